This design comes from an exercise in tuning for small area on the open sky130 flow, not from production work.
At most, simulation tests tie the RTL to the original design; equivalence was not proved.
Runs are listed by start time; runs that overlapped did not see each other's results, and the first one shown may already differ from the original design.
Not every run is shown, and edits may drop behaviour that the tests do not exercise.
The RTL of runs 1, 6 to 8, 12 and 25 was laid out without a check of its function.
No activity file was given, so power comes from the tool's default toggle rates.

### design/flow/run.sh
#!/bin/bash
# synth_recipe.tcl (not shown) runs the flow's synth.tcl, then flattens the netlist and writes it again
# the make line also repeats each setting of config.mk as NAME=value (left out here)
make -C /OpenROAD-flow-scripts/flow DESIGN_CONFIG=/design/flow/config.mk WORK_HOME=/design/flow/orfs CLKGATE_MAP_FILE= SYNTH_SCRIPT=/design/flow/synth_recipe.tcl finish
### design/flow/config.mk
export PLATFORM = sky130hd
export DESIGN_NAME = calc_mvd_cost
export DESIGN_NICKNAME = calc_mvd_cost
export VERILOG_FILES = /design/flow/design.v
export SDC_FILE = /design/flow/constraint.sdc
export NUM_CORES = 4
export LEC_CHECK = 0
export CAP_MARGIN = 20
export CORE_MARGIN = 2
export CORE_UTILIZATION = 40
export SLEW_MARGIN = 20
### design/flow/constraint.sdc
create_clock -name core_clock -period 9.0 [get_ports {ap_clk}]
set_input_delay 1.8000 -clock core_clock [delete_from_list [all_inputs] [get_ports {ap_clk}]]
set_output_delay 1.8000 -clock core_clock [all_outputs]
set_load 0.01 [all_outputs]
### design/flow/design.v
module calc_mvd_cost (
    input                       ap_clk,
    input                       ap_rst,
    input                       ap_start,
    input                       ap_ce,
    output logic                ap_done,
    output logic                ap_ready,
    output logic                ap_idle,
    input        [31:0]         x,
    input        [31:0]         y,
    input        [31:0]         mv_shift,
    input        [15:0]         mv_cand_0,
    input        [15:0]         mv_cand_1,
    input        [15:0]         mv_cand_2,
    input        [15:0]         mv_cand_3,
    output logic [63:0]         bitcost,
    output logic                bitcost_ap_vld,
    input        [63:0]         lambda_sqrt_integer_int64,
    input        [63:0]         lambda_sqrt_decimal_int64,
    output logic [63:0]         mvd_cost_int64,
    output logic                mvd_cost_int64_ap_vld
);
    localparam LAMBDA_DECIMAL_SHIFT_BITS = 14;
    localparam CTX_FRAC_BITS = 15;
    logic [31:0] x_shifted, y_shifted;
    logic [63:0] lambda_sqrt_integer_reg, lambda_sqrt_decimal_reg;
    logic [63:0] lambda_sqrt_integer_s2, lambda_sqrt_decimal_s2;
    logic [63:0] lambda_sqrt_integer_s3, lambda_sqrt_decimal_s3;
    logic [15:0] mv_cand_reg[4];
    logic [3:0] pipeline_valid;
    logic same_cand;
    logic [63:0] cand1_cost, cand2_cost;
    logic [63:0] selected_cost;
    logic [63:0] bitcost_s3;
    logic [63:0] cost_mult_lambda_int;
    logic [63:0] cost_mult_lambda_dec;
    logic ap_idle_r;
    logic ap_done_r;
    always_ff @(posedge ap_clk or posedge ap_rst) begin
        if (ap_rst) begin
            ap_idle_r <= 1'b1;
            ap_done_r <= 1'b0;
            x_shifted <= 32'b0;
            y_shifted <= 32'b0;
            lambda_sqrt_integer_reg <= 64'b0;
            lambda_sqrt_decimal_reg <= 64'b0;
            mv_cand_reg[0] <= 16'b0;
            mv_cand_reg[1] <= 16'b0;
            mv_cand_reg[2] <= 16'b0;
            mv_cand_reg[3] <= 16'b0;
            pipeline_valid[0] <= 1'b0;
            same_cand <= 1'b0;
            cand1_cost <= 64'b0;
            cand2_cost <= 64'b0;
            lambda_sqrt_integer_s2 <= 64'b0;
            lambda_sqrt_decimal_s2 <= 64'b0;
            pipeline_valid[1] <= 1'b0;
            selected_cost <= 0;
            lambda_sqrt_integer_s3 <= 64'b0;
            lambda_sqrt_decimal_s3 <= 64'b0;
            pipeline_valid[2] <= 1'b0;
            bitcost_s3 <= 64'b0;
            cost_mult_lambda_int <= 64'b0;
            cost_mult_lambda_dec <= 64'b0;
            pipeline_valid[3] <= 1'b0;
            bitcost <= 64'b0;
            bitcost_ap_vld <= 1'b0;
            mvd_cost_int64 <= 64'b0;
            mvd_cost_int64_ap_vld <= 1'b0;
        end
        else if (ap_ce) begin
            ap_idle_r <= ap_idle;
            ap_done_r <= ap_done;
            if (ap_start) begin
                x_shifted <= x << mv_shift;
                y_shifted <= y << mv_shift;
                lambda_sqrt_integer_reg <= lambda_sqrt_integer_int64;
                lambda_sqrt_decimal_reg <= lambda_sqrt_decimal_int64;
                mv_cand_reg[0] <= mv_cand_0;
                mv_cand_reg[1] <= mv_cand_1;
                mv_cand_reg[2] <= mv_cand_2;
                mv_cand_reg[3] <= mv_cand_3;
                pipeline_valid[0] <= 1'b1;
            end
            else begin
                pipeline_valid[0] <= 1'b0;
            end
            pipeline_valid[1] <= pipeline_valid[0];
            lambda_sqrt_integer_s2 <= lambda_sqrt_integer_reg;
            lambda_sqrt_decimal_s2 <= lambda_sqrt_decimal_reg;
                same_cand <= (mv_cand_reg[0] == mv_cand_reg[2]) && (mv_cand_reg[1] == mv_cand_reg[3]);
                cand1_cost <= get_mvd_coding_cost(
                    $signed(x_shifted) - $signed(mv_cand_reg[0]),
                    $signed(y_shifted) - $signed(mv_cand_reg[1])
                );
                cand2_cost <= get_mvd_coding_cost(
                    $signed(x_shifted) - $signed(mv_cand_reg[2]),
                    $signed(y_shifted) - $signed(mv_cand_reg[3])
                );
            pipeline_valid[2] <= pipeline_valid[1];
            lambda_sqrt_integer_s3 <= lambda_sqrt_integer_s2;
            lambda_sqrt_decimal_s3 <= lambda_sqrt_decimal_s2;
                if (same_cand) begin
                    selected_cost <= cand1_cost;
                end
                else begin
                    selected_cost <= (cand2_cost < cand1_cost) ? cand2_cost : cand1_cost;
                end
            pipeline_valid[3] <= pipeline_valid[2];
                bitcost_s3 <= selected_cost;
                cost_mult_lambda_int <= selected_cost * lambda_sqrt_integer_s3;
                cost_mult_lambda_dec <= selected_cost * lambda_sqrt_decimal_s3;
            bitcost_ap_vld <= pipeline_valid[3];
            mvd_cost_int64_ap_vld <= pipeline_valid[3];
                bitcost <= bitcost_s3;
                mvd_cost_int64 <= cost_mult_lambda_int + (cost_mult_lambda_dec >> LAMBDA_DECIMAL_SHIFT_BITS);
        end
    end
    assign ap_ready = 1'b1;
    assign ap_done  = mvd_cost_int64_ap_vld;
    always_comb begin
        ap_idle = ap_idle_r;
        if (ap_start && ap_ce) begin
            ap_idle = 0;
        end
        else if (ap_done_r && ap_ce) begin
            ap_idle = 1;
        end
    end
    function automatic logic [63:0] get_mvd_coding_cost(input logic signed [31:0] mvd_hor, input logic signed [31:0] mvd_ver);
        logic [63:0] bitcost_temp;
        logic [63:0] x_abs, y_abs;
        logic [63:0] Q;
        logic [63:0] a, b;
        bitcost_temp = 64'd4 << CTX_FRAC_BITS;
        x_abs = (mvd_hor < 0) ? -mvd_hor : mvd_hor;
        y_abs = (mvd_ver < 0) ? -mvd_ver : mvd_ver;
        Q = 64'd1 << CTX_FRAC_BITS;
        bitcost_temp += (x_abs == 1) ? Q : 64'b0;
        bitcost_temp += (y_abs == 1) ? Q : 64'b0;
        a = get_ep_ex_golomb_bitcost_withpow(x_abs);
        b = get_ep_ex_golomb_bitcost_withpow(y_abs);
        get_mvd_coding_cost = ((a + b + bitcost_temp) >> CTX_FRAC_BITS) << 34;
    endfunction
    function automatic logic [63:0] get_ep_ex_golomb_bitcost_withpow(input logic [63:0] symbol);
        if (symbol >= 32768)
            get_ep_ex_golomb_bitcost_withpow = 64'd983040;
        else if (symbol >= 16384)
            get_ep_ex_golomb_bitcost_withpow = 64'd917504;
        else if (symbol >= 8192)
            get_ep_ex_golomb_bitcost_withpow = 64'd851968;
        else if (symbol >= 4096)
            get_ep_ex_golomb_bitcost_withpow = 64'd786432;
        else if (symbol >= 2048)
            get_ep_ex_golomb_bitcost_withpow = 64'd720896;
        else if (symbol >= 1024)
            get_ep_ex_golomb_bitcost_withpow = 64'd655360;
        else if (symbol >= 512)
            get_ep_ex_golomb_bitcost_withpow = 64'd589824;
        else if (symbol >= 256)
            get_ep_ex_golomb_bitcost_withpow = 64'd524288;
        else if (symbol >= 128)
            get_ep_ex_golomb_bitcost_withpow = 64'd458752;
        else if (symbol >= 64)
            get_ep_ex_golomb_bitcost_withpow = 64'd393216;
        else if (symbol >= 32)
            get_ep_ex_golomb_bitcost_withpow = 64'd327680;
        else if (symbol >= 16)
            get_ep_ex_golomb_bitcost_withpow = 64'd262144;
        else if (symbol >= 8)
            get_ep_ex_golomb_bitcost_withpow = 64'd196608;
        else if (symbol >= 4)
            get_ep_ex_golomb_bitcost_withpow = 64'd131072;
        else if (symbol >= 2)
            get_ep_ex_golomb_bitcost_withpow = 64'd65536;
        else
            get_ep_ex_golomb_bitcost_withpow = 64'd0;
    endfunction
endmodule
==> results.py, run 1 <==
metrics = {
    "status": {
        "status": "timing/DRC/antenna clean",
    },
    "clock_tree": {
        "postCtsSetupBuffers": 0,
        "cts_resized": 0,
        "clockBufferDepth": 3,
        "cts_tree": "done",
        "clk_pin_slew_ps": 60,
        "clkLatencyLatePin_ps": 660,
        "clock-sinks": 455,
        "cts_buffers": 54,
        "clockRootBuffer": "clkbuf_16",
        "h-tree-depth": 2,
        "postCtsHoldBufs": 0,
    },
    "sta": {
        "whs_ps": 492,
        "slew_violations": 0,
        "setup_violations": 0,
        "relSlewSlack_pct": 31.8,
        "setup_ws_ps": 1010,
        "fin_tns_setup_ps": 0,
        "max_clock_freq_mhz": 125,
        "worst_pin_slew_ps": 1020,
        "fin_crit_sh_pct": 88.8,
        "rsz0062_at_grt": "false",
        "finClkSkew_ps": 16.2,
        "timing.final.crit_period_ps": 7990,
        "hold_viol_final": 0,
    },
    "die": {
        "die_x_um": 360,
        "die-area_um2": 129000,
        "row_count": 130,
        "initial_core_util_pct": 40.3,
        "ios": 425,
        "fp.dieH_um": 360,
        "core_um2": 126000,
    },
    "pwr": {
        "internal-power_mw": 9.29,
        "vdd_drop_max_v": 0.000300,
        "sw_frac_of_total_pct": 45.5,
        "clkPwrFrac_pct": 13.5,
        "leakagePower_nw": 26.3,
        "p_per_area_nw_per_um2": 301,
        "sequentialPowerShare_pct": 18.0,
        "p_sw_mw": 7.74,
        "p_total_mw": 17.0,
        "power_frac_comb_pct": 68.5,
    },
    "synth": {
        "synth_top_area_cell": "dfrtp_1",
        "synth.area.top_cells": "dfrtp_1, ha_1, fa_1",
        "async_flop_share_pct": 100,
        "syn-cell-area_um2": 50600,
        "ys_seq_area_share_pct": 22.5,
        "synth_edf_count": 0,
        "synth_flop_cell": "dfrtp_1",
        "yosysWarnings": 2,
        "avgSynthCellArea_um2": 9.12,
        "ys_types": 103,
        "synth_top_area_share_pct": 22.5,
        "synthCells": 5545,
        "synth_seq_cells": 455,
    },
    "setup_path": {
        "crit_path_frequent_cell": "ha_1",
        "crit_cells": 30,
        "end_kind": "flip-flop",
        "cp_slowest_cell": "fa_1",
        "critical_path.max_stage_delay_ps": 530,
        "worstPathRequired_ps": 9540,
        "arrival_ps": 8530,
        "path_class": "reg2reg",
        "critPathBufInv": 5,
        "path_delay_family": "adder cells",
        "start_kind": "flip-flop",
        "reg2reg_depth": 30,
        "cp_max_fo": 29,
        "r2r_slack_ps": 1010,
    },
    "hold_path": {
        "hold_path.class": "reg2reg",
        "min_path_cells": 1,
    },
    "detailed_routing": {
        "drt_iter0_markers": 2312,
        "drtAntennaViolNets": 0,
        "top_layer_used": "met5",
        "dr.pass1.iters": 6,
        "wl_per_cell_um": 18.3,
        "wl_met1_um": 61600,
        "num_vias": 40584,
        "wirelength_um": 136000,
        "drc_errors": 0,
        "drt-vias-per-instance": 5.48,
        "wl_met3_um": 6060,
        "wl_met2_um": 64300,
    },
    "placement": {
        "dp_hpwl_um": 108000,
        "place_ws_ps": 1000,
        "numPortBuffers": 278,
        "place_congestion": 0.887,
    },
    "cells_and_area": {
        "syn_to_final_growth_pct": 11.8,
        "final_common_cell": "ha_1",
        "fin_nets": 6852,
        "drive_above_1_share_pct": 10.8,
        "largest_reg_flops": 64,
        "mostFrequentLayoutCells": "ha_1, inv_1, nand2_1, dfrtp_1, mux2_2",
        "post-route-util_pct": 45.0,
    },
    "global_routing": {
        "grt_pass1_wl_um": 221000,
        "grtUsageTotal_pct": 21.0,
        "antenna_found_initial": 6,
        "grt_pass1_vias": 40279,
        "grt_overflow": 0,
        "grt_max_degree": 147,
    },
    "flow_run": {
        "cap_violations": 0,
    },
}
-- synthesized netlist by cell type (19+ instances only) --
master    number
nand3_1       86
nand2b_1      43
or3_1         39
o22ai_1       23
nor4_1        38
clkbuf_1     194
o21bai_1      22
o211ai_1      24
o31ai_1       38
nand4_1       39
nor3_1       105
or2_2         34
fa_1         235
a31oi_1       36
nor2_1       242
nand2_1      458
and3_1        40
mux4_2        42
buf_4         80
o21a_1        36
ha_1         619
a22o_1        37
mux2_2       355
dfrtp_1      454
a21o_1        74
o21ai_0      208
mux2i_1       89
inv_1        599
o31a_1        19
nor2b_1      100
xnor2_1      189
xor2_1        70
a21oi_1      274
a211oi_1      97
and2_1       196
-- worst register-to-register path, delay by kind of cell, from the launching register on --
family,cells,cell delay [ps]
flops,1,460
buf+inv,5,900
mux,1,260
compound gates,8,1570
xor+xnor,1,120
fa+ha+maj,11,4170
simple gates,4,380
-- stage by stage --
step | area [um^2] | cells
2_1_floorplan | 50900 | 5621
3_3_place_gp | 54700 | 7300
3_5_place_dp | 54700 | 7300
4_1_cts | 56500 | 7397
5_1_grt | 56500 | 7397
6_report | 56600 | 7400
-- metal layers --
metal / global-route usage, % / vias up
met5: 0 / -
met4: 6.13 / 2
met3: 2.19 / 162
met2: 35.4 / 935
met1: 28.4 / 19846
li1: - / 19639
-- power by group through the flow --
| stage | combinational [mW] | clock [mW] | sequential [mW] |
|---|---|---|---|
| 2_1_floorplan | 9.08 | 0 | 2.90 |
| 3_3_place_gp | 11.6 | 0 | 3.11 |
| 3_5_place_dp | 11.7 | 0 | 3.11 |
| 4_1_cts | 11.9 | 2.38 | 3.08 |
| 5_1_grt | 13.7 | 2.45 | 3.14 |
| 6_report | 11.7 | 2.31 | 3.06 |
-- final cells by class --
class,count,area (um^2)
multi-input cells,4274,35800
clock buffers,67,1480
flip-flops and latches,455,11400
repair buffers,322,3140
fillers,12279,69000
well taps,1650,2060
inverters,599,2250
clock inverters,30,373
diodes,3,7.51
-- final timing paths --
kind	from	endpoint
worst max-delay path	selected_cost[38]	cost_mult_lambda_int[63]
worst min-delay path	x_shifted[0]	x_shifted[0]
worst max register to register	selected_cost[38]	cost_mult_lambda_int[63]
worst min register to register	x_shifted[0]	x_shifted[0]
max in group asynchronous	ap_rst	bitcost_s3[36]
min in group asynchronous	ap_rst	lambda_sqrt_integer_reg[18]
-- cell families (layout without fill, tap and decap cells) --
logic type      count (synthesis)  in the layout  share of synthesized area (%)
simple gates                 1516           1516                           15.2
other cells                     2             81                         0.0149
compound gates               1081           1081                           14.4
mux                           486            486                           11.5
xor+xnor                      259            259                           4.49
buf+inv                       892           1018                           7.22
fa+ha+maj                     854            854                           24.6
flops                         455            455                           22.5
==> run 2: changes to the inputs <==
==> design/flow/design.v (replaced) <==
module calc_mvd_cost (
    input                       ap_clk,
    input                       ap_rst,
    input                       ap_start,
    input                       ap_ce,
    output logic                ap_done,
    output logic                ap_ready,
    output logic                ap_idle,
    input        [31:0]         x,
    input        [31:0]         y,
    input        [31:0]         mv_shift,
    input        [15:0]         mv_cand_0,
    input        [15:0]         mv_cand_1,
    input        [15:0]         mv_cand_2,
    input        [15:0]         mv_cand_3,
    output logic [63:0]         bitcost,
    output logic                bitcost_ap_vld,
    input        [63:0]         lambda_sqrt_integer_int64,
    input        [63:0]         lambda_sqrt_decimal_int64,
    output logic [63:0]         mvd_cost_int64,
    output logic                mvd_cost_int64_ap_vld
);
    logic        shift_big;
    logic [31:0] xs, ys;
    assign shift_big = |mv_shift[31:5];
    assign xs = shift_big ? 32'd0 : (x << mv_shift[4:0]);
    assign ys = shift_big ? 32'd0 : (y << mv_shift[4:0]);
    function automatic logic [3:0] hi_flags(input logic [15:0] hi);
        logic hzf, hof;
        hzf = ~|hi[15:1];
        hof = &hi[15:1];
        hi_flags = {hof & ~hi[0], hof & hi[0], hzf & hi[0], hzf & ~hi[0]};
    endfunction
    function automatic logic [4:0] comp_class(input logic [15:0] lo, input logic [3:0] hf,
                                              input logic [15:0] c);
        logic [16:0] t;
        logic [15:0] d, a;
        logic        sml, one;
        logic [3:0]  l;
        t = {1'b0, lo} + {1'b0, ~c} + 17'd1;
        d = t[15:0];
        case ({d[15], t[16], c[15]})
            3'b000: sml = hf[1];    
            3'b001: sml = hf[0];    
            3'b010: sml = hf[0];    
            3'b011: sml = hf[2];    
            3'b100: sml = hf[0];    
            3'b101: sml = hf[2];
            3'b110: sml = hf[2];
            default: sml = hf[3];   
        endcase
        a = d[15] ? (~d + 16'd1) : d;
        l = 4'd0;
        for (int i = 1; i < 16; i++)
            if (a[i]) l = i[3:0];
        one = sml & (a == 16'd1);
        comp_class = sml ? {one, l} : {1'b0, 4'd15};
    endfunction
    logic [3:0] xhf, yhf;
    logic [4:0] ca_h, ca_v, cb_h, cb_v;
    logic [5:0] ma, mb, m0;
    assign xhf = hi_flags(xs[31:16]);
    assign yhf = hi_flags(ys[31:16]);
    assign ca_h = comp_class(xs[15:0], xhf, mv_cand_0);
    assign ca_v = comp_class(ys[15:0], yhf, mv_cand_1);
    assign cb_h = comp_class(xs[15:0], xhf, mv_cand_2);
    assign cb_v = comp_class(ys[15:0], yhf, mv_cand_3);
    assign ma = {{1'b0, ca_h[3:0]} + {1'b0, ca_v[3:0]} + {4'd0, ca_h[4] & ca_v[4]}, ca_h[4] ^ ca_v[4]};
    assign mb = {{1'b0, cb_h[3:0]} + {1'b0, cb_v[3:0]} + {4'd0, cb_h[4] & cb_v[4]}, cb_h[4] ^ cb_v[4]};
    assign m0 = (mb < ma) ? mb : ma;
    logic [4:0]  vld;
    logic        ap_idle_r, ap_done_r;
    logic [5:0]  m1, m2, m3, m4, m5;
    logic [29:0] li1, ld1;
    logic [43:0] r2, r3, r4, r5;
    logic [6:0]  n1;
    logic [29:0] p1, q1, h1;
    assign n1 = {1'b0, m1} + 7'd4;
    assign p1 = n1 * ld1;
    assign q1 = n1 * li1;
    assign h1 = q1 + {14'd0, p1[29:14]};
    always_ff @(posedge ap_clk or posedge ap_rst) begin
        if (ap_rst) begin
            vld <= 5'd0;
            ap_idle_r <= 1'b1;
            ap_done_r <= 1'b0;
        end else if (ap_ce) begin
            vld <= {vld[3:0], ap_start};
            ap_idle_r <= ap_idle;
            ap_done_r <= ap_done;
        end
    end
    always_ff @(posedge ap_clk) begin
        if (ap_ce) begin
            m1 <= m0;
            li1 <= lambda_sqrt_integer_int64[29:0];
            ld1 <= lambda_sqrt_decimal_int64[29:0];
            m2 <= m1;
            r2 <= {h1, p1[13:0]};
            m3 <= m2;
            r3 <= r2;
            m4 <= m3;
            r4 <= r3;
            m5 <= m4;
            r5 <= r4;
        end
    end
    logic [6:0] n5;
    assign n5 = {1'b0, m5} + 7'd4;
    assign ap_done = vld[4];
    assign bitcost_ap_vld = vld[4];
    assign mvd_cost_int64_ap_vld = vld[4];
    assign ap_ready = 1'b1;
    assign bitcost = {23'd0, n5, 34'd0};
    assign mvd_cost_int64 = {r5, 20'd0};
    always_comb begin
        ap_idle = ap_idle_r;
        if (ap_start && ap_ce)
            ap_idle = 1'b0;
        else if (ap_done_r && ap_ce)
            ap_idle = 1'b1;
    end
endmodule
==> run 2 against run 1 <==
  * The layout now fails its checks (negative setup slack)
  * Final area fell by 29%
  * Critical path depth rose by 17
  * Global-route usage fell by 1.7 points
  * Critical endpoint is now r2[42]
  * Highest routed layer unchanged
==> results.py, run 2 <==
metrics = {
    "status": {
        "status": "finished with violations",
        "violations": "negative setup slack",
    },
    "synth": {
        "ys_seq_area_share_pct": 26.2,
        "synthAdderAreaFrac_pct": 23.3,
        "synth_top_family_by_area": "adder cells",
        "synth.area.top_cells": "edfxtp_1, fa_1, ha_1",
        "avgSynthCellArea_um2": 9.64,
        "ys_types": 128,
        "synth_flop_cell": "edfxtp_1",
        "async_flop_share_pct": 2.56,
        "synth_top_area_share_pct": 25.7,
        "synth-xor-area-share_pct": 5.16,
        "synth.cells.most_frequent": "inv_1, nand2_1, fa_1, edfxtp_1, and2_1",
        "synth_top_area_cell": "edfxtp_1",
        "synth_edf_count": 266,
        "syn-cell-area_um2": 31100,
        "yosysMostFrequentCell": "inv_1",
        "yosys.area_share.simple_pct": 18.1,
        "synth_compound_area_share_pct": 11.9,
        "yosysWarnings": 1,
        "synthCells": 3231,
        "synthMuxAreaShare_pct": 6.35,
        "synth_seq_cells": 273,
    },
    "sta": {
        "setup_ws_ps": -420,
        "setup_violations": 10,
        "timing.final.crit_period_ps": 9420,
        "max_clock_freq_mhz": 106,
        "slew_violations": 0,
        "fin_crit_sh_pct": 105,
        "hold_viol_final": 0,
        "finClkSkew_ps": 19.0,
        "rsz0062_at_grt": "true",
        "worst_pin_slew_ps": 992,
        "relSlewSlack_pct": 33.8,
    },
    "cells_and_area": {
        "antennaDiodeCount": 0,
        "drive_above_1_share_pct": 22.5,
        "fillers": 7048,
        "design_area_um2": 40300,
        "mostFrequentLayoutCells": "buf_4, inv_1, nand2_1, clkdlybuf4s50_1, edfxtp_1",
        "final_common_cell": "buf_4",
        "fin_nets": 4662,
        "multi_input_area_um2": 21400,
        "syn_to_final_growth_pct": 29.5,
        "seq_area_um2": 8160,
    },
    "global_routing": {
        "grt_max_degree": 194,
        "grt_overflow": 0,
        "grt_pass1_vias": 24685,
        "grt_pass1_wl_um": 127000,
        "antenna_found_initial": 9,
        "grtUsageTotal_pct": 19.3,
    },
    "setup_path": {
        "cp_slowest_cell": "fa_1",
        "start_kind": "flip-flop",
        "path_class": "reg2reg",
        "end_kind": "flip-flop",
        "crit_path_frequent_cell": "fa_1",
        "cp_max_fo": 4,
        "worstPathRequired_ps": 9310,
        "critical_path.max_stage_delay_ps": 530,
        "arrival_ps": 9730,
    },
    "clock_tree": {
        "clock-sinks": 273,
        "cts_buffers": 29,
        "h-tree-depth": 1,
        "clockBufferDepth": 3,
        "clk_pin_slew_ps": 60,
        "clockRootBuffer": "clkbuf_16",
        "clkLatencyLatePin_ps": 570,
        "cts_tree": "done",
    },
    "die": {
        "fp.dieH_um": 283,
        "die_x_um": 283,
        "initial_core_util_pct": 40.3,
        "ios": 425,
        "row_count": 102,
        "core_um2": 77200,
        "die-area_um2": 80100,
    },
    "placement": {
        "numPortBuffers": 278,
        "place_area_um2": 38300,
        "place_ws_ps": -968,
        "dp_hpwl_um": 63900,
        "place_congestion": 0.901,
    },
    "detailed_routing": {
        "drt-vias-per-instance": 4.96,
        "drtAntennaViolNets": 0,
        "drt_iter0_markers": 1343,
        "wl_per_cell_um": 15.7,
        "wirelength_um": 78900,
        "drc_errors": 0,
        "dr.pass1.iters": 5,
        "num_vias": 24871,
    },
    "hold_path": {
        "hold_path.class": "reg2reg",
    },
    "flow_run": {
        "cap_violations": 0,
    },
}
==> run 2: layer usage <==
metal / routed length (um) / track usage [%] / vias up
li1: - / - / 12340
met1: 34600 / 25.3 / 11870
met2: 38500 / 33.6 / 534
met3: 3740 / 2.85 / 109
met4: 2010 / 4.72 / 18
met5: 109 / 0 / -
==> run 2: final timing paths <==
kind                         from   endpoint  slack (ps)  cells past startpoint
setup / recovery            m1[2]     r2[42]        -420                     47
hold / removal             r3[23]     r4[23]         410                      0
setup reg to reg            m1[2]     r2[42]        -420                     47
hold reg to reg            r3[23]     r4[23]         410                      0
max in group asynchronous  ap_rst  ap_idle_r        7260                      2
min in group asynchronous  ap_rst     vld[4]        1470                      2
==> run 2: critical path, delay by kind of cell (launching register included) <==
family	cells	cell delay, ps
fa+ha+maj	10	4110
buf+inv	9	630
simple gates	7	790
flops	1	440
xor+xnor	1	100
compound gates	20	3080
==> run 2: cell families after synthesis <==
family	count (synthesis)
DFF	273
and+or+nand+nor	1085
other	2
buffers and inverters	621
AOI/OAI and AO/OA	534
muxes	124
adders and majority gates	420
xor gates and xnor gates	172
==> run 2: area by class of cell <==
| class | count | share of cell area [%] |
|---|---|---|
| clock inverters | 20 | 0.397 |
| multi-input cells | 2413 | 53.2 |
| inverters | 433 | 4.03 |
| well taps | 1040 | 3.23 |
| flip-flops and latches | 273 | 20.3 |
| clock buffers | 34 | 1.87 |
| repair buffers | 806 | 17.0 |
==> run 2: stage by stage <==
stage          std cells  utilization [%]  hold WS (ps)  setup TNS (ps)
2_1_floorplan       3307                -           400            -833
3_3_place_gp        4926             49.6           400          -10070
3_5_place_dp        4926             49.6           405          -12420
4_1_cts             5002             51.3           416           -3490
5_1_grt             5019             52.2           415           -9060
6_report            5019             52.2           412           -2870
==> run 2: repair_timing <==
item,4_1_cts,5_1_grt
resized for setup,55,119
endpoints found under the setup margin,18,23
pin swaps,45,76
cloned,0,0
hold buffers,0,0
buffers inserted,23,23
Power of run 2 is not shown: default switching activity piles up to over one toggle a cycle in this logic, so the estimate is an artifact.
==> run 3: changes to the inputs <==
--- a/design/flow/config.mk
+++ b/design/flow/config.mk
@@ -7,5 +7,5 @@
 export LEC_CHECK = 0
 export CAP_MARGIN = 20
 export CORE_MARGIN = 2
-export CORE_UTILIZATION = 40
+export CORE_UTILIZATION = 65
 export SLEW_MARGIN = 20
==> run 3 against run 2 <==
  * The flow now stops in 5_1_grt
  * Synthesized area unchanged
  * Synthesized cell count unchanged
==> results.py, run 3 <==
metrics = {
    "synth": {
        "yosysWarnings": 1,
        "yosys.area_share.simple_pct": 18.1,
        "synth_compound_area_share_pct": 11.9,
        "synth.area.top_cells": "edfxtp_1, fa_1, ha_1",
        "synth_edf_count": 266,
        "avgSynthCellArea_um2": 9.64,
        "synthCells": 3231,
        "synthMuxAreaShare_pct": 6.35,
        "synth_top_area_share_pct": 25.7,
        "synthAdderAreaFrac_pct": 23.3,
        "ys_seq_area_share_pct": 26.2,
        "synth_top_family_by_area": "adder cells",
        "yosysMostFrequentCell": "inv_1",
        "synth_flop_cell": "edfxtp_1",
        "ys_types": 128,
        "syn-cell-area_um2": 31100,
        "synth-xor-area-share_pct": 5.16,
        "synth.cells.most_frequent": "inv_1, nand2_1, fa_1, edfxtp_1, and2_1",
        "async_flop_share_pct": 2.56,
        "synth_top_area_cell": "edfxtp_1",
        "synth_seq_cells": 273,
    },
    "placement": {
        "place_congestion": 0.947,
        "numPortBuffers": 278,
        "dp_hpwl_um": 69900,
        "placed_cells": 4394,
    },
    "die": {
        "fp.dieH_um": 223,
        "die_x_um": 223,
        "initial_core_util_pct": 65.5,
        "row_count": 80,
        "ios": 425,
    },
    "clock_tree": {
        "clockRootBuffer": "clkbuf_16",
        "clockBufferDepth": 3,
        "h-tree-depth": 1,
        "cts_buffers": 26,
        "clock-sinks": 273,
    },
    "status": {
        "haltStage": "5_1_grt",
        "status": "aborted with a tool error",
        "stop_error": "[ERROR GRT-0232] Routing congestion too high. Check the congestion heatmap in the GUI.",
    },
    "global_routing": {
        "grt_overflow": 137,
        "antenna_found_initial": 22,
        "grtUsageTotal_pct": 76.5,
        "grt_max_degree": 106,
    },
    "sta": {
        "worstEndpointType": "register input",
        "grt-worst-endpoint": "r2[43]$_DFFE_PP_/D",
    },
}
## run 3: cell counts after synthesis
Identical to the previous run, type by type.
## run 3: worst min-delay path by stage
stage | from | slack (ps) | to | cells past startpoint
CTS | m2[0] | 420 | m3[0] | 0
detailed placement | m3[1] | 400 | m4[1] | 0
global placement | r2[16] | 400 | r3[16] | 0
floorplan | m2[0] | 400 | m3[0] | 0
## run 3: what timing repair did
item / 4_1_cts
hold buffers: 0
endpoints found under the hold margin: 0
endpoints found under the setup margin: 25
gates resized for setup: 97
cloned: 1
setup buffers: 52
pin swaps: 65
## run 3: metal layers
metal  GRT overflow  track usage, %
met1              7            77.3
met2             55            90.1
met3             13            66.5
met4             61            66.9
met5              1            51.9
## run 3: metrics by stage
step                      instance area [um^2]  setup slack (ps)
after floorplan                          31700              -215
after global placement                   36900              -549
after detailed placement                 36900             -1120
after CTS                                38700              -972
## run 3: cell families after synthesis
group | Yosys count
adder cells (fa/ha/maj) | 420
XOR/XNOR | 172
flip-flops | 273
multiplexers | 124
AND/OR/NAND/NOR | 1085
AO/OA/AOI/OAI | 534
other | 2
buffers and inverters | 621
==> run 4: changes to the inputs <==
==> design/flow/flow/run.sh (new file) <==
#!/bin/bash
set -euo pipefail
bash standard.sh "BUFFER_PORTS_ARGS=-buffer_cell sky130_fd_sc_hd__buf_1" finish > standard_flow.log 2>&1
==> design/flow/standard.sh (new file) <==
#!/bin/bash
# synth_recipe.tcl (not shown) runs the flow's synth.tcl, then flattens the netlist and writes it again
# the make line also repeats each setting of config.mk as NAME=value (left out here)
make -C /OpenROAD-flow-scripts/flow DESIGN_CONFIG=/design/flow/config.mk WORK_HOME=/design/flow/orfs CLKGATE_MAP_FILE= SYNTH_SCRIPT=/design/flow/synth_recipe.tcl "${@:-finish}"
--- a/design/flow/config.mk
+++ b/design/flow/config.mk
@@ -7,5 +7,5 @@
 export LEC_CHECK = 0
 export CAP_MARGIN = 20
 export CORE_MARGIN = 2
-export CORE_UTILIZATION = 65
+export CORE_UTILIZATION = 40
 export SLEW_MARGIN = 20
removed: design/flow/run.sh
==> run 4 against run 3 <==
  * Synthesized area did not move
  * Synthesized cell count unchanged
  * Now fails the layout checks on negative setup slack
==> results.py, run 4 <==
metrics = {
    "sta": {
        "finClkSkew_ps": 11.1,
        "hold_viol_final": 0,
        "relSlewSlack_pct": 33.1,
        "setup_ws_ps": -727,
        "timing.final.crit_period_ps": 9730,
        "max_clock_freq_mhz": 103,
        "slew_violations": 0,
        "setup_violations": 13,
        "rsz0062_at_grt": "true",
        "fin_tns_setup_ps": -6170,
        "worst_pin_slew_ps": 1000,
        "fin_crit_sh_pct": 108,
        "whs_ps": 412,
    },
    "flow_run": {
        "cap_violations": 0,
    },
    "detailed_routing": {
        "dr.pass1.iters": 5,
        "drt-vias-per-instance": 4.99,
        "wl_per_cell_um": 15.9,
        "num_vias": 24558,
        "wirelength_um": 78400,
        "drt_iter0_markers": 1395,
        "drc_errors": 0,
        "drtAntennaViolNets": 0,
    },
    "synth": {
        "synthCells": 3231,
        "synth.cells.most_frequent": "inv_1, nand2_1, fa_1, edfxtp_1, and2_1",
        "ys_types": 128,
        "synth_seq_cells": 273,
        "ys_seq_area_share_pct": 26.2,
        "yosysMostFrequentCell": "inv_1",
        "synth_edf_count": 266,
        "avgSynthCellArea_um2": 9.64,
        "syn-cell-area_um2": 31100,
        "synth_flop_cell": "edfxtp_1",
        "async_flop_share_pct": 2.56,
        "yosysWarnings": 1,
        "synth_top_area_cell": "edfxtp_1",
        "synth.area.top_cells": "edfxtp_1, fa_1, ha_1",
        "synth_top_area_share_pct": 25.7,
    },
    "cells_and_area": {
        "syn_to_final_growth_pct": 21.4,
        "final_common_cell": "buf_4",
        "drive_above_1_share_pct": 19.9,
        "fin_nets": 4567,
        "post-route-util_pct": 48.9,
        "design_area_um2": 37800,
        "fillers": 7262,
        "mostFrequentLayoutCells": "buf_4, inv_1, nand2_1, buf_1",
    },
    "global_routing": {
        "grt_pass1_wl_um": 125000,
        "grt_overflow": 0,
        "grtUsageTotal_pct": 19.1,
        "grt_pass1_vias": 23986,
        "grt_max_degree": 81,
        "antenna_found_initial": 11,
    },
    "status": {
        "status": "finished with violations",
        "violations": "negative setup slack",
    },
    "die": {
        "core_um2": 77200,
        "fp.dieH_um": 283,
        "die-area_um2": 80100,
        "row_count": 102,
        "initial_core_util_pct": 40.3,
        "die_x_um": 283,
        "ios": 425,
    },
    "clock_tree": {
        "clk_pin_slew_ps": 60,
        "cts_tree": "done",
        "h-tree-depth": 1,
        "clkLatencyLatePin_ps": 570,
        "clockRootBuffer": "clkbuf_16",
        "cts_buffers": 29,
        "clockBufferDepth": 3,
        "postCtsHoldBufs": 0,
        "clock-sinks": 273,
    },
    "setup_path": {
        "crit_path_frequent_cell": "buf_4",
        "arrival_ps": 10050,
        "cp_max_fo": 3,
        "start_kind": "flip-flop",
        "cp_slowest_cell": "fa_1",
        "worstPathRequired_ps": 9320,
        "end_kind": "flip-flop",
        "critical_path.max_stage_delay_ps": 540,
        "critPathBufInv": 49,
        "path_class": "reg2reg",
        "path_delay_family": "buffers and inverters",
    },
    "placement": {
        "dp_hpwl_um": 62200,
        "place_area_um2": 35500,
        "numPortBuffers": 278,
        "place_congestion": 0.925,
    },
    "hold_path": {
        "hold_path.class": "reg2reg",
    },
}
==> run 4: path summary, 6_finish.rpt <==
| kind | startpoint | end | slack [ps] | depth (start not counted) |
|---|---|---|---|---|
| worst min register to register | r2[27] | r3[27] | 410 | 0 |
| worst max register to register | m1[2] | r2[8] | -730 | 60 |
| max in group asynchronous | ap_rst | ap_idle_r | 7610 | 2 |
| worst min-delay path | r2[27] | r3[27] | 410 | 0 |
| min in group asynchronous | ap_rst | vld[0] | 1130 | 2 |
| worst max-delay path | m1[2] | r2[8] | -730 | 60 |
==> run 4: cell families (layout without fill, tap and decap cells) <==
kind of cell,count (synthesis),in the layout,share of synthesized area [%]
buffers and inverters,621,1196,8.99
other,2,80,0.0241
DFF,273,273,26.2
and+or+nand+nor,1085,1085,18.1
xor gates and xnor gates,172,172,5.16
AOI/OAI and AO/OA,534,534,11.9
adders and majority gates,420,420,23.3
muxes,124,124,6.35
==> run 4: cell type report <==
cell class,instances,area (um^2),share of cell area (%)
flip-flops and latches,273,8160,21.6
well taps,1040,1300,3.44
clock buffers,35,748,1.98
diodes,2,5.00,0.0132
multi-input cells,2413,21300,56.5
clock inverters,17,250,0.662
inverters,433,1630,4.31
repair buffers,711,4350,11.5
==> run 4: layer usage <==
layer	global-route usage, %	routed length, um	part of all wire (%)	vias up
met5	0	75	0.096	-
met4	5.92	2390	3.0	12
met2	32.7	37700	48	559
met3	2.56	3750	4.8	134
li1	-	-	-	12128
met1	25.1	34500	44	11725
==> run 4: timing repair <==
item	in CTS	in global routing
setup buffers	64	15
resized for setup	31	105
endpoints found under the setup margin	16	24
hold endpoints to repair	0	0
pin swaps	38	80
==> run 4: stage by stage <==
step           instances  setup WS, ps
3_5_place_dp        4795          -932
6_report            4924          -727
3_3_place_gp        4795          -819
2_1_floorplan       3307          -215
4_1_cts             4911          -447
5_1_grt             4922         -1000
Power of run 4 is left out for the same reason.
==> run 5: changes to the inputs <==
--- a/design/flow/design.v
+++ b/design/flow/design.v
@@ -71,14 +71,14 @@
     logic [4:0]  vld;
     logic        ap_idle_r, ap_done_r;
     logic [5:0]  m1, m2, m3, m4, m5;
-    logic [29:0] li1, ld1;
-    logic [43:0] r2, r3, r4, r5;
-    logic [6:0]  n1;
-    logic [29:0] p1, q1, h1;
+    logic [29:0] li1, ld1, li2, p2;
+    logic [43:0] r3, r4, r5;
+    logic [6:0]  n1, n2;
+    logic [29:0] p1, h2;
     assign n1 = {1'b0, m1} + 7'd4;
     assign p1 = n1 * ld1;
-    assign q1 = n1 * li1;
-    assign h1 = q1 + {14'd0, p1[29:14]};
+    assign n2 = {1'b0, m2} + 7'd4;
+    assign h2 = n2 * li2 + {14'd0, p2[29:14]};
     always_ff @(posedge ap_clk or posedge ap_rst) begin
         if (ap_rst) begin
             vld <= 5'd0;
@@ -96,9 +96,10 @@
             li1 <= lambda_sqrt_integer_int64[29:0];
             ld1 <= lambda_sqrt_decimal_int64[29:0];
             m2 <= m1;
-            r2 <= {h1, p1[13:0]};
+            li2 <= li1;
+            p2 <= p1;
             m3 <= m2;
-            r3 <= r2;
+            r3 <= {h2, p2[13:0]};
             m4 <= m3;
             r4 <= r3;
             m5 <= m4;
==> run 5 against run 4 <==
  * Now clean on timing, DRC and antenna
  * Via count up 2.8%
  * Final area fell by 1.5%
  * Hold slack got worse by 6.9 ps
  * First-iteration DRC count grew 3.2%
  * Non-clock buffer count down 114
  * Setup slack improved by 1200 ps
  * Sequential share of layout area increased by 1.6 points
  * Critical endpoint is now m1[5]
  * Synthesized cell count rose by 0.53%
  * Register-to-register slack better by 2600 ps
==> results.py, run 5 <==
metrics = {
    "status": {
        "status": "timing/DRC/antenna clean",
    },
    "setup_path": {
        "arrival_ps": 8860,
        "path_class": "in2reg",
        "cp_max_fo": 4,
        "end_kind": "flip-flop",
        "worstPathRequired_ps": 9310,
        "critical_path.max_stage_delay_ps": 530,
        "r2r_slack_ps": 1900,
        "cp_slowest_cell": "a2111oi_4",
        "crit_path_frequent_cell": "ha_1",
        "start_kind": "primary input",
    },
    "global_routing": {
        "grt_pass1_wl_um": 129000,
        "grtUsageTotal_pct": 19.1,
        "grt_use_met1_pct": 26.1,
        "use_met3_pct": 1.87,
        "grt_max_degree": 88,
        "grt_overflow": 0,
        "grt-busiest-layer": "met2",
        "globalRouteMet2Util_pct": 32.8,
        "grt_pass1_vias": 24651,
        "antenna_found_initial": 8,
    },
    "placement": {
        "place_congestion": 0.937,
        "numPortBuffers": 278,
        "dp_hpwl_um": 65100,
    },
    "flow_run": {
        "cap_violations": 0,
    },
    "synth": {
        "yosysWarnings": 1,
        "ys_seq_area_share_pct": 26.8,
        "synth_top_area_cell": "edfxtp_1",
        "syn-cell-area_um2": 32200,
        "async_flop_share_pct": 2.42,
        "synth.cells.most_frequent": "nand2_1, inv_1, edfxtp_1, fa_1, nor2_1",
        "synth_flop_cell": "edfxtp_1",
        "yosysMostFrequentCell": "nand2_1",
        "ys_types": 131,
        "synth_edf_count": 282,
        "synth.area.top_cells": "edfxtp_1, fa_1, ha_1",
        "synthCells": 3248,
        "synth_top_area_share_pct": 26.3,
        "synth_seq_cells": 289,
        "avgSynthCellArea_um2": 9.92,
    },
    "sta": {
        "slew_violations": 0,
        "hold_viol_final": 0,
        "worst_pin_slew_ps": 1040,
        "finClkSkew_ps": 20.9,
        "setup_violations": 0,
        "max_clock_freq_mhz": 117,
        "fin_crit_sh_pct": 95.0,
        "rsz0062_at_grt": "false",
        "relSlewSlack_pct": 30.9,
        "timing.final.crit_period_ps": 8550,
    },
    "die": {
        "initial_core_util_pct": 40.2,
        "core_um2": 80200,
        "ios": 425,
        "fp.dieH_um": 288,
        "die_x_um": 288,
        "row_count": 104,
        "die-area_um2": 82900,
    },
    "detailed_routing": {
        "drc_errors": 0,
        "num_vias": 25237,
        "wl_per_cell_um": 16.5,
        "drtAntennaViolNets": 0,
        "drt_iter0_markers": 1439,
        "dr.pass1.iters": 5,
        "drt-vias-per-instance": 5.21,
        "wirelength_um": 79800,
    },
    "clock_tree": {
        "clkLatencyLatePin_ps": 580,
        "cts_tree": "done",
        "h-tree-depth": 1,
        "clk_pin_slew_ps": 60,
        "clockRootBuffer": "clkbuf_16",
        "cts_buffers": 31,
        "clockBufferDepth": 3,
        "clock-sinks": 289,
    },
    "cells_and_area": {
        "post-route-util_pct": 46.4,
        "seq_area_um2": 8640,
        "fin_nets": 4466,
        "multi_input_area_um2": 21600,
        "syn_to_final_growth_pct": 15.5,
        "drive_above_1_share_pct": 15.7,
        "mostFrequentLayoutCells": "nand2_1, inv_1, buf_4, edfxtp_1, buf_1",
        "final_common_cell": "nand2_1",
        "fillers": 7777,
    },
    "hold_path": {
        "hold_path.class": "reg2reg",
    },
}
-- run 5: changes by cell type after synthesis, sizes merged, moves of 11 or more --
cell    before  now
nor3        58   71
inv        432  326
a21o        25   42
xnor2      136  122
xor2        36   54
mux2i       50   66
or2         11   26
mux2        25   36
and2       190  145
edfxtp     266  282
-- run 5: kinds of logic (layout without fill, tap and decap cells) --
group,Yosys count,after routing,synth area share [%]
adders and majority gates,431,431,22.8
DFF,289,289,26.8
and+or+nand+nor,1073,1073,17.3
buffers and inverters,521,977,7.49
AOI/OAI and AO/OA,596,596,13.1
muxes,160,160,7.42
xor gates and xnor gates,176,176,4.98
other,2,82,0.0233
-- run 5: path summary, 6_finish.rpt --
check	startpoint	to	cells after the start
setup / recovery	mv_shift[22]	m1[5]	33
hold / removal	li1[20]	li2[20]	0
setup reg to reg	m2[2]	r3[42]	23
hold reg to reg	li1[20]	li2[20]	0
max in group asynchronous	ap_rst	ap_idle_r	2
min in group asynchronous	ap_rst	vld[0]	2
-- run 5: stage by stage --
stage	hold slack [ps]	area (um^2)	instances	setup WS (ps)	TNS, ps
global route	403	37200	4843	9.48	0
detailed placement	405	36200	4784	-248	-989
CTS	396	37100	4838	351	0
floorplan	400	32500	3324	25.4	0
finish	406	37200	4844	449	0
global placement	402	36200	4784	-252	-1030
-- run 5: area by class of cell --
| type | count | share of cell area [%] |
|---|---|---|
| Antenna cell | 4 | 0.0269 |
| Multi-Input combinational cell | 2514 | 57.9 |
| Timing Repair Buffer | 597 | 9.39 |
| Clock buffer | 34 | 2.11 |
| Clock inverter | 20 | 0.474 |
| Tap cell | 1060 | 3.56 |
| Sequential cell | 289 | 23.2 |
| Inverter | 326 | 3.29 |
-- run 5: per-layer routing --
| metal | wire, um | up-vias |
|---|---|---|
| li1 | - | 12303 |
| met1 | 35800 | 12204 |
| met2 | 38500 | 619 |
| met3 | 3630 | 103 |
| met4 | 1770 | 8 |
| met5 | 53 | - |
-- run 5: worst max-delay path, delay by kind of cell --
family | cells | cell delay [ps]
compound gates | 8 | 1750
xor+xnor | 1 | 220
fa+ha+maj | 6 | 1540
buf+inv | 5 | 660
mux | 1 | 350
simple gates | 12 | 2500
-- run 5: timing repair --
action | in CTS | in global routing
setup buffers | 0 | 1
gates resized for setup | 0 | 11
hold buffers | 0 | 0
setup endpoints to repair | 0 | 6
Power of run 5 is not shown: the default activity estimate is doubtful for this run.
==> run 6: changes to the inputs <==
==> design/flow/design.v (replaced) <==
module calc_mvd_cost (
    input                       ap_clk,
    input                       ap_rst,
    input                       ap_start,
    input                       ap_ce,
    output logic                ap_done,
    output logic                ap_ready,
    output logic                ap_idle,
    input        [31:0]         x,
    input        [31:0]         y,
    input        [31:0]         mv_shift,
    input        [15:0]         mv_cand_0,
    input        [15:0]         mv_cand_1,
    input        [15:0]         mv_cand_2,
    input        [15:0]         mv_cand_3,
    output logic [63:0]         bitcost,
    output logic                bitcost_ap_vld,
    input        [63:0]         lambda_sqrt_integer_int64,
    input        [63:0]         lambda_sqrt_decimal_int64,
    output logic [63:0]         mvd_cost_int64,
    output logic                mvd_cost_int64_ap_vld
);
    logic        shift_big;
    assign shift_big = |mv_shift[31:5];
    function automatic logic [17:0] shift_axis(input logic [31:0] v, input logic [4:0] s,
                                               input logic big);
        logic [31:0] u;
        logic [15:0] lo;
        logic        f0, f1;
        u  = v << s[3:0];
        lo = (s[4] | big) ? 16'd0 : u[15:0];
        f0 = big | (s[4] ? (u[15:0] == 16'h0000) : (u[31:16] == 16'h0000));
        f1 = ~big & (s[4] ? (u[15:0] == 16'hFFFF) : (u[31:16] == 16'hFFFF));
        shift_axis = {f1, f0, lo};
    endfunction
    function automatic logic [4:0] comp_class(input logic [17:0] xa, input logic [15:0] c);
        logic [16:0] t;
        logic [15:0] d;
        logic [14:0] u;
        logic [15:1] th;
        logic        sgn, sml, one;
        logic [3:0]  l;
        t = {1'b0, xa[15:0]} + {1'b0, ~c} + 17'd1;
        d = t[15:0];
        sgn = d[15];
        sml = (d[15] ^ t[16] ^ c[15]) ? xa[16] : xa[17];
        u = d[14:0] ^ {15{sgn}};
        for (int i = 1; i < 15; i++)
            th[i] = (|(u >> i)) | (sgn & (&(u | ~((15'd1 << i) - 15'd1))));
        th[15] = sgn & (&u);
        l[3] = th[8];
        l[2] = (th[4] & ~th[8]) | th[12];
        l[1] = (th[2] & ~th[4]) | (th[6] & ~th[8]) | (th[10] & ~th[12]) | th[14];
        l[0] = (th[1] & ~th[2]) | (th[3] & ~th[4]) | (th[5] & ~th[6]) | (th[7] & ~th[8]) |
               (th[9] & ~th[10]) | (th[11] & ~th[12]) | (th[13] & ~th[14]) | th[15];
        one = (u[14:1] == 14'd0) & (u[0] ^ sgn);
        comp_class = {one & sml, l | {4{~sml}}};
    endfunction
    logic [17:0] xa, ya;
    logic [4:0]  ca_h, ca_v, cb_h, cb_v;
    logic [5:0]  ma, mb, m0;
    assign xa = shift_axis(x, mv_shift[4:0], shift_big);
    assign ya = shift_axis(y, mv_shift[4:0], shift_big);
    assign ca_h = comp_class(xa, mv_cand_0);
    assign ca_v = comp_class(ya, mv_cand_1);
    assign cb_h = comp_class(xa, mv_cand_2);
    assign cb_v = comp_class(ya, mv_cand_3);
    assign ma = {{1'b0, ca_h[3:0]} + {1'b0, ca_v[3:0]} + {4'd0, ca_h[4] & ca_v[4]}, ca_h[4] ^ ca_v[4]};
    assign mb = {{1'b0, cb_h[3:0]} + {1'b0, cb_v[3:0]} + {4'd0, cb_h[4] & cb_v[4]}, cb_h[4] ^ cb_v[4]};
    assign m0 = (mb < ma) ? mb : ma;
    logic [4:0]  vld;
    logic        ap_idle_r, ap_done_r;
    logic [5:0]  m1, m2, m3, m4, m5;
    logic [29:0] li1, ld1, li2, p2;
    logic [43:0] r3, r4, r5;
    logic [29:0] p1, h2;
    logic pt_w1, pt_w2, pt_w3, pt_w4, pt_w5, pt_w6, pt_w7, pt_w8, pt_w9, pt_w10, pt_w11, pt_w12, pt_w13, pt_w14, pt_w15, pt_w16, pt_w17, pt_w18, pt_w19, pt_w20, pt_w21, pt_w22, pt_w23, pt_w24, pt_w25, pt_w26, pt_w27, pt_w28, pt_w29, pt_w30, pt_w31, pt_w32, pt_w33, pt_w34, pt_w35, pt_w36, pt_w37, pt_w38, pt_w39, pt_w40, pt_w41, pt_w42, pt_w43, pt_w44, pt_w45, pt_w46, pt_w47, pt_w48, pt_w49, pt_w50, pt_w51, pt_w52, pt_w53, pt_w54, pt_w55, pt_w56, pt_w57, pt_w58, pt_w59, pt_w60, pt_w61, pt_w62, pt_w63, pt_w64, pt_w65, pt_w66, pt_w67, pt_w68, pt_w69, pt_w70, pt_w71, pt_w72, pt_w73, pt_w74, pt_w75, pt_w76, pt_w77, pt_w78, pt_w79, pt_w80, pt_w81, pt_w82, pt_w83, pt_w84, pt_w85, pt_w86, pt_w87, pt_w88, pt_w89, pt_w90, pt_w91, pt_w92, pt_w93, pt_w94, pt_w95, pt_w96, pt_w97, pt_w98, pt_w99, pt_w100, pt_w101, pt_w102, pt_w103, pt_w104, pt_w105, pt_w106, pt_w107, pt_w108, pt_w109, pt_w110, pt_w111, pt_w112, pt_w113, pt_w114, pt_w115, pt_w116, pt_w117, pt_w118, pt_w119, pt_w120, pt_w121, pt_w122, pt_w123, pt_w124, pt_w125, pt_w126, pt_w127, pt_w128, pt_w129, pt_w130, pt_w131, pt_w132, pt_w133, pt_w134, pt_w135, pt_w136, pt_w137, pt_w138, pt_w139, pt_w140, pt_w141, pt_w142, pt_w143, pt_w144, pt_w145, pt_w146, pt_w147, pt_w148, pt_w149, pt_w150, pt_w151, pt_w152, pt_w153, pt_w154, pt_w155, pt_w156, pt_w157, pt_w158, pt_w159, pt_w160, pt_w161, pt_w162, pt_w163, pt_w164, pt_w165, pt_w166, pt_w167, pt_w168, pt_w169, pt_w170, pt_w171, pt_w172, pt_w173, pt_w174, pt_w175, pt_w176, pt_w177, pt_w178, pt_w179, pt_w180, pt_w181, pt_w182, pt_w183, pt_w184, pt_w185, pt_w186, pt_w187, pt_w188, pt_w189, pt_w190, pt_w191, pt_w192, pt_w193, pt_w194, pt_w195, pt_w196, pt_w197, pt_w198, pt_w199, pt_w200, pt_w201, pt_w202, pt_w203, pt_w204, pt_w205, pt_w206, pt_w207, pt_w208, pt_w209, pt_w210, pt_w211, pt_w212, pt_w213, pt_w214, pt_w215, pt_w216, pt_w217, pt_w218, pt_w219, pt_w220, pt_w221, pt_w222, pt_w223, pt_w224, pt_w225, pt_w226, pt_w227, pt_w228, pt_w229, pt_w230, pt_w231, pt_w232, pt_w233, pt_w234, pt_w235, pt_w236, pt_w237, pt_w238, pt_w239, pt_w240, pt_w241, pt_w242, pt_w243, pt_w244, pt_w245, pt_w246, pt_w247, pt_w248, pt_w249, pt_w250, pt_w251, pt_w252, pt_w253, pt_w254, pt_w255, pt_w256, pt_w257, pt_w258, pt_w259, pt_w260, pt_w261, pt_w262, pt_w263, pt_w264, pt_w265, pt_w266, pt_w267, pt_w268;
    assign pt_w1 = (m1[0] & ld1[5]) ^ (m1[1] & ld1[4]);
    assign pt_w2 = (m1[0] & ld1[5]) & (m1[1] & ld1[4]);
    assign pt_w3 = (m1[0] & ld1[6]) ^ (m1[1] & ld1[5]) ^ (m1[2] & ld1[4]);
    assign pt_w4 = ((m1[0] & ld1[6]) & (m1[1] & ld1[5])) | ((m1[2] & ld1[4]) & ((m1[0] & ld1[6]) ^ (m1[1] & ld1[5])));
    assign pt_w5 = (m1[0] & ld1[7]) ^ (m1[1] & ld1[6]) ^ (m1[2] & ld1[5]);
    assign pt_w6 = ((m1[0] & ld1[7]) & (m1[1] & ld1[6])) | ((m1[2] & ld1[5]) & ((m1[0] & ld1[7]) ^ (m1[1] & ld1[6])));
    assign pt_w7 = (m1[0] & ld1[8]) ^ (m1[1] & ld1[7]) ^ (m1[2] & ld1[6]);
    assign pt_w8 = ((m1[0] & ld1[8]) & (m1[1] & ld1[7])) | ((m1[2] & ld1[6]) & ((m1[0] & ld1[8]) ^ (m1[1] & ld1[7])));
    assign pt_w9 = (m1[0] & ld1[9]) ^ (m1[1] & ld1[8]) ^ (m1[2] & ld1[7]);
    assign pt_w10 = ((m1[0] & ld1[9]) & (m1[1] & ld1[8])) | ((m1[2] & ld1[7]) & ((m1[0] & ld1[9]) ^ (m1[1] & ld1[8])));
    assign pt_w11 = (m1[0] & ld1[10]) ^ (m1[1] & ld1[9]) ^ (m1[2] & ld1[8]);
    assign pt_w12 = ((m1[0] & ld1[10]) & (m1[1] & ld1[9])) | ((m1[2] & ld1[8]) & ((m1[0] & ld1[10]) ^ (m1[1] & ld1[9])));
    assign pt_w13 = (m1[0] & ld1[11]) ^ (m1[1] & ld1[10]) ^ (m1[2] & ld1[9]);
    assign pt_w14 = ((m1[0] & ld1[11]) & (m1[1] & ld1[10])) | ((m1[2] & ld1[9]) & ((m1[0] & ld1[11]) ^ (m1[1] & ld1[10])));
    assign pt_w15 = (m1[0] & ld1[12]) ^ (m1[1] & ld1[11]) ^ (m1[2] & ld1[10]);
    assign pt_w16 = ((m1[0] & ld1[12]) & (m1[1] & ld1[11])) | ((m1[2] & ld1[10]) & ((m1[0] & ld1[12]) ^ (m1[1] & ld1[11])));
    assign pt_w17 = (m1[0] & ld1[13]) ^ (m1[1] & ld1[12]) ^ (m1[2] & ld1[11]);
    assign pt_w18 = ((m1[0] & ld1[13]) & (m1[1] & ld1[12])) | ((m1[2] & ld1[11]) & ((m1[0] & ld1[13]) ^ (m1[1] & ld1[12])));
    assign pt_w19 = (m1[0] & ld1[14]) ^ (m1[1] & ld1[13]) ^ (m1[2] & ld1[12]);
    assign pt_w20 = ((m1[0] & ld1[14]) & (m1[1] & ld1[13])) | ((m1[2] & ld1[12]) & ((m1[0] & ld1[14]) ^ (m1[1] & ld1[13])));
    assign pt_w21 = (m1[0] & ld1[15]) ^ (m1[1] & ld1[14]) ^ (m1[2] & ld1[13]);
    assign pt_w22 = ((m1[0] & ld1[15]) & (m1[1] & ld1[14])) | ((m1[2] & ld1[13]) & ((m1[0] & ld1[15]) ^ (m1[1] & ld1[14])));
    assign pt_w23 = (m1[0] & ld1[16]) ^ (m1[1] & ld1[15]) ^ (m1[2] & ld1[14]);
    assign pt_w24 = ((m1[0] & ld1[16]) & (m1[1] & ld1[15])) | ((m1[2] & ld1[14]) & ((m1[0] & ld1[16]) ^ (m1[1] & ld1[15])));
    assign pt_w25 = (m1[0] & ld1[17]) ^ (m1[1] & ld1[16]) ^ (m1[2] & ld1[15]);
    assign pt_w26 = ((m1[0] & ld1[17]) & (m1[1] & ld1[16])) | ((m1[2] & ld1[15]) & ((m1[0] & ld1[17]) ^ (m1[1] & ld1[16])));
    assign pt_w27 = (m1[0] & ld1[18]) ^ (m1[1] & ld1[17]) ^ (m1[2] & ld1[16]);
    assign pt_w28 = ((m1[0] & ld1[18]) & (m1[1] & ld1[17])) | ((m1[2] & ld1[16]) & ((m1[0] & ld1[18]) ^ (m1[1] & ld1[17])));
    assign pt_w29 = (m1[0] & ld1[19]) ^ (m1[1] & ld1[18]) ^ (m1[2] & ld1[17]);
    assign pt_w30 = ((m1[0] & ld1[19]) & (m1[1] & ld1[18])) | ((m1[2] & ld1[17]) & ((m1[0] & ld1[19]) ^ (m1[1] & ld1[18])));
    assign pt_w31 = (m1[0] & ld1[20]) ^ (m1[1] & ld1[19]) ^ (m1[2] & ld1[18]);
    assign pt_w32 = ((m1[0] & ld1[20]) & (m1[1] & ld1[19])) | ((m1[2] & ld1[18]) & ((m1[0] & ld1[20]) ^ (m1[1] & ld1[19])));
    assign pt_w33 = (m1[0] & ld1[21]) ^ (m1[1] & ld1[20]) ^ (m1[2] & ld1[19]);
    assign pt_w34 = ((m1[0] & ld1[21]) & (m1[1] & ld1[20])) | ((m1[2] & ld1[19]) & ((m1[0] & ld1[21]) ^ (m1[1] & ld1[20])));
    assign pt_w35 = (m1[0] & ld1[22]) ^ (m1[1] & ld1[21]) ^ (m1[2] & ld1[20]);
    assign pt_w36 = ((m1[0] & ld1[22]) & (m1[1] & ld1[21])) | ((m1[2] & ld1[20]) & ((m1[0] & ld1[22]) ^ (m1[1] & ld1[21])));
    assign pt_w37 = (m1[0] & ld1[23]) ^ (m1[1] & ld1[22]) ^ (m1[2] & ld1[21]);
    assign pt_w38 = ((m1[0] & ld1[23]) & (m1[1] & ld1[22])) | ((m1[2] & ld1[21]) & ((m1[0] & ld1[23]) ^ (m1[1] & ld1[22])));
    assign pt_w39 = (m1[0] & ld1[24]) ^ (m1[1] & ld1[23]) ^ (m1[2] & ld1[22]);
    assign pt_w40 = ((m1[0] & ld1[24]) & (m1[1] & ld1[23])) | ((m1[2] & ld1[22]) & ((m1[0] & ld1[24]) ^ (m1[1] & ld1[23])));
    assign pt_w41 = (m1[0] & ld1[25]) ^ (m1[1] & ld1[24]) ^ (m1[2] & ld1[23]);
    assign pt_w42 = ((m1[0] & ld1[25]) & (m1[1] & ld1[24])) | ((m1[2] & ld1[23]) & ((m1[0] & ld1[25]) ^ (m1[1] & ld1[24])));
    assign pt_w43 = (m1[0] & ld1[26]) ^ (m1[1] & ld1[25]) ^ (m1[2] & ld1[24]);
    assign pt_w44 = ((m1[0] & ld1[26]) & (m1[1] & ld1[25])) | ((m1[2] & ld1[24]) & ((m1[0] & ld1[26]) ^ (m1[1] & ld1[25])));
    assign pt_w45 = (m1[0] & ld1[27]) ^ (m1[1] & ld1[26]) ^ (m1[2] & ld1[25]);
    assign pt_w46 = ((m1[0] & ld1[27]) & (m1[1] & ld1[26])) | ((m1[2] & ld1[25]) & ((m1[0] & ld1[27]) ^ (m1[1] & ld1[26])));
    assign pt_w47 = (m1[0] & ld1[28]) ^ (m1[1] & ld1[27]) ^ (m1[2] & ld1[26]);
    assign pt_w48 = ((m1[0] & ld1[28]) & (m1[1] & ld1[27])) | ((m1[2] & ld1[26]) & ((m1[0] & ld1[28]) ^ (m1[1] & ld1[27])));
    assign pt_w49 = (m1[0] & ld1[29]) ^ (m1[1] & ld1[28]) ^ (m1[2] & ld1[27]);
    assign pt_w50 = ((m1[0] & ld1[29]) & (m1[1] & ld1[28])) | ((m1[2] & ld1[27]) & ((m1[0] & ld1[29]) ^ (m1[1] & ld1[28])));
    assign pt_w51 = (m1[0] & ld1[3]) ^ (m1[1] & ld1[2]);
    assign pt_w52 = (m1[0] & ld1[3]) & (m1[1] & ld1[2]);
    assign pt_w53 = (m1[0] & ld1[4]) ^ (m1[1] & ld1[3]) ^ (m1[2] & ld1[2]);
    assign pt_w54 = ((m1[0] & ld1[4]) & (m1[1] & ld1[3])) | ((m1[2] & ld1[2]) & ((m1[0] & ld1[4]) ^ (m1[1] & ld1[3])));
    assign pt_w55 = (m1[3] & ld1[1]) ^ (m1[4] & ld1[0]);
    assign pt_w56 = (m1[3] & ld1[1]) & (m1[4] & ld1[0]);
    assign pt_w57 = pt_w1 ^ (m1[2] & ld1[3]) ^ (m1[3] & ld1[2]);
    assign pt_w58 = (pt_w1 & (m1[2] & ld1[3])) | ((m1[3] & ld1[2]) & (pt_w1 ^ (m1[2] & ld1[3])));
    assign pt_w59 = (m1[4] & ld1[1]) ^ (m1[5] & ld1[0]) ^ ld1[3];
    assign pt_w60 = ((m1[4] & ld1[1]) & (m1[5] & ld1[0])) | (ld1[3] & ((m1[4] & ld1[1]) ^ (m1[5] & ld1[0])));
    assign pt_w61 = pt_w3 ^ (m1[3] & ld1[3]) ^ (m1[4] & ld1[2]);
    assign pt_w62 = (pt_w3 & (m1[3] & ld1[3])) | ((m1[4] & ld1[2]) & (pt_w3 ^ (m1[3] & ld1[3])));
    assign pt_w63 = (m1[5] & ld1[1]) ^ ld1[4] ^ pt_w2;
    assign pt_w64 = ((m1[5] & ld1[1]) & ld1[4]) | (pt_w2 & ((m1[5] & ld1[1]) ^ ld1[4]));
    assign pt_w65 = pt_w5 ^ (m1[3] & ld1[4]) ^ (m1[4] & ld1[3]);
    assign pt_w66 = (pt_w5 & (m1[3] & ld1[4])) | ((m1[4] & ld1[3]) & (pt_w5 ^ (m1[3] & ld1[4])));
    assign pt_w67 = (m1[5] & ld1[2]) ^ ld1[5] ^ pt_w4;
    assign pt_w68 = ((m1[5] & ld1[2]) & ld1[5]) | (pt_w4 & ((m1[5] & ld1[2]) ^ ld1[5]));
    assign pt_w69 = pt_w7 ^ (m1[3] & ld1[5]) ^ (m1[4] & ld1[4]);
    assign pt_w70 = (pt_w7 & (m1[3] & ld1[5])) | ((m1[4] & ld1[4]) & (pt_w7 ^ (m1[3] & ld1[5])));
    assign pt_w71 = (m1[5] & ld1[3]) ^ ld1[6] ^ pt_w6;
    assign pt_w72 = ((m1[5] & ld1[3]) & ld1[6]) | (pt_w6 & ((m1[5] & ld1[3]) ^ ld1[6]));
    assign pt_w73 = pt_w9 ^ (m1[3] & ld1[6]) ^ (m1[4] & ld1[5]);
    assign pt_w74 = (pt_w9 & (m1[3] & ld1[6])) | ((m1[4] & ld1[5]) & (pt_w9 ^ (m1[3] & ld1[6])));
    assign pt_w75 = (m1[5] & ld1[4]) ^ ld1[7] ^ pt_w8;
    assign pt_w76 = ((m1[5] & ld1[4]) & ld1[7]) | (pt_w8 & ((m1[5] & ld1[4]) ^ ld1[7]));
    assign pt_w77 = pt_w11 ^ (m1[3] & ld1[7]) ^ (m1[4] & ld1[6]);
    assign pt_w78 = (pt_w11 & (m1[3] & ld1[7])) | ((m1[4] & ld1[6]) & (pt_w11 ^ (m1[3] & ld1[7])));
    assign pt_w79 = (m1[5] & ld1[5]) ^ ld1[8] ^ pt_w10;
    assign pt_w80 = ((m1[5] & ld1[5]) & ld1[8]) | (pt_w10 & ((m1[5] & ld1[5]) ^ ld1[8]));
    assign pt_w81 = pt_w13 ^ (m1[3] & ld1[8]) ^ (m1[4] & ld1[7]);
    assign pt_w82 = (pt_w13 & (m1[3] & ld1[8])) | ((m1[4] & ld1[7]) & (pt_w13 ^ (m1[3] & ld1[8])));
    assign pt_w83 = (m1[5] & ld1[6]) ^ ld1[9] ^ pt_w12;
    assign pt_w84 = ((m1[5] & ld1[6]) & ld1[9]) | (pt_w12 & ((m1[5] & ld1[6]) ^ ld1[9]));
    assign pt_w85 = pt_w15 ^ (m1[3] & ld1[9]) ^ (m1[4] & ld1[8]);
    assign pt_w86 = (pt_w15 & (m1[3] & ld1[9])) | ((m1[4] & ld1[8]) & (pt_w15 ^ (m1[3] & ld1[9])));
    assign pt_w87 = (m1[5] & ld1[7]) ^ ld1[10] ^ pt_w14;
    assign pt_w88 = ((m1[5] & ld1[7]) & ld1[10]) | (pt_w14 & ((m1[5] & ld1[7]) ^ ld1[10]));
    assign pt_w89 = pt_w17 ^ (m1[3] & ld1[10]) ^ (m1[4] & ld1[9]);
    assign pt_w90 = (pt_w17 & (m1[3] & ld1[10])) | ((m1[4] & ld1[9]) & (pt_w17 ^ (m1[3] & ld1[10])));
    assign pt_w91 = (m1[5] & ld1[8]) ^ ld1[11] ^ pt_w16;
    assign pt_w92 = ((m1[5] & ld1[8]) & ld1[11]) | (pt_w16 & ((m1[5] & ld1[8]) ^ ld1[11]));
    assign pt_w93 = pt_w19 ^ (m1[3] & ld1[11]) ^ (m1[4] & ld1[10]);
    assign pt_w94 = (pt_w19 & (m1[3] & ld1[11])) | ((m1[4] & ld1[10]) & (pt_w19 ^ (m1[3] & ld1[11])));
    assign pt_w95 = (m1[5] & ld1[9]) ^ ld1[12] ^ pt_w18;
    assign pt_w96 = ((m1[5] & ld1[9]) & ld1[12]) | (pt_w18 & ((m1[5] & ld1[9]) ^ ld1[12]));
    assign pt_w97 = pt_w21 ^ (m1[3] & ld1[12]) ^ (m1[4] & ld1[11]);
    assign pt_w98 = (pt_w21 & (m1[3] & ld1[12])) | ((m1[4] & ld1[11]) & (pt_w21 ^ (m1[3] & ld1[12])));
    assign pt_w99 = (m1[5] & ld1[10]) ^ ld1[13] ^ pt_w20;
    assign pt_w100 = ((m1[5] & ld1[10]) & ld1[13]) | (pt_w20 & ((m1[5] & ld1[10]) ^ ld1[13]));
    assign pt_w101 = pt_w23 ^ (m1[3] & ld1[13]) ^ (m1[4] & ld1[12]);
    assign pt_w102 = (pt_w23 & (m1[3] & ld1[13])) | ((m1[4] & ld1[12]) & (pt_w23 ^ (m1[3] & ld1[13])));
    assign pt_w103 = (m1[5] & ld1[11]) ^ ld1[14] ^ pt_w22;
    assign pt_w104 = ((m1[5] & ld1[11]) & ld1[14]) | (pt_w22 & ((m1[5] & ld1[11]) ^ ld1[14]));
    assign pt_w105 = pt_w25 ^ (m1[3] & ld1[14]) ^ (m1[4] & ld1[13]);
    assign pt_w106 = (pt_w25 & (m1[3] & ld1[14])) | ((m1[4] & ld1[13]) & (pt_w25 ^ (m1[3] & ld1[14])));
    assign pt_w107 = (m1[5] & ld1[12]) ^ ld1[15] ^ pt_w24;
    assign pt_w108 = ((m1[5] & ld1[12]) & ld1[15]) | (pt_w24 & ((m1[5] & ld1[12]) ^ ld1[15]));
    assign pt_w109 = pt_w27 ^ (m1[3] & ld1[15]) ^ (m1[4] & ld1[14]);
    assign pt_w110 = (pt_w27 & (m1[3] & ld1[15])) | ((m1[4] & ld1[14]) & (pt_w27 ^ (m1[3] & ld1[15])));
    assign pt_w111 = (m1[5] & ld1[13]) ^ ld1[16] ^ pt_w26;
    assign pt_w112 = ((m1[5] & ld1[13]) & ld1[16]) | (pt_w26 & ((m1[5] & ld1[13]) ^ ld1[16]));
    assign pt_w113 = pt_w29 ^ (m1[3] & ld1[16]) ^ (m1[4] & ld1[15]);
    assign pt_w114 = (pt_w29 & (m1[3] & ld1[16])) | ((m1[4] & ld1[15]) & (pt_w29 ^ (m1[3] & ld1[16])));
    assign pt_w115 = (m1[5] & ld1[14]) ^ ld1[17] ^ pt_w28;
    assign pt_w116 = ((m1[5] & ld1[14]) & ld1[17]) | (pt_w28 & ((m1[5] & ld1[14]) ^ ld1[17]));
    assign pt_w117 = pt_w31 ^ (m1[3] & ld1[17]) ^ (m1[4] & ld1[16]);
    assign pt_w118 = (pt_w31 & (m1[3] & ld1[17])) | ((m1[4] & ld1[16]) & (pt_w31 ^ (m1[3] & ld1[17])));
    assign pt_w119 = (m1[5] & ld1[15]) ^ ld1[18] ^ pt_w30;
    assign pt_w120 = ((m1[5] & ld1[15]) & ld1[18]) | (pt_w30 & ((m1[5] & ld1[15]) ^ ld1[18]));
    assign pt_w121 = pt_w33 ^ (m1[3] & ld1[18]) ^ (m1[4] & ld1[17]);
    assign pt_w122 = (pt_w33 & (m1[3] & ld1[18])) | ((m1[4] & ld1[17]) & (pt_w33 ^ (m1[3] & ld1[18])));
    assign pt_w123 = (m1[5] & ld1[16]) ^ ld1[19] ^ pt_w32;
    assign pt_w124 = ((m1[5] & ld1[16]) & ld1[19]) | (pt_w32 & ((m1[5] & ld1[16]) ^ ld1[19]));
    assign pt_w125 = pt_w35 ^ (m1[3] & ld1[19]) ^ (m1[4] & ld1[18]);
    assign pt_w126 = (pt_w35 & (m1[3] & ld1[19])) | ((m1[4] & ld1[18]) & (pt_w35 ^ (m1[3] & ld1[19])));
    assign pt_w127 = (m1[5] & ld1[17]) ^ ld1[20] ^ pt_w34;
    assign pt_w128 = ((m1[5] & ld1[17]) & ld1[20]) | (pt_w34 & ((m1[5] & ld1[17]) ^ ld1[20]));
    assign pt_w129 = pt_w37 ^ (m1[3] & ld1[20]) ^ (m1[4] & ld1[19]);
    assign pt_w130 = (pt_w37 & (m1[3] & ld1[20])) | ((m1[4] & ld1[19]) & (pt_w37 ^ (m1[3] & ld1[20])));
    assign pt_w131 = (m1[5] & ld1[18]) ^ ld1[21] ^ pt_w36;
    assign pt_w132 = ((m1[5] & ld1[18]) & ld1[21]) | (pt_w36 & ((m1[5] & ld1[18]) ^ ld1[21]));
    assign pt_w133 = pt_w39 ^ (m1[3] & ld1[21]) ^ (m1[4] & ld1[20]);
    assign pt_w134 = (pt_w39 & (m1[3] & ld1[21])) | ((m1[4] & ld1[20]) & (pt_w39 ^ (m1[3] & ld1[21])));
    assign pt_w135 = (m1[5] & ld1[19]) ^ ld1[22] ^ pt_w38;
    assign pt_w136 = ((m1[5] & ld1[19]) & ld1[22]) | (pt_w38 & ((m1[5] & ld1[19]) ^ ld1[22]));
    assign pt_w137 = pt_w41 ^ (m1[3] & ld1[22]) ^ (m1[4] & ld1[21]);
    assign pt_w138 = (pt_w41 & (m1[3] & ld1[22])) | ((m1[4] & ld1[21]) & (pt_w41 ^ (m1[3] & ld1[22])));
    assign pt_w139 = (m1[5] & ld1[20]) ^ ld1[23] ^ pt_w40;
    assign pt_w140 = ((m1[5] & ld1[20]) & ld1[23]) | (pt_w40 & ((m1[5] & ld1[20]) ^ ld1[23]));
    assign pt_w141 = pt_w43 ^ (m1[3] & ld1[23]) ^ (m1[4] & ld1[22]);
    assign pt_w142 = (pt_w43 & (m1[3] & ld1[23])) | ((m1[4] & ld1[22]) & (pt_w43 ^ (m1[3] & ld1[23])));
    assign pt_w143 = (m1[5] & ld1[21]) ^ ld1[24] ^ pt_w42;
    assign pt_w144 = ((m1[5] & ld1[21]) & ld1[24]) | (pt_w42 & ((m1[5] & ld1[21]) ^ ld1[24]));
    assign pt_w145 = pt_w45 ^ (m1[3] & ld1[24]) ^ (m1[4] & ld1[23]);
    assign pt_w146 = (pt_w45 & (m1[3] & ld1[24])) | ((m1[4] & ld1[23]) & (pt_w45 ^ (m1[3] & ld1[24])));
    assign pt_w147 = (m1[5] & ld1[22]) ^ ld1[25] ^ pt_w44;
    assign pt_w148 = ((m1[5] & ld1[22]) & ld1[25]) | (pt_w44 & ((m1[5] & ld1[22]) ^ ld1[25]));
    assign pt_w149 = pt_w47 ^ (m1[3] & ld1[25]) ^ (m1[4] & ld1[24]);
    assign pt_w150 = (pt_w47 & (m1[3] & ld1[25])) | ((m1[4] & ld1[24]) & (pt_w47 ^ (m1[3] & ld1[25])));
    assign pt_w151 = (m1[5] & ld1[23]) ^ ld1[26] ^ pt_w46;
    assign pt_w152 = ((m1[5] & ld1[23]) & ld1[26]) | (pt_w46 & ((m1[5] & ld1[23]) ^ ld1[26]));
    assign pt_w153 = pt_w49 ^ (m1[3] & ld1[26]) ^ (m1[4] & ld1[25]);
    assign pt_w154 = (pt_w49 & (m1[3] & ld1[26])) | ((m1[4] & ld1[25]) & (pt_w49 ^ (m1[3] & ld1[26])));
    assign pt_w155 = (m1[5] & ld1[24]) ^ ld1[27] ^ pt_w48;
    assign pt_w156 = ((m1[5] & ld1[24]) & ld1[27]) | (pt_w48 & ((m1[5] & ld1[24]) ^ ld1[27]));
    assign pt_w157 = (m1[0] & ld1[2]) ^ (m1[1] & ld1[1]);
    assign pt_w158 = (m1[0] & ld1[2]) & (m1[1] & ld1[1]);
    assign pt_w159 = pt_w51 ^ (m1[2] & ld1[1]) ^ (m1[3] & ld1[0]);
    assign pt_w160 = (pt_w51 & (m1[2] & ld1[1])) | ((m1[3] & ld1[0]) & (pt_w51 ^ (m1[2] & ld1[1])));
    assign pt_w161 = pt_w53 ^ pt_w55 ^ ld1[2];
    assign pt_w162 = (pt_w53 & pt_w55) | (ld1[2] & (pt_w53 ^ pt_w55));
    assign pt_w163 = pt_w57 ^ pt_w59 ^ pt_w54;
    assign pt_w164 = (pt_w57 & pt_w59) | (pt_w54 & (pt_w57 ^ pt_w59));
    assign pt_w165 = pt_w61 ^ pt_w63 ^ pt_w58;
    assign pt_w166 = (pt_w61 & pt_w63) | (pt_w58 & (pt_w61 ^ pt_w63));
    assign pt_w167 = pt_w65 ^ pt_w67 ^ pt_w62;
    assign pt_w168 = (pt_w65 & pt_w67) | (pt_w62 & (pt_w65 ^ pt_w67));
    assign pt_w169 = pt_w69 ^ pt_w71 ^ pt_w66;
    assign pt_w170 = (pt_w69 & pt_w71) | (pt_w66 & (pt_w69 ^ pt_w71));
    assign pt_w171 = pt_w73 ^ pt_w75 ^ pt_w70;
    assign pt_w172 = (pt_w73 & pt_w75) | (pt_w70 & (pt_w73 ^ pt_w75));
    assign pt_w173 = pt_w77 ^ pt_w79 ^ pt_w74;
    assign pt_w174 = (pt_w77 & pt_w79) | (pt_w74 & (pt_w77 ^ pt_w79));
    assign pt_w175 = pt_w81 ^ pt_w83 ^ pt_w78;
    assign pt_w176 = (pt_w81 & pt_w83) | (pt_w78 & (pt_w81 ^ pt_w83));
    assign pt_w177 = pt_w85 ^ pt_w87 ^ pt_w82;
    assign pt_w178 = (pt_w85 & pt_w87) | (pt_w82 & (pt_w85 ^ pt_w87));
    assign pt_w179 = pt_w89 ^ pt_w91 ^ pt_w86;
    assign pt_w180 = (pt_w89 & pt_w91) | (pt_w86 & (pt_w89 ^ pt_w91));
    assign pt_w181 = pt_w93 ^ pt_w95 ^ pt_w90;
    assign pt_w182 = (pt_w93 & pt_w95) | (pt_w90 & (pt_w93 ^ pt_w95));
    assign pt_w183 = pt_w97 ^ pt_w99 ^ pt_w94;
    assign pt_w184 = (pt_w97 & pt_w99) | (pt_w94 & (pt_w97 ^ pt_w99));
    assign pt_w185 = pt_w101 ^ pt_w103 ^ pt_w98;
    assign pt_w186 = (pt_w101 & pt_w103) | (pt_w98 & (pt_w101 ^ pt_w103));
    assign pt_w187 = pt_w105 ^ pt_w107 ^ pt_w102;
    assign pt_w188 = (pt_w105 & pt_w107) | (pt_w102 & (pt_w105 ^ pt_w107));
    assign pt_w189 = pt_w109 ^ pt_w111 ^ pt_w106;
    assign pt_w190 = (pt_w109 & pt_w111) | (pt_w106 & (pt_w109 ^ pt_w111));
    assign pt_w191 = pt_w113 ^ pt_w115 ^ pt_w110;
    assign pt_w192 = (pt_w113 & pt_w115) | (pt_w110 & (pt_w113 ^ pt_w115));
    assign pt_w193 = pt_w117 ^ pt_w119 ^ pt_w114;
    assign pt_w194 = (pt_w117 & pt_w119) | (pt_w114 & (pt_w117 ^ pt_w119));
    assign pt_w195 = pt_w121 ^ pt_w123 ^ pt_w118;
    assign pt_w196 = (pt_w121 & pt_w123) | (pt_w118 & (pt_w121 ^ pt_w123));
    assign pt_w197 = pt_w125 ^ pt_w127 ^ pt_w122;
    assign pt_w198 = (pt_w125 & pt_w127) | (pt_w122 & (pt_w125 ^ pt_w127));
    assign pt_w199 = pt_w129 ^ pt_w131 ^ pt_w126;
    assign pt_w200 = (pt_w129 & pt_w131) | (pt_w126 & (pt_w129 ^ pt_w131));
    assign pt_w201 = pt_w133 ^ pt_w135 ^ pt_w130;
    assign pt_w202 = (pt_w133 & pt_w135) | (pt_w130 & (pt_w133 ^ pt_w135));
    assign pt_w203 = pt_w137 ^ pt_w139 ^ pt_w134;
    assign pt_w204 = (pt_w137 & pt_w139) | (pt_w134 & (pt_w137 ^ pt_w139));
    assign pt_w205 = pt_w141 ^ pt_w143 ^ pt_w138;
    assign pt_w206 = (pt_w141 & pt_w143) | (pt_w138 & (pt_w141 ^ pt_w143));
    assign pt_w207 = pt_w145 ^ pt_w147 ^ pt_w142;
    assign pt_w208 = (pt_w145 & pt_w147) | (pt_w142 & (pt_w145 ^ pt_w147));
    assign pt_w209 = pt_w149 ^ pt_w151 ^ pt_w146;
    assign pt_w210 = (pt_w149 & pt_w151) | (pt_w146 & (pt_w149 ^ pt_w151));
    assign pt_w211 = pt_w153 ^ pt_w155 ^ pt_w150;
    assign pt_w212 = (pt_w153 & pt_w155) | (pt_w150 & (pt_w153 ^ pt_w155));
    assign pt_w213 = pt_w157 ^ (m1[2] & ld1[0]);
    assign pt_w214 = pt_w157 & (m1[2] & ld1[0]);
    assign pt_w215 = pt_w159 ^ ld1[1] ^ pt_w158;
    assign pt_w216 = (pt_w159 & ld1[1]) | (pt_w158 & (pt_w159 ^ ld1[1]));
    assign pt_w217 = pt_w161 ^ pt_w52 ^ pt_w160;
    assign pt_w218 = (pt_w161 & pt_w52) | (pt_w160 & (pt_w161 ^ pt_w52));
    assign pt_w219 = pt_w163 ^ pt_w56 ^ pt_w162;
    assign pt_w220 = (pt_w163 & pt_w56) | (pt_w162 & (pt_w163 ^ pt_w56));
    assign pt_w221 = pt_w165 ^ pt_w60 ^ pt_w164;
    assign pt_w222 = (pt_w165 & pt_w60) | (pt_w164 & (pt_w165 ^ pt_w60));
    assign pt_w223 = pt_w167 ^ pt_w64 ^ pt_w166;
    assign pt_w224 = (pt_w167 & pt_w64) | (pt_w166 & (pt_w167 ^ pt_w64));
    assign pt_w225 = pt_w169 ^ pt_w68 ^ pt_w168;
    assign pt_w226 = (pt_w169 & pt_w68) | (pt_w168 & (pt_w169 ^ pt_w68));
    assign pt_w227 = pt_w171 ^ pt_w72 ^ pt_w170;
    assign pt_w228 = (pt_w171 & pt_w72) | (pt_w170 & (pt_w171 ^ pt_w72));
    assign pt_w229 = pt_w173 ^ pt_w76 ^ pt_w172;
    assign pt_w230 = (pt_w173 & pt_w76) | (pt_w172 & (pt_w173 ^ pt_w76));
    assign pt_w231 = pt_w175 ^ pt_w80 ^ pt_w174;
    assign pt_w232 = (pt_w175 & pt_w80) | (pt_w174 & (pt_w175 ^ pt_w80));
    assign pt_w233 = pt_w177 ^ pt_w84 ^ pt_w176;
    assign pt_w234 = (pt_w177 & pt_w84) | (pt_w176 & (pt_w177 ^ pt_w84));
    assign pt_w235 = pt_w179 ^ pt_w88 ^ pt_w178;
    assign pt_w236 = (pt_w179 & pt_w88) | (pt_w178 & (pt_w179 ^ pt_w88));
    assign pt_w237 = pt_w181 ^ pt_w92 ^ pt_w180;
    assign pt_w238 = (pt_w181 & pt_w92) | (pt_w180 & (pt_w181 ^ pt_w92));
    assign pt_w239 = pt_w183 ^ pt_w96 ^ pt_w182;
    assign pt_w240 = (pt_w183 & pt_w96) | (pt_w182 & (pt_w183 ^ pt_w96));
    assign pt_w241 = pt_w185 ^ pt_w100 ^ pt_w184;
    assign pt_w242 = (pt_w185 & pt_w100) | (pt_w184 & (pt_w185 ^ pt_w100));
    assign pt_w243 = pt_w187 ^ pt_w104 ^ pt_w186;
    assign pt_w244 = (pt_w187 & pt_w104) | (pt_w186 & (pt_w187 ^ pt_w104));
    assign pt_w245 = pt_w189 ^ pt_w108 ^ pt_w188;
    assign pt_w246 = (pt_w189 & pt_w108) | (pt_w188 & (pt_w189 ^ pt_w108));
    assign pt_w247 = pt_w191 ^ pt_w112 ^ pt_w190;
    assign pt_w248 = (pt_w191 & pt_w112) | (pt_w190 & (pt_w191 ^ pt_w112));
    assign pt_w249 = pt_w193 ^ pt_w116 ^ pt_w192;
    assign pt_w250 = (pt_w193 & pt_w116) | (pt_w192 & (pt_w193 ^ pt_w116));
    assign pt_w251 = pt_w195 ^ pt_w120 ^ pt_w194;
    assign pt_w252 = (pt_w195 & pt_w120) | (pt_w194 & (pt_w195 ^ pt_w120));
    assign pt_w253 = pt_w197 ^ pt_w124 ^ pt_w196;
    assign pt_w254 = (pt_w197 & pt_w124) | (pt_w196 & (pt_w197 ^ pt_w124));
    assign pt_w255 = pt_w199 ^ pt_w128 ^ pt_w198;
    assign pt_w256 = (pt_w199 & pt_w128) | (pt_w198 & (pt_w199 ^ pt_w128));
    assign pt_w257 = pt_w201 ^ pt_w132 ^ pt_w200;
    assign pt_w258 = (pt_w201 & pt_w132) | (pt_w200 & (pt_w201 ^ pt_w132));
    assign pt_w259 = pt_w203 ^ pt_w136 ^ pt_w202;
    assign pt_w260 = (pt_w203 & pt_w136) | (pt_w202 & (pt_w203 ^ pt_w136));
    assign pt_w261 = pt_w205 ^ pt_w140 ^ pt_w204;
    assign pt_w262 = (pt_w205 & pt_w140) | (pt_w204 & (pt_w205 ^ pt_w140));
    assign pt_w263 = pt_w207 ^ pt_w144 ^ pt_w206;
    assign pt_w264 = (pt_w207 & pt_w144) | (pt_w206 & (pt_w207 ^ pt_w144));
    assign pt_w265 = pt_w209 ^ pt_w148 ^ pt_w208;
    assign pt_w266 = (pt_w209 & pt_w148) | (pt_w208 & (pt_w209 ^ pt_w148));
    assign pt_w267 = pt_w211 ^ pt_w152 ^ pt_w210;
    assign pt_w268 = (pt_w211 & pt_w152) | (pt_w210 & (pt_w211 ^ pt_w152));
    logic [29:0] pt_a, pt_b;
    assign pt_a = {pt_w267, pt_w265, pt_w263, pt_w261, pt_w259, pt_w257, pt_w255, pt_w253, pt_w251, pt_w249, pt_w247, pt_w245, pt_w243, pt_w241, pt_w239, pt_w237, pt_w235, pt_w233, pt_w231, pt_w229, pt_w227, pt_w225, pt_w223, pt_w221, pt_w219, pt_w217, pt_w215, pt_w213, (m1[0] & ld1[1]), (m1[0] & ld1[0])};
    assign pt_b = {pt_w266, pt_w264, pt_w262, pt_w260, pt_w258, pt_w256, pt_w254, pt_w252, pt_w250, pt_w248, pt_w246, pt_w244, pt_w242, pt_w240, pt_w238, pt_w236, pt_w234, pt_w232, pt_w230, pt_w228, pt_w226, pt_w224, pt_w222, pt_w220, pt_w218, pt_w216, pt_w214, ld1[0], (m1[1] & ld1[0]), 1'b0};
    assign p1 = pt_a + pt_b;
    logic qt_w1, qt_w2, qt_w3, qt_w4, qt_w5, qt_w6, qt_w7, qt_w8, qt_w9, qt_w10, qt_w11, qt_w12, qt_w13, qt_w14, qt_w15, qt_w16, qt_w17, qt_w18, qt_w19, qt_w20, qt_w21, qt_w22, qt_w23, qt_w24, qt_w25, qt_w26, qt_w27, qt_w28, qt_w29, qt_w30, qt_w31, qt_w32, qt_w33, qt_w34, qt_w35, qt_w36, qt_w37, qt_w38, qt_w39, qt_w40, qt_w41, qt_w42, qt_w43, qt_w44, qt_w45, qt_w46, qt_w47, qt_w48, qt_w49, qt_w50, qt_w51, qt_w52, qt_w53, qt_w54, qt_w55, qt_w56, qt_w57, qt_w58, qt_w59, qt_w60, qt_w61, qt_w62, qt_w63, qt_w64, qt_w65, qt_w66, qt_w67, qt_w68, qt_w69, qt_w70, qt_w71, qt_w72, qt_w73, qt_w74, qt_w75, qt_w76, qt_w77, qt_w78, qt_w79, qt_w80, qt_w81, qt_w82, qt_w83, qt_w84, qt_w85, qt_w86, qt_w87, qt_w88, qt_w89, qt_w90, qt_w91, qt_w92, qt_w93, qt_w94, qt_w95, qt_w96, qt_w97, qt_w98, qt_w99, qt_w100, qt_w101, qt_w102, qt_w103, qt_w104, qt_w105, qt_w106, qt_w107, qt_w108, qt_w109, qt_w110, qt_w111, qt_w112, qt_w113, qt_w114, qt_w115, qt_w116, qt_w117, qt_w118, qt_w119, qt_w120, qt_w121, qt_w122, qt_w123, qt_w124, qt_w125, qt_w126, qt_w127, qt_w128, qt_w129, qt_w130, qt_w131, qt_w132, qt_w133, qt_w134, qt_w135, qt_w136, qt_w137, qt_w138, qt_w139, qt_w140, qt_w141, qt_w142, qt_w143, qt_w144, qt_w145, qt_w146, qt_w147, qt_w148, qt_w149, qt_w150, qt_w151, qt_w152, qt_w153, qt_w154, qt_w155, qt_w156, qt_w157, qt_w158, qt_w159, qt_w160, qt_w161, qt_w162, qt_w163, qt_w164, qt_w165, qt_w166, qt_w167, qt_w168, qt_w169, qt_w170, qt_w171, qt_w172, qt_w173, qt_w174, qt_w175, qt_w176, qt_w177, qt_w178, qt_w179, qt_w180, qt_w181, qt_w182, qt_w183, qt_w184, qt_w185, qt_w186, qt_w187, qt_w188, qt_w189, qt_w190, qt_w191, qt_w192, qt_w193, qt_w194, qt_w195, qt_w196, qt_w197, qt_w198, qt_w199, qt_w200, qt_w201, qt_w202, qt_w203, qt_w204, qt_w205, qt_w206, qt_w207, qt_w208, qt_w209, qt_w210, qt_w211, qt_w212, qt_w213, qt_w214, qt_w215, qt_w216, qt_w217, qt_w218, qt_w219, qt_w220, qt_w221, qt_w222, qt_w223, qt_w224, qt_w225, qt_w226, qt_w227, qt_w228, qt_w229, qt_w230, qt_w231, qt_w232, qt_w233, qt_w234, qt_w235, qt_w236, qt_w237, qt_w238, qt_w239, qt_w240, qt_w241, qt_w242, qt_w243, qt_w244, qt_w245, qt_w246, qt_w247, qt_w248, qt_w249, qt_w250, qt_w251, qt_w252, qt_w253, qt_w254, qt_w255, qt_w256, qt_w257, qt_w258, qt_w259, qt_w260, qt_w261, qt_w262, qt_w263, qt_w264, qt_w265, qt_w266, qt_w267, qt_w268, qt_w269, qt_w270, qt_w271, qt_w272, qt_w273, qt_w274, qt_w275, qt_w276, qt_w277, qt_w278, qt_w279, qt_w280, qt_w281, qt_w282, qt_w283, qt_w284, qt_w285, qt_w286, qt_w287, qt_w288, qt_w289, qt_w290, qt_w291, qt_w292, qt_w293, qt_w294, qt_w295, qt_w296, qt_w297, qt_w298, qt_w299, qt_w300, qt_w301, qt_w302, qt_w303, qt_w304, qt_w305, qt_w306, qt_w307, qt_w308, qt_w309, qt_w310, qt_w311, qt_w312, qt_w313, qt_w314, qt_w315, qt_w316, qt_w317, qt_w318, qt_w319, qt_w320, qt_w321, qt_w322, qt_w323, qt_w324, qt_w325, qt_w326;
    assign qt_w1 = (m2[0] & li2[4]) ^ (m2[1] & li2[3]);
    assign qt_w2 = (m2[0] & li2[4]) & (m2[1] & li2[3]);
    assign qt_w3 = (m2[0] & li2[5]) ^ (m2[1] & li2[4]) ^ (m2[2] & li2[3]);
    assign qt_w4 = ((m2[0] & li2[5]) & (m2[1] & li2[4])) | ((m2[2] & li2[3]) & ((m2[0] & li2[5]) ^ (m2[1] & li2[4])));
    assign qt_w5 = (m2[3] & li2[2]) ^ (m2[4] & li2[1]);
    assign qt_w6 = (m2[3] & li2[2]) & (m2[4] & li2[1]);
    assign qt_w7 = (m2[0] & li2[6]) ^ (m2[1] & li2[5]) ^ (m2[2] & li2[4]);
    assign qt_w8 = ((m2[0] & li2[6]) & (m2[1] & li2[5])) | ((m2[2] & li2[4]) & ((m2[0] & li2[6]) ^ (m2[1] & li2[5])));
    assign qt_w9 = (m2[3] & li2[3]) ^ (m2[4] & li2[2]) ^ (m2[5] & li2[1]);
    assign qt_w10 = ((m2[3] & li2[3]) & (m2[4] & li2[2])) | ((m2[5] & li2[1]) & ((m2[3] & li2[3]) ^ (m2[4] & li2[2])));
    assign qt_w11 = (m2[0] & li2[7]) ^ (m2[1] & li2[6]) ^ (m2[2] & li2[5]);
    assign qt_w12 = ((m2[0] & li2[7]) & (m2[1] & li2[6])) | ((m2[2] & li2[5]) & ((m2[0] & li2[7]) ^ (m2[1] & li2[6])));
    assign qt_w13 = (m2[3] & li2[4]) ^ (m2[4] & li2[3]) ^ (m2[5] & li2[2]);
    assign qt_w14 = ((m2[3] & li2[4]) & (m2[4] & li2[3])) | ((m2[5] & li2[2]) & ((m2[3] & li2[4]) ^ (m2[4] & li2[3])));
    assign qt_w15 = (m2[0] & li2[8]) ^ (m2[1] & li2[7]) ^ (m2[2] & li2[6]);
    assign qt_w16 = ((m2[0] & li2[8]) & (m2[1] & li2[7])) | ((m2[2] & li2[6]) & ((m2[0] & li2[8]) ^ (m2[1] & li2[7])));
    assign qt_w17 = (m2[3] & li2[5]) ^ (m2[4] & li2[4]) ^ (m2[5] & li2[3]);
    assign qt_w18 = ((m2[3] & li2[5]) & (m2[4] & li2[4])) | ((m2[5] & li2[3]) & ((m2[3] & li2[5]) ^ (m2[4] & li2[4])));
    assign qt_w19 = (m2[0] & li2[9]) ^ (m2[1] & li2[8]) ^ (m2[2] & li2[7]);
    assign qt_w20 = ((m2[0] & li2[9]) & (m2[1] & li2[8])) | ((m2[2] & li2[7]) & ((m2[0] & li2[9]) ^ (m2[1] & li2[8])));
    assign qt_w21 = (m2[3] & li2[6]) ^ (m2[4] & li2[5]) ^ (m2[5] & li2[4]);
    assign qt_w22 = ((m2[3] & li2[6]) & (m2[4] & li2[5])) | ((m2[5] & li2[4]) & ((m2[3] & li2[6]) ^ (m2[4] & li2[5])));
    assign qt_w23 = (m2[0] & li2[10]) ^ (m2[1] & li2[9]) ^ (m2[2] & li2[8]);
    assign qt_w24 = ((m2[0] & li2[10]) & (m2[1] & li2[9])) | ((m2[2] & li2[8]) & ((m2[0] & li2[10]) ^ (m2[1] & li2[9])));
    assign qt_w25 = (m2[3] & li2[7]) ^ (m2[4] & li2[6]) ^ (m2[5] & li2[5]);
    assign qt_w26 = ((m2[3] & li2[7]) & (m2[4] & li2[6])) | ((m2[5] & li2[5]) & ((m2[3] & li2[7]) ^ (m2[4] & li2[6])));
    assign qt_w27 = (m2[0] & li2[11]) ^ (m2[1] & li2[10]) ^ (m2[2] & li2[9]);
    assign qt_w28 = ((m2[0] & li2[11]) & (m2[1] & li2[10])) | ((m2[2] & li2[9]) & ((m2[0] & li2[11]) ^ (m2[1] & li2[10])));
    assign qt_w29 = (m2[3] & li2[8]) ^ (m2[4] & li2[7]) ^ (m2[5] & li2[6]);
    assign qt_w30 = ((m2[3] & li2[8]) & (m2[4] & li2[7])) | ((m2[5] & li2[6]) & ((m2[3] & li2[8]) ^ (m2[4] & li2[7])));
    assign qt_w31 = (m2[0] & li2[12]) ^ (m2[1] & li2[11]) ^ (m2[2] & li2[10]);
    assign qt_w32 = ((m2[0] & li2[12]) & (m2[1] & li2[11])) | ((m2[2] & li2[10]) & ((m2[0] & li2[12]) ^ (m2[1] & li2[11])));
    assign qt_w33 = (m2[3] & li2[9]) ^ (m2[4] & li2[8]) ^ (m2[5] & li2[7]);
    assign qt_w34 = ((m2[3] & li2[9]) & (m2[4] & li2[8])) | ((m2[5] & li2[7]) & ((m2[3] & li2[9]) ^ (m2[4] & li2[8])));
    assign qt_w35 = (m2[0] & li2[13]) ^ (m2[1] & li2[12]) ^ (m2[2] & li2[11]);
    assign qt_w36 = ((m2[0] & li2[13]) & (m2[1] & li2[12])) | ((m2[2] & li2[11]) & ((m2[0] & li2[13]) ^ (m2[1] & li2[12])));
    assign qt_w37 = (m2[3] & li2[10]) ^ (m2[4] & li2[9]) ^ (m2[5] & li2[8]);
    assign qt_w38 = ((m2[3] & li2[10]) & (m2[4] & li2[9])) | ((m2[5] & li2[8]) & ((m2[3] & li2[10]) ^ (m2[4] & li2[9])));
    assign qt_w39 = (m2[0] & li2[14]) ^ (m2[1] & li2[13]) ^ (m2[2] & li2[12]);
    assign qt_w40 = ((m2[0] & li2[14]) & (m2[1] & li2[13])) | ((m2[2] & li2[12]) & ((m2[0] & li2[14]) ^ (m2[1] & li2[13])));
    assign qt_w41 = (m2[3] & li2[11]) ^ (m2[4] & li2[10]) ^ (m2[5] & li2[9]);
    assign qt_w42 = ((m2[3] & li2[11]) & (m2[4] & li2[10])) | ((m2[5] & li2[9]) & ((m2[3] & li2[11]) ^ (m2[4] & li2[10])));
    assign qt_w43 = (m2[0] & li2[15]) ^ (m2[1] & li2[14]) ^ (m2[2] & li2[13]);
    assign qt_w44 = ((m2[0] & li2[15]) & (m2[1] & li2[14])) | ((m2[2] & li2[13]) & ((m2[0] & li2[15]) ^ (m2[1] & li2[14])));
    assign qt_w45 = (m2[3] & li2[12]) ^ (m2[4] & li2[11]) ^ (m2[5] & li2[10]);
    assign qt_w46 = ((m2[3] & li2[12]) & (m2[4] & li2[11])) | ((m2[5] & li2[10]) & ((m2[3] & li2[12]) ^ (m2[4] & li2[11])));
    assign qt_w47 = (m2[0] & li2[16]) ^ (m2[1] & li2[15]) ^ (m2[2] & li2[14]);
    assign qt_w48 = ((m2[0] & li2[16]) & (m2[1] & li2[15])) | ((m2[2] & li2[14]) & ((m2[0] & li2[16]) ^ (m2[1] & li2[15])));
    assign qt_w49 = (m2[3] & li2[13]) ^ (m2[4] & li2[12]);
    assign qt_w50 = (m2[3] & li2[13]) & (m2[4] & li2[12]);
    assign qt_w51 = (m2[0] & li2[17]) ^ (m2[1] & li2[16]) ^ (m2[2] & li2[15]);
    assign qt_w52 = ((m2[0] & li2[17]) & (m2[1] & li2[16])) | ((m2[2] & li2[15]) & ((m2[0] & li2[17]) ^ (m2[1] & li2[16])));
    assign qt_w53 = (m2[3] & li2[14]) ^ (m2[4] & li2[13]);
    assign qt_w54 = (m2[3] & li2[14]) & (m2[4] & li2[13]);
    assign qt_w55 = (m2[0] & li2[18]) ^ (m2[1] & li2[17]) ^ (m2[2] & li2[16]);
    assign qt_w56 = ((m2[0] & li2[18]) & (m2[1] & li2[17])) | ((m2[2] & li2[16]) & ((m2[0] & li2[18]) ^ (m2[1] & li2[17])));
    assign qt_w57 = (m2[3] & li2[15]) ^ (m2[4] & li2[14]);
    assign qt_w58 = (m2[3] & li2[15]) & (m2[4] & li2[14]);
    assign qt_w59 = (m2[0] & li2[19]) ^ (m2[1] & li2[18]) ^ (m2[2] & li2[17]);
    assign qt_w60 = ((m2[0] & li2[19]) & (m2[1] & li2[18])) | ((m2[2] & li2[17]) & ((m2[0] & li2[19]) ^ (m2[1] & li2[18])));
    assign qt_w61 = (m2[3] & li2[16]) ^ (m2[4] & li2[15]);
    assign qt_w62 = (m2[3] & li2[16]) & (m2[4] & li2[15]);
    assign qt_w63 = (m2[0] & li2[20]) ^ (m2[1] & li2[19]) ^ (m2[2] & li2[18]);
    assign qt_w64 = ((m2[0] & li2[20]) & (m2[1] & li2[19])) | ((m2[2] & li2[18]) & ((m2[0] & li2[20]) ^ (m2[1] & li2[19])));
    assign qt_w65 = (m2[3] & li2[17]) ^ (m2[4] & li2[16]);
    assign qt_w66 = (m2[3] & li2[17]) & (m2[4] & li2[16]);
    assign qt_w67 = (m2[0] & li2[21]) ^ (m2[1] & li2[20]) ^ (m2[2] & li2[19]);
    assign qt_w68 = ((m2[0] & li2[21]) & (m2[1] & li2[20])) | ((m2[2] & li2[19]) & ((m2[0] & li2[21]) ^ (m2[1] & li2[20])));
    assign qt_w69 = (m2[3] & li2[18]) ^ (m2[4] & li2[17]);
    assign qt_w70 = (m2[3] & li2[18]) & (m2[4] & li2[17]);
    assign qt_w71 = (m2[0] & li2[22]) ^ (m2[1] & li2[21]) ^ (m2[2] & li2[20]);
    assign qt_w72 = ((m2[0] & li2[22]) & (m2[1] & li2[21])) | ((m2[2] & li2[20]) & ((m2[0] & li2[22]) ^ (m2[1] & li2[21])));
    assign qt_w73 = (m2[3] & li2[19]) ^ (m2[4] & li2[18]);
    assign qt_w74 = (m2[3] & li2[19]) & (m2[4] & li2[18]);
    assign qt_w75 = (m2[0] & li2[23]) ^ (m2[1] & li2[22]) ^ (m2[2] & li2[21]);
    assign qt_w76 = ((m2[0] & li2[23]) & (m2[1] & li2[22])) | ((m2[2] & li2[21]) & ((m2[0] & li2[23]) ^ (m2[1] & li2[22])));
    assign qt_w77 = (m2[3] & li2[20]) ^ (m2[4] & li2[19]);
    assign qt_w78 = (m2[3] & li2[20]) & (m2[4] & li2[19]);
    assign qt_w79 = (m2[0] & li2[24]) ^ (m2[1] & li2[23]) ^ (m2[2] & li2[22]);
    assign qt_w80 = ((m2[0] & li2[24]) & (m2[1] & li2[23])) | ((m2[2] & li2[22]) & ((m2[0] & li2[24]) ^ (m2[1] & li2[23])));
    assign qt_w81 = (m2[3] & li2[21]) ^ (m2[4] & li2[20]);
    assign qt_w82 = (m2[3] & li2[21]) & (m2[4] & li2[20]);
    assign qt_w83 = (m2[0] & li2[25]) ^ (m2[1] & li2[24]) ^ (m2[2] & li2[23]);
    assign qt_w84 = ((m2[0] & li2[25]) & (m2[1] & li2[24])) | ((m2[2] & li2[23]) & ((m2[0] & li2[25]) ^ (m2[1] & li2[24])));
    assign qt_w85 = (m2[3] & li2[22]) ^ (m2[4] & li2[21]);
    assign qt_w86 = (m2[3] & li2[22]) & (m2[4] & li2[21]);
    assign qt_w87 = (m2[0] & li2[26]) ^ (m2[1] & li2[25]) ^ (m2[2] & li2[24]);
    assign qt_w88 = ((m2[0] & li2[26]) & (m2[1] & li2[25])) | ((m2[2] & li2[24]) & ((m2[0] & li2[26]) ^ (m2[1] & li2[25])));
    assign qt_w89 = (m2[3] & li2[23]) ^ (m2[4] & li2[22]);
    assign qt_w90 = (m2[3] & li2[23]) & (m2[4] & li2[22]);
    assign qt_w91 = (m2[0] & li2[27]) ^ (m2[1] & li2[26]) ^ (m2[2] & li2[25]);
    assign qt_w92 = ((m2[0] & li2[27]) & (m2[1] & li2[26])) | ((m2[2] & li2[25]) & ((m2[0] & li2[27]) ^ (m2[1] & li2[26])));
    assign qt_w93 = (m2[3] & li2[24]) ^ (m2[4] & li2[23]);
    assign qt_w94 = (m2[3] & li2[24]) & (m2[4] & li2[23]);
    assign qt_w95 = (m2[0] & li2[28]) ^ (m2[1] & li2[27]) ^ (m2[2] & li2[26]);
    assign qt_w96 = ((m2[0] & li2[28]) & (m2[1] & li2[27])) | ((m2[2] & li2[26]) & ((m2[0] & li2[28]) ^ (m2[1] & li2[27])));
    assign qt_w97 = (m2[3] & li2[25]) ^ (m2[4] & li2[24]);
    assign qt_w98 = (m2[3] & li2[25]) & (m2[4] & li2[24]);
    assign qt_w99 = (m2[0] & li2[29]) ^ (m2[1] & li2[28]) ^ (m2[2] & li2[27]);
    assign qt_w100 = ((m2[0] & li2[29]) & (m2[1] & li2[28])) | ((m2[2] & li2[27]) & ((m2[0] & li2[29]) ^ (m2[1] & li2[28])));
    assign qt_w101 = (m2[3] & li2[26]) ^ (m2[4] & li2[25]);
    assign qt_w102 = (m2[3] & li2[26]) & (m2[4] & li2[25]);
    assign qt_w103 = (m2[0] & li2[2]) ^ (m2[1] & li2[1]);
    assign qt_w104 = (m2[0] & li2[2]) & (m2[1] & li2[1]);
    assign qt_w105 = (m2[0] & li2[3]) ^ (m2[1] & li2[2]) ^ (m2[2] & li2[1]);
    assign qt_w106 = ((m2[0] & li2[3]) & (m2[1] & li2[2])) | ((m2[2] & li2[1]) & ((m2[0] & li2[3]) ^ (m2[1] & li2[2])));
    assign qt_w107 = (m2[3] & li2[0]) ^ li2[1];
    assign qt_w108 = (m2[3] & li2[0]) & li2[1];
    assign qt_w109 = qt_w1 ^ (m2[2] & li2[2]) ^ (m2[3] & li2[1]);
    assign qt_w110 = (qt_w1 & (m2[2] & li2[2])) | ((m2[3] & li2[1]) & (qt_w1 ^ (m2[2] & li2[2])));
    assign qt_w111 = (m2[4] & li2[0]) ^ li2[2] ^ p2[18];
    assign qt_w112 = ((m2[4] & li2[0]) & li2[2]) | (p2[18] & ((m2[4] & li2[0]) ^ li2[2]));
    assign qt_w113 = qt_w3 ^ qt_w5 ^ (m2[5] & li2[0]);
    assign qt_w114 = (qt_w3 & qt_w5) | ((m2[5] & li2[0]) & (qt_w3 ^ qt_w5));
    assign qt_w115 = li2[3] ^ p2[19] ^ qt_w2;
    assign qt_w116 = (li2[3] & p2[19]) | (qt_w2 & (li2[3] ^ p2[19]));
    assign qt_w117 = qt_w7 ^ qt_w9 ^ li2[4];
    assign qt_w118 = (qt_w7 & qt_w9) | (li2[4] & (qt_w7 ^ qt_w9));
    assign qt_w119 = p2[20] ^ qt_w4 ^ qt_w6;
    assign qt_w120 = (p2[20] & qt_w4) | (qt_w6 & (p2[20] ^ qt_w4));
    assign qt_w121 = qt_w11 ^ qt_w13 ^ li2[5];
    assign qt_w122 = (qt_w11 & qt_w13) | (li2[5] & (qt_w11 ^ qt_w13));
    assign qt_w123 = p2[21] ^ qt_w8 ^ qt_w10;
    assign qt_w124 = (p2[21] & qt_w8) | (qt_w10 & (p2[21] ^ qt_w8));
    assign qt_w125 = qt_w15 ^ qt_w17 ^ li2[6];
    assign qt_w126 = (qt_w15 & qt_w17) | (li2[6] & (qt_w15 ^ qt_w17));
    assign qt_w127 = p2[22] ^ qt_w12 ^ qt_w14;
    assign qt_w128 = (p2[22] & qt_w12) | (qt_w14 & (p2[22] ^ qt_w12));
    assign qt_w129 = qt_w19 ^ qt_w21 ^ li2[7];
    assign qt_w130 = (qt_w19 & qt_w21) | (li2[7] & (qt_w19 ^ qt_w21));
    assign qt_w131 = p2[23] ^ qt_w16 ^ qt_w18;
    assign qt_w132 = (p2[23] & qt_w16) | (qt_w18 & (p2[23] ^ qt_w16));
    assign qt_w133 = qt_w23 ^ qt_w25 ^ li2[8];
    assign qt_w134 = (qt_w23 & qt_w25) | (li2[8] & (qt_w23 ^ qt_w25));
    assign qt_w135 = p2[24] ^ qt_w20 ^ qt_w22;
    assign qt_w136 = (p2[24] & qt_w20) | (qt_w22 & (p2[24] ^ qt_w20));
    assign qt_w137 = qt_w27 ^ qt_w29 ^ li2[9];
    assign qt_w138 = (qt_w27 & qt_w29) | (li2[9] & (qt_w27 ^ qt_w29));
    assign qt_w139 = p2[25] ^ qt_w24 ^ qt_w26;
    assign qt_w140 = (p2[25] & qt_w24) | (qt_w26 & (p2[25] ^ qt_w24));
    assign qt_w141 = qt_w31 ^ qt_w33 ^ li2[10];
    assign qt_w142 = (qt_w31 & qt_w33) | (li2[10] & (qt_w31 ^ qt_w33));
    assign qt_w143 = p2[26] ^ qt_w28 ^ qt_w30;
    assign qt_w144 = (p2[26] & qt_w28) | (qt_w30 & (p2[26] ^ qt_w28));
    assign qt_w145 = qt_w35 ^ qt_w37 ^ li2[11];
    assign qt_w146 = (qt_w35 & qt_w37) | (li2[11] & (qt_w35 ^ qt_w37));
    assign qt_w147 = p2[27] ^ qt_w32 ^ qt_w34;
    assign qt_w148 = (p2[27] & qt_w32) | (qt_w34 & (p2[27] ^ qt_w32));
    assign qt_w149 = qt_w39 ^ qt_w41 ^ li2[12];
    assign qt_w150 = (qt_w39 & qt_w41) | (li2[12] & (qt_w39 ^ qt_w41));
    assign qt_w151 = p2[28] ^ qt_w36 ^ qt_w38;
    assign qt_w152 = (p2[28] & qt_w36) | (qt_w38 & (p2[28] ^ qt_w36));
    assign qt_w153 = qt_w43 ^ qt_w45 ^ li2[13];
    assign qt_w154 = (qt_w43 & qt_w45) | (li2[13] & (qt_w43 ^ qt_w45));
    assign qt_w155 = p2[29] ^ qt_w40 ^ qt_w42;
    assign qt_w156 = (p2[29] & qt_w40) | (qt_w42 & (p2[29] ^ qt_w40));
    assign qt_w157 = qt_w47 ^ qt_w49 ^ (m2[5] & li2[11]);
    assign qt_w158 = (qt_w47 & qt_w49) | ((m2[5] & li2[11]) & (qt_w47 ^ qt_w49));
    assign qt_w159 = li2[14] ^ qt_w44 ^ qt_w46;
    assign qt_w160 = (li2[14] & qt_w44) | (qt_w46 & (li2[14] ^ qt_w44));
    assign qt_w161 = qt_w51 ^ qt_w53 ^ (m2[5] & li2[12]);
    assign qt_w162 = (qt_w51 & qt_w53) | ((m2[5] & li2[12]) & (qt_w51 ^ qt_w53));
    assign qt_w163 = li2[15] ^ qt_w48 ^ qt_w50;
    assign qt_w164 = (li2[15] & qt_w48) | (qt_w50 & (li2[15] ^ qt_w48));
    assign qt_w165 = qt_w55 ^ qt_w57 ^ (m2[5] & li2[13]);
    assign qt_w166 = (qt_w55 & qt_w57) | ((m2[5] & li2[13]) & (qt_w55 ^ qt_w57));
    assign qt_w167 = li2[16] ^ qt_w52 ^ qt_w54;
    assign qt_w168 = (li2[16] & qt_w52) | (qt_w54 & (li2[16] ^ qt_w52));
    assign qt_w169 = qt_w59 ^ qt_w61 ^ (m2[5] & li2[14]);
    assign qt_w170 = (qt_w59 & qt_w61) | ((m2[5] & li2[14]) & (qt_w59 ^ qt_w61));
    assign qt_w171 = li2[17] ^ qt_w56 ^ qt_w58;
    assign qt_w172 = (li2[17] & qt_w56) | (qt_w58 & (li2[17] ^ qt_w56));
    assign qt_w173 = qt_w63 ^ qt_w65 ^ (m2[5] & li2[15]);
    assign qt_w174 = (qt_w63 & qt_w65) | ((m2[5] & li2[15]) & (qt_w63 ^ qt_w65));
    assign qt_w175 = li2[18] ^ qt_w60 ^ qt_w62;
    assign qt_w176 = (li2[18] & qt_w60) | (qt_w62 & (li2[18] ^ qt_w60));
    assign qt_w177 = qt_w67 ^ qt_w69 ^ (m2[5] & li2[16]);
    assign qt_w178 = (qt_w67 & qt_w69) | ((m2[5] & li2[16]) & (qt_w67 ^ qt_w69));
    assign qt_w179 = li2[19] ^ qt_w64 ^ qt_w66;
    assign qt_w180 = (li2[19] & qt_w64) | (qt_w66 & (li2[19] ^ qt_w64));
    assign qt_w181 = qt_w71 ^ qt_w73 ^ (m2[5] & li2[17]);
    assign qt_w182 = (qt_w71 & qt_w73) | ((m2[5] & li2[17]) & (qt_w71 ^ qt_w73));
    assign qt_w183 = li2[20] ^ qt_w68 ^ qt_w70;
    assign qt_w184 = (li2[20] & qt_w68) | (qt_w70 & (li2[20] ^ qt_w68));
    assign qt_w185 = qt_w75 ^ qt_w77 ^ (m2[5] & li2[18]);
    assign qt_w186 = (qt_w75 & qt_w77) | ((m2[5] & li2[18]) & (qt_w75 ^ qt_w77));
    assign qt_w187 = li2[21] ^ qt_w72 ^ qt_w74;
    assign qt_w188 = (li2[21] & qt_w72) | (qt_w74 & (li2[21] ^ qt_w72));
    assign qt_w189 = qt_w79 ^ qt_w81 ^ (m2[5] & li2[19]);
    assign qt_w190 = (qt_w79 & qt_w81) | ((m2[5] & li2[19]) & (qt_w79 ^ qt_w81));
    assign qt_w191 = li2[22] ^ qt_w76 ^ qt_w78;
    assign qt_w192 = (li2[22] & qt_w76) | (qt_w78 & (li2[22] ^ qt_w76));
    assign qt_w193 = qt_w83 ^ qt_w85 ^ (m2[5] & li2[20]);
    assign qt_w194 = (qt_w83 & qt_w85) | ((m2[5] & li2[20]) & (qt_w83 ^ qt_w85));
    assign qt_w195 = li2[23] ^ qt_w80 ^ qt_w82;
    assign qt_w196 = (li2[23] & qt_w80) | (qt_w82 & (li2[23] ^ qt_w80));
    assign qt_w197 = qt_w87 ^ qt_w89 ^ (m2[5] & li2[21]);
    assign qt_w198 = (qt_w87 & qt_w89) | ((m2[5] & li2[21]) & (qt_w87 ^ qt_w89));
    assign qt_w199 = li2[24] ^ qt_w84 ^ qt_w86;
    assign qt_w200 = (li2[24] & qt_w84) | (qt_w86 & (li2[24] ^ qt_w84));
    assign qt_w201 = qt_w91 ^ qt_w93 ^ (m2[5] & li2[22]);
    assign qt_w202 = (qt_w91 & qt_w93) | ((m2[5] & li2[22]) & (qt_w91 ^ qt_w93));
    assign qt_w203 = li2[25] ^ qt_w88 ^ qt_w90;
    assign qt_w204 = (li2[25] & qt_w88) | (qt_w90 & (li2[25] ^ qt_w88));
    assign qt_w205 = qt_w95 ^ qt_w97 ^ (m2[5] & li2[23]);
    assign qt_w206 = (qt_w95 & qt_w97) | ((m2[5] & li2[23]) & (qt_w95 ^ qt_w97));
    assign qt_w207 = li2[26] ^ qt_w92 ^ qt_w94;
    assign qt_w208 = (li2[26] & qt_w92) | (qt_w94 & (li2[26] ^ qt_w92));
    assign qt_w209 = qt_w99 ^ qt_w101 ^ (m2[5] & li2[24]);
    assign qt_w210 = (qt_w99 & qt_w101) | ((m2[5] & li2[24]) & (qt_w99 ^ qt_w101));
    assign qt_w211 = li2[27] ^ qt_w96 ^ qt_w98;
    assign qt_w212 = (li2[27] & qt_w96) | (qt_w98 & (li2[27] ^ qt_w96));
    assign qt_w213 = qt_w103 ^ (m2[2] & li2[0]);
    assign qt_w214 = qt_w103 & (m2[2] & li2[0]);
    assign qt_w215 = qt_w105 ^ qt_w107 ^ p2[17];
    assign qt_w216 = (qt_w105 & qt_w107) | (p2[17] & (qt_w105 ^ qt_w107));
    assign qt_w217 = qt_w109 ^ qt_w111 ^ qt_w106;
    assign qt_w218 = (qt_w109 & qt_w111) | (qt_w106 & (qt_w109 ^ qt_w111));
    assign qt_w219 = qt_w113 ^ qt_w115 ^ qt_w110;
    assign qt_w220 = (qt_w113 & qt_w115) | (qt_w110 & (qt_w113 ^ qt_w115));
    assign qt_w221 = qt_w117 ^ qt_w119 ^ qt_w114;
    assign qt_w222 = (qt_w117 & qt_w119) | (qt_w114 & (qt_w117 ^ qt_w119));
    assign qt_w223 = qt_w121 ^ qt_w123 ^ qt_w118;
    assign qt_w224 = (qt_w121 & qt_w123) | (qt_w118 & (qt_w121 ^ qt_w123));
    assign qt_w225 = qt_w125 ^ qt_w127 ^ qt_w122;
    assign qt_w226 = (qt_w125 & qt_w127) | (qt_w122 & (qt_w125 ^ qt_w127));
    assign qt_w227 = qt_w129 ^ qt_w131 ^ qt_w126;
    assign qt_w228 = (qt_w129 & qt_w131) | (qt_w126 & (qt_w129 ^ qt_w131));
    assign qt_w229 = qt_w133 ^ qt_w135 ^ qt_w130;
    assign qt_w230 = (qt_w133 & qt_w135) | (qt_w130 & (qt_w133 ^ qt_w135));
    assign qt_w231 = qt_w137 ^ qt_w139 ^ qt_w134;
    assign qt_w232 = (qt_w137 & qt_w139) | (qt_w134 & (qt_w137 ^ qt_w139));
    assign qt_w233 = qt_w141 ^ qt_w143 ^ qt_w138;
    assign qt_w234 = (qt_w141 & qt_w143) | (qt_w138 & (qt_w141 ^ qt_w143));
    assign qt_w235 = qt_w145 ^ qt_w147 ^ qt_w142;
    assign qt_w236 = (qt_w145 & qt_w147) | (qt_w142 & (qt_w145 ^ qt_w147));
    assign qt_w237 = qt_w149 ^ qt_w151 ^ qt_w146;
    assign qt_w238 = (qt_w149 & qt_w151) | (qt_w146 & (qt_w149 ^ qt_w151));
    assign qt_w239 = qt_w153 ^ qt_w155 ^ qt_w150;
    assign qt_w240 = (qt_w153 & qt_w155) | (qt_w150 & (qt_w153 ^ qt_w155));
    assign qt_w241 = qt_w157 ^ qt_w159 ^ qt_w154;
    assign qt_w242 = (qt_w157 & qt_w159) | (qt_w154 & (qt_w157 ^ qt_w159));
    assign qt_w243 = qt_w161 ^ qt_w163 ^ qt_w158;
    assign qt_w244 = (qt_w161 & qt_w163) | (qt_w158 & (qt_w161 ^ qt_w163));
    assign qt_w245 = qt_w165 ^ qt_w167 ^ qt_w162;
    assign qt_w246 = (qt_w165 & qt_w167) | (qt_w162 & (qt_w165 ^ qt_w167));
    assign qt_w247 = qt_w169 ^ qt_w171 ^ qt_w166;
    assign qt_w248 = (qt_w169 & qt_w171) | (qt_w166 & (qt_w169 ^ qt_w171));
    assign qt_w249 = qt_w173 ^ qt_w175 ^ qt_w170;
    assign qt_w250 = (qt_w173 & qt_w175) | (qt_w170 & (qt_w173 ^ qt_w175));
    assign qt_w251 = qt_w177 ^ qt_w179 ^ qt_w174;
    assign qt_w252 = (qt_w177 & qt_w179) | (qt_w174 & (qt_w177 ^ qt_w179));
    assign qt_w253 = qt_w181 ^ qt_w183 ^ qt_w178;
    assign qt_w254 = (qt_w181 & qt_w183) | (qt_w178 & (qt_w181 ^ qt_w183));
    assign qt_w255 = qt_w185 ^ qt_w187 ^ qt_w182;
    assign qt_w256 = (qt_w185 & qt_w187) | (qt_w182 & (qt_w185 ^ qt_w187));
    assign qt_w257 = qt_w189 ^ qt_w191 ^ qt_w186;
    assign qt_w258 = (qt_w189 & qt_w191) | (qt_w186 & (qt_w189 ^ qt_w191));
    assign qt_w259 = qt_w193 ^ qt_w195 ^ qt_w190;
    assign qt_w260 = (qt_w193 & qt_w195) | (qt_w190 & (qt_w193 ^ qt_w195));
    assign qt_w261 = qt_w197 ^ qt_w199 ^ qt_w194;
    assign qt_w262 = (qt_w197 & qt_w199) | (qt_w194 & (qt_w197 ^ qt_w199));
    assign qt_w263 = qt_w201 ^ qt_w203 ^ qt_w198;
    assign qt_w264 = (qt_w201 & qt_w203) | (qt_w198 & (qt_w201 ^ qt_w203));
    assign qt_w265 = qt_w205 ^ qt_w207 ^ qt_w202;
    assign qt_w266 = (qt_w205 & qt_w207) | (qt_w202 & (qt_w205 ^ qt_w207));
    assign qt_w267 = qt_w209 ^ qt_w211 ^ qt_w206;
    assign qt_w268 = (qt_w209 & qt_w211) | (qt_w206 & (qt_w209 ^ qt_w211));
    assign qt_w269 = (m2[0] & li2[1]) ^ (m2[1] & li2[0]);
    assign qt_w270 = (m2[0] & li2[1]) & (m2[1] & li2[0]);
    assign qt_w271 = qt_w213 ^ li2[0] ^ p2[16];
    assign qt_w272 = (qt_w213 & li2[0]) | (p2[16] & (qt_w213 ^ li2[0]));
    assign qt_w273 = qt_w215 ^ qt_w104 ^ qt_w214;
    assign qt_w274 = (qt_w215 & qt_w104) | (qt_w214 & (qt_w215 ^ qt_w104));
    assign qt_w275 = qt_w217 ^ qt_w108 ^ qt_w216;
    assign qt_w276 = (qt_w217 & qt_w108) | (qt_w216 & (qt_w217 ^ qt_w108));
    assign qt_w277 = qt_w219 ^ qt_w112 ^ qt_w218;
    assign qt_w278 = (qt_w219 & qt_w112) | (qt_w218 & (qt_w219 ^ qt_w112));
    assign qt_w279 = qt_w221 ^ qt_w116 ^ qt_w220;
    assign qt_w280 = (qt_w221 & qt_w116) | (qt_w220 & (qt_w221 ^ qt_w116));
    assign qt_w281 = qt_w223 ^ qt_w120 ^ qt_w222;
    assign qt_w282 = (qt_w223 & qt_w120) | (qt_w222 & (qt_w223 ^ qt_w120));
    assign qt_w283 = qt_w225 ^ qt_w124 ^ qt_w224;
    assign qt_w284 = (qt_w225 & qt_w124) | (qt_w224 & (qt_w225 ^ qt_w124));
    assign qt_w285 = qt_w227 ^ qt_w128 ^ qt_w226;
    assign qt_w286 = (qt_w227 & qt_w128) | (qt_w226 & (qt_w227 ^ qt_w128));
    assign qt_w287 = qt_w229 ^ qt_w132 ^ qt_w228;
    assign qt_w288 = (qt_w229 & qt_w132) | (qt_w228 & (qt_w229 ^ qt_w132));
    assign qt_w289 = qt_w231 ^ qt_w136 ^ qt_w230;
    assign qt_w290 = (qt_w231 & qt_w136) | (qt_w230 & (qt_w231 ^ qt_w136));
    assign qt_w291 = qt_w233 ^ qt_w140 ^ qt_w232;
    assign qt_w292 = (qt_w233 & qt_w140) | (qt_w232 & (qt_w233 ^ qt_w140));
    assign qt_w293 = qt_w235 ^ qt_w144 ^ qt_w234;
    assign qt_w294 = (qt_w235 & qt_w144) | (qt_w234 & (qt_w235 ^ qt_w144));
    assign qt_w295 = qt_w237 ^ qt_w148 ^ qt_w236;
    assign qt_w296 = (qt_w237 & qt_w148) | (qt_w236 & (qt_w237 ^ qt_w148));
    assign qt_w297 = qt_w239 ^ qt_w152 ^ qt_w238;
    assign qt_w298 = (qt_w239 & qt_w152) | (qt_w238 & (qt_w239 ^ qt_w152));
    assign qt_w299 = qt_w241 ^ qt_w156 ^ qt_w240;
    assign qt_w300 = (qt_w241 & qt_w156) | (qt_w240 & (qt_w241 ^ qt_w156));
    assign qt_w301 = qt_w243 ^ qt_w160 ^ qt_w242;
    assign qt_w302 = (qt_w243 & qt_w160) | (qt_w242 & (qt_w243 ^ qt_w160));
    assign qt_w303 = qt_w245 ^ qt_w164 ^ qt_w244;
    assign qt_w304 = (qt_w245 & qt_w164) | (qt_w244 & (qt_w245 ^ qt_w164));
    assign qt_w305 = qt_w247 ^ qt_w168 ^ qt_w246;
    assign qt_w306 = (qt_w247 & qt_w168) | (qt_w246 & (qt_w247 ^ qt_w168));
    assign qt_w307 = qt_w249 ^ qt_w172 ^ qt_w248;
    assign qt_w308 = (qt_w249 & qt_w172) | (qt_w248 & (qt_w249 ^ qt_w172));
    assign qt_w309 = qt_w251 ^ qt_w176 ^ qt_w250;
    assign qt_w310 = (qt_w251 & qt_w176) | (qt_w250 & (qt_w251 ^ qt_w176));
    assign qt_w311 = qt_w253 ^ qt_w180 ^ qt_w252;
    assign qt_w312 = (qt_w253 & qt_w180) | (qt_w252 & (qt_w253 ^ qt_w180));
    assign qt_w313 = qt_w255 ^ qt_w184 ^ qt_w254;
    assign qt_w314 = (qt_w255 & qt_w184) | (qt_w254 & (qt_w255 ^ qt_w184));
    assign qt_w315 = qt_w257 ^ qt_w188 ^ qt_w256;
    assign qt_w316 = (qt_w257 & qt_w188) | (qt_w256 & (qt_w257 ^ qt_w188));
    assign qt_w317 = qt_w259 ^ qt_w192 ^ qt_w258;
    assign qt_w318 = (qt_w259 & qt_w192) | (qt_w258 & (qt_w259 ^ qt_w192));
    assign qt_w319 = qt_w261 ^ qt_w196 ^ qt_w260;
    assign qt_w320 = (qt_w261 & qt_w196) | (qt_w260 & (qt_w261 ^ qt_w196));
    assign qt_w321 = qt_w263 ^ qt_w200 ^ qt_w262;
    assign qt_w322 = (qt_w263 & qt_w200) | (qt_w262 & (qt_w263 ^ qt_w200));
    assign qt_w323 = qt_w265 ^ qt_w204 ^ qt_w264;
    assign qt_w324 = (qt_w265 & qt_w204) | (qt_w264 & (qt_w265 ^ qt_w204));
    assign qt_w325 = qt_w267 ^ qt_w208 ^ qt_w266;
    assign qt_w326 = (qt_w267 & qt_w208) | (qt_w266 & (qt_w267 ^ qt_w208));
    logic [29:0] qt_a, qt_b;
    assign qt_a = {qt_w325, qt_w323, qt_w321, qt_w319, qt_w317, qt_w315, qt_w313, qt_w311, qt_w309, qt_w307, qt_w305, qt_w303, qt_w301, qt_w299, qt_w297, qt_w295, qt_w293, qt_w291, qt_w289, qt_w287, qt_w285, qt_w283, qt_w281, qt_w279, qt_w277, qt_w275, qt_w273, qt_w271, qt_w269, (m2[0] & li2[0])};
    assign qt_b = {qt_w324, qt_w322, qt_w320, qt_w318, qt_w316, qt_w314, qt_w312, qt_w310, qt_w308, qt_w306, qt_w304, qt_w302, qt_w300, qt_w298, qt_w296, qt_w294, qt_w292, qt_w290, qt_w288, qt_w286, qt_w284, qt_w282, qt_w280, qt_w278, qt_w276, qt_w274, qt_w272, qt_w270, p2[15], p2[14]};
    assign h2 = qt_a + qt_b;
    always_ff @(posedge ap_clk or posedge ap_rst) begin
        if (ap_rst) begin
            vld <= 5'd0;
            ap_idle_r <= 1'b1;
            ap_done_r <= 1'b0;
        end else if (ap_ce) begin
            vld <= {vld[3:0], ap_start};
            ap_idle_r <= ap_idle;
            ap_done_r <= ap_done;
        end
    end
    always_ff @(posedge ap_clk) begin
        if (ap_ce) begin
            m1 <= m0;
            li1 <= lambda_sqrt_integer_int64[29:0];
            ld1 <= lambda_sqrt_decimal_int64[29:0];
            m2 <= m1;
            li2 <= li1;
            p2 <= p1;
            m3 <= m2;
            r3 <= {h2, p2[13:0]};
            m4 <= m3;
            r4 <= r3;
            m5 <= m4;
            r5 <= r4;
        end
    end
    logic [6:0] n5;
    assign n5 = {1'b0, m5} + 7'd4;
    assign ap_done = vld[4];
    assign bitcost_ap_vld = vld[4];
    assign mvd_cost_int64_ap_vld = vld[4];
    assign ap_ready = 1'b1;
    assign bitcost = {23'd0, n5, 34'd0};
    assign mvd_cost_int64 = {r5, 20'd0};
    always_comb begin
        ap_idle = ap_idle_r;
        if (ap_start && ap_ce)
            ap_idle = 1'b0;
        else if (ap_done_r && ap_ce)
            ap_idle = 1'b1;
    end
endmodule
==> run 6 against run 5 <==
  * Synthesized cell count is 1.8% lower
  * Setup slack worse by 18 ps
  * First-iteration DRC count shrank 0.14%
  * Global-route usage shrank 0.58 points
  * Register-to-register slack gained 320 ps
  * Wire length down 8.5%
  * Synthesized area shrank 4.9%
  * Critical path type unchanged
==> results.py, run 6 <==
metrics = {
    "status": {
        "status": "timing/DRC/antenna clean",
    },
    "cells_and_area": {
        "syn_to_final_growth_pct": 15.6,
        "post-route-util_pct": 46.7,
        "fin_nets": 4386,
        "drive_above_1_share_pct": 12.2,
        "mostFrequentLayoutCells": "inv_1, nand2_1, edfxtp_1, buf_1, fa_1",
        "final_common_cell": "inv_1",
    },
    "sta": {
        "rsz0062_at_grt": "false",
        "slew_violations": 0,
        "fin_tns_setup_ps": 0,
        "worst_pin_slew_ps": 1060,
        "fin_crit_sh_pct": 95.2,
        "hold_viol_final": 0,
        "finClkSkew_ps": 21.7,
        "timing.final.crit_period_ps": 8570,
        "relSlewSlack_pct": 29.0,
        "setup_ws_ps": 432,
        "max_clock_freq_mhz": 117,
        "setup_violations": 0,
    },
    "hold_path": {
        "hold_path.class": "reg2reg",
        "holdCritStartpoint": "r3[25]",
        "min_path_cells": 0,
        "min_to": "r4[25]",
    },
    "detailed_routing": {
        "drt_iter0_markers": 1437,
        "wl_per_cell_um": 15.5,
        "wirelength_um": 73000,
        "dr.pass1.iters": 6,
        "drt-vias-per-instance": 5.03,
        "num_vias": 23738,
        "drtAntennaViolNets": 0,
        "drc_errors": 0,
    },
    "global_routing": {
        "grt_pass1_vias": 23283,
        "grt_pass1_wl_um": 119000,
        "antenna_found_initial": 3,
        "grt_overflow": 0,
        "grtUsageTotal_pct": 18.5,
        "grt_max_degree": 82,
    },
    "pwr": {
        "vdd_drop_max_v": 0.000331,
        "p_per_area_nw_per_um2": 349,
        "leakagePower_nw": 15.6,
        "p_total_mw": 12.4,
    },
    "setup_path": {
        "cp_max_fo": 3,
        "worstSetupStartpoint": "mv_shift[12]",
        "reg2reg_from": "m1[0]",
        "path_class": "in2reg",
        "arrival_ps": 8910,
        "critical_path.max_stage_delay_ps": 560,
        "r2r_slack_ps": 2220,
        "end_kind": "flip-flop",
        "worstPathRequired_ps": 9340,
        "cp_slowest_cell": "or4b_1",
        "rr_endpoint": "p2[28]",
        "reg2reg_depth": 21,
        "start_kind": "primary input",
    },
    "synth": {
        "synth_top_area_share_pct": 27.6,
        "ys_seq_area_share_pct": 28.2,
        "yosysMostFrequentCell": "inv_1",
        "synth_edf_count": 282,
        "yosysWarnings": 1,
        "ys_types": 105,
        "synth.cells.most_frequent": "inv_1, nand2_1, edfxtp_1, fa_1, and2_1",
        "synth_flop_cell": "edfxtp_1",
        "avgSynthCellArea_um2": 9.61,
        "synth_seq_cells": 289,
        "syn-cell-area_um2": 30600,
        "async_flop_share_pct": 2.42,
        "synth.area.top_cells": "edfxtp_1, fa_1, ha_1",
        "synthCells": 3190,
        "synth_top_area_cell": "edfxtp_1",
    },
    "placement": {
        "place_congestion": 0.936,
        "numPortBuffers": 278,
        "place_ws_ps": -361,
        "dp_hpwl_um": 58900,
    },
    "clock_tree": {
        "h-tree-depth": 1,
        "cts_tree": "done",
        "clkLatencyLatePin_ps": 590,
        "clk_pin_slew_ps": 60,
        "cts_buffers": 31,
        "clockBufferDepth": 3,
        "clockRootBuffer": "clkbuf_16",
        "clock-sinks": 289,
    },
    "die": {
        "initial_core_util_pct": 40.4,
        "fp.dieH_um": 281,
        "die_x_um": 281,
        "ios": 425,
        "die-area_um2": 78800,
        "row_count": 101,
        "core_um2": 75900,
    },
    "flow_run": {
        "cap_violations": 0,
    },
}
[run 6: cell count changes after synthesis, sizes merged, moves of 13 or more]
cell / previous run / this run
a211oi: 36 / 19
and2: 145 / 186
buf: 126 / 112
inv: 326 / 435
maj3: 16 / 3
mux2: 36 / 23
mux2i: 66 / 87
mux4: 58 / 21
nand2: 362 / 336
nand2b: 52 / 35
nor2b: 57 / 34
o31ai: 25 / 5
[run 6: worst max path at each step]
stage / endpoint / slack (ps) / cells past startpoint
after floorplan: m1[0] / 5 / 37
final: m1[0] / 430 / 33
after CTS: m1[0] / 260 / 33
after global routing: m1[0] / 20 / 34
after detailed placement: m1[5] / -360 / 33
after global placement: m1[5] / -320 / 33
[run 6: layout make-up]
| class | count | area, um^2 |
|---|---|---|
| clock inverters | 20 | 201 |
| diodes | 2 | 5.00 |
| fillers | 7307 | 40500 |
| inverters | 435 | 1630 |
| clock buffers | 36 | 795 |
| well taps | 1030 | 1290 |
| repair buffers | 539 | 3040 |
| multi-input cells | 2367 | 19800 |
| flip-flops and latches | 289 | 8640 |
[run 6: stage by stage]
step	hold slack [ps]	area, um^2	instances
finish	398	35400	4718
global placement	401	34300	4659
global route	402	35400	4718
CTS	394	35300	4715
floorplan	400	31000	3266
detailed placement	405	34300	4659
[run 6: worst max-delay path: cells and delay by family]
family / cells / cell delay (ps)
AND/OR/NAND/NOR: 8 / 2120
AO/OA/AOI/OAI: 12 / 2100
adder cells (fa/ha/maj): 5 / 1340
buffers and inverters: 5 / 650
multiplexers: 2 / 620
XOR/XNOR: 1 / 250
[run 6: cells by family after synthesis]
| family | synth area share, % |
|---|---|
| AOI/OAI and AO/OA | 11.1 |
| xor gates and xnor gates | 4.65 |
| adders and majority gates | 24.4 |
| buffers and inverters | 8.59 |
| DFF | 28.2 |
| muxes | 5.24 |
| other | 0.0245 |
| and+or+nand+nor | 17.8 |
[run 6: power by group]
group | internal, mW | switching, mW | leakage, nW
Combinational | 3.84 | 4.82 | 12.3
Clock | 0.719 | 0.528 | 0.485
Sequential | 2.34 | 0.131 | 2.84
[run 6: routing by layer]
metal  track usage, %  vias to the layer above  wire length (um)
met4             4.72                        0              1720
met3             1.60                       92              2720
met1             25.4                    11452             33900
li1                 -                    11682                 -
met5                0                        -                 0
met2             31.7                      512             34700
[run 6: repair_timing]
item,in CTS,in global routing
setup endpoints to repair,0,6
hold buffers,0,0
buffers inserted,0,1
resized for setup,0,24
==> run 7: changes to the inputs <==
--- a/design/flow/config.mk
+++ b/design/flow/config.mk
@@ -8,4 +8,5 @@
 export CAP_MARGIN = 20
 export CORE_MARGIN = 2
 export CORE_UTILIZATION = 40
+export GPL_TIMING_DRIVEN = 0
 export SLEW_MARGIN = 20
==> run 7 against run 6 <==
  * Critical path type unchanged
  * Still clean on timing, DRC and antenna
  * Sequential cell count unchanged
  * Sequential power about the same
  * Synthesized area unchanged
  * Final cell count decreased by 0.38%
  * Critical endpoint unchanged
  * Largest cell class unchanged
  * Die area unchanged
  * Sequential share of layout area decreased by 0.37 points
==> results.py, run 7 <==
metrics = {
    "status": {
        "status": "timing/DRC/antenna clean",
    },
    "setup_path": {
        "worstPathRequired_ps": 9290,
        "critPathBufInv": 8,
        "arrival_ps": 9060,
        "end_kind": "flip-flop",
        "worstSetupStartpoint": "mv_shift[0]",
        "path_class": "in2reg",
        "cp_max_fo": 10,
        "crit_cells": 36,
        "path_delay_family": "compound AO/OA/AOI/OAI gates",
        "start_kind": "primary input",
        "cp_slowest_cell": "or4_4",
        "reg2reg_depth": 22,
        "reg2reg_from": "m1[2]",
        "critical_path.max_stage_delay_ps": 600,
    },
    "sta": {
        "timing.final.crit_period_ps": 8780,
        "worst_pin_slew_ps": 890,
        "max_clock_freq_mhz": 114,
        "finClkSkew_ps": 31.2,
        "fin_tns_setup_ps": 0,
        "relSlewSlack_pct": 39.9,
        "slew_violations": 0,
        "setup_violations": 0,
        "fin_crit_sh_pct": 97.5,
        "hold_viol_final": 0,
    },
    "cells_and_area": {
        "design_area_um2": 36000,
        "mostFrequentLayoutCells": "inv_1, nand2_1, edfxtp_1, buf_1, fa_1",
        "syn_to_final_growth_pct": 17.4,
        "final_common_cell": "inv_1",
        "fillers": 7330,
        "fin_nets": 4362,
        "drive_above_1_share_pct": 12.3,
    },
    "global_routing": {
        "grt_pass1_vias": 22910,
        "grt_overflow": 0,
        "grt_pass1_wl_um": 121000,
        "grt_max_degree": 36,
        "antenna_found_initial": 9,
        "grtUsageTotal_pct": 19.3,
    },
    "synth": {
        "synth.area.top_cells": "edfxtp_1, fa_1, ha_1",
        "async_flop_share_pct": 2.42,
        "synth_seq_cells": 289,
        "avgSynthCellArea_um2": 9.61,
        "synth.cells.most_frequent": "inv_1, nand2_1, edfxtp_1, fa_1, and2_1",
        "yosysMostFrequentCell": "inv_1",
        "ys_types": 105,
        "ys_seq_area_share_pct": 28.2,
        "synth_top_area_share_pct": 27.6,
        "synth_flop_cell": "edfxtp_1",
        "synth_top_area_cell": "edfxtp_1",
        "syn-cell-area_um2": 30600,
        "synthCells": 3190,
        "yosysWarnings": 1,
        "synth_edf_count": 282,
    },
    "placement": {
        "numPortBuffers": 277,
        "place_congestion": 0.955,
        "dp_hpwl_um": 62200,
        "place_area_um2": 33500,
    },
    "clock_tree": {
        "clk_pin_slew_ps": 60,
        "clkLatencyLatePin_ps": 550,
        "clockRootBuffer": "clkbuf_16",
        "clock-sinks": 289,
        "cts_buffers": 35,
        "clockBufferDepth": 3,
        "h-tree-depth": 2,
        "cts_tree": "done",
    },
    "die": {
        "row_count": 101,
        "ios": 425,
        "fp.dieH_um": 281,
        "core_um2": 75900,
        "die-area_um2": 78800,
        "initial_core_util_pct": 40.4,
        "die_x_um": 281,
    },
    "pwr": {
        "leakagePower_nw": 15.6,
        "p_per_area_nw_per_um2": 350,
        "vdd_drop_max_v": 0.000367,
    },
    "detailed_routing": {
        "num_vias": 23748,
        "dr.pass1.iters": 6,
        "wirelength_um": 77300,
        "wl_met2_um": 36900,
        "drt-vias-per-instance": 5.05,
        "wl_per_cell_um": 16.5,
        "drt_iter0_markers": 1415,
        "drc_errors": 0,
        "wl_met3_um": 3120,
        "top_layer_used": "met5",
        "wl_met1_um": 34600,
        "drtAntennaViolNets": 0,
    },
    "flow_run": {
        "cap_violations": 0,
    },
    "hold_path": {
        "min_path_cells": 0,
        "holdCritStartpoint": "li1[12]",
        "hold_path.class": "reg2reg",
    },
}
-- run 7: cell count changes in the layout (fill, tap and decap cells not counted), sizes merged --
cell	delta
clkbuf	+57
bufinv	+1
clkinvlp	-1
clkinv	+4
buf	-82
diode	+3
-- run 7: through the flow --
stage	worst slack [ps]	power, mW	hold slack [ps]	utilization (%)	instances
2_1_floorplan	4.79	9.21	400	-	3266
3_3_place_gp	-6270	11.0	401	43.9	4573
3_5_place_dp	-1700	11.1	405	44.1	4582
4_1_cts	6.31	12.7	395	46.4	4656
5_1_grt	-47.2	14.0	403	47.4	4700
6_report	224	12.6	395	47.4	4700
-- run 7: power breakdown --
part           internal, mW  leakage [nW]  total [mW]  switching (mW)
logic                  3.86          12.1        8.69            4.84
clock network         0.854         0.575        1.41           0.556
registers              2.34          2.84        2.48           0.140
-- run 7: worst register-to-register path, delay by kind of cell, from the launching register on --
kind / cells / cell delay, ps
DFF: 1 / 340
and+or+nand+nor: 3 / 760
AOI/OAI and AO/OA: 8 / 2230
adders and majority gates: 5 / 2190
xor gates and xnor gates: 1 / 60
buffers and inverters: 5 / 1160
-- run 7: area by class of cell --
class	count	area [um^2]	area share, %
Timing Repair Buffer	341	1650	4.58
Clock inverter	24	255	0.710
Tap cell	1030	1290	3.58
Multi-Input combinational cell	2367	20400	56.7
Buffer	170	1180	3.27
Clock buffer	39	912	2.54
Sequential cell	289	8640	24.0
Inverter	435	1640	4.55
Antenna cell	5	12.5	0.0348
-- run 7: path summary, 6_finish.rpt --
kind	end	slack, ps
min in group asynchronous	ap_done_r	1140
max reg2reg	p2[28]	2000
min reg2reg	li2[12]	390
max in group asynchronous	ap_idle_r	7590
max	m1[0]	220
min	li2[12]	390
-- run 7: what timing repair did --
item,4_1_cts,5_1_grt
pin swaps,11,51
resized for setup,109,104
gates cloned,0,0
endpoints found under the setup margin,6,6
hold buffers,0,0
setup buffers,15,40
-- run 7: kinds of logic after synthesis --
family / Yosys count / share of synthesized area [%]
AOI/OAI and AO/OA: 508 / 11.1
xor gates and xnor gates: 160 / 4.65
adders and majority gates: 434 / 24.4
buffers and inverters: 610 / 8.59
DFF: 289 / 28.2
muxes: 131 / 5.24
other: 2 / 0.0245
and+or+nand+nor: 1056 / 17.8
-- run 7: routing by layer --
layer,GRT usage [%],vias up
met5,0,-
met4,7.06,8
met3,2.34,138
met2,32.6,606
met1,25.5,11351
li1,-,11645
==> run 8: changes to the inputs <==
==> design/flow/flow/run.sh (replaced) <==
#!/bin/bash
set -euo pipefail
bash standard.sh "BUFFER_PORTS_ARGS=-buffer_cell sky130_fd_sc_hd__buf_1" GPL_KEEP_OVERFLOW=0 finish > standard_flow.log 2>&1
--- a/design/flow/config.mk
+++ b/design/flow/config.mk
@@ -8,5 +8,4 @@
 export CAP_MARGIN = 20
 export CORE_MARGIN = 2
 export CORE_UTILIZATION = 40
-export GPL_TIMING_DRIVEN = 0
 export SLEW_MARGIN = 20
==> run 8 against run 7 <==
  * First-iteration DRC count increased by 0.49%
  * Still clean on timing, DRC and antenna
  * Final cell count decreased by 4.1%
  * Sequential share of layout area increased by 0.83 points
  * Sequential cell count unchanged
  * Die area unchanged
  * Final area decreased by 3.3%
  * Combinational power decreased by 2.3%
  * Total power decreased by 1.5%
  * Setup slack improved by 47 ps
  * Non-clock buffer count decreased by 185
==> results.py, run 8 <==
metrics = {
    "cells_and_area": {
        "seq_area_um2": 8640,
        "multi_input_area_um2": 20300,
        "fillers": 7309,
        "drive_above_1_share_pct": 8.20,
        "final_common_cell": "inv_1",
        "mostFrequentLayoutCells": "inv_1, nand2_1, edfxtp_1, buf_1, fa_1",
        "fin_nets": 4175,
        "syn_to_final_growth_pct": 13.4,
    },
    "detailed_routing": {
        "drt_iter0_markers": 1422,
        "drc_errors": 0,
        "wl_per_cell_um": 16.1,
        "drt-vias-per-instance": 5.11,
        "dr.pass1.iters": 6,
        "wirelength_um": 72500,
        "drtAntennaViolNets": 0,
        "num_vias": 23043,
    },
    "setup_path": {
        "start_kind": "primary input",
        "end_kind": "flip-flop",
        "reg2reg_from": "m1[1]",
        "arrival_ps": 9060,
        "reg2reg_depth": 22,
        "cp_slowest_cell": "or4_4",
        "worstPathRequired_ps": 9330,
        "worstSetupStartpoint": "mv_shift[2]",
        "path_class": "in2reg",
        "critical_path.max_stage_delay_ps": 590,
        "cp_max_fo": 21,
    },
    "synth": {
        "synthCells": 3190,
        "synth_flop_cell": "edfxtp_1",
        "yosysWarnings": 1,
        "avgSynthCellArea_um2": 9.61,
        "syn-cell-area_um2": 30600,
        "synth_seq_cells": 289,
        "ys_seq_area_share_pct": 28.2,
        "async_flop_share_pct": 2.42,
        "yosysMostFrequentCell": "inv_1",
        "synth_edf_count": 282,
        "ys_types": 105,
        "synth_top_area_share_pct": 27.6,
        "synth.cells.most_frequent": "inv_1, nand2_1, edfxtp_1, fa_1, and2_1",
        "synth.area.top_cells": "edfxtp_1, fa_1, ha_1",
        "synth_top_area_cell": "edfxtp_1",
    },
    "sta": {
        "hold_viol_final": 0,
        "finClkSkew_ps": 30.7,
        "fin_crit_sh_pct": 97.0,
        "max_clock_freq_mhz": 115,
        "setup_violations": 0,
        "slew_violations": 0,
        "relSlewSlack_pct": 21.6,
        "fin_tns_setup_ps": 0,
        "whs_ps": 404,
        "timing.final.crit_period_ps": 8730,
        "worst_pin_slew_ps": 1160,
    },
    "pwr": {
        "leakagePower_nw": 14.8,
        "p_per_area_nw_per_um2": 357,
        "vdd_drop_max_v": 0.000353,
        "p_total_mw": 12.4,
    },
    "die": {
        "fp.dieH_um": 281,
        "die_x_um": 281,
        "row_count": 101,
        "ios": 425,
        "core_um2": 75900,
        "die-area_um2": 78800,
        "initial_core_util_pct": 40.4,
    },
    "global_routing": {
        "grt_pass1_vias": 22583,
        "antenna_found_initial": 5,
        "grtUsageTotal_pct": 18.2,
        "grt_max_degree": 41,
        "grt_pass1_wl_um": 117000,
        "grt_overflow": 0,
    },
    "clock_tree": {
        "clockRootBuffer": "clkbuf_16",
        "cts_tree": "done",
        "h-tree-depth": 1,
        "cts_buffers": 31,
        "clock-sinks": 289,
        "postCtsHoldBufs": 0,
        "clockBufferDepth": 3,
        "clk_pin_slew_ps": 60,
        "clkLatencyLatePin_ps": 610,
    },
    "hold_path": {
        "hold_path.class": "reg2reg",
        "min_path_cells": 0,
        "holdCritStartpoint": "r3[26]",
    },
    "placement": {
        "dp_hpwl_um": 57100,
        "numPortBuffers": 278,
        "place_congestion": 0.899,
    },
    "flow_run": {
        "cap_violations": 0,
    },
    "status": {
        "status": "timing/DRC/antenna clean",
    },
}
[run 8: cell counts after synthesis]
Identical to the previous run, type by type.
[run 8: kinds of logic (layout without fill, tap and decap cells)]
logic type	count (synthesis)	in the layout	synth area share, %
and+or+nand+nor	1056	1057	17.8
buffers and inverters	610	818	8.59
AOI/OAI and AO/OA	508	508	11.1
adders and majority gates	434	434	24.4
DFF	289	289	28.2
xor gates and xnor gates	160	160	4.65
muxes	131	131	5.24
other	2	80	0.0245
[run 8: final timing paths]
check,endpoint,slack [ps]
max in group asynchronous,ap_idle_r,7610
worst min-delay path,r4[26],400
worst max-delay path,m1[5],270
worst max register to register,p2[28],2240
worst min register to register,r4[26],400
min in group asynchronous,vld[3],1120
[run 8: routing by layer]
| metal | GRT usage, % | wire length, um | part of all wire, % |
|---|---|---|---|
| met4 | 5.35 | 2040 | 2.8 |
| met3 | 2.16 | 3360 | 4.6 |
| met1 | 24.7 | 32900 | 45 |
| met5 | 0 | 46 | 0.063 |
| met2 | 30.4 | 34100 | 47 |
[run 8: layout make-up]
cell class,instances,share of cell area (%)
Clock inverter,19,0.849
Antenna cell,2,0.0144
Multi-Input combinational cell,2368,58.3
Inverter,435,4.74
Timing Repair inverter,1,0.0144
Tap cell,1030,3.71
Clock buffer,37,2.30
Timing Repair Buffer,326,5.20
Sequential cell,289,24.9
[run 8: critical path, delay by kind of cell]
kind,cells,cell delay [ps]
AND/OR/NAND/NOR,6,1500
buffers and inverters,6,880
AO/OA/AOI/OAI,13,2640
XOR/XNOR,1,290
multiplexers,1,350
adder cells (fa/ha/maj),5,1550
[run 8: metrics by stage]
stage	worst slack [ps]	utilization [%]	cells	area [um^2]
2_1_floorplan	4.79	-	3266	31000
3_3_place_gp	-6880	42.5	4399	32300
3_5_place_dp	-1680	43.1	4419	32700
4_1_cts	25.9	44.9	4484	34100
5_1_grt	-31.0	45.8	4506	34800
6_report	271	45.8	4507	34800
[run 8: where the power goes]
group | internal (mW) | switching, mW
Clock | 0.834 | 0.527
Sequential | 2.34 | 0.204
Combinational | 3.81 | 4.68
[run 8: timing repair]
item / 4_1_cts / 5_1_grt
setup endpoints to repair: 6 / 6
cloned: 2 / 3
gates resized for setup: 41 / 77
hold endpoints to repair: 0 / 0
pin swaps: 8 / 17
buffers inserted: 7 / 16
==> run 9: changes to the inputs <==
--- a/design/flow/design.v
+++ b/design/flow/design.v
@@ -58,7 +58,7 @@
     endfunction
     logic [17:0] xa, ya;
     logic [4:0]  ca_h, ca_v, cb_h, cb_v;
-    logic [5:0]  ma, mb, m0;
+    logic [5:0]  ma, mb;
     assign xa = shift_axis(x, mv_shift[4:0], shift_big);
     assign ya = shift_axis(y, mv_shift[4:0], shift_big);
     assign ca_h = comp_class(xa, mv_cand_0);
@@ -67,10 +67,10 @@
     assign cb_v = comp_class(ya, mv_cand_3);
     assign ma = {{1'b0, ca_h[3:0]} + {1'b0, ca_v[3:0]} + {4'd0, ca_h[4] & ca_v[4]}, ca_h[4] ^ ca_v[4]};
     assign mb = {{1'b0, cb_h[3:0]} + {1'b0, cb_v[3:0]} + {4'd0, cb_h[4] & cb_v[4]}, cb_h[4] ^ cb_v[4]};
-    assign m0 = (mb < ma) ? mb : ma;
     logic [4:0]  vld;
     logic        ap_idle_r, ap_done_r;
-    logic [5:0]  m1, m2, m3, m4, m5;
+    logic [5:0]  ma1, mb1, m1, m2, m3, m4, m5;
+    assign m1 = (mb1 < ma1) ? mb1 : ma1;
     logic [29:0] li1, ld1, li2, p2;
     logic [43:0] r3, r4, r5;
     logic [29:0] p1, h2;
@@ -691,7 +691,8 @@
     end
     always_ff @(posedge ap_clk) begin
         if (ap_ce) begin
-            m1 <= m0;
+            ma1 <= ma;
+            mb1 <= mb;
             li1 <= lambda_sqrt_integer_int64[29:0];
             ld1 <= lambda_sqrt_decimal_int64[29:0];
             m2 <= m1;
==> design/flow/flow/run.sh (replaced) <==
#!/bin/bash
set -euo pipefail
bash standard.sh "BUFFER_PORTS_ARGS=-buffer_cell sky130_fd_sc_hd__buf_1" finish > standard_flow.log 2>&1
==> run 9 against run 8 <==
  * Non-clock buffer count fell by 5
  * Critical path type is now reg2reg
  * Global-route usage fell by 0.86 points
  * Critical endpoint is now p2[28]
  * Combinational power fell by 6.8%
  * Critical path depth fell by 2
  * Final area fell by 1.4%
  * Largest power group unchanged
  * Sequential power fell by 3%
==> results.py, run 9 <==
metrics = {
    "setup_path": {
        "critical_path.max_stage_delay_ps": 740,
        "arrival_ps": 8600,
        "worstPathRequired_ps": 9330,
        "crit_path_frequent_cell": "inv_1",
        "end_kind": "flip-flop",
        "cp_slowest_cell": "inv_1",
        "path_class": "reg2reg",
        "start_kind": "flip-flop",
        "cp_max_fo": 24,
    },
    "clock_tree": {
        "h-tree-depth": 1,
        "postCtsSetupBuffers": 0,
        "clk_pin_slew_ps": 70,
        "cts_resized": 0,
        "clockBufferDepth": 3,
        "cts_buffers": 31,
        "cts_tree": "done",
        "clockRootBuffer": "clkbuf_16",
        "clkLatencyLatePin_ps": 580,
        "clock-sinks": 295,
        "postCtsHoldBufs": 0,
    },
    "status": {
        "status": "timing/DRC/antenna clean",
    },
    "synth": {
        "synth_top_area_share_pct": 27.6,
        "synth.cells.most_frequent": "inv_1, nand2_1, edfxtp_1, fa_1, ha_1",
        "ys_types": 118,
        "async_flop_share_pct": 2.37,
        "synth_seq_cells": 295,
        "synth_edf_count": 288,
        "yosys.area_share.simple_pct": 16.8,
        "synth_top_area_cell": "edfxtp_1",
        "synthAdderAreaFrac_pct": 23.9,
        "syn-cell-area_um2": 31300,
        "synthMuxAreaShare_pct": 6.55,
        "synth.area.top_cells": "edfxtp_1, fa_1, ha_1",
        "avgSynthCellArea_um2": 9.86,
        "yosysWarnings": 1,
        "synth_compound_area_share_pct": 11.0,
        "synth-xor-area-share_pct": 4.78,
        "synth_flop_cell": "edfxtp_1",
        "yosysMostFrequentCell": "inv_1",
        "synth_top_family_by_area": "adder cells",
        "synthCells": 3179,
        "ys_seq_area_share_pct": 28.2,
    },
    "pwr": {
        "leakagePower_nw": 14.5,
        "sequentialPowerShare_pct": 21.3,
        "power_frac_comb_pct": 68.0,
        "clkPwrFrac_pct": 10.7,
        "internal-power_mw": 6.62,
        "vdd_drop_max_v": 0.000239,
        "sw_frac_of_total_pct": 43.1,
        "p_per_area_nw_per_um2": 339,
        "p_sw_mw": 5.01,
        "p_total_mw": 11.6,
    },
    "sta": {
        "setup_violations": 0,
        "finClkSkew_ps": 14.4,
        "hold_viol_final": 0,
        "timing.final.crit_period_ps": 8260,
        "fin_crit_sh_pct": 91.8,
        "slew_violations": 0,
        "max_clock_freq_mhz": 121,
        "fin_tns_setup_ps": 0,
        "rsz0062_at_grt": "false",
        "relSlewSlack_pct": 33.7,
        "worst_pin_slew_ps": 995,
    },
    "global_routing": {
        "grt_max_degree": 158,
        "grt_overflow": 0,
        "grt_pass1_wl_um": 115000,
        "antenna_found_initial": 7,
        "grt_pass1_vias": 22569,
        "grtUsageTotal_pct": 17.3,
    },
    "cells_and_area": {
        "post-route-util_pct": 44.2,
        "stdcell_count": 4499,
        "fin_nets": 4154,
        "drive_above_1_share_pct": 7.06,
        "mostFrequentLayoutCells": "inv_1, nand2_1, edfxtp_1, buf_1, fa_1",
        "syn_to_final_growth_pct": 9.37,
        "design_area_um2": 34300,
        "final_common_cell": "inv_1",
    },
    "die": {
        "row_count": 102,
        "ios": 425,
        "die_x_um": 284,
        "core_um2": 77500,
        "fp.dieH_um": 284,
        "initial_core_util_pct": 40.4,
        "die-area_um2": 80600,
    },
    "detailed_routing": {
        "dr.pass1.iters": 7,
        "num_vias": 22892,
        "drt-vias-per-instance": 5.09,
        "drt_iter0_markers": 1293,
        "wl_per_cell_um": 15.7,
        "drc_errors": 0,
        "drtAntennaViolNets": 0,
        "wirelength_um": 70800,
    },
    "flow_run": {
        "cap_violations": 0,
    },
    "placement": {
        "dp_hpwl_um": 56200,
        "numPortBuffers": 278,
        "place_congestion": 0.878,
        "place_area_um2": 33200,
        "placed_cells": 4438,
    },
    "hold_path": {
        "hold_path.class": "reg2reg",
    },
}
==> run 9: through the flow <==
stage / hold slack (ps) / worst slack [ps]
after global placement: 401 / 672
after detailed placement: 405 / 636
after floorplan: 400 / 626
final: 411 / 735
after CTS: 414 / 605
after global routing: 412 / 41.3
==> run 9: worst paths after layout <==
check	startpoint	to	slack, ps	cells past startpoint
max	ma1[1]	p2[28]	740	30
min	r4[26]	r5[26]	410	0
max reg2reg	ma1[1]	p2[28]	740	30
min reg2reg	r4[26]	r5[26]	410	0
max in group asynchronous	ap_rst	ap_idle_r	7610	2
min in group asynchronous	ap_rst	vld[4]	1120	2
==> run 9: power groups by stage <==
stage	logic, mW	clock network, mW	registers, mW
5_1_grt	9.09	1.34	2.51
3_3_place_gp	7.85	0	2.50
3_5_place_dp	7.93	0	2.51
4_1_cts	8.00	1.30	2.48
6_report	7.91	1.25	2.47
2_1_floorplan	6.36	0	2.47
==> run 9: final cells by class <==
cell class | count | area [um^2]
Antenna cell | 3 | 7.51
Clock buffer | 35 | 791
Clock inverter | 23 | 218
Fill cell | 7545 | 43200
Inverter | 453 | 1700
Multi-Input combinational cell | 2329 | 20000
Sequential cell | 295 | 8820
Tap cell | 1040 | 1300
Timing Repair Buffer | 321 | 1390
==> run 9: kinds of logic after synthesis <==
| group | Yosys count |
|---|---|
| and+or+nand+nor | 1025 |
| buffers and inverters | 631 |
| AOI/OAI and AO/OA | 492 |
| adders and majority gates | 436 |
| DFF | 295 |
| xor gates and xnor gates | 164 |
| muxes | 134 |
| other | 2 |
==> run 9: metal layers <==
metal  routed length (um)  track usage, %
met5                   12               0
met4                 1680            4.34
met3                 3120            1.98
met2                33600            29.4
met1                32400            23.6
==> run 9: critical path: cells and delay by family, from the launching register on <==
family	cells	cell delay, ps
XOR/XNOR	1	80
buffers and inverters	7	1340
AO/OA/AOI/OAI	13	3550
flip-flops	1	380
AND/OR/NAND/NOR	3	300
multiplexers	1	290
adder cells (fa/ha/maj)	5	2090
==> run 10: changes to the inputs <==
==> design/flow/flow/run.sh (replaced) <==
#!/bin/bash
set -euo pipefail
work=$(pwd)
mkdir -p custom
# ORFS's synth.tcl, with the ABC script swapped after the preamble sets it
sed 's|^source \$::env(SCRIPTS_DIR)/synth_preamble.tcl$|&\nset abc_args [lreplace $abc_args 1 1 '"$work"'/flow/abc_area_timing.script]|' \
    "$FLOW_HOME/scripts/synth.tcl" > custom/synth.tcl
grep -q abc_area_timing custom/synth.tcl
sed 's|^source \$::env(SCRIPTS_DIR)/synth.tcl$|source '"$work"'/custom/synth.tcl|' synth_recipe.tcl > custom/synth_recipe.tcl
grep -q custom/synth.tcl custom/synth_recipe.tcl
bash standard.sh SYNTH_SCRIPT="$work/custom/synth_recipe.tcl" SYNTH_ARGS=-noabc \
    "BUFFER_PORTS_ARGS=-buffer_cell sky130_fd_sc_hd__buf_1" GPL_KEEP_OVERFLOW=0 finish > standard_flow.log 2>&1
==> design/flow/flow/abc_area_timing.script (new file) <==
&get -n
&st
&dch
&nf -R 1000
&put
buffer -c
topo
stime -c
upsize -c
dnsize -c
==> run 10 against run 9 <==
  * Setup slack got worse by 290 ps
  * Still clean on timing, DRC and antenna
  * Global-route usage about the same
  * Clock skew grew 1.4 ps
  * Critical endpoint is now mb1[3]
==> results.py, run 10 <==
metrics = {
    "sta": {
        "slew_violations": 0,
        "max_clock_freq_mhz": 117,
        "setup_ws_ps": 447,
        "rsz0062_at_grt": "false",
        "timing.final.crit_period_ps": 8550,
        "relSlewSlack_pct": 28.3,
        "finClkSkew_ps": 15.8,
        "hold_viol_final": 0,
        "fin_tns_setup_ps": 0,
        "worst_pin_slew_ps": 1070,
        "setup_violations": 0,
        "whs_ps": 415,
        "fin_crit_sh_pct": 95.0,
    },
    "placement": {
        "place_ws_ps": -874,
        "dp_hpwl_um": 50500,
        "place_congestion": 0.912,
        "placed_cells": 3790,
        "place_area_um2": 30000,
        "numPortBuffers": 278,
    },
    "synth": {
        "synth_flop_cell": "edfxtp_1",
        "synth_seq_cells": 295,
        "avgSynthCellArea_um2": 10.5,
        "synth_edf_count": 288,
        "syn-cell-area_um2": 27900,
        "synthCells": 2647,
        "ys_seq_area_share_pct": 31.7,
        "synth.cells.most_frequent": "edfxtp_1, fa_1, nand2_1, a21oi_1, nor2b_1",
        "synth_top_area_share_pct": 31.0,
        "async_flop_share_pct": 2.37,
        "synth.area.top_cells": "edfxtp_1, fa_1, ha_1",
        "yosysWarnings": 1,
        "yosysMostFrequentCell": "edfxtp_1",
        "ys_types": 74,
        "synth_top_area_cell": "edfxtp_1",
    },
    "pwr": {
        "leakagePower_nw": 12.6,
        "p_total_mw": 11.2,
        "p_per_area_nw_per_um2": 358,
        "vdd_drop_max_v": 0.000241,
    },
    "die": {
        "core_um2": 68800,
        "die-area_um2": 71800,
        "die_x_um": 268,
        "ios": 425,
        "fp.dieH_um": 268,
        "initial_core_util_pct": 40.5,
        "row_count": 96,
    },
    "cells_and_area": {
        "design_area_um2": 31300,
        "seq_area_um2": 8820,
        "stdcell_count": 3878,
        "final_common_cell": "edfxtp_1",
        "mostFrequentLayoutCells": "edfxtp_1, buf_1, fa_1, nand2_1, a21oi_1",
        "post-route-util_pct": 45.5,
        "fin_nets": 3659,
        "drive_above_1_share_pct": 6.28,
        "fillers": 6512,
        "multi_input_area_um2": 18200,
        "syn_to_final_growth_pct": 12.4,
    },
    "setup_path": {
        "r2r_slack_ps": 770,
        "end_kind": "flip-flop",
        "cp_slowest_cell": "fa_1",
        "path_class": "in2reg",
        "arrival_ps": 8860,
        "reg2reg_depth": 27,
        "worstPathRequired_ps": 9300,
        "critical_path.max_stage_delay_ps": 520,
        "cp_max_fo": 36,
        "start_kind": "primary input",
    },
    "detailed_routing": {
        "wl_per_cell_um": 16.2,
        "num_vias": 19645,
        "drc_errors": 0,
        "wirelength_um": 62700,
        "dr.pass1.iters": 5,
        "drt-vias-per-instance": 5.07,
        "drt_iter0_markers": 1108,
        "drtAntennaViolNets": 0,
    },
    "clock_tree": {
        "cts_tree": "done",
        "clockRootBuffer": "clkbuf_16",
        "cts_buffers": 29,
        "clk_pin_slew_ps": 70,
        "h-tree-depth": 1,
        "clkLatencyLatePin_ps": 560,
        "clock-sinks": 295,
        "clockBufferDepth": 3,
        "postCtsHoldBufs": 0,
    },
    "global_routing": {
        "grtUsageTotal_pct": 17.3,
        "grt_use_met1_pct": 22.3,
        "grt_max_degree": 55,
        "grt_overflow": 0,
        "antenna_found_initial": 4,
        "grt-busiest-layer": "met2",
        "use_met3_pct": 1.68,
        "grt_pass1_wl_um": 102000,
        "globalRouteMet2Util_pct": 31.3,
        "grt_pass1_vias": 20442,
    },
    "hold_path": {
        "hold_path.class": "reg2reg",
        "min_path_cells": 0,
    },
    "status": {
        "status": "timing/DRC/antenna clean",
    },
    "flow_run": {
        "cap_violations": 0,
    },
}
[run 10: worst paths after layout]
path,endpoint,from
worst max-delay path,mb1[3],mv_shift[0]
worst min-delay path,r5[28],r4[28]
worst max register to register,p2[29],ma1[1]
worst min register to register,r5[28],r4[28]
max in group asynchronous,ap_idle_r,ap_rst
min in group asynchronous,vld[0],ap_rst
[run 10: kinds of logic (layout without fill, tap and decap cells)]
group / count (synthesis) / in the layout / share of synthesized area, %
AND/OR/NAND/NOR: 907 / 907 / 17.0
adder cells (fa/ha/maj): 444 / 444 / 27.3
AO/OA/AOI/OAI: 433 / 433 / 8.95
flip-flops: 295 / 295 / 31.7
buffers and inverters: 267 / 486 / 4.80
XOR/XNOR: 204 / 206 / 6.57
multiplexers: 95 / 95 / 3.71
other: 2 / 81 / 0.0269
[run 10: power breakdown]
part / switching [mW] / leakage, nW / internal [mW]
clock network: 0.526 / 0.459 / 0.709
logic: 4.16 / 9.20 / 3.28
registers: 0.155 / 2.90 / 2.39
[run 10: layer usage]
layer | wire length (um) | up-vias
met2 | 31500 | 408
met3 | 2530 | 75
met5 | 22 | -
met1 | 27400 | 9618
li1 | - | 9540
met4 | 1270 | 4
[run 10: layout make-up]
| type | instances | area share [%] |
|---|---|---|
| clock buffer | 31 | 2.34 |
| multi-input combinational | 2163 | 58.0 |
| clock inverter | 21 | 0.739 |
| inverter | 100 | 1.22 |
| tap | 931 | 3.72 |
| sequential | 295 | 28.2 |
| antenna | 3 | 0.0240 |
| timing repair buffer | 334 | 5.84 |
[run 10: worst max-delay path: cells and delay by family]
family,cells,cell delay [ps]
muxes,1,200
xor gates and xnor gates,3,810
AOI/OAI and AO/OA,8,1590
buffers and inverters,4,930
adders and majority gates,3,1290
and+or+nand+nor,13,2210
[run 10: timing repair]
item	in CTS	in global routing
pin swaps	1	4
gates cloned	2	0
gates resized for setup	3	9
setup endpoints to repair	8	11
setup buffers	0	30
==> run 11: changes to the inputs <==
--- a/design/flow/flow/run.sh
+++ b/design/flow/flow/run.sh
@@ -9,4 +9,4 @@
 sed 's|^source \$::env(SCRIPTS_DIR)/synth.tcl$|source '"$work"'/custom/synth.tcl|' synth_recipe.tcl > custom/synth_recipe.tcl
 grep -q custom/synth.tcl custom/synth_recipe.tcl
 bash standard.sh SYNTH_SCRIPT="$work/custom/synth_recipe.tcl" SYNTH_ARGS=-noabc \
-    "BUFFER_PORTS_ARGS=-buffer_cell sky130_fd_sc_hd__buf_1" GPL_KEEP_OVERFLOW=0 finish > standard_flow.log 2>&1
+    "BUFFER_PORTS_ARGS=-buffer_cell sky130_fd_sc_hd__buf_1" finish > standard_flow.log 2>&1
==> run 11 against run 10 <==
  * Still clean
  * Register-to-register slack gained 420 ps
  * Clock skew grew 1.5 ps
  * Wire length grew 2.4%
  * Critical path depth shrank 1
==> results.py, run 11 <==
metrics = {
    "global_routing": {
        "grt_max_degree": 169,
        "grt_pass1_vias": 20687,
        "antenna_found_initial": 8,
        "grtUsageTotal_pct": 17.7,
        "grt_pass1_wl_um": 103000,
        "grt_overflow": 0,
    },
    "die": {
        "die-area_um2": 71800,
        "core_um2": 68800,
        "initial_core_util_pct": 40.5,
        "row_count": 96,
        "fp.dieH_um": 268,
        "die_x_um": 268,
        "ios": 425,
    },
    "sta": {
        "setup_violations": 0,
        "slew_violations": 0,
        "max_clock_freq_mhz": 122,
        "finClkSkew_ps": 17.4,
        "timing.final.crit_period_ps": 8190,
        "worst_pin_slew_ps": 920,
        "rsz0062_at_grt": "false",
        "fin_tns_setup_ps": 0,
        "fin_crit_sh_pct": 91.0,
        "hold_viol_final": 0,
        "setup_ws_ps": 811,
        "relSlewSlack_pct": 38.7,
    },
    "setup_path": {
        "cp_max_fo": 12,
        "path_class": "in2reg",
        "worstPathRequired_ps": 9310,
        "critical_path.max_stage_delay_ps": 470,
        "start_kind": "primary input",
        "reg2reg_from": "ma1[1]",
        "cp_slowest_cell": "fa_1",
        "end_kind": "flip-flop",
        "worstSetupStartpoint": "mv_shift[15]",
        "arrival_ps": 8500,
    },
    "synth": {
        "synthCells": 2647,
        "synth_edf_count": 288,
        "yosysWarnings": 1,
        "synth_top_area_share_pct": 31.0,
        "yosysMostFrequentCell": "edfxtp_1",
        "synth.cells.most_frequent": "edfxtp_1, fa_1, nand2_1, a21oi_1, nor2b_1",
        "avgSynthCellArea_um2": 10.5,
        "async_flop_share_pct": 2.37,
        "ys_types": 74,
        "synth.area.top_cells": "edfxtp_1, fa_1, ha_1",
        "synth_flop_cell": "edfxtp_1",
        "ys_seq_area_share_pct": 31.7,
        "syn-cell-area_um2": 27900,
        "synth_seq_cells": 295,
        "synth_top_area_cell": "edfxtp_1",
    },
    "cells_and_area": {
        "post-route-util_pct": 44.8,
        "syn_to_final_growth_pct": 10.7,
        "fin_nets": 3649,
        "final_common_cell": "edfxtp_1",
        "drive_above_1_share_pct": 5.86,
        "mostFrequentLayoutCells": "edfxtp_1, buf_1, fa_1, nand2_1, a21oi_1",
    },
    "clock_tree": {
        "clk_pin_slew_ps": 60,
        "postCtsHoldBufs": 0,
        "postCtsSetupBuffers": 0,
        "clockRootBuffer": "clkbuf_16",
        "clkLatencyLatePin_ps": 570,
        "clockBufferDepth": 3,
        "cts_tree": "done",
        "clock-sinks": 295,
        "cts_resized": 0,
        "cts_buffers": 30,
        "h-tree-depth": 1,
    },
    "detailed_routing": {
        "drc_errors": 0,
        "dr.pass1.iters": 5,
        "wirelength_um": 64200,
        "wl_per_cell_um": 16.6,
        "drt_iter0_markers": 1103,
        "num_vias": 19748,
        "drtAntennaViolNets": 0,
        "drt-vias-per-instance": 5.10,
    },
    "hold_path": {
        "hold_path.class": "reg2reg",
        "holdCritStartpoint": "r4[34]",
    },
    "pwr": {
        "internal-power_mw": 6.38,
        "clkPwrFrac_pct": 11.2,
        "p_sw_mw": 4.84,
        "vdd_drop_max_v": 0.000235,
        "leakagePower_nw": 12.4,
        "sequentialPowerShare_pct": 22.5,
        "sw_frac_of_total_pct": 43.1,
        "power_frac_comb_pct": 66.3,
        "p_per_area_nw_per_um2": 364,
    },
    "placement": {
        "place_ws_ps": 232,
        "numPortBuffers": 278,
        "dp_hpwl_um": 51600,
        "place_congestion": 0.910,
    },
    "flow_run": {
        "cap_violations": 0,
    },
    "status": {
        "status": "timing/DRC/antenna clean",
    },
}
## run 11: logic make-up (layout without fill, tap and decap cells)
family,after synthesis,in the layout,share of synthesized area [%]
AOI/OAI and AO/OA,433,433,8.95
xor gates and xnor gates,204,204,6.57
adders and majority gates,444,444,27.3
buffers and inverters,267,481,4.80
DFF,295,295,31.7
muxes,95,95,3.71
other,2,80,0.0269
and+or+nand+nor,907,907,17.0
## run 11: stage by stage
stage | instances | power (mW) | area (um^2) | hold WS (ps)
after floorplan | 2723 | 8.36 | 28200 | 400
after global placement | 3811 | 9.78 | 29800 | 400
after detailed placement | 3811 | 9.98 | 29800 | 405
after CTS | 3867 | 11.3 | 30800 | 417
after global routing | 3869 | 12.4 | 30800 | 424
final | 3870 | 11.2 | 30800 | 415
## run 11: cell type report
class | count | area, um^2
clock inverters | 23 | 215
multi-input cells | 2161 | 18000
well taps | 931 | 1160
clock buffers | 33 | 783
flip-flops and latches | 295 | 8820
fillers | 6511 | 38000
inverters | 100 | 378
diodes | 2 | 5.00
repair buffers | 325 | 1440
## run 11: power by group through the flow
| stage | clock, mW | sequential (mW) | combinational [mW] |
|---|---|---|---|
| 6_report | 1.25 | 2.53 | 7.43 |
| 5_1_grt | 1.35 | 2.56 | 8.45 |
| 4_1_cts | 1.30 | 2.54 | 7.47 |
| 3_5_place_dp | 0 | 2.56 | 7.42 |
| 3_3_place_gp | 0 | 2.55 | 7.23 |
| 2_1_floorplan | 0 | 2.52 | 5.84 |
## run 11: worst paths after layout
check,slack [ps],cells after the start,endpoint
min reg2reg,410,0,r5[34]
min in group asynchronous,1130,2,vld[0]
max,810,31,mb1[3]
max reg2reg,1190,30,p2[29]
min,410,0,r5[34]
max in group asynchronous,7600,2,ap_idle_r
## run 11: metal layers
layer / up-vias / GRT usage, % / share of wire, %
met1: 9667 / 22.2 / 43
li1: 9530 / - / -
met2: 468 / 32.6 / 51
met5: - / 0 / 0.081
met4: 10 / 3.68 / 1.6
met3: 73 / 2.13 / 4.7
## run 11: critical path, delay by kind of cell
kind / cells / cell delay, ps
buffers and inverters: 2 / 150
adders and majority gates: 4 / 1570
and+or+nand+nor: 15 / 3120
AOI/OAI and AO/OA: 8 / 1380
xor gates and xnor gates: 2 / 440
==> run 12: changes to the inputs <==
--- a/design/flow/design.v
+++ b/design/flow/design.v
@@ -35,12 +35,26 @@
     endfunction
     function automatic logic [4:0] comp_class(input logic [17:0] xa, input logic [15:0] c);
         logic [16:0] t;
+        logic [7:0]  rh, ih;
+        logic        cl, ch;
         logic [15:0] d;
         logic [14:0] u;
         logic [15:1] th;
         logic        sgn, sml, one;
         logic [3:0]  l;
-        t = {1'b0, xa[15:0]} + {1'b0, ~c} + 17'd1;
+        cl = 1'b1;
+        for (int i = 0; i < 8; i++) begin
+            t[i] = xa[i] ^ ~c[i] ^ cl;
+            cl = (xa[i] & ~c[i]) | (cl & (xa[i] ^ ~c[i]));
+        end
+        ch = 1'b0;
+        for (int i = 8; i < 16; i++) begin
+            rh[i - 8] = xa[i] ^ ~c[i] ^ ch;
+            ch = (xa[i] & ~c[i]) | (ch & (xa[i] ^ ~c[i]));
+        end
+        ih = rh + 8'd1;
+        t[15:8] = cl ? ih : rh;
+        t[16] = ch | (cl & (&rh));
         d = t[15:0];
         sgn = d[15];
         sml = (d[15] ^ t[16] ^ c[15]) ? xa[16] : xa[17];
@@ -58,18 +72,18 @@
     endfunction
     logic [17:0] xa, ya;
     logic [4:0]  ca_h, ca_v, cb_h, cb_v;
-    logic [5:0]  ma, mb;
     assign xa = shift_axis(x, mv_shift[4:0], shift_big);
     assign ya = shift_axis(y, mv_shift[4:0], shift_big);
     assign ca_h = comp_class(xa, mv_cand_0);
     assign ca_v = comp_class(ya, mv_cand_1);
     assign cb_h = comp_class(xa, mv_cand_2);
     assign cb_v = comp_class(ya, mv_cand_3);
-    assign ma = {{1'b0, ca_h[3:0]} + {1'b0, ca_v[3:0]} + {4'd0, ca_h[4] & ca_v[4]}, ca_h[4] ^ ca_v[4]};
-    assign mb = {{1'b0, cb_h[3:0]} + {1'b0, cb_v[3:0]} + {4'd0, cb_h[4] & cb_v[4]}, cb_h[4] ^ cb_v[4]};
     logic [4:0]  vld;
     logic        ap_idle_r, ap_done_r;
+    logic [4:0]  ca_h1, ca_v1, cb_h1, cb_v1;
     logic [5:0]  ma1, mb1, m1, m2, m3, m4, m5;
+    assign ma1 = {{1'b0, ca_h1[3:0]} + {1'b0, ca_v1[3:0]} + {4'd0, ca_h1[4] & ca_v1[4]}, ca_h1[4] ^ ca_v1[4]};
+    assign mb1 = {{1'b0, cb_h1[3:0]} + {1'b0, cb_v1[3:0]} + {4'd0, cb_h1[4] & cb_v1[4]}, cb_h1[4] ^ cb_v1[4]};
     assign m1 = (mb1 < ma1) ? mb1 : ma1;
     logic [29:0] li1, ld1, li2, p2;
     logic [43:0] r3, r4, r5;
@@ -346,7 +360,174 @@
     logic [29:0] pt_a, pt_b;
     assign pt_a = {pt_w267, pt_w265, pt_w263, pt_w261, pt_w259, pt_w257, pt_w255, pt_w253, pt_w251, pt_w249, pt_w247, pt_w245, pt_w243, pt_w241, pt_w239, pt_w237, pt_w235, pt_w233, pt_w231, pt_w229, pt_w227, pt_w225, pt_w223, pt_w221, pt_w219, pt_w217, pt_w215, pt_w213, (m1[0] & ld1[1]), (m1[0] & ld1[0])};
     assign pt_b = {pt_w266, pt_w264, pt_w262, pt_w260, pt_w258, pt_w256, pt_w254, pt_w252, pt_w250, pt_w248, pt_w246, pt_w244, pt_w242, pt_w240, pt_w238, pt_w236, pt_w234, pt_w232, pt_w230, pt_w228, pt_w226, pt_w224, pt_w222, pt_w220, pt_w218, pt_w216, pt_w214, ld1[0], (m1[1] & ld1[0]), 1'b0};
-    assign p1 = pt_a + pt_b;
+    logic [29:0] pa_g, pa_p, pa_s;
+    assign pa_g = pt_a & pt_b;
+    assign pa_p = pt_a ^ pt_b;
+    wire pa_G1 = pa_g[1] | (pa_p[1] & pa_g[0]);
+    wire pa_P1 = pa_p[1] & pa_p[0];
+    wire pa_G2 = pa_g[3] | (pa_p[3] & pa_g[2]);
+    wire pa_P2 = pa_p[3] & pa_p[2];
+    wire pa_G3 = pa_g[5] | (pa_p[5] & pa_g[4]);
+    wire pa_P3 = pa_p[5] & pa_p[4];
+    wire pa_G4 = pa_g[7] | (pa_p[7] & pa_g[6]);
+    wire pa_P4 = pa_p[7] & pa_p[6];
+    wire pa_G5 = pa_g[9] | (pa_p[9] & pa_g[8]);
+    wire pa_P5 = pa_p[9] & pa_p[8];
+    wire pa_G6 = pa_g[11] | (pa_p[11] & pa_g[10]);
+    wire pa_P6 = pa_p[11] & pa_p[10];
+    wire pa_G7 = pa_g[13] | (pa_p[13] & pa_g[12]);
+    wire pa_P7 = pa_p[13] & pa_p[12];
+    wire pa_G8 = pa_g[15] | (pa_p[15] & pa_g[14]);
+    wire pa_P8 = pa_p[15] & pa_p[14];
+    wire pa_G9 = pa_g[17] | (pa_p[17] & pa_g[16]);
+    wire pa_P9 = pa_p[17] & pa_p[16];
+    wire pa_G10 = pa_g[19] | (pa_p[19] & pa_g[18]);
+    wire pa_P10 = pa_p[19] & pa_p[18];
+    wire pa_G11 = pa_g[21] | (pa_p[21] & pa_g[20]);
+    wire pa_P11 = pa_p[21] & pa_p[20];
+    wire pa_G12 = pa_g[23] | (pa_p[23] & pa_g[22]);
+    wire pa_P12 = pa_p[23] & pa_p[22];
+    wire pa_G13 = pa_g[25] | (pa_p[25] & pa_g[24]);
+    wire pa_P13 = pa_p[25] & pa_p[24];
+    wire pa_G14 = pa_g[27] | (pa_p[27] & pa_g[26]);
+    wire pa_P14 = pa_p[27] & pa_p[26];
+    wire pa_G15 = pa_g[2] | (pa_p[2] & pa_G1);
+    wire pa_P15 = pa_p[2] & pa_P1;
+    wire pa_G16 = pa_G2 | (pa_P2 & pa_G1);
+    wire pa_P16 = pa_P2 & pa_P1;
+    wire pa_G17 = pa_g[6] | (pa_p[6] & pa_G3);
+    wire pa_P17 = pa_p[6] & pa_P3;
+    wire pa_G18 = pa_G4 | (pa_P4 & pa_G3);
+    wire pa_P18 = pa_P4 & pa_P3;
+    wire pa_G19 = pa_g[10] | (pa_p[10] & pa_G5);
+    wire pa_P19 = pa_p[10] & pa_P5;
+    wire pa_G20 = pa_G6 | (pa_P6 & pa_G5);
+    wire pa_P20 = pa_P6 & pa_P5;
+    wire pa_G21 = pa_g[14] | (pa_p[14] & pa_G7);
+    wire pa_P21 = pa_p[14] & pa_P7;
+    wire pa_G22 = pa_G8 | (pa_P8 & pa_G7);
+    wire pa_P22 = pa_P8 & pa_P7;
+    wire pa_G23 = pa_g[18] | (pa_p[18] & pa_G9);
+    wire pa_P23 = pa_p[18] & pa_P9;
+    wire pa_G24 = pa_G10 | (pa_P10 & pa_G9);
+    wire pa_P24 = pa_P10 & pa_P9;
+    wire pa_G25 = pa_g[22] | (pa_p[22] & pa_G11);
+    wire pa_P25 = pa_p[22] & pa_P11;
+    wire pa_G26 = pa_G12 | (pa_P12 & pa_G11);
+    wire pa_P26 = pa_P12 & pa_P11;
+    wire pa_G27 = pa_g[26] | (pa_p[26] & pa_G13);
+    wire pa_P27 = pa_p[26] & pa_P13;
+    wire pa_G28 = pa_G14 | (pa_P14 & pa_G13);
+    wire pa_P28 = pa_P14 & pa_P13;
+    wire pa_G29 = pa_g[4] | (pa_p[4] & pa_G16);
+    wire pa_P29 = pa_p[4] & pa_P16;
+    wire pa_G30 = pa_G3 | (pa_P3 & pa_G16);
+    wire pa_P30 = pa_P3 & pa_P16;
+    wire pa_G31 = pa_G17 | (pa_P17 & pa_G16);
+    wire pa_P31 = pa_P17 & pa_P16;
+    wire pa_G32 = pa_G18 | (pa_P18 & pa_G16);
+    wire pa_P32 = pa_P18 & pa_P16;
+    wire pa_G33 = pa_g[12] | (pa_p[12] & pa_G20);
+    wire pa_P33 = pa_p[12] & pa_P20;
+    wire pa_G34 = pa_G7 | (pa_P7 & pa_G20);
+    wire pa_P34 = pa_P7 & pa_P20;
+    wire pa_G35 = pa_G21 | (pa_P21 & pa_G20);
+    wire pa_P35 = pa_P21 & pa_P20;
+    wire pa_G36 = pa_G22 | (pa_P22 & pa_G20);
+    wire pa_P36 = pa_P22 & pa_P20;
+    wire pa_G37 = pa_g[20] | (pa_p[20] & pa_G24);
+    wire pa_P37 = pa_p[20] & pa_P24;
+    wire pa_G38 = pa_G11 | (pa_P11 & pa_G24);
+    wire pa_P38 = pa_P11 & pa_P24;
+    wire pa_G39 = pa_G25 | (pa_P25 & pa_G24);
+    wire pa_P39 = pa_P25 & pa_P24;
+    wire pa_G40 = pa_G26 | (pa_P26 & pa_G24);
+    wire pa_P40 = pa_P26 & pa_P24;
+    wire pa_G41 = pa_g[28] | (pa_p[28] & pa_G28);
+    wire pa_P41 = pa_p[28] & pa_P28;
+    wire pa_G42 = pa_g[8] | (pa_p[8] & pa_G32);
+    wire pa_P42 = pa_p[8] & pa_P32;
+    wire pa_G43 = pa_G5 | (pa_P5 & pa_G32);
+    wire pa_P43 = pa_P5 & pa_P32;
+    wire pa_G44 = pa_G19 | (pa_P19 & pa_G32);
+    wire pa_P44 = pa_P19 & pa_P32;
+    wire pa_G45 = pa_G20 | (pa_P20 & pa_G32);
+    wire pa_P45 = pa_P20 & pa_P32;
+    wire pa_G46 = pa_G33 | (pa_P33 & pa_G32);
+    wire pa_P46 = pa_P33 & pa_P32;
+    wire pa_G47 = pa_G34 | (pa_P34 & pa_G32);
+    wire pa_P47 = pa_P34 & pa_P32;
+    wire pa_G48 = pa_G35 | (pa_P35 & pa_G32);
+    wire pa_P48 = pa_P35 & pa_P32;
+    wire pa_G49 = pa_G36 | (pa_P36 & pa_G32);
+    wire pa_P49 = pa_P36 & pa_P32;
+    wire pa_G50 = pa_g[24] | (pa_p[24] & pa_G40);
+    wire pa_P50 = pa_p[24] & pa_P40;
+    wire pa_G51 = pa_G13 | (pa_P13 & pa_G40);
+    wire pa_P51 = pa_P13 & pa_P40;
+    wire pa_G52 = pa_G27 | (pa_P27 & pa_G40);
+    wire pa_P52 = pa_P27 & pa_P40;
+    wire pa_G53 = pa_G28 | (pa_P28 & pa_G40);
+    wire pa_P53 = pa_P28 & pa_P40;
+    wire pa_G54 = pa_G41 | (pa_P41 & pa_G40);
+    wire pa_P54 = pa_P41 & pa_P40;
+    wire pa_G55 = pa_g[16] | (pa_p[16] & pa_G49);
+    wire pa_P55 = pa_p[16] & pa_P49;
+    wire pa_G56 = pa_G9 | (pa_P9 & pa_G49);
+    wire pa_P56 = pa_P9 & pa_P49;
+    wire pa_G57 = pa_G23 | (pa_P23 & pa_G49);
+    wire pa_P57 = pa_P23 & pa_P49;
+    wire pa_G58 = pa_G24 | (pa_P24 & pa_G49);
+    wire pa_P58 = pa_P24 & pa_P49;
+    wire pa_G59 = pa_G37 | (pa_P37 & pa_G49);
+    wire pa_P59 = pa_P37 & pa_P49;
+    wire pa_G60 = pa_G38 | (pa_P38 & pa_G49);
+    wire pa_P60 = pa_P38 & pa_P49;
+    wire pa_G61 = pa_G39 | (pa_P39 & pa_G49);
+    wire pa_P61 = pa_P39 & pa_P49;
+    wire pa_G62 = pa_G40 | (pa_P40 & pa_G49);
+    wire pa_P62 = pa_P40 & pa_P49;
+    wire pa_G63 = pa_G50 | (pa_P50 & pa_G49);
+    wire pa_P63 = pa_P50 & pa_P49;
+    wire pa_G64 = pa_G51 | (pa_P51 & pa_G49);
+    wire pa_P64 = pa_P51 & pa_P49;
+    wire pa_G65 = pa_G52 | (pa_P52 & pa_G49);
+    wire pa_P65 = pa_P52 & pa_P49;
+    wire pa_G66 = pa_G53 | (pa_P53 & pa_G49);
+    wire pa_P66 = pa_P53 & pa_P49;
+    wire pa_G67 = pa_G54 | (pa_P54 & pa_G49);
+    wire pa_P67 = pa_P54 & pa_P49;
+    assign pa_s[0] = pa_p[0];
+    assign pa_s[1] = pa_p[1] ^ pa_g[0];
+    assign pa_s[2] = pa_p[2] ^ pa_G1;
+    assign pa_s[3] = pa_p[3] ^ pa_G15;
+    assign pa_s[4] = pa_p[4] ^ pa_G16;
+    assign pa_s[5] = pa_p[5] ^ pa_G29;
+    assign pa_s[6] = pa_p[6] ^ pa_G30;
+    assign pa_s[7] = pa_p[7] ^ pa_G31;
+    assign pa_s[8] = pa_p[8] ^ pa_G32;
+    assign pa_s[9] = pa_p[9] ^ pa_G42;
+    assign pa_s[10] = pa_p[10] ^ pa_G43;
+    assign pa_s[11] = pa_p[11] ^ pa_G44;
+    assign pa_s[12] = pa_p[12] ^ pa_G45;
+    assign pa_s[13] = pa_p[13] ^ pa_G46;
+    assign pa_s[14] = pa_p[14] ^ pa_G47;
+    assign pa_s[15] = pa_p[15] ^ pa_G48;
+    assign pa_s[16] = pa_p[16] ^ pa_G49;
+    assign pa_s[17] = pa_p[17] ^ pa_G55;
+    assign pa_s[18] = pa_p[18] ^ pa_G56;
+    assign pa_s[19] = pa_p[19] ^ pa_G57;
+    assign pa_s[20] = pa_p[20] ^ pa_G58;
+    assign pa_s[21] = pa_p[21] ^ pa_G59;
+    assign pa_s[22] = pa_p[22] ^ pa_G60;
+    assign pa_s[23] = pa_p[23] ^ pa_G61;
+    assign pa_s[24] = pa_p[24] ^ pa_G62;
+    assign pa_s[25] = pa_p[25] ^ pa_G63;
+    assign pa_s[26] = pa_p[26] ^ pa_G64;
+    assign pa_s[27] = pa_p[27] ^ pa_G65;
+    assign pa_s[28] = pa_p[28] ^ pa_G66;
+    assign pa_s[29] = pa_p[29] ^ pa_G67;
+    assign p1 = pa_s;
     logic qt_w1, qt_w2, qt_w3, qt_w4, qt_w5, qt_w6, qt_w7, qt_w8, qt_w9, qt_w10, qt_w11, qt_w12, qt_w13, qt_w14, qt_w15, qt_w16, qt_w17, qt_w18, qt_w19, qt_w20, qt_w21, qt_w22, qt_w23, qt_w24, qt_w25, qt_w26, qt_w27, qt_w28, qt_w29, qt_w30, qt_w31, qt_w32, qt_w33, qt_w34, qt_w35, qt_w36, qt_w37, qt_w38, qt_w39, qt_w40, qt_w41, qt_w42, qt_w43, qt_w44, qt_w45, qt_w46, qt_w47, qt_w48, qt_w49, qt_w50, qt_w51, qt_w52, qt_w53, qt_w54, qt_w55, qt_w56, qt_w57, qt_w58, qt_w59, qt_w60, qt_w61, qt_w62, qt_w63, qt_w64, qt_w65, qt_w66, qt_w67, qt_w68, qt_w69, qt_w70, qt_w71, qt_w72, qt_w73, qt_w74, qt_w75, qt_w76, qt_w77, qt_w78, qt_w79, qt_w80, qt_w81, qt_w82, qt_w83, qt_w84, qt_w85, qt_w86, qt_w87, qt_w88, qt_w89, qt_w90, qt_w91, qt_w92, qt_w93, qt_w94, qt_w95, qt_w96, qt_w97, qt_w98, qt_w99, qt_w100, qt_w101, qt_w102, qt_w103, qt_w104, qt_w105, qt_w106, qt_w107, qt_w108, qt_w109, qt_w110, qt_w111, qt_w112, qt_w113, qt_w114, qt_w115, qt_w116, qt_w117, qt_w118, qt_w119, qt_w120, qt_w121, qt_w122, qt_w123, qt_w124, qt_w125, qt_w126, qt_w127, qt_w128, qt_w129, qt_w130, qt_w131, qt_w132, qt_w133, qt_w134, qt_w135, qt_w136, qt_w137, qt_w138, qt_w139, qt_w140, qt_w141, qt_w142, qt_w143, qt_w144, qt_w145, qt_w146, qt_w147, qt_w148, qt_w149, qt_w150, qt_w151, qt_w152, qt_w153, qt_w154, qt_w155, qt_w156, qt_w157, qt_w158, qt_w159, qt_w160, qt_w161, qt_w162, qt_w163, qt_w164, qt_w165, qt_w166, qt_w167, qt_w168, qt_w169, qt_w170, qt_w171, qt_w172, qt_w173, qt_w174, qt_w175, qt_w176, qt_w177, qt_w178, qt_w179, qt_w180, qt_w181, qt_w182, qt_w183, qt_w184, qt_w185, qt_w186, qt_w187, qt_w188, qt_w189, qt_w190, qt_w191, qt_w192, qt_w193, qt_w194, qt_w195, qt_w196, qt_w197, qt_w198, qt_w199, qt_w200, qt_w201, qt_w202, qt_w203, qt_w204, qt_w205, qt_w206, qt_w207, qt_w208, qt_w209, qt_w210, qt_w211, qt_w212, qt_w213, qt_w214, qt_w215, qt_w216, qt_w217, qt_w218, qt_w219, qt_w220, qt_w221, qt_w222, qt_w223, qt_w224, qt_w225, qt_w226, qt_w227, qt_w228, qt_w229, qt_w230, qt_w231, qt_w232, qt_w233, qt_w234, qt_w235, qt_w236, qt_w237, qt_w238, qt_w239, qt_w240, qt_w241, qt_w242, qt_w243, qt_w244, qt_w245, qt_w246, qt_w247, qt_w248, qt_w249, qt_w250, qt_w251, qt_w252, qt_w253, qt_w254, qt_w255, qt_w256, qt_w257, qt_w258, qt_w259, qt_w260, qt_w261, qt_w262, qt_w263, qt_w264, qt_w265, qt_w266, qt_w267, qt_w268, qt_w269, qt_w270, qt_w271, qt_w272, qt_w273, qt_w274, qt_w275, qt_w276, qt_w277, qt_w278, qt_w279, qt_w280, qt_w281, qt_w282, qt_w283, qt_w284, qt_w285, qt_w286, qt_w287, qt_w288, qt_w289, qt_w290, qt_w291, qt_w292, qt_w293, qt_w294, qt_w295, qt_w296, qt_w297, qt_w298, qt_w299, qt_w300, qt_w301, qt_w302, qt_w303, qt_w304, qt_w305, qt_w306, qt_w307, qt_w308, qt_w309, qt_w310, qt_w311, qt_w312, qt_w313, qt_w314, qt_w315, qt_w316, qt_w317, qt_w318, qt_w319, qt_w320, qt_w321, qt_w322, qt_w323, qt_w324, qt_w325, qt_w326;
     assign qt_w1 = (m2[0] & li2[4]) ^ (m2[1] & li2[3]);
     assign qt_w2 = (m2[0] & li2[4]) & (m2[1] & li2[3]);
@@ -677,7 +858,42 @@
     logic [29:0] qt_a, qt_b;
     assign qt_a = {qt_w325, qt_w323, qt_w321, qt_w319, qt_w317, qt_w315, qt_w313, qt_w311, qt_w309, qt_w307, qt_w305, qt_w303, qt_w301, qt_w299, qt_w297, qt_w295, qt_w293, qt_w291, qt_w289, qt_w287, qt_w285, qt_w283, qt_w281, qt_w279, qt_w277, qt_w275, qt_w273, qt_w271, qt_w269, (m2[0] & li2[0])};
     assign qt_b = {qt_w324, qt_w322, qt_w320, qt_w318, qt_w316, qt_w314, qt_w312, qt_w310, qt_w308, qt_w306, qt_w304, qt_w302, qt_w300, qt_w298, qt_w296, qt_w294, qt_w292, qt_w290, qt_w288, qt_w286, qt_w284, qt_w282, qt_w280, qt_w278, qt_w276, qt_w274, qt_w272, qt_w270, p2[15], p2[14]};
-    assign h2 = qt_a + qt_b;
+    logic [29:0] qa_s;
+    logic [9:0] qa_r0;
+    logic qa_c0;
+    always_comb begin
+        qa_c0 = 1'b0;
+        for (int i = 0; i < 10; i++) begin
+            qa_r0[i] = qt_a[0 + i] ^ qt_b[0 + i] ^ qa_c0;
+            qa_c0 = (qt_a[0 + i] & qt_b[0 + i]) | (qa_c0 & (qt_a[0 + i] ^ qt_b[0 + i]));
+        end
+    end
+    assign qa_s[9:0] = qa_r0;
+    wire qa_k0 = qa_c0;
+    logic [9:0] qa_r1;
+    logic qa_c1;
+    always_comb begin
+        qa_c1 = 1'b0;
+        for (int i = 0; i < 10; i++) begin
+            qa_r1[i] = qt_a[10 + i] ^ qt_b[10 + i] ^ qa_c1;
+            qa_c1 = (qt_a[10 + i] & qt_b[10 + i]) | (qa_c1 & (qt_a[10 + i] ^ qt_b[10 + i]));
+        end
+    end
+    wire [9:0] qa_i1 = qa_r1 + 10'd1;
+    assign qa_s[19:10] = qa_k0 ? qa_i1 : qa_r1;
+    wire qa_k1 = qa_c1 | (qa_k0 & (&qa_r1));
+    logic [9:0] qa_r2;
+    logic qa_c2;
+    always_comb begin
+        qa_c2 = 1'b0;
+        for (int i = 0; i < 10; i++) begin
+            qa_r2[i] = qt_a[20 + i] ^ qt_b[20 + i] ^ qa_c2;
+            qa_c2 = (qt_a[20 + i] & qt_b[20 + i]) | (qa_c2 & (qt_a[20 + i] ^ qt_b[20 + i]));
+        end
+    end
+    wire [9:0] qa_i2 = qa_r2 + 10'd1;
+    assign qa_s[29:20] = qa_k1 ? qa_i2 : qa_r2;
+    assign h2 = qa_s;
     always_ff @(posedge ap_clk or posedge ap_rst) begin
         if (ap_rst) begin
             vld <= 5'd0;
@@ -691,8 +907,10 @@
     end
     always_ff @(posedge ap_clk) begin
         if (ap_ce) begin
-            ma1 <= ma;
-            mb1 <= mb;
+            ca_h1 <= ca_h;
+            ca_v1 <= ca_v;
+            cb_h1 <= cb_h;
+            cb_v1 <= cb_v;
             li1 <= lambda_sqrt_integer_int64[29:0];
             ld1 <= lambda_sqrt_decimal_int64[29:0];
             m2 <= m1;
==> run 12 against run 11 <==
  * Synthesized area fell by 2.9%
  * Still clean on timing, DRC and antenna
  * Non-clock buffer count rose by 109
  * Setup slack worse by 470 ps
  * Final cell count fell by 6.7%
  * Die area shrank 2.8%
  * Wire length shrank 6.5%
  * Critical endpoint is now cb_v1[0]
  * Sequential cell count is 8 higher
==> results.py, run 12 <==
metrics = {
    "synth": {
        "synth_top_area_share_pct": 32.8,
        "yosys.area_share.simple_pct": 17.2,
        "synth-xor-area-share_pct": 5.13,
        "synth_top_area_cell": "edfxtp_1",
        "async_flop_share_pct": 2.31,
        "synth.area.top_cells": "edfxtp_1, fa_1, and2_1",
        "synth_edf_count": 296,
        "yosysMostFrequentCell": "fa_1",
        "synthMuxAreaShare_pct": 4.00,
        "syn-cell-area_um2": 27100,
        "yosysWarnings": 1,
        "synth.cells.most_frequent": "fa_1, edfxtp_1, and2_1, nand2_1, nor2_1",
        "avgSynthCellArea_um2": 11.6,
        "synth_top_family_by_area": "adder cells",
        "synth_flop_cell": "edfxtp_1",
        "synth_seq_cells": 303,
        "synth_compound_area_share_pct": 5.43,
        "ys_seq_area_share_pct": 33.5,
        "synthCells": 2335,
        "ys_types": 71,
        "synthAdderAreaFrac_pct": 30.5,
    },
    "die": {
        "fp.dieH_um": 264,
        "row_count": 95,
        "die_x_um": 264,
        "ios": 425,
        "initial_core_util_pct": 40.4,
        "core_um2": 67000,
        "die-area_um2": 69800,
    },
    "clock_tree": {
        "clkLatencyLatePin_ps": 580,
        "h-tree-depth": 1,
        "cts_buffers": 31,
        "clock-sinks": 303,
        "postCtsHoldBufs": 0,
        "clockRootBuffer": "clkbuf_16",
        "cts_tree": "done",
        "clockBufferDepth": 3,
        "clk_pin_slew_ps": 70,
    },
    "global_routing": {
        "grt_max_degree": 79,
        "grt_pass1_vias": 19193,
        "grtUsageTotal_pct": 17.2,
        "grt_pass1_wl_um": 97600,
        "antenna_found_initial": 6,
        "grt_overflow": 0,
    },
    "setup_path": {
        "cp_max_fo": 14,
        "start_kind": "primary input",
        "end_kind": "flip-flop",
        "worstPathRequired_ps": 9300,
        "path_class": "in2reg",
        "arrival_ps": 8960,
    },
    "cells_and_area": {
        "design_area_um2": 31100,
        "stdcell_count": 3611,
        "fillers": 6222,
        "syn_to_final_growth_pct": 15.1,
        "drive_above_1_share_pct": 11.9,
        "fin_nets": 3453,
        "final_common_cell": "fa_1",
        "mostFrequentLayoutCells": "fa_1, edfxtp_1, buf_1, and2_1, nand2_1",
    },
    "detailed_routing": {
        "num_vias": 18063,
        "drc_errors": 0,
        "drt_iter0_markers": 925,
        "drtAntennaViolNets": 0,
        "drt-vias-per-instance": 5.00,
        "wl_per_cell_um": 16.6,
        "dr.pass1.iters": 7,
        "wirelength_um": 60100,
    },
    "placement": {
        "place_congestion": 0.889,
        "place_ws_ps": -243,
        "numPortBuffers": 278,
        "place_area_um2": 30000,
        "dp_hpwl_um": 48700,
        "placed_cells": 3545,
    },
    "sta": {
        "relSlewSlack_pct": 35.1,
        "finClkSkew_ps": 23.3,
        "fin_crit_sh_pct": 96.2,
        "worst_pin_slew_ps": 974,
        "slew_violations": 0,
        "hold_viol_final": 0,
        "max_clock_freq_mhz": 115,
        "setup_violations": 0,
        "rsz0062_at_grt": "false",
        "timing.final.crit_period_ps": 8660,
        "setup_ws_ps": 340,
        "whs_ps": 407,
    },
    "status": {
        "status": "timing/DRC/antenna clean",
    },
    "hold_path": {
        "hold_path.class": "reg2reg",
    },
    "flow_run": {
        "cap_violations": 0,
    },
}
## run 12: cell count changes in the layout (fill, tap and decap cells not counted), moves of 43 or more
cell     before  now
and2_1      168  220
ha_1        172   94
fa_1        272  334
a21oi_1     183   99
xnor2_1     136   93
nor2b_1     178  124
buf_4        45  150
inv_1        99   50
## run 12: cell families (layout without fill, tap and decap cells)
| logic type | count (synthesis) | after routing |
|---|---|---|
| fa+ha+maj | 448 | 448 |
| other cells | 2 | 80 |
| compound gates | 255 | 255 |
| flops | 303 | 303 |
| xor+xnor | 155 | 155 |
| buf+inv | 217 | 542 |
| simple gates | 854 | 854 |
| mux | 101 | 101 |
## run 12: through the flow
| step | utilization, % | TNS (ps) |
|---|---|---|
| after floorplan | - | -201 |
| after global placement | 44.7 | -572 |
| after detailed placement | 44.7 | -1130 |
| after CTS | 46.2 | 0 |
| after global routing | 46.4 | 0 |
| final | 46.5 | 0 |
## run 12: critical path, stage by stage
cell and delay (ps):
buf_1 70, nor4_1 270, and4_1 220, nand4_1 90, buf_4 180, nor2_4 160
buf_12 120, nand2_1 90, ha_1 230, fa_1 380, fa_2 350, fa_2 350
fa_2 340, fa_2 340, fa_2 350, fa_2 400, or3_4 360, nor4_4 350
xnor2_4 230, buf_4 290, xnor2_1 170, and3_1 210, nand4_1 120, nor3_1 280
and3_1 240, a21boi_0 370, o221ai_1 190, or3_1 390
## run 12: area by class of cell
cell class | count | area, um^2 | share of cell area, %
clock buffer | 35 | 791 | 2.54
multi-input combinational | 1891 | 17500 | 56.1
clock inverter | 21 | 234 | 0.751
inverter | 52 | 195 | 0.627
sequential | 303 | 9060 | 29.1
tap | 873 | 1090 | 3.51
timing repair buffer | 434 | 2300 | 7.38
antenna | 2 | 5.00 | 0.0161
## run 12: repair_timing
item	4_1_cts	5_1_grt
setup buffers	0	8
resized for setup	0	12
endpoints found under the setup margin	0	11
## run 12: worst paths after layout
check	endpoint	cells past startpoint	slack (ps)	start
worst min register to register	r4[11]	0	410	r3[11]
worst max-delay path	cb_v1[0]	28	340	mv_shift[17]
worst max register to register	p2[27]	29	660	ca_v1[4]
max in group asynchronous	ap_idle_r	2	7610	ap_rst
min in group asynchronous	vld[1]	2	1120	ap_rst
worst min-delay path	r4[11]	0	410	r3[11]
## run 12: per-layer routing
metal / global-route usage [%] / vias to the layer above / wire length (um) / part of all wire [%]
li1: - / 8617 / - / -
met1: 21.4 / 8982 / 24700 / 41
met2: 31.5 / 387 / 31300 / 52
met3: 2.57 / 69 / 2990 / 5.0
met4: 3.99 / 8 / 1020 / 1.7
met5: 0 / - / 46 / 0.077
Power of run 12 is not shown: the default activity estimate is doubtful for this run.
==> run 13: changes to the inputs <==
--- a/design/flow/design.v
+++ b/design/flow/design.v
@@ -38,8 +38,7 @@
         logic [7:0]  rh, ih;
         logic        cl, ch;
         logic [15:0] d;
-        logic [14:0] u;
-        logic [15:1] th;
+        logic [15:0] a;
         logic        sgn, sml, one;
         logic [3:0]  l;
         cl = 1'b1;
@@ -58,16 +57,11 @@
         d = t[15:0];
         sgn = d[15];
         sml = (d[15] ^ t[16] ^ c[15]) ? xa[16] : xa[17];
-        u = d[14:0] ^ {15{sgn}};
-        for (int i = 1; i < 15; i++)
-            th[i] = (|(u >> i)) | (sgn & (&(u | ~((15'd1 << i) - 15'd1))));
-        th[15] = sgn & (&u);
-        l[3] = th[8];
-        l[2] = (th[4] & ~th[8]) | th[12];
-        l[1] = (th[2] & ~th[4]) | (th[6] & ~th[8]) | (th[10] & ~th[12]) | th[14];
-        l[0] = (th[1] & ~th[2]) | (th[3] & ~th[4]) | (th[5] & ~th[6]) | (th[7] & ~th[8]) |
-               (th[9] & ~th[10]) | (th[11] & ~th[12]) | (th[13] & ~th[14]) | th[15];
-        one = (u[14:1] == 14'd0) & (u[0] ^ sgn);
+        a = sgn ? (~d + 16'd1) : d;
+        l = 4'd0;
+        for (int i = 1; i < 16; i++)
+            if (a[i]) l = i[3:0];
+        one = (a == 16'd1);
         comp_class = {one & sml, l | {4{~sml}}};
     endfunction
     logic [17:0] xa, ya;
--- a/design/flow/config.mk
+++ b/design/flow/config.mk
@@ -8,4 +8,5 @@
 export CAP_MARGIN = 20
 export CORE_MARGIN = 2
 export CORE_UTILIZATION = 40
+export CTS_BUF_LIST = sky130_fd_sc_hd__clkbuf_4
 export SLEW_MARGIN = 20
==> run 13 against run 12 <==
  * Critical path depth increased by 3
  * Sequential cell count did not move
  * Setup slack gained 350 ps
  * First-iteration DRC count fell by 22%
  * Critical path type is now reg2reg
==> results.py, run 13 <==
metrics = {
    "sta": {
        "setup_ws_ps": 688,
        "whs_ps": 380,
        "worst_pin_slew_ps": 952,
        "timing.final.crit_period_ps": 8310,
        "slew_violations": 0,
        "finClkSkew_ps": 67.2,
        "setup_violations": 0,
        "rsz0062_at_grt": "false",
        "max_clock_freq_mhz": 120,
        "hold_viol_final": 0,
        "fin_crit_sh_pct": 92.4,
        "relSlewSlack_pct": 36.5,
    },
    "die": {
        "initial_core_util_pct": 40.3,
        "die-area_um2": 69700,
        "ios": 425,
        "row_count": 95,
        "fp.dieH_um": 264,
        "die_x_um": 264,
        "core_um2": 67000,
    },
    "synth": {
        "synth_compound_area_share_pct": 5.78,
        "synthAdderAreaFrac_pct": 30.5,
        "synth-xor-area-share_pct": 4.98,
        "yosys.area_share.simple_pct": 16.6,
        "avgSynthCellArea_um2": 11.6,
        "synth_edf_count": 296,
        "ys_seq_area_share_pct": 33.5,
        "synthCells": 2332,
        "synthMuxAreaShare_pct": 4.05,
        "synth_top_family_by_area": "adder cells",
        "synth.cells.most_frequent": "fa_1, edfxtp_1, and2_1, nand2_1, nor2_1",
        "synth_seq_cells": 303,
        "synth_top_area_cell": "edfxtp_1",
        "ys_types": 73,
        "async_flop_share_pct": 2.31,
        "yosysWarnings": 1,
        "syn-cell-area_um2": 27000,
        "synth_top_area_share_pct": 32.9,
        "synth.area.top_cells": "edfxtp_1, fa_1, and2_1",
        "yosysMostFrequentCell": "fa_1",
        "synth_flop_cell": "edfxtp_1",
    },
    "cells_and_area": {
        "design_area_um2": 30000,
        "fin_nets": 3401,
        "mostFrequentLayoutCells": "fa_1, edfxtp_1, buf_1, and2_1, nand2_1",
        "post-route-util_pct": 44.7,
        "syn_to_final_growth_pct": 10.8,
        "drive_above_1_share_pct": 9.48,
        "final_common_cell": "fa_1",
    },
    "hold_path": {
        "min_to": "m4[5]",
        "min_path_cells": 0,
        "holdCritStartpoint": "m3[5]",
        "hold_path.class": "reg2reg",
    },
    "setup_path": {
        "path_class": "reg2reg",
        "reg2reg_depth": 31,
        "worstPathRequired_ps": 9500,
        "rr_endpoint": "p2[27]",
        "r2r_slack_ps": 690,
        "end_kind": "flip-flop",
        "start_kind": "flip-flop",
        "cp_slowest_cell": "fa_1",
        "cp_max_fo": 22,
        "critical_path.max_stage_delay_ps": 560,
        "reg2reg_from": "ca_h1[4]",
        "arrival_ps": 8810,
    },
    "flow_run": {
        "cap_violations": 0,
    },
    "global_routing": {
        "grt_pass1_vias": 19438,
        "grt_overflow": 0,
        "antenna_found_initial": 9,
        "grt_pass1_wl_um": 96900,
        "grtUsageTotal_pct": 17.3,
        "grt_max_degree": 80,
    },
    "detailed_routing": {
        "drt_iter0_markers": 720,
        "wl_per_cell_um": 16.6,
        "drtAntennaViolNets": 0,
        "num_vias": 17854,
        "dr.pass1.iters": 5,
        "drt-vias-per-instance": 4.96,
        "drc_errors": 0,
        "wirelength_um": 59600,
    },
    "placement": {
        "place_ws_ps": -76.1,
        "numPortBuffers": 278,
        "dp_hpwl_um": 47800,
        "place_congestion": 0.892,
        "place_area_um2": 28900,
    },
    "clock_tree": {
        "postCtsHoldBufs": 0,
        "clockRootBuffer": "clkbuf_4",
        "clkLatencyLatePin_ps": 800,
        "clock-sinks": 303,
        "cts_buffers": 79,
        "h-tree-depth": 3,
        "cts_resized": 0,
        "clockBufferDepth": 3,
        "clk_pin_slew_ps": 60,
        "postCtsSetupBuffers": 0,
        "cts_tree": "done",
    },
    "status": {
        "status": "timing/DRC/antenna clean",
    },
}
[run 13: changes by cell type in the layout (fill, tap and decap cells not counted), sizes merged, moves of 6 or more]
cell | previous run | this run
buf | 431 | 332
clkbuf | 38 | 114
clkinv | 10 | 28
inv | 57 | 45
nand2 | 172 | 180
nor2 | 140 | 156
nor4 | 31 | 25
nor4b | 12 | 6
o21ai | 89 | 106
or3 | 17 | 9
[run 13: metal layers]
| metal | vias up | share of wire, % | GRT usage [%] |
|---|---|---|---|
| met3 | 96 | 5.0 | 3.65 |
| met1 | 8804 | 40 | 20.5 |
| li1 | 8524 | - | - |
| met2 | 416 | 52 | 31.1 |
| met4 | 14 | 2.5 | 5.79 |
| met5 | - | 0.16 | 0 |
[run 13: how the worst max path moves through the flow]
stage,cells after the start,end,from
2_1_floorplan,29,ca_v1[0],mv_shift[9]
5_1_grt,31,ca_h1[0],mv_shift[7]
6_report,31,p2[27],ca_h1[4]
4_1_cts,31,p2[28],ca_h1[4]
3_3_place_gp,31,ca_h1[0],mv_shift[13]
3_5_place_dp,31,ca_h1[0],mv_shift[7]
[run 13: cell type report]
class,instances,area (um^2)
antenna,4,10.0
multi-input combinational,1896,17100
clock inverter,31,210
timing repair buffer,336,1490
fill,6351,37100
sequential,303,9060
tap,873,1090
inverter,45,169
clock buffer,110,826
[run 13: kinds of logic (layout without fill, tap and decap cells)]
logic type               after synthesis  after routing
AND/OR/NAND/NOR                      841            841
adder cells (fa/ha/maj)              448            448
flip-flops                           303            303
AO/OA/AOI/OAI                        275            275
buffers and inverters                209            522
XOR/XNOR                             153            153
multiplexers                         101            101
other                                  2             82
[run 13: worst max-delay path: cells and delay by family (launching register included)]
kind	cells	cell delay, ps
xor+xnor	1	110
flops	1	410
mux	1	490
fa+ha+maj	8	3090
simple gates	8	850
compound gates	11	2660
buf+inv	2	430
[run 13: metrics by stage]
step / setup TNS (ps) / std cells
final: 0 / 3598
after global routing: 0 / 3597
after CTS: 0 / 3594
after detailed placement: -76.1 / 3453
after global placement: 0 / 3453
after floorplan: 0 / 2408
Power of run 13 is not shown: the default activity estimate is doubtful for this run.
==> run 14: changes to the inputs <==
--- a/design/flow/config.mk
+++ b/design/flow/config.mk
@@ -8,5 +8,4 @@
 export CAP_MARGIN = 20
 export CORE_MARGIN = 2
 export CORE_UTILIZATION = 40
-export CTS_BUF_LIST = sky130_fd_sc_hd__clkbuf_4
 export SLEW_MARGIN = 20
==> run 14 against run 13 <==
  * Setup slack worse by 6.5 ps
  * Register-to-register slack about the same
  * Critical path depth up 1
  * Non-clock buffer count up 1
  * Sequential cell count unchanged
  * Final area up 0.10%
  * Wire length down 0.74%
  * Hold slack better by 25 ps
  * Synthesized cell count unchanged
  * Final cell count down 2.5%
  * Still clean
  * Sequential share of layout area about the same
==> results.py, run 14 <==
metrics = {
    "status": {
        "status": "timing/DRC/antenna clean",
    },
    "detailed_routing": {
        "wirelength_um": 59200,
        "wl_per_cell_um": 16.9,
        "dr.pass1.iters": 4,
        "drtAntennaViolNets": 0,
        "drc_errors": 0,
        "drt-vias-per-instance": 5.01,
        "num_vias": 17572,
        "drt_iter0_markers": 840,
    },
    "sta": {
        "max_clock_freq_mhz": 120,
        "worst_pin_slew_ps": 973,
        "fin_crit_sh_pct": 92.4,
        "hold_viol_final": 0,
        "timing.final.crit_period_ps": 8320,
        "fin_tns_setup_ps": 0,
        "finClkSkew_ps": 19.1,
        "relSlewSlack_pct": 35.1,
        "slew_violations": 0,
        "rsz0062_at_grt": "false",
        "setup_violations": 0,
    },
    "cells_and_area": {
        "syn_to_final_growth_pct": 10.9,
        "fin_nets": 3357,
        "mostFrequentLayoutCells": "fa_1, edfxtp_1, buf_1, and2_1, nand2_1",
        "final_common_cell": "fa_1",
        "antennaDiodeCount": 0,
        "drive_above_1_share_pct": 6.94,
    },
    "synth": {
        "ys_types": 73,
        "avgSynthCellArea_um2": 11.6,
        "synth_top_area_cell": "edfxtp_1",
        "yosysWarnings": 1,
        "synth_seq_cells": 303,
        "syn-cell-area_um2": 27000,
        "async_flop_share_pct": 2.31,
        "synth.area.top_cells": "edfxtp_1, fa_1, and2_1",
        "synth_top_area_share_pct": 32.9,
        "ys_seq_area_share_pct": 33.5,
        "synth_flop_cell": "edfxtp_1",
        "synthCells": 2332,
        "yosysMostFrequentCell": "fa_1",
        "synth_edf_count": 296,
        "synth.cells.most_frequent": "fa_1, edfxtp_1, and2_1, nand2_1, nor2_1",
    },
    "die": {
        "row_count": 95,
        "die_x_um": 264,
        "die-area_um2": 69700,
        "core_um2": 67000,
        "initial_core_util_pct": 40.3,
        "ios": 425,
        "fp.dieH_um": 264,
    },
    "hold_path": {
        "hold_path.class": "reg2reg",
        "holdCritStartpoint": "r4[4]",
    },
    "setup_path": {
        "reg2reg_from": "ca_h1[4]",
        "end_kind": "flip-flop",
        "worstSetupStartpoint": "ca_h1[4]",
        "arrival_ps": 8580,
        "cp_max_fo": 22,
        "critical_path.max_stage_delay_ps": 560,
        "start_kind": "flip-flop",
        "path_class": "reg2reg",
        "worstPathRequired_ps": 9260,
        "cp_slowest_cell": "fa_1",
    },
    "global_routing": {
        "globalRouteMet2Util_pct": 30.8,
        "grtUsageTotal_pct": 17.0,
        "antenna_found_initial": 7,
        "grt_pass1_vias": 18954,
        "grt_overflow": 0,
        "grt_pass1_wl_um": 96000,
        "grt_use_met1_pct": 20.6,
        "grt_max_degree": 80,
        "use_met3_pct": 3.14,
        "grt-busiest-layer": "met2",
    },
    "placement": {
        "numPortBuffers": 278,
        "place_congestion": 0.892,
        "dp_hpwl_um": 47800,
    },
    "clock_tree": {
        "clockRootBuffer": "clkbuf_16",
        "cts_tree": "done",
        "postCtsHoldBufs": 0,
        "h-tree-depth": 2,
        "cts_buffers": 34,
        "clkLatencyLatePin_ps": 530,
        "clk_pin_slew_ps": 60,
        "clock-sinks": 303,
        "clockBufferDepth": 3,
    },
    "flow_run": {
        "cap_violations": 0,
    },
}
-- run 14: cell count changes in the layout (fill, tap and decap cells not counted), moves of 2 or more --
| cell | previous run | this run |
|---|---|---|
| clkbuf_1 | 0 | 3 |
| clkbuf_16 | 0 | 35 |
| clkbuf_4 | 112 | 2 |
| clkinv_1 | 20 | 8 |
| clkinv_2 | 8 | 3 |
| clkinvlp_4 | 0 | 2 |
| diode_2 | 4 | 0 |
-- run 14: path summary, 6_finish.rpt --
kind / end / slack (ps) / cells past startpoint
max in group asynchronous: ap_idle_r / 7570 / 2
worst max-delay path: p2[22] / 680 / 32
worst min register to register: r5[4] / 410 / 0
min in group asynchronous: vld[0] / 1170 / 2
worst min-delay path: r5[4] / 410 / 0
worst max register to register: p2[22] / 680 / 32
-- run 14: critical path: cells and delay by family, from the launching register on --
kind                       cells  cell delay, ps
xor gates and xnor gates       1             150
muxes                          1             480
adders and majority gates      8            3100
and+or+nand+nor               10            1080
AOI/OAI and AO/OA             10            2390
DFF                            1             400
buffers and inverters          2             430
-- run 14: cell families after synthesis --
| logic type | count (synthesis) | share of synthesized area [%] |
|---|---|---|
| simple gates | 841 | 16.6 |
| fa+ha+maj | 448 | 30.5 |
| flops | 303 | 33.5 |
| compound gates | 275 | 5.78 |
| buf+inv | 209 | 4.51 |
| xor+xnor | 153 | 4.98 |
| mux | 101 | 4.05 |
| other cells | 2 | 0.0278 |
-- run 14: metrics by stage --
stage | cell area [um^2] | setup slack (ps) | std cells | hold slack, ps | utilization, %
2_1_floorplan | 27300 | 266 | 2408 | 400 | -
3_3_place_gp | 28900 | 59.8 | 3453 | 400 | 43.1
3_5_place_dp | 28900 | -76.1 | 3453 | 405 | 43.1
4_1_cts | 30000 | 450 | 3508 | 404 | 44.7
5_1_grt | 30000 | 79.3 | 3509 | 400 | 44.8
6_report | 30000 | 682 | 3509 | 405 | 44.8
-- run 14: routing by layer --
| layer | wire, um | part of all wire (%) |
|---|---|---|
| met1 | 24100 | 41 |
| met2 | 30700 | 52 |
| met3 | 2890 | 4.9 |
| met4 | 1460 | 2.5 |
| met5 | 97 | 0.16 |
-- run 14: layout make-up --
cell class,count,area [um^2]
clock buffers,38,887
multi-input cells,1896,17100
well taps,873,1090
inverters,45,169
repair buffers,337,1500
fillers,6295,37000
flip-flops and latches,303,9060
clock inverters,17,176
-- run 14: what timing repair did --
item	CTS	global route
setup endpoints to repair	0	3
hold endpoints to repair	0	0
resized for setup	0	2
setup buffers	0	1
Power of run 14 is not shown: the default activity estimate is doubtful for this run.
==> run 15: changes to the inputs <==
--- a/design/flow/config.mk
+++ b/design/flow/config.mk
@@ -8,4 +8,6 @@
 export CAP_MARGIN = 20
 export CORE_MARGIN = 2
 export CORE_UTILIZATION = 40
+export CTS_CLUSTER_DIAMETER = 150
+export CTS_CLUSTER_SIZE = 30
 export SLEW_MARGIN = 20
==> run 15 against run 14 <==
  * Global-route usage fell by 0.22 points
  * Clock skew rose by 12 ps
  * Synthesized cell count did not move
  * Critical path depth did not move
  * Clock-buffer cell count fell by 20
  * Wire length fell by 0.83%
  * Die area did not move
  * Synthesized area did not move
==> results.py, run 15 <==
metrics = {
    "synth": {
        "synth.area.top_cells": "edfxtp_1, fa_1, and2_1",
        "ys_seq_area_share_pct": 33.5,
        "synthAdderAreaFrac_pct": 30.5,
        "synth_compound_area_share_pct": 5.78,
        "synth_seq_cells": 303,
        "ys_types": 73,
        "synthCells": 2332,
        "yosysMostFrequentCell": "fa_1",
        "synth_edf_count": 296,
        "synthMuxAreaShare_pct": 4.05,
        "yosysWarnings": 1,
        "avgSynthCellArea_um2": 11.6,
        "synth_top_area_share_pct": 32.9,
        "async_flop_share_pct": 2.31,
        "synth_flop_cell": "edfxtp_1",
        "synth.cells.most_frequent": "fa_1, edfxtp_1, and2_1, nand2_1, nor2_1",
        "syn-cell-area_um2": 27000,
        "synth_top_family_by_area": "adder cells",
        "yosys.area_share.simple_pct": 16.6,
        "synth-xor-area-share_pct": 4.98,
        "synth_top_area_cell": "edfxtp_1",
    },
    "placement": {
        "placed_cells": 3453,
        "numPortBuffers": 278,
        "place_congestion": 0.892,
        "place_ws_ps": -76.1,
        "dp_hpwl_um": 47800,
    },
    "detailed_routing": {
        "drc_errors": 0,
        "drtAntennaViolNets": 0,
        "wl_per_cell_um": 16.9,
        "wirelength_um": 58700,
        "drt-vias-per-instance": 5.03,
        "num_vias": 17488,
        "dr.pass1.iters": 5,
        "drt_iter0_markers": 939,
    },
    "cells_and_area": {
        "final_common_cell": "fa_1",
        "drive_above_1_share_pct": 5.88,
        "stdcell_count": 3474,
        "syn_to_final_growth_pct": 8.54,
        "mostFrequentLayoutCells": "fa_1, edfxtp_1, buf_1, and2_1, nand2_1",
        "post-route-util_pct": 43.8,
        "fin_nets": 3337,
        "antennaDiodeCount": 0,
    },
    "setup_path": {
        "cp_max_fo": 5,
        "end_kind": "flip-flop",
        "reg2reg_depth": 31,
        "start_kind": "primary input",
        "r2r_slack_ps": 660,
        "path_class": "in2reg",
        "arrival_ps": 8680,
        "worstPathRequired_ps": 9270,
        "cp_slowest_cell": "fa_1",
        "reg2reg_from": "ca_h1[4]",
        "crit_path_frequent_cell": "fa_1",
        "rr_endpoint": "p2[27]",
        "critical_path.max_stage_delay_ps": 440,
    },
    "die": {
        "die_x_um": 264,
        "core_um2": 67000,
        "die-area_um2": 69700,
        "row_count": 95,
        "initial_core_util_pct": 40.3,
        "ios": 425,
        "fp.dieH_um": 264,
    },
    "status": {
        "status": "timing/DRC/antenna clean",
    },
    "sta": {
        "setup_ws_ps": 599,
        "slew_violations": 0,
        "relSlewSlack_pct": 37.0,
        "fin_tns_setup_ps": 0,
        "timing.final.crit_period_ps": 8400,
        "rsz0062_at_grt": "false",
        "fin_crit_sh_pct": 93.3,
        "hold_viol_final": 0,
        "setup_violations": 0,
        "max_clock_freq_mhz": 119,
        "finClkSkew_ps": 30.6,
        "worst_pin_slew_ps": 946,
    },
    "clock_tree": {
        "postCtsHoldBufs": 0,
        "clock-sinks": 303,
        "clockBufferDepth": 3,
        "h-tree-depth": 1,
        "cts_buffers": 14,
        "clkLatencyLatePin_ps": 540,
        "clockRootBuffer": "clkbuf_16",
        "clk_pin_slew_ps": 110,
        "cts_tree": "done",
    },
    "global_routing": {
        "antenna_found_initial": 7,
        "grtUsageTotal_pct": 16.8,
        "grt_max_degree": 80,
        "grt_overflow": 0,
        "grt_pass1_vias": 18773,
        "grt_pass1_wl_um": 95200,
    },
    "hold_path": {
        "min_path_cells": 0,
        "hold_path.class": "reg2reg",
        "holdCritStartpoint": "r3[37]",
        "min_to": "r4[37]",
    },
    "flow_run": {
        "cap_violations": 0,
    },
}
-- run 15: worst max path at each step --
stage / from / cells after the start / slack [ps] / end
final: mv_shift[7] / 32 / 600 / ca_h1[0]
after global routing: mv_shift[7] / 32 / 20 / ca_h1[0]
after CTS: ca_h1[4] / 31 / 450 / p2[28]
after detailed placement: mv_shift[7] / 31 / -80 / ca_h1[0]
after global placement: mv_shift[13] / 31 / 60 / ca_h1[0]
after floorplan: mv_shift[9] / 29 / 270 / ca_v1[0]
-- run 15: per-stage QoR --
step / hold WS, ps / cell area, um^2
global placement: 400 / 28900
global route: 429 / 29400
CTS: 418 / 29300
floorplan: 400 / 27300
finish: 425 / 29400
detailed placement: 405 / 28900
-- run 15: logic make-up (layout without fill, tap and decap cells) --
group | count (synthesis) | count (layout)
AOI/OAI and AO/OA | 275 | 275
adders and majority gates | 448 | 448
and+or+nand+nor | 841 | 841
other | 2 | 78
xor gates and xnor gates | 153 | 153
muxes | 101 | 101
buffers and inverters | 209 | 402
DFF | 303 | 303
-- run 15: worst max-delay path: cells and delay by family --
family	cells	cell delay, ps
xor gates and xnor gates	2	390
AOI/OAI and AO/OA	5	540
buffers and inverters	3	420
adders and majority gates	8	3020
and+or+nand+nor	14	2490
-- run 15: final cells by class --
type	count	area, um^2
Timing Repair Buffer	337	1500
Tap cell	873	1090
Multi-Input combinational cell	1896	17100
Clock buffer	18	387
Sequential cell	303	9060
Clock inverter	2	32.5
Fill cell	6361	37700
Inverter	45	169
-- run 15: layer usage --
layer  vias up  GRT usage, %  routed length, um
met5         -             0                 97
met4        14          3.96               1160
met3        72          2.47               2670
met2       392          30.9              30700
met1      8699          20.7              24100
li1       8311             -                  -
-- run 15: timing repair --
action	in CTS	in global routing
endpoints found under the setup margin	0	6
resized for setup	0	1
setup buffers	0	1
Power of run 15 is not shown: the default activity estimate is doubtful for this run.
==> run 16: changes to the inputs <==
--- a/design/flow/config.mk
+++ b/design/flow/config.mk
@@ -8,6 +8,6 @@
 export CAP_MARGIN = 20
 export CORE_MARGIN = 2
 export CORE_UTILIZATION = 40
-export CTS_CLUSTER_DIAMETER = 150
-export CTS_CLUSTER_SIZE = 30
+export CTS_CLUSTER_DIAMETER = 100
+export CTS_CLUSTER_SIZE = 24
 export SLEW_MARGIN = 20
==> run 16 against run 15 <==
  * Die area stayed put
  * Critical path type unchanged
  * Global-route usage is 0.084 points higher
  * Critical path depth stayed put
  * Highest routed layer unchanged
  * Largest cell class unchanged
  * Maximum frequency is 0.16% lower
  * Still clean
  * Critical endpoint unchanged
==> results.py, run 16 <==
metrics = {
    "sta": {
        "relSlewSlack_pct": 36.7,
        "rsz0062_at_grt": "false",
        "max_clock_freq_mhz": 119,
        "slew_violations": 0,
        "hold_viol_final": 0,
        "finClkSkew_ps": 23.6,
        "fin_crit_sh_pct": 93.5,
        "setup_violations": 0,
        "timing.final.crit_period_ps": 8410,
        "worst_pin_slew_ps": 949,
    },
    "clock_tree": {
        "h-tree-depth": 1,
        "clockRootBuffer": "clkbuf_16",
        "clockBufferDepth": 3,
        "cts_tree": "done",
        "postCtsHoldBufs": 0,
        "clkLatencyLatePin_ps": 540,
        "cts_buffers": 18,
        "clock-sinks": 303,
        "clk_pin_slew_ps": 90,
    },
    "synth": {
        "ys_types": 73,
        "synth_seq_cells": 303,
        "synth.area.top_cells": "edfxtp_1, fa_1, and2_1",
        "synthCells": 2332,
        "synth.cells.most_frequent": "fa_1, edfxtp_1, and2_1, nand2_1, nor2_1",
        "async_flop_share_pct": 2.31,
        "synth_compound_area_share_pct": 5.78,
        "synthAdderAreaFrac_pct": 30.5,
        "yosys.area_share.simple_pct": 16.6,
        "yosysMostFrequentCell": "fa_1",
        "synth-xor-area-share_pct": 4.98,
        "synth_flop_cell": "edfxtp_1",
        "avgSynthCellArea_um2": 11.6,
        "synthMuxAreaShare_pct": 4.05,
        "synth_top_area_cell": "edfxtp_1",
        "ys_seq_area_share_pct": 33.5,
        "yosysWarnings": 1,
        "synth_top_family_by_area": "adder cells",
        "synth_edf_count": 296,
        "synth_top_area_share_pct": 32.9,
        "syn-cell-area_um2": 27000,
    },
    "flow_run": {
        "cap_violations": 0,
    },
    "cells_and_area": {
        "antennaDiodeCount": 0,
        "seq_area_um2": 9060,
        "syn_to_final_growth_pct": 9.07,
        "fin_nets": 3341,
        "drive_above_1_share_pct": 6.17,
        "mostFrequentLayoutCells": "fa_1, edfxtp_1, buf_1, and2_1, nand2_1",
        "stdcell_count": 3482,
        "final_common_cell": "fa_1",
        "multi_input_area_um2": 17100,
        "fillers": 6338,
        "design_area_um2": 29500,
    },
    "setup_path": {
        "path_class": "in2reg",
        "r2r_slack_ps": 710,
        "cp_max_fo": 5,
        "critical_path.max_stage_delay_ps": 440,
        "critPathBufInv": 3,
        "reg2reg_depth": 31,
        "path_delay_family": "adder cells",
        "crit_path_frequent_cell": "fa_1",
        "arrival_ps": 8680,
        "end_kind": "flip-flop",
        "worstPathRequired_ps": 9260,
        "cp_slowest_cell": "fa_1",
        "crit_cells": 32,
        "start_kind": "primary input",
    },
    "detailed_routing": {
        "wirelength_um": 59100,
        "wl_per_cell_um": 17.0,
        "drt-vias-per-instance": 5.04,
        "drc_errors": 0,
        "num_vias": 17538,
        "dr.pass1.iters": 5,
        "drtAntennaViolNets": 0,
        "drt_iter0_markers": 849,
    },
    "global_routing": {
        "grt_overflow": 0,
        "use_met3_pct": 2.42,
        "grtUsageTotal_pct": 16.9,
        "grt_use_met1_pct": 20.7,
        "antenna_found_initial": 7,
        "grt_pass1_vias": 18763,
        "grt_max_degree": 80,
        "grt-busiest-layer": "met2",
        "globalRouteMet2Util_pct": 30.9,
        "grt_pass1_wl_um": 95400,
    },
    "placement": {
        "place_congestion": 0.892,
        "placed_cells": 3453,
        "dp_hpwl_um": 47800,
        "numPortBuffers": 278,
        "place_area_um2": 28900,
    },
    "die": {
        "ios": 425,
        "die_x_um": 264,
        "core_um2": 67000,
        "initial_core_util_pct": 40.3,
        "die-area_um2": 69700,
        "fp.dieH_um": 264,
        "row_count": 95,
    },
    "hold_path": {
        "hold_path.class": "reg2reg",
        "min_path_cells": 0,
    },
    "status": {
        "status": "timing/DRC/antenna clean",
    },
}
-- run 16: cell families after synthesis --
kind of cell               Yosys count
xor gates and xnor gates           153
AOI/OAI and AO/OA                  275
buffers and inverters              209
adders and majority gates          448
DFF                                303
muxes                              101
and+or+nand+nor                    841
other                                2
-- run 16: layout make-up --
cell class	count	area share [%]
multi-input combinational	1896	58.0
inverter	45	0.573
tap	873	3.70
clock buffer	22	1.65
sequential	303	30.7
timing repair buffer	337	5.08
clock inverter	6	0.259
-- run 16: through the flow --
| step | setup WS (ps) | hold slack [ps] | setup TNS [ps] | util, % |
|---|---|---|---|---|
| floorplan | 266 | 400 | 0 | - |
| global placement | 59.8 | 400 | 0 | 43.1 |
| detailed placement | -76.1 | 405 | -76.1 | 43.1 |
| CTS | 468 | 425 | 0 | 44.0 |
| global route | 9.60 | 422 | 0 | 44.0 |
| finish | 585 | 421 | 0 | 44.0 |
-- run 16: timing repair --
| item | in CTS | in global routing |
|---|---|---|
| buffers inserted | 0 | 1 |
| endpoints found under the setup margin | 0 | 6 |
| gates resized for setup | 0 | 1 |
-- run 16: worst paths after layout --
check / start / end
max: mv_shift[7] / ca_h1[0]
min: r4[2] / r5[2]
max reg2reg: ca_h1[4] / p2[27]
min reg2reg: r4[2] / r5[2]
max in group asynchronous: ap_rst / ap_idle_r
min in group asynchronous: ap_rst / vld[0]
-- run 16: worst register-to-register path, delay by kind of cell (launching register included) --
kind / cells / cell delay [ps]
fa+ha+maj: 8 / 3090
buf+inv: 2 / 430
mux: 1 / 480
simple gates: 8 / 850
flops: 1 / 410
compound gates: 11 / 2660
xor+xnor: 1 / 110
-- run 16: routing by layer --
layer	vias up	part of all wire [%]	wire (um)
met2	382	52	30600
met4	14	2.4	1430
met5	-	0.16	97
met1	8734	41	24200
li1	8325	-	-
met3	83	4.5	2680
Power of run 16 is not shown: the default activity estimate is doubtful for this run.
==> run 17: changes to the inputs <==
--- a/design/flow/flow/run.sh
+++ b/design/flow/flow/run.sh
@@ -8,5 +8,5 @@
 grep -q abc_area_timing custom/synth.tcl
 sed 's|^source \$::env(SCRIPTS_DIR)/synth.tcl$|source '"$work"'/custom/synth.tcl|' synth_recipe.tcl > custom/synth_recipe.tcl
 grep -q custom/synth.tcl custom/synth_recipe.tcl
-bash standard.sh SYNTH_SCRIPT="$work/custom/synth_recipe.tcl" SYNTH_ARGS=-noabc \
+bash standard.sh SYNTH_SCRIPT="$work/custom/synth_recipe.tcl" SYNTH_ARGS=-noabc SYNTH_INSBUF=0 \
     "BUFFER_PORTS_ARGS=-buffer_cell sky130_fd_sc_hd__buf_1" finish > standard_flow.log 2>&1
--- a/design/flow/config.mk
+++ b/design/flow/config.mk
@@ -8,6 +8,5 @@
 export CAP_MARGIN = 20
 export CORE_MARGIN = 2
 export CORE_UTILIZATION = 40
-export CTS_CLUSTER_DIAMETER = 100
-export CTS_CLUSTER_SIZE = 24
+export GPL_TIMING_DRIVEN = 0
 export SLEW_MARGIN = 20
==> run 17 against run 16 <==
  * Synthesized area shrank 2.3%
  * Maximum frequency is 1.8% lower
  * Non-clock buffer count grew 43
  * Final area grew 2.9%
  * Still clean
  * Global-route usage grew 1.7 points
  * Wire length increased by 5.8%
  * Sequential cell count unchanged
  * Core utilization increased by 2.2 points
  * Clock skew down 0.79 ps
  * Via count grew 2.8%
==> results.py, run 17 <==
metrics = {
    "status": {
        "status": "timing/DRC/antenna clean",
    },
    "clock_tree": {
        "h-tree-depth": 2,
        "clockRootBuffer": "clkbuf_16",
        "clk_pin_slew_ps": 60,
        "cts_tree": "done",
        "cts_buffers": 34,
        "clockBufferDepth": 3,
        "clock-sinks": 303,
        "clkLatencyLatePin_ps": 540,
    },
    "detailed_routing": {
        "num_vias": 18034,
        "wl_met1_um": 25900,
        "wl_met3_um": 2800,
        "drt_iter0_markers": 864,
        "drt-vias-per-instance": 5.08,
        "wl_met2_um": 32600,
        "drtAntennaViolNets": 0,
        "dr.pass1.iters": 7,
        "wl_per_cell_um": 17.6,
        "top_layer_used": "met5",
        "wirelength_um": 62500,
        "drc_errors": 0,
    },
    "global_routing": {
        "grt_pass1_vias": 19238,
        "antenna_found_initial": 7,
        "grt_pass1_wl_um": 100000,
        "grt_overflow": 0,
        "grtUsageTotal_pct": 18.6,
        "grt_max_degree": 38,
    },
    "synth": {
        "avgSynthCellArea_um2": 11.7,
        "ys_seq_area_share_pct": 34.3,
        "synthCells": 2250,
        "synth_flop_cell": "edfxtp_1",
        "synth.area.top_cells": "edfxtp_1, fa_1, and2_1",
        "synth.cells.most_frequent": "fa_1, edfxtp_1, and2_1, nand2_1, nor2_1",
        "ys_types": 73,
        "async_flop_share_pct": 2.31,
        "yosysWarnings": 1,
        "syn-cell-area_um2": 26400,
        "synth_top_area_cell": "edfxtp_1",
        "synth_edf_count": 296,
        "synth_seq_cells": 303,
        "synth_top_area_share_pct": 33.6,
        "yosysMostFrequentCell": "fa_1",
    },
    "setup_path": {
        "arrival_ps": 8850,
        "reg2reg_depth": 22,
        "crit_chain": "clkbuf_1 > clkbuf_1 > and2_1 > fa_1 > fa_1 > fa_1 > fa_1 > ha_1 > fa_1 > fa_1 > fa_1 > fa_1 > fa_1 > fa_1 > fa_1 > fa_1 > fa_1 > a31o_2 > nand4_1 > nor2_1 > nand3_1 > xnor2_1",
        "start_kind": "flip-flop",
        "end_kind": "flip-flop",
        "crit_path_frequent_cell": "fa_1",
        "reg2reg_from": "m2[1]",
        "cp_max_fo": 10,
        "path_class": "reg2reg",
        "worstPathRequired_ps": 9280,
        "rr_endpoint": "r3[43]",
        "r2r_slack_ps": 430,
        "cp_slowest_cell": "fa_1",
        "critical_path.max_stage_delay_ps": 540,
    },
    "placement": {
        "dp_hpwl_um": 51500,
        "place_area_um2": 29000,
        "place_congestion": 0.934,
        "placed_cells": 3475,
        "numPortBuffers": 275,
    },
    "hold_path": {
        "hold_path.class": "reg2reg",
        "min_to": "r3[7]",
        "min_path_cells": 0,
        "holdCritStartpoint": "p2[7]",
    },
    "die": {
        "ios": 425,
        "fp.dieH_um": 261,
        "die_x_um": 261,
        "core_um2": 65600,
        "die-area_um2": 68200,
        "row_count": 94,
        "initial_core_util_pct": 40.3,
    },
    "flow_run": {
        "cap_violations": 0,
    },
    "sta": {
        "rsz0062_at_grt": "false",
        "relSlewSlack_pct": 46.4,
        "finClkSkew_ps": 22.8,
        "hold_viol_final": 0,
        "slew_violations": 0,
        "max_clock_freq_mhz": 117,
        "fin_crit_sh_pct": 95.2,
        "worst_pin_slew_ps": 799,
        "setup_violations": 0,
        "timing.final.crit_period_ps": 8570,
    },
    "cells_and_area": {
        "stdcell_count": 3549,
        "design_area_um2": 30300,
        "final_common_cell": "fa_1",
        "syn_to_final_growth_pct": 14.8,
        "drive_above_1_share_pct": 7.38,
        "mostFrequentLayoutCells": "fa_1, edfxtp_1, buf_1, and2_1, nand2_1",
        "fin_nets": 3400,
        "post-route-util_pct": 46.2,
    },
}
[run 17: per-layer routing]
layer / vias to the layer above / global-route usage [%]
met5: - / 0
met4: 8 / 4.29
met3: 85 / 2.57
met2: 444 / 34.4
met1: 9054 / 22.9
li1: 8443 / -
[run 17: cells by family after synthesis]
| logic type | count (synthesis) | synth area share, % |
|---|---|---|
| simple gates | 841 | 17.0 |
| fa+ha+maj | 448 | 31.2 |
| flops | 303 | 34.3 |
| compound gates | 275 | 5.92 |
| xor+xnor | 153 | 5.10 |
| buf+inv | 127 | 2.29 |
| mux | 101 | 4.15 |
| other cells | 2 | 0.0284 |
[run 17: cell type report]
class | instances | area [um^2]
Inverter | 45 | 169
Timing Repair Buffer | 299 | 1350
Sequential cell | 303 | 9060
Buffer | 81 | 445
Fill cell | 6132 | 35300
Clock inverter | 23 | 190
Multi-Input combinational cell | 1896 | 17200
Clock buffer | 37 | 883
Tap cell | 864 | 1080
Antenna cell | 1 | 2.50
[run 17: how the worst max path moves through the flow]
stage / from / endpoint / slack (ps) / depth (start not counted)
3_5_place_dp: mv_shift[7] / cb_v1[0] / -1440 / 30
2_1_floorplan: mv_shift[9] / ca_v1[0] / 270 / 29
3_3_place_gp: ap_ce / ap_idle / -6720 / 5
6_report: m2[1] / r3[43] / 430 / 22
4_1_cts: mv_shift[7] / ca_v1[0] / -40 / 31
5_1_grt: mv_shift[7] / ca_v1[0] / 20 / 32
[run 17: critical path: cells and delay by family, from the launching register on]
family	cells	cell delay, ps
fa+ha+maj	14	5750
buf+inv	2	930
simple gates	4	750
flops	1	440
compound gates	1	280
xor+xnor	1	140
[run 17: per-stage QoR]
stage	setup slack, ps	hold WS (ps)	TNS (ps)
3_3_place_gp	-6720	401	-1460810
3_5_place_dp	-1440	405	-23300
6_report	433	408	0
4_1_cts	-43.3	410	-43.3
5_1_grt	20.3	420	0
2_1_floorplan	266	400	0
[run 17: repair_timing]
| item | in CTS | in global routing |
|---|---|---|
| hold buffers | 0 | 0 |
| pin swaps | 0 | 5 |
| setup endpoints to repair | 25 | 35 |
| gates resized for setup | 6 | 32 |
| setup buffers | 2 | 12 |
Power of run 17 is not shown: the default activity estimate is doubtful for this run.
==> run 18: changes to the inputs <==
--- a/design/flow/flow/run.sh
+++ b/design/flow/flow/run.sh
@@ -8,5 +8,5 @@
 grep -q abc_area_timing custom/synth.tcl
 sed 's|^source \$::env(SCRIPTS_DIR)/synth.tcl$|source '"$work"'/custom/synth.tcl|' synth_recipe.tcl > custom/synth_recipe.tcl
 grep -q custom/synth.tcl custom/synth_recipe.tcl
-bash standard.sh SYNTH_SCRIPT="$work/custom/synth_recipe.tcl" SYNTH_ARGS=-noabc SYNTH_INSBUF=0 \
+bash standard.sh SYNTH_SCRIPT="$work/custom/synth_recipe.tcl" SYNTH_ARGS=-noabc \
     "BUFFER_PORTS_ARGS=-buffer_cell sky130_fd_sc_hd__buf_1" finish > standard_flow.log 2>&1
==> design/flow/config.mk (replaced) <==
export PLATFORM = sky130hd
export DESIGN_NAME = calc_mvd_cost
export DESIGN_NICKNAME = calc_mvd_cost
export VERILOG_FILES = /design/flow/design.v
export SDC_FILE = /design/flow/constraint.sdc
export NUM_CORES = 4
export LEC_CHECK = 0
export CAP_MARGIN = 5
export CORE_MARGIN = 2
export CORE_UTILIZATION = 40
export CTS_CLUSTER_DIAMETER = 100
export CTS_CLUSTER_SIZE = 24
export SLEW_MARGIN = 5
==> run 18 against run 17 <==
  * Via count down 2.8%
  * Non-clock buffer count decreased by 43
  * Register-to-register slack better by 280 ps
  * Maximum frequency rose by 1.8%
  * Final area shrank 2.8%
  * Critical endpoint is now ca_h1[0]
  * Highest routed layer unchanged
  * Die area is 2.3% higher
  * Synthesized cell count increased by 3.6%
==> results.py, run 18 <==
metrics = {
    "sta": {
        "timing.final.crit_period_ps": 8410,
        "rsz0062_at_grt": "false",
        "finClkSkew_ps": 23.6,
        "max_clock_freq_mhz": 119,
        "worst_pin_slew_ps": 949,
        "relSlewSlack_pct": 36.7,
        "hold_viol_final": 0,
        "setup_violations": 0,
        "fin_crit_sh_pct": 93.5,
        "setup_ws_ps": 585,
        "slew_violations": 0,
    },
    "cells_and_area": {
        "antennaDiodeCount": 0,
        "final_common_cell": "fa_1",
        "syn_to_final_growth_pct": 9.07,
        "fin_nets": 3341,
        "drive_above_1_share_pct": 6.17,
        "design_area_um2": 29500,
        "mostFrequentLayoutCells": "fa_1, edfxtp_1, buf_1, and2_1, nand2_1",
        "post-route-util_pct": 44.0,
        "fillers": 6338,
    },
    "setup_path": {
        "path_class": "in2reg",
        "crit_path_frequent_cell": "fa_1",
        "arrival_ps": 8680,
        "worstSetupStartpoint": "mv_shift[7]",
        "reg2reg_from": "ca_h1[4]",
        "critPathBufInv": 3,
        "worstPathRequired_ps": 9260,
        "path_delay_family": "adder cells",
        "critical_path.max_stage_delay_ps": 440,
        "start_kind": "primary input",
        "cp_slowest_cell": "fa_1",
        "end_kind": "flip-flop",
        "cp_max_fo": 5,
    },
    "clock_tree": {
        "cts_buffers": 18,
        "clkLatencyLatePin_ps": 540,
        "clockBufferDepth": 3,
        "h-tree-depth": 1,
        "cts_tree": "done",
        "clock-sinks": 303,
        "clk_pin_slew_ps": 90,
        "clockRootBuffer": "clkbuf_16",
    },
    "synth": {
        "ys_types": 73,
        "synth_top_area_share_pct": 32.9,
        "synth.area.top_cells": "edfxtp_1, fa_1, and2_1",
        "yosysMostFrequentCell": "fa_1",
        "synth_edf_count": 296,
        "avgSynthCellArea_um2": 11.6,
        "synth.cells.most_frequent": "fa_1, edfxtp_1, and2_1, nand2_1, nor2_1",
        "async_flop_share_pct": 2.31,
        "yosysWarnings": 1,
        "synthCells": 2332,
        "syn-cell-area_um2": 27000,
        "synth_top_area_cell": "edfxtp_1",
        "synth_seq_cells": 303,
        "synth_flop_cell": "edfxtp_1",
        "ys_seq_area_share_pct": 33.5,
    },
    "global_routing": {
        "grt_pass1_vias": 18763,
        "antenna_found_initial": 7,
        "grtUsageTotal_pct": 16.9,
        "grt_pass1_wl_um": 95400,
        "grt_overflow": 0,
        "grt_max_degree": 80,
    },
    "hold_path": {
        "hold_path.class": "reg2reg",
        "holdCritStartpoint": "r4[2]",
    },
    "die": {
        "core_um2": 67000,
        "fp.dieH_um": 264,
        "initial_core_util_pct": 40.3,
        "row_count": 95,
        "die-area_um2": 69700,
        "ios": 425,
        "die_x_um": 264,
    },
    "placement": {
        "place_congestion": 0.892,
        "numPortBuffers": 278,
        "place_area_um2": 28900,
        "dp_hpwl_um": 47800,
        "place_ws_ps": -76.1,
    },
    "detailed_routing": {
        "drt_iter0_markers": 849,
        "dr.pass1.iters": 5,
        "drt-vias-per-instance": 5.04,
        "wirelength_um": 59100,
        "num_vias": 17538,
        "wl_per_cell_um": 17.0,
        "drtAntennaViolNets": 0,
        "drc_errors": 0,
    },
    "status": {
        "status": "timing/DRC/antenna clean",
    },
    "flow_run": {
        "cap_violations": 0,
    },
}
[run 18: cell types whose count changed in the layout (fill, tap and decap cells not counted), sizes merged, moves of 2 or more]
| cell | delta |
|---|---|
| clkbuf | -48 |
| bufinv | -2 |
| clkinv | -13 |
| buf | -10 |
[run 18: cells by family after synthesis]
family / count (synthesis) / synth area share, %
other cells: 2 / 0.0278
buf+inv: 209 / 4.51
compound gates: 275 / 5.78
xor+xnor: 153 / 4.98
flops: 303 / 33.5
mux: 101 / 4.05
fa+ha+maj: 448 / 30.5
simple gates: 841 / 16.6
[run 18: per-layer routing]
metal	GRT usage, %	up-vias	wire (um)
met1	20.7	8734	24200
li1	-	8325	-
met3	2.42	83	2680
met5	0	-	97
met4	4.65	14	1430
met2	30.9	382	30600
[run 18: worst paths after layout]
| path | endpoint | slack (ps) | depth (start not counted) |
|---|---|---|---|
| worst max-delay path | ca_h1[0] | 590 | 32 |
| worst min-delay path | r5[2] | 420 | 0 |
| worst max register to register | p2[27] | 710 | 31 |
| worst min register to register | r5[2] | 420 | 0 |
| max in group asynchronous | ap_idle_r | 7590 | 2 |
| min in group asynchronous | vld[0] | 1150 | 2 |
[run 18: layout make-up]
type | instances | area [um^2] | share of cell area (%)
clock buffer | 22 | 487 | 1.65
tap | 873 | 1090 | 3.70
timing repair buffer | 337 | 1500 | 5.08
clock inverter | 6 | 76.3 | 0.259
multi-input combinational | 1896 | 17100 | 58.0
inverter | 45 | 169 | 0.573
sequential | 303 | 9060 | 30.7
[run 18: stage by stage]
step | hold slack (ps) | setup TNS, ps | instances
floorplan | 400 | 0 | 2408
global placement | 400 | 0 | 3453
detailed placement | 405 | -76.1 | 3453
CTS | 425 | 0 | 3481
global route | 422 | 0 | 3482
finish | 421 | 0 | 3482
[run 18: what timing repair did]
item / in CTS / in global routing
hold buffers: 0 / 0
gates resized for setup: 0 / 1
setup endpoints to repair: 0 / 6
buffers inserted: 0 / 1
hold endpoints to repair: 0 / 0
Power of run 18 is not shown: the default activity estimate is doubtful for this run.
==> run 19: changes to the inputs <==
==> design/flow/config.mk (replaced) <==
export PLATFORM = sky130hd
export DESIGN_NAME = calc_mvd_cost
export DESIGN_NICKNAME = calc_mvd_cost
export VERILOG_FILES = /design/flow/design.v
export SDC_FILE = /design/flow/constraint.sdc
export NUM_CORES = 4
export LEC_CHECK = 0
export CAP_MARGIN = 20
export CORE_MARGIN = 2
export CORE_UTILIZATION = 50
export CTS_CLUSTER_DIAMETER = 100
export CTS_CLUSTER_SIZE = 24
export PLACE_DENSITY = 0.7
export SLEW_MARGIN = 20
==> run 19 against run 18 <==
  * Via count increased by 0.19%
  * Setup slack got worse by 110 ps
  * Die area is 20% lower
  * Sequential cell count is the same
  * Sequential share of layout area is 0.35 points higher
  * First-iteration DRC count down 6.5%
  * Still clean
==> results.py, run 19 <==
metrics = {
    "detailed_routing": {
        "wirelength_um": 56700,
        "drc_errors": 0,
        "drt_iter0_markers": 794,
        "wl_per_cell_um": 17.2,
        "num_vias": 17572,
        "dr.pass1.iters": 6,
        "drtAntennaViolNets": 0,
        "drt-vias-per-instance": 5.32,
    },
    "placement": {
        "place_congestion": 0.946,
        "placed_cells": 3276,
        "place_area_um2": 28700,
        "numPortBuffers": 278,
        "dp_hpwl_um": 45800,
    },
    "die": {
        "core_um2": 53600,
        "fp.dieH_um": 237,
        "die-area_um2": 56000,
        "ios": 425,
        "row_count": 85,
        "die_x_um": 237,
        "initial_core_util_pct": 50.5,
    },
    "setup_path": {
        "arrival_ps": 8790,
        "worstPathRequired_ps": 9260,
        "path_class": "in2reg",
        "r2r_slack_ps": 570,
        "crit_path_frequent_cell": "fa_1",
        "cp_max_fo": 11,
        "cp_slowest_cell": "fa_1",
        "reg2reg_depth": 29,
        "critPathBufInv": 3,
        "start_kind": "primary input",
        "critical_path.max_stage_delay_ps": 440,
        "path_delay_family": "adder cells",
        "end_kind": "flip-flop",
        "crit_cells": 32,
    },
    "synth": {
        "synth_top_area_cell": "edfxtp_1",
        "synth_edf_count": 296,
        "synth.cells.most_frequent": "fa_1, edfxtp_1, and2_1, nand2_1, nor2_1",
        "ys_seq_area_share_pct": 33.5,
        "ys_types": 73,
        "avgSynthCellArea_um2": 11.6,
        "syn-cell-area_um2": 27000,
        "yosysWarnings": 1,
        "synth_flop_cell": "edfxtp_1",
        "synth.area.top_cells": "edfxtp_1, fa_1, and2_1",
        "yosysMostFrequentCell": "fa_1",
        "async_flop_share_pct": 2.31,
        "synth_seq_cells": 303,
        "synthCells": 2332,
        "synth_top_area_share_pct": 32.9,
    },
    "sta": {
        "timing.final.crit_period_ps": 8530,
        "hold_viol_final": 0,
        "fin_crit_sh_pct": 94.7,
        "relSlewSlack_pct": 38.2,
        "finClkSkew_ps": 15.3,
        "worst_pin_slew_ps": 927,
        "setup_violations": 0,
        "slew_violations": 0,
        "max_clock_freq_mhz": 117,
        "rsz0062_at_grt": "false",
    },
    "hold_path": {
        "min_path_cells": 0,
        "hold_path.class": "reg2reg",
    },
    "cells_and_area": {
        "design_area_um2": 29200,
        "syn_to_final_growth_pct": 7.86,
        "stdcell_count": 3305,
        "final_common_cell": "fa_1",
        "fillers": 4654,
        "fin_nets": 3339,
        "drive_above_1_share_pct": 5.99,
        "mostFrequentLayoutCells": "fa_1, edfxtp_1, buf_1, and2_1, nand2_1",
    },
    "clock_tree": {
        "clockBufferDepth": 3,
        "clockRootBuffer": "clkbuf_16",
        "clock-sinks": 303,
        "cts_tree": "done",
        "cts_resized": 0,
        "clk_pin_slew_ps": 90,
        "cts_buffers": 17,
        "h-tree-depth": 1,
        "postCtsSetupBuffers": 0,
        "clkLatencyLatePin_ps": 510,
        "postCtsHoldBufs": 0,
    },
    "global_routing": {
        "grt_max_degree": 74,
        "antenna_found_initial": 6,
        "grt_pass1_wl_um": 93000,
        "grt_overflow": 0,
        "grtUsageTotal_pct": 20.5,
        "grt_pass1_vias": 18733,
    },
    "status": {
        "status": "timing/DRC/antenna clean",
    },
    "flow_run": {
        "cap_violations": 0,
    },
}
[run 19: cell types whose count changed in the layout (fill, tap and decap cells not counted), moves of 2 or more]
cell and delta:
diode_2 +5, inv_6 -3, mux2i_2 +3, mux2i_4 -3, clkbuf_16 -2
[run 19: metal layers]
layer,vias up,share of wire (%),track usage [%]
met5,-,0.041,0
met4,4,2.0,5.27
met3,76,4.4,1.98
met2,408,52,37.5
met1,8778,42,26.2
li1,8306,-,-
[run 19: cells by family (layout without fill, tap and decap cells)]
family	count (synthesis)	after routing	synth area share, %
and+or+nand+nor	841	841	16.6
AOI/OAI and AO/OA	275	275	5.78
muxes	101	101	4.05
buffers and inverters	209	405	4.51
xor gates and xnor gates	153	153	4.98
DFF	303	303	33.5
other	2	83	0.0278
adders and majority gates	448	448	30.5
[run 19: area by class of cell]
class	instances	area (um^2)	share of cell area, %
diodes	5	12.5	0.0429
clock buffers	20	437	1.50
clock inverters	4	38.8	0.133
inverters	45	169	0.579
multi-input cells	1896	17100	58.6
flip-flops and latches	303	9060	31.1
well taps	696	871	2.98
repair buffers	336	1490	5.11
[run 19: through the flow]
step / hold slack [ps] / setup slack, ps / setup TNS, ps / util [%]
final: 415 / 473 / 0 / 54.4
after global routing: 416 / 30.0 / 0 / 54.4
after CTS: 416 / 426 / 0 / 54.4
after detailed placement: 405 / -108 / -197 / 53.5
after global placement: 401 / -7.40 / -7.40 / 53.5
after floorplan: 400 / 266 / 0 / -
[run 19: worst paths after layout]
path,start,to
min in group asynchronous,ap_rst,vld[2]
hold / removal,m4[2],m5[2]
setup reg to reg,ca_v1[4],p2[21]
hold reg to reg,m4[2],m5[2]
max in group asynchronous,ap_rst,ap_idle_r
setup / recovery,mv_shift[7],ca_h1[0]
Power of run 19 is not shown: the default activity estimate is doubtful for this run.
==> run 20: changes to the inputs <==
==> design/flow/flow/abc_area_timing.script (replaced) <==
&get -n
&st
&dch
&nf -R 1000
&st
&dch
&nf -R 1000
&put
buffer -c
topo
stime -c
upsize -c
dnsize -c
==> run 20 against run 19 <==
  * Still clean on timing, DRC and antenna
  * Sequential cell count unchanged
  * First-iteration DRC count down 14%
  * Die area shrank 0.13%
  * Global-route usage down 0.30 points
  * Core utilization increased by 0.19 points
  * Wire length decreased by 1.7%
  * Synthesized cell count is 0.81% higher
  * Non-clock buffer count fell by 2
  * Hold slack lost 22 ps
  * Setup slack better by 58 ps
==> results.py, run 20 <==
metrics = {
    "sta": {
        "max_clock_freq_mhz": 118,
        "setup_ws_ps": 531,
        "fin_crit_sh_pct": 94.1,
        "slew_violations": 0,
        "timing.final.crit_period_ps": 8470,
        "whs_ps": 393,
        "setup_violations": 0,
        "rsz0062_at_grt": "false",
        "worst_pin_slew_ps": 997,
        "finClkSkew_ps": 31.4,
        "hold_viol_final": 0,
        "relSlewSlack_pct": 33.5,
    },
    "synth": {
        "synth.area.top_cells": "edfxtp_1, fa_1, and2_1",
        "ys_seq_area_share_pct": 33.6,
        "ys_types": 72,
        "yosysMostFrequentCell": "fa_1",
        "synth_flop_cell": "edfxtp_1",
        "synthCells": 2351,
        "synth_compound_area_share_pct": 5.81,
        "avgSynthCellArea_um2": 11.5,
        "synthMuxAreaShare_pct": 3.78,
        "synth.cells.most_frequent": "fa_1, edfxtp_1, and2_1, nand2_1, nor2_1",
        "async_flop_share_pct": 2.31,
        "syn-cell-area_um2": 27000,
        "synth-xor-area-share_pct": 4.90,
        "synth_edf_count": 296,
        "synthAdderAreaFrac_pct": 30.5,
        "synth_top_family_by_area": "adder cells",
        "yosys.area_share.simple_pct": 17.0,
        "synth_top_area_share_pct": 32.9,
        "yosysWarnings": 1,
        "synth_top_area_cell": "edfxtp_1",
        "synth_seq_cells": 303,
    },
    "hold_path": {
        "hold_path.class": "reg2reg",
        "holdCritStartpoint": "r4[1]",
        "min_path_cells": 0,
        "min_to": "r5[1]",
    },
    "setup_path": {
        "reg2reg_depth": 32,
        "critical_path.max_stage_delay_ps": 460,
        "cp_max_fo": 6,
        "cp_slowest_cell": "or4_1",
        "worstPathRequired_ps": 9280,
        "start_kind": "primary input",
        "arrival_ps": 8750,
        "end_kind": "flip-flop",
        "path_delay_family": "adder cells",
        "crit_path_frequent_cell": "fa_1",
        "crit_cells": 32,
        "critPathBufInv": 5,
        "r2r_slack_ps": 790,
        "reg2reg_from": "ca_v1[4]",
        "rr_endpoint": "p2[22]",
        "path_class": "in2reg",
    },
    "flow_run": {
        "cap_violations": 0,
    },
    "detailed_routing": {
        "drt-vias-per-instance": 5.29,
        "drt_iter0_markers": 679,
        "wl_per_cell_um": 16.8,
        "dr.pass1.iters": 5,
        "wirelength_um": 55800,
        "drtAntennaViolNets": 0,
        "drc_errors": 0,
        "num_vias": 17584,
    },
    "die": {
        "fp.dieH_um": 236,
        "row_count": 85,
        "ios": 425,
        "die_x_um": 236,
        "initial_core_util_pct": 50.4,
        "die-area_um2": 55900,
        "core_um2": 53600,
    },
    "placement": {
        "place_ws_ps": -249,
        "dp_hpwl_um": 45000,
        "place_congestion": 0.914,
        "placed_cells": 3296,
        "numPortBuffers": 278,
    },
    "clock_tree": {
        "clk_pin_slew_ps": 100,
        "clockRootBuffer": "clkbuf_16",
        "clkLatencyLatePin_ps": 540,
        "cts_buffers": 18,
        "clock-sinks": 303,
        "cts_tree": "done",
        "postCtsHoldBufs": 0,
        "h-tree-depth": 1,
        "clockBufferDepth": 3,
    },
    "global_routing": {
        "grt_pass1_wl_um": 92100,
        "grt_overflow": 0,
        "antenna_found_initial": 5,
        "grt_max_degree": 82,
        "grtUsageTotal_pct": 20.2,
        "grt_pass1_vias": 18878,
    },
    "cells_and_area": {
        "drive_above_1_share_pct": 6.39,
        "mostFrequentLayoutCells": "fa_1, edfxtp_1, buf_1, and2_1, nand2_1",
        "syn_to_final_growth_pct": 8.37,
        "fin_nets": 3361,
        "multi_input_area_um2": 17100,
        "stdcell_count": 3326,
        "fillers": 4686,
        "seq_area_um2": 9060,
        "final_common_cell": "fa_1",
    },
    "status": {
        "status": "timing/DRC/antenna clean",
    },
}
run 20: cell count changes in the layout (fill, tap and decap cells not counted), sizes merged, moves of 6 or more:
cell    before  now
a21oi      105  125
mux2i       51   44
nor3        26   32
nor2       156  163
a21o         7   14
xor2        54   42
nand2b      17   23
and3        11   17
inv         46   60
nand3       33   26
nand2      180  171
nor2b      120  128
run 20: layout make-up:
class	count	share of cell area [%]
Antenna cell	2	0.0171
Clock buffer	23	1.71
Clock inverter	4	0.227
Inverter	58	0.744
Multi-Input combinational cell	1906	58.3
Sequential cell	303	31.0
Tap cell	696	2.97
Timing Repair Buffer	334	5.03
run 20: kinds of logic after synthesis:
family                     after synthesis
and+or+nand+nor                        861
adders and majority gates              448
DFF                                    303
AOI/OAI and AO/OA                      280
buffers and inverters                  218
xor gates and xnor gates               146
muxes                                   93
other                                    2
run 20: worst reg2reg max path, delay by kind of cell (launching register included):
kind,cells,cell delay (ps)
compound gates,10,1900
fa+ha+maj,9,3790
buf+inv,4,600
flops,1,390
mux,1,440
simple gates,8,890
run 20: per-layer routing:
| metal | global-route usage (%) | part of all wire (%) | vias to the layer above |
|---|---|---|---|
| met5 | 0 | 0.059 | - |
| met4 | 4.95 | 2.0 | 6 |
| met3 | 2.94 | 4.4 | 69 |
| met2 | 37.5 | 53 | 340 |
| met1 | 24.7 | 41 | 8822 |
| li1 | - | - | 8347 |
run 20: metrics by stage:
step	util (%)	setup TNS, ps	instance area [um^2]
global route	54.6	0	29300
global placement	53.5	-109	28700
finish	54.6	0	29300
CTS	54.6	0	29300
floorplan	-	0	27300
detailed placement	53.5	-887	28700
run 20: worst max-delay path by stage:
stage	startpoint	end	slack, ps
2_1_floorplan	mv_shift[3]	ca_h1[0]	230
3_3_place_gp	mv_shift[13]	ca_v1[0]	-50
3_5_place_dp	mv_shift[17]	ca_v1[0]	-250
4_1_cts	mv_shift[17]	ca_v1[0]	300
5_1_grt	mv_shift[10]	cb_v1[0]	70
6_report	mv_shift[17]	ca_v1[0]	530
run 20: what timing repair did:
| action | CTS | global route |
|---|---|---|
| setup endpoints to repair | 0 | 5 |
| setup buffers | 0 | 1 |
| resized for setup | 0 | 2 |
Power of run 20 is not shown: the default activity estimate is doubtful for this run.
==> run 21: too many edits to list; what changed since run 20 <==
design/flow/design.v: 936 -> 748 lines; modules unchanged: 0
  calc_mvd_cost: edited, 936 -> 748 lines, shown in part
==> module calc_mvd_cost as of run 21, first 44 of 748 lines <==
module calc_mvd_cost (
    input                       ap_clk,
    input                       ap_rst,
    input                       ap_start,
    input                       ap_ce,
    output logic                ap_done,
    output logic                ap_ready,
    output logic                ap_idle,
    input        [31:0]         x,
    input        [31:0]         y,
    input        [31:0]         mv_shift,
    input        [15:0]         mv_cand_0,
    input        [15:0]         mv_cand_1,
    input        [15:0]         mv_cand_2,
    input        [15:0]         mv_cand_3,
    output logic [63:0]         bitcost,
    output logic                bitcost_ap_vld,
    input        [63:0]         lambda_sqrt_integer_int64,
    input        [63:0]         lambda_sqrt_decimal_int64,
    output logic [63:0]         mvd_cost_int64,
    output logic                mvd_cost_int64_ap_vld
);
    logic        shift_big;
    assign shift_big = |mv_shift[31:5];
    function automatic logic [17:0] shift_axis(input logic [31:0] v, input logic [4:0] s,
                                               input logic big);
        logic [31:0] u;
        logic [15:0] lo;
        logic        f0, f1;
        u  = v << s[3:0];
        lo = (s[4] | big) ? 16'd0 : u[15:0];
        f0 = big | (s[4] ? (u[15:0] == 16'h0000) : (u[31:16] == 16'h0000));
        f1 = ~big & (s[4] ? (u[15:0] == 16'hFFFF) : (u[31:16] == 16'hFFFF));
        shift_axis = {f1, f0, lo};
    endfunction
    function automatic logic [4:0] comp_class(input logic [17:0] xa, input logic [15:0] c);
        logic [16:0] t;
        logic [7:0]  rh, ih;
        logic        cl, ch;
        logic [15:0] d;
        logic [15:0] a;
        logic        sgn, sml, one;
        logic [3:0]  l;
        cl = 1'b1;
==> design/flow/flow/abc_area_timing.script (replaced) <==
&get -n
&st
&dch
&nf -R 1000
&put
buffer -c
topo
stime -c
upsize -c
dnsize -c
==> run 21 against run 20 <==
  * Synthesized cell count down 1.2%
  * Non-clock buffer count down 1
  * Critical endpoint is now p2[29]
  * Clock-buffer cell count down 2
  * Wire length up 2.4%
  * Clock skew about the same
  * Highest routed layer unchanged
  * Maximum frequency up 0.25%
==> results.py, run 21 <==
metrics = {
    "clock_tree": {
        "cts_buffers": 17,
        "cts_tree": "done",
        "clkLatencyLatePin_ps": 530,
        "clk_pin_slew_ps": 90,
        "clockBufferDepth": 3,
        "h-tree-depth": 1,
        "postCtsHoldBufs": 0,
        "clockRootBuffer": "clkbuf_16",
        "clock-sinks": 303,
    },
    "setup_path": {
        "worstPathRequired_ps": 9250,
        "path_class": "reg2reg",
        "critPathBufInv": 3,
        "path_delay_family": "compound AO/OA/AOI/OAI gates",
        "end_kind": "flip-flop",
        "cp_max_fo": 13,
        "cp_slowest_cell": "fa_1",
        "crit_path_frequent_cell": "fa_1",
        "start_kind": "flip-flop",
        "arrival_ps": 8700,
        "critical_path.max_stage_delay_ps": 530,
    },
    "synth": {
        "async_flop_share_pct": 2.31,
        "yosys.area_share.simple_pct": 10.7,
        "ys_seq_area_share_pct": 34.8,
        "synth_seq_cells": 303,
        "yosysWarnings": 1,
        "synth_top_area_share_pct": 34.1,
        "synth_top_area_cell": "edfxtp_1",
        "synth_top_family_by_area": "adder cells",
        "synth-xor-area-share_pct": 10.6,
        "syn-cell-area_um2": 26100,
        "ys_types": 73,
        "synth.cells.most_frequent": "edfxtp_1, fa_1, xnor2_1, nand2_1, nor2_1",
        "synthMuxAreaShare_pct": 4.10,
        "synth.area.top_cells": "edfxtp_1, fa_1, xnor2_1",
        "yosysMostFrequentCell": "edfxtp_1",
        "synthAdderAreaFrac_pct": 24.2,
        "synth_edf_count": 296,
        "synth_compound_area_share_pct": 10.8,
        "synth_flop_cell": "edfxtp_1",
        "synthCells": 2322,
        "avgSynthCellArea_um2": 11.2,
    },
    "detailed_routing": {
        "wl_per_cell_um": 17.5,
        "dr.pass1.iters": 5,
        "drtAntennaViolNets": 0,
        "drc_errors": 0,
        "num_vias": 18040,
        "drt_iter0_markers": 1155,
        "drt-vias-per-instance": 5.54,
        "wirelength_um": 57100,
    },
    "sta": {
        "setup_violations": 0,
        "whs_ps": 421,
        "relSlewSlack_pct": 34.7,
        "finClkSkew_ps": 31.6,
        "rsz0062_at_grt": "true",
        "max_clock_freq_mhz": 118,
        "timing.final.crit_period_ps": 8450,
        "slew_violations": 0,
        "fin_crit_sh_pct": 93.9,
        "worst_pin_slew_ps": 980,
        "hold_viol_final": 0,
    },
    "global_routing": {
        "grt_pass1_wl_um": 90900,
        "grtUsageTotal_pct": 20.8,
        "grt_max_degree": 88,
        "grt_pass1_vias": 18049,
        "antenna_found_initial": 8,
        "grt_overflow": 0,
    },
    "die": {
        "core_um2": 51400,
        "die-area_um2": 54000,
        "die_x_um": 232,
        "initial_core_util_pct": 50.7,
        "row_count": 83,
        "ios": 425,
        "fp.dieH_um": 232,
    },
    "cells_and_area": {
        "syn_to_final_growth_pct": 8.15,
        "final_common_cell": "edfxtp_1",
        "mostFrequentLayoutCells": "edfxtp_1, buf_1, fa_1, xnor2_1, nand2_1",
        "multi_input_area_um2": 16100,
        "drive_above_1_share_pct": 6.34,
        "fillers": 4411,
        "fin_nets": 3210,
        "seq_area_um2": 9060,
    },
    "status": {
        "status": "timing/DRC/antenna clean",
    },
    "placement": {
        "numPortBuffers": 278,
        "place_congestion": 0.893,
        "dp_hpwl_um": 44700,
    },
    "flow_run": {
        "cap_violations": 0,
    },
    "hold_path": {
        "hold_path.class": "reg2reg",
    },
}
## run 21: path summary, 6_finish.rpt
kind,startpoint,end,slack [ps],cells after the start
min in group asynchronous,ap_rst,vld[4],1170,2
setup reg to reg,cb_v1[4],p2[29],550,32
max in group asynchronous,ap_rst,ap_idle_r,7570,2
setup / recovery,cb_v1[4],p2[29],550,32
hold reg to reg,m3[5],m4[5],420,0
hold / removal,m3[5],m4[5],420,0
## run 21: repair_timing
action,in CTS,in global routing
gates resized for setup,0,4
endpoints found under the setup margin,0,14
setup buffers,0,4
## run 21: stage by stage
step / instance area [um^2] / cells / TNS [ps] / util, % / setup WS, ps
2_1_floorplan: 26300 / 2398 / 0 / - / 283
3_3_place_gp: 27600 / 3223 / 0 / 53.7 / 126
3_5_place_dp: 27600 / 3223 / -15.7 / 53.7 / -15.7
4_1_cts: 28100 / 3249 / 0 / 54.7 / 135
5_1_grt: 28200 / 3253 / -27.9 / 54.8 / -27.9
6_report: 28200 / 3255 / 0 / 54.8 / 552
## run 21: layer usage
metal	track usage, %	up-vias	wire length, um
met1	25.9	8802	22800
met4	7.19	12	1690
met3	2.47	116	3080
met2	37.4	570	29500
li1	-	8540	-
met5	0	-	76
## run 21: cell families after synthesis
family | count (synthesis)
adder cells (fa/ha/maj) | 352
other | 2
flip-flops | 303
AO/OA/AOI/OAI | 437
XOR/XNOR | 315
AND/OR/NAND/NOR | 582
multiplexers | 100
buffers and inverters | 231
## run 21: area by class of cell
class | count | share of cell area, %
diodes | 2 | 0.0178
clock buffers | 21 | 1.60
clock inverters | 5 | 0.244
inverters | 47 | 0.626
multi-input cells | 1864 | 57.1
flip-flops and latches | 303 | 32.2
well taps | 680 | 3.02
repair buffers | 333 | 5.24
## run 21: worst register-to-register path, delay by kind of cell (launching register included)
kind | cells | cell delay [ps]
flops | 1 | 400
buf+inv | 3 | 530
fa+ha+maj | 8 | 3150
simple gates | 4 | 480
xor+xnor | 2 | 390
compound gates | 15 | 3230
Power of run 21 is left out: the tool's default activity adds up to more than one toggle a clock period on the data nets, which glitch-free logic cannot reach.
==> run 22: changes to the inputs <==
==> design/flow/design.v (replaced) <==
module calc_mvd_cost (
    input                       ap_clk,
    input                       ap_rst,
    input                       ap_start,
    input                       ap_ce,
    output logic                ap_done,
    output logic                ap_ready,
    output logic                ap_idle,
    input        [31:0]         x,
    input        [31:0]         y,
    input        [31:0]         mv_shift,
    input        [15:0]         mv_cand_0,
    input        [15:0]         mv_cand_1,
    input        [15:0]         mv_cand_2,
    input        [15:0]         mv_cand_3,
    output logic [63:0]         bitcost,
    output logic                bitcost_ap_vld,
    input        [63:0]         lambda_sqrt_integer_int64,
    input        [63:0]         lambda_sqrt_decimal_int64,
    output logic [63:0]         mvd_cost_int64,
    output logic                mvd_cost_int64_ap_vld
);
    logic        shift_big;
    assign shift_big = |mv_shift[31:5];
    function automatic logic [17:0] shift_axis(input logic [31:0] v, input logic [4:0] s,
                                               input logic big);
        logic [31:0] u;
        logic [15:0] lo;
        logic        f0, f1;
        u  = v << s[3:0];
        lo = (s[4] | big) ? 16'd0 : u[15:0];
        f0 = big | (s[4] ? (u[15:0] == 16'h0000) : (u[31:16] == 16'h0000));
        f1 = ~big & (s[4] ? (u[15:0] == 16'hFFFF) : (u[31:16] == 16'hFFFF));
        shift_axis = {f1, f0, lo};
    endfunction
    function automatic logic [4:0] comp_class(input logic [17:0] xa, input logic [15:0] c);
        logic [16:0] t;
        logic [7:0]  rh, ih;
        logic        cl, ch;
        logic [15:0] d;
        logic [15:0] a;
        logic        sgn, sml, one;
        logic [3:0]  l;
        cl = 1'b1;
        for (int i = 0; i < 8; i++) begin
            t[i] = xa[i] ^ ~c[i] ^ cl;
            cl = (xa[i] & ~c[i]) | (cl & (xa[i] ^ ~c[i]));
        end
        ch = 1'b0;
        for (int i = 8; i < 16; i++) begin
            rh[i - 8] = xa[i] ^ ~c[i] ^ ch;
            ch = (xa[i] & ~c[i]) | (ch & (xa[i] ^ ~c[i]));
        end
        ih = rh + 8'd1;
        t[15:8] = cl ? ih : rh;
        t[16] = ch | (cl & (&rh));
        d = t[15:0];
        sgn = d[15];
        sml = (d[15] ^ t[16] ^ c[15]) ? xa[16] : xa[17];
        a = sgn ? (~d + 16'd1) : d;
        l = 4'd0;
        for (int i = 1; i < 16; i++)
            if (a[i]) l = i[3:0];
        one = (a == 16'd1);
        comp_class = {one & sml, l | {4{~sml}}};
    endfunction
    logic [17:0] xa, ya;
    logic [4:0]  ca_h, ca_v, cb_h, cb_v;
    assign xa = shift_axis(x, mv_shift[4:0], shift_big);
    assign ya = shift_axis(y, mv_shift[4:0], shift_big);
    assign ca_h = comp_class(xa, mv_cand_0);
    assign ca_v = comp_class(ya, mv_cand_1);
    assign cb_h = comp_class(xa, mv_cand_2);
    assign cb_v = comp_class(ya, mv_cand_3);
    logic [4:0]  vld;
    logic        ap_idle_r, ap_done_r;
    logic [4:0]  ca_h1, ca_v1, cb_h1, cb_v1;
    logic [5:0]  ma1, mb1, m1, m2, m3, m4, m5;
    assign ma1 = {{1'b0, ca_h1[3:0]} + {1'b0, ca_v1[3:0]} + {4'd0, ca_h1[4] & ca_v1[4]}, ca_h1[4] ^ ca_v1[4]};
    assign mb1 = {{1'b0, cb_h1[3:0]} + {1'b0, cb_v1[3:0]} + {4'd0, cb_h1[4] & cb_v1[4]}, cb_h1[4] ^ cb_v1[4]};
    assign m1 = (mb1 < ma1) ? mb1 : ma1;
    logic [29:0] li1, ld1, li2, p2;
    logic [43:0] r3, r4, r5;
    logic [29:0] p1, h2;
    wire [6:0] pt_n = {1'b0, m1} + 7'd4;
    wire pt_one0 = pt_n[0] ^ 1'b0;
    wire pt_two0 = (pt_n[1] & ~pt_n[0] & ~1'b0) | (~pt_n[1] & pt_n[0] & 1'b0);
    wire pt_neg0 = pt_n[1];
    wire pt_one1 = pt_n[2] ^ pt_n[1];
    wire pt_two1 = (pt_n[3] & ~pt_n[2] & ~pt_n[1]) | (~pt_n[3] & pt_n[2] & pt_n[1]);
    wire pt_neg1 = pt_n[3];
    wire pt_one2 = pt_n[4] ^ pt_n[3];
    wire pt_two2 = (pt_n[5] & ~pt_n[4] & ~pt_n[3]) | (~pt_n[5] & pt_n[4] & pt_n[3]);
    wire pt_neg2 = pt_n[5];
    wire pt_top = pt_n[6] | pt_n[5];
    logic pt_w1, pt_w2, pt_w3, pt_w4, pt_w5, pt_w6, pt_w7, pt_w8, pt_w9, pt_w10, pt_w11, pt_w12, pt_w13, pt_w14, pt_w15, pt_w16, pt_w17, pt_w18, pt_w19, pt_w20, pt_w21, pt_w22, pt_w23, pt_w24, pt_w25, pt_w26, pt_w27, pt_w28, pt_w29, pt_w30, pt_w31, pt_w32, pt_w33, pt_w34, pt_w35, pt_w36, pt_w37, pt_w38, pt_w39, pt_w40, pt_w41, pt_w42, pt_w43, pt_w44, pt_w45, pt_w46, pt_w47, pt_w48, pt_w49, pt_w50, pt_w51, pt_w52, pt_w53, pt_w54, pt_w55, pt_w56, pt_w57, pt_w58, pt_w59, pt_w60, pt_w61, pt_w62, pt_w63, pt_w64, pt_w65, pt_w66, pt_w67, pt_w68, pt_w69, pt_w70, pt_w71, pt_w72, pt_w73, pt_w74, pt_w75, pt_w76, pt_w77, pt_w78, pt_w79, pt_w80, pt_w81, pt_w82, pt_w83, pt_w84, pt_w85, pt_w86, pt_w87, pt_w88, pt_w89, pt_w90, pt_w91, pt_w92, pt_w93, pt_w94, pt_w95, pt_w96, pt_w97, pt_w98, pt_w99, pt_w100, pt_w101, pt_w102, pt_w103, pt_w104, pt_w105, pt_w106, pt_w107, pt_w108;
    assign pt_w1 = (((pt_one0 & ld1[4]) | (pt_two0 & ld1[3])) ^ pt_neg0) ^ (((pt_one1 & ld1[2]) | (pt_two1 & ld1[1])) ^ pt_neg1);
    assign pt_w2 = (((pt_one0 & ld1[4]) | (pt_two0 & ld1[3])) ^ pt_neg0) & (((pt_one1 & ld1[2]) | (pt_two1 & ld1[1])) ^ pt_neg1);
    assign pt_w3 = (((pt_one0 & ld1[5]) | (pt_two0 & ld1[4])) ^ pt_neg0) ^ (((pt_one1 & ld1[3]) | (pt_two1 & ld1[2])) ^ pt_neg1);
    assign pt_w4 = (((pt_one0 & ld1[5]) | (pt_two0 & ld1[4])) ^ pt_neg0) & (((pt_one1 & ld1[3]) | (pt_two1 & ld1[2])) ^ pt_neg1);
    assign pt_w5 = (((pt_one0 & ld1[6]) | (pt_two0 & ld1[5])) ^ pt_neg0) ^ (((pt_one1 & ld1[4]) | (pt_two1 & ld1[3])) ^ pt_neg1) ^ (((pt_one2 & ld1[2]) | (pt_two2 & ld1[1])) ^ pt_neg2);
    assign pt_w6 = ((((pt_one0 & ld1[6]) | (pt_two0 & ld1[5])) ^ pt_neg0) & (((pt_one1 & ld1[4]) | (pt_two1 & ld1[3])) ^ pt_neg1)) | ((((pt_one2 & ld1[2]) | (pt_two2 & ld1[1])) ^ pt_neg2) & ((((pt_one0 & ld1[6]) | (pt_two0 & ld1[5])) ^ pt_neg0) ^ (((pt_one1 & ld1[4]) | (pt_two1 & ld1[3])) ^ pt_neg1)));
    assign pt_w7 = (((pt_one0 & ld1[7]) | (pt_two0 & ld1[6])) ^ pt_neg0) ^ (((pt_one1 & ld1[5]) | (pt_two1 & ld1[4])) ^ pt_neg1) ^ (((pt_one2 & ld1[3]) | (pt_two2 & ld1[2])) ^ pt_neg2);
    assign pt_w8 = ((((pt_one0 & ld1[7]) | (pt_two0 & ld1[6])) ^ pt_neg0) & (((pt_one1 & ld1[5]) | (pt_two1 & ld1[4])) ^ pt_neg1)) | ((((pt_one2 & ld1[3]) | (pt_two2 & ld1[2])) ^ pt_neg2) & ((((pt_one0 & ld1[7]) | (pt_two0 & ld1[6])) ^ pt_neg0) ^ (((pt_one1 & ld1[5]) | (pt_two1 & ld1[4])) ^ pt_neg1)));
    assign pt_w9 = (((pt_one0 & ld1[8]) | (pt_two0 & ld1[7])) ^ pt_neg0) ^ (((pt_one1 & ld1[6]) | (pt_two1 & ld1[5])) ^ pt_neg1) ^ (((pt_one2 & ld1[4]) | (pt_two2 & ld1[3])) ^ pt_neg2);
    assign pt_w10 = ((((pt_one0 & ld1[8]) | (pt_two0 & ld1[7])) ^ pt_neg0) & (((pt_one1 & ld1[6]) | (pt_two1 & ld1[5])) ^ pt_neg1)) | ((((pt_one2 & ld1[4]) | (pt_two2 & ld1[3])) ^ pt_neg2) & ((((pt_one0 & ld1[8]) | (pt_two0 & ld1[7])) ^ pt_neg0) ^ (((pt_one1 & ld1[6]) | (pt_two1 & ld1[5])) ^ pt_neg1)));
    assign pt_w11 = (((pt_one0 & ld1[9]) | (pt_two0 & ld1[8])) ^ pt_neg0) ^ (((pt_one1 & ld1[7]) | (pt_two1 & ld1[6])) ^ pt_neg1) ^ (((pt_one2 & ld1[5]) | (pt_two2 & ld1[4])) ^ pt_neg2);
    assign pt_w12 = ((((pt_one0 & ld1[9]) | (pt_two0 & ld1[8])) ^ pt_neg0) & (((pt_one1 & ld1[7]) | (pt_two1 & ld1[6])) ^ pt_neg1)) | ((((pt_one2 & ld1[5]) | (pt_two2 & ld1[4])) ^ pt_neg2) & ((((pt_one0 & ld1[9]) | (pt_two0 & ld1[8])) ^ pt_neg0) ^ (((pt_one1 & ld1[7]) | (pt_two1 & ld1[6])) ^ pt_neg1)));
    assign pt_w13 = (((pt_one0 & ld1[10]) | (pt_two0 & ld1[9])) ^ pt_neg0) ^ (((pt_one1 & ld1[8]) | (pt_two1 & ld1[7])) ^ pt_neg1) ^ (((pt_one2 & ld1[6]) | (pt_two2 & ld1[5])) ^ pt_neg2);
    assign pt_w14 = ((((pt_one0 & ld1[10]) | (pt_two0 & ld1[9])) ^ pt_neg0) & (((pt_one1 & ld1[8]) | (pt_two1 & ld1[7])) ^ pt_neg1)) | ((((pt_one2 & ld1[6]) | (pt_two2 & ld1[5])) ^ pt_neg2) & ((((pt_one0 & ld1[10]) | (pt_two0 & ld1[9])) ^ pt_neg0) ^ (((pt_one1 & ld1[8]) | (pt_two1 & ld1[7])) ^ pt_neg1)));
    assign pt_w15 = (((pt_one0 & ld1[11]) | (pt_two0 & ld1[10])) ^ pt_neg0) ^ (((pt_one1 & ld1[9]) | (pt_two1 & ld1[8])) ^ pt_neg1) ^ (((pt_one2 & ld1[7]) | (pt_two2 & ld1[6])) ^ pt_neg2);
    assign pt_w16 = ((((pt_one0 & ld1[11]) | (pt_two0 & ld1[10])) ^ pt_neg0) & (((pt_one1 & ld1[9]) | (pt_two1 & ld1[8])) ^ pt_neg1)) | ((((pt_one2 & ld1[7]) | (pt_two2 & ld1[6])) ^ pt_neg2) & ((((pt_one0 & ld1[11]) | (pt_two0 & ld1[10])) ^ pt_neg0) ^ (((pt_one1 & ld1[9]) | (pt_two1 & ld1[8])) ^ pt_neg1)));
    assign pt_w17 = (((pt_one0 & ld1[12]) | (pt_two0 & ld1[11])) ^ pt_neg0) ^ (((pt_one1 & ld1[10]) | (pt_two1 & ld1[9])) ^ pt_neg1) ^ (((pt_one2 & ld1[8]) | (pt_two2 & ld1[7])) ^ pt_neg2);
    assign pt_w18 = ((((pt_one0 & ld1[12]) | (pt_two0 & ld1[11])) ^ pt_neg0) & (((pt_one1 & ld1[10]) | (pt_two1 & ld1[9])) ^ pt_neg1)) | ((((pt_one2 & ld1[8]) | (pt_two2 & ld1[7])) ^ pt_neg2) & ((((pt_one0 & ld1[12]) | (pt_two0 & ld1[11])) ^ pt_neg0) ^ (((pt_one1 & ld1[10]) | (pt_two1 & ld1[9])) ^ pt_neg1)));
    assign pt_w19 = (((pt_one0 & ld1[13]) | (pt_two0 & ld1[12])) ^ pt_neg0) ^ (((pt_one1 & ld1[11]) | (pt_two1 & ld1[10])) ^ pt_neg1) ^ (((pt_one2 & ld1[9]) | (pt_two2 & ld1[8])) ^ pt_neg2);
    assign pt_w20 = ((((pt_one0 & ld1[13]) | (pt_two0 & ld1[12])) ^ pt_neg0) & (((pt_one1 & ld1[11]) | (pt_two1 & ld1[10])) ^ pt_neg1)) | ((((pt_one2 & ld1[9]) | (pt_two2 & ld1[8])) ^ pt_neg2) & ((((pt_one0 & ld1[13]) | (pt_two0 & ld1[12])) ^ pt_neg0) ^ (((pt_one1 & ld1[11]) | (pt_two1 & ld1[10])) ^ pt_neg1)));
    assign pt_w21 = (((pt_one0 & ld1[14]) | (pt_two0 & ld1[13])) ^ pt_neg0) ^ (((pt_one1 & ld1[12]) | (pt_two1 & ld1[11])) ^ pt_neg1) ^ (((pt_one2 & ld1[10]) | (pt_two2 & ld1[9])) ^ pt_neg2);
    assign pt_w22 = ((((pt_one0 & ld1[14]) | (pt_two0 & ld1[13])) ^ pt_neg0) & (((pt_one1 & ld1[12]) | (pt_two1 & ld1[11])) ^ pt_neg1)) | ((((pt_one2 & ld1[10]) | (pt_two2 & ld1[9])) ^ pt_neg2) & ((((pt_one0 & ld1[14]) | (pt_two0 & ld1[13])) ^ pt_neg0) ^ (((pt_one1 & ld1[12]) | (pt_two1 & ld1[11])) ^ pt_neg1)));
    assign pt_w23 = (((pt_one0 & ld1[15]) | (pt_two0 & ld1[14])) ^ pt_neg0) ^ (((pt_one1 & ld1[13]) | (pt_two1 & ld1[12])) ^ pt_neg1) ^ (((pt_one2 & ld1[11]) | (pt_two2 & ld1[10])) ^ pt_neg2);
    assign pt_w24 = ((((pt_one0 & ld1[15]) | (pt_two0 & ld1[14])) ^ pt_neg0) & (((pt_one1 & ld1[13]) | (pt_two1 & ld1[12])) ^ pt_neg1)) | ((((pt_one2 & ld1[11]) | (pt_two2 & ld1[10])) ^ pt_neg2) & ((((pt_one0 & ld1[15]) | (pt_two0 & ld1[14])) ^ pt_neg0) ^ (((pt_one1 & ld1[13]) | (pt_two1 & ld1[12])) ^ pt_neg1)));
    assign pt_w25 = (((pt_one0 & ld1[16]) | (pt_two0 & ld1[15])) ^ pt_neg0) ^ (((pt_one1 & ld1[14]) | (pt_two1 & ld1[13])) ^ pt_neg1) ^ (((pt_one2 & ld1[12]) | (pt_two2 & ld1[11])) ^ pt_neg2);
    assign pt_w26 = ((((pt_one0 & ld1[16]) | (pt_two0 & ld1[15])) ^ pt_neg0) & (((pt_one1 & ld1[14]) | (pt_two1 & ld1[13])) ^ pt_neg1)) | ((((pt_one2 & ld1[12]) | (pt_two2 & ld1[11])) ^ pt_neg2) & ((((pt_one0 & ld1[16]) | (pt_two0 & ld1[15])) ^ pt_neg0) ^ (((pt_one1 & ld1[14]) | (pt_two1 & ld1[13])) ^ pt_neg1)));
    assign pt_w27 = (((pt_one0 & ld1[17]) | (pt_two0 & ld1[16])) ^ pt_neg0) ^ (((pt_one1 & ld1[15]) | (pt_two1 & ld1[14])) ^ pt_neg1) ^ (((pt_one2 & ld1[13]) | (pt_two2 & ld1[12])) ^ pt_neg2);
    assign pt_w28 = ((((pt_one0 & ld1[17]) | (pt_two0 & ld1[16])) ^ pt_neg0) & (((pt_one1 & ld1[15]) | (pt_two1 & ld1[14])) ^ pt_neg1)) | ((((pt_one2 & ld1[13]) | (pt_two2 & ld1[12])) ^ pt_neg2) & ((((pt_one0 & ld1[17]) | (pt_two0 & ld1[16])) ^ pt_neg0) ^ (((pt_one1 & ld1[15]) | (pt_two1 & ld1[14])) ^ pt_neg1)));
    assign pt_w29 = (((pt_one0 & ld1[18]) | (pt_two0 & ld1[17])) ^ pt_neg0) ^ (((pt_one1 & ld1[16]) | (pt_two1 & ld1[15])) ^ pt_neg1) ^ (((pt_one2 & ld1[14]) | (pt_two2 & ld1[13])) ^ pt_neg2);
    assign pt_w30 = ((((pt_one0 & ld1[18]) | (pt_two0 & ld1[17])) ^ pt_neg0) & (((pt_one1 & ld1[16]) | (pt_two1 & ld1[15])) ^ pt_neg1)) | ((((pt_one2 & ld1[14]) | (pt_two2 & ld1[13])) ^ pt_neg2) & ((((pt_one0 & ld1[18]) | (pt_two0 & ld1[17])) ^ pt_neg0) ^ (((pt_one1 & ld1[16]) | (pt_two1 & ld1[15])) ^ pt_neg1)));
    assign pt_w31 = (((pt_one0 & ld1[19]) | (pt_two0 & ld1[18])) ^ pt_neg0) ^ (((pt_one1 & ld1[17]) | (pt_two1 & ld1[16])) ^ pt_neg1) ^ (((pt_one2 & ld1[15]) | (pt_two2 & ld1[14])) ^ pt_neg2);
    assign pt_w32 = ((((pt_one0 & ld1[19]) | (pt_two0 & ld1[18])) ^ pt_neg0) & (((pt_one1 & ld1[17]) | (pt_two1 & ld1[16])) ^ pt_neg1)) | ((((pt_one2 & ld1[15]) | (pt_two2 & ld1[14])) ^ pt_neg2) & ((((pt_one0 & ld1[19]) | (pt_two0 & ld1[18])) ^ pt_neg0) ^ (((pt_one1 & ld1[17]) | (pt_two1 & ld1[16])) ^ pt_neg1)));
    assign pt_w33 = (((pt_one0 & ld1[20]) | (pt_two0 & ld1[19])) ^ pt_neg0) ^ (((pt_one1 & ld1[18]) | (pt_two1 & ld1[17])) ^ pt_neg1) ^ (((pt_one2 & ld1[16]) | (pt_two2 & ld1[15])) ^ pt_neg2);
    assign pt_w34 = ((((pt_one0 & ld1[20]) | (pt_two0 & ld1[19])) ^ pt_neg0) & (((pt_one1 & ld1[18]) | (pt_two1 & ld1[17])) ^ pt_neg1)) | ((((pt_one2 & ld1[16]) | (pt_two2 & ld1[15])) ^ pt_neg2) & ((((pt_one0 & ld1[20]) | (pt_two0 & ld1[19])) ^ pt_neg0) ^ (((pt_one1 & ld1[18]) | (pt_two1 & ld1[17])) ^ pt_neg1)));
    assign pt_w35 = (((pt_one0 & ld1[21]) | (pt_two0 & ld1[20])) ^ pt_neg0) ^ (((pt_one1 & ld1[19]) | (pt_two1 & ld1[18])) ^ pt_neg1) ^ (((pt_one2 & ld1[17]) | (pt_two2 & ld1[16])) ^ pt_neg2);
    assign pt_w36 = ((((pt_one0 & ld1[21]) | (pt_two0 & ld1[20])) ^ pt_neg0) & (((pt_one1 & ld1[19]) | (pt_two1 & ld1[18])) ^ pt_neg1)) | ((((pt_one2 & ld1[17]) | (pt_two2 & ld1[16])) ^ pt_neg2) & ((((pt_one0 & ld1[21]) | (pt_two0 & ld1[20])) ^ pt_neg0) ^ (((pt_one1 & ld1[19]) | (pt_two1 & ld1[18])) ^ pt_neg1)));
    assign pt_w37 = (((pt_one0 & ld1[22]) | (pt_two0 & ld1[21])) ^ pt_neg0) ^ (((pt_one1 & ld1[20]) | (pt_two1 & ld1[19])) ^ pt_neg1) ^ (((pt_one2 & ld1[18]) | (pt_two2 & ld1[17])) ^ pt_neg2);
    assign pt_w38 = ((((pt_one0 & ld1[22]) | (pt_two0 & ld1[21])) ^ pt_neg0) & (((pt_one1 & ld1[20]) | (pt_two1 & ld1[19])) ^ pt_neg1)) | ((((pt_one2 & ld1[18]) | (pt_two2 & ld1[17])) ^ pt_neg2) & ((((pt_one0 & ld1[22]) | (pt_two0 & ld1[21])) ^ pt_neg0) ^ (((pt_one1 & ld1[20]) | (pt_two1 & ld1[19])) ^ pt_neg1)));
    assign pt_w39 = (((pt_one0 & ld1[23]) | (pt_two0 & ld1[22])) ^ pt_neg0) ^ (((pt_one1 & ld1[21]) | (pt_two1 & ld1[20])) ^ pt_neg1) ^ (((pt_one2 & ld1[19]) | (pt_two2 & ld1[18])) ^ pt_neg2);
    assign pt_w40 = ((((pt_one0 & ld1[23]) | (pt_two0 & ld1[22])) ^ pt_neg0) & (((pt_one1 & ld1[21]) | (pt_two1 & ld1[20])) ^ pt_neg1)) | ((((pt_one2 & ld1[19]) | (pt_two2 & ld1[18])) ^ pt_neg2) & ((((pt_one0 & ld1[23]) | (pt_two0 & ld1[22])) ^ pt_neg0) ^ (((pt_one1 & ld1[21]) | (pt_two1 & ld1[20])) ^ pt_neg1)));
    assign pt_w41 = (((pt_one0 & ld1[24]) | (pt_two0 & ld1[23])) ^ pt_neg0) ^ (((pt_one1 & ld1[22]) | (pt_two1 & ld1[21])) ^ pt_neg1) ^ (((pt_one2 & ld1[20]) | (pt_two2 & ld1[19])) ^ pt_neg2);
    assign pt_w42 = ((((pt_one0 & ld1[24]) | (pt_two0 & ld1[23])) ^ pt_neg0) & (((pt_one1 & ld1[22]) | (pt_two1 & ld1[21])) ^ pt_neg1)) | ((((pt_one2 & ld1[20]) | (pt_two2 & ld1[19])) ^ pt_neg2) & ((((pt_one0 & ld1[24]) | (pt_two0 & ld1[23])) ^ pt_neg0) ^ (((pt_one1 & ld1[22]) | (pt_two1 & ld1[21])) ^ pt_neg1)));
    assign pt_w43 = (((pt_one0 & ld1[25]) | (pt_two0 & ld1[24])) ^ pt_neg0) ^ (((pt_one1 & ld1[23]) | (pt_two1 & ld1[22])) ^ pt_neg1) ^ (((pt_one2 & ld1[21]) | (pt_two2 & ld1[20])) ^ pt_neg2);
    assign pt_w44 = ((((pt_one0 & ld1[25]) | (pt_two0 & ld1[24])) ^ pt_neg0) & (((pt_one1 & ld1[23]) | (pt_two1 & ld1[22])) ^ pt_neg1)) | ((((pt_one2 & ld1[21]) | (pt_two2 & ld1[20])) ^ pt_neg2) & ((((pt_one0 & ld1[25]) | (pt_two0 & ld1[24])) ^ pt_neg0) ^ (((pt_one1 & ld1[23]) | (pt_two1 & ld1[22])) ^ pt_neg1)));
    assign pt_w45 = (((pt_one0 & ld1[26]) | (pt_two0 & ld1[25])) ^ pt_neg0) ^ (((pt_one1 & ld1[24]) | (pt_two1 & ld1[23])) ^ pt_neg1) ^ (((pt_one2 & ld1[22]) | (pt_two2 & ld1[21])) ^ pt_neg2);
    assign pt_w46 = ((((pt_one0 & ld1[26]) | (pt_two0 & ld1[25])) ^ pt_neg0) & (((pt_one1 & ld1[24]) | (pt_two1 & ld1[23])) ^ pt_neg1)) | ((((pt_one2 & ld1[22]) | (pt_two2 & ld1[21])) ^ pt_neg2) & ((((pt_one0 & ld1[26]) | (pt_two0 & ld1[25])) ^ pt_neg0) ^ (((pt_one1 & ld1[24]) | (pt_two1 & ld1[23])) ^ pt_neg1)));
    assign pt_w47 = (((pt_one0 & ld1[27]) | (pt_two0 & ld1[26])) ^ pt_neg0) ^ (((pt_one1 & ld1[25]) | (pt_two1 & ld1[24])) ^ pt_neg1) ^ (((pt_one2 & ld1[23]) | (pt_two2 & ld1[22])) ^ pt_neg2);
    assign pt_w48 = ((((pt_one0 & ld1[27]) | (pt_two0 & ld1[26])) ^ pt_neg0) & (((pt_one1 & ld1[25]) | (pt_two1 & ld1[24])) ^ pt_neg1)) | ((((pt_one2 & ld1[23]) | (pt_two2 & ld1[22])) ^ pt_neg2) & ((((pt_one0 & ld1[27]) | (pt_two0 & ld1[26])) ^ pt_neg0) ^ (((pt_one1 & ld1[25]) | (pt_two1 & ld1[24])) ^ pt_neg1)));
    assign pt_w49 = (((pt_one0 & ld1[28]) | (pt_two0 & ld1[27])) ^ pt_neg0) ^ (((pt_one1 & ld1[26]) | (pt_two1 & ld1[25])) ^ pt_neg1) ^ (((pt_one2 & ld1[24]) | (pt_two2 & ld1[23])) ^ pt_neg2);
    assign pt_w50 = ((((pt_one0 & ld1[28]) | (pt_two0 & ld1[27])) ^ pt_neg0) & (((pt_one1 & ld1[26]) | (pt_two1 & ld1[25])) ^ pt_neg1)) | ((((pt_one2 & ld1[24]) | (pt_two2 & ld1[23])) ^ pt_neg2) & ((((pt_one0 & ld1[28]) | (pt_two0 & ld1[27])) ^ pt_neg0) ^ (((pt_one1 & ld1[26]) | (pt_two1 & ld1[25])) ^ pt_neg1)));
    assign pt_w51 = (((pt_one0 & ld1[29]) | (pt_two0 & ld1[28])) ^ pt_neg0) ^ (((pt_one1 & ld1[27]) | (pt_two1 & ld1[26])) ^ pt_neg1) ^ (((pt_one2 & ld1[25]) | (pt_two2 & ld1[24])) ^ pt_neg2);
    assign pt_w52 = ((((pt_one0 & ld1[29]) | (pt_two0 & ld1[28])) ^ pt_neg0) & (((pt_one1 & ld1[27]) | (pt_two1 & ld1[26])) ^ pt_neg1)) | ((((pt_one2 & ld1[25]) | (pt_two2 & ld1[24])) ^ pt_neg2) & ((((pt_one0 & ld1[29]) | (pt_two0 & ld1[28])) ^ pt_neg0) ^ (((pt_one1 & ld1[27]) | (pt_two1 & ld1[26])) ^ pt_neg1)));
    assign pt_w53 = (((pt_one0 & ld1[2]) | (pt_two0 & ld1[1])) ^ pt_neg0) ^ ((pt_one1 & ld1[0]) ^ pt_neg1);
    assign pt_w54 = (((pt_one0 & ld1[2]) | (pt_two0 & ld1[1])) ^ pt_neg0) & ((pt_one1 & ld1[0]) ^ pt_neg1);
    assign pt_w55 = (((pt_one0 & ld1[3]) | (pt_two0 & ld1[2])) ^ pt_neg0) ^ (((pt_one1 & ld1[1]) | (pt_two1 & ld1[0])) ^ pt_neg1);
    assign pt_w56 = (((pt_one0 & ld1[3]) | (pt_two0 & ld1[2])) ^ pt_neg0) & (((pt_one1 & ld1[1]) | (pt_two1 & ld1[0])) ^ pt_neg1);
    assign pt_w57 = pt_w1 ^ ((pt_one2 & ld1[0]) ^ pt_neg2) ^ pt_neg2;
    assign pt_w58 = (pt_w1 & ((pt_one2 & ld1[0]) ^ pt_neg2)) | (pt_neg2 & (pt_w1 ^ ((pt_one2 & ld1[0]) ^ pt_neg2)));
    assign pt_w59 = pt_w3 ^ (((pt_one2 & ld1[1]) | (pt_two2 & ld1[0])) ^ pt_neg2) ^ pt_w2;
    assign pt_w60 = (pt_w3 & (((pt_one2 & ld1[1]) | (pt_two2 & ld1[0])) ^ pt_neg2)) | (pt_w2 & (pt_w3 ^ (((pt_one2 & ld1[1]) | (pt_two2 & ld1[0])) ^ pt_neg2)));
    assign pt_w61 = pt_w5 ^ (pt_top & ld1[0]) ^ pt_w4;
    assign pt_w62 = (pt_w5 & (pt_top & ld1[0])) | (pt_w4 & (pt_w5 ^ (pt_top & ld1[0])));
    assign pt_w63 = pt_w7 ^ (pt_top & ld1[1]) ^ pt_w6;
    assign pt_w64 = (pt_w7 & (pt_top & ld1[1])) | (pt_w6 & (pt_w7 ^ (pt_top & ld1[1])));
    assign pt_w65 = pt_w9 ^ (pt_top & ld1[2]) ^ pt_w8;
    assign pt_w66 = (pt_w9 & (pt_top & ld1[2])) | (pt_w8 & (pt_w9 ^ (pt_top & ld1[2])));
    assign pt_w67 = pt_w11 ^ (pt_top & ld1[3]) ^ pt_w10;
    assign pt_w68 = (pt_w11 & (pt_top & ld1[3])) | (pt_w10 & (pt_w11 ^ (pt_top & ld1[3])));
    assign pt_w69 = pt_w13 ^ (pt_top & ld1[4]) ^ pt_w12;
    assign pt_w70 = (pt_w13 & (pt_top & ld1[4])) | (pt_w12 & (pt_w13 ^ (pt_top & ld1[4])));
    assign pt_w71 = pt_w15 ^ (pt_top & ld1[5]) ^ pt_w14;
    assign pt_w72 = (pt_w15 & (pt_top & ld1[5])) | (pt_w14 & (pt_w15 ^ (pt_top & ld1[5])));
    assign pt_w73 = pt_w17 ^ (pt_top & ld1[6]) ^ pt_w16;
    assign pt_w74 = (pt_w17 & (pt_top & ld1[6])) | (pt_w16 & (pt_w17 ^ (pt_top & ld1[6])));
    assign pt_w75 = pt_w19 ^ (pt_top & ld1[7]) ^ pt_w18;
    assign pt_w76 = (pt_w19 & (pt_top & ld1[7])) | (pt_w18 & (pt_w19 ^ (pt_top & ld1[7])));
    assign pt_w77 = pt_w21 ^ (pt_top & ld1[8]) ^ pt_w20;
    assign pt_w78 = (pt_w21 & (pt_top & ld1[8])) | (pt_w20 & (pt_w21 ^ (pt_top & ld1[8])));
    assign pt_w79 = pt_w23 ^ (pt_top & ld1[9]) ^ pt_w22;
    assign pt_w80 = (pt_w23 & (pt_top & ld1[9])) | (pt_w22 & (pt_w23 ^ (pt_top & ld1[9])));
    assign pt_w81 = pt_w25 ^ (pt_top & ld1[10]) ^ pt_w24;
    assign pt_w82 = (pt_w25 & (pt_top & ld1[10])) | (pt_w24 & (pt_w25 ^ (pt_top & ld1[10])));
    assign pt_w83 = pt_w27 ^ (pt_top & ld1[11]) ^ pt_w26;
    assign pt_w84 = (pt_w27 & (pt_top & ld1[11])) | (pt_w26 & (pt_w27 ^ (pt_top & ld1[11])));
    assign pt_w85 = pt_w29 ^ (pt_top & ld1[12]) ^ pt_w28;
    assign pt_w86 = (pt_w29 & (pt_top & ld1[12])) | (pt_w28 & (pt_w29 ^ (pt_top & ld1[12])));
    assign pt_w87 = pt_w31 ^ (pt_top & ld1[13]) ^ pt_w30;
    assign pt_w88 = (pt_w31 & (pt_top & ld1[13])) | (pt_w30 & (pt_w31 ^ (pt_top & ld1[13])));
    assign pt_w89 = pt_w33 ^ (pt_top & ld1[14]) ^ pt_w32;
    assign pt_w90 = (pt_w33 & (pt_top & ld1[14])) | (pt_w32 & (pt_w33 ^ (pt_top & ld1[14])));
    assign pt_w91 = pt_w35 ^ (pt_top & ld1[15]) ^ pt_w34;
    assign pt_w92 = (pt_w35 & (pt_top & ld1[15])) | (pt_w34 & (pt_w35 ^ (pt_top & ld1[15])));
    assign pt_w93 = pt_w37 ^ (pt_top & ld1[16]) ^ pt_w36;
    assign pt_w94 = (pt_w37 & (pt_top & ld1[16])) | (pt_w36 & (pt_w37 ^ (pt_top & ld1[16])));
    assign pt_w95 = pt_w39 ^ (pt_top & ld1[17]) ^ pt_w38;
    assign pt_w96 = (pt_w39 & (pt_top & ld1[17])) | (pt_w38 & (pt_w39 ^ (pt_top & ld1[17])));
    assign pt_w97 = pt_w41 ^ (pt_top & ld1[18]) ^ pt_w40;
    assign pt_w98 = (pt_w41 & (pt_top & ld1[18])) | (pt_w40 & (pt_w41 ^ (pt_top & ld1[18])));
    assign pt_w99 = pt_w43 ^ (pt_top & ld1[19]) ^ pt_w42;
    assign pt_w100 = (pt_w43 & (pt_top & ld1[19])) | (pt_w42 & (pt_w43 ^ (pt_top & ld1[19])));
    assign pt_w101 = pt_w45 ^ (pt_top & ld1[20]) ^ pt_w44;
    assign pt_w102 = (pt_w45 & (pt_top & ld1[20])) | (pt_w44 & (pt_w45 ^ (pt_top & ld1[20])));
    assign pt_w103 = pt_w47 ^ (pt_top & ld1[21]) ^ pt_w46;
    assign pt_w104 = (pt_w47 & (pt_top & ld1[21])) | (pt_w46 & (pt_w47 ^ (pt_top & ld1[21])));
    assign pt_w105 = pt_w49 ^ (pt_top & ld1[22]) ^ pt_w48;
    assign pt_w106 = (pt_w49 & (pt_top & ld1[22])) | (pt_w48 & (pt_w49 ^ (pt_top & ld1[22])));
    assign pt_w107 = pt_w51 ^ (pt_top & ld1[23]) ^ pt_w50;
    assign pt_w108 = (pt_w51 & (pt_top & ld1[23])) | (pt_w50 & (pt_w51 ^ (pt_top & ld1[23])));
    logic [29:0] pt_a, pt_b;
    assign pt_a = {pt_w107, pt_w105, pt_w103, pt_w101, pt_w99, pt_w97, pt_w95, pt_w93, pt_w91, pt_w89, pt_w87, pt_w85, pt_w83, pt_w81, pt_w79, pt_w77, pt_w75, pt_w73, pt_w71, pt_w69, pt_w67, pt_w65, pt_w63, pt_w61, pt_w59, pt_w57, pt_w55, pt_w53, (((pt_one0 & ld1[1]) | (pt_two0 & ld1[0])) ^ pt_neg0), ((pt_one0 & ld1[0]) ^ pt_neg0)};
    assign pt_b = {pt_w106, pt_w104, pt_w102, pt_w100, pt_w98, pt_w96, pt_w94, pt_w92, pt_w90, pt_w88, pt_w86, pt_w84, pt_w82, pt_w80, pt_w78, pt_w76, pt_w74, pt_w72, pt_w70, pt_w68, pt_w66, pt_w64, pt_w62, pt_w60, pt_w58, pt_w56, pt_w54, pt_neg1, 1'b0, pt_neg0};
    logic [29:0] pa_g, pa_p, pa_s;
    assign pa_g = pt_a & pt_b;
    assign pa_p = pt_a ^ pt_b;
    wire pa_G1 = pa_g[1] | (pa_p[1] & pa_g[0]);
    wire pa_P1 = pa_p[1] & pa_p[0];
    wire pa_G2 = pa_g[3] | (pa_p[3] & pa_g[2]);
    wire pa_P2 = pa_p[3] & pa_p[2];
    wire pa_G3 = pa_g[5] | (pa_p[5] & pa_g[4]);
    wire pa_P3 = pa_p[5] & pa_p[4];
    wire pa_G4 = pa_g[7] | (pa_p[7] & pa_g[6]);
    wire pa_P4 = pa_p[7] & pa_p[6];
    wire pa_G5 = pa_g[9] | (pa_p[9] & pa_g[8]);
    wire pa_P5 = pa_p[9] & pa_p[8];
    wire pa_G6 = pa_g[11] | (pa_p[11] & pa_g[10]);
    wire pa_P6 = pa_p[11] & pa_p[10];
    wire pa_G7 = pa_g[13] | (pa_p[13] & pa_g[12]);
    wire pa_P7 = pa_p[13] & pa_p[12];
    wire pa_G8 = pa_g[15] | (pa_p[15] & pa_g[14]);
    wire pa_P8 = pa_p[15] & pa_p[14];
    wire pa_G9 = pa_g[17] | (pa_p[17] & pa_g[16]);
    wire pa_P9 = pa_p[17] & pa_p[16];
    wire pa_G10 = pa_g[19] | (pa_p[19] & pa_g[18]);
    wire pa_P10 = pa_p[19] & pa_p[18];
    wire pa_G11 = pa_g[21] | (pa_p[21] & pa_g[20]);
    wire pa_P11 = pa_p[21] & pa_p[20];
    wire pa_G12 = pa_g[23] | (pa_p[23] & pa_g[22]);
    wire pa_P12 = pa_p[23] & pa_p[22];
    wire pa_G13 = pa_g[25] | (pa_p[25] & pa_g[24]);
    wire pa_P13 = pa_p[25] & pa_p[24];
    wire pa_G14 = pa_g[27] | (pa_p[27] & pa_g[26]);
    wire pa_P14 = pa_p[27] & pa_p[26];
    wire pa_G15 = pa_g[2] | (pa_p[2] & pa_G1);
    wire pa_P15 = pa_p[2] & pa_P1;
    wire pa_G16 = pa_G2 | (pa_P2 & pa_G1);
    wire pa_P16 = pa_P2 & pa_P1;
    wire pa_G17 = pa_g[6] | (pa_p[6] & pa_G3);
    wire pa_P17 = pa_p[6] & pa_P3;
    wire pa_G18 = pa_G4 | (pa_P4 & pa_G3);
    wire pa_P18 = pa_P4 & pa_P3;
    wire pa_G19 = pa_g[10] | (pa_p[10] & pa_G5);
    wire pa_P19 = pa_p[10] & pa_P5;
    wire pa_G20 = pa_G6 | (pa_P6 & pa_G5);
    wire pa_P20 = pa_P6 & pa_P5;
    wire pa_G21 = pa_g[14] | (pa_p[14] & pa_G7);
    wire pa_P21 = pa_p[14] & pa_P7;
    wire pa_G22 = pa_G8 | (pa_P8 & pa_G7);
    wire pa_P22 = pa_P8 & pa_P7;
    wire pa_G23 = pa_g[18] | (pa_p[18] & pa_G9);
    wire pa_P23 = pa_p[18] & pa_P9;
    wire pa_G24 = pa_G10 | (pa_P10 & pa_G9);
    wire pa_P24 = pa_P10 & pa_P9;
    wire pa_G25 = pa_g[22] | (pa_p[22] & pa_G11);
    wire pa_P25 = pa_p[22] & pa_P11;
    wire pa_G26 = pa_G12 | (pa_P12 & pa_G11);
    wire pa_P26 = pa_P12 & pa_P11;
    wire pa_G27 = pa_g[26] | (pa_p[26] & pa_G13);
    wire pa_P27 = pa_p[26] & pa_P13;
    wire pa_G28 = pa_G14 | (pa_P14 & pa_G13);
    wire pa_P28 = pa_P14 & pa_P13;
    wire pa_G29 = pa_g[4] | (pa_p[4] & pa_G16);
    wire pa_P29 = pa_p[4] & pa_P16;
    wire pa_G30 = pa_G3 | (pa_P3 & pa_G16);
    wire pa_P30 = pa_P3 & pa_P16;
    wire pa_G31 = pa_G17 | (pa_P17 & pa_G16);
    wire pa_P31 = pa_P17 & pa_P16;
    wire pa_G32 = pa_G18 | (pa_P18 & pa_G16);
    wire pa_P32 = pa_P18 & pa_P16;
    wire pa_G33 = pa_g[12] | (pa_p[12] & pa_G20);
    wire pa_P33 = pa_p[12] & pa_P20;
    wire pa_G34 = pa_G7 | (pa_P7 & pa_G20);
    wire pa_P34 = pa_P7 & pa_P20;
    wire pa_G35 = pa_G21 | (pa_P21 & pa_G20);
    wire pa_P35 = pa_P21 & pa_P20;
    wire pa_G36 = pa_G22 | (pa_P22 & pa_G20);
    wire pa_P36 = pa_P22 & pa_P20;
    wire pa_G37 = pa_g[20] | (pa_p[20] & pa_G24);
    wire pa_P37 = pa_p[20] & pa_P24;
    wire pa_G38 = pa_G11 | (pa_P11 & pa_G24);
    wire pa_P38 = pa_P11 & pa_P24;
    wire pa_G39 = pa_G25 | (pa_P25 & pa_G24);
    wire pa_P39 = pa_P25 & pa_P24;
    wire pa_G40 = pa_G26 | (pa_P26 & pa_G24);
    wire pa_P40 = pa_P26 & pa_P24;
    wire pa_G41 = pa_g[28] | (pa_p[28] & pa_G28);
    wire pa_P41 = pa_p[28] & pa_P28;
    wire pa_G42 = pa_g[8] | (pa_p[8] & pa_G32);
    wire pa_P42 = pa_p[8] & pa_P32;
    wire pa_G43 = pa_G5 | (pa_P5 & pa_G32);
    wire pa_P43 = pa_P5 & pa_P32;
    wire pa_G44 = pa_G19 | (pa_P19 & pa_G32);
    wire pa_P44 = pa_P19 & pa_P32;
    wire pa_G45 = pa_G20 | (pa_P20 & pa_G32);
    wire pa_P45 = pa_P20 & pa_P32;
    wire pa_G46 = pa_G33 | (pa_P33 & pa_G32);
    wire pa_P46 = pa_P33 & pa_P32;
    wire pa_G47 = pa_G34 | (pa_P34 & pa_G32);
    wire pa_P47 = pa_P34 & pa_P32;
    wire pa_G48 = pa_G35 | (pa_P35 & pa_G32);
    wire pa_P48 = pa_P35 & pa_P32;
    wire pa_G49 = pa_G36 | (pa_P36 & pa_G32);
    wire pa_P49 = pa_P36 & pa_P32;
    wire pa_G50 = pa_g[24] | (pa_p[24] & pa_G40);
    wire pa_P50 = pa_p[24] & pa_P40;
    wire pa_G51 = pa_G13 | (pa_P13 & pa_G40);
    wire pa_P51 = pa_P13 & pa_P40;
    wire pa_G52 = pa_G27 | (pa_P27 & pa_G40);
    wire pa_P52 = pa_P27 & pa_P40;
    wire pa_G53 = pa_G28 | (pa_P28 & pa_G40);
    wire pa_P53 = pa_P28 & pa_P40;
    wire pa_G54 = pa_G41 | (pa_P41 & pa_G40);
    wire pa_P54 = pa_P41 & pa_P40;
    wire pa_G55 = pa_g[16] | (pa_p[16] & pa_G49);
    wire pa_P55 = pa_p[16] & pa_P49;
    wire pa_G56 = pa_G9 | (pa_P9 & pa_G49);
    wire pa_P56 = pa_P9 & pa_P49;
    wire pa_G57 = pa_G23 | (pa_P23 & pa_G49);
    wire pa_P57 = pa_P23 & pa_P49;
    wire pa_G58 = pa_G24 | (pa_P24 & pa_G49);
    wire pa_P58 = pa_P24 & pa_P49;
    wire pa_G59 = pa_G37 | (pa_P37 & pa_G49);
    wire pa_P59 = pa_P37 & pa_P49;
    wire pa_G60 = pa_G38 | (pa_P38 & pa_G49);
    wire pa_P60 = pa_P38 & pa_P49;
    wire pa_G61 = pa_G39 | (pa_P39 & pa_G49);
    wire pa_P61 = pa_P39 & pa_P49;
    wire pa_G62 = pa_G40 | (pa_P40 & pa_G49);
    wire pa_P62 = pa_P40 & pa_P49;
    wire pa_G63 = pa_G50 | (pa_P50 & pa_G49);
    wire pa_P63 = pa_P50 & pa_P49;
    wire pa_G64 = pa_G51 | (pa_P51 & pa_G49);
    wire pa_P64 = pa_P51 & pa_P49;
    wire pa_G65 = pa_G52 | (pa_P52 & pa_G49);
    wire pa_P65 = pa_P52 & pa_P49;
    wire pa_G66 = pa_G53 | (pa_P53 & pa_G49);
    wire pa_P66 = pa_P53 & pa_P49;
    wire pa_G67 = pa_G54 | (pa_P54 & pa_G49);
    wire pa_P67 = pa_P54 & pa_P49;
    assign pa_s[0] = pa_p[0];
    assign pa_s[1] = pa_p[1] ^ pa_g[0];
    assign pa_s[2] = pa_p[2] ^ pa_G1;
    assign pa_s[3] = pa_p[3] ^ pa_G15;
    assign pa_s[4] = pa_p[4] ^ pa_G16;
    assign pa_s[5] = pa_p[5] ^ pa_G29;
    assign pa_s[6] = pa_p[6] ^ pa_G30;
    assign pa_s[7] = pa_p[7] ^ pa_G31;
    assign pa_s[8] = pa_p[8] ^ pa_G32;
    assign pa_s[9] = pa_p[9] ^ pa_G42;
    assign pa_s[10] = pa_p[10] ^ pa_G43;
    assign pa_s[11] = pa_p[11] ^ pa_G44;
    assign pa_s[12] = pa_p[12] ^ pa_G45;
    assign pa_s[13] = pa_p[13] ^ pa_G46;
    assign pa_s[14] = pa_p[14] ^ pa_G47;
    assign pa_s[15] = pa_p[15] ^ pa_G48;
    assign pa_s[16] = pa_p[16] ^ pa_G49;
    assign pa_s[17] = pa_p[17] ^ pa_G55;
    assign pa_s[18] = pa_p[18] ^ pa_G56;
    assign pa_s[19] = pa_p[19] ^ pa_G57;
    assign pa_s[20] = pa_p[20] ^ pa_G58;
    assign pa_s[21] = pa_p[21] ^ pa_G59;
    assign pa_s[22] = pa_p[22] ^ pa_G60;
    assign pa_s[23] = pa_p[23] ^ pa_G61;
    assign pa_s[24] = pa_p[24] ^ pa_G62;
    assign pa_s[25] = pa_p[25] ^ pa_G63;
    assign pa_s[26] = pa_p[26] ^ pa_G64;
    assign pa_s[27] = pa_p[27] ^ pa_G65;
    assign pa_s[28] = pa_p[28] ^ pa_G66;
    assign pa_s[29] = pa_p[29] ^ pa_G67;
    assign p1 = pa_s;
    wire [6:0] qt_n = {1'b0, m2} + 7'd4;
    wire qt_one0 = qt_n[0] ^ 1'b0;
    wire qt_two0 = (qt_n[1] & ~qt_n[0] & ~1'b0) | (~qt_n[1] & qt_n[0] & 1'b0);
    wire qt_neg0 = qt_n[1];
    wire qt_one1 = qt_n[2] ^ qt_n[1];
    wire qt_two1 = (qt_n[3] & ~qt_n[2] & ~qt_n[1]) | (~qt_n[3] & qt_n[2] & qt_n[1]);
    wire qt_neg1 = qt_n[3];
    wire qt_one2 = qt_n[4] ^ qt_n[3];
    wire qt_two2 = (qt_n[5] & ~qt_n[4] & ~qt_n[3]) | (~qt_n[5] & qt_n[4] & qt_n[3]);
    wire qt_neg2 = qt_n[5];
    wire qt_top = qt_n[6] | qt_n[5];
    logic qt_w1, qt_w2, qt_w3, qt_w4, qt_w5, qt_w6, qt_w7, qt_w8, qt_w9, qt_w10, qt_w11, qt_w12, qt_w13, qt_w14, qt_w15, qt_w16, qt_w17, qt_w18, qt_w19, qt_w20, qt_w21, qt_w22, qt_w23, qt_w24, qt_w25, qt_w26, qt_w27, qt_w28, qt_w29, qt_w30, qt_w31, qt_w32, qt_w33, qt_w34, qt_w35, qt_w36, qt_w37, qt_w38, qt_w39, qt_w40, qt_w41, qt_w42, qt_w43, qt_w44, qt_w45, qt_w46, qt_w47, qt_w48, qt_w49, qt_w50, qt_w51, qt_w52, qt_w53, qt_w54, qt_w55, qt_w56, qt_w57, qt_w58, qt_w59, qt_w60, qt_w61, qt_w62, qt_w63, qt_w64, qt_w65, qt_w66, qt_w67, qt_w68, qt_w69, qt_w70, qt_w71, qt_w72, qt_w73, qt_w74, qt_w75, qt_w76, qt_w77, qt_w78, qt_w79, qt_w80, qt_w81, qt_w82, qt_w83, qt_w84, qt_w85, qt_w86, qt_w87, qt_w88, qt_w89, qt_w90, qt_w91, qt_w92, qt_w93, qt_w94, qt_w95, qt_w96, qt_w97, qt_w98, qt_w99, qt_w100, qt_w101, qt_w102, qt_w103, qt_w104, qt_w105, qt_w106, qt_w107, qt_w108, qt_w109, qt_w110, qt_w111, qt_w112, qt_w113, qt_w114, qt_w115, qt_w116, qt_w117, qt_w118, qt_w119, qt_w120, qt_w121, qt_w122, qt_w123, qt_w124, qt_w125, qt_w126, qt_w127, qt_w128, qt_w129, qt_w130, qt_w131, qt_w132, qt_w133, qt_w134, qt_w135, qt_w136, qt_w137, qt_w138, qt_w139, qt_w140, qt_w141, qt_w142, qt_w143, qt_w144, qt_w145, qt_w146, qt_w147, qt_w148, qt_w149, qt_w150, qt_w151, qt_w152, qt_w153, qt_w154, qt_w155, qt_w156, qt_w157, qt_w158, qt_w159, qt_w160, qt_w161, qt_w162, qt_w163, qt_w164, qt_w165, qt_w166, qt_w167, qt_w168;
    assign qt_w1 = (((qt_one0 & li2[4]) | (qt_two0 & li2[3])) ^ qt_neg0) ^ (((qt_one1 & li2[2]) | (qt_two1 & li2[1])) ^ qt_neg1);
    assign qt_w2 = (((qt_one0 & li2[4]) | (qt_two0 & li2[3])) ^ qt_neg0) & (((qt_one1 & li2[2]) | (qt_two1 & li2[1])) ^ qt_neg1);
    assign qt_w3 = (((qt_one0 & li2[5]) | (qt_two0 & li2[4])) ^ qt_neg0) ^ (((qt_one1 & li2[3]) | (qt_two1 & li2[2])) ^ qt_neg1);
    assign qt_w4 = (((qt_one0 & li2[5]) | (qt_two0 & li2[4])) ^ qt_neg0) & (((qt_one1 & li2[3]) | (qt_two1 & li2[2])) ^ qt_neg1);
    assign qt_w5 = (((qt_one0 & li2[6]) | (qt_two0 & li2[5])) ^ qt_neg0) ^ (((qt_one1 & li2[4]) | (qt_two1 & li2[3])) ^ qt_neg1) ^ (((qt_one2 & li2[2]) | (qt_two2 & li2[1])) ^ qt_neg2);
    assign qt_w6 = ((((qt_one0 & li2[6]) | (qt_two0 & li2[5])) ^ qt_neg0) & (((qt_one1 & li2[4]) | (qt_two1 & li2[3])) ^ qt_neg1)) | ((((qt_one2 & li2[2]) | (qt_two2 & li2[1])) ^ qt_neg2) & ((((qt_one0 & li2[6]) | (qt_two0 & li2[5])) ^ qt_neg0) ^ (((qt_one1 & li2[4]) | (qt_two1 & li2[3])) ^ qt_neg1)));
    assign qt_w7 = (((qt_one0 & li2[7]) | (qt_two0 & li2[6])) ^ qt_neg0) ^ (((qt_one1 & li2[5]) | (qt_two1 & li2[4])) ^ qt_neg1) ^ (((qt_one2 & li2[3]) | (qt_two2 & li2[2])) ^ qt_neg2);
    assign qt_w8 = ((((qt_one0 & li2[7]) | (qt_two0 & li2[6])) ^ qt_neg0) & (((qt_one1 & li2[5]) | (qt_two1 & li2[4])) ^ qt_neg1)) | ((((qt_one2 & li2[3]) | (qt_two2 & li2[2])) ^ qt_neg2) & ((((qt_one0 & li2[7]) | (qt_two0 & li2[6])) ^ qt_neg0) ^ (((qt_one1 & li2[5]) | (qt_two1 & li2[4])) ^ qt_neg1)));
    assign qt_w9 = (((qt_one0 & li2[8]) | (qt_two0 & li2[7])) ^ qt_neg0) ^ (((qt_one1 & li2[6]) | (qt_two1 & li2[5])) ^ qt_neg1) ^ (((qt_one2 & li2[4]) | (qt_two2 & li2[3])) ^ qt_neg2);
    assign qt_w10 = ((((qt_one0 & li2[8]) | (qt_two0 & li2[7])) ^ qt_neg0) & (((qt_one1 & li2[6]) | (qt_two1 & li2[5])) ^ qt_neg1)) | ((((qt_one2 & li2[4]) | (qt_two2 & li2[3])) ^ qt_neg2) & ((((qt_one0 & li2[8]) | (qt_two0 & li2[7])) ^ qt_neg0) ^ (((qt_one1 & li2[6]) | (qt_two1 & li2[5])) ^ qt_neg1)));
    assign qt_w11 = (((qt_one0 & li2[9]) | (qt_two0 & li2[8])) ^ qt_neg0) ^ (((qt_one1 & li2[7]) | (qt_two1 & li2[6])) ^ qt_neg1) ^ (((qt_one2 & li2[5]) | (qt_two2 & li2[4])) ^ qt_neg2);
    assign qt_w12 = ((((qt_one0 & li2[9]) | (qt_two0 & li2[8])) ^ qt_neg0) & (((qt_one1 & li2[7]) | (qt_two1 & li2[6])) ^ qt_neg1)) | ((((qt_one2 & li2[5]) | (qt_two2 & li2[4])) ^ qt_neg2) & ((((qt_one0 & li2[9]) | (qt_two0 & li2[8])) ^ qt_neg0) ^ (((qt_one1 & li2[7]) | (qt_two1 & li2[6])) ^ qt_neg1)));
    assign qt_w13 = (((qt_one0 & li2[10]) | (qt_two0 & li2[9])) ^ qt_neg0) ^ (((qt_one1 & li2[8]) | (qt_two1 & li2[7])) ^ qt_neg1) ^ (((qt_one2 & li2[6]) | (qt_two2 & li2[5])) ^ qt_neg2);
    assign qt_w14 = ((((qt_one0 & li2[10]) | (qt_two0 & li2[9])) ^ qt_neg0) & (((qt_one1 & li2[8]) | (qt_two1 & li2[7])) ^ qt_neg1)) | ((((qt_one2 & li2[6]) | (qt_two2 & li2[5])) ^ qt_neg2) & ((((qt_one0 & li2[10]) | (qt_two0 & li2[9])) ^ qt_neg0) ^ (((qt_one1 & li2[8]) | (qt_two1 & li2[7])) ^ qt_neg1)));
    assign qt_w15 = (((qt_one0 & li2[11]) | (qt_two0 & li2[10])) ^ qt_neg0) ^ (((qt_one1 & li2[9]) | (qt_two1 & li2[8])) ^ qt_neg1) ^ (((qt_one2 & li2[7]) | (qt_two2 & li2[6])) ^ qt_neg2);
    assign qt_w16 = ((((qt_one0 & li2[11]) | (qt_two0 & li2[10])) ^ qt_neg0) & (((qt_one1 & li2[9]) | (qt_two1 & li2[8])) ^ qt_neg1)) | ((((qt_one2 & li2[7]) | (qt_two2 & li2[6])) ^ qt_neg2) & ((((qt_one0 & li2[11]) | (qt_two0 & li2[10])) ^ qt_neg0) ^ (((qt_one1 & li2[9]) | (qt_two1 & li2[8])) ^ qt_neg1)));
    assign qt_w17 = (((qt_one0 & li2[12]) | (qt_two0 & li2[11])) ^ qt_neg0) ^ (((qt_one1 & li2[10]) | (qt_two1 & li2[9])) ^ qt_neg1) ^ (((qt_one2 & li2[8]) | (qt_two2 & li2[7])) ^ qt_neg2);
    assign qt_w18 = ((((qt_one0 & li2[12]) | (qt_two0 & li2[11])) ^ qt_neg0) & (((qt_one1 & li2[10]) | (qt_two1 & li2[9])) ^ qt_neg1)) | ((((qt_one2 & li2[8]) | (qt_two2 & li2[7])) ^ qt_neg2) & ((((qt_one0 & li2[12]) | (qt_two0 & li2[11])) ^ qt_neg0) ^ (((qt_one1 & li2[10]) | (qt_two1 & li2[9])) ^ qt_neg1)));
    assign qt_w19 = (((qt_one0 & li2[13]) | (qt_two0 & li2[12])) ^ qt_neg0) ^ (((qt_one1 & li2[11]) | (qt_two1 & li2[10])) ^ qt_neg1) ^ (((qt_one2 & li2[9]) | (qt_two2 & li2[8])) ^ qt_neg2);
    assign qt_w20 = ((((qt_one0 & li2[13]) | (qt_two0 & li2[12])) ^ qt_neg0) & (((qt_one1 & li2[11]) | (qt_two1 & li2[10])) ^ qt_neg1)) | ((((qt_one2 & li2[9]) | (qt_two2 & li2[8])) ^ qt_neg2) & ((((qt_one0 & li2[13]) | (qt_two0 & li2[12])) ^ qt_neg0) ^ (((qt_one1 & li2[11]) | (qt_two1 & li2[10])) ^ qt_neg1)));
    assign qt_w21 = (((qt_one0 & li2[14]) | (qt_two0 & li2[13])) ^ qt_neg0) ^ (((qt_one1 & li2[12]) | (qt_two1 & li2[11])) ^ qt_neg1) ^ (((qt_one2 & li2[10]) | (qt_two2 & li2[9])) ^ qt_neg2);
    assign qt_w22 = ((((qt_one0 & li2[14]) | (qt_two0 & li2[13])) ^ qt_neg0) & (((qt_one1 & li2[12]) | (qt_two1 & li2[11])) ^ qt_neg1)) | ((((qt_one2 & li2[10]) | (qt_two2 & li2[9])) ^ qt_neg2) & ((((qt_one0 & li2[14]) | (qt_two0 & li2[13])) ^ qt_neg0) ^ (((qt_one1 & li2[12]) | (qt_two1 & li2[11])) ^ qt_neg1)));
    assign qt_w23 = (((qt_one0 & li2[15]) | (qt_two0 & li2[14])) ^ qt_neg0) ^ (((qt_one1 & li2[13]) | (qt_two1 & li2[12])) ^ qt_neg1) ^ (((qt_one2 & li2[11]) | (qt_two2 & li2[10])) ^ qt_neg2);
    assign qt_w24 = ((((qt_one0 & li2[15]) | (qt_two0 & li2[14])) ^ qt_neg0) & (((qt_one1 & li2[13]) | (qt_two1 & li2[12])) ^ qt_neg1)) | ((((qt_one2 & li2[11]) | (qt_two2 & li2[10])) ^ qt_neg2) & ((((qt_one0 & li2[15]) | (qt_two0 & li2[14])) ^ qt_neg0) ^ (((qt_one1 & li2[13]) | (qt_two1 & li2[12])) ^ qt_neg1)));
    assign qt_w25 = (((qt_one0 & li2[16]) | (qt_two0 & li2[15])) ^ qt_neg0) ^ (((qt_one1 & li2[14]) | (qt_two1 & li2[13])) ^ qt_neg1);
    assign qt_w26 = (((qt_one0 & li2[16]) | (qt_two0 & li2[15])) ^ qt_neg0) & (((qt_one1 & li2[14]) | (qt_two1 & li2[13])) ^ qt_neg1);
    assign qt_w27 = (((qt_one0 & li2[17]) | (qt_two0 & li2[16])) ^ qt_neg0) ^ (((qt_one1 & li2[15]) | (qt_two1 & li2[14])) ^ qt_neg1);
    assign qt_w28 = (((qt_one0 & li2[17]) | (qt_two0 & li2[16])) ^ qt_neg0) & (((qt_one1 & li2[15]) | (qt_two1 & li2[14])) ^ qt_neg1);
    assign qt_w29 = (((qt_one0 & li2[18]) | (qt_two0 & li2[17])) ^ qt_neg0) ^ (((qt_one1 & li2[16]) | (qt_two1 & li2[15])) ^ qt_neg1);
    assign qt_w30 = (((qt_one0 & li2[18]) | (qt_two0 & li2[17])) ^ qt_neg0) & (((qt_one1 & li2[16]) | (qt_two1 & li2[15])) ^ qt_neg1);
    assign qt_w31 = (((qt_one0 & li2[19]) | (qt_two0 & li2[18])) ^ qt_neg0) ^ (((qt_one1 & li2[17]) | (qt_two1 & li2[16])) ^ qt_neg1);
    assign qt_w32 = (((qt_one0 & li2[19]) | (qt_two0 & li2[18])) ^ qt_neg0) & (((qt_one1 & li2[17]) | (qt_two1 & li2[16])) ^ qt_neg1);
    assign qt_w33 = (((qt_one0 & li2[20]) | (qt_two0 & li2[19])) ^ qt_neg0) ^ (((qt_one1 & li2[18]) | (qt_two1 & li2[17])) ^ qt_neg1);
    assign qt_w34 = (((qt_one0 & li2[20]) | (qt_two0 & li2[19])) ^ qt_neg0) & (((qt_one1 & li2[18]) | (qt_two1 & li2[17])) ^ qt_neg1);
    assign qt_w35 = (((qt_one0 & li2[21]) | (qt_two0 & li2[20])) ^ qt_neg0) ^ (((qt_one1 & li2[19]) | (qt_two1 & li2[18])) ^ qt_neg1);
    assign qt_w36 = (((qt_one0 & li2[21]) | (qt_two0 & li2[20])) ^ qt_neg0) & (((qt_one1 & li2[19]) | (qt_two1 & li2[18])) ^ qt_neg1);
    assign qt_w37 = (((qt_one0 & li2[22]) | (qt_two0 & li2[21])) ^ qt_neg0) ^ (((qt_one1 & li2[20]) | (qt_two1 & li2[19])) ^ qt_neg1);
    assign qt_w38 = (((qt_one0 & li2[22]) | (qt_two0 & li2[21])) ^ qt_neg0) & (((qt_one1 & li2[20]) | (qt_two1 & li2[19])) ^ qt_neg1);
    assign qt_w39 = (((qt_one0 & li2[23]) | (qt_two0 & li2[22])) ^ qt_neg0) ^ (((qt_one1 & li2[21]) | (qt_two1 & li2[20])) ^ qt_neg1);
    assign qt_w40 = (((qt_one0 & li2[23]) | (qt_two0 & li2[22])) ^ qt_neg0) & (((qt_one1 & li2[21]) | (qt_two1 & li2[20])) ^ qt_neg1);
    assign qt_w41 = (((qt_one0 & li2[24]) | (qt_two0 & li2[23])) ^ qt_neg0) ^ (((qt_one1 & li2[22]) | (qt_two1 & li2[21])) ^ qt_neg1);
    assign qt_w42 = (((qt_one0 & li2[24]) | (qt_two0 & li2[23])) ^ qt_neg0) & (((qt_one1 & li2[22]) | (qt_two1 & li2[21])) ^ qt_neg1);
    assign qt_w43 = (((qt_one0 & li2[25]) | (qt_two0 & li2[24])) ^ qt_neg0) ^ (((qt_one1 & li2[23]) | (qt_two1 & li2[22])) ^ qt_neg1);
    assign qt_w44 = (((qt_one0 & li2[25]) | (qt_two0 & li2[24])) ^ qt_neg0) & (((qt_one1 & li2[23]) | (qt_two1 & li2[22])) ^ qt_neg1);
    assign qt_w45 = (((qt_one0 & li2[26]) | (qt_two0 & li2[25])) ^ qt_neg0) ^ (((qt_one1 & li2[24]) | (qt_two1 & li2[23])) ^ qt_neg1);
    assign qt_w46 = (((qt_one0 & li2[26]) | (qt_two0 & li2[25])) ^ qt_neg0) & (((qt_one1 & li2[24]) | (qt_two1 & li2[23])) ^ qt_neg1);
    assign qt_w47 = (((qt_one0 & li2[27]) | (qt_two0 & li2[26])) ^ qt_neg0) ^ (((qt_one1 & li2[25]) | (qt_two1 & li2[24])) ^ qt_neg1);
    assign qt_w48 = (((qt_one0 & li2[27]) | (qt_two0 & li2[26])) ^ qt_neg0) & (((qt_one1 & li2[25]) | (qt_two1 & li2[24])) ^ qt_neg1);
    assign qt_w49 = (((qt_one0 & li2[28]) | (qt_two0 & li2[27])) ^ qt_neg0) ^ (((qt_one1 & li2[26]) | (qt_two1 & li2[25])) ^ qt_neg1);
    assign qt_w50 = (((qt_one0 & li2[28]) | (qt_two0 & li2[27])) ^ qt_neg0) & (((qt_one1 & li2[26]) | (qt_two1 & li2[25])) ^ qt_neg1);
    assign qt_w51 = (((qt_one0 & li2[29]) | (qt_two0 & li2[28])) ^ qt_neg0) ^ (((qt_one1 & li2[27]) | (qt_two1 & li2[26])) ^ qt_neg1);
    assign qt_w52 = (((qt_one0 & li2[29]) | (qt_two0 & li2[28])) ^ qt_neg0) & (((qt_one1 & li2[27]) | (qt_two1 & li2[26])) ^ qt_neg1);
    assign qt_w53 = (((qt_one0 & li2[2]) | (qt_two0 & li2[1])) ^ qt_neg0) ^ ((qt_one1 & li2[0]) ^ qt_neg1);
    assign qt_w54 = (((qt_one0 & li2[2]) | (qt_two0 & li2[1])) ^ qt_neg0) & ((qt_one1 & li2[0]) ^ qt_neg1);
    assign qt_w55 = (((qt_one0 & li2[3]) | (qt_two0 & li2[2])) ^ qt_neg0) ^ (((qt_one1 & li2[1]) | (qt_two1 & li2[0])) ^ qt_neg1);
    assign qt_w56 = (((qt_one0 & li2[3]) | (qt_two0 & li2[2])) ^ qt_neg0) & (((qt_one1 & li2[1]) | (qt_two1 & li2[0])) ^ qt_neg1);
    assign qt_w57 = qt_w1 ^ ((qt_one2 & li2[0]) ^ qt_neg2) ^ qt_neg2;
    assign qt_w58 = (qt_w1 & ((qt_one2 & li2[0]) ^ qt_neg2)) | (qt_neg2 & (qt_w1 ^ ((qt_one2 & li2[0]) ^ qt_neg2)));
    assign qt_w59 = qt_w3 ^ (((qt_one2 & li2[1]) | (qt_two2 & li2[0])) ^ qt_neg2) ^ p2[19];
    assign qt_w60 = (qt_w3 & (((qt_one2 & li2[1]) | (qt_two2 & li2[0])) ^ qt_neg2)) | (p2[19] & (qt_w3 ^ (((qt_one2 & li2[1]) | (qt_two2 & li2[0])) ^ qt_neg2)));
    assign qt_w61 = qt_w5 ^ (qt_top & li2[0]) ^ p2[20];
    assign qt_w62 = (qt_w5 & (qt_top & li2[0])) | (p2[20] & (qt_w5 ^ (qt_top & li2[0])));
    assign qt_w63 = qt_w7 ^ (qt_top & li2[1]) ^ p2[21];
    assign qt_w64 = (qt_w7 & (qt_top & li2[1])) | (p2[21] & (qt_w7 ^ (qt_top & li2[1])));
    assign qt_w65 = qt_w9 ^ (qt_top & li2[2]) ^ p2[22];
    assign qt_w66 = (qt_w9 & (qt_top & li2[2])) | (p2[22] & (qt_w9 ^ (qt_top & li2[2])));
    assign qt_w67 = qt_w11 ^ (qt_top & li2[3]) ^ p2[23];
    assign qt_w68 = (qt_w11 & (qt_top & li2[3])) | (p2[23] & (qt_w11 ^ (qt_top & li2[3])));
    assign qt_w69 = qt_w13 ^ (qt_top & li2[4]) ^ p2[24];
    assign qt_w70 = (qt_w13 & (qt_top & li2[4])) | (p2[24] & (qt_w13 ^ (qt_top & li2[4])));
    assign qt_w71 = qt_w15 ^ (qt_top & li2[5]) ^ p2[25];
    assign qt_w72 = (qt_w15 & (qt_top & li2[5])) | (p2[25] & (qt_w15 ^ (qt_top & li2[5])));
    assign qt_w73 = qt_w17 ^ (qt_top & li2[6]) ^ p2[26];
    assign qt_w74 = (qt_w17 & (qt_top & li2[6])) | (p2[26] & (qt_w17 ^ (qt_top & li2[6])));
    assign qt_w75 = qt_w19 ^ (qt_top & li2[7]) ^ p2[27];
    assign qt_w76 = (qt_w19 & (qt_top & li2[7])) | (p2[27] & (qt_w19 ^ (qt_top & li2[7])));
    assign qt_w77 = qt_w21 ^ (qt_top & li2[8]) ^ p2[28];
    assign qt_w78 = (qt_w21 & (qt_top & li2[8])) | (p2[28] & (qt_w21 ^ (qt_top & li2[8])));
    assign qt_w79 = qt_w23 ^ (qt_top & li2[9]) ^ p2[29];
    assign qt_w80 = (qt_w23 & (qt_top & li2[9])) | (p2[29] & (qt_w23 ^ (qt_top & li2[9])));
    assign qt_w81 = qt_w25 ^ (((qt_one2 & li2[12]) | (qt_two2 & li2[11])) ^ qt_neg2) ^ (qt_top & li2[10]);
    assign qt_w82 = (qt_w25 & (((qt_one2 & li2[12]) | (qt_two2 & li2[11])) ^ qt_neg2)) | ((qt_top & li2[10]) & (qt_w25 ^ (((qt_one2 & li2[12]) | (qt_two2 & li2[11])) ^ qt_neg2)));
    assign qt_w83 = qt_w27 ^ (((qt_one2 & li2[13]) | (qt_two2 & li2[12])) ^ qt_neg2) ^ (qt_top & li2[11]);
    assign qt_w84 = (qt_w27 & (((qt_one2 & li2[13]) | (qt_two2 & li2[12])) ^ qt_neg2)) | ((qt_top & li2[11]) & (qt_w27 ^ (((qt_one2 & li2[13]) | (qt_two2 & li2[12])) ^ qt_neg2)));
    assign qt_w85 = qt_w29 ^ (((qt_one2 & li2[14]) | (qt_two2 & li2[13])) ^ qt_neg2) ^ (qt_top & li2[12]);
    assign qt_w86 = (qt_w29 & (((qt_one2 & li2[14]) | (qt_two2 & li2[13])) ^ qt_neg2)) | ((qt_top & li2[12]) & (qt_w29 ^ (((qt_one2 & li2[14]) | (qt_two2 & li2[13])) ^ qt_neg2)));
    assign qt_w87 = qt_w31 ^ (((qt_one2 & li2[15]) | (qt_two2 & li2[14])) ^ qt_neg2) ^ (qt_top & li2[13]);
    assign qt_w88 = (qt_w31 & (((qt_one2 & li2[15]) | (qt_two2 & li2[14])) ^ qt_neg2)) | ((qt_top & li2[13]) & (qt_w31 ^ (((qt_one2 & li2[15]) | (qt_two2 & li2[14])) ^ qt_neg2)));
    assign qt_w89 = qt_w33 ^ (((qt_one2 & li2[16]) | (qt_two2 & li2[15])) ^ qt_neg2) ^ (qt_top & li2[14]);
    assign qt_w90 = (qt_w33 & (((qt_one2 & li2[16]) | (qt_two2 & li2[15])) ^ qt_neg2)) | ((qt_top & li2[14]) & (qt_w33 ^ (((qt_one2 & li2[16]) | (qt_two2 & li2[15])) ^ qt_neg2)));
    assign qt_w91 = qt_w35 ^ (((qt_one2 & li2[17]) | (qt_two2 & li2[16])) ^ qt_neg2) ^ (qt_top & li2[15]);
    assign qt_w92 = (qt_w35 & (((qt_one2 & li2[17]) | (qt_two2 & li2[16])) ^ qt_neg2)) | ((qt_top & li2[15]) & (qt_w35 ^ (((qt_one2 & li2[17]) | (qt_two2 & li2[16])) ^ qt_neg2)));
    assign qt_w93 = qt_w37 ^ (((qt_one2 & li2[18]) | (qt_two2 & li2[17])) ^ qt_neg2) ^ (qt_top & li2[16]);
    assign qt_w94 = (qt_w37 & (((qt_one2 & li2[18]) | (qt_two2 & li2[17])) ^ qt_neg2)) | ((qt_top & li2[16]) & (qt_w37 ^ (((qt_one2 & li2[18]) | (qt_two2 & li2[17])) ^ qt_neg2)));
    assign qt_w95 = qt_w39 ^ (((qt_one2 & li2[19]) | (qt_two2 & li2[18])) ^ qt_neg2) ^ (qt_top & li2[17]);
    assign qt_w96 = (qt_w39 & (((qt_one2 & li2[19]) | (qt_two2 & li2[18])) ^ qt_neg2)) | ((qt_top & li2[17]) & (qt_w39 ^ (((qt_one2 & li2[19]) | (qt_two2 & li2[18])) ^ qt_neg2)));
    assign qt_w97 = qt_w41 ^ (((qt_one2 & li2[20]) | (qt_two2 & li2[19])) ^ qt_neg2) ^ (qt_top & li2[18]);
    assign qt_w98 = (qt_w41 & (((qt_one2 & li2[20]) | (qt_two2 & li2[19])) ^ qt_neg2)) | ((qt_top & li2[18]) & (qt_w41 ^ (((qt_one2 & li2[20]) | (qt_two2 & li2[19])) ^ qt_neg2)));
    assign qt_w99 = qt_w43 ^ (((qt_one2 & li2[21]) | (qt_two2 & li2[20])) ^ qt_neg2) ^ (qt_top & li2[19]);
    assign qt_w100 = (qt_w43 & (((qt_one2 & li2[21]) | (qt_two2 & li2[20])) ^ qt_neg2)) | ((qt_top & li2[19]) & (qt_w43 ^ (((qt_one2 & li2[21]) | (qt_two2 & li2[20])) ^ qt_neg2)));
    assign qt_w101 = qt_w45 ^ (((qt_one2 & li2[22]) | (qt_two2 & li2[21])) ^ qt_neg2) ^ (qt_top & li2[20]);
    assign qt_w102 = (qt_w45 & (((qt_one2 & li2[22]) | (qt_two2 & li2[21])) ^ qt_neg2)) | ((qt_top & li2[20]) & (qt_w45 ^ (((qt_one2 & li2[22]) | (qt_two2 & li2[21])) ^ qt_neg2)));
    assign qt_w103 = qt_w47 ^ (((qt_one2 & li2[23]) | (qt_two2 & li2[22])) ^ qt_neg2) ^ (qt_top & li2[21]);
    assign qt_w104 = (qt_w47 & (((qt_one2 & li2[23]) | (qt_two2 & li2[22])) ^ qt_neg2)) | ((qt_top & li2[21]) & (qt_w47 ^ (((qt_one2 & li2[23]) | (qt_two2 & li2[22])) ^ qt_neg2)));
    assign qt_w105 = qt_w49 ^ (((qt_one2 & li2[24]) | (qt_two2 & li2[23])) ^ qt_neg2) ^ (qt_top & li2[22]);
    assign qt_w106 = (qt_w49 & (((qt_one2 & li2[24]) | (qt_two2 & li2[23])) ^ qt_neg2)) | ((qt_top & li2[22]) & (qt_w49 ^ (((qt_one2 & li2[24]) | (qt_two2 & li2[23])) ^ qt_neg2)));
    assign qt_w107 = qt_w51 ^ (((qt_one2 & li2[25]) | (qt_two2 & li2[24])) ^ qt_neg2) ^ (qt_top & li2[23]);
    assign qt_w108 = (qt_w51 & (((qt_one2 & li2[25]) | (qt_two2 & li2[24])) ^ qt_neg2)) | ((qt_top & li2[23]) & (qt_w51 ^ (((qt_one2 & li2[25]) | (qt_two2 & li2[24])) ^ qt_neg2)));
    assign qt_w109 = ((qt_one0 & li2[0]) ^ qt_neg0) ^ qt_neg0;
    assign qt_w110 = ((qt_one0 & li2[0]) ^ qt_neg0) & qt_neg0;
    assign qt_w111 = (((qt_one0 & li2[1]) | (qt_two0 & li2[0])) ^ qt_neg0) ^ p2[15];
    assign qt_w112 = (((qt_one0 & li2[1]) | (qt_two0 & li2[0])) ^ qt_neg0) & p2[15];
    assign qt_w113 = qt_w53 ^ qt_neg1 ^ p2[16];
    assign qt_w114 = (qt_w53 & qt_neg1) | (p2[16] & (qt_w53 ^ qt_neg1));
    assign qt_w115 = qt_w55 ^ p2[17] ^ qt_w54;
    assign qt_w116 = (qt_w55 & p2[17]) | (qt_w54 & (qt_w55 ^ p2[17]));
    assign qt_w117 = qt_w57 ^ p2[18] ^ qt_w56;
    assign qt_w118 = (qt_w57 & p2[18]) | (qt_w56 & (qt_w57 ^ p2[18]));
    assign qt_w119 = qt_w59 ^ qt_w2 ^ qt_w58;
    assign qt_w120 = (qt_w59 & qt_w2) | (qt_w58 & (qt_w59 ^ qt_w2));
    assign qt_w121 = qt_w61 ^ qt_w4 ^ qt_w60;
    assign qt_w122 = (qt_w61 & qt_w4) | (qt_w60 & (qt_w61 ^ qt_w4));
    assign qt_w123 = qt_w63 ^ qt_w6 ^ qt_w62;
    assign qt_w124 = (qt_w63 & qt_w6) | (qt_w62 & (qt_w63 ^ qt_w6));
    assign qt_w125 = qt_w65 ^ qt_w8 ^ qt_w64;
    assign qt_w126 = (qt_w65 & qt_w8) | (qt_w64 & (qt_w65 ^ qt_w8));
    assign qt_w127 = qt_w67 ^ qt_w10 ^ qt_w66;
    assign qt_w128 = (qt_w67 & qt_w10) | (qt_w66 & (qt_w67 ^ qt_w10));
    assign qt_w129 = qt_w69 ^ qt_w12 ^ qt_w68;
    assign qt_w130 = (qt_w69 & qt_w12) | (qt_w68 & (qt_w69 ^ qt_w12));
    assign qt_w131 = qt_w71 ^ qt_w14 ^ qt_w70;
    assign qt_w132 = (qt_w71 & qt_w14) | (qt_w70 & (qt_w71 ^ qt_w14));
    assign qt_w133 = qt_w73 ^ qt_w16 ^ qt_w72;
    assign qt_w134 = (qt_w73 & qt_w16) | (qt_w72 & (qt_w73 ^ qt_w16));
    assign qt_w135 = qt_w75 ^ qt_w18 ^ qt_w74;
    assign qt_w136 = (qt_w75 & qt_w18) | (qt_w74 & (qt_w75 ^ qt_w18));
    assign qt_w137 = qt_w77 ^ qt_w20 ^ qt_w76;
    assign qt_w138 = (qt_w77 & qt_w20) | (qt_w76 & (qt_w77 ^ qt_w20));
    assign qt_w139 = qt_w79 ^ qt_w22 ^ qt_w78;
    assign qt_w140 = (qt_w79 & qt_w22) | (qt_w78 & (qt_w79 ^ qt_w22));
    assign qt_w141 = qt_w81 ^ qt_w24 ^ qt_w80;
    assign qt_w142 = (qt_w81 & qt_w24) | (qt_w80 & (qt_w81 ^ qt_w24));
    assign qt_w143 = qt_w83 ^ qt_w26 ^ qt_w82;
    assign qt_w144 = (qt_w83 & qt_w26) | (qt_w82 & (qt_w83 ^ qt_w26));
    assign qt_w145 = qt_w85 ^ qt_w28 ^ qt_w84;
    assign qt_w146 = (qt_w85 & qt_w28) | (qt_w84 & (qt_w85 ^ qt_w28));
    assign qt_w147 = qt_w87 ^ qt_w30 ^ qt_w86;
    assign qt_w148 = (qt_w87 & qt_w30) | (qt_w86 & (qt_w87 ^ qt_w30));
    assign qt_w149 = qt_w89 ^ qt_w32 ^ qt_w88;
    assign qt_w150 = (qt_w89 & qt_w32) | (qt_w88 & (qt_w89 ^ qt_w32));
    assign qt_w151 = qt_w91 ^ qt_w34 ^ qt_w90;
    assign qt_w152 = (qt_w91 & qt_w34) | (qt_w90 & (qt_w91 ^ qt_w34));
    assign qt_w153 = qt_w93 ^ qt_w36 ^ qt_w92;
    assign qt_w154 = (qt_w93 & qt_w36) | (qt_w92 & (qt_w93 ^ qt_w36));
    assign qt_w155 = qt_w95 ^ qt_w38 ^ qt_w94;
    assign qt_w156 = (qt_w95 & qt_w38) | (qt_w94 & (qt_w95 ^ qt_w38));
    assign qt_w157 = qt_w97 ^ qt_w40 ^ qt_w96;
    assign qt_w158 = (qt_w97 & qt_w40) | (qt_w96 & (qt_w97 ^ qt_w40));
    assign qt_w159 = qt_w99 ^ qt_w42 ^ qt_w98;
    assign qt_w160 = (qt_w99 & qt_w42) | (qt_w98 & (qt_w99 ^ qt_w42));
    assign qt_w161 = qt_w101 ^ qt_w44 ^ qt_w100;
    assign qt_w162 = (qt_w101 & qt_w44) | (qt_w100 & (qt_w101 ^ qt_w44));
    assign qt_w163 = qt_w103 ^ qt_w46 ^ qt_w102;
    assign qt_w164 = (qt_w103 & qt_w46) | (qt_w102 & (qt_w103 ^ qt_w46));
    assign qt_w165 = qt_w105 ^ qt_w48 ^ qt_w104;
    assign qt_w166 = (qt_w105 & qt_w48) | (qt_w104 & (qt_w105 ^ qt_w48));
    assign qt_w167 = qt_w107 ^ qt_w50 ^ qt_w106;
    assign qt_w168 = (qt_w107 & qt_w50) | (qt_w106 & (qt_w107 ^ qt_w50));
    logic [29:0] qt_a, qt_b;
    assign qt_a = {qt_w167, qt_w165, qt_w163, qt_w161, qt_w159, qt_w157, qt_w155, qt_w153, qt_w151, qt_w149, qt_w147, qt_w145, qt_w143, qt_w141, qt_w139, qt_w137, qt_w135, qt_w133, qt_w131, qt_w129, qt_w127, qt_w125, qt_w123, qt_w121, qt_w119, qt_w117, qt_w115, qt_w113, qt_w111, qt_w109};
    assign qt_b = {qt_w166, qt_w164, qt_w162, qt_w160, qt_w158, qt_w156, qt_w154, qt_w152, qt_w150, qt_w148, qt_w146, qt_w144, qt_w142, qt_w140, qt_w138, qt_w136, qt_w134, qt_w132, qt_w130, qt_w128, qt_w126, qt_w124, qt_w122, qt_w120, qt_w118, qt_w116, qt_w114, qt_w112, qt_w110, p2[14]};
    logic [29:0] qa_s;
    logic [9:0] qa_r0;
    logic qa_c0;
    always_comb begin
        qa_c0 = 1'b0;
        for (int i = 0; i < 10; i++) begin
            qa_r0[i] = qt_a[0 + i] ^ qt_b[0 + i] ^ qa_c0;
            qa_c0 = (qt_a[0 + i] & qt_b[0 + i]) | (qa_c0 & (qt_a[0 + i] ^ qt_b[0 + i]));
        end
    end
    assign qa_s[9:0] = qa_r0;
    wire qa_k0 = qa_c0;
    logic [9:0] qa_r1;
    logic qa_c1;
    always_comb begin
        qa_c1 = 1'b0;
        for (int i = 0; i < 10; i++) begin
            qa_r1[i] = qt_a[10 + i] ^ qt_b[10 + i] ^ qa_c1;
            qa_c1 = (qt_a[10 + i] & qt_b[10 + i]) | (qa_c1 & (qt_a[10 + i] ^ qt_b[10 + i]));
        end
    end
    wire [9:0] qa_i1 = qa_r1 + 10'd1;
    assign qa_s[19:10] = qa_k0 ? qa_i1 : qa_r1;
    wire qa_k1 = qa_c1 | (qa_k0 & (&qa_r1));
    logic [9:0] qa_r2;
    logic qa_c2;
    always_comb begin
        qa_c2 = 1'b0;
        for (int i = 0; i < 10; i++) begin
            qa_r2[i] = qt_a[20 + i] ^ qt_b[20 + i] ^ qa_c2;
            qa_c2 = (qt_a[20 + i] & qt_b[20 + i]) | (qa_c2 & (qt_a[20 + i] ^ qt_b[20 + i]));
        end
    end
    wire [9:0] qa_i2 = qa_r2 + 10'd1;
    assign qa_s[29:20] = qa_k1 ? qa_i2 : qa_r2;
    assign h2 = qa_s;
    always_ff @(posedge ap_clk or posedge ap_rst) begin
        if (ap_rst) begin
            vld <= 5'd0;
            ap_idle_r <= 1'b1;
            ap_done_r <= 1'b0;
        end else if (ap_ce) begin
            vld <= {vld[3:0], ap_start};
            ap_idle_r <= ap_idle;
            ap_done_r <= ap_done;
        end
    end
    always_ff @(posedge ap_clk) begin
        if (ap_ce) begin
            ca_h1 <= ca_h;
            ca_v1 <= ca_v;
            cb_h1 <= cb_h;
            cb_v1 <= cb_v;
            li1 <= lambda_sqrt_integer_int64[29:0];
            ld1 <= lambda_sqrt_decimal_int64[29:0];
            m2 <= m1;
            li2 <= li1;
            p2 <= p1;
            m3 <= m2;
            r3 <= {h2, p2[13:0]};
            m4 <= m3;
            r4 <= r3;
            m5 <= m4;
            r5 <= r4;
        end
    end
    logic [6:0] n5;
    assign n5 = {1'b0, m5} + 7'd4;
    assign ap_done = vld[4];
    assign bitcost_ap_vld = vld[4];
    assign mvd_cost_int64_ap_vld = vld[4];
    assign ap_ready = 1'b1;
    assign bitcost = {23'd0, n5, 34'd0};
    assign mvd_cost_int64 = {r5, 20'd0};
    always_comb begin
        ap_idle = ap_idle_r;
        if (ap_start && ap_ce)
            ap_idle = 1'b0;
        else if (ap_done_r && ap_ce)
            ap_idle = 1'b1;
    end
endmodule
==> run 22 against run 21 <==
  * Wire length down 0.98%
  * First-iteration DRC count shrank 1.1%
  * Hold slack lost 11 ps
  * Synthesized cell count fell by 1.4%
  * Sequential share of layout area grew 1.3 points
  * Setup slack worse by 18 ps
  * Final cell count fell by 1.6%
  * Core utilization is 0.43 points lower
  * Clock-buffer cell count unchanged
==> results.py, run 22 <==
metrics = {
    "global_routing": {
        "antenna_found_initial": 4,
        "grtUsageTotal_pct": 21.4,
        "grt_max_degree": 184,
        "grt_pass1_vias": 18210,
        "grt_pass1_wl_um": 91200,
        "grt_overflow": 0,
    },
    "cells_and_area": {
        "seq_area_um2": 9060,
        "fin_nets": 3122,
        "multi_input_area_um2": 15100,
        "syn_to_final_growth_pct": 8.07,
        "drive_above_1_share_pct": 6.25,
        "mostFrequentLayoutCells": "edfxtp_1, buf_1, xnor2_1, fa_1, nand2_1",
        "fillers": 4405,
        "final_common_cell": "edfxtp_1",
        "post-route-util_pct": 54.4,
    },
    "placement": {
        "place_congestion": 0.911,
        "dp_hpwl_um": 43900,
        "numPortBuffers": 278,
    },
    "clock_tree": {
        "clockBufferDepth": 3,
        "cts_tree": "done",
        "cts_buffers": 16,
        "clkLatencyLatePin_ps": 530,
        "postCtsHoldBufs": 0,
        "clk_pin_slew_ps": 100,
        "clockRootBuffer": "clkbuf_16",
        "clock-sinks": 303,
        "h-tree-depth": 1,
    },
    "setup_path": {
        "end_kind": "flip-flop",
        "arrival_ps": 8720,
        "cp_max_fo": 25,
        "cp_slowest_cell": "fa_1",
        "path_delay_family": "adder cells",
        "path_class": "reg2reg",
        "r2r_slack_ps": 530,
        "worstPathRequired_ps": 9260,
        "reg2reg_depth": 34,
        "critical_path.max_stage_delay_ps": 550,
        "critPathBufInv": 3,
        "crit_cells": 34,
        "start_kind": "flip-flop",
    },
    "sta": {
        "hold_viol_final": 0,
        "setup_violations": 0,
        "timing.final.crit_period_ps": 8470,
        "relSlewSlack_pct": 38.6,
        "slew_violations": 0,
        "finClkSkew_ps": 27.5,
        "fin_crit_sh_pct": 94.1,
        "worst_pin_slew_ps": 922,
        "max_clock_freq_mhz": 118,
    },
    "synth": {
        "yosysMostFrequentCell": "edfxtp_1",
        "synth_top_family_by_area": "adder cells",
        "synth_flop_cell": "edfxtp_1",
        "synthAdderAreaFrac_pct": 21.1,
        "synth_compound_area_share_pct": 10.7,
        "avgSynthCellArea_um2": 11.0,
        "synth.cells.most_frequent": "edfxtp_1, xnor2_1, fa_1, nand2_1, nor2_1",
        "async_flop_share_pct": 2.31,
        "synth_edf_count": 296,
        "yosysWarnings": 1,
        "synth-xor-area-share_pct": 11.2,
        "syn-cell-area_um2": 25100,
        "synth_top_area_share_pct": 35.4,
        "synth_seq_cells": 303,
        "ys_types": 72,
        "synth.area.top_cells": "edfxtp_1, fa_1, xnor2_1",
        "synthCells": 2290,
        "synthMuxAreaShare_pct": 4.46,
        "ys_seq_area_share_pct": 36.1,
        "synth_top_area_cell": "edfxtp_1",
        "yosys.area_share.simple_pct": 11.4,
    },
    "detailed_routing": {
        "wl_per_cell_um": 17.7,
        "wirelength_um": 56600,
        "drt_iter0_markers": 1142,
        "num_vias": 17782,
        "dr.pass1.iters": 6,
        "drtAntennaViolNets": 0,
        "drc_errors": 0,
        "drt-vias-per-instance": 5.55,
    },
    "die": {
        "core_um2": 49900,
        "row_count": 82,
        "die_x_um": 228,
        "initial_core_util_pct": 50.3,
        "die-area_um2": 52000,
        "ios": 425,
        "fp.dieH_um": 228,
    },
    "flow_run": {
        "cap_violations": 0,
    },
    "hold_path": {
        "hold_path.class": "reg2reg",
        "min_path_cells": 0,
    },
    "status": {
        "status": "timing/DRC/antenna clean",
    },
}
[run 22: cell types whose count changed after synthesis, moves of 7 or more]
| cell | change |
|---|---|
| buf_2 | -11 |
| nand3_1 | +7 |
| nor2b_1 | +21 |
| nor2_1 | +9 |
| and2_1 | -24 |
| o21ai_1 | -13 |
| buf_4 | +8 |
| inv_1 | +7 |
| fa_1 | -52 |
| mux2_2 | +13 |
[run 22: cell families (layout without fill, tap and decap cells)]
logic type | count (synthesis) | count (layout)
muxes | 104 | 104
xor gates and xnor gates | 316 | 316
DFF | 303 | 303
adders and majority gates | 304 | 304
buffers and inverters | 238 | 402
other | 2 | 79
AOI/OAI and AO/OA | 419 | 419
and+or+nand+nor | 604 | 604
[run 22: final timing paths]
path                              to  startpoint
hold reg to reg                r5[0]       r4[0]
setup / recovery              p2[27]    ca_h1[4]
max in group asynchronous  ap_idle_r      ap_rst
min in group asynchronous  ap_done_r      ap_rst
hold / removal                 r5[0]       r4[0]
setup reg to reg              p2[27]    ca_h1[4]
[run 22: area by class of cell]
class                   instances  area share, %
multi-input cells            1825           55.8
flip-flops and latches        303           33.4
repair buffers                325           5.25
well taps                     672           3.10
clock buffers                  21           1.62
inverters                      55          0.761
clock inverters                 1         0.0415
diodes                          1        0.00923
[run 22: per-layer routing]
metal / vias up / GRT usage, % / routed length, um
li1: 8421 / - / -
met1: 8701 / 25.8 / 22000
met2: 546 / 39.4 / 29700
met3: 106 / 2.73 / 3070
met4: 8 / 7.11 / 1730
met5: - / 0 / 47
[run 22: what timing repair did]
action                     4_1_cts  5_1_grt
setup buffers                    0        1
gates resized for setup          0        7
setup endpoints to repair        0       12
[run 22: per-stage QoR]
step	hold WS, ps	instance area [um^2]	TNS [ps]	setup slack [ps]	std cells
2_1_floorplan	400	25400	0	291	2366
3_3_place_gp	400	26600	0	150	3179
3_5_place_dp	405	26600	0	74.2	3179
4_1_cts	408	27100	0	235	3201
5_1_grt	426	27100	-72.6	-57.4	3202
6_report	409	27100	0	534	3203
Power of run 22 is left out for the same reason.
==> run 23: changes to the inputs <==
--- a/design/flow/config.mk
+++ b/design/flow/config.mk
@@ -7,8 +7,8 @@
 export LEC_CHECK = 0
 export CAP_MARGIN = 20
 export CORE_MARGIN = 2
-export CORE_UTILIZATION = 50
+export CORE_UTILIZATION = 58
 export CTS_CLUSTER_DIAMETER = 100
 export CTS_CLUSTER_SIZE = 24
-export PLACE_DENSITY = 0.7
+export PLACE_DENSITY = 0.78
 export SLEW_MARGIN = 20
==> run 23 against run 22 <==
  * Via count rose by 0.49%
  * Global-route usage rose by 3.1 points
  * Die area fell by 14%
  * Maximum frequency fell by 1.3%
  * Clock-buffer cell count rose by 1
  * Final cell count fell by 2.8%
  * Hold slack got worse by 14 ps
  * Critical path type unchanged
  * Largest cell class unchanged
==> results.py, run 23 <==
metrics = {
    "status": {
        "status": "timing/DRC/antenna clean",
    },
    "placement": {
        "dp_hpwl_um": 43000,
        "numPortBuffers": 278,
        "place_congestion": 0.918,
        "placed_cells": 3090,
    },
    "cells_and_area": {
        "fin_nets": 3119,
        "stdcell_count": 3113,
        "fillers": 3469,
        "antennaDiodeCount": 0,
        "post-route-util_pct": 62.9,
        "final_common_cell": "edfxtp_1",
        "syn_to_final_growth_pct": 7.48,
        "drive_above_1_share_pct": 6.01,
        "mostFrequentLayoutCells": "edfxtp_1, buf_1, xnor2_1, fa_1, nand2_1",
    },
    "synth": {
        "synth_top_area_share_pct": 35.4,
        "ys_seq_area_share_pct": 36.1,
        "avgSynthCellArea_um2": 11.0,
        "syn-cell-area_um2": 25100,
        "yosysMostFrequentCell": "edfxtp_1",
        "synth_flop_cell": "edfxtp_1",
        "ys_types": 72,
        "synth_seq_cells": 303,
        "synth.cells.most_frequent": "edfxtp_1, xnor2_1, fa_1, nand2_1, nor2_1",
        "synth.area.top_cells": "edfxtp_1, fa_1, xnor2_1",
        "synthCells": 2290,
        "async_flop_share_pct": 2.31,
        "synth_top_area_cell": "edfxtp_1",
        "synth_edf_count": 296,
        "yosysWarnings": 1,
    },
    "sta": {
        "slew_violations": 0,
        "setup_violations": 0,
        "relSlewSlack_pct": 37.2,
        "rsz0062_at_grt": "false",
        "worst_pin_slew_ps": 943,
        "fin_crit_sh_pct": 95.3,
        "finClkSkew_ps": 25.6,
        "fin_tns_setup_ps": 0,
        "hold_viol_final": 0,
        "timing.final.crit_period_ps": 8580,
        "max_clock_freq_mhz": 117,
    },
    "clock_tree": {
        "h-tree-depth": 1,
        "postCtsHoldBufs": 0,
        "cts_tree": "done",
        "clock-sinks": 303,
        "clockBufferDepth": 3,
        "clockRootBuffer": "clkbuf_16",
        "clk_pin_slew_ps": 110,
        "clkLatencyLatePin_ps": 540,
        "cts_buffers": 16,
    },
    "global_routing": {
        "antenna_found_initial": 1,
        "grt_pass1_vias": 17936,
        "grtUsageTotal_pct": 24.5,
        "grt_max_degree": 195,
        "grt_pass1_wl_um": 88100,
        "grt_overflow": 0,
    },
    "setup_path": {
        "cp_slowest_cell": "fa_1",
        "cp_max_fo": 25,
        "path_class": "reg2reg",
        "start_kind": "flip-flop",
        "crit_path_frequent_cell": "fa_1",
        "end_kind": "flip-flop",
        "worstPathRequired_ps": 9270,
        "critical_path.max_stage_delay_ps": 580,
        "reg2reg_depth": 26,
        "arrival_ps": 8850,
    },
    "detailed_routing": {
        "num_vias": 17870,
        "drtAntennaViolNets": 0,
        "wl_per_cell_um": 17.8,
        "drt-vias-per-instance": 5.74,
        "drc_errors": 0,
        "dr.pass1.iters": 5,
        "wirelength_um": 55400,
        "drt_iter0_markers": 1106,
    },
    "die": {
        "initial_core_util_pct": 58.5,
        "die_x_um": 212,
        "row_count": 76,
        "core_um2": 42900,
        "fp.dieH_um": 212,
        "ios": 425,
        "die-area_um2": 44900,
    },
    "hold_path": {
        "hold_path.class": "reg2reg",
        "min_path_cells": 0,
    },
    "flow_run": {
        "cap_violations": 0,
    },
}
[run 23: through the flow]
stage / setup slack (ps) / hold slack, ps / area (um^2)
after global routing: 0.228 / 408 / 27000
after global placement: 199 / 400 / 26500
after detailed placement: 10.2 / 405 / 26500
after CTS: 189 / 403 / 27000
after floorplan: 291 / 400 / 25400
final: 422 / 396 / 27000
[run 23: per-layer routing]
layer / up-vias / routed length, um / global-route usage [%]
li1: 8405 / - / -
met1: 8762 / 21400 / 29.2
met2: 607 / 29700 / 46.2
met3: 94 / 2800 / 2.39
met4: 2 / 1480 / 8.11
met5: - / 11 / 0
[run 23: path summary, 6_finish.rpt]
check                            start        end  slack [ps]
worst max-delay path             m2[2]     r3[43]         420
worst min-delay path             p2[3]      r3[3]         400
worst max register to register   m2[2]     r3[43]         420
worst min register to register   p2[3]      r3[3]         400
max in group asynchronous       ap_rst  ap_idle_r        7580
min in group asynchronous       ap_rst     vld[0]        1160
[run 23: what timing repair did]
item / 4_1_cts / 5_1_grt
setup buffers: 0 / 0
gates resized for setup: 0 / 3
setup endpoints to repair: 0 / 4
[run 23: cell type report]
| cell class | count | area, um^2 | area share, % |
|---|---|---|---|
| multi-input combinational | 1825 | 15100 | 56.1 |
| sequential | 303 | 9060 | 33.6 |
| timing repair buffer | 322 | 1400 | 5.17 |
| tap | 585 | 732 | 2.71 |
| clock buffer | 22 | 444 | 1.65 |
| inverter | 55 | 206 | 0.765 |
| clock inverter | 1 | 11.3 | 0.0417 |
[run 23: critical path: cells and delay by family (launching register included)]
kind	cells	cell delay, ps
AO/OA/AOI/OAI	4	530
XOR/XNOR	3	610
adder cells (fa/ha/maj)	14	5610
buffers and inverters	1	310
flip-flops	1	520
AND/OR/NAND/NOR	4	690
[run 23: logic make-up (layout without fill, tap and decap cells)]
logic type	Yosys count	in the layout	share of synthesized area (%)
AND/OR/NAND/NOR	604	604	11.4
AO/OA/AOI/OAI	419	419	10.7
XOR/XNOR	316	316	11.2
adder cells (fa/ha/maj)	304	304	21.1
flip-flops	303	303	36.1
buffers and inverters	238	400	4.95
multiplexers	104	104	4.46
other	2	78	0.0299
Power of run 23 is left out for the same reason.
==> run 24: changes to the inputs <==
--- a/design/flow/config.mk
+++ b/design/flow/config.mk
@@ -7,8 +7,8 @@
 export LEC_CHECK = 0
 export CAP_MARGIN = 20
 export CORE_MARGIN = 2
-export CORE_UTILIZATION = 58
-export CTS_CLUSTER_DIAMETER = 100
-export CTS_CLUSTER_SIZE = 24
-export PLACE_DENSITY = 0.78
+export CORE_UTILIZATION = 50
+export CTS_CLUSTER_DIAMETER = 120
+export CTS_CLUSTER_SIZE = 28
+export PLACE_DENSITY = 0.7
 export SLEW_MARGIN = 20
==> run 24 against run 23 <==
  * Still clean
  * Synthesized area unchanged
  * Via count decreased by 0.42%
  * Sequential cell count unchanged
  * Final area increased by 0.34%
  * Critical path type unchanged
  * Critical endpoint is now p2[27]
==> results.py, run 24 <==
metrics = {
    "status": {
        "status": "timing/DRC/antenna clean",
    },
    "setup_path": {
        "cp_slowest_cell": "fa_1",
        "critical_path.max_stage_delay_ps": 550,
        "start_kind": "flip-flop",
        "end_kind": "flip-flop",
        "arrival_ps": 8720,
        "r2r_slack_ps": 550,
        "worstPathRequired_ps": 9260,
        "rr_endpoint": "p2[27]",
        "reg2reg_from": "ca_v1[4]",
        "crit_end": "p2[27]",
        "reg2reg_depth": 34,
        "path_class": "reg2reg",
        "worstSetupStartpoint": "ca_v1[4]",
        "cp_max_fo": 25,
    },
    "cells_and_area": {
        "fillers": 4409,
        "stdcell_count": 3201,
        "drive_above_1_share_pct": 6.17,
        "mostFrequentLayoutCells": "edfxtp_1, buf_1, xnor2_1, fa_1, nand2_1",
        "final_common_cell": "edfxtp_1",
        "seq_area_um2": 9060,
        "multi_input_area_um2": 15100,
        "fin_nets": 3120,
        "syn_to_final_growth_pct": 7.85,
    },
    "synth": {
        "syn-cell-area_um2": 25100,
        "yosysMostFrequentCell": "edfxtp_1",
        "synthCells": 2290,
        "avgSynthCellArea_um2": 11.0,
        "synth_edf_count": 296,
        "synth.area.top_cells": "edfxtp_1, fa_1, xnor2_1",
        "synth_top_area_cell": "edfxtp_1",
        "synth_flop_cell": "edfxtp_1",
        "yosysWarnings": 1,
        "ys_seq_area_share_pct": 36.1,
        "synth_seq_cells": 303,
        "synth.cells.most_frequent": "edfxtp_1, xnor2_1, fa_1, nand2_1, nor2_1",
        "async_flop_share_pct": 2.31,
        "ys_types": 72,
        "synth_top_area_share_pct": 35.4,
    },
    "sta": {
        "slew_violations": 0,
        "setup_violations": 0,
        "fin_crit_sh_pct": 93.9,
        "timing.final.crit_period_ps": 8450,
        "worst_pin_slew_ps": 933,
        "max_clock_freq_mhz": 118,
        "relSlewSlack_pct": 37.8,
        "finClkSkew_ps": 26.2,
        "hold_viol_final": 0,
        "whs_ps": 417,
    },
    "placement": {
        "numPortBuffers": 278,
        "place_congestion": 0.911,
        "dp_hpwl_um": 43900,
        "placed_cells": 3179,
    },
    "global_routing": {
        "grt_pass1_wl_um": 91100,
        "grtUsageTotal_pct": 21.4,
        "antenna_found_initial": 4,
        "grt_pass1_vias": 18170,
        "grt_max_degree": 184,
        "grt_overflow": 0,
    },
    "detailed_routing": {
        "drtAntennaViolNets": 0,
        "dr.pass1.iters": 8,
        "drt_iter0_markers": 1109,
        "wl_per_cell_um": 17.7,
        "drt-vias-per-instance": 5.56,
        "num_vias": 17795,
        "drc_errors": 0,
        "wirelength_um": 56600,
    },
    "clock_tree": {
        "clkLatencyLatePin_ps": 520,
        "cts_buffers": 14,
        "clk_pin_slew_ps": 100,
        "h-tree-depth": 1,
        "clockBufferDepth": 3,
        "clockRootBuffer": "clkbuf_16",
        "postCtsHoldBufs": 0,
        "clock-sinks": 303,
        "cts_tree": "done",
    },
    "die": {
        "die_x_um": 228,
        "core_um2": 49900,
        "ios": 425,
        "row_count": 82,
        "initial_core_util_pct": 50.3,
        "fp.dieH_um": 228,
        "die-area_um2": 52000,
    },
    "hold_path": {
        "hold_path.class": "reg2reg",
        "min_path_cells": 0,
    },
    "flow_run": {
        "cap_violations": 0,
    },
}
## run 24: worst min path at each step
stage,startpoint,to,slack [ps]
finish,li1[23],li2[23],420
global route,li1[23],li2[23],410
CTS,li1[23],li2[23],410
detailed placement,li1[14],li2[14],400
global placement,r4[21],r5[21],400
floorplan,li1[0],li2[0],400
## run 24: routing by layer
layer | part of all wire (%) | up-vias | GRT usage [%]
li1 | - | 8419 | -
met1 | 39 | 8680 | 26.0
met2 | 52 | 588 | 39.3
met3 | 5.9 | 100 | 2.78
met4 | 2.8 | 8 | 6.64
met5 | 0.083 | - | 0
## run 24: worst max-delay path, delay by kind of cell, from the launching register on
family / cells / cell delay, ps
mux: 1 / 440
xor+xnor: 3 / 510
simple gates: 8 / 1240
compound gates: 11 / 2070
buf+inv: 3 / 450
fa+ha+maj: 8 / 3040
flops: 1 / 430
## run 24: stage by stage
stage                     util, %  area [um^2]  worst slack [ps]  TNS (ps)
after floorplan                 -        25400               291         0
after global placement       53.4        26600               150         0
after detailed placement     53.4        26600              74.2         0
after CTS                    54.2        27000               244         0
after global routing         54.3        27100             -57.3     -57.3
final                        54.3        27100               545         0
## run 24: timing repair
action	in CTS	in global routing
buffers inserted	0	1
gates resized for setup	0	7
setup endpoints to repair	0	12
## run 24: cell type report
cell class	instances	share of cell area, %
multi-input combinational	1825	55.9
tap	672	3.11
antenna	1	0.00925
clock inverter	1	0.0231
clock buffer	19	1.44
timing repair buffer	325	5.27
sequential	303	33.5
inverter	55	0.763
## run 24: kinds of logic (layout without fill, tap and decap cells)
logic type / after synthesis / after routing / synth area share (%)
other: 2 / 79 / 0.0299
XOR/XNOR: 316 / 316 / 11.2
AND/OR/NAND/NOR: 604 / 604 / 11.4
adder cells (fa/ha/maj): 304 / 304 / 21.1
flip-flops: 303 / 303 / 36.1
multiplexers: 104 / 104 / 4.46
AO/OA/AOI/OAI: 419 / 419 / 10.7
buffers and inverters: 238 / 400 / 4.95
Power of run 24 is left out for the same reason.
==> run 25: changes to the inputs <==
--- a/design/flow/design.v
+++ b/design/flow/design.v
@@ -72,12 +72,12 @@
     assign ca_v = comp_class(ya, mv_cand_1);
     assign cb_h = comp_class(xa, mv_cand_2);
     assign cb_v = comp_class(ya, mv_cand_3);
+    logic [5:0]  ma, mb;
+    assign ma = {{1'b0, ca_h[3:0]} + {1'b0, ca_v[3:0]} + {4'd0, ca_h[4] & ca_v[4]}, ca_h[4] ^ ca_v[4]};
+    assign mb = {{1'b0, cb_h[3:0]} + {1'b0, cb_v[3:0]} + {4'd0, cb_h[4] & cb_v[4]}, cb_h[4] ^ cb_v[4]};
     logic [4:0]  vld;
     logic        ap_idle_r, ap_done_r;
-    logic [4:0]  ca_h1, ca_v1, cb_h1, cb_v1;
     logic [5:0]  ma1, mb1, m1, m2, m3, m4, m5;
-    assign ma1 = {{1'b0, ca_h1[3:0]} + {1'b0, ca_v1[3:0]} + {4'd0, ca_h1[4] & ca_v1[4]}, ca_h1[4] ^ ca_v1[4]};
-    assign mb1 = {{1'b0, cb_h1[3:0]} + {1'b0, cb_v1[3:0]} + {4'd0, cb_h1[4] & cb_v1[4]}, cb_h1[4] ^ cb_v1[4]};
     assign m1 = (mb1 < ma1) ? mb1 : ma1;
     logic [29:0] li1, ld1, li2, p2;
     logic [43:0] r3, r4, r5;
@@ -605,10 +605,8 @@
     end
     always_ff @(posedge ap_clk) begin
         if (ap_ce) begin
-            ca_h1 <= ca_h;
-            ca_v1 <= ca_v;
-            cb_h1 <= cb_h;
-            cb_v1 <= cb_v;
+            ma1 <= ma;
+            mb1 <= mb;
             li1 <= lambda_sqrt_integer_int64[29:0];
             ld1 <= lambda_sqrt_decimal_int64[29:0];
             m2 <= m1;
--- a/design/flow/config.mk
+++ b/design/flow/config.mk
@@ -8,7 +8,7 @@
 export CAP_MARGIN = 20
 export CORE_MARGIN = 2
 export CORE_UTILIZATION = 50
-export CTS_CLUSTER_DIAMETER = 120
-export CTS_CLUSTER_SIZE = 28
+export CTS_CLUSTER_DIAMETER = 100
+export CTS_CLUSTER_SIZE = 24
 export PLACE_DENSITY = 0.7
 export SLEW_MARGIN = 20
==> run 25 against run 24 <==
  * Still clean on timing, DRC and antenna
  * Global-route usage grew 0.69 points
  * Hold slack worse by 13 ps
  * Core utilization increased by 3.2 points
  * Synthesized cell count hardly changed
  * Sequential cell count down 8
  * Clock skew up 9.4 ps
  * Die area shrank 0.97%
  * First-iteration DRC count shrank 5.6%
  * Clock-buffer cell count up 3
  * Via count is 1.9% higher
  * Final area rose by 4.0%
  * Maximum frequency fell by 2.5%
  * Largest cell class unchanged
==> results.py, run 25 <==
metrics = {
    "synth": {
        "synth_top_area_share_pct": 34.8,
        "synth.cells.most_frequent": "edfxtp_1, xnor2_1, fa_1, nand2_1, nor2_1",
        "ys_seq_area_share_pct": 35.5,
        "yosysWarnings": 1,
        "syn-cell-area_um2": 24800,
        "ys_types": 68,
        "async_flop_share_pct": 2.37,
        "synth-xor-area-share_pct": 11.2,
        "synth_top_area_cell": "edfxtp_1",
        "avgSynthCellArea_um2": 10.9,
        "synthMuxAreaShare_pct": 4.37,
        "synth_seq_cells": 295,
        "synth_edf_count": 288,
        "synthAdderAreaFrac_pct": 21.4,
        "yosys.area_share.simple_pct": 11.7,
        "synth_top_family_by_area": "adder cells",
        "synthCells": 2288,
        "synth.area.top_cells": "edfxtp_1, fa_1, xnor2_1",
        "synth_flop_cell": "edfxtp_1",
        "yosysMostFrequentCell": "edfxtp_1",
        "synth_compound_area_share_pct": 10.8,
    },
    "global_routing": {
        "grt_max_degree": 84,
        "grt_pass1_wl_um": 91000,
        "grt_pass1_vias": 18368,
        "grtUsageTotal_pct": 22.1,
        "antenna_found_initial": 12,
        "grt_overflow": 0,
    },
    "placement": {
        "dp_hpwl_um": 45800,
        "place_area_um2": 27500,
        "place_ws_ps": -634,
        "numPortBuffers": 278,
        "place_congestion": 0.914,
    },
    "setup_path": {
        "critical_path.max_stage_delay_ps": 430,
        "cp_max_fo": 5,
        "crit_path_frequent_cell": "fa_2",
        "worstPathRequired_ps": 9260,
        "cp_slowest_cell": "fa_2",
        "arrival_ps": 8930,
        "path_class": "in2reg",
        "start_kind": "primary input",
        "end_kind": "flip-flop",
    },
    "clock_tree": {
        "clockBufferDepth": 3,
        "h-tree-depth": 1,
        "clkLatencyLatePin_ps": 530,
        "clock-sinks": 295,
        "cts_tree": "done",
        "cts_buffers": 16,
        "postCtsHoldBufs": 0,
        "clk_pin_slew_ps": 90,
        "clockRootBuffer": "clkbuf_16",
    },
    "detailed_routing": {
        "drt_iter0_markers": 1047,
        "num_vias": 18129,
        "dr.pass1.iters": 8,
        "drtAntennaViolNets": 0,
        "wirelength_um": 57600,
        "wl_per_cell_um": 17.3,
        "drc_errors": 0,
        "drt-vias-per-instance": 5.45,
    },
    "sta": {
        "hold_viol_final": 0,
        "setup_violations": 0,
        "relSlewSlack_pct": 27.9,
        "worst_pin_slew_ps": 1080,
        "whs_ps": 405,
        "fin_crit_sh_pct": 96.3,
        "setup_ws_ps": 332,
        "finClkSkew_ps": 35.6,
        "slew_violations": 0,
        "max_clock_freq_mhz": 115,
        "timing.final.crit_period_ps": 8670,
    },
    "die": {
        "core_um2": 49000,
        "die-area_um2": 51500,
        "row_count": 81,
        "initial_core_util_pct": 50.8,
        "fp.dieH_um": 227,
        "die_x_um": 227,
        "ios": 425,
    },
    "cells_and_area": {
        "post-route-util_pct": 57.5,
        "mostFrequentLayoutCells": "edfxtp_1, buf_1, xnor2_1, nand2_1, nor2_1",
        "drive_above_1_share_pct": 12.9,
        "multi_input_area_um2": 15400,
        "seq_area_um2": 8820,
        "fin_nets": 3249,
        "design_area_um2": 28100,
        "syn_to_final_growth_pct": 13.3,
        "fillers": 4204,
        "final_common_cell": "edfxtp_1",
    },
    "status": {
        "status": "timing/DRC/antenna clean",
    },
    "hold_path": {
        "hold_path.class": "reg2reg",
    },
    "flow_run": {
        "cap_violations": 0,
    },
}
[run 25: cell type report]
type	instances	area share (%)
tap	664	2.95
clock buffer	22	1.58
clock inverter	1	0.0711
inverter	55	0.738
antenna	5	0.0445
timing repair buffer	455	8.58
sequential	295	31.4
multi-input combinational	1830	54.7
[run 25: per-stage QoR]
stage               setup TNS (ps)  std cells
floorplan                        0       2364
global placement             -2910       3294
detailed placement           -4860       3294
CTS                              0       3317
global route                 -7.36       3323
finish                           0       3327
[run 25: path summary, 6_finish.rpt]
| kind | start | endpoint | slack, ps | cells after the start |
|---|---|---|---|---|
| hold / removal | li1[6] | li2[6] | 400 | 0 |
| setup / recovery | mv_shift[15] | ma1[3] | 330 | 29 |
| hold reg to reg | li1[6] | li2[6] | 400 | 0 |
| min in group asynchronous | ap_rst | vld[2] | 1160 | 2 |
| setup reg to reg | m2[2] | r3[42] | 380 | 24 |
| max in group asynchronous | ap_rst | ap_idle_r | 7570 | 2 |
[run 25: worst max-delay path, delay by kind of cell]
kind | cells | cell delay, ps
adders and majority gates | 10 | 3560
xor gates and xnor gates | 3 | 590
AOI/OAI and AO/OA | 1 | 300
muxes | 1 | 310
and+or+nand+nor | 10 | 1900
buffers and inverters | 4 | 470
[run 25: routing by layer]
metal	vias to the layer above	wire, um	GRT usage [%]
met3	101	3220	3.56
met2	487	30600	41.9
met1	8872	22200	25.4
met4	14	1440	6.28
met5	-	99	0
li1	8655	-	-
[run 25: repair_timing]
item	CTS	global route
setup endpoints to repair	4	11
buffers inserted	0	5
pin swaps	1	11
gates resized for setup	4	35
[run 25: kinds of logic (layout without fill, tap and decap cells)]
group	after synthesis	count (layout)
simple gates	609	609
compound gates	419	419
xor+xnor	318	318
fa+ha+maj	304	304
flops	295	295
buf+inv	239	533
mux	102	102
other cells	2	83
Power of run 25 is left out for the same reason.
==> run 26: changes to the inputs <==
--- a/design/flow/design.v
+++ b/design/flow/design.v
@@ -24,10 +24,18 @@
     assign shift_big = |mv_shift[31:5];
     function automatic logic [17:0] shift_axis(input logic [31:0] v, input logic [4:0] s,
                                                input logic big);
-        logic [31:0] u;
+        logic [31:0] u, w;
+        logic [3:0]  a, b;
         logic [15:0] lo;
         logic        f0, f1;
-        u  = v << s[3:0];
+        a = 4'b0001 << s[1:0];
+        b = 4'b0001 << s[3:2];
+        for (int i = 0; i < 32; i++)
+            w[i] = (a[0] & v[i]) | (a[1] & (i >= 1 ? v[i - 1] : 1'b0)) |
+                   (a[2] & (i >= 2 ? v[i - 2] : 1'b0)) | (a[3] & (i >= 3 ? v[i - 3] : 1'b0));
+        for (int i = 0; i < 32; i++)
+            u[i] = (b[0] & w[i]) | (b[1] & (i >= 4 ? w[i - 4] : 1'b0)) |
+                   (b[2] & (i >= 8 ? w[i - 8] : 1'b0)) | (b[3] & (i >= 12 ? w[i - 12] : 1'b0));
         lo = (s[4] | big) ? 16'd0 : u[15:0];
         f0 = big | (s[4] ? (u[15:0] == 16'h0000) : (u[31:16] == 16'h0000));
         f1 = ~big & (s[4] ? (u[15:0] == 16'hFFFF) : (u[31:16] == 16'hFFFF));
@@ -72,12 +80,12 @@
     assign ca_v = comp_class(ya, mv_cand_1);
     assign cb_h = comp_class(xa, mv_cand_2);
     assign cb_v = comp_class(ya, mv_cand_3);
-    logic [5:0]  ma, mb;
-    assign ma = {{1'b0, ca_h[3:0]} + {1'b0, ca_v[3:0]} + {4'd0, ca_h[4] & ca_v[4]}, ca_h[4] ^ ca_v[4]};
-    assign mb = {{1'b0, cb_h[3:0]} + {1'b0, cb_v[3:0]} + {4'd0, cb_h[4] & cb_v[4]}, cb_h[4] ^ cb_v[4]};
     logic [4:0]  vld;
     logic        ap_idle_r, ap_done_r;
+    logic [4:0]  ca_h1, ca_v1, cb_h1, cb_v1;
     logic [5:0]  ma1, mb1, m1, m2, m3, m4, m5;
+    assign ma1 = {{1'b0, ca_h1[3:0]} + {1'b0, ca_v1[3:0]} + {4'd0, ca_h1[4] & ca_v1[4]}, ca_h1[4] ^ ca_v1[4]};
+    assign mb1 = {{1'b0, cb_h1[3:0]} + {1'b0, cb_v1[3:0]} + {4'd0, cb_h1[4] & cb_v1[4]}, cb_h1[4] ^ cb_v1[4]};
     assign m1 = (mb1 < ma1) ? mb1 : ma1;
     logic [29:0] li1, ld1, li2, p2;
     logic [43:0] r3, r4, r5;
@@ -605,8 +613,10 @@
     end
     always_ff @(posedge ap_clk) begin
         if (ap_ce) begin
-            ma1 <= ma;
-            mb1 <= mb;
+            ca_h1 <= ca_h;
+            ca_v1 <= ca_v;
+            cb_h1 <= cb_h;
+            cb_v1 <= cb_v;
             li1 <= lambda_sqrt_integer_int64[29:0];
             ld1 <= lambda_sqrt_decimal_int64[29:0];
             m2 <= m1;
--- a/design/flow/config.mk
+++ b/design/flow/config.mk
@@ -7,8 +7,8 @@
 export LEC_CHECK = 0
 export CAP_MARGIN = 20
 export CORE_MARGIN = 2
-export CORE_UTILIZATION = 50
+export CORE_UTILIZATION = 45
 export CTS_CLUSTER_DIAMETER = 100
 export CTS_CLUSTER_SIZE = 24
-export PLACE_DENSITY = 0.7
+export PLACE_DENSITY = 0.65
 export SLEW_MARGIN = 20
==> run 26 against run 25 <==
  * Clock skew down 13 ps
  * Synthesized cell count decreased by 2.2%
  * Die area increased by 11%
  * Maximum frequency grew 2.1%
  * Sequential cell count up 8
  * Critical path depth shrank 5
  * First-iteration DRC count grew 44%
  * Global-route usage decreased by 2.0 points
  * Register-to-register slack better by 130 ps
  * Core utilization fell by 8.3 points
  * Final area decreased by 4.2%
==> results.py, run 26 <==
metrics = {
    "setup_path": {
        "arrival_ps": 8760,
        "crit_path_frequent_cell": "fa_1",
        "reg2reg_from": "m2[2]",
        "worstPathRequired_ps": 9280,
        "cp_max_fo": 8,
        "critPathBufInv": 0,
        "critical_path.max_stage_delay_ps": 540,
        "rr_endpoint": "r3[42]",
        "end_kind": "flip-flop",
        "start_kind": "flip-flop",
        "cp_slowest_cell": "fa_1",
        "path_delay_family": "adder cells",
        "reg2reg_depth": 24,
        "path_class": "reg2reg",
        "r2r_slack_ps": 510,
        "crit_chain": "ha_1 > xnor2_1 > mux2i_1 > a21oi_2 > a22oi_1 > xnor2_1 > fa_1 > fa_1 > fa_1 > ha_1 > fa_1 > fa_1 > fa_1 > fa_1 > fa_1 > fa_1 > fa_1 > fa_1 > fa_1 > a31o_2 > nand4_1 > nor2_1 > nand3_1 > xnor2_1",
    },
    "sta": {
        "fin_crit_sh_pct": 94.3,
        "relSlewSlack_pct": 37.2,
        "worst_pin_slew_ps": 941,
        "setup_ws_ps": 513,
        "max_clock_freq_mhz": 118,
        "rsz0062_at_grt": "false",
        "finClkSkew_ps": 22.5,
        "hold_viol_final": 0,
        "fin_tns_setup_ps": 0,
        "setup_violations": 0,
        "slew_violations": 0,
        "timing.final.crit_period_ps": 8490,
    },
    "detailed_routing": {
        "wirelength_um": 57700,
        "drc_errors": 0,
        "dr.pass1.iters": 10,
        "drtAntennaViolNets": 0,
        "num_vias": 18050,
        "wl_per_cell_um": 18.1,
        "drt-vias-per-instance": 5.66,
        "drt_iter0_markers": 1509,
    },
    "clock_tree": {
        "cts_buffers": 16,
        "postCtsSetupBuffers": 0,
        "clockBufferDepth": 3,
        "cts_tree": "done",
        "clock-sinks": 303,
        "cts_resized": 0,
        "clockRootBuffer": "clkbuf_16",
        "postCtsHoldBufs": 0,
        "clk_pin_slew_ps": 100,
        "clkLatencyLatePin_ps": 530,
        "h-tree-depth": 1,
    },
    "global_routing": {
        "grt_pass1_vias": 17859,
        "grt_overflow": 0,
        "grt_max_degree": 78,
        "grtUsageTotal_pct": 20.0,
        "antenna_found_initial": 7,
        "grt_pass1_wl_um": 92600,
    },
    "placement": {
        "place_area_um2": 26500,
        "numPortBuffers": 278,
        "place_ws_ps": 177,
        "dp_hpwl_um": 44700,
        "place_congestion": 0.924,
    },
    "synth": {
        "yosysWarnings": 1,
        "synth_edf_count": 296,
        "synth_seq_cells": 303,
        "async_flop_share_pct": 2.31,
        "syn-cell-area_um2": 24800,
        "yosysMostFrequentCell": "nand2_1",
        "ys_types": 73,
        "synth.area.top_cells": "edfxtp_1, fa_1, xnor2_1",
        "synthCells": 2238,
        "synth_top_area_cell": "edfxtp_1",
        "synth.cells.most_frequent": "nand2_1, edfxtp_1, xnor2_1, fa_1, a22oi_1",
        "ys_seq_area_share_pct": 36.6,
        "avgSynthCellArea_um2": 11.1,
        "synth_flop_cell": "edfxtp_1",
        "synth_top_area_share_pct": 35.9,
    },
    "hold_path": {
        "holdCritStartpoint": "li1[10]",
        "min_to": "li2[10]",
        "hold_path.class": "reg2reg",
        "min_path_cells": 0,
    },
    "die": {
        "die_x_um": 239,
        "core_um2": 54800,
        "die-area_um2": 57000,
        "fp.dieH_um": 239,
        "row_count": 86,
        "initial_core_util_pct": 45.3,
        "ios": 425,
    },
    "cells_and_area": {
        "seq_area_um2": 9060,
        "fillers": 4978,
        "syn_to_final_growth_pct": 8.79,
        "mostFrequentLayoutCells": "nand2_1, edfxtp_1, buf_1, xnor2_1, fa_1",
        "drive_above_1_share_pct": 5.15,
        "design_area_um2": 27000,
        "fin_nets": 3075,
        "final_common_cell": "nand2_1",
        "antennaDiodeCount": 0,
        "multi_input_area_um2": 14900,
    },
    "flow_run": {
        "cap_violations": 0,
    },
    "status": {
        "status": "timing/DRC/antenna clean",
    },
}
run 26: worst max-delay path by stage:
stage                          end  depth (start not counted)  slack [ps]    startpoint
final                       r3[42]                         24         510         m2[2]
after global routing        p2[26]                         36          30      ca_v1[4]
after CTS                   p2[26]                         36         180      ca_v1[4]
after detailed placement  ca_v1[0]                         31         180  mv_shift[11]
after global placement    ca_v1[0]                         32         260  mv_shift[11]
after floorplan           cb_h1[0]                         24         370  mv_shift[19]
run 26: area by class of cell:
class | instances | share of cell area, %
Timing Repair Buffer | 336 | 5.50
Clock inverter | 1 | 0.0186
Multi-Input combinational cell | 1772 | 55.1
Clock buffer | 22 | 1.76
Tap cell | 704 | 3.27
Inverter | 50 | 0.696
Sequential cell | 303 | 33.6
run 26: worst register-to-register path, delay by kind of cell, from the launching register on:
kind / cells / cell delay [ps]
adder cells (fa/ha/maj): 14 / 5650
AO/OA/AOI/OAI: 3 / 750
XOR/XNOR: 3 / 700
flip-flops: 1 / 520
AND/OR/NAND/NOR: 3 / 480
multiplexers: 1 / 150
run 26: cell families after synthesis:
kind of cell	count (synthesis)	share of synthesized area [%]
AOI/OAI and AO/OA	427	13.2
buffers and inverters	239	4.92
DFF	303	36.6
xor gates and xnor gates	316	11.3
muxes	17	0.747
adders and majority gates	304	21.4
other	2	0.0303
and+or+nand+nor	630	11.8
run 26: layer usage:
metal	part of all wire (%)	GRT usage, %	vias to the layer above
li1	-	-	8478
met1	40	25.0	8848
met2	52	36.5	619
met3	5.7	2.19	91
met4	2.5	5.95	14
met5	0.15	0	-
run 26: through the flow:
step	hold WS, ps	instances	util [%]
2_1_floorplan	400	2314	-
3_3_place_gp	400	3165	48.3
3_5_place_dp	405	3165	48.3
4_1_cts	417	3188	49.2
5_1_grt	423	3188	49.2
6_report	418	3188	49.2
Power of run 26 is left out for the same reason.
==> run 27: changes to the inputs <==
--- a/design/flow/config.mk
+++ b/design/flow/config.mk
@@ -7,8 +7,8 @@
 export LEC_CHECK = 0
 export CAP_MARGIN = 20
 export CORE_MARGIN = 2
-export CORE_UTILIZATION = 45
+export CORE_UTILIZATION = 50
 export CTS_CLUSTER_DIAMETER = 100
 export CTS_CLUSTER_SIZE = 24
-export PLACE_DENSITY = 0.65
+export PLACE_DENSITY = 0.7
 export SLEW_MARGIN = 20
==> run 27 against run 26 <==
  * Still clean
  * Highest routed layer unchanged
  * Setup slack gained 42 ps
  * Maximum frequency increased by 0.50%
  * Critical path depth unchanged
  * Final area shrank 0.23%
  * Hold slack improved by 2.1 ps
==> results.py, run 27 <==
metrics = {
    "cells_and_area": {
        "mostFrequentLayoutCells": "nand2_1, edfxtp_1, buf_1, xnor2_1, fa_1",
        "final_common_cell": "nand2_1",
        "fillers": 4285,
        "syn_to_final_growth_pct": 8.53,
        "fin_nets": 3074,
        "drive_above_1_share_pct": 5.04,
    },
    "die": {
        "core_um2": 49000,
        "die_x_um": 227,
        "ios": 425,
        "row_count": 81,
        "die-area_um2": 51400,
        "fp.dieH_um": 227,
        "initial_core_util_pct": 50.6,
    },
    "setup_path": {
        "cp_slowest_cell": "fa_1",
        "arrival_ps": 8720,
        "cp_max_fo": 11,
        "critical_path.max_stage_delay_ps": 560,
        "path_class": "reg2reg",
        "critPathBufInv": 1,
        "end_kind": "flip-flop",
        "worstPathRequired_ps": 9270,
        "crit_path_frequent_cell": "fa_1",
        "path_delay_family": "adder cells",
        "start_kind": "flip-flop",
        "crit_chain": "ha_1 > xnor2_2 > mux2i_1 > a21oi_2 > buf_4 > a22oi_1 > xnor2_1 > fa_1 > fa_1 > fa_1 > fa_1 > fa_1 > fa_1 > fa_1 > fa_1 > fa_1 > fa_1 > fa_1 > fa_1 > a31o_2 > nand4_1 > nor2_1 > nand3_1 > xnor2_1",
    },
    "detailed_routing": {
        "drt_iter0_markers": 1488,
        "drtAntennaViolNets": 0,
        "drc_errors": 0,
        "wirelength_um": 56500,
        "dr.pass1.iters": 9,
        "wl_per_cell_um": 17.9,
        "drt-vias-per-instance": 5.73,
        "num_vias": 18053,
    },
    "sta": {
        "hold_viol_final": 0,
        "rsz0062_at_grt": "false",
        "worst_pin_slew_ps": 1070,
        "finClkSkew_ps": 18.5,
        "slew_violations": 0,
        "timing.final.crit_period_ps": 8450,
        "fin_tns_setup_ps": 0,
        "relSlewSlack_pct": 29.0,
        "max_clock_freq_mhz": 118,
        "setup_violations": 0,
        "fin_crit_sh_pct": 93.8,
    },
    "global_routing": {
        "grt_max_degree": 87,
        "antenna_found_initial": 8,
        "grt_pass1_wl_um": 90800,
        "use_met3_pct": 2.55,
        "grt_use_met1_pct": 27.0,
        "grt_overflow": 0,
        "grtUsageTotal_pct": 21.9,
        "grt-busiest-layer": "met2",
        "grt_pass1_vias": 17857,
        "globalRouteMet2Util_pct": 40.1,
    },
    "placement": {
        "dp_hpwl_um": 43900,
        "numPortBuffers": 278,
        "place_congestion": 0.881,
    },
    "clock_tree": {
        "postCtsHoldBufs": 0,
        "h-tree-depth": 1,
        "clkLatencyLatePin_ps": 530,
        "clockBufferDepth": 3,
        "clock-sinks": 303,
        "postCtsSetupBuffers": 0,
        "cts_buffers": 16,
        "clk_pin_slew_ps": 100,
        "cts_tree": "done",
        "clockRootBuffer": "clkbuf_16",
    },
    "synth": {
        "synth.cells.most_frequent": "nand2_1, edfxtp_1, xnor2_1, fa_1, a22oi_1",
        "synthCells": 2238,
        "syn-cell-area_um2": 24800,
        "ys_seq_area_share_pct": 36.6,
        "synth_top_area_cell": "edfxtp_1",
        "synth.area.top_cells": "edfxtp_1, fa_1, xnor2_1",
        "synth_edf_count": 296,
        "yosysMostFrequentCell": "nand2_1",
        "avgSynthCellArea_um2": 11.1,
        "synth_top_area_share_pct": 35.9,
        "synth_flop_cell": "edfxtp_1",
        "ys_types": 73,
        "yosysWarnings": 1,
        "async_flop_share_pct": 2.31,
        "synth_seq_cells": 303,
    },
    "flow_run": {
        "cap_violations": 0,
    },
    "status": {
        "status": "timing/DRC/antenna clean",
    },
    "hold_path": {
        "hold_path.class": "reg2reg",
    },
}
## run 27: area by class of cell
class | count | area, um^2 | area share (%)
clock buffer | 21 | 440 | 1.64
antenna | 4 | 10.0 | 0.0372
multi-input combinational | 1772 | 14900 | 55.3
timing repair buffer | 335 | 1490 | 5.53
sequential | 303 | 9060 | 33.7
tap | 664 | 831 | 3.09
clock inverter | 1 | 8.76 | 0.0326
inverter | 50 | 188 | 0.698
## run 27: repair_timing
action                                  4_1_cts  5_1_grt
endpoints found under the hold margin         0        0
endpoints found under the setup margin        0        6
resized for setup                             0        3
## run 27: routing by layer
| layer | wire (um) | part of all wire (%) |
|---|---|---|
| met1 | 22400 | 40 |
| met4 | 1420 | 2.5 |
| met5 | 64 | 0.11 |
| met3 | 3230 | 5.7 |
| met2 | 29400 | 52 |
## run 27: path summary, 6_finish.rpt
path,startpoint,to,slack (ps),cells past startpoint
hold reg to reg,li1[11],li2[11],420,0
min in group asynchronous,ap_rst,ap_done_r,1160,2
setup reg to reg,m2[2],r3[42],550,24
hold / removal,li1[11],li2[11],420,0
max in group asynchronous,ap_rst,ap_idle_r,7570,2
setup / recovery,m2[2],r3[42],550,24
## run 27: cells by family (layout without fill, tap and decap cells)
| kind of cell | count (synthesis) | after routing | synth area share [%] |
|---|---|---|---|
| xor+xnor | 316 | 316 | 11.3 |
| simple gates | 630 | 630 | 11.8 |
| flops | 303 | 303 | 36.6 |
| compound gates | 427 | 427 | 13.2 |
| other cells | 2 | 82 | 0.0303 |
| buf+inv | 239 | 407 | 4.92 |
| fa+ha+maj | 304 | 304 | 21.4 |
| mux | 17 | 17 | 0.747 |
## run 27: through the flow
| stage | instances | utilization [%] | area, um^2 | setup WS (ps) | hold slack (ps) |
|---|---|---|---|---|---|
| floorplan | 2314 | - | 25100 | 371 | 400 |
| finish | 3150 | 55.0 | 26900 | 555 | 421 |
| detailed placement | 3124 | 54.0 | 26400 | 121 | 405 |
| global placement | 3124 | 54.0 | 26400 | 219 | 401 |
| CTS | 3146 | 54.9 | 26900 | 325 | 415 |
| global route | 3147 | 54.9 | 26900 | 96.4 | 428 |
Power of run 27 is left out for the same reason.

re-timing with driven ports:
The flow's constraints put no driver on any port. The routed layouts listed below were extracted and timed again, unchanged, in two steps.
Step 1 assumes that a clkbuf_16 drives the clock port and a buf_2 every other input.
Step 2 moves the port delays by t, midway between the first and last clock arrival at a register: inputs arrive t later, outputs are due t later. That takes back most of the time a late clock gives input paths.
Three values: no drivers, after step 1, after step 2; two values: the first two.
run | shift t [ns] | setup WS [ns] | worst setup path at the end | worst slew at a driven data input, ns
run 1 | 0.729 | 1.012 / 1.012 / 1.012 | register to register | 0.12
run 2 | 0.615 | -0.420 / -0.420 / -0.420 | register to register | 0.13
run 4 | 0.615 | -0.727 / -0.727 / -0.727 | register to register | 0.12
run 5 | 0.627 | 0.449 / 0.482 / -0.146 | input to register | 0.12
run 6 | 0.643 | 0.432 / 0.466 / -0.177 | input to register | 0.11
run 7 | 0.597 | 0.224 / 0.254 / -0.343 | input to register | 0.10
run 8 | 0.647 | 0.271 / 0.295 / -0.352 | input to register | 0.11
run 9 | 0.625 | 0.735 / 0.735 / 0.616 | input to register | 0.12
run 10 | 0.601 | 0.447 / 0.470 / -0.131 | input to register | 0.11
run 11 | 0.611 | 0.811 / 0.826 / 0.215 | input to register | 0.12
run 12 | 0.619 | 0.340 / 0.372 / -0.247 | input to register | 0.12
run 13 | 0.819 | 0.688 / 0.688 / -0.089 | input to register | 0.07
run 14 | 0.577 | 0.682 / 0.682 / 0.146 | input to register | 0.07
run 15 | 0.579 | 0.599 / 0.638 / 0.059 | input to register | 0.07
run 16 | 0.589 | 0.585 / 0.625 / 0.037 | input to register | 0.07
run 17 | 0.591 | 0.433 / 0.433 / -0.051 | input to register | 0.08
run 18 | 0.589 | 0.585 / 0.625 / 0.037 | input to register | 0.07
run 19 | 0.566 | 0.473 / 0.512 / -0.053 | input to register | 0.12
run 20 | 0.587 | 0.531 / 0.571 / -0.015 | input to register | 0.08
run 21 | 0.565 | 0.552 / 0.552 / 0.087 | input to register | 0.09
run 22 | 0.563 | 0.534 / 0.534 / 0.069 | input to register | 0.07
run 23 | 0.568 | 0.422 / 0.422 / 0.037 | input to register | 0.13
run 24 | 0.556 | 0.545 / 0.545 / 0.040 | input to register | 0.07
run 25 | 0.562 | 0.332 / 0.361 / -0.201 | input to register | 0.12
run 26 | 0.568 | 0.513 / 0.513 / 0.204 | input to register | 0.08
run 27 | 0.567 | 0.555 / 0.555 / 0.114 | input to register | 0.09
With both steps, setup timing fails in 11 of these runs, where it was met with ideal ports. The setup slack of run 13, which loses most, moves by 0.000 ns with the drivers and by -0.777 ns with both steps.
